Context: an optimization exercise on an open-source flow, tuned for small area, a short achievable clock period and few clock cycles. The choices shown serve that exercise and are no tape-out recipe. Where RTL was checked, it was by simulation tests only, not by an equivalence proof against the original. Order is by start time. A run may have started before the one above it ended, and the first run may already hold edits. The series may have gaps, and a smaller design here may also do less where the tests do not look. Function not checked in runs 3, 4, 6 to 8 and 11: the RTL went through the layout flow alone.

<file path="flow/design.v">
module PSE ( clk,reset,Xin,Yin,point_num,valid,Xout,Yout);
input clk;
input reset;
input [9:0] Xin;
input [9:0] Yin;
input [2:0] point_num;
output reg valid;
output reg [9:0] Xout;
output reg [9:0] Yout;
reg [1:0] cstate;  
reg [10:0] input_x [0:5];
reg [10:0] input_y [0:5];
reg [10:0] temp_inputx;  
reg [10:0] temp_inputy;
integer input_counter; 
integer output_counter;
reg [2:0] cal_counter;
reg [10:0] A_x;
reg [10:0] A_y;
reg [10:0] B_x;
reg [10:0] B_y;
integer i ;
reg  [21:0] temp1;  
reg  [21:0] temp2;
reg  [22:0] temp3;
parameter  s_read = 2'd0 , s_calculate = 2'd1 ,  s_done = 2'd2;
always@(posedge clk) begin
	if(reset) begin
		valid = 1'd0;
		Xout = 10'd0;
		Yout = 10'd0;
		temp_inputx = 11'd0;
		temp_inputy = 11'd0;
		temp1 = 22'd0;
		temp2 = 22'd0;
		temp3 = 23'd0;
		cstate = s_read;
		input_counter = 0;
		output_counter = 0;
		cal_counter = 3'd0;
		A_x = 11'd0;
		A_y = 11'd0;
		B_x = 11'd0;
		B_y = 11'd0;
		for(i=0;i<=5;i=i+1)begin
			input_x[i] = 11'd0;
			input_y[i] = 11'd0;
		end
	end		
	else begin
		case(cstate)	
			s_read:begin
				valid = 1'd0;
				Xout = 10'd0;
				Yout = 10'd0;
				cal_counter = point_num-3'd1;
				output_counter = 0;
				temp_inputx = 11'd0;
				temp_inputy = 11'd0;
				temp1 = 22'd0;
				temp2 = 22'd0;
				temp3 = 23'd0;
				A_x = 11'd0;
				A_y = 11'd0;
				B_x = 11'd0;
				B_y = 11'd0;
				input_x[input_counter] = {1'b0,Xin};
				input_y[input_counter] = {1'b0,Yin};
				if(input_counter < (point_num-1))begin
					input_counter = input_counter + 1;
					cstate = s_read;
				end
				else begin
					input_counter = 0;
					cstate = s_calculate;
				end
			end
			s_calculate:begin
				valid = 1'd0;
				Xout = 10'd0;
				Yout = 10'd0;
				output_counter = 0;
				if(cal_counter>=3'd2) begin
					for(i=1;i<=4;i=i+1) begin
						if(i<cal_counter) begin
							A_x = input_x[i] - input_x[0];
							A_y = input_y[i] - input_y[0];
							B_x = input_x[i+1] - input_x[0];
							B_y = input_y[i+1] - input_y[0];
							temp1 = {{11{A_x[10]}},A_x}*{{11{B_y[10]}},B_y};
							temp2 = {{11{A_y[10]}},A_y}*{{11{B_x[10]}},B_x};
							temp3 = {temp1[21],temp1} - {temp2[21],temp2};
							if(temp3[22] == 0)begin  
								temp_inputx = input_x[i];
								input_x[i] = input_x[i+1];
								input_x[i+1] = temp_inputx;
								temp_inputy = input_y[i];
								input_y[i] = input_y[i+1];
								input_y[i+1] = temp_inputy;
							end
						end
					end
					cal_counter = cal_counter-3'd1;
					cstate = s_calculate;
				end
				else begin
					cal_counter = point_num-3'd1;
					cstate = s_done;
				end
			end
			s_done:begin
				temp_inputx = 11'd0;
				temp_inputy = 11'd0;
				temp1 = 22'd0;
				temp2 = 22'd0;
				temp3 = 23'd0;
				cstate = s_read;
				input_counter = 0;
				cal_counter = 3'd0;
				A_x = 11'd0;
				A_y = 11'd0;
				B_x = 11'd0;
				B_y = 11'd0;
				Xout = input_x[output_counter][9:0];
				Yout = input_y[output_counter][9:0];
				if(output_counter==point_num)begin
					valid = 1'd0;
					output_counter = 0;
					cstate = s_read;
				end
				else begin
					valid = 1'd1;
					output_counter = output_counter + 1;
					cstate = s_done;
				end
			end
		endcase
	end
end
endmodule
</file>
<file path="flow/run.sh">
#!/bin/bash
# synth_recipe.tcl (not shown) runs the flow's synth.tcl, then flattens the netlist and writes it again
# the make line also repeats each setting of config.mk as NAME=value (left out here)
make -C /OpenROAD-flow-scripts/flow DESIGN_CONFIG=/design/flow/config.mk WORK_HOME=/design/flow/orfs CLKGATE_MAP_FILE= SYNTH_SCRIPT=/design/flow/synth_recipe.tcl finish
</file>
<file path="flow/config.mk">
export PLATFORM = sky130hd
export DESIGN_NAME = PSE
export DESIGN_NICKNAME = PSE
export VERILOG_FILES = /design/flow/design.v
export SDC_FILE = /design/flow/constraint.sdc
export NUM_CORES = 4
export LEC_CHECK = 0
export CAP_MARGIN = 20
export CORE_MARGIN = 2
export CORE_UTILIZATION = 40
export SLEW_MARGIN = 20
</file>
<file path="flow/constraint.sdc">
create_clock -name core_clock -period 35.0 [get_ports {clk}]
set_input_delay 7.0000 -clock core_clock [delete_from_list [all_inputs] [get_ports {clk}]]
set_output_delay 7.0000 -clock core_clock [all_outputs]
set_load 0.01 [all_outputs]
</file>
==> results of run 1 <==
final timing paths:
path | start | cells after the start | endpoint
worst max-delay path | input_y[0][0] | 139 | input_x[4][7]
worst min-delay path | valid | 2 | valid
worst max register to register | input_y[0][0] | 139 | input_x[4][7]
worst min register to register | valid | 2 | valid
tightest hold or removal path: cells and delay by family, from the launching register on:
kind | cells | cell delay (ns)
AOI/OAI and AO/OA | 1 | 0.06
DFF | 1 | 0.31
buffers and inverters | 1 | 0.05
flip-flops by register name, indices dropped and copies added, names as in the netlist:
register        flops
input_y            65
valid               1
input_counter      32
cstate              2
cal_counter         3
Yout               10
input_x            65
Xout               10
output_counter     32
stage by stage:
step                area, um2  setup slack, ns
finish                  62500             1.06
global route            62500           -0.109
CTS                     61400           0.0210
detailed placement      60300            -1.63
global placement        60300            -1.12
floorplan               56700            0.996
synthesized netlist by cell type (all sizes together), types with 41 or more instances:
cell type | n | share of area, %
inv | 1334 | 8.8
a21boi | 45 | 0.62
o21ai | 176 | 1.6
mux2i | 41 | 0.92
a21oi | 243 | 2.2
nand2b | 94 | 1.0
clkbuf | 212 | 1.4
a22oi | 48 | 0.64
or3 | 45 | 0.50
a31oi | 65 | 0.74
nor3 | 78 | 0.69
ha | 520 | 11
and3 | 48 | 0.53
fa | 1116 | 39
or2 | 61 | 0.67
dfxtp | 220 | 7.8
and2 | 73 | 0.81
nand2 | 524 | 3.5
xor2 | 64 | 1.0
nor2 | 714 | 4.7
a21o | 101 | 1.3
nand3 | 74 | 0.65
xnor2 | 169 | 2.6
a211oi | 53 | 0.71
nor2b | 69 | 0.76
metal layers:
layer | global-route usage, % | vias up | part of all wire [%]
li1 | - | 20626 | -
met1 | 34.5 | 23111 | 42
met2 | 40.8 | 1869 | 46
met3 | 3.62 | 428 | 7.9
met4 | 10.3 | 4 | 4.9
met5 | 0 | - | 0.013
area by class of cell:
class / instances / area share [%]
antenna: 1 / 0.00400
clock buffer: 37 / 1.22
clock inverter: 9 / 0.252
inverter: 1337 / 8.03
multi-input combinational: 4734 / 75.5
sequential: 220 / 7.05
tap: 1890 / 3.78
timing repair buffer: 314 / 4.14
repair_timing:
action                                  4_1_cts  5_1_grt
buffers inserted                              1       45
resized for setup                            40      179
endpoints found under the setup margin       44       44
pin swaps                                     2       53
hold endpoints to repair                      0        0
gates cloned                                  0        5
cells in the final DEF (no fill, tap or decap), drive strengths merged, types with 65 or more instances in the layout:
master  instances
nor3           78
nand2         524
fa           1116
nor2b          69
xnor2         170
nor2          714
buf           267
a21o          101
inv          1335
o21ai         176
nand3          74
nand2b         94
a31oi          65
dfxtp         220
ha            520
a21oi         243
and2           73
kinds of logic after synthesis:
group / Yosys count
flip-flops: 220
multiplexers: 55
XOR/XNOR: 236
AO/OA/AOI/OAI: 903
buffers and inverters: 1572
adder cells (fa/ha/maj): 1636
AND/OR/NAND/NOR: 1902
==> run summary, run 1 <==
The global routing usage summed across all routing layers came out at between 20 and 30%. The die is between 300 and 400 um wide. The final sum of negative setup slack came out at 0 ns. The complex-gate fraction of the synthesized area came out at 10.4%.

The count of flip-flops with a built-in enable after synthesis came out at 0. The clock latency on the worst-skew pair is between 0.5 and 0.6 ns. The weighted congestion at the end of routability-driven global placement is 1.07. The most numerous cell type found on the critical path is sky130_fd_sc_hd__fa_1.

The detailed-route wire length is 184 mm. The number of warnings printed during yosys synthesis is 3. The count of endpoints failing setup in the final report came out at 0. The total die area is 0.145 mm2. The maximum single-stage delay on the critical path is 0.67 ns. The worst clock skew is 0.0408 ns. The number of global-route vias before repair came out at 48125. The synthesized netlist occupies a cell area of 0.0567 mm2. The length of the first detailed-routing pass in iterations came out at 7. The aggregate global routing overflow came out at 0. The worst pin sits at a relative slew slack of 14.1%. The post-layout minimum cycle time came out at around 34 ns. The placement row count came out at 138. TritonCTS built the clock tree. The final hold violation count was 0.

The vertical die dimension came out at ~380 um. Once detail routing completed, the nets flagged for antenna violations numbered 0. The path class of the tightest hold or removal check is register to register. The clock drives 220 sinks.

The max capacitance violation total came out at 0. The required time of the critical path came out at 35.42 ns. The simple logic cell fraction of the synthesized area came out at 15.4%.

When the netlist entered floorplanning its net count stood at 8185. The post-layout utilization of the core is 44.3%. In this run the mean area of a mapped cell was 8.69 um2. The number of levels the H-tree was split into came out at 1. The setup check on the worst reg-to-reg path leaves a slack of 1.06 ns.

The data arrival time of the worst path is about 34 ns. Clock tree synthesis selected as its root buffer the cell sky130_fd_sc_hd__clkbuf_16. The maximum clock frequency came out at 0.0295 GHz. The number of cells produced by synthesis is 6524. The floorplan core area came out at 0.141 mm2. The number of buffers inserted by port buffering came out at 45. The clock-pin slew on the worst setup and hold paths is roughly 0.060 ns. The count of routing violations after the opening detailed-route iteration came out at 3875. The number of distinct library cell variants in the gate-level netlist after synthesis is 88.

The clock passes through at most 3 buffers. The ratio of cells with drive above 1 in the final layout is 8.40%. Summing the areas of all fa, ha and maj instances in the mapped netlist gives 50.9% of the synthesized area. In the final layout, flip-flops and latches occupy 0.00441 mm2.

The count of filler cells inserted in the layout is between 10000 and 15000. The effective utilization at floorplan is approximately 40%. The multiplexer fraction of the synthesized cell area came out at around 1.2%. The final route contains 46038 vias. The pin count of the biggest net entering global routing came out at 89. The final HPWL from detailed placement is 152 mm. The cell with the biggest individual delay on the critical path is sky130_fd_sc_hd__fa_2. The first global-routing pass estimated 286 mm of wire.

Synthesis inferred 220 register bits. Dividing the detail-routed wire length by the instance count gives 21.5 um. For the pin with the worst max-slew slack, the measured transition is 1.28 ns.

The top-level port count is 46. The combinational family with the most area after synthesis is adder cells. Together, buffers and inverters on the worst path number 31. The post-synthesis to final-layout area growth came out at 10.2%.

The kind of end point of the critical path is a register. The cell count after placement came out at 8444. The initial antenna violation count came out at 6. The area used by multi-input combinational logic came out at 0.0472 mm2. The area share of xor/xnor cells in the synthesized design came out at 3.75%. The max-slew violation total from the final report is 0. The number of vias per cell after detailed routing is 5.39. The post-detailed-route DRC marker count is 0. The final worst-path cycle share is between 90% and 100%. The tightest hold margin came out at 0.470 ns. The share of the Yosys chip area taken by registers is 7.77%.

The cell family contributing the most delay on the critical path is adder cells. The number of standard cells in the final layout excluding fillers came out at 8542. The post-synthesis async set-or-reset flop share is 0%. The worst setup path is launched from a register. The most used flip-flop cell after synthesis is sky130_fd_sc_hd__dfxtp_1. The largest driver fanout on the critical path came out at 10. The final net count came out at 8294. The run finished with no timing, DRC or antenna violations. The critical path is of the register to register type. The number of CTS-inserted buffers is 26. The post-cts hold buffer count is 0.
Testbench counts, summed over its fixed seeds: cycles 43,057.
Power of run 1 is left out: the tool's default activity adds up to more than one toggle a clock period on the data nets, which glitch-free logic cannot reach.
==> run 2: changes to the inputs <==
==> flow/design.v (replaced) <==
module PSE (clk, reset, Xin, Yin, point_num, valid, Xout, Yout);
input clk;
input reset;
input [9:0] Xin;
input [9:0] Yin;
input [2:0] point_num;
output reg valid;
output reg [9:0] Xout;
output reg [9:0] Yout;
localparam ST_IN = 2'd0, ST_PROC = 2'd1, ST_GAP = 2'd2;
reg [1:0] st;
reg [2:0] nreg;      
reg [2:0] cnt;       
reg [2:0] len;       
reg [2:0] pos;       
reg [2:0] ocnt;      
reg [2:0] L0, L1, L2, L3, L4;
reg [5:1] bsel;      
reg [5:2] asel;      
reg [19:0] S0;
reg [21:0] S1, S2, S3, S4, S5;    
wire [2:0] ins = len + 3'd1;               
wire last_ins = (len == nreg - 3'd2);      
wire outph = (st == ST_PROC) && (ocnt != 3'd0);
wire merging = last_ins && outph;
wire active = last_ins ? merging : (ins < cnt);
wire [21:0] A = ({22{asel[2]}} & S2) | ({22{asel[3]}} & S3) |
                ({22{asel[4]}} & S4) | ({22{asel[5]}} & S5);
wire [21:0] B = ({22{bsel[1]}} & S1) | ({22{bsel[2]}} & S2) | ({22{bsel[3]}} & S3) |
                ({22{bsel[4]}} & S4) | ({22{bsel[5]}} & S5);
wire bef;    
pse_cmp cmp (.ax(A[21:11]), .ay(A[10:0]), .bx(B[21:11]), .by(B[10:0]), .bef(bef));
wire [10:0] dxin = {1'b0, Xin} - {1'b0, S0[19:10]};
wire [10:0] dyin = {1'b0, Yin} - {1'b0, S0[9:0]};
wire [19:0] araw = {A[20:11] + S0[19:10], A[9:0] + S0[9:0]};
wire [19:0] braw = {B[20:11] + S0[19:10], B[9:0] + S0[9:0]};
wire at_end = (pos == len - 3'd1);
wire done_now = active && (bef || at_end);
wire [2:0] q = bef ? pos : pos + 3'd1;     
wire [2:0] len_n = len + {2'd0, done_now};
wire p0_wait = (st == ST_PROC) && (ocnt == 3'd0);
wire emit_p0 = p0_wait && ((len == nreg - 3'd2) || ((len == nreg - 3'd3) && done_now));
wire emit = emit_p0 || outph;
wire out_last = (ocnt == nreg - 3'd1);
wire sel_p0 = (ocnt == 3'd0);
wire sel_a = !sel_p0 && merging && bef;
wire sel_b = !sel_p0 && !(merging && bef);
reg [2:0] Ln0, Ln1, Ln2, Ln3, Ln4, pos_n, lp_n;
always @(*) begin
	Ln0 = L0; Ln1 = L1; Ln2 = L2; Ln3 = L3; Ln4 = L4;
	if (done_now) begin
		if (q == 3'd0) Ln0 = ins;
		if (q == 3'd1) Ln1 = ins; else if (q < 3'd1) Ln1 = L0;
		if (q == 3'd2) Ln2 = ins; else if (q < 3'd2) Ln2 = L1;
		if (q == 3'd3) Ln3 = ins; else if (q < 3'd3) Ln3 = L2;
		if (q == 3'd4) Ln4 = ins; else if (q < 3'd4) Ln4 = L3;
	end
	if (active)
		pos_n = (merging || !done_now) ? pos + 3'd1 : 3'd0;
	else if (outph)
		pos_n = pos + 3'd1;
	else
		pos_n = pos;
	case (pos_n)
		3'd0: lp_n = Ln0;
		3'd1: lp_n = Ln1;
		3'd2: lp_n = Ln2;
		3'd3: lp_n = Ln3;
		default: lp_n = Ln4;
	endcase
end
always @(posedge clk) begin
	if (st == ST_IN) begin
		case (cnt)
			3'd0: S0 <= {Xin, Yin};
			3'd1: S1 <= {dxin, dyin};
			3'd2: S2 <= {dxin, dyin};
			3'd3: S3 <= {dxin, dyin};
			3'd4: S4 <= {dxin, dyin};
			default: S5 <= {dxin, dyin};
		endcase
		if (cnt == 3'd0) nreg <= point_num;
	end
	{Xout, Yout} <= ({20{sel_p0}} & S0) | ({20{sel_a}} & araw) | ({20{sel_b}} & braw);
end
always @(posedge clk) begin
	if (reset || st == ST_GAP) begin
		st <= ST_IN;
		cnt <= 3'd0;
		len <= 3'd1;
		pos <= 3'd0;
		ocnt <= 3'd0;
		L0 <= 3'd1;
		bsel <= 5'b00001;
		asel <= 4'b0001;
		valid <= 1'b0;
	end else begin
		valid <= emit;
		L0 <= Ln0; L1 <= Ln1; L2 <= Ln2; L3 <= Ln3; L4 <= Ln4;
		pos <= pos_n;
		len <= len_n;
		bsel <= {lp_n == 3'd5, lp_n == 3'd4, lp_n == 3'd3, lp_n == 3'd2, lp_n == 3'd1};
		if (done_now) asel <= {asel[4:2], 1'b0};
		if (emit) ocnt <= ocnt + 3'd1;
		if (st == ST_IN) begin
			cnt <= cnt + 3'd1;
			if (cnt != 3'd0 && cnt == nreg - 3'd1) st <= ST_PROC;
		end else if (outph && out_last) begin
			st <= ST_GAP;
		end
	end
end
endmodule
module pse_cmp (ax, ay, bx, by, bef);
input [10:0] ax, ay, bx, by;
output bef;
wire ao1;
wire at2;
wire an3;
wire ap4;
wire ap5;
wire ap6;
wire ap7;
wire ap8;
wire ap9;
wire ap10;
wire ap11;
wire ap12;
wire ap13;
wire ap14;
wire ap15;
wire ao16;
wire at17;
wire an18;
wire ap19;
wire ap20;
wire ap21;
wire ap22;
wire ap23;
wire ap24;
wire ap25;
wire ap26;
wire ap27;
wire ap28;
wire ap29;
wire ap30;
wire ao31;
wire at32;
wire an33;
wire ap34;
wire ap35;
wire ap36;
wire ap37;
wire ap38;
wire ap39;
wire ap40;
wire ap41;
wire ap42;
wire ap43;
wire ap44;
wire ap45;
wire ao46;
wire at47;
wire an48;
wire ap49;
wire ap50;
wire ap51;
wire ap52;
wire ap53;
wire ap54;
wire ap55;
wire ap56;
wire ap57;
wire ap58;
wire ap59;
wire ap60;
wire ao61;
wire at62;
wire an63;
wire ap64;
wire ap65;
wire ap66;
wire ap67;
wire ap68;
wire ap69;
wire ap70;
wire ap71;
wire ap72;
wire ap73;
wire ap74;
wire ap75;
wire ao76;
wire at77;
wire an78;
wire ap79;
wire ap80;
wire ap81;
wire ap82;
wire ap83;
wire ap84;
wire ap85;
wire ap86;
wire ap87;
wire ap88;
wire ap89;
wire ap90;
wire bo91;
wire bt92;
wire bn93;
wire bp94;
wire bp95;
wire bp96;
wire bp97;
wire bp98;
wire bp99;
wire bp100;
wire bp101;
wire bp102;
wire bp103;
wire bp104;
wire bp105;
wire bo106;
wire bt107;
wire bn108;
wire bp109;
wire bp110;
wire bp111;
wire bp112;
wire bp113;
wire bp114;
wire bp115;
wire bp116;
wire bp117;
wire bp118;
wire bp119;
wire bp120;
wire bo121;
wire bt122;
wire bn123;
wire bp124;
wire bp125;
wire bp126;
wire bp127;
wire bp128;
wire bp129;
wire bp130;
wire bp131;
wire bp132;
wire bp133;
wire bp134;
wire bp135;
wire bo136;
wire bt137;
wire bn138;
wire bp139;
wire bp140;
wire bp141;
wire bp142;
wire bp143;
wire bp144;
wire bp145;
wire bp146;
wire bp147;
wire bp148;
wire bp149;
wire bp150;
wire bo151;
wire bt152;
wire bn153;
wire bp154;
wire bp155;
wire bp156;
wire bp157;
wire bp158;
wire bp159;
wire bp160;
wire bp161;
wire bp162;
wire bp163;
wire bp164;
wire bp165;
wire bo166;
wire bt167;
wire bn168;
wire bp169;
wire bp170;
wire bp171;
wire bp172;
wire bp173;
wire bp174;
wire bp175;
wire bp176;
wire bp177;
wire bp178;
wire bp179;
wire bp180;
wire k181;
wire k182;
wire k183;
wire k184;
wire k185;
wire k186;
wire s187;
wire c188;
wire s189;
wire c190;
wire s191;
wire c192;
wire s193;
wire c194;
wire s195;
wire c196;
wire s197;
wire c198;
wire s199;
wire c200;
wire s201;
wire c202;
wire s203;
wire c204;
wire s205;
wire c206;
wire s207;
wire c208;
wire s209;
wire c210;
wire s211;
wire c212;
wire s213;
wire c214;
wire s215;
wire c216;
wire s217;
wire c218;
wire s219;
wire c220;
wire s221;
wire c222;
wire s223;
wire c224;
wire s225;
wire c226;
wire s227;
wire c228;
wire s229;
wire c230;
wire s231;
wire c232;
wire s233;
wire c234;
wire s235;
wire c236;
wire s237;
wire c238;
wire s239;
wire c240;
wire s241;
wire c242;
wire s243;
wire c244;
wire s245;
wire c246;
wire s247;
wire c248;
wire s249;
wire c250;
wire s251;
wire c252;
wire s253;
wire c254;
wire s255;
wire c256;
wire s257;
wire c258;
wire s259;
wire c260;
wire s261;
wire c262;
wire s263;
wire c264;
wire s265;
wire c266;
wire s267;
wire c268;
wire s269;
wire c270;
wire s271;
wire c272;
wire s273;
wire c274;
wire s275;
wire c276;
wire s277;
wire c278;
wire s279;
wire c280;
wire s281;
wire c282;
wire s283;
wire c284;
wire s285;
wire c286;
wire s287;
wire c288;
wire s289;
wire c290;
wire s291;
wire c292;
wire s293;
wire c294;
wire s295;
wire c296;
wire s297;
wire c298;
wire s299;
wire c300;
wire s301;
wire c302;
wire s303;
wire c304;
wire s305;
wire c306;
wire s307;
wire c308;
wire s309;
wire c310;
wire s311;
wire c312;
wire s313;
wire c314;
wire s315;
wire c316;
wire s317;
wire c318;
wire s319;
wire c320;
wire s321;
wire c322;
wire s323;
wire c324;
wire s325;
wire c326;
wire s327;
wire c328;
wire s329;
wire c330;
wire s331;
wire c332;
wire s333;
wire c334;
wire s335;
wire c336;
wire s337;
wire c338;
wire s339;
wire c340;
wire s341;
wire c342;
wire s343;
wire c344;
wire s345;
wire c346;
wire s347;
wire c348;
wire s349;
wire c350;
wire s351;
wire c352;
wire s353;
wire c354;
wire s355;
wire c356;
wire s357;
wire c358;
wire s359;
wire c360;
wire s361;
wire c362;
wire s363;
wire c364;
wire s365;
wire c366;
wire s367;
wire c368;
wire s369;
wire c370;
wire s371;
wire c372;
wire s373;
wire c374;
wire s375;
wire c376;
wire s377;
wire c378;
wire s379;
wire c380;
wire s381;
wire c382;
wire s383;
wire c384;
wire s385;
wire c386;
wire s387;
wire c388;
wire s389;
wire c390;
wire s391;
wire c392;
wire s393;
wire c394;
wire s395;
wire c396;
wire s397;
wire c398;
wire s399;
wire c400;
wire s401;
wire c402;
wire s403;
wire c404;
wire s405;
wire c406;
wire s407;
wire c408;
wire s409;
wire c410;
wire s411;
wire c412;
wire s413;
wire c414;
wire s415;
wire c416;
wire s417;
wire c418;
wire s419;
wire c420;
wire s421;
wire c422;
wire s423;
wire c424;
wire s425;
wire c426;
wire s427;
wire c428;
wire s429;
wire c430;
wire s431;
wire c432;
wire s433;
wire c434;
wire s435;
wire c436;
wire s437;
wire c438;
wire s439;
wire c440;
wire s441;
wire c442;
wire s443;
wire c444;
wire s445;
wire c446;
wire s447;
wire c448;
wire s449;
wire c450;
wire s451;
wire c452;
wire s453;
wire c454;
wire s455;
wire c456;
wire s457;
wire c458;
wire s459;
wire c460;
assign ao1 = ax[0] ^ 1'b0;
assign at2 = (ax[1] & ~ax[0] & ~1'b0) | (~ax[1] & ax[0] & 1'b0);
assign an3 = ax[1];
assign ap4 = ((ao1 & by[0]) | (at2 & 1'b0)) ^ an3;
assign ap5 = ((ao1 & by[1]) | (at2 & by[0])) ^ an3;
assign ap6 = ((ao1 & by[2]) | (at2 & by[1])) ^ an3;
assign ap7 = ((ao1 & by[3]) | (at2 & by[2])) ^ an3;
assign ap8 = ((ao1 & by[4]) | (at2 & by[3])) ^ an3;
assign ap9 = ((ao1 & by[5]) | (at2 & by[4])) ^ an3;
assign ap10 = ((ao1 & by[6]) | (at2 & by[5])) ^ an3;
assign ap11 = ((ao1 & by[7]) | (at2 & by[6])) ^ an3;
assign ap12 = ((ao1 & by[8]) | (at2 & by[7])) ^ an3;
assign ap13 = ((ao1 & by[9]) | (at2 & by[8])) ^ an3;
assign ap14 = ((ao1 & by[10]) | (at2 & by[9])) ^ an3;
assign ap15 = ~(((ao1 & by[10]) | (at2 & by[10])) ^ an3);
assign ao16 = ax[2] ^ ax[1];
assign at17 = (ax[3] & ~ax[2] & ~ax[1]) | (~ax[3] & ax[2] & ax[1]);
assign an18 = ax[3];
assign ap19 = ((ao16 & by[0]) | (at17 & 1'b0)) ^ an18;
assign ap20 = ((ao16 & by[1]) | (at17 & by[0])) ^ an18;
assign ap21 = ((ao16 & by[2]) | (at17 & by[1])) ^ an18;
assign ap22 = ((ao16 & by[3]) | (at17 & by[2])) ^ an18;
assign ap23 = ((ao16 & by[4]) | (at17 & by[3])) ^ an18;
assign ap24 = ((ao16 & by[5]) | (at17 & by[4])) ^ an18;
assign ap25 = ((ao16 & by[6]) | (at17 & by[5])) ^ an18;
assign ap26 = ((ao16 & by[7]) | (at17 & by[6])) ^ an18;
assign ap27 = ((ao16 & by[8]) | (at17 & by[7])) ^ an18;
assign ap28 = ((ao16 & by[9]) | (at17 & by[8])) ^ an18;
assign ap29 = ((ao16 & by[10]) | (at17 & by[9])) ^ an18;
assign ap30 = ~(((ao16 & by[10]) | (at17 & by[10])) ^ an18);
assign ao31 = ax[4] ^ ax[3];
assign at32 = (ax[5] & ~ax[4] & ~ax[3]) | (~ax[5] & ax[4] & ax[3]);
assign an33 = ax[5];
assign ap34 = ((ao31 & by[0]) | (at32 & 1'b0)) ^ an33;
assign ap35 = ((ao31 & by[1]) | (at32 & by[0])) ^ an33;
assign ap36 = ((ao31 & by[2]) | (at32 & by[1])) ^ an33;
assign ap37 = ((ao31 & by[3]) | (at32 & by[2])) ^ an33;
assign ap38 = ((ao31 & by[4]) | (at32 & by[3])) ^ an33;
assign ap39 = ((ao31 & by[5]) | (at32 & by[4])) ^ an33;
assign ap40 = ((ao31 & by[6]) | (at32 & by[5])) ^ an33;
assign ap41 = ((ao31 & by[7]) | (at32 & by[6])) ^ an33;
assign ap42 = ((ao31 & by[8]) | (at32 & by[7])) ^ an33;
assign ap43 = ((ao31 & by[9]) | (at32 & by[8])) ^ an33;
assign ap44 = ((ao31 & by[10]) | (at32 & by[9])) ^ an33;
assign ap45 = ~(((ao31 & by[10]) | (at32 & by[10])) ^ an33);
assign ao46 = ax[6] ^ ax[5];
assign at47 = (ax[7] & ~ax[6] & ~ax[5]) | (~ax[7] & ax[6] & ax[5]);
assign an48 = ax[7];
assign ap49 = ((ao46 & by[0]) | (at47 & 1'b0)) ^ an48;
assign ap50 = ((ao46 & by[1]) | (at47 & by[0])) ^ an48;
assign ap51 = ((ao46 & by[2]) | (at47 & by[1])) ^ an48;
assign ap52 = ((ao46 & by[3]) | (at47 & by[2])) ^ an48;
assign ap53 = ((ao46 & by[4]) | (at47 & by[3])) ^ an48;
assign ap54 = ((ao46 & by[5]) | (at47 & by[4])) ^ an48;
assign ap55 = ((ao46 & by[6]) | (at47 & by[5])) ^ an48;
assign ap56 = ((ao46 & by[7]) | (at47 & by[6])) ^ an48;
assign ap57 = ((ao46 & by[8]) | (at47 & by[7])) ^ an48;
assign ap58 = ((ao46 & by[9]) | (at47 & by[8])) ^ an48;
assign ap59 = ((ao46 & by[10]) | (at47 & by[9])) ^ an48;
assign ap60 = ~(((ao46 & by[10]) | (at47 & by[10])) ^ an48);
assign ao61 = ax[8] ^ ax[7];
assign at62 = (ax[9] & ~ax[8] & ~ax[7]) | (~ax[9] & ax[8] & ax[7]);
assign an63 = ax[9];
assign ap64 = ((ao61 & by[0]) | (at62 & 1'b0)) ^ an63;
assign ap65 = ((ao61 & by[1]) | (at62 & by[0])) ^ an63;
assign ap66 = ((ao61 & by[2]) | (at62 & by[1])) ^ an63;
assign ap67 = ((ao61 & by[3]) | (at62 & by[2])) ^ an63;
assign ap68 = ((ao61 & by[4]) | (at62 & by[3])) ^ an63;
assign ap69 = ((ao61 & by[5]) | (at62 & by[4])) ^ an63;
assign ap70 = ((ao61 & by[6]) | (at62 & by[5])) ^ an63;
assign ap71 = ((ao61 & by[7]) | (at62 & by[6])) ^ an63;
assign ap72 = ((ao61 & by[8]) | (at62 & by[7])) ^ an63;
assign ap73 = ((ao61 & by[9]) | (at62 & by[8])) ^ an63;
assign ap74 = ((ao61 & by[10]) | (at62 & by[9])) ^ an63;
assign ap75 = ~(((ao61 & by[10]) | (at62 & by[10])) ^ an63);
assign ao76 = ax[10] ^ ax[9];
assign at77 = (ax[10] & ~ax[10] & ~ax[9]) | (~ax[10] & ax[10] & ax[9]);
assign an78 = ax[10];
assign ap79 = ((ao76 & by[0]) | (at77 & 1'b0)) ^ an78;
assign ap80 = ((ao76 & by[1]) | (at77 & by[0])) ^ an78;
assign ap81 = ((ao76 & by[2]) | (at77 & by[1])) ^ an78;
assign ap82 = ((ao76 & by[3]) | (at77 & by[2])) ^ an78;
assign ap83 = ((ao76 & by[4]) | (at77 & by[3])) ^ an78;
assign ap84 = ((ao76 & by[5]) | (at77 & by[4])) ^ an78;
assign ap85 = ((ao76 & by[6]) | (at77 & by[5])) ^ an78;
assign ap86 = ((ao76 & by[7]) | (at77 & by[6])) ^ an78;
assign ap87 = ((ao76 & by[8]) | (at77 & by[7])) ^ an78;
assign ap88 = ((ao76 & by[9]) | (at77 & by[8])) ^ an78;
assign ap89 = ((ao76 & by[10]) | (at77 & by[9])) ^ an78;
assign ap90 = ~(((ao76 & by[10]) | (at77 & by[10])) ^ an78);
assign bo91 = ay[0] ^ 1'b0;
assign bt92 = (ay[1] & ~ay[0] & ~1'b0) | (~ay[1] & ay[0] & 1'b0);
assign bn93 = ~ay[1];
assign bp94 = ((bo91 & bx[0]) | (bt92 & 1'b0)) ^ bn93;
assign bp95 = ((bo91 & bx[1]) | (bt92 & bx[0])) ^ bn93;
assign bp96 = ((bo91 & bx[2]) | (bt92 & bx[1])) ^ bn93;
assign bp97 = ((bo91 & bx[3]) | (bt92 & bx[2])) ^ bn93;
assign bp98 = ((bo91 & bx[4]) | (bt92 & bx[3])) ^ bn93;
assign bp99 = ((bo91 & bx[5]) | (bt92 & bx[4])) ^ bn93;
assign bp100 = ((bo91 & bx[6]) | (bt92 & bx[5])) ^ bn93;
assign bp101 = ((bo91 & bx[7]) | (bt92 & bx[6])) ^ bn93;
assign bp102 = ((bo91 & bx[8]) | (bt92 & bx[7])) ^ bn93;
assign bp103 = ((bo91 & bx[9]) | (bt92 & bx[8])) ^ bn93;
assign bp104 = ((bo91 & bx[10]) | (bt92 & bx[9])) ^ bn93;
assign bp105 = ~(((bo91 & bx[10]) | (bt92 & bx[10])) ^ bn93);
assign bo106 = ay[2] ^ ay[1];
assign bt107 = (ay[3] & ~ay[2] & ~ay[1]) | (~ay[3] & ay[2] & ay[1]);
assign bn108 = ~ay[3];
assign bp109 = ((bo106 & bx[0]) | (bt107 & 1'b0)) ^ bn108;
assign bp110 = ((bo106 & bx[1]) | (bt107 & bx[0])) ^ bn108;
assign bp111 = ((bo106 & bx[2]) | (bt107 & bx[1])) ^ bn108;
assign bp112 = ((bo106 & bx[3]) | (bt107 & bx[2])) ^ bn108;
assign bp113 = ((bo106 & bx[4]) | (bt107 & bx[3])) ^ bn108;
assign bp114 = ((bo106 & bx[5]) | (bt107 & bx[4])) ^ bn108;
assign bp115 = ((bo106 & bx[6]) | (bt107 & bx[5])) ^ bn108;
assign bp116 = ((bo106 & bx[7]) | (bt107 & bx[6])) ^ bn108;
assign bp117 = ((bo106 & bx[8]) | (bt107 & bx[7])) ^ bn108;
assign bp118 = ((bo106 & bx[9]) | (bt107 & bx[8])) ^ bn108;
assign bp119 = ((bo106 & bx[10]) | (bt107 & bx[9])) ^ bn108;
assign bp120 = ~(((bo106 & bx[10]) | (bt107 & bx[10])) ^ bn108);
assign bo121 = ay[4] ^ ay[3];
assign bt122 = (ay[5] & ~ay[4] & ~ay[3]) | (~ay[5] & ay[4] & ay[3]);
assign bn123 = ~ay[5];
assign bp124 = ((bo121 & bx[0]) | (bt122 & 1'b0)) ^ bn123;
assign bp125 = ((bo121 & bx[1]) | (bt122 & bx[0])) ^ bn123;
assign bp126 = ((bo121 & bx[2]) | (bt122 & bx[1])) ^ bn123;
assign bp127 = ((bo121 & bx[3]) | (bt122 & bx[2])) ^ bn123;
assign bp128 = ((bo121 & bx[4]) | (bt122 & bx[3])) ^ bn123;
assign bp129 = ((bo121 & bx[5]) | (bt122 & bx[4])) ^ bn123;
assign bp130 = ((bo121 & bx[6]) | (bt122 & bx[5])) ^ bn123;
assign bp131 = ((bo121 & bx[7]) | (bt122 & bx[6])) ^ bn123;
assign bp132 = ((bo121 & bx[8]) | (bt122 & bx[7])) ^ bn123;
assign bp133 = ((bo121 & bx[9]) | (bt122 & bx[8])) ^ bn123;
assign bp134 = ((bo121 & bx[10]) | (bt122 & bx[9])) ^ bn123;
assign bp135 = ~(((bo121 & bx[10]) | (bt122 & bx[10])) ^ bn123);
assign bo136 = ay[6] ^ ay[5];
assign bt137 = (ay[7] & ~ay[6] & ~ay[5]) | (~ay[7] & ay[6] & ay[5]);
assign bn138 = ~ay[7];
assign bp139 = ((bo136 & bx[0]) | (bt137 & 1'b0)) ^ bn138;
assign bp140 = ((bo136 & bx[1]) | (bt137 & bx[0])) ^ bn138;
assign bp141 = ((bo136 & bx[2]) | (bt137 & bx[1])) ^ bn138;
assign bp142 = ((bo136 & bx[3]) | (bt137 & bx[2])) ^ bn138;
assign bp143 = ((bo136 & bx[4]) | (bt137 & bx[3])) ^ bn138;
assign bp144 = ((bo136 & bx[5]) | (bt137 & bx[4])) ^ bn138;
assign bp145 = ((bo136 & bx[6]) | (bt137 & bx[5])) ^ bn138;
assign bp146 = ((bo136 & bx[7]) | (bt137 & bx[6])) ^ bn138;
assign bp147 = ((bo136 & bx[8]) | (bt137 & bx[7])) ^ bn138;
assign bp148 = ((bo136 & bx[9]) | (bt137 & bx[8])) ^ bn138;
assign bp149 = ((bo136 & bx[10]) | (bt137 & bx[9])) ^ bn138;
assign bp150 = ~(((bo136 & bx[10]) | (bt137 & bx[10])) ^ bn138);
assign bo151 = ay[8] ^ ay[7];
assign bt152 = (ay[9] & ~ay[8] & ~ay[7]) | (~ay[9] & ay[8] & ay[7]);
assign bn153 = ~ay[9];
assign bp154 = ((bo151 & bx[0]) | (bt152 & 1'b0)) ^ bn153;
assign bp155 = ((bo151 & bx[1]) | (bt152 & bx[0])) ^ bn153;
assign bp156 = ((bo151 & bx[2]) | (bt152 & bx[1])) ^ bn153;
assign bp157 = ((bo151 & bx[3]) | (bt152 & bx[2])) ^ bn153;
assign bp158 = ((bo151 & bx[4]) | (bt152 & bx[3])) ^ bn153;
assign bp159 = ((bo151 & bx[5]) | (bt152 & bx[4])) ^ bn153;
assign bp160 = ((bo151 & bx[6]) | (bt152 & bx[5])) ^ bn153;
assign bp161 = ((bo151 & bx[7]) | (bt152 & bx[6])) ^ bn153;
assign bp162 = ((bo151 & bx[8]) | (bt152 & bx[7])) ^ bn153;
assign bp163 = ((bo151 & bx[9]) | (bt152 & bx[8])) ^ bn153;
assign bp164 = ((bo151 & bx[10]) | (bt152 & bx[9])) ^ bn153;
assign bp165 = ~(((bo151 & bx[10]) | (bt152 & bx[10])) ^ bn153);
assign bo166 = ay[10] ^ ay[9];
assign bt167 = (ay[10] & ~ay[10] & ~ay[9]) | (~ay[10] & ay[10] & ay[9]);
assign bn168 = ~ay[10];
assign bp169 = ((bo166 & bx[0]) | (bt167 & 1'b0)) ^ bn168;
assign bp170 = ((bo166 & bx[1]) | (bt167 & bx[0])) ^ bn168;
assign bp171 = ((bo166 & bx[2]) | (bt167 & bx[1])) ^ bn168;
assign bp172 = ((bo166 & bx[3]) | (bt167 & bx[2])) ^ bn168;
assign bp173 = ((bo166 & bx[4]) | (bt167 & bx[3])) ^ bn168;
assign bp174 = ((bo166 & bx[5]) | (bt167 & bx[4])) ^ bn168;
assign bp175 = ((bo166 & bx[6]) | (bt167 & bx[5])) ^ bn168;
assign bp176 = ((bo166 & bx[7]) | (bt167 & bx[6])) ^ bn168;
assign bp177 = ((bo166 & bx[8]) | (bt167 & bx[7])) ^ bn168;
assign bp178 = ((bo166 & bx[9]) | (bt167 & bx[8])) ^ bn168;
assign bp179 = ((bo166 & bx[10]) | (bt167 & bx[9])) ^ bn168;
assign bp180 = ~(((bo166 & bx[10]) | (bt167 & bx[10])) ^ bn168);
assign k181 = ~bp171;
assign k182 = ~bp171;
assign k183 = ~bp174;
assign k184 = ~bp176;
assign k185 = ~bp178;
assign k186 = ~bp180;
assign s187 = ap14 ^ ap27;
assign c188 = ap14 & ap27;
assign s189 = ap10 ^ ap23;
assign c190 = ap10 & ap23;
assign s191 = ap12 ^ ap25 ^ ap38;
assign c192 = (ap12 & ap25) | (ap12 & ap38) | (ap25 & ap38);
assign s193 = ap51 ^ ap64;
assign c194 = ap51 & ap64;
assign s195 = ap13 ^ ap26 ^ ap39;
assign c196 = (ap13 & ap26) | (ap13 & ap39) | (ap26 & ap39);
assign s197 = ap52 ^ ap65;
assign c198 = ap52 & ap65;
assign s199 = s187 ^ ap40 ^ ap53;
assign c200 = (s187 & ap40) | (s187 & ap53) | (ap40 & ap53);
assign s201 = ap66 ^ ap79 ^ an78;
assign c202 = (ap66 & ap79) | (ap66 & an78) | (ap79 & an78);
assign s203 = bp104 ^ bp117 ^ bp130;
assign c204 = (bp104 & bp117) | (bp104 & bp130) | (bp117 & bp130);
assign s205 = c188 ^ ap15 ^ ap28;
assign c206 = (c188 & ap15) | (c188 & ap28) | (ap15 & ap28);
assign s207 = ap41 ^ ap54 ^ ap67;
assign c208 = (ap41 & ap54) | (ap41 & ap67) | (ap54 & ap67);
assign s209 = ap80 ^ bp105 ^ bp118;
assign c210 = (ap80 & bp105) | (ap80 & bp118) | (bp105 & bp118);
assign s211 = bp131 ^ bp144;
assign c212 = bp131 & bp144;
assign s213 = ap29 ^ ap42 ^ ap55;
assign c214 = (ap29 & ap42) | (ap29 & ap55) | (ap42 & ap55);
assign s215 = ap68 ^ ap81 ^ bp119;
assign c216 = (ap68 & ap81) | (ap68 & bp119) | (ap81 & bp119);
assign s217 = bp132 ^ bp145;
assign c218 = bp132 & bp145;
assign s219 = ap30 ^ ap43 ^ ap56;
assign c220 = (ap30 & ap43) | (ap30 & ap56) | (ap43 & ap56);
assign s221 = ap69 ^ ap82 ^ bp120;
assign c222 = (ap69 & ap82) | (ap69 & bp120) | (ap82 & bp120);
assign s223 = bp133 ^ bp146;
assign c224 = bp133 & bp146;
assign s225 = ap44 ^ ap57 ^ ap70;
assign c226 = (ap44 & ap57) | (ap44 & ap70) | (ap57 & ap70);
assign s227 = ap83 ^ bp134;
assign c228 = ap83 & bp134;
assign s229 = ap45 ^ ap58;
assign c230 = ap45 & ap58;
assign s231 = ap8 ^ ap21 ^ ap34;
assign c232 = (ap8 & ap21) | (ap8 & ap34) | (ap21 & ap34);
assign s233 = ap9 ^ ap22;
assign c234 = ap9 & ap22;
assign s235 = s189 ^ ap36 ^ ap49;
assign c236 = (s189 & ap36) | (s189 & ap49) | (ap36 & ap49);
assign s237 = an48 ^ bp100 ^ bp113;
assign c238 = (an48 & bp100) | (an48 & bp113) | (bp100 & bp113);
assign s239 = c190 ^ ap11 ^ ap24;
assign c240 = (c190 & ap11) | (c190 & ap24) | (ap11 & ap24);
assign s241 = ap37 ^ ap50 ^ bp101;
assign c242 = (ap37 & ap50) | (ap37 & bp101) | (ap50 & bp101);
assign s243 = bp114 ^ bp127;
assign c244 = bp114 & bp127;
assign s245 = s191 ^ s193 ^ an63;
assign c246 = (s191 & s193) | (s191 & an63) | (s193 & an63);
assign s247 = bp102 ^ bp115 ^ bp128;
assign c248 = (bp102 & bp115) | (bp102 & bp128) | (bp115 & bp128);
assign s249 = bp141 ^ bp154 ^ bn153;
assign c250 = (bp141 & bp154) | (bp141 & bn153) | (bp154 & bn153);
assign s251 = c192 ^ c194 ^ s195;
assign c252 = (c192 & c194) | (c192 & s195) | (c194 & s195);
assign s253 = s197 ^ bp103 ^ bp116;
assign c254 = (s197 & bp103) | (s197 & bp116) | (bp103 & bp116);
assign s255 = bp129 ^ bp142 ^ bp155;
assign c256 = (bp129 & bp142) | (bp129 & bp155) | (bp142 & bp155);
assign s257 = c196 ^ c198 ^ s199;
assign c258 = (c196 & c198) | (c196 & s199) | (c198 & s199);
assign s259 = s201 ^ s203 ^ bp143;
assign c260 = (s201 & s203) | (s201 & bp143) | (s203 & bp143);
assign s261 = bp156 ^ bp169 ^ bn168;
assign c262 = (bp156 & bp169) | (bp156 & bn168) | (bp169 & bn168);
assign s263 = c200 ^ c202 ^ c204;
assign c264 = (c200 & c202) | (c200 & c204) | (c202 & c204);
assign s265 = s205 ^ s207 ^ s209;
assign c266 = (s205 & s207) | (s205 & s209) | (s207 & s209);
assign s267 = s211 ^ bp157 ^ bp170;
assign c268 = (s211 & bp157) | (s211 & bp170) | (bp157 & bp170);
assign s269 = c206 ^ c208 ^ c210;
assign c270 = (c206 & c208) | (c206 & c210) | (c208 & c210);
assign s271 = c212 ^ s213 ^ s215;
assign c272 = (c212 & s213) | (c212 & s215) | (s213 & s215);
assign s273 = s217 ^ bp158 ^ k181;
assign c274 = (s217 & bp158) | (s217 & k181) | (bp158 & k181);
assign s275 = c214 ^ c216 ^ c218;
assign c276 = (c214 & c216) | (c214 & c218) | (c216 & c218);
assign s277 = s219 ^ s221 ^ s223;
assign c278 = (s219 & s221) | (s219 & s223) | (s221 & s223);
assign s279 = bp159 ^ bp172 ^ k182;
assign c280 = (bp159 & bp172) | (bp159 & k182) | (bp172 & k182);
assign s281 = c220 ^ c222 ^ c224;
assign c282 = (c220 & c222) | (c220 & c224) | (c222 & c224);
assign s283 = s225 ^ s227 ^ bp147;
assign c284 = (s225 & s227) | (s225 & bp147) | (s227 & bp147);
assign s285 = bp160 ^ bp173 ^ bp171;
assign c286 = (bp160 & bp173) | (bp160 & bp171) | (bp173 & bp171);
assign s287 = c226 ^ c228 ^ s229;
assign c288 = (c226 & c228) | (c226 & s229) | (c228 & s229);
assign s289 = ap71 ^ ap84 ^ bp135;
assign c290 = (ap71 & ap84) | (ap71 & bp135) | (ap84 & bp135);
assign s291 = bp148 ^ bp161 ^ k183;
assign c292 = (bp148 & bp161) | (bp148 & k183) | (bp161 & k183);
assign s293 = c230 ^ ap59 ^ ap72;
assign c294 = (c230 & ap59) | (c230 & ap72) | (ap59 & ap72);
assign s295 = ap85 ^ bp149 ^ bp162;
assign c296 = (ap85 & bp149) | (ap85 & bp162) | (bp149 & bp162);
assign s297 = bp175 ^ bp174;
assign c298 = bp175 & bp174;
assign s299 = ap60 ^ ap73 ^ ap86;
assign c300 = (ap60 & ap73) | (ap60 & ap86) | (ap73 & ap86);
assign s301 = bp150 ^ bp163;
assign c302 = bp150 & bp163;
assign s303 = ap74 ^ ap87;
assign c304 = ap74 & ap87;
assign s305 = ap6 ^ ap19 ^ an18;
assign c306 = (ap6 & ap19) | (ap6 & an18) | (ap19 & an18);
assign s307 = ap7 ^ ap20;
assign c308 = ap7 & ap20;
assign s309 = s231 ^ an33 ^ bp98;
assign c310 = (s231 & an33) | (s231 & bp98) | (an33 & bp98);
assign s311 = bp111 ^ bp124;
assign c312 = bp111 & bp124;
assign s313 = c232 ^ s233 ^ ap35;
assign c314 = (c232 & s233) | (c232 & ap35) | (s233 & ap35);
assign s315 = bp99 ^ bp112 ^ bp125;
assign c316 = (bp99 & bp112) | (bp99 & bp125) | (bp112 & bp125);
assign s317 = c234 ^ s235 ^ s237;
assign c318 = (c234 & s235) | (c234 & s237) | (s235 & s237);
assign s319 = bp126 ^ bp139 ^ bn138;
assign c320 = (bp126 & bp139) | (bp126 & bn138) | (bp139 & bn138);
assign s321 = c236 ^ c238 ^ s239;
assign c322 = (c236 & c238) | (c236 & s239) | (c238 & s239);
assign s323 = s241 ^ s243 ^ bp140;
assign c324 = (s241 & s243) | (s241 & bp140) | (s243 & bp140);
assign s325 = c240 ^ c242 ^ c244;
assign c326 = (c240 & c242) | (c240 & c244) | (c242 & c244);
assign s327 = s245 ^ s247 ^ s249;
assign c328 = (s245 & s247) | (s245 & s249) | (s247 & s249);
assign s329 = c246 ^ c248 ^ c250;
assign c330 = (c246 & c248) | (c246 & c250) | (c248 & c250);
assign s331 = s251 ^ s253 ^ s255;
assign c332 = (s251 & s253) | (s251 & s255) | (s253 & s255);
assign s333 = c252 ^ c254 ^ c256;
assign c334 = (c252 & c254) | (c252 & c256) | (c254 & c256);
assign s335 = s257 ^ s259 ^ s261;
assign c336 = (s257 & s259) | (s257 & s261) | (s259 & s261);
assign s337 = c258 ^ c260 ^ c262;
assign c338 = (c258 & c260) | (c258 & c262) | (c260 & c262);
assign s339 = s263 ^ s265 ^ s267;
assign c340 = (s263 & s265) | (s263 & s267) | (s265 & s267);
assign s341 = c264 ^ c266 ^ c268;
assign c342 = (c264 & c266) | (c264 & c268) | (c266 & c268);
assign s343 = s269 ^ s271 ^ s273;
assign c344 = (s269 & s271) | (s269 & s273) | (s271 & s273);
assign s345 = c270 ^ c272 ^ c274;
assign c346 = (c270 & c272) | (c270 & c274) | (c272 & c274);
assign s347 = s275 ^ s277 ^ s279;
assign c348 = (s275 & s277) | (s275 & s279) | (s277 & s279);
assign s349 = c276 ^ c278 ^ c280;
assign c350 = (c276 & c278) | (c276 & c280) | (c278 & c280);
assign s351 = s281 ^ s283 ^ s285;
assign c352 = (s281 & s283) | (s281 & s285) | (s283 & s285);
assign s353 = c282 ^ c284 ^ c286;
assign c354 = (c282 & c284) | (c282 & c286) | (c284 & c286);
assign s355 = s287 ^ s289 ^ s291;
assign c356 = (s287 & s289) | (s287 & s291) | (s289 & s291);
assign s357 = c288 ^ c290 ^ c292;
assign c358 = (c288 & c290) | (c288 & c292) | (c290 & c292);
assign s359 = s293 ^ s295 ^ s297;
assign c360 = (s293 & s295) | (s293 & s297) | (s295 & s297);
assign s361 = c294 ^ c296 ^ c298;
assign c362 = (c294 & c296) | (c294 & c298) | (c296 & c298);
assign s363 = s299 ^ s301 ^ k184;
assign c364 = (s299 & s301) | (s299 & k184) | (s301 & k184);
assign s365 = c300 ^ c302 ^ s303;
assign c366 = (c300 & c302) | (c300 & s303) | (c302 & s303);
assign s367 = bp164 ^ bp177 ^ bp176;
assign c368 = (bp164 & bp177) | (bp164 & bp176) | (bp177 & bp176);
assign s369 = c304 ^ ap75 ^ ap88;
assign c370 = (c304 & ap75) | (c304 & ap88) | (ap75 & ap88);
assign s371 = bp165 ^ k185;
assign c372 = bp165 & k185;
assign s373 = ap89 ^ bp179;
assign c374 = ap89 & bp179;
assign s375 = ap4 ^ an3;
assign c376 = ap4 & an3;
assign s377 = s305 ^ bp96;
assign c378 = s305 & bp96;
assign s379 = c306 ^ s307 ^ bp97;
assign c380 = (c306 & s307) | (c306 & bp97) | (s307 & bp97);
assign s381 = c308 ^ s309 ^ s311;
assign c382 = (c308 & s309) | (c308 & s311) | (s309 & s311);
assign s383 = c310 ^ c312 ^ s313;
assign c384 = (c310 & c312) | (c310 & s313) | (c312 & s313);
assign s385 = c314 ^ c316 ^ s317;
assign c386 = (c314 & c316) | (c314 & s317) | (c316 & s317);
assign s387 = c318 ^ c320 ^ s321;
assign c388 = (c318 & c320) | (c318 & s321) | (c320 & s321);
assign s389 = c322 ^ c324 ^ s325;
assign c390 = (c322 & c324) | (c322 & s325) | (c324 & s325);
assign s391 = c326 ^ c328 ^ s329;
assign c392 = (c326 & c328) | (c326 & s329) | (c328 & s329);
assign s393 = c330 ^ c332 ^ s333;
assign c394 = (c330 & c332) | (c330 & s333) | (c332 & s333);
assign s395 = c334 ^ c336 ^ s337;
assign c396 = (c334 & c336) | (c334 & s337) | (c336 & s337);
assign s397 = c338 ^ c340 ^ s341;
assign c398 = (c338 & c340) | (c338 & s341) | (c340 & s341);
assign s399 = c342 ^ c344 ^ s345;
assign c400 = (c342 & c344) | (c342 & s345) | (c344 & s345);
assign s401 = c346 ^ c348 ^ s349;
assign c402 = (c346 & c348) | (c346 & s349) | (c348 & s349);
assign s403 = c350 ^ c352 ^ s353;
assign c404 = (c350 & c352) | (c350 & s353) | (c352 & s353);
assign s405 = c354 ^ c356 ^ s357;
assign c406 = (c354 & c356) | (c354 & s357) | (c356 & s357);
assign s407 = c358 ^ c360 ^ s361;
assign c408 = (c358 & c360) | (c358 & s361) | (c360 & s361);
assign s409 = c362 ^ c364 ^ s365;
assign c410 = (c362 & c364) | (c362 & s365) | (c364 & s365);
assign s411 = c366 ^ c368 ^ s369;
assign c412 = (c366 & c368) | (c366 & s369) | (c368 & s369);
assign s413 = c370 ^ c372 ^ s373;
assign c414 = (c370 & c372) | (c370 & s373) | (c372 & s373);
assign s415 = c374 ^ ap90;
assign c416 = c374 & ap90;
assign s417 = s375 ^ bp94;
assign c418 = s375 & bp94;
assign s419 = c376 ^ ap5 ^ bp95;
assign c420 = (c376 & ap5) | (c376 & bp95) | (ap5 & bp95);
assign s421 = s377 ^ bp109 ^ bn108;
assign c422 = (s377 & bp109) | (s377 & bn108) | (bp109 & bn108);
assign s423 = c378 ^ s379 ^ bp110;
assign c424 = (c378 & s379) | (c378 & bp110) | (s379 & bp110);
assign s425 = c380 ^ s381 ^ bn123;
assign c426 = (c380 & s381) | (c380 & bn123) | (s381 & bn123);
assign s427 = c382 ^ s383 ^ s315;
assign c428 = (c382 & s383) | (c382 & s315) | (s383 & s315);
assign s429 = c384 ^ s385 ^ s319;
assign c430 = (c384 & s385) | (c384 & s319) | (s385 & s319);
assign s431 = c386 ^ s387 ^ s323;
assign c432 = (c386 & s387) | (c386 & s323) | (s387 & s323);
assign s433 = c388 ^ s389 ^ s327;
assign c434 = (c388 & s389) | (c388 & s327) | (s389 & s327);
assign s435 = c390 ^ s391 ^ s331;
assign c436 = (c390 & s391) | (c390 & s331) | (s391 & s331);
assign s437 = c392 ^ s393 ^ s335;
assign c438 = (c392 & s393) | (c392 & s335) | (s393 & s335);
assign s439 = c394 ^ s395 ^ s339;
assign c440 = (c394 & s395) | (c394 & s339) | (s395 & s339);
assign s441 = c396 ^ s397 ^ s343;
assign c442 = (c396 & s397) | (c396 & s343) | (s397 & s343);
assign s443 = c398 ^ s399 ^ s347;
assign c444 = (c398 & s399) | (c398 & s347) | (s399 & s347);
assign s445 = c400 ^ s401 ^ s351;
assign c446 = (c400 & s401) | (c400 & s351) | (s401 & s351);
assign s447 = c402 ^ s403 ^ s355;
assign c448 = (c402 & s403) | (c402 & s355) | (s403 & s355);
assign s449 = c404 ^ s405 ^ s359;
assign c450 = (c404 & s405) | (c404 & s359) | (s405 & s359);
assign s451 = c406 ^ s407 ^ s363;
assign c452 = (c406 & s407) | (c406 & s363) | (s407 & s363);
assign s453 = c408 ^ s409 ^ s367;
assign c454 = (c408 & s409) | (c408 & s367) | (s409 & s367);
assign s455 = c410 ^ s411 ^ s371;
assign c456 = (c410 & s411) | (c410 & s371) | (s411 & s371);
assign s457 = c412 ^ s413 ^ bp178;
assign c458 = (c412 & s413) | (c412 & bp178) | (s413 & bp178);
assign s459 = c414 ^ s415 ^ k186;
assign c460 = (c414 & s415) | (c414 & k186) | (s415 & k186);
wire [21:0] r1 = {c458, c456, c454, c452, c450, c448, c446, c444, c442, c440, c438, c436, c434, c432, c430, c428, c426, c424, c422, c420, c418, s417};
wire [21:0] r2 = {s459, s457, s455, s453, s451, s449, s447, s445, s443, s441, s439, s437, s435, s433, s431, s429, s427, s425, s423, s421, s419, bn93};
wire [21:0] sum = r1 + r2;
assign bef = sum[21];
endmodule
==> run summary, run 2 <==
The floorplan core area came out at 0.0441 mm2 (was 0.141 mm2). The capturing point of the worst reg2reg path is bsel[5] (was input_x[4][7]). The number of levels the H-tree was split into came to 4 (was 1). The origin of the worst min-delay path is L0[2] (was valid). The number of standard cells in the final layout excluding fillers came out at 2559 (was 8542). The critical path class was register to register (unchanged). The most common cell in the synthesized netlist was sky130_fd_sc_hd__a21oi_1 (was sky130_fd_sc_hd__inv_1). The ratio of cells with drive above 1 in the final layout came out at 4.78% (was 8.40%). The depth of the worst register-to-register path is 26 (was 139). The maximum clock frequency came out at 0.102 GHz (was 0.0295 GHz).

The number of cells traversed by the worst hold path is 2 (unchanged). The transition at the pin with the smallest max-transition slack is 1.06 ns (was 1.28 ns). The post-synthesis average cell area is 8.92 um2 (was 8.69 um2). The number of vias per cell after detailed routing came to 6.19 (was 5.39).

The placement row count is 77 (was 138). The total number of vias came to 15831 (was 46038). The antenna cell count came out at 0 (was 1). The chip width is 215 um (was 380 um). The sequential element share of the synthesized area came out at 29.6% (was 7.77%). The cell with the biggest individual delay on the critical path is sky130_fd_sc_hd__clkinv_1 (was sky130_fd_sc_hd__fa_2). The synthesis-stage register bit count is 192 (was 220).

The post-synthesis to final-layout area growth came out at 8.34% (was 10.2%). The tightest slew margin relative to the limit was 29.4% (was 14.1%). The number of CTS-inserted buffers was 17 (was 26). The maximum single-stage delay on the critical path is 0.95 ns (was 0.67 ns). The count of buffer and inverter cells on the critical path came to 4 (was 31). The worst clock skew is 0.0136 ns (was 0.0408 ns). The remaining antenna violation count came out at 0 (unchanged). The total die area came out at 0.0464 mm2 (was 0.145 mm2). The initial antenna violation count is 0 (was 6). The final worst-path cycle share is 28.0% (was 97.0%).

The combined area of all synthesized cells is 0.0179 mm2 (was 0.0567 mm2). The cell count after placement is 2527 (was 8444). Run status: timing/DRC/antenna clean (unchanged). The kind of end point of the critical path is a register (unchanged). The max capacitance violation total was 0 (unchanged).

The root buffer cell was sky130_fd_sc_hd__clkbuf_16 (unchanged). The synthesized netlist net count came out at 2256 (was 8185). The clock sink count came out at 192 (was 220).

The worst-case hold path end point is L0[2] (was valid). The number of warnings printed during yosys synthesis was 1 (was 3). The final sum of negative setup slack is 0 ns (unchanged). The maximum root-to-sink buffer count is 2 (was 3). The first-pass GRT wire length came out at 92.3 mm (was 286 mm). The clock latency on the worst-skew pair is 0.45 ns (was 0.57 ns).

Commonest non-fill, non-tap cells in the layout: 204 x sky130_fd_sc_hd__a21oi_1, 200 x sky130_fd_sc_hd__inv_1, 171 x sky130_fd_sc_hd__nand2_1, 145 x sky130_fd_sc_hd__edfxtp_1, 125 x sky130_fd_sc_hd__o21ai_0 (was 1316 x sky130_fd_sc_hd__inv_1, 1100 x sky130_fd_sc_hd__fa_1, 701 x sky130_fd_sc_hd__nor2_1, 520 x sky130_fd_sc_hd__nand2_1, 511 x sky130_fd_sc_hd__ha_1). The startpoint of the lowest-slack register-to-register path was asel[2] (was input_y[0][0]). The required time of the critical path came out at 35.35 ns (was 35.42 ns). The top-area cell type share of the netlist area is 24.3% (was 39.4%). The final hold violation count came to 0 (unchanged). The aggregate global routing overflow is 0 (unchanged). The effective utilization at floorplan came out at 40.5% (was 40.2%).

The post-detailed-route DRC marker count came out at 0 (unchanged). The TritonCTS clock tree is built (unchanged). The count of routing violations after the opening detailed-route iteration came out at 1747 (was 3875).

The slack of the worst reg-to-reg path is 25.20 ns (was 1.06 ns). The number of distinct library cell variants in the gate-level netlist after synthesis is 74 (was 88). Leading post-synthesis cells by instance count: 204 x sky130_fd_sc_hd__a21oi_1, 200 x sky130_fd_sc_hd__inv_1, 171 x sky130_fd_sc_hd__nand2_1 (was 1325 x sky130_fd_sc_hd__inv_1, 1116 x sky130_fd_sc_hd__fa_1, 713 x sky130_fd_sc_hd__nor2_1). The number of resized instances in the post-cts repair step came out at 0 (was 40). The vertical die dimension is 215 um (was 380 um). The length of the first detailed-routing pass in iterations came out at 6 (was 7). Setup repair after global routing left no endpoint under its margin.

The number of buffers inserted by port buffering was 45 (unchanged). The max-slew violation total from the final report came out at 0 (unchanged). The total setup buffers inserted after CTS is 0 (was 1).

The top-level port count was 46 (unchanged). The data arrival time of the worst path is 10.15 ns (was 34.36 ns). The most repeated library cell on the critical path was sky130_fd_sc_hd__fa_1 (unchanged). The leading cell type in the layout, fill and taps excluded is sky130_fd_sc_hd__a21oi_1 (was sky130_fd_sc_hd__inv_1). The global routing usage summed across all routing layers is 25.9% (was 25.4%). The cell type with the highest aggregate area in the netlist is sky130_fd_sc_hd__edfxtp_1 (was sky130_fd_sc_hd__fa_1). The clock-pin slew on the worst setup and hold paths came out at 0.08 ns (was 0.06 ns). The post-cts hold buffer count is 0 (unchanged).

The post-layout utilization of the core was 43.9% (was 44.3%). The post-layout minimum cycle time is 9.80 ns (was 33.94 ns). The number of global-route vias before repair came to 15288 (was 48125). The final HPWL from detailed placement came out at 44.6 mm (was 152 mm). The count of flip-flops with a built-in enable after synthesis came out at 145 (was 0).

The type of origin of the critical path was a register (unchanged). The post-synthesis async set-or-reset flop share came to 0% (unchanged). The pin count of the biggest net entering global routing is 41 (was 89). Cells taking the most area after synthesis: sky130_fd_sc_hd__edfxtp_1 24%, sky130_fd_sc_hd__fa_1 13%, sky130_fd_sc_hd__ha_1 7.9%, sky130_fd_sc_hd__a21oi_1 5.7%, sky130_fd_sc_hd__dfxtp_1 5.3% (was sky130_fd_sc_hd__fa_1 39%, sky130_fd_sc_hd__ha_1 11%, sky130_fd_sc_hd__inv_1 8.8%, sky130_fd_sc_hd__dfxtp_1 7.8%, sky130_fd_sc_hd__nor2_1 4.7%). The count of endpoints failing setup in the final report came to 0 (unchanged). The detailed-route wire length is 60.1 mm (was 184 mm). The most used flip-flop cell after synthesis was sky130_fd_sc_hd__edfxtp_1 (was sky130_fd_sc_hd__dfxtp_1). The detail-routed net length per standard cell was 23.5 um (was 21.5 um). The cell class contributing the biggest share of worst-path delay is adder cells (unchanged).

The type of the tightest min-delay check is register to register (unchanged). The final net count came out at 2206 (was 8294). The number of cells produced by synthesis is 2004 (was 6524). The weighted congestion at the end of routability-driven global placement was 0.971 (was 1.07). The largest driver fanout on the critical path came out at 27 (was 10).
## run 2: cell count changes after synthesis, moves of 63 or more
cell                       before  now
sky130_fd_sc_hd__a21o_1       101   25
sky130_fd_sc_hd__clkbuf_1     212  118
sky130_fd_sc_hd__dfxtp_1      220   47
sky130_fd_sc_hd__edfxtp_1       0  145
sky130_fd_sc_hd__fa_1        1116  114
sky130_fd_sc_hd__ha_1         520  113
sky130_fd_sc_hd__inv_1       1325  200
sky130_fd_sc_hd__nand2_1      524  171
sky130_fd_sc_hd__nand2b_1      94   18
sky130_fd_sc_hd__nor2_1       713   94
sky130_fd_sc_hd__nor2b_1       69    6
sky130_fd_sc_hd__xnor2_1      168   55
## run 2: worst min-delay path, cell delays in order (launching register included)
cell and delay [ns]:
sky130_fd_sc_hd__dfxtp_1 0.33, sky130_fd_sc_hd__nor2_1 0.10, sky130_fd_sc_hd__a211oi_1 0.05
## run 2: logic make-up after synthesis
family | Yosys count | share of synthesized area (%)
AND/OR/NAND/NOR | 426 | 11.3
XOR/XNOR | 91 | 4.50
multiplexers | 17 | 1.05
buffers and inverters | 359 | 7.58
AO/OA/AOI/OAI | 691 | 25.3
adder cells (fa/ha/maj) | 228 | 20.7
flip-flops | 192 | 29.6
## run 2: worst max-delay path by stage
stage | startpoint | to | slack (ns) | depth (start not counted)
floorplan | Yin[1] | S1[9] | 25.98 | 12
global placement | Yin[1] | S2[9] | 25.24 | 13
detailed placement | Yin[1] | S2[9] | 25.24 | 13
CTS | asel[2] | bsel[5] | 25.34 | 26
global route | asel[2] | bsel[3] | 24.67 | 26
finish | asel[2] | bsel[5] | 25.20 | 26
## run 2: area by class of cell
cell class | instances | area (um2)
Inverter | 213 | 800
Clock inverter | 15 | 189
Sequential cell | 192 | 5300
Clock buffer | 17 | 425
Timing Repair Buffer | 77 | 691
Multi-Input combinational cell | 1453 | 11200
Tap cell | 592 | 741
Fill cell | 4401 | 24800
## run 2: metrics by stage
stage	setup WS (ns)	instance area (um2)	hold WS [ns]
finish	25.20	19400	0.519
CTS	25.34	19400	0.518
floorplan	25.98	17900	0.466
detailed placement	25.24	18800	0.511
global placement	25.24	18800	0.510
global route	24.67	19400	0.576
## run 2: routing by layer
| metal | up-vias | share of wire, % | track usage [%] |
|---|---|---|---|
| met3 | 94 | 7.7 | 3.37 |
| li1 | 7158 | - | - |
| met4 | 0 | 2.7 | 8.09 |
| met5 | - | 0 | 0 |
| met2 | 829 | 45 | 41.4 |
| met1 | 7750 | 44 | 36.6 |
Testbench counts for the RTL of run 2, summed over its fixed seeds: cycles 32,736.
Power of run 2 is left out for the same reason.
==> run 3: changes to the inputs <==
--- a/flow/design.v
+++ b/flow/design.v
@@ -9,3 +9,3 @@
 output reg [9:0] Yout;
-localparam ST_IN = 2'd0, ST_PROC = 2'd1, ST_GAP = 2'd2;
+localparam ST_IN = 2'd0, ST_PAIR = 2'd1, ST_OUT = 2'd2, ST_GAP = 2'd3;
 reg [1:0] st;
@@ -13,58 +13,44 @@
 reg [2:0] cnt;       
-reg [2:0] len;       
-reg [2:0] pos;       
-reg [2:0] ocnt;      
-reg [2:0] L0, L1, L2, L3, L4;
-reg [5:1] bsel;      
-reg [5:2] asel;      
+reg [1:0] len;       
+reg [1:0] pos;       
+reg [1:0] pc;        
+reg [2:0] L0, L1, L2;
+reg [5:1] asel;      
+reg [4:1] bsel;      
 reg [19:0] S0;
-reg [21:0] S1, S2, S3, S4, S5;    
-wire [2:0] ins = len + 3'd1;               
-wire last_ins = (len == nreg - 3'd2);      
-wire outph = (st == ST_PROC) && (ocnt != 3'd0);
-wire merging = last_ins && outph;
-wire active = last_ins ? merging : (ins < cnt);
-wire [21:0] A = ({22{asel[2]}} & S2) | ({22{asel[3]}} & S3) |
-                ({22{asel[4]}} & S4) | ({22{asel[5]}} & S5);
-wire [21:0] B = ({22{bsel[1]}} & S1) | ({22{bsel[2]}} & S2) | ({22{bsel[3]}} & S3) |
-                ({22{bsel[4]}} & S4) | ({22{bsel[5]}} & S5);
+reg [19:0] S1, S2, S3, S4, S5;
+wire [19:0] A = ({20{asel[1]}} & S1) | ({20{asel[2]}} & S2) | ({20{asel[3]}} & S3) |
+                ({20{asel[4]}} & S4) | ({20{asel[5]}} & S5);
+wire [19:0] B = ({20{bsel[1]}} & S1) | ({20{bsel[2]}} & S2) | ({20{bsel[3]}} & S3) |
+                ({20{bsel[4]}} & S4);
 wire bef;    
-pse_cmp cmp (.ax(A[21:11]), .ay(A[10:0]), .bx(B[21:11]), .by(B[10:0]), .bef(bef));
-wire [10:0] dxin = {1'b0, Xin} - {1'b0, S0[19:10]};
-wire [10:0] dyin = {1'b0, Yin} - {1'b0, S0[9:0]};
-wire [19:0] araw = {A[20:11] + S0[19:10], A[9:0] + S0[9:0]};
-wire [19:0] braw = {B[20:11] + S0[19:10], B[9:0] + S0[9:0]};
-wire at_end = (pos == len - 3'd1);
-wire done_now = active && (bef || at_end);
-wire [2:0] q = bef ? pos : pos + 3'd1;     
-wire [2:0] len_n = len + {2'd0, done_now};
-wire p0_wait = (st == ST_PROC) && (ocnt == 3'd0);
-wire emit_p0 = p0_wait && ((len == nreg - 3'd2) || ((len == nreg - 3'd3) && done_now));
-wire emit = emit_p0 || outph;
-wire out_last = (ocnt == nreg - 3'd1);
-wire sel_p0 = (ocnt == 3'd0);
-wire sel_a = !sel_p0 && merging && bef;
-wire sel_b = !sel_p0 && !(merging && bef);
-reg [2:0] Ln0, Ln1, Ln2, Ln3, Ln4, pos_n, lp_n;
+wire [10:0] ax = {1'b0, A[19:10]} - {1'b0, S0[19:10]};
+wire [10:0] ay = {1'b0, A[9:0]} - {1'b0, S0[9:0]};
+wire [10:0] bx = {1'b0, B[19:10]} - {1'b0, S0[19:10]};
+wire [10:0] by = {1'b0, B[9:0]} - {1'b0, S0[9:0]};
+pse_cmp cmp (.ax(ax), .ay(ay), .bx(bx), .by(by), .bef(bef));
+wire [5:1] hi_oh = {nreg == 3'd6, nreg == 3'd5, nreg == 3'd4, nreg == 3'd3, 1'b0};
+wire [5:1] lo_oh = {1'b0, nreg == 3'd6, nreg == 3'd5, nreg == 3'd4, nreg == 3'd3};
+wire [2:0] ins = {1'b0, len} + 3'd1;
+wire ins_act = (st == ST_IN) && (ins + 3'd3 <= nreg) && (ins < cnt) && (cnt != 3'd0);
+wire at_end = (pos == len - 2'd1);
+wire ins_done = ins_act && (bef || at_end);
+wire [1:0] q = bef ? pos : pos + 2'd1;     
+wire lrem = (pos != len);
+wire prem = (pc != 2'd2);
+wire sel_a = prem && (!lrem || bef);
+wire last_out = (pos + pc + 3'd2 == {1'b0, len} + 3'd3) ;    
+reg [2:0] Ln0, Ln1, Ln2, lp;
 always @(*) begin
-	Ln0 = L0; Ln1 = L1; Ln2 = L2; Ln3 = L3; Ln4 = L4;
-	if (done_now) begin
-		if (q == 3'd0) Ln0 = ins;
-		if (q == 3'd1) Ln1 = ins; else if (q < 3'd1) Ln1 = L0;
-		if (q == 3'd2) Ln2 = ins; else if (q < 3'd2) Ln2 = L1;
-		if (q == 3'd3) Ln3 = ins; else if (q < 3'd3) Ln3 = L2;
-		if (q == 3'd4) Ln4 = ins; else if (q < 3'd4) Ln4 = L3;
+	Ln0 = L0; Ln1 = L1; Ln2 = L2;
+	if (ins_done) begin
+		if (q == 2'd0) Ln0 = ins;
+		if (q == 2'd1) Ln1 = ins; else if (q < 2'd1) Ln1 = L0;
+		if (q == 2'd2) Ln2 = ins; else if (q < 2'd2) Ln2 = L1;
 	end
-	if (active)
-		pos_n = (merging || !done_now) ? pos + 3'd1 : 3'd0;
-	else if (outph)
-		pos_n = pos + 3'd1;
-	else
-		pos_n = pos;
-	case (pos_n)
-		3'd0: lp_n = Ln0;
-		3'd1: lp_n = Ln1;
-		3'd2: lp_n = Ln2;
-		3'd3: lp_n = Ln3;
-		default: lp_n = Ln4;
+end
+always @(*) begin
+	case (pos)
+		2'd0: lp = L1;
+		default: lp = L2;
 	endcase
@@ -75,7 +61,7 @@
 			3'd0: S0 <= {Xin, Yin};
-			3'd1: S1 <= {dxin, dyin};
-			3'd2: S2 <= {dxin, dyin};
-			3'd3: S3 <= {dxin, dyin};
-			3'd4: S4 <= {dxin, dyin};
-			default: S5 <= {dxin, dyin};
+			3'd1: S1 <= {Xin, Yin};
+			3'd2: S2 <= {Xin, Yin};
+			3'd3: S3 <= {Xin, Yin};
+			3'd4: S4 <= {Xin, Yin};
+			default: S5 <= {Xin, Yin};
 		endcase
@@ -83,3 +69,6 @@
 	end
-	{Xout, Yout} <= ({20{sel_p0}} & S0) | ({20{sel_a}} & araw) | ({20{sel_b}} & braw);
+	if (st == ST_PAIR)
+		{Xout, Yout} <= S0;
+	else
+		{Xout, Yout} <= ({20{sel_a}} & A) | ({20{!sel_a}} & B);
 end
@@ -89,23 +78,49 @@
 		cnt <= 3'd0;
-		len <= 3'd1;
-		pos <= 3'd0;
-		ocnt <= 3'd0;
+		pos <= 2'd0;
+		pc <= 2'd0;
 		L0 <= 3'd1;
-		bsel <= 5'b00001;
-		asel <= 4'b0001;
+		asel <= 5'b00010;
+		bsel <= 4'b0001;
 		valid <= 1'b0;
 	end else begin
-		valid <= emit;
-		L0 <= Ln0; L1 <= Ln1; L2 <= Ln2; L3 <= Ln3; L4 <= Ln4;
-		pos <= pos_n;
-		len <= len_n;
-		bsel <= {lp_n == 3'd5, lp_n == 3'd4, lp_n == 3'd3, lp_n == 3'd2, lp_n == 3'd1};
-		if (done_now) asel <= {asel[4:2], 1'b0};
-		if (emit) ocnt <= ocnt + 3'd1;
-		if (st == ST_IN) begin
-			cnt <= cnt + 3'd1;
-			if (cnt != 3'd0 && cnt == nreg - 3'd1) st <= ST_PROC;
-		end else if (outph && out_last) begin
-			st <= ST_GAP;
-		end
+		L0 <= Ln0; L1 <= Ln1; L2 <= Ln2;
+		case (st)
+			ST_IN: begin
+				valid <= 1'b0;
+				cnt <= cnt + 3'd1;
+				if (cnt == 3'd0) len <= (point_num == 3'd3) ? 2'd0 : 2'd1;
+				if (ins_done) begin
+					len <= len + 2'd1;
+					pos <= 2'd0;
+					asel <= {asel[4:1], 1'b0};
+					bsel <= (q == 2'd0) ? asel[4:1] : (1'b1 << (L0 - 3'd1));
+				end else if (ins_act) begin
+					pos <= pos + 2'd1;
+					bsel <= 1'b1 << (lp - 3'd1);
+				end
+				if (cnt != 3'd0 && cnt == nreg - 3'd1) begin
+					st <= ST_PAIR;
+					asel <= hi_oh;
+					bsel <= lo_oh[4:1];
+				end
+			end
+			ST_PAIR: begin
+				valid <= 1'b1;
+				st <= ST_OUT;
+				pos <= 2'd0;
+				asel <= bef ? hi_oh : lo_oh;
+				bsel <= 1'b1 << (L0 - 3'd1);
+			end
+			default: begin
+				valid <= 1'b1;
+				if (sel_a) begin
+					pc <= pc + 2'd1;
+					asel <= (hi_oh | lo_oh) & ~asel;
+				end else begin
+					pos <= pos + 2'd1;
+					bsel <= 1'b1 << (lp - 3'd1);
+				end
+				if (last_out) st <= ST_GAP;
+			end
+		endcase
 	end
--- a/flow/config.mk
+++ b/flow/config.mk
@@ -7,5 +7,6 @@
 export LEC_CHECK = 0
+export ABC_AREA = 1
 export CAP_MARGIN = 20
 export CORE_MARGIN = 2
-export CORE_UTILIZATION = 40
-export SLEW_MARGIN = 20
+export CORE_UTILIZATION = 60
+export SLEW_MARGIN = 60
==> run summary, run 3 <==
The weighted congestion at the end of routability-driven global placement came out at 0.981 (was 0.971). The placement row count is 59 (was 77). The tightest slew margin relative to the limit is 59.5% (was 29.4%). Setup repair after global routing missed its margin: no (unchanged).

The total number of vias came out at 12746 (was 15831). The most repeated library cell on the critical path was sky130_fd_sc_hd__inv_1 (was sky130_fd_sc_hd__fa_1). The total die area came out at 0.0274 mm2 (was 0.0464 mm2). The post-detailed-route DRC marker count is 0 (unchanged). The sequential element share of the synthesized area came to 30.5% (was 29.6%). The number of resized instances in the post-cts repair step was 0 (unchanged). The number of buffers inserted by port buffering came out at 45 (unchanged). The detail-routed net length per standard cell came to 19.5 um (was 23.5 um). The global routing usage summed across all routing layers came out at 31.9% (was 25.9%). The maximum single-stage delay on the critical path came out at 0.55 ns (was 0.95 ns). The number of warnings printed during yosys synthesis was 1 (unchanged). The length of the first detailed-routing pass in iterations came out at 6 (unchanged).

The aggregate global routing overflow came out at 0 (unchanged). Leading post-synthesis cells by instance count: 329 x sky130_fd_sc_hd__inv_1, 272 x sky130_fd_sc_hd__nand2_1, 131 x sky130_fd_sc_hd__edfxtp_1 (was 204 x sky130_fd_sc_hd__a21oi_1, 200 x sky130_fd_sc_hd__inv_1, 171 x sky130_fd_sc_hd__nand2_1). The count of flip-flops with a built-in enable after synthesis came out at 131 (was 145). The total setup buffers inserted after CTS is 0 (unchanged). The critical path class is register to register (unchanged). The worst clock skew came out at 0.00985 ns (was 0.0136 ns). The remaining antenna violation count came out at 0 (unchanged).

The most common cell in the synthesized netlist is sky130_fd_sc_hd__inv_1 (was sky130_fd_sc_hd__a21oi_1). The top-area cell type share of the netlist area is 25.1% (was 24.3%). The synthesis-stage register bit count is 173 (was 192). The combined area of all synthesized cells came out at 0.0156 mm2 (was 0.0179 mm2). Commonest non-fill, non-tap cells in the layout: 325 x sky130_fd_sc_hd__inv_1, 270 x sky130_fd_sc_hd__nand2_1, 131 x sky130_fd_sc_hd__edfxtp_1, 116 x sky130_fd_sc_hd__xor2_1, 111 x sky130_fd_sc_hd__o21ai_0 (was 204 x sky130_fd_sc_hd__a21oi_1, 200 x sky130_fd_sc_hd__inv_1, 171 x sky130_fd_sc_hd__nand2_1, 145 x sky130_fd_sc_hd__edfxtp_1, 125 x sky130_fd_sc_hd__o21ai_0). The antenna cell count came out at 0 (unchanged).

The most used flip-flop cell after synthesis is sky130_fd_sc_hd__edfxtp_1 (unchanged). The maximum clock frequency is 0.108 GHz (was 0.102 GHz). The count of buffer and inverter cells on the critical path came out at 8 (was 4).

The number of CTS-inserted buffers is 17 (unchanged). The max capacitance violation total came out at 0 (unchanged). The number of global-route vias before repair came to 12359 (was 15288). The number of distinct library cell variants in the gate-level netlist after synthesis is 52 (was 74).

The effective utilization at floorplan was 60.5% (was 40.5%). The final worst-path cycle share came out at 26.5% (was 28.0%). The floorplan core area is 0.0258 mm2 (was 0.0441 mm2).

The cell class contributing the biggest share of worst-path delay is adder cells (unchanged). The post-cts hold buffer count was 0 (unchanged). The largest driver fanout on the critical path came out at 21 (was 27).

The chip width is 165 um (was 215 um). Run status: timing/DRC/antenna clean (unchanged). The final HPWL from detailed placement came out at 33.3 mm (was 44.6 mm). The count of endpoints failing setup in the final report came out at 0 (unchanged). The number of levels the H-tree was split into is 4 (unchanged). The type of the tightest min-delay check is register to register (unchanged). The transition at the pin with the smallest max-transition slack came to 0.607 ns (was 1.06 ns). The type of origin of the critical path is a register (unchanged). The final hold violation count is 0 (unchanged). The first-pass GRT wire length came out at 66.5 mm (was 92.3 mm). The clock latency on the worst-skew pair came out at 0.44 ns (was 0.45 ns). The kind of end point of the critical path is a register (unchanged).

The count of filler cells inserted in the layout came out at 2194 (was 4401). The maximum root-to-sink buffer count is 2 (unchanged). The leading cell type in the layout, fill and taps excluded is sky130_fd_sc_hd__inv_1 (was sky130_fd_sc_hd__a21oi_1).

The detailed-route wire length is 42.5 mm (was 60.1 mm). The pin count of the biggest net entering global routing came to 41 (unchanged). The top-level port count is 46 (unchanged).

The post-synthesis async set-or-reset flop share came out at 0% (unchanged). The data arrival time of the worst path is 9.38 ns (was 10.15 ns). Cells taking the most area after synthesis: sky130_fd_sc_hd__edfxtp_1 25%, sky130_fd_sc_hd__fa_1 14%, sky130_fd_sc_hd__ha_1 8.2%, sky130_fd_sc_hd__inv_1 7.9%, sky130_fd_sc_hd__xor2_1 6.6% (was sky130_fd_sc_hd__edfxtp_1 24%, sky130_fd_sc_hd__fa_1 13%, sky130_fd_sc_hd__ha_1 7.9%, sky130_fd_sc_hd__a21oi_1 5.7%, sky130_fd_sc_hd__dfxtp_1 5.3%). The post-synthesis to final-layout area growth came to 9.20% (was 8.34%). The number of vias per cell after detailed routing came out at 5.84 (was 6.19). The synthesized netlist net count is 2060 (was 2256).

The clock sink count is 173 (was 192). The vertical die dimension is 165 um (was 215 um). The TritonCTS clock tree is built (unchanged). The clock-pin slew on the worst setup and hold paths came to 0.07 ns (was 0.08 ns). The post-layout minimum cycle time came out at 9.27 ns (was 9.80 ns). The post-synthesis average cell area is 8.59 um2 (was 8.92 um2).

The ratio of cells with drive above 1 in the final layout came out at 6.87% (was 4.78%). The required time of the critical path came to 35.11 ns (was 35.35 ns). The final net count is 2074 (was 2206). The cell type with the highest aggregate area in the netlist is sky130_fd_sc_hd__edfxtp_1 (unchanged). The initial antenna violation count came out at 0 (unchanged). The max-slew violation total from the final report is 0 (unchanged). The count of routing violations after the opening detailed-route iteration came out at 1272 (was 1747). The cell with the biggest individual delay on the critical path is sky130_fd_sc_hd__fa_1 (was sky130_fd_sc_hd__clkinv_1). The number of cells produced by synthesis came out at 1822 (was 2004). The root buffer cell was sky130_fd_sc_hd__clkbuf_16 (unchanged). The final sum of negative setup slack is 0 ns (unchanged).
run 3: cell count changes in the layout (fill, tap and decap cells not counted), moves of 27 or more:
cell                       change
sky130_fd_sc_hd__a21oi_1     -107
sky130_fd_sc_hd__a22oi_1      -87
sky130_fd_sc_hd__inv_1       +125
sky130_fd_sc_hd__nand2_1      +99
sky130_fd_sc_hd__nand3_1      +27
sky130_fd_sc_hd__nor3_1       -32
sky130_fd_sc_hd__o221ai_1     -48
sky130_fd_sc_hd__o22ai_1      +45
sky130_fd_sc_hd__xnor2_1      -37
sky130_fd_sc_hd__xor2_1       +81
run 3: final timing paths:
| path | from | endpoint | slack [ns] | depth (start not counted) |
|---|---|---|---|---|
| max | asel[2] | L2[1] | 25.73 | 36 |
| min | pos[1] | pos[1] | 0.50 | 2 |
| max reg2reg | asel[2] | L2[1] | 25.73 | 36 |
| min reg2reg | pos[1] | pos[1] | 0.50 | 2 |
run 3: layout make-up:
type                       count  area (um2)  share of cell area (%)
multi-input combinational   1232        9390                    54.9
sequential                   173        4780                    28.0
inverter                     349        1310                    7.68
timing repair buffer          63         586                    3.43
clock buffer                  17         425                    2.49
tap                          335         419                    2.45
clock inverter                15         179                    1.05
run 3: routing by layer:
metal	vias to the layer above	routed length, um	track usage [%]
met5	-	0	0
met4	0	1710	14.8
met3	119	2820	4.60
met2	560	19900	52.0
met1	5984	18000	42.4
li1	6083	-	-
run 3: cells by family (layout without fill, tap and decap cells):
family,after synthesis,in the layout,share of synthesized area [%]
simple gates,453,453,12.4
xor+xnor,140,140,8.05
buf+inv,417,444,10.2
fa+ha+maj,213,213,22.4
flops,173,173,30.5
compound gates,426,426,16.5
run 3: worst min-delay path: cells and delay by family (launching register included):
| kind | cells | cell delay [ns] |
|---|---|---|
| flip-flops | 1 | 0.34 |
| AO/OA/AOI/OAI | 1 | 0.06 |
| AND/OR/NAND/NOR | 1 | 0.07 |
run 3: metrics by stage:
stage	hold WS [ns]	worst slack, ns	utilization [%]	area [um2]	cells
after global routing	0.527	25.13	66.1	17100	2184
final	0.505	25.73	66.1	17100	2184
after CTS	0.507	25.73	66.0	17000	2184
after detailed placement	0.495	25.74	63.6	16400	2152
after global placement	0.490	25.37	63.5	16400	2152
after floorplan	0.451	26.90	-	15600	1822
Power of run 3 is left out for the same reason.
==> run 4: changes to the inputs <==
--- a/flow/config.mk
+++ b/flow/config.mk
@@ -8,5 +8,5 @@
 export ABC_AREA = 1
-export CAP_MARGIN = 20
+export CAP_MARGIN = 50
 export CORE_MARGIN = 2
 export CORE_UTILIZATION = 60
-export SLEW_MARGIN = 60
+export SLEW_MARGIN = 85
==> run summary, run 4 <==
Run status: timing/DRC/antenna clean (unchanged). The number of warnings printed during yosys synthesis is 1 (unchanged). The placement row count came out at 59 (unchanged). The final hold violation count is 0 (unchanged). The post-layout utilization of the core came to 76.9% (was 66.1%). The aggregate global routing overflow is 0 (unchanged). The number of vias per cell after detailed routing came out at 5.92 (was 5.84).

Leading post-synthesis cells by instance count: 329 x sky130_fd_sc_hd__inv_1, 272 x sky130_fd_sc_hd__nand2_1, 131 x sky130_fd_sc_hd__edfxtp_1 (unchanged). The initial antenna violation count is 1 (was 0). The number of levels the H-tree was split into came out at 4 (unchanged). The max capacitance violation total came to 0 (unchanged). The cell class contributing the biggest share of worst-path delay was buffers and inverters (was adder cells). The count of buffer and inverter cells on the critical path was 7 (was 8). The total number of vias is 13461 (was 12746). The maximum single-stage delay on the critical path is 0.53 ns (was 0.55 ns). The type of origin of the critical path was an input port (was register). The most used flip-flop cell after synthesis is sky130_fd_sc_hd__edfxtp_1 (unchanged). The detailed-route wire length came out at 45.9 mm (was 42.5 mm).

The post-cts hold buffer count is 0 (unchanged). The number of resized instances in the post-cts repair step is 0 (unchanged). The length of the first detailed-routing pass in iterations came out at 6 (unchanged).

The count of flip-flops with a built-in enable after synthesis was 131 (unchanged). The number of CTS-inserted buffers came to 17 (unchanged). The count of routing violations after the opening detailed-route iteration is 1044 (was 1272). The effective utilization at floorplan is 60.5% (unchanged). The pin count of the biggest net entering global routing came to 28 (was 41). The remaining antenna violation count came to 0 (unchanged). The combined area of all synthesized cells came out at 0.0156 mm2 (unchanged). Cells taking the most area after synthesis: sky130_fd_sc_hd__edfxtp_1 25%, sky130_fd_sc_hd__fa_1 14%, sky130_fd_sc_hd__ha_1 8.2%, sky130_fd_sc_hd__inv_1 7.9%, sky130_fd_sc_hd__xor2_1 6.6% (unchanged). The weighted congestion at the end of routability-driven global placement is 0.981 (unchanged). The most repeated library cell on the critical path is sky130_fd_sc_hd__clkdlybuf4s50_1 (was sky130_fd_sc_hd__inv_1). The area used by multi-input combinational logic was 0.0114 mm2 (was 0.00939 mm2). The worst clock skew is 0.00899 ns (was 0.00985 ns). The post-synthesis to final-layout area growth is 27.0% (was 9.20%).

The clock-pin slew on the worst setup and hold paths came to 0.07 ns (about the same). The max-slew violation total from the final report is 0 (unchanged). The top-area cell type share of the netlist area is 25.1% (unchanged). The clock sink count came out at 173 (unchanged). The most common cell in the synthesized netlist is sky130_fd_sc_hd__inv_1 (unchanged). The total setup buffers inserted after CTS came out at 0 (unchanged). Setup repair after global routing missed its margin: no (unchanged). The data arrival time of the worst path is 10.32 ns (was 9.38 ns).

The count of endpoints failing setup in the final report is 0 (unchanged). The ratio of cells with drive above 1 in the final layout is 26.4% (was 6.87%). The cell type with the highest aggregate area in the netlist was sky130_fd_sc_hd__edfxtp_1 (unchanged).

The sequential element share of the synthesized area is 30.5% (unchanged). The post-layout minimum cycle time came out at 9.95 ns (was 9.27 ns). The top-level port count is 46 (unchanged).

The post-synthesis async set-or-reset flop share was 0% (unchanged). Commonest non-fill, non-tap cells in the layout: 310 x sky130_fd_sc_hd__inv_1, 246 x sky130_fd_sc_hd__nand2_1, 131 x sky130_fd_sc_hd__edfxtp_1, 107 x sky130_fd_sc_hd__fa_1, 83 x sky130_fd_sc_hd__ha_1 (was 325 x sky130_fd_sc_hd__inv_1, 270 x sky130_fd_sc_hd__nand2_1, 131 x sky130_fd_sc_hd__edfxtp_1, 116 x sky130_fd_sc_hd__xor2_1, 111 x sky130_fd_sc_hd__o21ai_0). The transition at the pin with the smallest max-transition slack is 0.272 ns (was 0.607 ns). The leading cell type in the layout, fill and taps excluded is sky130_fd_sc_hd__inv_1 (unchanged). The maximum root-to-sink buffer count is 2 (unchanged). The post-synthesis average cell area came out at 8.59 um2 (unchanged). The antenna cell count came out at 0 (unchanged).

The number of cells produced by synthesis came out at 1822 (unchanged). The floorplan core area is 0.0258 mm2 (unchanged). The total die area was 0.0274 mm2 (unchanged). The sequential cell area came out at 0.00480 mm2 (was 0.00478 mm2).

The critical path class is input port to register (was register to register). The number of buffers inserted by port buffering is 45 (unchanged). The TritonCTS clock tree is built (unchanged).

The type of the tightest min-delay check is register to register (unchanged). The synthesized netlist net count is 2060 (unchanged). The root buffer cell is sky130_fd_sc_hd__clkbuf_16 (unchanged). The final non-filler cell area came to 0.0199 mm2 (was 0.0171 mm2). The tightest hold margin is 0.514 ns (was 0.505 ns). The number of distinct library cell variants in the gate-level netlist after synthesis came to 52 (unchanged). The synthesis-stage register bit count is 173 (unchanged).

The chip width came out at 165 um (unchanged). The count of filler cells inserted in the layout came out at 1832 (was 2194). The required time of the critical path is 35.37 ns (was 35.11 ns). The final worst-path cycle share came out at 28.4% (was 26.5%). The post-detailed-route DRC marker count came to 0 (unchanged). The first-pass GRT wire length came out at 70.4 mm (was 66.5 mm). The final net count is 2163 (was 2074). The number of global-route vias before repair came out at 13330 (was 12359).

The kind of end point of the critical path was a register (unchanged). The vertical die dimension is 165 um (unchanged). The signal on the critical path passes through buf_2 -> a2111oi_4 -> clkdlybuf4s50_1 -> clkdlybuf4s50_1 -> clkdlybuf4s50_1 -> clkdlybuf4s50_1 -> clkdlybuf4s50_1 -> clkdlybuf4s50_1. The global routing usage summed across all routing layers came out at 33.8% (was 31.9%). The cell area after placement came out at 0.0185 mm2 (was 0.0164 mm2).

The maximum clock frequency came out at 0.100 GHz (was 0.108 GHz). The cell with the biggest individual delay on the critical path is sky130_fd_sc_hd__clkdlybuf4s50_1 (was sky130_fd_sc_hd__fa_1). The final sum of negative setup slack is 0 ns (unchanged). The detail-routed net length per standard cell came out at 20.2 um (was 19.5 um). The final HPWL from detailed placement is 35.6 mm (was 33.3 mm). The tightest slew margin relative to the limit is 81.8% (was 59.5%). The clock latency on the worst-skew pair came out at 0.44 ns (about the same).

The largest driver fanout on the critical path is 3 (was 21).
## run 4: path summary, 6_finish.rpt
path / to / startpoint / slack (ns) / cells past startpoint
setup / recovery: st[0] / reset / 25.05 / 8
hold / removal: bsel[3] / bsel[3] / 0.51 / 2
setup reg to reg: bsel[3] / asel[2] / 25.26 / 48
hold reg to reg: bsel[3] / bsel[3] / 0.51 / 2
## run 4: layer usage
layer	track usage, %	vias to the layer above	share of wire, %
met5	0	-	0
met4	17.2	0	4.9
met3	5.54	173	7.0
met2	56.6	615	48
met1	42.2	6443	40
li1	-	6230	-
## run 4: through the flow
stage	instances	setup WS [ns]
6_report	2273	25.05
4_1_cts	2252	25.41
5_1_grt	2273	24.68
3_3_place_gp	2152	25.37
2_1_floorplan	1822	26.90
3_5_place_dp	2220	25.42
## run 4: cells by family after synthesis
family / after synthesis / share of synthesized area, %
AND/OR/NAND/NOR: 453 / 12.4
buffers and inverters: 417 / 10.2
XOR/XNOR: 140 / 8.05
AO/OA/AOI/OAI: 426 / 16.5
adder cells (fa/ha/maj): 213 / 22.4
flip-flops: 173 / 30.5
## run 4: final cells by class
type,instances,share of cell area [%]
inverters,349,7.07
well taps,335,2.11
flip-flops and latches,173,24.2
clock inverters,15,0.913
clock buffers,17,2.14
repair buffers,152,6.33
multi-input cells,1232,57.3
## run 4: worst min-delay path, cell delays in order, from the launching register on
cell,delay [ns]
sky130_fd_sc_hd__dfxtp_4,0.35
sky130_fd_sc_hd__nand2_1,0.06
sky130_fd_sc_hd__a21oi_1,0.06
Power of run 4 is left out for the same reason.
==> run 5: changes to the inputs <==
--- a/flow/design.v
+++ b/flow/design.v
@@ -19,4 +19,3 @@
 reg [4:1] bsel;      
-reg [19:0] S0;
-reg [19:0] S1, S2, S3, S4, S5;
+reg [19:0] S0, S1, S2, S3, S4, S5;
 wire [19:0] A = ({20{asel[1]}} & S1) | ({20{asel[2]}} & S2) | ({20{asel[3]}} & S3) |
@@ -25,3 +24,2 @@
                 ({20{bsel[4]}} & S4);
-wire bef;    
 wire [10:0] ax = {1'b0, A[19:10]} - {1'b0, S0[19:10]};
@@ -30,2 +28,3 @@
 wire [10:0] by = {1'b0, B[9:0]} - {1'b0, S0[9:0]};
+wire bef;    
 pse_cmp cmp (.ax(ax), .ay(ay), .bx(bx), .by(by), .bef(bef));
@@ -34,25 +33,77 @@
 wire [2:0] ins = {1'b0, len} + 3'd1;
-wire ins_act = (st == ST_IN) && (ins + 3'd3 <= nreg) && (ins < cnt) && (cnt != 3'd0);
+wire ins_act = (st == ST_IN) && (ins + 3'd3 <= nreg) && (ins < cnt);
 wire at_end = (pos == len - 2'd1);
-wire ins_done = ins_act && (bef || at_end);
-wire [1:0] q = bef ? pos : pos + 2'd1;     
+wire take_last = (st == ST_IN) && (cnt != 3'd0) && (cnt == nreg - 3'd1);
 wire lrem = (pos != len);
 wire prem = (pc != 2'd2);
-wire sel_a = prem && (!lrem || bef);
-wire last_out = (pos + pc + 3'd2 == {1'b0, len} + 3'd3) ;    
-reg [2:0] Ln0, Ln1, Ln2, lp;
-always @(*) begin
-	Ln0 = L0; Ln1 = L1; Ln2 = L2;
-	if (ins_done) begin
-		if (q == 2'd0) Ln0 = ins;
-		if (q == 2'd1) Ln1 = ins; else if (q < 2'd1) Ln1 = L0;
-		if (q == 2'd2) Ln2 = ins; else if (q < 2'd2) Ln2 = L1;
+wire last_out = ({1'b0, pos} + {1'b0, pc} == {1'b0, len} + 3'd1);   
+wire [2:0] lp = (pos == 2'd0) ? L1 : L2;
+wire [4:1] lp_oh = {1'b0, lp == 3'd3, lp == 3'd2, lp == 3'd1};
+wire [4:1] l0_oh = {1'b0, L0 == 3'd3, L0 == 3'd2, L0 == 3'd1};
+localparam NW = 9 + 2 + 2 + 2 + 5 + 4 + 2 + 1 + 1;
+function [NW-1:0] nxt;
+	input b;
+	reg [2:0] n0, n1, n2;
+	reg [1:0] nlen, npos, npc, nst;
+	reg [5:1] nasel;
+	reg [4:1] nbsel;
+	reg nvalid, sela;
+	reg [1:0] q;
+	begin
+		n0 = L0; n1 = L1; n2 = L2;
+		nlen = len; npos = pos; npc = pc; nst = st;
+		nasel = asel; nbsel = bsel; nvalid = 1'b0; sela = 1'b0;
+		case (st)
+			ST_IN: begin
+				if (ins_act) begin
+					if (b || at_end) begin
+						q = b ? pos : pos + 2'd1;    
+						if (q == 2'd0) n0 = ins;
+						if (q == 2'd1) n1 = ins; else if (q < 2'd1) n1 = L0;
+						if (q == 2'd2) n2 = ins; else if (q < 2'd2) n2 = L1;
+						nlen = len + 2'd1;
+						npos = 2'd0;
+						nasel = {asel[4:1], 1'b0};
+						nbsel = (q == 2'd0) ? asel[4:1] : l0_oh;
+					end else begin
+						npos = pos + 2'd1;
+						nbsel = lp_oh;
+					end
+				end
+				if (take_last) begin
+					nst = ST_PAIR;
+					nasel = hi_oh;
+					nbsel = lo_oh[4:1];
+				end
+			end
+			ST_PAIR: begin
+				nvalid = 1'b1;
+				nst = ST_OUT;
+				npos = 2'd0;
+				nasel = b ? hi_oh : lo_oh;
+				nbsel = l0_oh;
+			end
+			ST_OUT: begin
+				nvalid = 1'b1;
+				sela = prem && (!lrem || b);
+				if (sela) begin
+					npc = pc + 2'd1;
+					nasel = (hi_oh | lo_oh) & ~asel;
+				end else begin
+					npos = pos + 2'd1;
+					nbsel = lp_oh;
+				end
+				if (last_out) nst = ST_GAP;
+			end
+			default: begin
+				nst = ST_IN;
+			end
+		endcase
+		nxt = {n0, n1, n2, nlen, npos, npc, nasel, nbsel, nst, nvalid, sela};
 	end
-end
-always @(*) begin
-	case (pos)
-		2'd0: lp = L1;
-		default: lp = L2;
-	endcase
-end
+endfunction
+wire [NW-1:0] nx0 = nxt(1'b0);
+wire [NW-1:0] nx1 = nxt(1'b1);
+wire [NW-1:0] nx = bef ? nx1 : nx0;
+wire sel_a = nx[0];
 always @(posedge clk) begin
@@ -67,3 +118,2 @@
 		endcase
-		if (cnt == 3'd0) nreg <= point_num;
 	end
@@ -73,7 +123,5 @@
 		{Xout, Yout} <= ({20{sel_a}} & A) | ({20{!sel_a}} & B);
-end
-always @(posedge clk) begin
-	if (reset || st == ST_GAP) begin
-		st <= ST_IN;
-		cnt <= 3'd0;
+	if (st == ST_IN && cnt == 3'd0) begin
+		nreg <= point_num;
+		len <= (point_num == 3'd3) ? 2'd0 : 2'd1;
 		pos <= 2'd0;
@@ -83,44 +131,16 @@
 		bsel <= 4'b0001;
+	end else begin
+		{L0, L1, L2, len, pos, pc, asel, bsel} <= nx[NW-1:4];
+	end
+end
+always @(posedge clk) begin
+	if (reset) begin
+		st <= ST_IN;
+		cnt <= 3'd0;
 		valid <= 1'b0;
 	end else begin
-		L0 <= Ln0; L1 <= Ln1; L2 <= Ln2;
-		case (st)
-			ST_IN: begin
-				valid <= 1'b0;
-				cnt <= cnt + 3'd1;
-				if (cnt == 3'd0) len <= (point_num == 3'd3) ? 2'd0 : 2'd1;
-				if (ins_done) begin
-					len <= len + 2'd1;
-					pos <= 2'd0;
-					asel <= {asel[4:1], 1'b0};
-					bsel <= (q == 2'd0) ? asel[4:1] : (1'b1 << (L0 - 3'd1));
-				end else if (ins_act) begin
-					pos <= pos + 2'd1;
-					bsel <= 1'b1 << (lp - 3'd1);
-				end
-				if (cnt != 3'd0 && cnt == nreg - 3'd1) begin
-					st <= ST_PAIR;
-					asel <= hi_oh;
-					bsel <= lo_oh[4:1];
-				end
-			end
-			ST_PAIR: begin
-				valid <= 1'b1;
-				st <= ST_OUT;
-				pos <= 2'd0;
-				asel <= bef ? hi_oh : lo_oh;
-				bsel <= 1'b1 << (L0 - 3'd1);
-			end
-			default: begin
-				valid <= 1'b1;
-				if (sel_a) begin
-					pc <= pc + 2'd1;
-					asel <= (hi_oh | lo_oh) & ~asel;
-				end else begin
-					pos <= pos + 2'd1;
-					bsel <= 1'b1 << (lp - 3'd1);
-				end
-				if (last_out) st <= ST_GAP;
-			end
-		endcase
+		st <= nx[3:2];
+		valid <= nx[1];
+		if (st == ST_IN) cnt <= cnt + 3'd1;
+		else if (st == ST_GAP) cnt <= 3'd0;
 	end
--- a/flow/config.mk
+++ b/flow/config.mk
@@ -8,5 +8,5 @@
 export ABC_AREA = 1
-export CAP_MARGIN = 50
+export CAP_MARGIN = 20
 export CORE_MARGIN = 2
 export CORE_UTILIZATION = 60
-export SLEW_MARGIN = 85
+export SLEW_MARGIN = 40
==> run summary, run 5 <==
Run status: timing/DRC/antenna clean (unchanged). The total number of vias came out at 13848 (was 13461). The weighted congestion at the end of routability-driven global placement is 1.00 (was 0.981). The worst clock skew came to 0.0158 ns (was 0.00899 ns). The global routing usage summed across all routing layers was 32.4% (was 33.8%). Leading post-synthesis cells by instance count: 400 x sky130_fd_sc_hd__nand2_1, 347 x sky130_fd_sc_hd__inv_1, 131 x sky130_fd_sc_hd__edfxtp_1 (was 329 x sky130_fd_sc_hd__inv_1, 272 x sky130_fd_sc_hd__nand2_1, 131 x sky130_fd_sc_hd__edfxtp_1). The number of levels the H-tree was split into is 4 (unchanged).

The final HPWL from detailed placement is 35.8 mm (was 35.6 mm). The top-level port count came out at 46 (unchanged). The cell count after placement came out at 2355 (was 2220). The pin count of the biggest net entering global routing is 39 (was 28). The combined area of all synthesized cells came out at 0.0165 mm2 (was 0.0156 mm2). The floorplan core area came to 0.0270 mm2 (was 0.0258 mm2).

The post-cts hold buffer count came to 0 (unchanged). The cell area after placement came out at 0.0172 mm2 (was 0.0185 mm2). The most repeated library cell on the critical path was sky130_fd_sc_hd__inv_1 (was sky130_fd_sc_hd__clkdlybuf4s50_1). The kind of end point of the critical path is a register (unchanged). The most common cell in the synthesized netlist was sky130_fd_sc_hd__nand2_1 (was sky130_fd_sc_hd__inv_1). The remaining antenna violation count is 0 (unchanged). The post-layout minimum cycle time came out at 9.50 ns (was 9.95 ns). The max-slew violation total from the final report came out at 0 (unchanged).

The clock sink count is 173 (unchanged). The number of standard cells in the final layout excluding fillers came out at 2387 (was 2273). The post-synthesis async set-or-reset flop share came out at 0% (unchanged). The transition at the pin with the smallest max-transition slack is 0.811 ns (was 0.272 ns). The count of buffer and inverter cells on the critical path came out at 7 (unchanged). The tightest slew margin relative to the limit is 45.8% (was 81.8%).

The count of routing violations after the opening detailed-route iteration came out at 1102 (was 1044). The ratio of cells with drive above 1 in the final layout came to 6.01% (was 26.4%). The placement row count was 60 (was 59). The required time of the critical path is 35.31 ns (was 35.37 ns). The cell with the biggest individual delay on the critical path is sky130_fd_sc_hd__inv_1 (was sky130_fd_sc_hd__clkdlybuf4s50_1).

The root buffer cell was sky130_fd_sc_hd__clkbuf_16 (unchanged). The final worst-path cycle share was 27.1% (was 28.4%). The max capacitance violation total is 0 (unchanged). The post-detailed-route DRC marker count was 0 (unchanged). The TritonCTS clock tree is built (unchanged).

The number of CTS-inserted buffers came out at 17 (unchanged). The sequential element share of the synthesized area is 29.0% (was 30.5%). The clock latency on the worst-skew pair came out at 0.43 ns (was 0.44 ns). The post-synthesis to final-layout area growth is 8.29% (was 27.0%). The synthesized netlist net count is 2266 (was 2060). The number of vias per cell after detailed routing came out at 5.80 (was 5.92).

The aggregate global routing overflow came out at 0 (unchanged). The total setup buffers inserted after CTS was 0 (unchanged). Cells taking the most area after synthesis: sky130_fd_sc_hd__edfxtp_1 24%, sky130_fd_sc_hd__fa_1 14%, sky130_fd_sc_hd__nand2_1 9.1%, sky130_fd_sc_hd__ha_1 8.2%, sky130_fd_sc_hd__inv_1 7.9% (was sky130_fd_sc_hd__edfxtp_1 25%, sky130_fd_sc_hd__fa_1 14%, sky130_fd_sc_hd__ha_1 8.2%, sky130_fd_sc_hd__inv_1 7.9%, sky130_fd_sc_hd__xor2_1 6.6%). The number of resized instances in the post-cts repair step came out at 0 (unchanged). The data arrival time of the worst path is 9.81 ns (was 10.32 ns). The chip width was 170 um (was 165 um). The synthesis-stage register bit count is 173 (unchanged). The largest driver fanout on the critical path is 24 (was 3).

The count of flip-flops with a built-in enable after synthesis came out at 131 (unchanged). The first-pass GRT wire length came out at 71.5 mm (was 70.4 mm). The maximum root-to-sink buffer count came out at 2 (unchanged). The length of the first detailed-routing pass in iterations is 7 (was 6). The final hold violation count is 0 (unchanged). The number of cells produced by synthesis is 2021 (was 1822).

The maximum clock frequency is 0.105 GHz (was 0.100 GHz). The post-synthesis average cell area is 8.15 um2 (was 8.59 um2). The maximum single-stage delay on the critical path came to 0.61 ns (was 0.53 ns). The initial antenna violation count is 0 (was 1). The number of distinct library cell variants in the gate-level netlist after synthesis is 57 (was 52). The critical path class is register to register (was input port to register). The leading cell type in the layout, fill and taps excluded was sky130_fd_sc_hd__nand2_1 (was sky130_fd_sc_hd__inv_1). The count of endpoints failing setup in the final report is 0 (unchanged).

The type of the tightest min-delay check is register to register (unchanged). The number of buffers inserted by port buffering came to 45 (unchanged). The final sum of negative setup slack came to 0 ns (unchanged). The number of global-route vias before repair is 13199 (was 13330). The clock-pin slew on the worst setup and hold paths is 0.08 ns (was 0.07 ns).

The number of warnings printed during yosys synthesis is 1 (unchanged). The detail-routed net length per standard cell came to 19.5 um (was 20.2 um). Setup repair after global routing missed its margin: no (unchanged).

The most used flip-flop cell after synthesis is sky130_fd_sc_hd__edfxtp_1 (unchanged). The total die area is 0.0288 mm2 (was 0.0274 mm2). The post-layout utilization of the core is 66.2% (was 76.9%).

The effective utilization at floorplan came out at 61.1% (was 60.5%). Commonest non-fill, non-tap cells in the layout: 400 x sky130_fd_sc_hd__nand2_1, 346 x sky130_fd_sc_hd__inv_1, 131 x sky130_fd_sc_hd__edfxtp_1, 114 x sky130_fd_sc_hd__xor2_1, 112 x sky130_fd_sc_hd__fa_1 (was 310 x sky130_fd_sc_hd__inv_1, 246 x sky130_fd_sc_hd__nand2_1, 131 x sky130_fd_sc_hd__edfxtp_1, 107 x sky130_fd_sc_hd__fa_1, 83 x sky130_fd_sc_hd__ha_1). The detailed-route wire length is 46.5 mm (was 45.9 mm). The top-area cell type share of the netlist area came out at 23.9% (was 25.1%). The final net count is 2278 (was 2163). The type of origin of the critical path is a register (was input port). The antenna cell count is 0 (unchanged). The cell type with the highest aggregate area in the netlist was sky130_fd_sc_hd__edfxtp_1 (unchanged).

The cell class contributing the biggest share of worst-path delay is simple AND/OR/NAND/NOR gates (was buffers and inverters). The final non-filler cell area is 0.0178 mm2 (was 0.0199 mm2). The vertical die dimension came out at 170 um (was 165 um).
-- run 5: routing by layer --
metal | part of all wire, % | track usage, % | routed length, um | vias up
met5 | 0 | 0 | 0 | -
met4 | 4.2 | 14.3 | 1970 | 0
met3 | 7.3 | 3.73 | 3380 | 118
met2 | 48 | 55.0 | 22100 | 624
met1 | 41 | 42.1 | 19000 | 6456
li1 | - | - | - | 6650
-- run 5: area by class of cell --
| class | instances | area [um2] |
|---|---|---|
| fill | 2343 | 9110 |
| multi-input combinational | 1411 | 10000 |
| inverter | 368 | 1380 |
| clock inverter | 15 | 213 |
| timing repair buffer | 62 | 578 |
| tap | 341 | 427 |
| sequential | 173 | 4770 |
| clock buffer | 17 | 425 |
-- run 5: kinds of logic after synthesis --
logic type,Yosys count,synth area share [%]
adders and majority gates,220,21.8
DFF,173,29.0
muxes,1,0.0608
AOI/OAI and AO/OA,402,14.5
buffers and inverters,437,10.4
xor gates and xnor gates,134,7.17
and+or+nand+nor,654,17.1
-- run 5: worst reg2reg max path, delay by kind of cell (launching register included) --
kind                       cells  cell delay [ns]
xor gates and xnor gates       1             0.17
buffers and inverters          7             1.50
and+or+nand+nor               17             3.29
adders and majority gates      7             3.14
DFF                            1             0.36
AOI/OAI and AO/OA              7             0.94
-- run 5: metrics by stage --
stage	hold slack (ns)	setup WS, ns
floorplan	0.447	27.46
global placement	0.465	25.72
detailed placement	0.471	25.66
CTS	0.491	25.64
global route	0.522	24.89
finish	0.492	25.50
-- run 5: worst paths after layout --
path,startpoint,end,depth (start not counted),slack (ns)
hold / removal,pc[0],pc[0],1,0.49
hold reg to reg,pc[0],pc[0],1,0.49
setup / recovery,asel[2],Xout[3],39,25.50
setup reg to reg,asel[2],Xout[3],39,25.50
Testbench counts for the RTL of run 5, summed over its fixed seeds: cycles 31,902.
Power of run 5 is left out for the same reason.
==> run 6: changes to the inputs <==
--- a/flow/design.v
+++ b/flow/design.v
@@ -331,4 +331,4 @@
 wire bp180;
-wire k181;
-wire k182;
+wire s181;
+wire c182;
 wire k183;
@@ -337,4 +337,4 @@
 wire k186;
-wire s187;
-wire c188;
+wire k187;
+wire k188;
 wire s189;
@@ -791,10 +791,10 @@
 assign bp180 = ~(((bo166 & bx[10]) | (bt167 & bx[10])) ^ bn168);
-assign k181 = ~bp171;
-assign k182 = ~bp171;
-assign k183 = ~bp174;
-assign k184 = ~bp176;
-assign k185 = ~bp178;
-assign k186 = ~bp180;
-assign s187 = ap14 ^ ap27;
-assign c188 = ap14 & ap27;
+assign s181 = an78 ^ bn168;
+assign c182 = an78 & bn168;
+assign k183 = ~bp171;
+assign k184 = ~bp171;
+assign k185 = ~bp174;
+assign k186 = ~bp176;
+assign k187 = ~bp178;
+assign k188 = ~bp180;
 assign s189 = ap10 ^ ap23;
@@ -809,16 +809,16 @@
 assign c198 = ap52 & ap65;
-assign s199 = s187 ^ ap40 ^ ap53;
-assign c200 = (s187 & ap40) | (s187 & ap53) | (ap40 & ap53);
-assign s201 = ap66 ^ ap79 ^ an78;
-assign c202 = (ap66 & ap79) | (ap66 & an78) | (ap79 & an78);
+assign s199 = ap14 ^ ap27 ^ ap40;
+assign c200 = (ap14 & ap27) | (ap14 & ap40) | (ap27 & ap40);
+assign s201 = ap53 ^ ap66 ^ ap79;
+assign c202 = (ap53 & ap66) | (ap53 & ap79) | (ap66 & ap79);
 assign s203 = bp104 ^ bp117 ^ bp130;
 assign c204 = (bp104 & bp117) | (bp104 & bp130) | (bp117 & bp130);
-assign s205 = c188 ^ ap15 ^ ap28;
-assign c206 = (c188 & ap15) | (c188 & ap28) | (ap15 & ap28);
-assign s207 = ap41 ^ ap54 ^ ap67;
-assign c208 = (ap41 & ap54) | (ap41 & ap67) | (ap54 & ap67);
-assign s209 = ap80 ^ bp105 ^ bp118;
-assign c210 = (ap80 & bp105) | (ap80 & bp118) | (bp105 & bp118);
-assign s211 = bp131 ^ bp144;
-assign c212 = bp131 & bp144;
+assign s205 = ap15 ^ ap28 ^ ap41;
+assign c206 = (ap15 & ap28) | (ap15 & ap41) | (ap28 & ap41);
+assign s207 = ap54 ^ ap67 ^ ap80;
+assign c208 = (ap54 & ap67) | (ap54 & ap80) | (ap67 & ap80);
+assign s209 = bp105 ^ bp118 ^ bp131;
+assign c210 = (bp105 & bp118) | (bp105 & bp131) | (bp118 & bp131);
+assign s211 = bp144 ^ bp157;
+assign c212 = bp144 & bp157;
 assign s213 = ap29 ^ ap42 ^ ap55;
@@ -871,4 +871,4 @@
 assign c260 = (s201 & s203) | (s201 & bp143) | (s203 & bp143);
-assign s261 = bp156 ^ bp169 ^ bn168;
-assign c262 = (bp156 & bp169) | (bp156 & bn168) | (bp169 & bn168);
+assign s261 = bp156 ^ bp169 ^ s181;
+assign c262 = (bp156 & bp169) | (bp156 & s181) | (bp169 & s181);
 assign s263 = c200 ^ c202 ^ c204;
@@ -877,4 +877,4 @@
 assign c266 = (s205 & s207) | (s205 & s209) | (s207 & s209);
-assign s267 = s211 ^ bp157 ^ bp170;
-assign c268 = (s211 & bp157) | (s211 & bp170) | (bp157 & bp170);
+assign s267 = s211 ^ bp170 ^ c182;
+assign c268 = (s211 & bp170) | (s211 & c182) | (bp170 & c182);
 assign s269 = c206 ^ c208 ^ c210;
@@ -883,4 +883,4 @@
 assign c272 = (c212 & s213) | (c212 & s215) | (s213 & s215);
-assign s273 = s217 ^ bp158 ^ k181;
-assign c274 = (s217 & bp158) | (s217 & k181) | (bp158 & k181);
+assign s273 = s217 ^ bp158 ^ k183;
+assign c274 = (s217 & bp158) | (s217 & k183) | (bp158 & k183);
 assign s275 = c214 ^ c216 ^ c218;
@@ -889,4 +889,4 @@
 assign c278 = (s219 & s221) | (s219 & s223) | (s221 & s223);
-assign s279 = bp159 ^ bp172 ^ k182;
-assign c280 = (bp159 & bp172) | (bp159 & k182) | (bp172 & k182);
+assign s279 = bp159 ^ bp172 ^ k184;
+assign c280 = (bp159 & bp172) | (bp159 & k184) | (bp172 & k184);
 assign s281 = c220 ^ c222 ^ c224;
@@ -901,4 +901,4 @@
 assign c290 = (ap71 & ap84) | (ap71 & bp135) | (ap84 & bp135);
-assign s291 = bp148 ^ bp161 ^ k183;
-assign c292 = (bp148 & bp161) | (bp148 & k183) | (bp161 & k183);
+assign s291 = bp148 ^ bp161 ^ k185;
+assign c292 = (bp148 & bp161) | (bp148 & k185) | (bp161 & k185);
 assign s293 = c230 ^ ap59 ^ ap72;
@@ -973,4 +973,4 @@
 assign c362 = (c294 & c296) | (c294 & c298) | (c296 & c298);
-assign s363 = s299 ^ s301 ^ k184;
-assign c364 = (s299 & s301) | (s299 & k184) | (s301 & k184);
+assign s363 = s299 ^ s301 ^ k186;
+assign c364 = (s299 & s301) | (s299 & k186) | (s301 & k186);
 assign s365 = c300 ^ c302 ^ s303;
@@ -981,4 +981,4 @@
 assign c370 = (c304 & ap75) | (c304 & ap88) | (ap75 & ap88);
-assign s371 = bp165 ^ k185;
-assign c372 = bp165 & k185;
+assign s371 = bp165 ^ k187;
+assign c372 = bp165 & k187;
 assign s373 = ap89 ^ bp179;
@@ -1069,4 +1069,4 @@
 assign c458 = (c412 & s413) | (c412 & bp178) | (s413 & bp178);
-assign s459 = c414 ^ s415 ^ k186;
-assign c460 = (c414 & s415) | (c414 & k186) | (s415 & k186);
+assign s459 = c414 ^ s415 ^ k188;
+assign c460 = (c414 & s415) | (c414 & k188) | (s415 & k188);
 wire [21:0] r1 = {c458, c456, c454, c452, c450, c448, c446, c444, c442, c440, c438, c436, c434, c432, c430, c428, c426, c424, c422, c420, c418, s417};
--- a/flow/config.mk
+++ b/flow/config.mk
@@ -8,5 +8,5 @@
 export ABC_AREA = 1
-export CAP_MARGIN = 20
+export CAP_MARGIN = 60
 export CORE_MARGIN = 2
 export CORE_UTILIZATION = 60
-export SLEW_MARGIN = 40
+export SLEW_MARGIN = 60
==> run summary, run 6 <==
The initial antenna violation count came to 0 (unchanged). The total number of vias is 14454 (was 13848). The leading cell type in the layout, fill and taps excluded is sky130_fd_sc_hd__nand2_1 (unchanged). The number of gates on the worst path with buffers counted is 42 (was 39). The post-placement worst setup slack came out at 25.95 ns (was 25.66 ns). The sequential cell area is 0.00478 mm2 (was 0.00477 mm2). The top-level port count is 46 (unchanged). The clock sink count is 173 (unchanged). The final worst-path cycle share was 26.5% (was 27.1%). The area share of xor/xnor cells in the synthesized design is 6.49% (was 7.17%). The number of vias per cell after detailed routing is 5.75 (was 5.80).

The total setup buffers inserted after CTS is 0 (unchanged). The combinational family with the most area after synthesis was adder cells (unchanged). The data arrival time of the worst path was 9.58 ns (was 9.81 ns).

The effective utilization at floorplan was 60.7% (was 61.1%). The kind of end point of the critical path is a register (unchanged). The number of cells traversed by the worst hold path is 2 (was 1). The clock-pin slew on the worst setup and hold paths was 0.07 ns (was 0.08 ns). The cell type with the highest aggregate area in the netlist is sky130_fd_sc_hd__edfxtp_1 (unchanged).

The post-cts hold buffer count came out at 0 (unchanged). Run status: timing/DRC/antenna clean (unchanged). The detailed-route wire length came to 47.7 mm (was 46.5 mm). The area used by multi-input combinational logic is 0.0103 mm2 (was 0.0100 mm2). The count of routing violations after the opening detailed-route iteration is 1330 (was 1102). The final hold violation count is 0 (unchanged). The worst setup margin came out at 25.74 ns (was 25.50 ns). The post-synthesis async set-or-reset flop share came out at 0% (unchanged). The tightest slew margin relative to the limit came out at 55.9% (was 45.8%). The cell with the biggest individual delay on the critical path is sky130_fd_sc_hd__fa_1 (was sky130_fd_sc_hd__inv_1). The most used flip-flop cell after synthesis is sky130_fd_sc_hd__edfxtp_1 (unchanged). The post-synthesis to final-layout area growth came out at 8.22% (was 8.29%). The sequential element share of the synthesized area came out at 28.5% (was 29.0%).

The remaining antenna violation count is 0 (unchanged). The number of standard cells in the final layout excluding fillers is 2514 (was 2387). The antenna cell count is 0 (unchanged).

The length of the first detailed-routing pass in iterations is 6 (was 7). The final HPWL from detailed placement came out at 36.8 mm (was 35.8 mm). The weighted congestion at the end of routability-driven global placement is 0.976 (was 1.00).

The detail-routed net length per standard cell is 19.0 um (was 19.5 um). The final sum of negative setup slack is 0 ns (unchanged). The root buffer cell is sky130_fd_sc_hd__clkbuf_16 (unchanged). The type of origin of the critical path is a register (unchanged). The chip width is 171 um (was 170 um). The synthesized netlist net count is 2365 (was 2266). The pin count of the biggest net entering global routing came out at 30 (was 39). The maximum root-to-sink buffer count was 2 (unchanged). The count of flip-flops with a built-in enable after synthesis came out at 131 (unchanged). The number of CTS-inserted buffers is 17 (unchanged).

The total die area is 0.0293 mm2 (was 0.0288 mm2). The floorplan core area came to 0.0276 mm2 (was 0.0270 mm2). The number of warnings printed during yosys synthesis is 1 (unchanged). The largest driver fanout on the critical path came out at 27 (was 24).

The aggregate global routing overflow came out at 0 (unchanged). The multiplexer fraction of the synthesized cell area was 0.0597% (was 0.0608%). The maximum single-stage delay on the critical path is 0.55 ns (was 0.61 ns).

Leading post-synthesis cells by instance count: 511 x sky130_fd_sc_hd__nand2_1, 358 x sky130_fd_sc_hd__inv_1, 131 x sky130_fd_sc_hd__edfxtp_1 (was 400 x sky130_fd_sc_hd__nand2_1, 347 x sky130_fd_sc_hd__inv_1, 131 x sky130_fd_sc_hd__edfxtp_1). The required time of the critical path came out at 35.32 ns (was 35.31 ns). The first-pass GRT wire length is 75.0 mm (was 71.5 mm). The count of buffer and inverter cells on the critical path is 8 (was 7). The number of global-route vias before repair is 14085 (was 13199).

The max capacitance violation total is 0 (unchanged). The global routing usage summed across all routing layers came out at 33.4% (was 32.4%). The number of resized instances in the post-cts repair step is 0 (unchanged).

The type of the tightest min-delay check is register to register (unchanged). Cells taking the most area after synthesis: sky130_fd_sc_hd__edfxtp_1 23%, sky130_fd_sc_hd__fa_1 14%, sky130_fd_sc_hd__nand2_1 11%, sky130_fd_sc_hd__ha_1 8.1%, sky130_fd_sc_hd__inv_1 8.0% (was sky130_fd_sc_hd__edfxtp_1 24%, sky130_fd_sc_hd__fa_1 14%, sky130_fd_sc_hd__nand2_1 9.1%, sky130_fd_sc_hd__ha_1 8.2%, sky130_fd_sc_hd__inv_1 7.9%). The count of endpoints failing setup in the final report is 0 (unchanged). The simple logic cell fraction of the synthesized area is 20.0% (was 17.1%). The number of distinct library cell variants in the gate-level netlist after synthesis is 57 (unchanged). The ratio of cells with drive above 1 in the final layout is 5.95% (was 6.01%). The vertical die dimension was 171 um (was 170 um). The most repeated library cell on the critical path is sky130_fd_sc_hd__nand2_1 (was sky130_fd_sc_hd__inv_1). The cell class contributing the biggest share of worst-path delay was simple AND/OR/NAND/NOR gates (unchanged). The placement row count came out at 61 (was 60). The critical path class was register to register (unchanged). The top-area cell type share of the netlist area came out at 23.5% (was 23.9%). The final net count came out at 2371 (was 2278).

The combined area of all synthesized cells is 0.0168 mm2 (was 0.0165 mm2). The area share of fa/ha/maj cells after synthesis is 21.7% (was 21.8%). Commonest non-fill, non-tap cells in the layout: 508 x sky130_fd_sc_hd__nand2_1, 353 x sky130_fd_sc_hd__inv_1, 131 x sky130_fd_sc_hd__edfxtp_1, 122 x sky130_fd_sc_hd__nand3_1, 113 x sky130_fd_sc_hd__fa_1 (was 400 x sky130_fd_sc_hd__nand2_1, 346 x sky130_fd_sc_hd__inv_1, 131 x sky130_fd_sc_hd__edfxtp_1, 114 x sky130_fd_sc_hd__xor2_1, 112 x sky130_fd_sc_hd__fa_1).

The post-layout minimum cycle time came out at 9.26 ns (was 9.50 ns). The depth of the worst register-to-register path came to 42 (was 39). The clock latency on the worst-skew pair is 0.43 ns (about the same). The TritonCTS clock tree is built (unchanged). The complex-gate fraction of the synthesized area is 12.8% (was 14.5%).

The number of cells produced by synthesis is 2118 (was 2021). The max-slew violation total from the final report is 0 (unchanged). The transition at the pin with the smallest max-transition slack was 0.654 ns (was 0.811 ns). The worst clock skew is 0.0152 ns (was 0.0158 ns). The post-detailed-route DRC marker count was 0 (unchanged). Setup repair after global routing missed its margin: no (unchanged). The number of levels the H-tree was split into is 4 (unchanged). The count of filler cells inserted in the layout is 2428 (was 2343). The maximum clock frequency came out at 0.108 GHz (was 0.105 GHz). The post-synthesis average cell area was 7.92 um2 (was 8.15 um2). The cell count after placement came to 2481 (was 2355). The most common cell in the synthesized netlist is sky130_fd_sc_hd__nand2_1 (unchanged). The number of buffers inserted by port buffering is 45 (unchanged). The synthesis-stage register bit count came to 173 (unchanged).
==> run 6: changes by cell type in the layout (fill, tap and decap cells not counted), sizes merged, moves of 5 or more <==
cell,change
nand3,+43
o21ai,-42
xor2,-14
inv,+8
a21oi,-6
nand2,+111
nand4,-5
==> run 6: cell type report <==
type | instances | share of cell area [%]
Multi-Input combinational cell | 1495 | 56.9
Sequential cell | 173 | 26.4
Inverter | 374 | 7.75
Timing Repair Buffer | 63 | 3.21
Tap cell | 378 | 2.61
Clock buffer | 17 | 2.34
Clock inverter | 14 | 0.820
==> run 6: worst paths after layout <==
kind              slack, ns    start       to
hold reg to reg        0.48   S0[19]  Xout[9]
setup / recovery      25.74  asel[1]  Xout[1]
hold / removal         0.48   S0[19]  Xout[9]
setup reg to reg      25.74  asel[1]  Xout[1]
==> run 6: cells by family after synthesis <==
family | after synthesis
AOI/OAI and AO/OA | 359
xor gates and xnor gates | 117
adders and majority gates | 222
buffers and inverters | 450
DFF | 173
muxes | 1
and+or+nand+nor | 796
==> run 6: routing by layer <==
layer	vias up	routed length, um	GRT usage [%]	share of wire (%)
met2	707	22500	55.7	47
met5	-	0	0	0
met3	153	3520	4.19	7.4
met4	0	2390	16.9	5.0
met1	6703	19300	43.1	40
li1	6891	-	-	-
==> run 6: tightest hold or removal path: cells and delay by family (launching register included) <==
family	cells	cell delay, ns
flip-flops	1	0.35
AND/OR/NAND/NOR	2	0.10
==> run 6: through the flow <==
step / hold slack, ns / utilization, % / instance area, um2
2_1_floorplan: 0.442 / - / 16800
4_1_cts: 0.481 / 65.6 / 18100
3_3_place_gp: 0.456 / 63.2 / 17500
6_report: 0.480 / 65.7 / 18200
3_5_place_dp: 0.465 / 63.5 / 17500
5_1_grt: 0.503 / 65.7 / 18200
Power of run 6 is left out for the same reason.
==> run 7: changes to the inputs <==
--- a/flow/design.v
+++ b/flow/design.v
@@ -799,274 +799,138 @@
 assign k188 = ~bp180;
-assign s189 = ap10 ^ ap23;
-assign c190 = ap10 & ap23;
-assign s191 = ap12 ^ ap25 ^ ap38;
-assign c192 = (ap12 & ap25) | (ap12 & ap38) | (ap25 & ap38);
-assign s193 = ap51 ^ ap64;
-assign c194 = ap51 & ap64;
-assign s195 = ap13 ^ ap26 ^ ap39;
-assign c196 = (ap13 & ap26) | (ap13 & ap39) | (ap26 & ap39);
-assign s197 = ap52 ^ ap65;
-assign c198 = ap52 & ap65;
-assign s199 = ap14 ^ ap27 ^ ap40;
-assign c200 = (ap14 & ap27) | (ap14 & ap40) | (ap27 & ap40);
-assign s201 = ap53 ^ ap66 ^ ap79;
-assign c202 = (ap53 & ap66) | (ap53 & ap79) | (ap66 & ap79);
-assign s203 = bp104 ^ bp117 ^ bp130;
-assign c204 = (bp104 & bp117) | (bp104 & bp130) | (bp117 & bp130);
-assign s205 = ap15 ^ ap28 ^ ap41;
-assign c206 = (ap15 & ap28) | (ap15 & ap41) | (ap28 & ap41);
-assign s207 = ap54 ^ ap67 ^ ap80;
-assign c208 = (ap54 & ap67) | (ap54 & ap80) | (ap67 & ap80);
-assign s209 = bp105 ^ bp118 ^ bp131;
-assign c210 = (bp105 & bp118) | (bp105 & bp131) | (bp118 & bp131);
-assign s211 = bp144 ^ bp157;
-assign c212 = bp144 & bp157;
-assign s213 = ap29 ^ ap42 ^ ap55;
-assign c214 = (ap29 & ap42) | (ap29 & ap55) | (ap42 & ap55);
-assign s215 = ap68 ^ ap81 ^ bp119;
-assign c216 = (ap68 & ap81) | (ap68 & bp119) | (ap81 & bp119);
-assign s217 = bp132 ^ bp145;
-assign c218 = bp132 & bp145;
-assign s219 = ap30 ^ ap43 ^ ap56;
-assign c220 = (ap30 & ap43) | (ap30 & ap56) | (ap43 & ap56);
-assign s221 = ap69 ^ ap82 ^ bp120;
-assign c222 = (ap69 & ap82) | (ap69 & bp120) | (ap82 & bp120);
-assign s223 = bp133 ^ bp146;
-assign c224 = bp133 & bp146;
-assign s225 = ap44 ^ ap57 ^ ap70;
-assign c226 = (ap44 & ap57) | (ap44 & ap70) | (ap57 & ap70);
-assign s227 = ap83 ^ bp134;
-assign c228 = ap83 & bp134;
-assign s229 = ap45 ^ ap58;
-assign c230 = ap45 & ap58;
-assign s231 = ap8 ^ ap21 ^ ap34;
-assign c232 = (ap8 & ap21) | (ap8 & ap34) | (ap21 & ap34);
-assign s233 = ap9 ^ ap22;
-assign c234 = ap9 & ap22;
-assign s235 = s189 ^ ap36 ^ ap49;
-assign c236 = (s189 & ap36) | (s189 & ap49) | (ap36 & ap49);
-assign s237 = an48 ^ bp100 ^ bp113;
-assign c238 = (an48 & bp100) | (an48 & bp113) | (bp100 & bp113);
-assign s239 = c190 ^ ap11 ^ ap24;
-assign c240 = (c190 & ap11) | (c190 & ap24) | (ap11 & ap24);
-assign s241 = ap37 ^ ap50 ^ bp101;
-assign c242 = (ap37 & ap50) | (ap37 & bp101) | (ap50 & bp101);
-assign s243 = bp114 ^ bp127;
-assign c244 = bp114 & bp127;
-assign s245 = s191 ^ s193 ^ an63;
-assign c246 = (s191 & s193) | (s191 & an63) | (s193 & an63);
-assign s247 = bp102 ^ bp115 ^ bp128;
-assign c248 = (bp102 & bp115) | (bp102 & bp128) | (bp115 & bp128);
-assign s249 = bp141 ^ bp154 ^ bn153;
-assign c250 = (bp141 & bp154) | (bp141 & bn153) | (bp154 & bn153);
-assign s251 = c192 ^ c194 ^ s195;
-assign c252 = (c192 & c194) | (c192 & s195) | (c194 & s195);
-assign s253 = s197 ^ bp103 ^ bp116;
-assign c254 = (s197 & bp103) | (s197 & bp116) | (bp103 & bp116);
-assign s255 = bp129 ^ bp142 ^ bp155;
-assign c256 = (bp129 & bp142) | (bp129 & bp155) | (bp142 & bp155);
-assign s257 = c196 ^ c198 ^ s199;
-assign c258 = (c196 & c198) | (c196 & s199) | (c198 & s199);
-assign s259 = s201 ^ s203 ^ bp143;
-assign c260 = (s201 & s203) | (s201 & bp143) | (s203 & bp143);
-assign s261 = bp156 ^ bp169 ^ s181;
-assign c262 = (bp156 & bp169) | (bp156 & s181) | (bp169 & s181);
-assign s263 = c200 ^ c202 ^ c204;
-assign c264 = (c200 & c202) | (c200 & c204) | (c202 & c204);
-assign s265 = s205 ^ s207 ^ s209;
-assign c266 = (s205 & s207) | (s205 & s209) | (s207 & s209);
-assign s267 = s211 ^ bp170 ^ c182;
-assign c268 = (s211 & bp170) | (s211 & c182) | (bp170 & c182);
-assign s269 = c206 ^ c208 ^ c210;
-assign c270 = (c206 & c208) | (c206 & c210) | (c208 & c210);
-assign s271 = c212 ^ s213 ^ s215;
-assign c272 = (c212 & s213) | (c212 & s215) | (s213 & s215);
-assign s273 = s217 ^ bp158 ^ k183;
-assign c274 = (s217 & bp158) | (s217 & k183) | (bp158 & k183);
-assign s275 = c214 ^ c216 ^ c218;
-assign c276 = (c214 & c216) | (c214 & c218) | (c216 & c218);
-assign s277 = s219 ^ s221 ^ s223;
-assign c278 = (s219 & s221) | (s219 & s223) | (s221 & s223);
-assign s279 = bp159 ^ bp172 ^ k184;
-assign c280 = (bp159 & bp172) | (bp159 & k184) | (bp172 & k184);
-assign s281 = c220 ^ c222 ^ c224;
-assign c282 = (c220 & c222) | (c220 & c224) | (c222 & c224);
-assign s283 = s225 ^ s227 ^ bp147;
-assign c284 = (s225 & s227) | (s225 & bp147) | (s227 & bp147);
-assign s285 = bp160 ^ bp173 ^ bp171;
-assign c286 = (bp160 & bp173) | (bp160 & bp171) | (bp173 & bp171);
-assign s287 = c226 ^ c228 ^ s229;
-assign c288 = (c226 & c228) | (c226 & s229) | (c228 & s229);
-assign s289 = ap71 ^ ap84 ^ bp135;
-assign c290 = (ap71 & ap84) | (ap71 & bp135) | (ap84 & bp135);
-assign s291 = bp148 ^ bp161 ^ k185;
-assign c292 = (bp148 & bp161) | (bp148 & k185) | (bp161 & k185);
-assign s293 = c230 ^ ap59 ^ ap72;
-assign c294 = (c230 & ap59) | (c230 & ap72) | (ap59 & ap72);
-assign s295 = ap85 ^ bp149 ^ bp162;
-assign c296 = (ap85 & bp149) | (ap85 & bp162) | (bp149 & bp162);
-assign s297 = bp175 ^ bp174;
-assign c298 = bp175 & bp174;
-assign s299 = ap60 ^ ap73 ^ ap86;
-assign c300 = (ap60 & ap73) | (ap60 & ap86) | (ap73 & ap86);
-assign s301 = bp150 ^ bp163;
-assign c302 = bp150 & bp163;
-assign s303 = ap74 ^ ap87;
-assign c304 = ap74 & ap87;
-assign s305 = ap6 ^ ap19 ^ an18;
-assign c306 = (ap6 & ap19) | (ap6 & an18) | (ap19 & an18);
-assign s307 = ap7 ^ ap20;
-assign c308 = ap7 & ap20;
-assign s309 = s231 ^ an33 ^ bp98;
-assign c310 = (s231 & an33) | (s231 & bp98) | (an33 & bp98);
-assign s311 = bp111 ^ bp124;
-assign c312 = bp111 & bp124;
-assign s313 = c232 ^ s233 ^ ap35;
-assign c314 = (c232 & s233) | (c232 & ap35) | (s233 & ap35);
-assign s315 = bp99 ^ bp112 ^ bp125;
-assign c316 = (bp99 & bp112) | (bp99 & bp125) | (bp112 & bp125);
-assign s317 = c234 ^ s235 ^ s237;
-assign c318 = (c234 & s235) | (c234 & s237) | (s235 & s237);
-assign s319 = bp126 ^ bp139 ^ bn138;
-assign c320 = (bp126 & bp139) | (bp126 & bn138) | (bp139 & bn138);
-assign s321 = c236 ^ c238 ^ s239;
-assign c322 = (c236 & c238) | (c236 & s239) | (c238 & s239);
-assign s323 = s241 ^ s243 ^ bp140;
-assign c324 = (s241 & s243) | (s241 & bp140) | (s243 & bp140);
-assign s325 = c240 ^ c242 ^ c244;
-assign c326 = (c240 & c242) | (c240 & c244) | (c242 & c244);
-assign s327 = s245 ^ s247 ^ s249;
-assign c328 = (s245 & s247) | (s245 & s249) | (s247 & s249);
-assign s329 = c246 ^ c248 ^ c250;
-assign c330 = (c246 & c248) | (c246 & c250) | (c248 & c250);
-assign s331 = s251 ^ s253 ^ s255;
-assign c332 = (s251 & s253) | (s251 & s255) | (s253 & s255);
-assign s333 = c252 ^ c254 ^ c256;
-assign c334 = (c252 & c254) | (c252 & c256) | (c254 & c256);
-assign s335 = s257 ^ s259 ^ s261;
-assign c336 = (s257 & s259) | (s257 & s261) | (s259 & s261);
-assign s337 = c258 ^ c260 ^ c262;
-assign c338 = (c258 & c260) | (c258 & c262) | (c260 & c262);
-assign s339 = s263 ^ s265 ^ s267;
-assign c340 = (s263 & s265) | (s263 & s267) | (s265 & s267);
-assign s341 = c264 ^ c266 ^ c268;
-assign c342 = (c264 & c266) | (c264 & c268) | (c266 & c268);
-assign s343 = s269 ^ s271 ^ s273;
-assign c344 = (s269 & s271) | (s269 & s273) | (s271 & s273);
-assign s345 = c270 ^ c272 ^ c274;
-assign c346 = (c270 & c272) | (c270 & c274) | (c272 & c274);
-assign s347 = s275 ^ s277 ^ s279;
-assign c348 = (s275 & s277) | (s275 & s279) | (s277 & s279);
-assign s349 = c276 ^ c278 ^ c280;
-assign c350 = (c276 & c278) | (c276 & c280) | (c278 & c280);
-assign s351 = s281 ^ s283 ^ s285;
-assign c352 = (s281 & s283) | (s281 & s285) | (s283 & s285);
-assign s353 = c282 ^ c284 ^ c286;
-assign c354 = (c282 & c284) | (c282 & c286) | (c284 & c286);
-assign s355 = s287 ^ s289 ^ s291;
-assign c356 = (s287 & s289) | (s287 & s291) | (s289 & s291);
-assign s357 = c288 ^ c290 ^ c292;
-assign c358 = (c288 & c290) | (c288 & c292) | (c290 & c292);
-assign s359 = s293 ^ s295 ^ s297;
-assign c360 = (s293 & s295) | (s293 & s297) | (s295 & s297);
-assign s361 = c294 ^ c296 ^ c298;
-assign c362 = (c294 & c296) | (c294 & c298) | (c296 & c298);
-assign s363 = s299 ^ s301 ^ k186;
-assign c364 = (s299 & s301) | (s299 & k186) | (s301 & k186);
-assign s365 = c300 ^ c302 ^ s303;
-assign c366 = (c300 & c302) | (c300 & s303) | (c302 & s303);
-assign s367 = bp164 ^ bp177 ^ bp176;
-assign c368 = (bp164 & bp177) | (bp164 & bp176) | (bp177 & bp176);
-assign s369 = c304 ^ ap75 ^ ap88;
-assign c370 = (c304 & ap75) | (c304 & ap88) | (ap75 & ap88);
-assign s371 = bp165 ^ k187;
-assign c372 = bp165 & k187;
-assign s373 = ap89 ^ bp179;
-assign c374 = ap89 & bp179;
-assign s375 = ap4 ^ an3;
-assign c376 = ap4 & an3;
-assign s377 = s305 ^ bp96;
-assign c378 = s305 & bp96;
-assign s379 = c306 ^ s307 ^ bp97;
-assign c380 = (c306 & s307) | (c306 & bp97) | (s307 & bp97);
-assign s381 = c308 ^ s309 ^ s311;
-assign c382 = (c308 & s309) | (c308 & s311) | (s309 & s311);
-assign s383 = c310 ^ c312 ^ s313;
-assign c384 = (c310 & c312) | (c310 & s313) | (c312 & s313);
-assign s385 = c314 ^ c316 ^ s317;
-assign c386 = (c314 & c316) | (c314 & s317) | (c316 & s317);
-assign s387 = c318 ^ c320 ^ s321;
-assign c388 = (c318 & c320) | (c318 & s321) | (c320 & s321);
-assign s389 = c322 ^ c324 ^ s325;
-assign c390 = (c322 & c324) | (c322 & s325) | (c324 & s325);
-assign s391 = c326 ^ c328 ^ s329;
-assign c392 = (c326 & c328) | (c326 & s329) | (c328 & s329);
-assign s393 = c330 ^ c332 ^ s333;
-assign c394 = (c330 & c332) | (c330 & s333) | (c332 & s333);
-assign s395 = c334 ^ c336 ^ s337;
-assign c396 = (c334 & c336) | (c334 & s337) | (c336 & s337);
-assign s397 = c338 ^ c340 ^ s341;
-assign c398 = (c338 & c340) | (c338 & s341) | (c340 & s341);
-assign s399 = c342 ^ c344 ^ s345;
-assign c400 = (c342 & c344) | (c342 & s345) | (c344 & s345);
-assign s401 = c346 ^ c348 ^ s349;
-assign c402 = (c346 & c348) | (c346 & s349) | (c348 & s349);
-assign s403 = c350 ^ c352 ^ s353;
-assign c404 = (c350 & c352) | (c350 & s353) | (c352 & s353);
-assign s405 = c354 ^ c356 ^ s357;
-assign c406 = (c354 & c356) | (c354 & s357) | (c356 & s357);
-assign s407 = c358 ^ c360 ^ s361;
-assign c408 = (c358 & c360) | (c358 & s361) | (c360 & s361);
-assign s409 = c362 ^ c364 ^ s365;
-assign c410 = (c362 & c364) | (c362 & s365) | (c364 & s365);
-assign s411 = c366 ^ c368 ^ s369;
-assign c412 = (c366 & c368) | (c366 & s369) | (c368 & s369);
-assign s413 = c370 ^ c372 ^ s373;
-assign c414 = (c370 & c372) | (c370 & s373) | (c372 & s373);
-assign s415 = c374 ^ ap90;
-assign c416 = c374 & ap90;
-assign s417 = s375 ^ bp94;
-assign c418 = s375 & bp94;
-assign s419 = c376 ^ ap5 ^ bp95;
-assign c420 = (c376 & ap5) | (c376 & bp95) | (ap5 & bp95);
-assign s421 = s377 ^ bp109 ^ bn108;
-assign c422 = (s377 & bp109) | (s377 & bn108) | (bp109 & bn108);
-assign s423 = c378 ^ s379 ^ bp110;
-assign c424 = (c378 & s379) | (c378 & bp110) | (s379 & bp110);
-assign s425 = c380 ^ s381 ^ bn123;
-assign c426 = (c380 & s381) | (c380 & bn123) | (s381 & bn123);
-assign s427 = c382 ^ s383 ^ s315;
-assign c428 = (c382 & s383) | (c382 & s315) | (s383 & s315);
-assign s429 = c384 ^ s385 ^ s319;
-assign c430 = (c384 & s385) | (c384 & s319) | (s385 & s319);
-assign s431 = c386 ^ s387 ^ s323;
-assign c432 = (c386 & s387) | (c386 & s323) | (s387 & s323);
-assign s433 = c388 ^ s389 ^ s327;
-assign c434 = (c388 & s389) | (c388 & s327) | (s389 & s327);
-assign s435 = c390 ^ s391 ^ s331;
-assign c436 = (c390 & s391) | (c390 & s331) | (s391 & s331);
-assign s437 = c392 ^ s393 ^ s335;
-assign c438 = (c392 & s393) | (c392 & s335) | (s393 & s335);
-assign s439 = c394 ^ s395 ^ s339;
-assign c440 = (c394 & s395) | (c394 & s339) | (s395 & s339);
-assign s441 = c396 ^ s397 ^ s343;
-assign c442 = (c396 & s397) | (c396 & s343) | (s397 & s343);
-assign s443 = c398 ^ s399 ^ s347;
-assign c444 = (c398 & s399) | (c398 & s347) | (s399 & s347);
-assign s445 = c400 ^ s401 ^ s351;
-assign c446 = (c400 & s401) | (c400 & s351) | (s401 & s351);
-assign s447 = c402 ^ s403 ^ s355;
-assign c448 = (c402 & s403) | (c402 & s355) | (s403 & s355);
-assign s449 = c404 ^ s405 ^ s359;
-assign c450 = (c404 & s405) | (c404 & s359) | (s405 & s359);
-assign s451 = c406 ^ s407 ^ s363;
-assign c452 = (c406 & s407) | (c406 & s363) | (s407 & s363);
-assign s453 = c408 ^ s409 ^ s367;
-assign c454 = (c408 & s409) | (c408 & s367) | (s409 & s367);
-assign s455 = c410 ^ s411 ^ s371;
-assign c456 = (c410 & s411) | (c410 & s371) | (s411 & s371);
-assign s457 = c412 ^ s413 ^ bp178;
-assign c458 = (c412 & s413) | (c412 & bp178) | (s413 & bp178);
-assign s459 = c414 ^ s415 ^ k188;
-assign c460 = (c414 & s415) | (c414 & k188) | (s415 & k188);
+pse_ha us189 (.a(ap10), .b(ap23), .s(s189), .co(c190));
+pse_fa us191 (.a(ap12), .b(ap25), .c(ap38), .s(s191), .co(c192));
+pse_ha us193 (.a(ap51), .b(ap64), .s(s193), .co(c194));
+pse_fa us195 (.a(ap13), .b(ap26), .c(ap39), .s(s195), .co(c196));
+pse_ha us197 (.a(ap52), .b(ap65), .s(s197), .co(c198));
+pse_fa us199 (.a(ap14), .b(ap27), .c(ap40), .s(s199), .co(c200));
+pse_fa us201 (.a(ap53), .b(ap66), .c(ap79), .s(s201), .co(c202));
+pse_fa us203 (.a(bp104), .b(bp117), .c(bp130), .s(s203), .co(c204));
+pse_fa us205 (.a(ap15), .b(ap28), .c(ap41), .s(s205), .co(c206));
+pse_fa us207 (.a(ap54), .b(ap67), .c(ap80), .s(s207), .co(c208));
+pse_fa us209 (.a(bp105), .b(bp118), .c(bp131), .s(s209), .co(c210));
+pse_ha us211 (.a(bp144), .b(bp157), .s(s211), .co(c212));
+pse_fa us213 (.a(ap29), .b(ap42), .c(ap55), .s(s213), .co(c214));
+pse_fa us215 (.a(ap68), .b(ap81), .c(bp119), .s(s215), .co(c216));
+pse_ha us217 (.a(bp132), .b(bp145), .s(s217), .co(c218));
+pse_fa us219 (.a(ap30), .b(ap43), .c(ap56), .s(s219), .co(c220));
+pse_fa us221 (.a(ap69), .b(ap82), .c(bp120), .s(s221), .co(c222));
+pse_ha us223 (.a(bp133), .b(bp146), .s(s223), .co(c224));
+pse_fa us225 (.a(ap44), .b(ap57), .c(ap70), .s(s225), .co(c226));
+pse_ha us227 (.a(ap83), .b(bp134), .s(s227), .co(c228));
+pse_ha us229 (.a(ap45), .b(ap58), .s(s229), .co(c230));
+pse_fa us231 (.a(ap8), .b(ap21), .c(ap34), .s(s231), .co(c232));
+pse_ha us233 (.a(ap9), .b(ap22), .s(s233), .co(c234));
+pse_fa us235 (.a(s189), .b(ap36), .c(ap49), .s(s235), .co(c236));
+pse_fa us237 (.a(an48), .b(bp100), .c(bp113), .s(s237), .co(c238));
+pse_fa us239 (.a(c190), .b(ap11), .c(ap24), .s(s239), .co(c240));
+pse_fa us241 (.a(ap37), .b(ap50), .c(bp101), .s(s241), .co(c242));
+pse_ha us243 (.a(bp114), .b(bp127), .s(s243), .co(c244));
+pse_fa us245 (.a(s191), .b(s193), .c(an63), .s(s245), .co(c246));
+pse_fa us247 (.a(bp102), .b(bp115), .c(bp128), .s(s247), .co(c248));
+pse_fa us249 (.a(bp141), .b(bp154), .c(bn153), .s(s249), .co(c250));
+pse_fa us251 (.a(c192), .b(c194), .c(s195), .s(s251), .co(c252));
+pse_fa us253 (.a(s197), .b(bp103), .c(bp116), .s(s253), .co(c254));
+pse_fa us255 (.a(bp129), .b(bp142), .c(bp155), .s(s255), .co(c256));
+pse_fa us257 (.a(c196), .b(c198), .c(s199), .s(s257), .co(c258));
+pse_fa us259 (.a(s201), .b(s203), .c(bp143), .s(s259), .co(c260));
+pse_fa us261 (.a(bp156), .b(bp169), .c(s181), .s(s261), .co(c262));
+pse_fa us263 (.a(c200), .b(c202), .c(c204), .s(s263), .co(c264));
+pse_fa us265 (.a(s205), .b(s207), .c(s209), .s(s265), .co(c266));
+pse_fa us267 (.a(s211), .b(bp170), .c(c182), .s(s267), .co(c268));
+pse_fa us269 (.a(c206), .b(c208), .c(c210), .s(s269), .co(c270));
+pse_fa us271 (.a(c212), .b(s213), .c(s215), .s(s271), .co(c272));
+pse_fa us273 (.a(s217), .b(bp158), .c(k183), .s(s273), .co(c274));
+pse_fa us275 (.a(c214), .b(c216), .c(c218), .s(s275), .co(c276));
+pse_fa us277 (.a(s219), .b(s221), .c(s223), .s(s277), .co(c278));
+pse_fa us279 (.a(bp159), .b(bp172), .c(k184), .s(s279), .co(c280));
+pse_fa us281 (.a(c220), .b(c222), .c(c224), .s(s281), .co(c282));
+pse_fa us283 (.a(s225), .b(s227), .c(bp147), .s(s283), .co(c284));
+pse_fa us285 (.a(bp160), .b(bp173), .c(bp171), .s(s285), .co(c286));
+pse_fa us287 (.a(c226), .b(c228), .c(s229), .s(s287), .co(c288));
+pse_fa us289 (.a(ap71), .b(ap84), .c(bp135), .s(s289), .co(c290));
+pse_fa us291 (.a(bp148), .b(bp161), .c(k185), .s(s291), .co(c292));
+pse_fa us293 (.a(c230), .b(ap59), .c(ap72), .s(s293), .co(c294));
+pse_fa us295 (.a(ap85), .b(bp149), .c(bp162), .s(s295), .co(c296));
+pse_ha us297 (.a(bp175), .b(bp174), .s(s297), .co(c298));
+pse_fa us299 (.a(ap60), .b(ap73), .c(ap86), .s(s299), .co(c300));
+pse_ha us301 (.a(bp150), .b(bp163), .s(s301), .co(c302));
+pse_ha us303 (.a(ap74), .b(ap87), .s(s303), .co(c304));
+pse_fa us305 (.a(ap6), .b(ap19), .c(an18), .s(s305), .co(c306));
+pse_ha us307 (.a(ap7), .b(ap20), .s(s307), .co(c308));
+pse_fa us309 (.a(s231), .b(an33), .c(bp98), .s(s309), .co(c310));
+pse_ha us311 (.a(bp111), .b(bp124), .s(s311), .co(c312));
+pse_fa us313 (.a(c232), .b(s233), .c(ap35), .s(s313), .co(c314));
+pse_fa us315 (.a(bp99), .b(bp112), .c(bp125), .s(s315), .co(c316));
+pse_fa us317 (.a(c234), .b(s235), .c(s237), .s(s317), .co(c318));
+pse_fa us319 (.a(bp126), .b(bp139), .c(bn138), .s(s319), .co(c320));
+pse_fa us321 (.a(c236), .b(c238), .c(s239), .s(s321), .co(c322));
+pse_fa us323 (.a(s241), .b(s243), .c(bp140), .s(s323), .co(c324));
+pse_fa us325 (.a(c240), .b(c242), .c(c244), .s(s325), .co(c326));
+pse_fa us327 (.a(s245), .b(s247), .c(s249), .s(s327), .co(c328));
+pse_fa us329 (.a(c246), .b(c248), .c(c250), .s(s329), .co(c330));
+pse_fa us331 (.a(s251), .b(s253), .c(s255), .s(s331), .co(c332));
+pse_fa us333 (.a(c252), .b(c254), .c(c256), .s(s333), .co(c334));
+pse_fa us335 (.a(s257), .b(s259), .c(s261), .s(s335), .co(c336));
+pse_fa us337 (.a(c258), .b(c260), .c(c262), .s(s337), .co(c338));
+pse_fa us339 (.a(s263), .b(s265), .c(s267), .s(s339), .co(c340));
+pse_fa us341 (.a(c264), .b(c266), .c(c268), .s(s341), .co(c342));
+pse_fa us343 (.a(s269), .b(s271), .c(s273), .s(s343), .co(c344));
+pse_fa us345 (.a(c270), .b(c272), .c(c274), .s(s345), .co(c346));
+pse_fa us347 (.a(s275), .b(s277), .c(s279), .s(s347), .co(c348));
+pse_fa us349 (.a(c276), .b(c278), .c(c280), .s(s349), .co(c350));
+pse_fa us351 (.a(s281), .b(s283), .c(s285), .s(s351), .co(c352));
+pse_fa us353 (.a(c282), .b(c284), .c(c286), .s(s353), .co(c354));
+pse_fa us355 (.a(s287), .b(s289), .c(s291), .s(s355), .co(c356));
+pse_fa us357 (.a(c288), .b(c290), .c(c292), .s(s357), .co(c358));
+pse_fa us359 (.a(s293), .b(s295), .c(s297), .s(s359), .co(c360));
+pse_fa us361 (.a(c294), .b(c296), .c(c298), .s(s361), .co(c362));
+pse_fa us363 (.a(s299), .b(s301), .c(k186), .s(s363), .co(c364));
+pse_fa us365 (.a(c300), .b(c302), .c(s303), .s(s365), .co(c366));
+pse_fa us367 (.a(bp164), .b(bp177), .c(bp176), .s(s367), .co(c368));
+pse_fa us369 (.a(c304), .b(ap75), .c(ap88), .s(s369), .co(c370));
+pse_ha us371 (.a(bp165), .b(k187), .s(s371), .co(c372));
+pse_ha us373 (.a(ap89), .b(bp179), .s(s373), .co(c374));
+pse_ha us375 (.a(ap4), .b(an3), .s(s375), .co(c376));
+pse_ha us377 (.a(s305), .b(bp96), .s(s377), .co(c378));
+pse_fa us379 (.a(c306), .b(s307), .c(bp97), .s(s379), .co(c380));
+pse_fa us381 (.a(c308), .b(s309), .c(s311), .s(s381), .co(c382));
+pse_fa us383 (.a(c310), .b(c312), .c(s313), .s(s383), .co(c384));
+pse_fa us385 (.a(c314), .b(c316), .c(s317), .s(s385), .co(c386));
+pse_fa us387 (.a(c318), .b(c320), .c(s321), .s(s387), .co(c388));
+pse_fa us389 (.a(c322), .b(c324), .c(s325), .s(s389), .co(c390));
+pse_fa us391 (.a(c326), .b(c328), .c(s329), .s(s391), .co(c392));
+pse_fa us393 (.a(c330), .b(c332), .c(s333), .s(s393), .co(c394));
+pse_fa us395 (.a(c334), .b(c336), .c(s337), .s(s395), .co(c396));
+pse_fa us397 (.a(c338), .b(c340), .c(s341), .s(s397), .co(c398));
+pse_fa us399 (.a(c342), .b(c344), .c(s345), .s(s399), .co(c400));
+pse_fa us401 (.a(c346), .b(c348), .c(s349), .s(s401), .co(c402));
+pse_fa us403 (.a(c350), .b(c352), .c(s353), .s(s403), .co(c404));
+pse_fa us405 (.a(c354), .b(c356), .c(s357), .s(s405), .co(c406));
+pse_fa us407 (.a(c358), .b(c360), .c(s361), .s(s407), .co(c408));
+pse_fa us409 (.a(c362), .b(c364), .c(s365), .s(s409), .co(c410));
+pse_fa us411 (.a(c366), .b(c368), .c(s369), .s(s411), .co(c412));
+pse_fa us413 (.a(c370), .b(c372), .c(s373), .s(s413), .co(c414));
+pse_ha us415 (.a(c374), .b(ap90), .s(s415), .co(c416));
+pse_ha us417 (.a(s375), .b(bp94), .s(s417), .co(c418));
+pse_fa us419 (.a(c376), .b(ap5), .c(bp95), .s(s419), .co(c420));
+pse_fa us421 (.a(s377), .b(bp109), .c(bn108), .s(s421), .co(c422));
+pse_fa us423 (.a(c378), .b(s379), .c(bp110), .s(s423), .co(c424));
+pse_fa us425 (.a(c380), .b(s381), .c(bn123), .s(s425), .co(c426));
+pse_fa us427 (.a(c382), .b(s383), .c(s315), .s(s427), .co(c428));
+pse_fa us429 (.a(c384), .b(s385), .c(s319), .s(s429), .co(c430));
+pse_fa us431 (.a(c386), .b(s387), .c(s323), .s(s431), .co(c432));
+pse_fa us433 (.a(c388), .b(s389), .c(s327), .s(s433), .co(c434));
+pse_fa us435 (.a(c390), .b(s391), .c(s331), .s(s435), .co(c436));
+pse_fa us437 (.a(c392), .b(s393), .c(s335), .s(s437), .co(c438));
+pse_fa us439 (.a(c394), .b(s395), .c(s339), .s(s439), .co(c440));
+pse_fa us441 (.a(c396), .b(s397), .c(s343), .s(s441), .co(c442));
+pse_fa us443 (.a(c398), .b(s399), .c(s347), .s(s443), .co(c444));
+pse_fa us445 (.a(c400), .b(s401), .c(s351), .s(s445), .co(c446));
+pse_fa us447 (.a(c402), .b(s403), .c(s355), .s(s447), .co(c448));
+pse_fa us449 (.a(c404), .b(s405), .c(s359), .s(s449), .co(c450));
+pse_fa us451 (.a(c406), .b(s407), .c(s363), .s(s451), .co(c452));
+pse_fa us453 (.a(c408), .b(s409), .c(s367), .s(s453), .co(c454));
+pse_fa us455 (.a(c410), .b(s411), .c(s371), .s(s455), .co(c456));
+pse_fa us457 (.a(c412), .b(s413), .c(bp178), .s(s457), .co(c458));
+pse_fa us459 (.a(c414), .b(s415), .c(k188), .s(s459), .co(c460));
 wire [21:0] r1 = {c458, c456, c454, c452, c450, c448, c446, c444, c442, c440, c438, c436, c434, c432, c430, c428, c426, c424, c422, c420, c418, s417};
@@ -1076 +940,13 @@
 endmodule
+module pse_fa (a, b, c, s, co);
+input a, b, c;
+output s, co;
+assign s = a ^ b ^ c;
+assign co = (a & b) | (a & c) | (b & c);
+endmodule
+module pse_ha (a, b, s, co);
+input a, b;
+output s, co;
+assign s = a ^ b;
+assign co = a & b;
+endmodule
--- a/flow/config.mk
+++ b/flow/config.mk
@@ -8,3 +8,3 @@
 export ABC_AREA = 1
-export CAP_MARGIN = 60
+export CAP_MARGIN = 20
 export CORE_MARGIN = 2
@@ -12 +12,3 @@
 export SLEW_MARGIN = 60
+export SYNTH_HIERARCHICAL = 1
+export SYNTH_MINIMUM_KEEP_SIZE = 0
==> run summary, run 7 <==
The number of warnings printed during yosys synthesis is 7 (was 1). The antenna cell count was 0 (unchanged). The number of resized instances in the post-cts repair step came out at 0 (unchanged).

The post-synthesis to final-layout area growth is 9.07% (was 8.22%). The origin of the worst min-delay path was S0[10] (was S0[19]). The number of global-route vias before repair came to 12671 (was 14085). The maximum root-to-sink buffer count came out at 2 (unchanged). The top-area cell type share of the netlist area is 24.8% (was 23.5%). The required time of the critical path came out at 35.31 ns (was 35.32 ns). Leading post-synthesis cells by instance count: 359 x sky130_fd_sc_hd__nand2_1, 208 x sky130_fd_sc_hd__inv_1, 134 x sky130_fd_sc_hd__xor2_1 (was 511 x sky130_fd_sc_hd__nand2_1, 358 x sky130_fd_sc_hd__inv_1, 131 x sky130_fd_sc_hd__edfxtp_1). The final hold violation count is 0 (unchanged). The critical path class is register to register (unchanged). The post-synthesis async set-or-reset flop share came to 0% (unchanged).

The cell count after placement is 2152 (was 2481). The remaining antenna violation count is 0 (unchanged). The combined area of all synthesized cells is 0.0159 mm2 (was 0.0168 mm2). The final HPWL from detailed placement came out at 33.9 mm (was 36.8 mm). The tightest slew margin relative to the limit is 59.3% (was 55.9%). Setup repair after global routing missed its margin: no (unchanged). The synthesized netlist net count came to 2071 (was 2365). The count of endpoints failing setup in the final report is 0 (unchanged). The post-cts hold buffer count was 0 (unchanged). The clock latency on the worst-skew pair came to 0.44 ns (was 0.43 ns). The sequential element share of the synthesized area is 30.1% (was 28.5%). The chip width is 167 um (was 171 um).

The vertical die dimension came out at 167 um (was 171 um). The aggregate global routing overflow is 0 (unchanged). The final sum of negative setup slack is 0 ns (unchanged). The startpoint of the lowest-slack register-to-register path is asel[2] (was asel[1]).

The initial antenna violation count is 0 (unchanged). The slack of the worst reg-to-reg path came to 25.71 ns (was 25.74 ns). The number of cells produced by synthesis is 1818 (was 2118).

The top-level port count came out at 46 (unchanged). The worst-case hold path end point is Xout[0] (was Xout[9]). The most common cell in the synthesized netlist is sky130_fd_sc_hd__nand2_1 (unchanged).

The effective utilization at floorplan came out at 61.1% (was 60.7%). The first-pass GRT wire length is 69.0 mm (was 75.0 mm). The worst clock skew came out at 0.0137 ns (was 0.0152 ns). The count of routing violations after the opening detailed-route iteration came out at 1214 (was 1330).

The count of flip-flops with a built-in enable after synthesis came out at 131 (unchanged). The TritonCTS clock tree is built (unchanged). The clock-pin slew on the worst setup and hold paths came out at 0.08 ns (was 0.07 ns).

The pin count of the biggest net entering global routing is 32 (was 30). Commonest non-fill, non-tap cells in the layout: 358 x sky130_fd_sc_hd__nand2_1, 205 x sky130_fd_sc_hd__inv_1, 131 x sky130_fd_sc_hd__edfxtp_1, 128 x sky130_fd_sc_hd__xor2_1, 120 x sky130_fd_sc_hd__fa_1 (was 508 x sky130_fd_sc_hd__nand2_1, 353 x sky130_fd_sc_hd__inv_1, 131 x sky130_fd_sc_hd__edfxtp_1, 122 x sky130_fd_sc_hd__nand3_1, 113 x sky130_fd_sc_hd__fa_1). The most used flip-flop cell after synthesis was sky130_fd_sc_hd__edfxtp_1 (unchanged). The data arrival time of the worst path came out at 9.60 ns (was 9.58 ns).

The total die area came out at 0.0278 mm2 (was 0.0293 mm2). The synthesis-stage register bit count came out at 173 (unchanged). The capturing point of the worst reg2reg path is Xout[1] (unchanged). The kind of end point of the critical path was a register (unchanged). The count of buffer and inverter cells on the critical path is 4 (was 8). The maximum clock frequency is 0.108 GHz (about the same).

The post-detailed-route DRC marker count came out at 0 (unchanged). The cell type with the highest aggregate area in the netlist is sky130_fd_sc_hd__edfxtp_1 (unchanged). The root buffer cell is sky130_fd_sc_hd__clkbuf_16 (unchanged). The depth of the worst register-to-register path was 36 (was 42). The post-layout minimum cycle time came out at 9.29 ns (was 9.26 ns). The type of the tightest min-delay check is register to register (unchanged). The type of origin of the critical path is a register (unchanged). The total number of vias came out at 12905 (was 14454). The weighted congestion at the end of routability-driven global placement is 0.984 (was 0.976). The transition at the pin with the smallest max-transition slack came out at 0.608 ns (was 0.654 ns).

The total setup buffers inserted after CTS is 0 (unchanged). The largest driver fanout on the critical path is 29 (was 27). The number of standard cells in the final layout excluding fillers was 2185 (was 2514). The number of distinct library cell variants in the gate-level netlist after synthesis came to 49 (was 57). The number of CTS-inserted buffers came to 17 (unchanged). The max capacitance violation total was 0 (unchanged).

Run status: timing/DRC/antenna clean (unchanged). The floorplan core area is 0.0260 mm2 (was 0.0276 mm2). The length of the first detailed-routing pass in iterations is 6 (unchanged). The max-slew violation total from the final report came out at 0 (unchanged). The number of buffers inserted by port buffering is 45 (unchanged). The global routing usage summed across all routing layers is 31.7% (was 33.4%). The leading cell type in the layout, fill and taps excluded is sky130_fd_sc_hd__nand2_1 (unchanged). The number of vias per cell after detailed routing is 5.91 (was 5.75).

The number of levels the H-tree was split into is 4 (unchanged). Cells taking the most area after synthesis: sky130_fd_sc_hd__edfxtp_1 25%, sky130_fd_sc_hd__fa_1 15%, sky130_fd_sc_hd__ha_1 8.5%, sky130_fd_sc_hd__nand2_1 8.5%, sky130_fd_sc_hd__xor2_1 7.4% (was sky130_fd_sc_hd__edfxtp_1 23%, sky130_fd_sc_hd__fa_1 14%, sky130_fd_sc_hd__nand2_1 11%, sky130_fd_sc_hd__ha_1 8.1%, sky130_fd_sc_hd__inv_1 8.0%). The final net count came out at 2090 (was 2371). The maximum single-stage delay on the critical path is 0.51 ns (was 0.55 ns). The post-synthesis average cell area is 8.73 um2 (was 7.92 um2).

The detailed-route wire length came out at 43.3 mm (was 47.7 mm). The number of cells traversed by the worst hold path is 2 (unchanged). The clock sink count came to 173 (unchanged). The cell class contributing the biggest share of worst-path delay is adder cells (was simple AND/OR/NAND/NOR gates). The final worst-path cycle share was 26.5% (about the same).

The placement row count is 59 (was 61). The cell with the biggest individual delay on the critical path is sky130_fd_sc_hd__fa_1 (unchanged). The detail-routed net length per standard cell came out at 19.8 um (was 19.0 um). The ratio of cells with drive above 1 in the final layout is 6.76% (was 5.95%).
## run 7: cell count changes after synthesis, sizes merged, moves of 32 or more
cell	delta
inv	-148
nand3	-70
xor2	+33
clkbuf	-32
nand2	-156
## run 7: kinds of logic after synthesis
family / count (synthesis) / share of synthesized area [%]
AOI/OAI and AO/OA: 399 / 15.4
xor gates and xnor gates: 147 / 8.11
adders and majority gates: 228 / 23.7
buffers and inverters: 312 / 8.17
DFF: 173 / 30.1
and+or+nand+nor: 559 / 14.6
## run 7: final cells by class
type,count,area (um2)
Sequential cell,173,4780
Clock inverter,15,193
Timing Repair Buffer,65,613
Inverter,247,937
Clock buffer,17,425
Tap cell,335,419
Multi-Input combinational cell,1333,9940
Fill cell,2252,8680
## run 7: worst max-delay path by stage
stage / start / endpoint / slack (ns) / cells past startpoint
2_1_floorplan: asel[2] / L2[0] / 27.43 / 37
3_3_place_gp: asel[2] / Xout[1] / 25.00 / 36
3_5_place_dp: asel[1] / Xout[1] / 25.81 / 36
4_1_cts: asel[1] / Xout[1] / 25.78 / 36
5_1_grt: asel[1] / Xout[1] / 25.09 / 36
6_report: asel[2] / Xout[1] / 25.71 / 36
## run 7: modules after synthesis, one instance, submodules excluded
module   cell area, um2  times used  flops+latches  cells inside
pse_cmp            3050           1              0           509
pse_ha             12.5          21              0             1
PSE               10300           1            173          1173
pse_fa             20.0         115              0             1
## run 7: metrics by stage
stage	hold WS (ns)	worst slack [ns]	area (um2)	utilization (%)
floorplan	0.469	27.43	15900	-
global placement	0.515	25.00	16600	63.7
detailed placement	0.521	25.81	16700	64.2
CTS	0.535	25.78	17300	66.6
global route	0.582	25.09	17300	66.6
finish	0.543	25.71	17300	66.6
## run 7: worst min-delay path, cell delays in order (launching register included)
cell and delay (ns):
sky130_fd_sc_hd__edfxtp_1 0.38, sky130_fd_sc_hd__nand2_1 0.08, sky130_fd_sc_hd__nand2_1 0.06
## run 7: routing by layer
layer | vias to the layer above | track usage, % | share of wire [%]
met4 | 0 | 9.41 | 2.3
met5 | - | 0 | 0
met1 | 6192 | 43.6 | 43
met3 | 62 | 3.16 | 5.9
li1 | 6152 | - | -
met2 | 499 | 53.5 | 49
Power of run 7 is left out for the same reason.
==> run 8: changes to the inputs <==
==> flow/flow/run.sh (new file) <==
#!/bin/bash
# Layout flow: the standard flow (standard.sh), with two changes in how
# the layout is made:
#  * the port buffers are sky130_fd_sc_hd__buf_2 cells (buffer_ports picks a
#    slow delay cell by default);
#  * after global placement and repair_design, size.tcl upsizes gates on the
#    worst paths (drive strengths only; the netlist's function, the registers
#    and the constraints stay the same), before detailed placement.
# Each step's full output goes to a log file of its own in this folder.
set -euo pipefail
export BUFFER_PORTS_ARGS="-buffer_cell sky130_fd_sc_hd__buf_2"
RES=$PWD/orfs/results/$FLOW_PLATFORM/PSE/base
bash standard.sh $RES/3_4_place_resized.odb > flow_1_to_resize.log 2>&1
cp $RES/3_4_place_resized.odb $RES/3_4_place_resized_unsized.odb
SIZE_IN=$RES/3_4_place_resized_unsized.odb SIZE_OUT=$RES/3_4_place_resized.odb \
  LIB=$FLOW_HOME/platforms/$FLOW_PLATFORM/lib/sky130_fd_sc_hd__tt_025C_1v80.lib \
  SDC=$FLOW_SDC SIZE_ITERS=400 SIZE_WINDOW=0.3 \
  openroad -exit -no_init flow/size.tcl > flow_2_size.log 2>&1
bash standard.sh > flow_3_to_finish.log 2>&1
==> flow/flow/size.tcl (new file) <==
# Gate sizing on the worst paths.  For the worst endpoint, try a one-step
# upsize of each cell that drives a stage of its worst path and keep the one
# that helps that endpoint most without hurting the design's worst slack;
# repeat.  Constraints are not changed: this only picks drive strengths.
read_db $::env(SIZE_IN)
read_liberty $::env(LIB)
read_sdc $::env(SDC)
source $::env(FLOW_HOME)/platforms/sky130hd/setRC.tcl
estimate_parasitics -placement

proc wns {} { return [expr {[sta::worst_slack_cmd max] * 1e9}] }
proc ep_slack {pin} {
  set pe [lindex [find_timing_paths -path_delay max -to $pin -group_path_count 1] 0]
  return [expr {[$pe slack] * 1e9}]
}
proc bigger {master} {
  if {![regexp {^(.*)_([0-9]+)$} $master -> base sz]} { return "" }
  foreach s {1 2 4 6 8 12 16} {
    if {$s <= $sz} continue
    if {[llength [get_lib_cells -quiet */${base}_$s]] > 0} { return "${base}_$s" }
  }
  return ""
}
set dont {__fa_ __ha_ __clkbuf_ __clkinv dlygate clkdlybuf __tap __fill __decap __conb}

set start [wns]
puts "start wns [format %.3f $start]"
set stuck [dict create]
set n 0
for {set it 0} {$it < $::env(SIZE_ITERS)} {incr it} {
  set ws [wns]
  # worst endpoint that is not stuck
  set pe ""
  foreach p [find_timing_paths -path_delay max -group_path_count 200 -endpoint_path_count 1 -sort_by_slack] {
    set ep [get_full_name [$p pin]]
    if {![dict exists $stuck $ep]} { set pe $p; break }
  }
  if {$pe eq ""} break
  set endpin [$pe pin]
  set epname [get_full_name $endpin]
  if {[expr {[$pe slack] * 1e9}] > $ws + $::env(SIZE_WINDOW)} break
  set es [expr {[$pe slack] * 1e9}]
  set cands {}
  foreach pin [[$pe path] pins] {
    if {![$pin is_driver]} continue
    set inst [$pin instance]
    if {$inst eq "NULL" || $inst eq ""} continue
    set iname [get_full_name $inst]
    set m [get_property $inst ref_name]
    set skip 0
    foreach d $dont { if {[string first $d $m] >= 0} { set skip 1 } }
    if {$skip} continue
    set b [bigger $m]
    if {$b ne ""} { lappend cands [list $iname $m $b] }
  }
  set best ""; set bestes [expr {$es + 0.002}]
  foreach c $cands {
    lassign $c iname m b
    replace_cell $iname [get_lib_cells */$b]
    estimate_parasitics -placement
    set e [ep_slack $endpin]
    set w [wns]
    replace_cell $iname [get_lib_cells */$m]
    estimate_parasitics -placement
    if {$e > $bestes && $w >= $ws - 0.0005} { set bestes $e; set best $c }
  }
  if {$best eq ""} { dict set stuck $epname 1; continue }
  lassign $best iname m b
  replace_cell $iname [get_lib_cells */$b]
  estimate_parasitics -placement
  incr n
  puts "it $it $epname: $iname $m -> $b endpoint [format %.3f $es] -> [format %.3f $bestes] wns [format %.3f [wns]]"
}
puts "end wns [format %.3f [wns]] (start [format %.3f $start]), $n cells upsized"
write_db $::env(SIZE_OUT)
==> flow/standard.sh (new file) <==
#!/bin/bash
# synth_recipe.tcl (not shown) runs the flow's synth.tcl, then flattens the netlist and writes it again
# the make line also repeats each setting of config.mk as NAME=value (left out here)
make -C /OpenROAD-flow-scripts/flow DESIGN_CONFIG=/design/flow/config.mk WORK_HOME=/design/flow/orfs CLKGATE_MAP_FILE= SYNTH_SCRIPT=/design/flow/synth_recipe.tcl "${@:-finish}"
removed: flow/run.sh
==> run summary, run 8 <==
Run status: timing/DRC/antenna clean (unchanged). The transition at the pin with the smallest max-transition slack came to 0.609 ns (was 0.608 ns). The cell area after placement is 0.0166 mm2 (was 0.0167 mm2). The timing endpoint of the critical path is Xout[3] (was Xout[1]).

The number of standard cells in the final layout excluding fillers came to 2183 (was 2185). The cell with the biggest individual delay on the critical path is sky130_fd_sc_hd__fa_1 (unchanged). The post-cts hold buffer count is 0 (unchanged).

The type of origin of the critical path is a register (unchanged). The number of warnings printed during yosys synthesis is 7 (unchanged). The clock sink count came out at 173 (unchanged). The count of flip-flops with a built-in enable after synthesis was 131 (unchanged). The global routing usage summed across all routing layers came out at 32.1% (was 31.7%). The most used flip-flop cell after synthesis is sky130_fd_sc_hd__edfxtp_1 (unchanged). The final hold violation count was 0 (unchanged).

The post-synthesis average cell area is 8.73 um2 (unchanged). The floorplan core area came to 0.0260 mm2 (unchanged). The aggregate global routing overflow came to 0 (unchanged). The combined area of all synthesized cells is 0.0159 mm2 (unchanged). The first-pass GRT wire length is 69.8 mm (was 69.0 mm). The pin count of the biggest net entering global routing came out at 32 (unchanged). The number of global-route vias before repair is 12917 (was 12671).

Counting stages on the worst path, the most repeated cell is sky130_fd_sc_hd__fa_1. The number of cells produced by synthesis is 1818 (unchanged). The worst clock skew is 0.0168 ns (was 0.0137 ns). The max capacitance violation total came out at 0 (unchanged).

The leading cell type in the layout, fill and taps excluded is sky130_fd_sc_hd__nand2_1 (unchanged). The max-slew violation total from the final report is 0 (unchanged). The largest driver fanout on the critical path came out at 29 (unchanged).

The top-area cell type share of the netlist area is 24.8% (unchanged). The count of endpoints failing setup in the final report is 0 (unchanged). The TritonCTS clock tree was built (unchanged). The number of cells traversed by the worst hold path is 2 (unchanged). The maximum single-stage delay on the critical path came to 0.61 ns (was 0.51 ns).

The number of resized instances in the post-cts repair step came out at 0 (unchanged). The chip width was 167 um (unchanged). The number of distinct library cell variants in the gate-level netlist after synthesis came out at 49 (unchanged).

The slack of the worst reg-to-reg path is 26.35 ns (was 25.71 ns). The number of levels the H-tree was split into came out at 4 (unchanged). The detailed-route wire length came out at 44.1 mm (was 43.3 mm). The startpoint of the lowest-slack register-to-register path is asel[2] (unchanged).

The capturing point of the worst reg2reg path is Xout[3] (was Xout[1]). The final sum of negative setup slack came out at 0 ns (unchanged). The number of buffers inserted by port buffering is 45 (unchanged). The placement row count came out at 59 (unchanged). The initial antenna violation count is 0 (unchanged).

The clock latency on the worst-skew pair is 0.44 ns (about the same). The synthesis-stage register bit count came out at 173 (unchanged). The maximum clock frequency came to 0.116 GHz (was 0.108 GHz).

The number of vias per cell after detailed routing came to 5.93 (was 5.91). The vertical die dimension came out at 167 um (unchanged). The sequential element share of the synthesized area was 30.1% (unchanged). The post-detailed-route DRC marker count came out at 0 (unchanged). Cells taking the most area after synthesis: sky130_fd_sc_hd__edfxtp_1 25%, sky130_fd_sc_hd__fa_1 15%, sky130_fd_sc_hd__ha_1 8.5%, sky130_fd_sc_hd__nand2_1 8.5%, sky130_fd_sc_hd__xor2_1 7.4% (unchanged). Leading post-synthesis cells by instance count: 359 x sky130_fd_sc_hd__nand2_1, 208 x sky130_fd_sc_hd__inv_1, 134 x sky130_fd_sc_hd__xor2_1 (unchanged).

The final net count came out at 2088 (was 2090). The type of the tightest min-delay check was register to register (unchanged). The tightest slew margin relative to the limit came out at 59.2% (was 59.3%).

The detail-routed net length per standard cell is 20.2 um (was 19.8 um). The final non-filler cell area is 0.0173 mm2 (about the same). The launch point of the critical path is asel[2] (unchanged). The depth of the worst register-to-register path was 33 (was 36). The number of CTS-inserted buffers came out at 17 (unchanged). The total setup buffers inserted after CTS came to 0 (unchanged). Setup repair after global routing missed its margin: no (unchanged).

The post-synthesis to final-layout area growth came out at 8.74% (was 9.07%). The weighted congestion at the end of routability-driven global placement is 0.942 (was 0.984). The final worst-path cycle share is 24.7% (was 26.5%). The synthesized netlist net count came out at 2071 (unchanged). The critical path class was register to register (unchanged). The top-level port count is 46 (unchanged). The final HPWL from detailed placement was 34.5 mm (was 33.9 mm). The ratio of cells with drive above 1 in the final layout came to 10.8% (was 6.76%). The required time of the critical path came out at 35.30 ns (was 35.31 ns). The total number of vias is 12948 (was 12905). The root buffer cell is sky130_fd_sc_hd__clkbuf_16 (unchanged).

The most common cell in the synthesized netlist is sky130_fd_sc_hd__nand2_1 (unchanged). The maximum root-to-sink buffer count is 2 (unchanged). The kind of end point of the critical path was a register (unchanged).

The post-synthesis async set-or-reset flop share came out at 0% (unchanged). The length of the first detailed-routing pass in iterations was 5 (was 6). The post-layout minimum cycle time is 8.65 ns (was 9.29 ns).

The antenna cell count is 0 (unchanged). The count of routing violations after the opening detailed-route iteration is 1083 (was 1214). The remaining antenna violation count came out at 0 (unchanged). Commonest non-fill, non-tap cells in the layout: 348 x sky130_fd_sc_hd__nand2_1, 203 x sky130_fd_sc_hd__inv_1, 131 x sky130_fd_sc_hd__edfxtp_1, 129 x sky130_fd_sc_hd__xor2_1, 120 x sky130_fd_sc_hd__fa_1 (was 358 x sky130_fd_sc_hd__nand2_1, 205 x sky130_fd_sc_hd__inv_1, 131 x sky130_fd_sc_hd__edfxtp_1, 128 x sky130_fd_sc_hd__xor2_1, 120 x sky130_fd_sc_hd__fa_1). The total die area came out at 0.0278 mm2 (unchanged).

The cell type with the highest aggregate area in the netlist is sky130_fd_sc_hd__edfxtp_1 (unchanged). The cell count after placement is 2151 (was 2152). The effective utilization at floorplan is 61.1% (unchanged). The clock-pin slew on the worst setup and hold paths came to 0.08 ns (about the same). The data arrival time of the worst path is 8.95 ns (was 9.60 ns).
## run 8: final cells by class
class / instances / area, um2
multi-input cells: 1333 / 10100
flip-flops and latches: 173 / 4780
clock buffers: 17 / 425
clock inverters: 15 / 216
repair buffers: 63 / 360
inverters: 247 / 961
fillers: 2177 / 8730
well taps: 335 / 419
## run 8: how the worst min path moves through the flow
| stage | startpoint | endpoint |
|---|---|---|
| 6_report | S0[10] | Xout[0] |
| 3_3_place_gp | S0[10] | Xout[0] |
| 2_1_floorplan | pc[0] | pc[0] |
| 3_5_place_dp | S0[10] | Xout[0] |
| 5_1_grt | S0[16] | Xout[6] |
| 4_1_cts | S0[10] | Xout[0] |
## run 8: Yosys stat by module, one instance, submodules excluded
| module | cells inside | flops+latches |
|---|---|---|
| PSE | 1173 | 173 |
| pse_cmp | 509 | 0 |
| pse_fa | 1 | 0 |
| pse_ha | 1 | 0 |
## run 8: worst max-delay path: cells and delay by family (launching register included)
family,cells,cell delay [ns]
XOR/XNOR,2,0.36
flip-flops,1,0.40
AND/OR/NAND/NOR,10,2.20
AO/OA/AOI/OAI,10,1.60
buffers and inverters,4,0.78
adder cells (fa/ha/maj),7,3.13
## run 8: logic make-up (layout without fill, tap and decap cells)
family / after synthesis / in the layout / share of synthesized area [%]
simple gates: 559 / 559 / 14.6
compound gates: 399 / 399 / 15.4
buf+inv: 312 / 342 / 8.17
fa+ha+maj: 228 / 228 / 23.7
flops: 173 / 173 / 30.1
xor+xnor: 147 / 147 / 8.11
## run 8: through the flow
step           worst slack (ns)  util (%)  hold WS, ns
2_1_floorplan             27.43         -        0.469
3_3_place_gp              24.94      62.8        0.503
3_5_place_dp              26.44      63.8        0.515
4_1_cts                   26.40      66.3        0.534
5_1_grt                   25.76      66.4        0.577
6_report                  26.35      66.4        0.526
## run 8: routing by layer
layer / track usage, % / vias to the layer above / wire length, um
met1: 43.2 / 6199 / 18700
met3: 3.78 / 78 / 2810
li1: - / 6149 / -
met5: 0 / - / 0
met4: 11.2 / 0 / 1370
met2: 54.2 / 522 / 21200
Power of run 8 is left out for the same reason.
==> run 9: changes to the inputs <==
==> flow/design.v: back to that of run 5 <==
==> flow/run.sh (new file) <==
#!/bin/bash
# synth_recipe.tcl (not shown) runs the flow's synth.tcl, then flattens the netlist and writes it again
# the make line also repeats each setting of config.mk as NAME=value (left out here)
make -C /OpenROAD-flow-scripts/flow DESIGN_CONFIG=/design/flow/config.mk WORK_HOME=/design/flow/orfs CLKGATE_MAP_FILE= SYNTH_SCRIPT=/design/flow/synth_recipe.tcl finish
--- a/flow/config.mk
+++ b/flow/config.mk
@@ -12,3 +12 @@
 export SLEW_MARGIN = 60
-export SYNTH_HIERARCHICAL = 1
-export SYNTH_MINIMUM_KEEP_SIZE = 0
removed: flow/flow/run.sh
removed: flow/flow/size.tcl
removed: flow/standard.sh
==> run summary, run 9 <==
The clock latency on the worst-skew pair came out at 0.44 ns (about the same). The number of vias per cell after detailed routing is 5.84 (was 5.93). The area share of xor/xnor cells in the synthesized design is 7.17% (was 8.11%). The combined area of all synthesized cells came out at 0.0165 mm2 (was 0.0159 mm2).

The simple logic cell fraction of the synthesized area is 17.1% (was 14.6%). The depth of the worst register-to-register path came out at 34 (was 33). Cells taking the most area after synthesis: sky130_fd_sc_hd__edfxtp_1 24%, sky130_fd_sc_hd__fa_1 14%, sky130_fd_sc_hd__nand2_1 9.1%, sky130_fd_sc_hd__ha_1 8.2%, sky130_fd_sc_hd__inv_1 7.9% (was sky130_fd_sc_hd__edfxtp_1 25%, sky130_fd_sc_hd__fa_1 15%, sky130_fd_sc_hd__ha_1 8.5%, sky130_fd_sc_hd__nand2_1 8.5%, sky130_fd_sc_hd__xor2_1 7.4%). The complex-gate fraction of the synthesized area came out at 14.5% (was 15.4%). The worst clock skew is 0.0169 ns (was 0.0168 ns). The number of warnings printed during yosys synthesis came to 1 (was 7). The final worst-path cycle share came out at 25.3% (was 24.7%). The length of the first detailed-routing pass in iterations is 6 (was 5). The effective utilization at floorplan came to 61.1% (about the same). The final net count came to 2282 (was 2088). The post-synthesis async set-or-reset flop share is 0% (unchanged). The maximum root-to-sink buffer count came out at 2 (unchanged). The post-synthesis average cell area is 8.15 um2 (was 8.73 um2). Commonest non-fill, non-tap cells in the layout: 396 x sky130_fd_sc_hd__nand2_1, 343 x sky130_fd_sc_hd__inv_1, 131 x sky130_fd_sc_hd__edfxtp_1, 114 x sky130_fd_sc_hd__xor2_1, 111 x sky130_fd_sc_hd__fa_1 (was 348 x sky130_fd_sc_hd__nand2_1, 203 x sky130_fd_sc_hd__inv_1, 131 x sky130_fd_sc_hd__edfxtp_1, 129 x sky130_fd_sc_hd__xor2_1, 120 x sky130_fd_sc_hd__fa_1). The final hold violation count came out at 0 (unchanged). The initial antenna violation count is 0 (unchanged).

The number of gates on the worst path with buffers counted came out at 34 (was 33). The number of resized instances in the post-cts repair step is 0 (unchanged). The post-layout minimum cycle time came out at 8.85 ns (was 8.65 ns). The total setup buffers inserted after CTS was 0 (unchanged). The slack of the worst reg-to-reg path is 26.15 ns (was 26.35 ns). The clock-pin slew on the worst setup and hold paths came out at 0.08 ns (about the same).

The required time of the critical path is 35.14 ns (was 35.30 ns). The synthesis-stage register bit count is 173 (unchanged). Run status: timing/DRC/antenna clean (unchanged). The cell class contributing the biggest share of worst-path delay is adder cells (unchanged). The kind of end point of the critical path is a register (unchanged). The count of flip-flops with a built-in enable after synthesis was 131 (unchanged). The weighted congestion at the end of routability-driven global placement is 1.00 (was 0.942). The post-placement worst setup slack is 26.20 ns (was 26.44 ns). The timing endpoint of the critical path is L2[2] (was Xout[3]). The type of origin of the critical path was a register (unchanged). The number of global-route vias before repair came out at 13201 (was 12917). The post-detailed-route DRC marker count was 0 (unchanged). The multiplexer fraction of the synthesized cell area came out at 0.0608% (was 0%). The tightest slew margin relative to the limit came out at 58.4% (was 59.2%). The antenna cell count is 0 (unchanged).

The TritonCTS clock tree is built (unchanged). The cell type with the highest aggregate area in the netlist is sky130_fd_sc_hd__edfxtp_1 (unchanged). Setup repair after global routing missed its margin: no (unchanged).

The most used flip-flop cell after synthesis was sky130_fd_sc_hd__edfxtp_1 (unchanged). The sequential element share of the synthesized area came out at 29.0% (was 30.1%). The count of endpoints failing setup in the final report was 0 (unchanged).

The worst setup margin came out at 26.15 ns (was 26.35 ns). The post-layout utilization of the core came to 66.5% (was 66.4%). The leading cell type in the layout, fill and taps excluded is sky130_fd_sc_hd__nand2_1 (unchanged). The number of cells produced by synthesis was 2021 (was 1818).

The maximum clock frequency came out at 0.113 GHz (was 0.116 GHz). The capturing point of the worst reg2reg path is L2[2] (was Xout[3]). The vertical die dimension is 170 um (was 167 um). The aggregate global routing overflow came out at 0 (unchanged). The number of buffers inserted by port buffering came out at 45 (unchanged). The critical path class is register to register (unchanged). The ratio of cells with drive above 1 in the final layout came to 6.73% (was 10.8%).

The final sum of negative setup slack is 0 ns (unchanged). Leading post-synthesis cells by instance count: 400 x sky130_fd_sc_hd__nand2_1, 347 x sky130_fd_sc_hd__inv_1, 131 x sky130_fd_sc_hd__edfxtp_1 (was 359 x sky130_fd_sc_hd__nand2_1, 208 x sky130_fd_sc_hd__inv_1, 134 x sky130_fd_sc_hd__xor2_1). The detailed-route wire length is 46.7 mm (was 44.1 mm). The maximum single-stage delay on the critical path came out at 0.76 ns (was 0.61 ns). The chip width is 170 um (was 167 um).

The cell with the biggest individual delay on the critical path is sky130_fd_sc_hd__fa_1 (unchanged). The placement row count is 60 (was 59). The tightest hold margin was 0.487 ns (was 0.526 ns). The final HPWL from detailed placement is 35.8 mm (was 34.5 mm).

The number of levels the H-tree was split into is 4 (unchanged). The number of CTS-inserted buffers was 17 (unchanged). The clock sink count is 173 (unchanged). The detail-routed net length per standard cell is 19.5 um (was 20.2 um). The startpoint of the lowest-slack register-to-register path is asel[4] (was asel[2]). The data arrival time of the worst path is 9.00 ns (was 8.95 ns).

The type of the tightest min-delay check was register to register (unchanged). The max capacitance violation total is 0 (unchanged). The post-synthesis to final-layout area growth is 8.82% (was 8.74%). The first-pass GRT wire length came to 71.9 mm (was 69.8 mm). The top-level port count is 46 (unchanged). The floorplan core area is 0.0270 mm2 (was 0.0260 mm2). The root buffer cell is sky130_fd_sc_hd__clkbuf_16 (unchanged). The total die area came out at 0.0288 mm2 (was 0.0278 mm2).

The number of distinct library cell variants in the gate-level netlist after synthesis came out at 57 (was 49). The combinational family with the most area after synthesis is adder cells (unchanged). The global routing usage summed across all routing layers was 32.7% (was 32.1%). The top-area cell type share of the netlist area was 23.9% (was 24.8%). The max-slew violation total from the final report was 0 (unchanged). The remaining antenna violation count is 0 (unchanged).

The most common cell in the synthesized netlist is sky130_fd_sc_hd__nand2_1 (unchanged). The count of routing violations after the opening detailed-route iteration is 1339 (was 1083). The area share of fa/ha/maj cells after synthesis was 21.8% (was 23.7%). The launch point of the critical path is asel[4] (was asel[2]).

The pin count of the biggest net entering global routing was 39 (was 32). The count of buffer and inverter cells on the critical path came to 9 (was 4). The post-cts hold buffer count is 0 (unchanged).

The total number of vias is 13971 (was 12948). The transition at the pin with the smallest max-transition slack came out at 0.617 ns (was 0.609 ns). The synthesized netlist net count is 2266 (was 2071). The largest driver fanout on the critical path came out at 24 (was 29).
[run 9: cells by family (layout without fill, tap and decap cells)]
| family | Yosys count | after routing |
|---|---|---|
| AND/OR/NAND/NOR | 654 | 654 |
| XOR/XNOR | 134 | 134 |
| multiplexers | 1 | 1 |
| buffers and inverters | 437 | 466 |
| adder cells (fa/ha/maj) | 220 | 220 |
| AO/OA/AOI/OAI | 402 | 402 |
| flip-flops | 173 | 173 |
[run 9: final cells by class]
| type | instances | area [um2] |
|---|---|---|
| tap | 341 | 427 |
| sequential | 173 | 4770 |
| multi-input combinational | 1411 | 10100 |
| clock buffer | 17 | 425 |
| timing repair buffer | 66 | 613 |
| fill | 2362 | 9020 |
| clock inverter | 15 | 210 |
| inverter | 368 | 1380 |
[run 9: worst min path at each step]
stage | from | endpoint | slack, ns | cells after the start
CTS | pc[0] | pc[0] | 0.49 | 1
finish | pc[0] | pc[0] | 0.49 | 1
global placement | pc[0] | pc[0] | 0.47 | 1
global route | pc[0] | pc[0] | 0.52 | 1
detailed placement | pc[0] | pc[0] | 0.47 | 1
floorplan | pc[0] | pc[0] | 0.45 | 1
[run 9: per-stage QoR]
step | std cells | area, um2
4_1_cts | 2388 | 17900
5_1_grt | 2391 | 17900
6_report | 2391 | 17900
2_1_floorplan | 2021 | 16500
3_5_place_dp | 2356 | 17300
3_3_place_gp | 2355 | 17200
[run 9: per-layer routing]
metal,GRT usage (%),vias up,part of all wire [%]
met5,0,-,0
met4,14.7,0,4.3
met3,4.90,133,7.0
met2,54.7,609,47
met1,42.3,6567,41
li1,-,6662,-
[run 9: worst reg2reg max path: cells and delay by family, from the launching register on]
kind / cells / cell delay, ns
flip-flops: 1 / 0.31
XOR/XNOR: 1 / 0.45
AO/OA/AOI/OAI: 2 / 0.44
AND/OR/NAND/NOR: 14 / 2.47
buffers and inverters: 9 / 1.11
adder cells (fa/ha/maj): 8 / 3.79
Testbench counts for the RTL of run 9, summed over its fixed seeds: cycles 31,902.
Power of run 9 is left out for the same reason.
==> run 10: changes to the inputs <==
--- a/flow/design.v
+++ b/flow/design.v
@@ -107,3 +107,9 @@
 wire [NW-1:0] nx = bef ? nx1 : nx0;
-wire sel_a = nx[0];
+wire pair = (st == ST_PAIR);
+wire sa1 = !pair && prem;
+wire sa0 = !pair && prem && !lrem;
+wire sb1 = !pair && !prem;
+wire sb0 = !pair && !(prem && !lrem);
+wire [19:0] xo1 = ({20{pair}} & S0) | ({20{sa1}} & A) | ({20{sb1}} & B);
+wire [19:0] xo0 = ({20{pair}} & S0) | ({20{sa0}} & A) | ({20{sb0}} & B);
 always @(posedge clk) begin
@@ -119,6 +125,3 @@
 	end
-	if (st == ST_PAIR)
-		{Xout, Yout} <= S0;
-	else
-		{Xout, Yout} <= ({20{sel_a}} & A) | ({20{!sel_a}} & B);
+	{Xout, Yout} <= ({20{bef}} & xo1) | ({20{!bef}} & xo0);
 	if (st == ST_IN && cnt == 3'd0) begin
@@ -331,4 +334,4 @@
 wire bp180;
-wire k181;
-wire k182;
+wire s181;
+wire c182;
 wire k183;
@@ -337,4 +340,4 @@
 wire k186;
-wire s187;
-wire c188;
+wire k187;
+wire k188;
 wire s189;
@@ -791,282 +794,146 @@
 assign bp180 = ~(((bo166 & bx[10]) | (bt167 & bx[10])) ^ bn168);
-assign k181 = ~bp171;
-assign k182 = ~bp171;
-assign k183 = ~bp174;
-assign k184 = ~bp176;
-assign k185 = ~bp178;
-assign k186 = ~bp180;
-assign s187 = ap14 ^ ap27;
-assign c188 = ap14 & ap27;
-assign s189 = ap10 ^ ap23;
-assign c190 = ap10 & ap23;
-assign s191 = ap12 ^ ap25 ^ ap38;
-assign c192 = (ap12 & ap25) | (ap12 & ap38) | (ap25 & ap38);
-assign s193 = ap51 ^ ap64;
-assign c194 = ap51 & ap64;
-assign s195 = ap13 ^ ap26 ^ ap39;
-assign c196 = (ap13 & ap26) | (ap13 & ap39) | (ap26 & ap39);
-assign s197 = ap52 ^ ap65;
-assign c198 = ap52 & ap65;
-assign s199 = s187 ^ ap40 ^ ap53;
-assign c200 = (s187 & ap40) | (s187 & ap53) | (ap40 & ap53);
-assign s201 = ap66 ^ ap79 ^ an78;
-assign c202 = (ap66 & ap79) | (ap66 & an78) | (ap79 & an78);
-assign s203 = bp104 ^ bp117 ^ bp130;
-assign c204 = (bp104 & bp117) | (bp104 & bp130) | (bp117 & bp130);
-assign s205 = c188 ^ ap15 ^ ap28;
-assign c206 = (c188 & ap15) | (c188 & ap28) | (ap15 & ap28);
-assign s207 = ap41 ^ ap54 ^ ap67;
-assign c208 = (ap41 & ap54) | (ap41 & ap67) | (ap54 & ap67);
-assign s209 = ap80 ^ bp105 ^ bp118;
-assign c210 = (ap80 & bp105) | (ap80 & bp118) | (bp105 & bp118);
-assign s211 = bp131 ^ bp144;
-assign c212 = bp131 & bp144;
-assign s213 = ap29 ^ ap42 ^ ap55;
-assign c214 = (ap29 & ap42) | (ap29 & ap55) | (ap42 & ap55);
-assign s215 = ap68 ^ ap81 ^ bp119;
-assign c216 = (ap68 & ap81) | (ap68 & bp119) | (ap81 & bp119);
-assign s217 = bp132 ^ bp145;
-assign c218 = bp132 & bp145;
-assign s219 = ap30 ^ ap43 ^ ap56;
-assign c220 = (ap30 & ap43) | (ap30 & ap56) | (ap43 & ap56);
-assign s221 = ap69 ^ ap82 ^ bp120;
-assign c222 = (ap69 & ap82) | (ap69 & bp120) | (ap82 & bp120);
-assign s223 = bp133 ^ bp146;
-assign c224 = bp133 & bp146;
-assign s225 = ap44 ^ ap57 ^ ap70;
-assign c226 = (ap44 & ap57) | (ap44 & ap70) | (ap57 & ap70);
-assign s227 = ap83 ^ bp134;
-assign c228 = ap83 & bp134;
-assign s229 = ap45 ^ ap58;
-assign c230 = ap45 & ap58;
-assign s231 = ap8 ^ ap21 ^ ap34;
-assign c232 = (ap8 & ap21) | (ap8 & ap34) | (ap21 & ap34);
-assign s233 = ap9 ^ ap22;
-assign c234 = ap9 & ap22;
-assign s235 = s189 ^ ap36 ^ ap49;
-assign c236 = (s189 & ap36) | (s189 & ap49) | (ap36 & ap49);
-assign s237 = an48 ^ bp100 ^ bp113;
-assign c238 = (an48 & bp100) | (an48 & bp113) | (bp100 & bp113);
-assign s239 = c190 ^ ap11 ^ ap24;
-assign c240 = (c190 & ap11) | (c190 & ap24) | (ap11 & ap24);
-assign s241 = ap37 ^ ap50 ^ bp101;
-assign c242 = (ap37 & ap50) | (ap37 & bp101) | (ap50 & bp101);
-assign s243 = bp114 ^ bp127;
-assign c244 = bp114 & bp127;
-assign s245 = s191 ^ s193 ^ an63;
-assign c246 = (s191 & s193) | (s191 & an63) | (s193 & an63);
-assign s247 = bp102 ^ bp115 ^ bp128;
-assign c248 = (bp102 & bp115) | (bp102 & bp128) | (bp115 & bp128);
-assign s249 = bp141 ^ bp154 ^ bn153;
-assign c250 = (bp141 & bp154) | (bp141 & bn153) | (bp154 & bn153);
-assign s251 = c192 ^ c194 ^ s195;
-assign c252 = (c192 & c194) | (c192 & s195) | (c194 & s195);
-assign s253 = s197 ^ bp103 ^ bp116;
-assign c254 = (s197 & bp103) | (s197 & bp116) | (bp103 & bp116);
-assign s255 = bp129 ^ bp142 ^ bp155;
-assign c256 = (bp129 & bp142) | (bp129 & bp155) | (bp142 & bp155);
-assign s257 = c196 ^ c198 ^ s199;
-assign c258 = (c196 & c198) | (c196 & s199) | (c198 & s199);
-assign s259 = s201 ^ s203 ^ bp143;
-assign c260 = (s201 & s203) | (s201 & bp143) | (s203 & bp143);
-assign s261 = bp156 ^ bp169 ^ bn168;
-assign c262 = (bp156 & bp169) | (bp156 & bn168) | (bp169 & bn168);
-assign s263 = c200 ^ c202 ^ c204;
-assign c264 = (c200 & c202) | (c200 & c204) | (c202 & c204);
-assign s265 = s205 ^ s207 ^ s209;
-assign c266 = (s205 & s207) | (s205 & s209) | (s207 & s209);
-assign s267 = s211 ^ bp157 ^ bp170;
-assign c268 = (s211 & bp157) | (s211 & bp170) | (bp157 & bp170);
-assign s269 = c206 ^ c208 ^ c210;
-assign c270 = (c206 & c208) | (c206 & c210) | (c208 & c210);
-assign s271 = c212 ^ s213 ^ s215;
-assign c272 = (c212 & s213) | (c212 & s215) | (s213 & s215);
-assign s273 = s217 ^ bp158 ^ k181;
-assign c274 = (s217 & bp158) | (s217 & k181) | (bp158 & k181);
-assign s275 = c214 ^ c216 ^ c218;
-assign c276 = (c214 & c216) | (c214 & c218) | (c216 & c218);
-assign s277 = s219 ^ s221 ^ s223;
-assign c278 = (s219 & s221) | (s219 & s223) | (s221 & s223);
-assign s279 = bp159 ^ bp172 ^ k182;
-assign c280 = (bp159 & bp172) | (bp159 & k182) | (bp172 & k182);
-assign s281 = c220 ^ c222 ^ c224;
-assign c282 = (c220 & c222) | (c220 & c224) | (c222 & c224);
-assign s283 = s225 ^ s227 ^ bp147;
-assign c284 = (s225 & s227) | (s225 & bp147) | (s227 & bp147);
-assign s285 = bp160 ^ bp173 ^ bp171;
-assign c286 = (bp160 & bp173) | (bp160 & bp171) | (bp173 & bp171);
-assign s287 = c226 ^ c228 ^ s229;
-assign c288 = (c226 & c228) | (c226 & s229) | (c228 & s229);
-assign s289 = ap71 ^ ap84 ^ bp135;
-assign c290 = (ap71 & ap84) | (ap71 & bp135) | (ap84 & bp135);
-assign s291 = bp148 ^ bp161 ^ k183;
-assign c292 = (bp148 & bp161) | (bp148 & k183) | (bp161 & k183);
-assign s293 = c230 ^ ap59 ^ ap72;
-assign c294 = (c230 & ap59) | (c230 & ap72) | (ap59 & ap72);
-assign s295 = ap85 ^ bp149 ^ bp162;
-assign c296 = (ap85 & bp149) | (ap85 & bp162) | (bp149 & bp162);
-assign s297 = bp175 ^ bp174;
-assign c298 = bp175 & bp174;
-assign s299 = ap60 ^ ap73 ^ ap86;
-assign c300 = (ap60 & ap73) | (ap60 & ap86) | (ap73 & ap86);
-assign s301 = bp150 ^ bp163;
-assign c302 = bp150 & bp163;
-assign s303 = ap74 ^ ap87;
-assign c304 = ap74 & ap87;
-assign s305 = ap6 ^ ap19 ^ an18;
-assign c306 = (ap6 & ap19) | (ap6 & an18) | (ap19 & an18);
-assign s307 = ap7 ^ ap20;
-assign c308 = ap7 & ap20;
-assign s309 = s231 ^ an33 ^ bp98;
-assign c310 = (s231 & an33) | (s231 & bp98) | (an33 & bp98);
-assign s311 = bp111 ^ bp124;
-assign c312 = bp111 & bp124;
-assign s313 = c232 ^ s233 ^ ap35;
-assign c314 = (c232 & s233) | (c232 & ap35) | (s233 & ap35);
-assign s315 = bp99 ^ bp112 ^ bp125;
-assign c316 = (bp99 & bp112) | (bp99 & bp125) | (bp112 & bp125);
-assign s317 = c234 ^ s235 ^ s237;
-assign c318 = (c234 & s235) | (c234 & s237) | (s235 & s237);
-assign s319 = bp126 ^ bp139 ^ bn138;
-assign c320 = (bp126 & bp139) | (bp126 & bn138) | (bp139 & bn138);
-assign s321 = c236 ^ c238 ^ s239;
-assign c322 = (c236 & c238) | (c236 & s239) | (c238 & s239);
-assign s323 = s241 ^ s243 ^ bp140;
-assign c324 = (s241 & s243) | (s241 & bp140) | (s243 & bp140);
-assign s325 = c240 ^ c242 ^ c244;
-assign c326 = (c240 & c242) | (c240 & c244) | (c242 & c244);
-assign s327 = s245 ^ s247 ^ s249;
-assign c328 = (s245 & s247) | (s245 & s249) | (s247 & s249);
-assign s329 = c246 ^ c248 ^ c250;
-assign c330 = (c246 & c248) | (c246 & c250) | (c248 & c250);
-assign s331 = s251 ^ s253 ^ s255;
-assign c332 = (s251 & s253) | (s251 & s255) | (s253 & s255);
-assign s333 = c252 ^ c254 ^ c256;
-assign c334 = (c252 & c254) | (c252 & c256) | (c254 & c256);
-assign s335 = s257 ^ s259 ^ s261;
-assign c336 = (s257 & s259) | (s257 & s261) | (s259 & s261);
-assign s337 = c258 ^ c260 ^ c262;
-assign c338 = (c258 & c260) | (c258 & c262) | (c260 & c262);
-assign s339 = s263 ^ s265 ^ s267;
-assign c340 = (s263 & s265) | (s263 & s267) | (s265 & s267);
-assign s341 = c264 ^ c266 ^ c268;
-assign c342 = (c264 & c266) | (c264 & c268) | (c266 & c268);
-assign s343 = s269 ^ s271 ^ s273;
-assign c344 = (s269 & s271) | (s269 & s273) | (s271 & s273);
-assign s345 = c270 ^ c272 ^ c274;
-assign c346 = (c270 & c272) | (c270 & c274) | (c272 & c274);
-assign s347 = s275 ^ s277 ^ s279;
-assign c348 = (s275 & s277) | (s275 & s279) | (s277 & s279);
-assign s349 = c276 ^ c278 ^ c280;
-assign c350 = (c276 & c278) | (c276 & c280) | (c278 & c280);
-assign s351 = s281 ^ s283 ^ s285;
-assign c352 = (s281 & s283) | (s281 & s285) | (s283 & s285);
-assign s353 = c282 ^ c284 ^ c286;
-assign c354 = (c282 & c284) | (c282 & c286) | (c284 & c286);
-assign s355 = s287 ^ s289 ^ s291;
-assign c356 = (s287 & s289) | (s287 & s291) | (s289 & s291);
-assign s357 = c288 ^ c290 ^ c292;
-assign c358 = (c288 & c290) | (c288 & c292) | (c290 & c292);
-assign s359 = s293 ^ s295 ^ s297;
-assign c360 = (s293 & s295) | (s293 & s297) | (s295 & s297);
-assign s361 = c294 ^ c296 ^ c298;
-assign c362 = (c294 & c296) | (c294 & c298) | (c296 & c298);
-assign s363 = s299 ^ s301 ^ k184;
-assign c364 = (s299 & s301) | (s299 & k184) | (s301 & k184);
-assign s365 = c300 ^ c302 ^ s303;
-assign c366 = (c300 & c302) | (c300 & s303) | (c302 & s303);
-assign s367 = bp164 ^ bp177 ^ bp176;
-assign c368 = (bp164 & bp177) | (bp164 & bp176) | (bp177 & bp176);
-assign s369 = c304 ^ ap75 ^ ap88;
-assign c370 = (c304 & ap75) | (c304 & ap88) | (ap75 & ap88);
-assign s371 = bp165 ^ k185;
-assign c372 = bp165 & k185;
-assign s373 = ap89 ^ bp179;
-assign c374 = ap89 & bp179;
-assign s375 = ap4 ^ an3;
-assign c376 = ap4 & an3;
-assign s377 = s305 ^ bp96;
-assign c378 = s305 & bp96;
-assign s379 = c306 ^ s307 ^ bp97;
-assign c380 = (c306 & s307) | (c306 & bp97) | (s307 & bp97);
-assign s381 = c308 ^ s309 ^ s311;
-assign c382 = (c308 & s309) | (c308 & s311) | (s309 & s311);
-assign s383 = c310 ^ c312 ^ s313;
-assign c384 = (c310 & c312) | (c310 & s313) | (c312 & s313);
-assign s385 = c314 ^ c316 ^ s317;
-assign c386 = (c314 & c316) | (c314 & s317) | (c316 & s317);
-assign s387 = c318 ^ c320 ^ s321;
-assign c388 = (c318 & c320) | (c318 & s321) | (c320 & s321);
-assign s389 = c322 ^ c324 ^ s325;
-assign c390 = (c322 & c324) | (c322 & s325) | (c324 & s325);
-assign s391 = c326 ^ c328 ^ s329;
-assign c392 = (c326 & c328) | (c326 & s329) | (c328 & s329);
-assign s393 = c330 ^ c332 ^ s333;
-assign c394 = (c330 & c332) | (c330 & s333) | (c332 & s333);
-assign s395 = c334 ^ c336 ^ s337;
-assign c396 = (c334 & c336) | (c334 & s337) | (c336 & s337);
-assign s397 = c338 ^ c340 ^ s341;
-assign c398 = (c338 & c340) | (c338 & s341) | (c340 & s341);
-assign s399 = c342 ^ c344 ^ s345;
-assign c400 = (c342 & c344) | (c342 & s345) | (c344 & s345);
-assign s401 = c346 ^ c348 ^ s349;
-assign c402 = (c346 & c348) | (c346 & s349) | (c348 & s349);
-assign s403 = c350 ^ c352 ^ s353;
-assign c404 = (c350 & c352) | (c350 & s353) | (c352 & s353);
-assign s405 = c354 ^ c356 ^ s357;
-assign c406 = (c354 & c356) | (c354 & s357) | (c356 & s357);
-assign s407 = c358 ^ c360 ^ s361;
-assign c408 = (c358 & c360) | (c358 & s361) | (c360 & s361);
-assign s409 = c362 ^ c364 ^ s365;
-assign c410 = (c362 & c364) | (c362 & s365) | (c364 & s365);
-assign s411 = c366 ^ c368 ^ s369;
-assign c412 = (c366 & c368) | (c366 & s369) | (c368 & s369);
-assign s413 = c370 ^ c372 ^ s373;
-assign c414 = (c370 & c372) | (c370 & s373) | (c372 & s373);
-assign s415 = c374 ^ ap90;
-assign c416 = c374 & ap90;
-assign s417 = s375 ^ bp94;
-assign c418 = s375 & bp94;
-assign s419 = c376 ^ ap5 ^ bp95;
-assign c420 = (c376 & ap5) | (c376 & bp95) | (ap5 & bp95);
-assign s421 = s377 ^ bp109 ^ bn108;
-assign c422 = (s377 & bp109) | (s377 & bn108) | (bp109 & bn108);
-assign s423 = c378 ^ s379 ^ bp110;
-assign c424 = (c378 & s379) | (c378 & bp110) | (s379 & bp110);
-assign s425 = c380 ^ s381 ^ bn123;
-assign c426 = (c380 & s381) | (c380 & bn123) | (s381 & bn123);
-assign s427 = c382 ^ s383 ^ s315;
-assign c428 = (c382 & s383) | (c382 & s315) | (s383 & s315);
-assign s429 = c384 ^ s385 ^ s319;
-assign c430 = (c384 & s385) | (c384 & s319) | (s385 & s319);
-assign s431 = c386 ^ s387 ^ s323;
-assign c432 = (c386 & s387) | (c386 & s323) | (s387 & s323);
-assign s433 = c388 ^ s389 ^ s327;
-assign c434 = (c388 & s389) | (c388 & s327) | (s389 & s327);
-assign s435 = c390 ^ s391 ^ s331;
-assign c436 = (c390 & s391) | (c390 & s331) | (s391 & s331);
-assign s437 = c392 ^ s393 ^ s335;
-assign c438 = (c392 & s393) | (c392 & s335) | (s393 & s335);
-assign s439 = c394 ^ s395 ^ s339;
-assign c440 = (c394 & s395) | (c394 & s339) | (s395 & s339);
-assign s441 = c396 ^ s397 ^ s343;
-assign c442 = (c396 & s397) | (c396 & s343) | (s397 & s343);
-assign s443 = c398 ^ s399 ^ s347;
-assign c444 = (c398 & s399) | (c398 & s347) | (s399 & s347);
-assign s445 = c400 ^ s401 ^ s351;
-assign c446 = (c400 & s401) | (c400 & s351) | (s401 & s351);
-assign s447 = c402 ^ s403 ^ s355;
-assign c448 = (c402 & s403) | (c402 & s355) | (s403 & s355);
-assign s449 = c404 ^ s405 ^ s359;
-assign c450 = (c404 & s405) | (c404 & s359) | (s405 & s359);
-assign s451 = c406 ^ s407 ^ s363;
-assign c452 = (c406 & s407) | (c406 & s363) | (s407 & s363);
-assign s453 = c408 ^ s409 ^ s367;
-assign c454 = (c408 & s409) | (c408 & s367) | (s409 & s367);
-assign s455 = c410 ^ s411 ^ s371;
-assign c456 = (c410 & s411) | (c410 & s371) | (s411 & s371);
-assign s457 = c412 ^ s413 ^ bp178;
-assign c458 = (c412 & s413) | (c412 & bp178) | (s413 & bp178);
-assign s459 = c414 ^ s415 ^ k186;
-assign c460 = (c414 & s415) | (c414 & k186) | (s415 & k186);
+assign s181 = an78 ^ bn168;
+assign c182 = an78 & bn168;
+assign k183 = ~bp171;
+assign k184 = ~bp171;
+assign k185 = ~bp174;
+assign k186 = ~bp176;
+assign k187 = ~bp178;
+assign k188 = ~bp180;
+pse_ha us189 (.a(ap10), .b(ap23), .s(s189), .co(c190));
+pse_fa us191 (.a(ap12), .b(ap25), .c(ap38), .s(s191), .co(c192));
+pse_ha us193 (.a(ap51), .b(ap64), .s(s193), .co(c194));
+pse_fa us195 (.a(ap13), .b(ap26), .c(ap39), .s(s195), .co(c196));
+pse_ha us197 (.a(ap52), .b(ap65), .s(s197), .co(c198));
+pse_fa us199 (.a(ap14), .b(ap27), .c(ap40), .s(s199), .co(c200));
+pse_fa us201 (.a(ap53), .b(ap66), .c(ap79), .s(s201), .co(c202));
+pse_fa us203 (.a(bp104), .b(bp117), .c(bp130), .s(s203), .co(c204));
+pse_fa us205 (.a(ap15), .b(ap28), .c(ap41), .s(s205), .co(c206));
+pse_fa us207 (.a(ap54), .b(ap67), .c(ap80), .s(s207), .co(c208));
+pse_fa us209 (.a(bp105), .b(bp118), .c(bp131), .s(s209), .co(c210));
+pse_ha us211 (.a(bp144), .b(bp157), .s(s211), .co(c212));
+pse_fa us213 (.a(ap29), .b(ap42), .c(ap55), .s(s213), .co(c214));
+pse_fa us215 (.a(ap68), .b(ap81), .c(bp119), .s(s215), .co(c216));
+pse_ha us217 (.a(bp132), .b(bp145), .s(s217), .co(c218));
+pse_fa us219 (.a(ap30), .b(ap43), .c(ap56), .s(s219), .co(c220));
+pse_fa us221 (.a(ap69), .b(ap82), .c(bp120), .s(s221), .co(c222));
+pse_ha us223 (.a(bp133), .b(bp146), .s(s223), .co(c224));
+pse_fa us225 (.a(ap44), .b(ap57), .c(ap70), .s(s225), .co(c226));
+pse_ha us227 (.a(ap83), .b(bp134), .s(s227), .co(c228));
+pse_ha us229 (.a(ap45), .b(ap58), .s(s229), .co(c230));
+pse_fa us231 (.a(ap8), .b(ap21), .c(ap34), .s(s231), .co(c232));
+pse_ha us233 (.a(ap9), .b(ap22), .s(s233), .co(c234));
+pse_fa us235 (.a(s189), .b(ap36), .c(ap49), .s(s235), .co(c236));
+pse_fa us237 (.a(an48), .b(bp100), .c(bp113), .s(s237), .co(c238));
+pse_fa us239 (.a(c190), .b(ap11), .c(ap24), .s(s239), .co(c240));
+pse_fa us241 (.a(ap37), .b(ap50), .c(bp101), .s(s241), .co(c242));
+pse_ha us243 (.a(bp114), .b(bp127), .s(s243), .co(c244));
+pse_fa us245 (.a(s191), .b(s193), .c(an63), .s(s245), .co(c246));
+pse_fa us247 (.a(bp102), .b(bp115), .c(bp128), .s(s247), .co(c248));
+pse_fa us249 (.a(bp141), .b(bp154), .c(bn153), .s(s249), .co(c250));
+pse_fa us251 (.a(c192), .b(c194), .c(s195), .s(s251), .co(c252));
+pse_fa us253 (.a(s197), .b(bp103), .c(bp116), .s(s253), .co(c254));
+pse_fa us255 (.a(bp129), .b(bp142), .c(bp155), .s(s255), .co(c256));
+pse_fa us257 (.a(c196), .b(c198), .c(s199), .s(s257), .co(c258));
+pse_fa us259 (.a(s201), .b(s203), .c(bp143), .s(s259), .co(c260));
+pse_fa us261 (.a(bp156), .b(bp169), .c(s181), .s(s261), .co(c262));
+pse_fa us263 (.a(c200), .b(c202), .c(c204), .s(s263), .co(c264));
+pse_fa us265 (.a(s205), .b(s207), .c(s209), .s(s265), .co(c266));
+pse_fa us267 (.a(s211), .b(bp170), .c(c182), .s(s267), .co(c268));
+pse_fa us269 (.a(c206), .b(c208), .c(c210), .s(s269), .co(c270));
+pse_fa us271 (.a(c212), .b(s213), .c(s215), .s(s271), .co(c272));
+pse_fa us273 (.a(s217), .b(bp158), .c(k183), .s(s273), .co(c274));
+pse_fa us275 (.a(c214), .b(c216), .c(c218), .s(s275), .co(c276));
+pse_fa us277 (.a(s219), .b(s221), .c(s223), .s(s277), .co(c278));
+pse_fa us279 (.a(bp159), .b(bp172), .c(k184), .s(s279), .co(c280));
+pse_fa us281 (.a(c220), .b(c222), .c(c224), .s(s281), .co(c282));
+pse_fa us283 (.a(s225), .b(s227), .c(bp147), .s(s283), .co(c284));
+pse_fa us285 (.a(bp160), .b(bp173), .c(bp171), .s(s285), .co(c286));
+pse_fa us287 (.a(c226), .b(c228), .c(s229), .s(s287), .co(c288));
+pse_fa us289 (.a(ap71), .b(ap84), .c(bp135), .s(s289), .co(c290));
+pse_fa us291 (.a(bp148), .b(bp161), .c(k185), .s(s291), .co(c292));
+pse_fa us293 (.a(c230), .b(ap59), .c(ap72), .s(s293), .co(c294));
+pse_fa us295 (.a(ap85), .b(bp149), .c(bp162), .s(s295), .co(c296));
+pse_ha us297 (.a(bp175), .b(bp174), .s(s297), .co(c298));
+pse_fa us299 (.a(ap60), .b(ap73), .c(ap86), .s(s299), .co(c300));
+pse_ha us301 (.a(bp150), .b(bp163), .s(s301), .co(c302));
+pse_ha us303 (.a(ap74), .b(ap87), .s(s303), .co(c304));
+pse_fa us305 (.a(ap6), .b(ap19), .c(an18), .s(s305), .co(c306));
+pse_ha us307 (.a(ap7), .b(ap20), .s(s307), .co(c308));
+pse_fa us309 (.a(s231), .b(an33), .c(bp98), .s(s309), .co(c310));
+pse_ha us311 (.a(bp111), .b(bp124), .s(s311), .co(c312));
+pse_fa us313 (.a(c232), .b(s233), .c(ap35), .s(s313), .co(c314));
+pse_fa us315 (.a(bp99), .b(bp112), .c(bp125), .s(s315), .co(c316));
+pse_fa us317 (.a(c234), .b(s235), .c(s237), .s(s317), .co(c318));
+pse_fa us319 (.a(bp126), .b(bp139), .c(bn138), .s(s319), .co(c320));
+pse_fa us321 (.a(c236), .b(c238), .c(s239), .s(s321), .co(c322));
+pse_fa us323 (.a(s241), .b(s243), .c(bp140), .s(s323), .co(c324));
+pse_fa us325 (.a(c240), .b(c242), .c(c244), .s(s325), .co(c326));
+pse_fa us327 (.a(s245), .b(s247), .c(s249), .s(s327), .co(c328));
+pse_fa us329 (.a(c246), .b(c248), .c(c250), .s(s329), .co(c330));
+pse_fa us331 (.a(s251), .b(s253), .c(s255), .s(s331), .co(c332));
+pse_fa us333 (.a(c252), .b(c254), .c(c256), .s(s333), .co(c334));
+pse_fa us335 (.a(s257), .b(s259), .c(s261), .s(s335), .co(c336));
+pse_fa us337 (.a(c258), .b(c260), .c(c262), .s(s337), .co(c338));
+pse_fa us339 (.a(s263), .b(s265), .c(s267), .s(s339), .co(c340));
+pse_fa us341 (.a(c264), .b(c266), .c(c268), .s(s341), .co(c342));
+pse_fa us343 (.a(s269), .b(s271), .c(s273), .s(s343), .co(c344));
+pse_fa us345 (.a(c270), .b(c272), .c(c274), .s(s345), .co(c346));
+pse_fa us347 (.a(s275), .b(s277), .c(s279), .s(s347), .co(c348));
+pse_fa us349 (.a(c276), .b(c278), .c(c280), .s(s349), .co(c350));
+pse_fa us351 (.a(s281), .b(s283), .c(s285), .s(s351), .co(c352));
+pse_fa us353 (.a(c282), .b(c284), .c(c286), .s(s353), .co(c354));
+pse_fa us355 (.a(s287), .b(s289), .c(s291), .s(s355), .co(c356));
+pse_fa us357 (.a(c288), .b(c290), .c(c292), .s(s357), .co(c358));
+pse_fa us359 (.a(s293), .b(s295), .c(s297), .s(s359), .co(c360));
+pse_fa us361 (.a(c294), .b(c296), .c(c298), .s(s361), .co(c362));
+pse_fa us363 (.a(s299), .b(s301), .c(k186), .s(s363), .co(c364));
+pse_fa us365 (.a(c300), .b(c302), .c(s303), .s(s365), .co(c366));
+pse_fa us367 (.a(bp164), .b(bp177), .c(bp176), .s(s367), .co(c368));
+pse_fa us369 (.a(c304), .b(ap75), .c(ap88), .s(s369), .co(c370));
+pse_ha us371 (.a(bp165), .b(k187), .s(s371), .co(c372));
+pse_ha us373 (.a(ap89), .b(bp179), .s(s373), .co(c374));
+pse_ha us375 (.a(ap4), .b(an3), .s(s375), .co(c376));
+pse_ha us377 (.a(s305), .b(bp96), .s(s377), .co(c378));
+pse_fa us379 (.a(c306), .b(s307), .c(bp97), .s(s379), .co(c380));
+pse_fa us381 (.a(c308), .b(s309), .c(s311), .s(s381), .co(c382));
+pse_fa us383 (.a(c310), .b(c312), .c(s313), .s(s383), .co(c384));
+pse_fa us385 (.a(c314), .b(c316), .c(s317), .s(s385), .co(c386));
+pse_fa us387 (.a(c318), .b(c320), .c(s321), .s(s387), .co(c388));
+pse_fa us389 (.a(c322), .b(c324), .c(s325), .s(s389), .co(c390));
+pse_fa us391 (.a(c326), .b(c328), .c(s329), .s(s391), .co(c392));
+pse_fa us393 (.a(c330), .b(c332), .c(s333), .s(s393), .co(c394));
+pse_fa us395 (.a(c334), .b(c336), .c(s337), .s(s395), .co(c396));
+pse_fa us397 (.a(c338), .b(c340), .c(s341), .s(s397), .co(c398));
+pse_fa us399 (.a(c342), .b(c344), .c(s345), .s(s399), .co(c400));
+pse_fa us401 (.a(c346), .b(c348), .c(s349), .s(s401), .co(c402));
+pse_fa us403 (.a(c350), .b(c352), .c(s353), .s(s403), .co(c404));
+pse_fa us405 (.a(c354), .b(c356), .c(s357), .s(s405), .co(c406));
+pse_fa us407 (.a(c358), .b(c360), .c(s361), .s(s407), .co(c408));
+pse_fa us409 (.a(c362), .b(c364), .c(s365), .s(s409), .co(c410));
+pse_fa us411 (.a(c366), .b(c368), .c(s369), .s(s411), .co(c412));
+pse_fa us413 (.a(c370), .b(c372), .c(s373), .s(s413), .co(c414));
+pse_ha us415 (.a(c374), .b(ap90), .s(s415), .co(c416));
+pse_ha us417 (.a(s375), .b(bp94), .s(s417), .co(c418));
+pse_fa us419 (.a(c376), .b(ap5), .c(bp95), .s(s419), .co(c420));
+pse_fa us421 (.a(s377), .b(bp109), .c(bn108), .s(s421), .co(c422));
+pse_fa us423 (.a(c378), .b(s379), .c(bp110), .s(s423), .co(c424));
+pse_fa us425 (.a(c380), .b(s381), .c(bn123), .s(s425), .co(c426));
+pse_fa us427 (.a(c382), .b(s383), .c(s315), .s(s427), .co(c428));
+pse_fa us429 (.a(c384), .b(s385), .c(s319), .s(s429), .co(c430));
+pse_fa us431 (.a(c386), .b(s387), .c(s323), .s(s431), .co(c432));
+pse_fa us433 (.a(c388), .b(s389), .c(s327), .s(s433), .co(c434));
+pse_fa us435 (.a(c390), .b(s391), .c(s331), .s(s435), .co(c436));
+pse_fa us437 (.a(c392), .b(s393), .c(s335), .s(s437), .co(c438));
+pse_fa us439 (.a(c394), .b(s395), .c(s339), .s(s439), .co(c440));
+pse_fa us441 (.a(c396), .b(s397), .c(s343), .s(s441), .co(c442));
+pse_fa us443 (.a(c398), .b(s399), .c(s347), .s(s443), .co(c444));
+pse_fa us445 (.a(c400), .b(s401), .c(s351), .s(s445), .co(c446));
+pse_fa us447 (.a(c402), .b(s403), .c(s355), .s(s447), .co(c448));
+pse_fa us449 (.a(c404), .b(s405), .c(s359), .s(s449), .co(c450));
+pse_fa us451 (.a(c406), .b(s407), .c(s363), .s(s451), .co(c452));
+pse_fa us453 (.a(c408), .b(s409), .c(s367), .s(s453), .co(c454));
+pse_fa us455 (.a(c410), .b(s411), .c(s371), .s(s455), .co(c456));
+pse_fa us457 (.a(c412), .b(s413), .c(bp178), .s(s457), .co(c458));
+pse_fa us459 (.a(c414), .b(s415), .c(k188), .s(s459), .co(c460));
 wire [21:0] r1 = {c458, c456, c454, c452, c450, c448, c446, c444, c442, c440, c438, c436, c434, c432, c430, c428, c426, c424, c422, c420, c418, s417};
@@ -1076 +943,13 @@
 endmodule
+module pse_fa (a, b, c, s, co);
+input a, b, c;
+output s, co;
+assign s = a ^ b ^ c;
+assign co = (a & b) | (a & c) | (b & c);
+endmodule
+module pse_ha (a, b, s, co);
+input a, b;
+output s, co;
+assign s = a ^ b;
+assign co = a & b;
+endmodule
==> flow/flow/run.sh (new file) <==
#!/bin/bash
# Layout flow: the standard flow (standard.sh), with two changes in how
# the layout is made:
#  * the port buffers are sky130_fd_sc_hd__buf_2 cells (buffer_ports picks a
#    slow delay cell by default);
#  * after global placement and repair_design, size.tcl upsizes gates on the
#    worst paths (drive strengths only; the netlist's function, the registers
#    and the constraints stay the same), before detailed placement.
# Each step's full output goes to a log file of its own in this folder.
set -euo pipefail
export BUFFER_PORTS_ARGS="-buffer_cell sky130_fd_sc_hd__buf_2"
RES=$PWD/orfs/results/$FLOW_PLATFORM/PSE/base
bash standard.sh $RES/3_4_place_resized.odb > flow_1_to_resize.log 2>&1
cp $RES/3_4_place_resized.odb $RES/3_4_place_resized_unsized.odb
SIZE_IN=$RES/3_4_place_resized_unsized.odb SIZE_OUT=$RES/3_4_place_resized.odb \
  LIB=$FLOW_HOME/platforms/$FLOW_PLATFORM/lib/sky130_fd_sc_hd__tt_025C_1v80.lib \
  SDC=$FLOW_SDC SIZE_ITERS=400 SIZE_WINDOW=0.3 \
  openroad -exit -no_init flow/size.tcl > flow_2_size.log 2>&1
bash standard.sh > flow_3_to_finish.log 2>&1
==> flow/flow/size.tcl (new file) <==
# Gate sizing on the worst paths.  For the worst endpoint, try a one-step
# upsize of each cell that drives a stage of its worst path and keep the one
# that helps that endpoint most without hurting the design's worst slack;
# repeat.  Constraints are not changed: this only picks drive strengths.
read_db $::env(SIZE_IN)
read_liberty $::env(LIB)
read_sdc $::env(SDC)
source $::env(FLOW_HOME)/platforms/sky130hd/setRC.tcl
estimate_parasitics -placement

proc wns {} { return [expr {[sta::worst_slack_cmd max] * 1e9}] }
proc ep_slack {pin} {
  set pe [lindex [find_timing_paths -path_delay max -to $pin -group_path_count 1] 0]
  return [expr {[$pe slack] * 1e9}]
}
proc bigger {master} {
  if {![regexp {^(.*)_([0-9]+)$} $master -> base sz]} { return "" }
  foreach s {1 2 4 6 8 12 16} {
    if {$s <= $sz} continue
    if {[llength [get_lib_cells -quiet */${base}_$s]] > 0} { return "${base}_$s" }
  }
  return ""
}
set dont {__fa_ __ha_ __clkbuf_ __clkinv dlygate clkdlybuf __tap __fill __decap __conb}

set start [wns]
puts "start wns [format %.3f $start]"
set stuck [dict create]
set n 0
for {set it 0} {$it < $::env(SIZE_ITERS)} {incr it} {
  set ws [wns]
  # worst endpoint that is not stuck
  set pe ""
  # the worst endpoint sets the period: stop once it cannot be helped
  set p [lindex [find_timing_paths -path_delay max -group_path_count 1 -sort_by_slack] 0]
  if {[dict exists $stuck [get_full_name [$p pin]]]} break
  set pe $p
  set endpin [$pe pin]
  set epname [get_full_name $endpin]
  if {[expr {[$pe slack] * 1e9}] > $ws + $::env(SIZE_WINDOW)} break
  set es [expr {[$pe slack] * 1e9}]
  set cands {}
  foreach pin [[$pe path] pins] {
    if {![$pin is_driver]} continue
    set inst [$pin instance]
    if {$inst eq "NULL" || $inst eq ""} continue
    set iname [get_full_name $inst]
    set m [get_property $inst ref_name]
    set skip 0
    foreach d $dont { if {[string first $d $m] >= 0} { set skip 1 } }
    if {$skip} continue
    set b [bigger $m]
    if {$b ne ""} { lappend cands [list $iname $m $b] }
  }
  set best ""; set bestes [expr {$es + 0.002}]
  foreach c $cands {
    lassign $c iname m b
    replace_cell $iname [get_lib_cells */$b]
    estimate_parasitics -placement
    set e [ep_slack $endpin]
    set w [wns]
    replace_cell $iname [get_lib_cells */$m]
    estimate_parasitics -placement
    if {$e > $bestes && $w >= $ws - 0.0005} { set bestes $e; set best $c }
  }
  if {$best eq ""} { dict set stuck $epname 1; continue }
  lassign $best iname m b
  replace_cell $iname [get_lib_cells */$b]
  estimate_parasitics -placement
  incr n
  puts "it $it $epname: $iname $m -> $b endpoint [format %.3f $es] -> [format %.3f $bestes] wns [format %.3f [wns]]"
}
puts "end wns [format %.3f [wns]] (start [format %.3f $start]), $n cells upsized"
write_db $::env(SIZE_OUT)
==> flow/standard.sh (new file) <==
#!/bin/bash
# synth_recipe.tcl (not shown) runs the flow's synth.tcl, then flattens the netlist and writes it again
# the make line also repeats each setting of config.mk as NAME=value (left out here)
make -C /OpenROAD-flow-scripts/flow DESIGN_CONFIG=/design/flow/config.mk WORK_HOME=/design/flow/orfs CLKGATE_MAP_FILE= SYNTH_SCRIPT=/design/flow/synth_recipe.tcl "${@:-finish}"
--- a/flow/config.mk
+++ b/flow/config.mk
@@ -12 +12,3 @@
 export SLEW_MARGIN = 60
+export SYNTH_HIERARCHICAL = 1
+export SYNTH_MINIMUM_KEEP_SIZE = 0
removed: flow/run.sh
==> run summary, run 10 <==
Run status: timing/DRC/antenna clean (unchanged). The weighted congestion at the end of routability-driven global placement is 0.970 (was 1.00). The top-area cell type share of the netlist area came to 24.3% (was 23.9%).

The most common cell in the synthesized netlist is sky130_fd_sc_hd__nand2_1 (unchanged). The largest driver fanout on the critical path is 23 (was 24). The clock-pin slew on the worst setup and hold paths came out at 0.08 ns (about the same). The maximum single-stage delay on the critical path was 0.65 ns (was 0.76 ns). The worst-case hold path end point is Xout[4] (was pc[0]). The clock latency on the worst-skew pair is 0.45 ns (was 0.44 ns). The length of the first detailed-routing pass in iterations is 6 (unchanged).

The leading cell type in the layout, fill and taps excluded is sky130_fd_sc_hd__nand2_1 (unchanged). The max capacitance violation total is 0 (unchanged). The number of warnings printed during yosys synthesis is 7 (was 1). The startpoint of the lowest-slack register-to-register path is asel[3] (was asel[4]). The initial antenna violation count is 0 (unchanged). The number of distinct library cell variants in the gate-level netlist after synthesis is 52 (was 57). The combined area of all synthesized cells is 0.0162 mm2 (was 0.0165 mm2). The number of levels the H-tree was split into came out at 4 (unchanged). The number of vias per cell after detailed routing was 5.99 (was 5.84).

The number of resized instances in the post-cts repair step is 0 (unchanged). The maximum clock frequency came to 0.120 GHz (was 0.113 GHz). The complex-gate fraction of the synthesized area is 14.8% (was 14.5%).

The total setup buffers inserted after CTS is 0 (unchanged). The clock sink count came out at 173 (unchanged). The floorplan core area was 0.0267 mm2 (was 0.0270 mm2).

The count of flip-flops with a built-in enable after synthesis was 131 (unchanged). The synthesis-stage register bit count came to 173 (unchanged). The cell type with the highest aggregate area in the netlist is sky130_fd_sc_hd__edfxtp_1 (unchanged). The ratio of cells with drive above 1 in the final layout came out at 9.93% (was 6.73%).

The area share of xor/xnor cells in the synthesized design was 7.90% (was 7.17%). The final hold violation count came out at 0 (unchanged). The post-synthesis average cell area is 8.47 um2 (was 8.15 um2).

The final worst-path cycle share came out at 23.7% (was 25.3%). The first-pass GRT wire length came out at 74.3 mm (was 71.9 mm). The chip width was 168 um (was 170 um). The synthesized netlist net count is 2165 (was 2266). The count of routing violations after the opening detailed-route iteration came out at 1597 (was 1339). The post-synthesis to final-layout area growth is 8.44% (was 8.82%).

The aggregate global routing overflow came out at 0 (unchanged). The final sum of negative setup slack is 0 ns (unchanged). The post-synthesis async set-or-reset flop share came to 0% (unchanged). The vertical die dimension came to 168 um (was 170 um). The top-level port count came out at 46 (unchanged). The post-layout utilization of the core was 65.7% (was 66.5%). The number of global-route vias before repair is 13233 (was 13201). The final net count is 2173 (was 2282). The worst clock skew is 0.0122 ns (was 0.0169 ns). The detailed-route wire length came out at 47.4 mm (was 46.7 mm). The simple logic cell fraction of the synthesized area is 17.6% (was 17.1%). Cells taking the most area after synthesis: sky130_fd_sc_hd__edfxtp_1 24%, sky130_fd_sc_hd__fa_1 15%, sky130_fd_sc_hd__nand2_1 11%, sky130_fd_sc_hd__ha_1 8.3%, sky130_fd_sc_hd__xor2_1 7.0% (was sky130_fd_sc_hd__edfxtp_1 24%, sky130_fd_sc_hd__fa_1 14%, sky130_fd_sc_hd__nand2_1 9.1%, sky130_fd_sc_hd__ha_1 8.2%, sky130_fd_sc_hd__inv_1 7.9%). The max-slew violation total from the final report is 0 (unchanged). The tightest slew margin relative to the limit came out at 63.6% (was 58.4%). The post-cts hold buffer count is 0 (unchanged).

The maximum root-to-sink buffer count came out at 2 (unchanged). The detail-routed net length per standard cell is 20.9 um (was 19.5 um). The most used flip-flop cell after synthesis was sky130_fd_sc_hd__edfxtp_1 (unchanged). The number of cells traversed by the worst hold path was 2 (was 1).

The kind of end point of the critical path is a register (unchanged). The effective utilization at floorplan came out at 60.6% (was 61.1%). The combinational family with the most area after synthesis is adder cells (unchanged). The pin count of the biggest net entering global routing was 56 (was 39).

The number of cells produced by synthesis is 1912 (was 2021). The remaining antenna violation count came to 0 (unchanged). The cell with the biggest individual delay on the critical path is sky130_fd_sc_hd__dfxtp_2 (was sky130_fd_sc_hd__fa_1). The count of endpoints failing setup in the final report is 0 (unchanged). Among the stages of the critical path, the cell type that occurs most often is sky130_fd_sc_hd__nand2_1. The total die area came out at 0.0283 mm2 (was 0.0288 mm2). Setup repair after global routing missed its margin: no (unchanged). The critical path class is register to register (unchanged). The post-detailed-route DRC marker count is 0 (unchanged). The number of CTS-inserted buffers is 17 (unchanged). Leading post-synthesis cells by instance count: 483 x sky130_fd_sc_hd__nand2_1, 158 x sky130_fd_sc_hd__inv_1, 148 x sky130_fd_sc_hd__a21oi_1 (was 400 x sky130_fd_sc_hd__nand2_1, 347 x sky130_fd_sc_hd__inv_1, 131 x sky130_fd_sc_hd__edfxtp_1). Commonest non-fill, non-tap cells in the layout: 479 x sky130_fd_sc_hd__nand2_1, 154 x sky130_fd_sc_hd__inv_1, 148 x sky130_fd_sc_hd__a21oi_1, 131 x sky130_fd_sc_hd__edfxtp_1 (was 396 x sky130_fd_sc_hd__nand2_1, 343 x sky130_fd_sc_hd__inv_1, 131 x sky130_fd_sc_hd__edfxtp_1, 114 x sky130_fd_sc_hd__xor2_1, 111 x sky130_fd_sc_hd__fa_1).

The origin of the worst min-delay path is S0[14] (was pc[0]). The placement row count is 60 (unchanged). The root buffer cell is sky130_fd_sc_hd__clkbuf_16 (unchanged). The total number of vias came out at 13621 (was 13971).

The count of filler cells inserted in the layout came out at 2260 (was 2362). The TritonCTS clock tree is built (unchanged). The slack of the worst reg-to-reg path is 26.70 ns (was 26.15 ns). The antenna cell count is 0 (unchanged). The depth of the worst register-to-register path is 36 (was 34).

The transition at the pin with the smallest max-transition slack is 0.543 ns (was 0.617 ns). The sequential element share of the synthesized area came to 29.5% (was 29.0%). The number of buffers inserted by port buffering is 45 (unchanged). The multiplexer fraction of the synthesized cell area was 0% (was 0.0608%). The post-layout minimum cycle time came out at 8.30 ns (was 8.85 ns). The global routing usage summed across all routing layers came out at 34.1% (was 32.7%).

The capturing point of the worst reg2reg path was bsel[2] (was L2[2]). The type of the tightest min-delay check was register to register (unchanged). The type of origin of the critical path is a register (unchanged). The final HPWL from detailed placement came out at 37.5 mm (was 35.8 mm). The data arrival time of the worst path came out at 8.67 ns (was 9.00 ns). The area share of fa/ha/maj cells after synthesis is 23.2% (was 21.8%).

The required time of the critical path is 35.37 ns (was 35.14 ns).
## run 10: cell count changes after synthesis, moves of 16 or more
cell | previous run | this run
sky130_fd_sc_hd__clkbuf_1 | 42 | 26
sky130_fd_sc_hd__inv_1 | 347 | 158
sky130_fd_sc_hd__and3_1 | 20 | 0
sky130_fd_sc_hd__nand2_1 | 400 | 483
sky130_fd_sc_hd__clkinv_1 | 8 | 25
sky130_fd_sc_hd__buf_2 | 15 | 33
sky130_fd_sc_hd__a21oi_1 | 97 | 148
sky130_fd_sc_hd__nand3_1 | 79 | 51
sky130_fd_sc_hd__o21ai_0 | 103 | 82
## run 10: kinds of logic after synthesis
logic type               count (synthesis)
flip-flops                             173
XOR/XNOR                               146
AND/OR/NAND/NOR                        682
AO/OA/AOI/OAI                          414
adder cells (fa/ha/maj)                228
buffers and inverters                  269
## run 10: how the worst max path moves through the flow
stage / from / to / slack, ns / cells after the start
floorplan: point_num[1] / len[0] / 27.52 / 3
global placement: asel[2] / L2[0] / 25.35 / 29
detailed placement: asel[3] / L2[1] / 26.82 / 33
CTS: asel[3] / L2[0] / 26.82 / 33
global route: asel[1] / asel[4] / 26.18 / 38
finish: asel[3] / bsel[2] / 26.70 / 36
## run 10: Yosys stat by module, one instance, submodules excluded
module	area [um2]	times used	cells	flops+latches
PSE	10600	1	1267	173
pse_cmp	3050	1	509	0
pse_fa	20.0	115	1	0
pse_ha	12.5	21	1	0
## run 10: final cells by class
cell class                      instances  area, um2  share of cell area [%]
Tap cell                              341        427                    2.43
Timing Repair Buffer                   61        375                    2.14
Sequential cell                       173       4780                    27.2
Inverter                              197        763                    4.35
Clock inverter                         15        223                    1.27
Clock buffer                           17        425                    2.42
Multi-Input combinational cell       1470      10600                    60.1
## run 10: worst max-delay path: cells and delay by family (launching register included)
kind | cells | cell delay, ns
AND/OR/NAND/NOR | 18 | 2.23
XOR/XNOR | 2 | 0.34
buffers and inverters | 1 | 0.25
adder cells (fa/ha/maj) | 7 | 3.06
AO/OA/AOI/OAI | 8 | 1.61
flip-flops | 1 | 0.65
## run 10: per-layer routing
layer / vias to the layer above / track usage, % / share of wire, %
met2: 643 / 57.0 / 48
met3: 110 / 3.90 / 7.0
met5: - / 0 / 0
li1: 6437 / - / -
met4: 0 / 16.9 / 5.4
met1: 6431 / 44.3 / 40
## run 10: per-stage QoR
stage / std cells / hold slack [ns] / area, um2 / setup WS [ns]
finish: 2274 / 0.504 / 17600 / 26.70
global route: 2274 / 0.510 / 17600 / 26.18
CTS: 2274 / 0.499 / 17500 / 26.82
detailed placement: 2242 / 0.482 / 16900 / 26.82
global placement: 2237 / 0.477 / 16600 / 25.35
floorplan: 1912 / 0.446 / 16200 / 27.52
Testbench counts for the RTL of run 10, summed over its fixed seeds: cycles 31,902.
Power of run 10 is left out for the same reason.
==> run 11: changes to the inputs <==
--- a/flow/design.v
+++ b/flow/design.v
@@ -107,9 +107,3 @@
 wire [NW-1:0] nx = bef ? nx1 : nx0;
-wire pair = (st == ST_PAIR);
-wire sa1 = !pair && prem;
-wire sa0 = !pair && prem && !lrem;
-wire sb1 = !pair && !prem;
-wire sb0 = !pair && !(prem && !lrem);
-wire [19:0] xo1 = ({20{pair}} & S0) | ({20{sa1}} & A) | ({20{sb1}} & B);
-wire [19:0] xo0 = ({20{pair}} & S0) | ({20{sa0}} & A) | ({20{sb0}} & B);
+wire sel_a = nx[0];
 always @(posedge clk) begin
@@ -125,3 +119,6 @@
 	end
-	{Xout, Yout} <= ({20{bef}} & xo1) | ({20{!bef}} & xo0);
+	if (st == ST_PAIR)
+		{Xout, Yout} <= S0;
+	else
+		{Xout, Yout} <= ({20{sel_a}} & A) | ({20{!sel_a}} & B);
 	if (st == ST_IN && cnt == 3'd0) begin
--- a/flow/config.mk
+++ b/flow/config.mk
@@ -10,3 +10,4 @@
 export CORE_MARGIN = 2
-export CORE_UTILIZATION = 60
+export CORE_UTILIZATION = 70
+export PLACE_DENSITY = 0.75
 export SLEW_MARGIN = 60
==> run summary, run 11 <==
The transition at the pin with the smallest max-transition slack was 0.553 ns (was 0.543 ns). The most repeated library cell on the critical path is sky130_fd_sc_hd__nand2_1 (unchanged). The origin of the worst min-delay path is S0[16] (was S0[14]). The TritonCTS clock tree was built (unchanged). The effective utilization at floorplan came to 70.7% (was 60.6%). The aggregate global routing overflow is 0 (unchanged). The max capacitance violation total is 0 (unchanged). The worst clock skew came out at 0.0158 ns (was 0.0122 ns). The clock sink count is 173 (unchanged).

Leading post-synthesis cells by instance count: 359 x sky130_fd_sc_hd__nand2_1, 208 x sky130_fd_sc_hd__inv_1, 134 x sky130_fd_sc_hd__xor2_1 (was 483 x sky130_fd_sc_hd__nand2_1, 158 x sky130_fd_sc_hd__inv_1, 148 x sky130_fd_sc_hd__a21oi_1). Commonest non-fill, non-tap cells in the layout: 354 x sky130_fd_sc_hd__nand2_1, 205 x sky130_fd_sc_hd__inv_1, 131 x sky130_fd_sc_hd__edfxtp_1, 127 x sky130_fd_sc_hd__xor2_1, 120 x sky130_fd_sc_hd__fa_1 (was 479 x sky130_fd_sc_hd__nand2_1, 154 x sky130_fd_sc_hd__inv_1, 148 x sky130_fd_sc_hd__a21oi_1, 131 x sky130_fd_sc_hd__edfxtp_1). The total setup buffers inserted after CTS is 0 (unchanged). The count of filler cells inserted in the layout is 1658 (was 2260).

The number of warnings printed during yosys synthesis came out at 7 (unchanged). The post-synthesis async set-or-reset flop share is 0% (unchanged). The sequential element share of the synthesized area is 30.1% (was 29.5%). The number of resized instances in the post-cts repair step came out at 0 (unchanged). The final net count came to 2089 (was 2173).

The final non-filler cell area is 0.0171 mm2 (was 0.0176 mm2). The data arrival time of the worst path came out at 8.94 ns (was 8.67 ns). The number of levels the H-tree was split into came out at 4 (unchanged). The post-synthesis to final-layout area growth came out at 7.79% (was 8.44%).

The ratio of cells with drive above 1 in the final layout is 9.63% (was 9.93%). The leading cell type in the layout, fill and taps excluded is sky130_fd_sc_hd__nand2_1 (unchanged). The max-slew violation total from the final report is 0 (unchanged).

The cell type with the highest aggregate area in the netlist was sky130_fd_sc_hd__edfxtp_1 (unchanged). The maximum clock frequency came out at 0.116 GHz (was 0.120 GHz). The type of the tightest min-delay check is register to register (unchanged). The top-level port count came out at 46 (unchanged).

The pin count of the biggest net entering global routing came to 32 (was 56). The detail-routed net length per standard cell is 20.1 um (was 20.9 um). The number of global-route vias before repair was 13318 (was 13233). The largest driver fanout on the critical path is 29 (was 23). The final sum of negative setup slack was 0 ns (unchanged).

The count of endpoints failing setup in the final report came out at 0 (unchanged). The cell with the biggest individual delay on the critical path is sky130_fd_sc_hd__fa_1 (was sky130_fd_sc_hd__dfxtp_2). The number of CTS-inserted buffers is 17 (unchanged). The chip width is 155 um (was 168 um). The number of distinct library cell variants in the gate-level netlist after synthesis came out at 49 (was 52). The count of routing violations after the opening detailed-route iteration is 1402 (was 1597).

The vertical die dimension came out at 155 um (was 168 um). The total die area came out at 0.0239 mm2 (was 0.0283 mm2). Setup repair after global routing missed its margin: no (unchanged). The startpoint of the lowest-slack register-to-register path is bsel[2] (was asel[3]).

The number of buffers inserted by port buffering is 45 (unchanged). The antenna cell count came out at 0 (unchanged). The total number of vias is 13199 (was 13621). The clock-pin slew on the worst setup and hold paths came out at 0.08 ns (about the same). The final HPWL from detailed placement came out at 32.9 mm (was 37.5 mm). The post-synthesis average cell area is 8.73 um2 (was 8.47 um2). The detailed-route wire length came out at 42.9 mm (was 47.4 mm).

The area share of xor/xnor cells in the synthesized design came out at 8.11% (was 7.90%). The tightest slew margin relative to the limit is 63.0% (was 63.6%). The most used flip-flop cell after synthesis was sky130_fd_sc_hd__edfxtp_1 (unchanged). The clock latency on the worst-skew pair is 0.44 ns (was 0.45 ns). The simple logic cell fraction of the synthesized area is 14.6% (was 17.6%). The combined area of all synthesized cells came out at 0.0159 mm2 (was 0.0162 mm2).

The critical path class was register to register (unchanged). The initial antenna violation count came out at 0 (unchanged). The top-area cell type share of the netlist area came out at 24.8% (was 24.3%). The final hold violation count is 0 (unchanged). The placement row count is 55 (was 60). The number of vias per cell after detailed routing came to 6.19 (was 5.99).

The cell area after placement was 0.0165 mm2 (was 0.0169 mm2). The launch point of the critical path is bsel[2] (was asel[3]). The synthesis-stage register bit count is 173 (unchanged).

The required time of the critical path is 35.31 ns (was 35.37 ns). The multiplexer fraction of the synthesized cell area is 0% (unchanged). The maximum root-to-sink buffer count is 2 (unchanged). The number of cells produced by synthesis is 1818 (was 1912). The floorplan core area is 0.0224 mm2 (was 0.0267 mm2).

The first-pass GRT wire length is 69.1 mm (was 74.3 mm). The combinational family with the most area after synthesis is adder cells (unchanged). The global routing usage summed across all routing layers came out at 36.9% (was 34.1%). The remaining antenna violation count is 0 (unchanged).

The complex-gate fraction of the synthesized area is 15.4% (was 14.8%). The post-layout minimum cycle time is 8.64 ns (was 8.30 ns). The weighted congestion at the end of routability-driven global placement came to 0.965 (was 0.970).

The post-cts hold buffer count came out at 0 (unchanged). The length of the first detailed-routing pass in iterations is 6 (unchanged). The kind of end point of the critical path is a register (unchanged). The area share of fa/ha/maj cells after synthesis is 23.7% (was 23.2%).

Cells taking the most area after synthesis: sky130_fd_sc_hd__edfxtp_1 25%, sky130_fd_sc_hd__fa_1 15%, sky130_fd_sc_hd__ha_1 8.5%, sky130_fd_sc_hd__nand2_1 8.5%, sky130_fd_sc_hd__xor2_1 7.4% (was sky130_fd_sc_hd__edfxtp_1 24%, sky130_fd_sc_hd__fa_1 15%, sky130_fd_sc_hd__nand2_1 11%, sky130_fd_sc_hd__ha_1 8.3%, sky130_fd_sc_hd__xor2_1 7.0%). The type of origin of the critical path is a register (unchanged). The final worst-path cycle share is 24.7% (was 23.7%). The synthesized netlist net count came out at 2071 (was 2165). The maximum single-stage delay on the critical path came to 0.58 ns (was 0.65 ns). The root buffer cell is sky130_fd_sc_hd__clkbuf_16 (unchanged). The most common cell in the synthesized netlist is sky130_fd_sc_hd__nand2_1 (unchanged).

The count of flip-flops with a built-in enable after synthesis is 131 (unchanged). Run status: timing/DRC/antenna clean (unchanged). The post-detailed-route DRC marker count was 0 (unchanged).
==> run 11: changes by cell type after synthesis, moves of 7 or more <==
| cell | previous run | this run |
|---|---|---|
| sky130_fd_sc_hd__a21oi_1 | 148 | 94 |
| sky130_fd_sc_hd__a22o_1 | 4 | 22 |
| sky130_fd_sc_hd__inv_1 | 158 | 208 |
| sky130_fd_sc_hd__nand2_1 | 483 | 359 |
| sky130_fd_sc_hd__o21ai_2 | 1 | 8 |
| sky130_fd_sc_hd__o22ai_1 | 99 | 111 |
==> run 11: worst max-delay path, delay by kind of cell, from the launching register on <==
family / cells / cell delay, ns
XOR/XNOR: 2 / 0.57
flip-flops: 1 / 0.38
AO/OA/AOI/OAI: 8 / 1.46
adder cells (fa/ha/maj): 7 / 3.11
buffers and inverters: 5 / 1.05
AND/OR/NAND/NOR: 14 / 1.86
==> run 11: kinds of logic (layout without fill, tap and decap cells) <==
logic type / count (synthesis) / count (layout)
adders and majority gates: 228 / 228
AOI/OAI and AO/OA: 399 / 399
and+or+nand+nor: 559 / 559
buffers and inverters: 312 / 343
xor gates and xnor gates: 147 / 147
DFF: 173 / 173
==> run 11: cell type report <==
class,instances,area [um2],share of cell area (%)
Sequential cell,173,4780,27.9
Inverter,247,967,5.65
Clock inverter,15,208,1.21
Multi-Input combinational cell,1333,10000,58.5
Timing Repair Buffer,64,372,2.17
Tap cell,285,357,2.08
Clock buffer,17,425,2.49
==> run 11: metrics by stage <==
step / instances / hold slack, ns / util [%] / worst slack [ns]
final: 2134 / 0.527 / 76.3 / 26.36
after global routing: 2134 / 0.558 / 76.3 / 25.82
after CTS: 2134 / 0.526 / 76.2 / 26.46
after detailed placement: 2102 / 0.506 / 73.4 / 26.56
after global placement: 2100 / 0.508 / 72.5 / 25.03
after floorplan: 1818 / 0.469 / - / 27.43
==> run 11: worst paths after layout <==
kind	end	slack (ns)	cells past startpoint
hold reg to reg	Xout[6]	0.53	2
setup / recovery	Xout[3]	26.36	36
hold / removal	Xout[6]	0.53	2
setup reg to reg	Xout[3]	26.36	36
==> run 11: modules after synthesis, one instance, submodules excluded <==
module   copies in the design  flops+latches  cells
pse_fa                    115              0      1
pse_cmp                     1              0    509
PSE                         1            173   1173
pse_ha                     21              0      1
==> run 11: layer usage <==
| metal | track usage (%) | part of all wire [%] | wire length, um | vias to the layer above |
|---|---|---|---|---|
| li1 | - | - | - | 6140 |
| met2 | 62.6 | 48 | 20800 | 663 |
| met3 | 4.34 | 7.7 | 3280 | 139 |
| met1 | 48.7 | 40 | 17100 | 6257 |
| met4 | 15.2 | 4.0 | 1700 | 0 |
| met5 | 0 | 0 | 0 | - |
Power of run 11 is left out for the same reason.
==> run 12: changes to the inputs <==
--- a/flow/design.v
+++ b/flow/design.v
@@ -107,3 +107,9 @@
 wire [NW-1:0] nx = bef ? nx1 : nx0;
-wire sel_a = nx[0];
+wire pair = (st == ST_PAIR);
+wire sa1 = !pair && prem;
+wire sa0 = !pair && prem && !lrem;
+wire sb1 = !pair && !prem;
+wire sb0 = !pair && !(prem && !lrem);
+wire [19:0] xo1 = ({20{pair}} & S0) | ({20{sa1}} & A) | ({20{sb1}} & B);
+wire [19:0] xo0 = ({20{pair}} & S0) | ({20{sa0}} & A) | ({20{sb0}} & B);
 always @(posedge clk) begin
@@ -119,6 +125,3 @@
 	end
-	if (st == ST_PAIR)
-		{Xout, Yout} <= S0;
-	else
-		{Xout, Yout} <= ({20{sel_a}} & A) | ({20{!sel_a}} & B);
+	{Xout, Yout} <= ({20{bef}} & xo1) | ({20{!bef}} & xo0);
 	if (st == ST_IN && cnt == 3'd0) begin
--- a/flow/flow/size.tcl
+++ b/flow/flow/size.tcl
@@ -23,3 +23,3 @@
 }
-set dont {__fa_ __ha_ __clkbuf_ __clkinv dlygate clkdlybuf __tap __fill __decap __conb}
+set dont {__clkbuf_ __clkinv dlygate clkdlybuf __tap __fill __decap __conb}
 
--- a/flow/config.mk
+++ b/flow/config.mk
@@ -10,4 +10,3 @@
 export CORE_MARGIN = 2
-export CORE_UTILIZATION = 70
-export PLACE_DENSITY = 0.75
+export CORE_UTILIZATION = 60
 export SLEW_MARGIN = 60
==> run summary, run 12 <==
The final net count is 2173 (was 2089). The number of cells traversed by the worst hold path is 2 (unchanged). The ratio of cells with drive above 1 in the final layout is 9.93% (was 9.63%). The met1 routing resource usage after global routing came to 43.8% (was 48.7%). The final worst-path cycle share came out at 23.8% (was 24.7%). The length of the first detailed-routing pass in iterations came out at 6 (unchanged). The capturing point of the worst reg2reg path is bsel[2] (was Xout[3]). The cell with the biggest individual delay on the critical path is sky130_fd_sc_hd__fa_1 (unchanged). Setup repair after global routing missed its margin: no (unchanged). The top-area cell type share of the netlist area is 24.3% (was 24.8%). The transition at the pin with the smallest max-transition slack is 0.589 ns (was 0.553 ns). The detailed-route wire length came out at 47.6 mm (was 42.9 mm). The number of vias per cell after detailed routing was 6.00 (was 6.19). The number of cells produced by synthesis came out at 1912 (was 1818). The total number of vias is 13647 (was 13199). Leading post-synthesis cells by instance count: 483 x sky130_fd_sc_hd__nand2_1, 158 x sky130_fd_sc_hd__inv_1, 148 x sky130_fd_sc_hd__a21oi_1 (was 359 x sky130_fd_sc_hd__nand2_1, 208 x sky130_fd_sc_hd__inv_1, 134 x sky130_fd_sc_hd__xor2_1). The number of distinct library cell variants in the gate-level netlist after synthesis came out at 52 (was 49). The type of origin of the critical path is a register (unchanged). The sequential cell area came to 0.00479 mm2 (was 0.00478 mm2). The post-layout minimum cycle time is 8.32 ns (was 8.64 ns). The effective utilization at floorplan is 60.6% (was 70.7%). Run status: timing/DRC/antenna clean (unchanged). The maximum clock frequency came out at 0.120 GHz (was 0.116 GHz).

The type of the tightest min-delay check is register to register (unchanged). The number of warnings printed during yosys synthesis came out at 7 (unchanged). The kind of end point of the critical path was a register (unchanged). The floorplan core area is 0.0267 mm2 (was 0.0224 mm2). The post-synthesis average cell area is 8.47 um2 (was 8.73 um2). The depth of the worst register-to-register path is 35 (was 36). The max capacitance violation total is 0 (unchanged). The critical path class is register to register (unchanged). The met2 usage is 57.6% (was 62.6%). The count of filler cells inserted in the layout came out at 2243 (was 1658). The top-level port count came out at 46 (unchanged). The final non-filler cell area came out at 0.0176 mm2 (was 0.0171 mm2). The antenna cell count is 0 (unchanged). The startpoint of the lowest-slack register-to-register path is asel[1] (was bsel[2]). The count of routing violations after the opening detailed-route iteration is 1640 (was 1402).

The number of levels the H-tree was split into was 4 (unchanged). The max-slew violation total from the final report is 0 (unchanged). The met3 layer usage reported by global route is 3.93% (was 4.34%). The cell class contributing the biggest share of worst-path delay is adder cells (unchanged).

The initial antenna violation count was 0 (unchanged). The most common cell in the synthesized netlist was sky130_fd_sc_hd__nand2_1 (unchanged). The maximum single-stage delay on the critical path was 0.54 ns (was 0.58 ns). The required time of the critical path came to 35.37 ns (was 35.31 ns).

The detail-routed net length per standard cell is 20.9 um (was 20.1 um). The count of endpoints failing setup in the final report came to 0 (unchanged). The cell area after placement is 0.0169 mm2 (was 0.0165 mm2). The vertical die dimension is 168 um (was 155 um). The weighted congestion at the end of routability-driven global placement came out at 0.970 (was 0.965).

The global routing usage summed across all routing layers is 34.1% (was 36.9%). Cells taking the most area after synthesis: sky130_fd_sc_hd__edfxtp_1 24%, sky130_fd_sc_hd__fa_1 15%, sky130_fd_sc_hd__nand2_1 11%, sky130_fd_sc_hd__ha_1 8.3%, sky130_fd_sc_hd__xor2_1 7.0% (was sky130_fd_sc_hd__edfxtp_1 25%, sky130_fd_sc_hd__fa_1 15%, sky130_fd_sc_hd__ha_1 8.5%, sky130_fd_sc_hd__nand2_1 8.5%, sky130_fd_sc_hd__xor2_1 7.4%). The clock sink count came out at 173 (unchanged). The most repeated library cell on the critical path is sky130_fd_sc_hd__nand2_1 (unchanged). The post-synthesis to final-layout area growth is 8.41% (was 7.79%). The synthesized netlist net count came to 2165 (was 2071). The root buffer cell is sky130_fd_sc_hd__clkbuf_16 (unchanged). The cell type with the highest aggregate area in the netlist is sky130_fd_sc_hd__edfxtp_1 (unchanged). The post-detailed-route DRC marker count is 0 (unchanged). The chip width is 168 um (was 155 um).

The origin of the worst min-delay path is S0[14] (was S0[16]). The pin count of the biggest net entering global routing is 56 (was 32). The final HPWL from detailed placement came to 37.4 mm (was 32.9 mm).

The worst clock skew came out at 0.0116 ns (was 0.0158 ns). The remaining antenna violation count is 0 (unchanged). The worst-case hold path end point is Xout[4] (was Xout[6]). The number of resized instances in the post-cts repair step came to 0 (unchanged). The clock latency on the worst-skew pair came out at 0.45 ns (was 0.44 ns). The tightest slew margin relative to the limit came out at 60.6% (was 63.0%). The post-synthesis async set-or-reset flop share was 0% (unchanged).

Commonest non-fill, non-tap cells in the layout: 479 x sky130_fd_sc_hd__nand2_1, 154 x sky130_fd_sc_hd__inv_1, 148 x sky130_fd_sc_hd__a21oi_1, 131 x sky130_fd_sc_hd__edfxtp_1, 121 x sky130_fd_sc_hd__xor2_1 (was 354 x sky130_fd_sc_hd__nand2_1, 205 x sky130_fd_sc_hd__inv_1, 131 x sky130_fd_sc_hd__edfxtp_1, 127 x sky130_fd_sc_hd__xor2_1, 120 x sky130_fd_sc_hd__fa_1). The clock-pin slew on the worst setup and hold paths came out at 0.08 ns (about the same). The first-pass GRT wire length is 74.2 mm (was 69.1 mm). The final hold violation count is 0 (unchanged). The busiest layer in global routing is met2 (unchanged). The slack of the worst reg-to-reg path is 26.68 ns (was 26.36 ns).

The total setup buffers inserted after CTS was 0 (unchanged). The number of CTS-inserted buffers is 17 (unchanged). The leading cell type in the layout, fill and taps excluded is sky130_fd_sc_hd__nand2_1 (unchanged). The total die area came out at 0.0283 mm2 (was 0.0239 mm2). The combined area of all synthesized cells came to 0.0162 mm2 (was 0.0159 mm2). The largest driver fanout on the critical path came out at 22 (was 29). The number of buffers inserted by port buffering is 45 (unchanged).

The count of buffer and inverter cells on the critical path is 2 (was 5). The most used flip-flop cell after synthesis is sky130_fd_sc_hd__edfxtp_1 (unchanged). The post-cts hold buffer count came out at 0 (unchanged).

The count of flip-flops with a built-in enable after synthesis came out at 131 (unchanged). The TritonCTS clock tree is built (unchanged). The sequential element share of the synthesized area is 29.5% (was 30.1%).

The placement row count is 60 (was 55). The data arrival time of the worst path is 8.69 ns (was 8.94 ns). The aggregate global routing overflow came to 0 (unchanged). The number of global-route vias before repair came out at 13356 (was 13318). The synthesis-stage register bit count came out at 173 (unchanged). The maximum root-to-sink buffer count is 2 (unchanged).

The final sum of negative setup slack came out at 0 ns (unchanged). The area used by multi-input combinational logic came out at 0.0106 mm2 (was 0.0100 mm2).
run 12: worst max path at each step:
stage / to / depth (start not counted) / startpoint
after CTS: L2[1] / 30 / asel[1]
after global routing: bsel[2] / 36 / asel[3]
after detailed placement: L2[0] / 30 / asel[3]
after global placement: L2[0] / 29 / asel[2]
final: bsel[2] / 35 / asel[1]
after floorplan: len[0] / 3 / point_num[1]
run 12: tightest hold or removal path: cells and delay by family (launching register included):
kind / cells / cell delay [ns]
DFF: 1 / 0.37
AOI/OAI and AO/OA: 1 / 0.07
and+or+nand+nor: 1 / 0.05
run 12: through the flow:
stage          utilization [%]  hold WS [ns]  setup slack (ns)  instances
4_1_cts                   65.6         0.499             26.83       2274
3_3_place_gp              62.1         0.477             25.35       2237
2_1_floorplan                -         0.446             27.52       1912
5_1_grt                   65.7         0.511             26.16       2274
6_report                  65.7         0.508             26.68       2274
3_5_place_dp              63.2         0.481             26.83       2242
run 12: metal layers:
| layer | wire (um) | vias up |
|---|---|---|
| met5 | 0 | - |
| met3 | 2910 | 111 |
| li1 | - | 6432 |
| met4 | 2380 | 0 |
| met1 | 19300 | 6484 |
| met2 | 23100 | 620 |
run 12: kinds of logic after synthesis:
logic type               synth area share, %
AO/OA/AOI/OAI                           14.8
XOR/XNOR                                7.90
adder cells (fa/ha/maj)                 23.2
buffers and inverters                   6.97
flip-flops                              29.5
AND/OR/NAND/NOR                         17.6
run 12: layout make-up:
| type | instances | share of cell area, % |
|---|---|---|
| clock buffers | 17 | 2.42 |
| multi-input cells | 1470 | 60.1 |
| flip-flops and latches | 173 | 27.3 |
| clock inverters | 15 | 1.27 |
| repair buffers | 61 | 2.14 |
| well taps | 341 | 2.43 |
| inverters | 197 | 4.35 |
run 12: per-module statistics from Yosys, one instance, submodules excluded:
| module | flip-flops and latches | cells inside |
|---|---|---|
| PSE | 173 | 1267 |
| pse_cmp | 0 | 509 |
| pse_fa | 0 | 1 |
| pse_ha | 0 | 1 |
Testbench counts for the RTL of run 12, summed over its fixed seeds: cycles 31,902.
Power of run 12 is left out for the same reason.
==> run 13: changes to the inputs <==
--- a/flow/config.mk
+++ b/flow/config.mk
@@ -11,3 +11,3 @@
 export CORE_UTILIZATION = 60
-export SLEW_MARGIN = 60
+export SLEW_MARGIN = 20
 export SYNTH_HIERARCHICAL = 1
==> run summary, run 13 <==
The maximum clock frequency came to 0.116 GHz (was 0.120 GHz). The type of the tightest min-delay check is register to register (unchanged). The most common cell in the synthesized netlist is sky130_fd_sc_hd__nand2_1 (unchanged). The count of endpoints failing setup in the final report is 0 (unchanged). The final worst-path cycle share is 24.7% (was 23.8%).

The clock-pin slew on the worst setup and hold paths is 0.08 ns (about the same). The max-slew violation total from the final report came out at 0 (unchanged). The weighted congestion at the end of routability-driven global placement is 0.970 (unchanged).

The chip width came out at 168 um (unchanged). The worst clock skew was 0.0134 ns (was 0.0116 ns). The slack of the worst reg-to-reg path came out at 26.37 ns (was 26.68 ns).

The type of origin of the critical path is a register (unchanged). The global routing usage summed across all routing layers was 33.8% (was 34.1%). The number of resized instances in the post-cts repair step is 0 (unchanged). The count of filler cells inserted in the layout was 2284 (was 2243). The maximum single-stage delay on the critical path is 0.93 ns (was 0.54 ns).

The length of the first detailed-routing pass in iterations came out at 5 (was 6). The final net count came out at 2169 (was 2173). The most used flip-flop cell after synthesis is sky130_fd_sc_hd__edfxtp_1 (unchanged). The transition at the pin with the smallest max-transition slack came to 1.09 ns (was 0.589 ns). The number of warnings printed during yosys synthesis came out at 7 (unchanged).

The root buffer cell was sky130_fd_sc_hd__clkbuf_16 (unchanged). The floorplan core area came out at 0.0267 mm2 (unchanged). The kind of end point of the critical path is a register (unchanged). The number of distinct library cell variants in the gate-level netlist after synthesis is 52 (unchanged). The final sum of negative setup slack is 0 ns (unchanged). The synthesized netlist net count came out at 2165 (unchanged). The number of levels the H-tree was split into came out at 4 (unchanged). The startpoint of the lowest-slack register-to-register path is asel[3] (was asel[1]). The max capacitance violation total came out at 0 (unchanged).

Setup repair after global routing missed its margin: no (unchanged). The clock latency on the worst-skew pair came to 0.44 ns (was 0.45 ns). The post-layout minimum cycle time came to 8.63 ns (was 8.32 ns). Leading post-synthesis cells by instance count: 483 x sky130_fd_sc_hd__nand2_1, 158 x sky130_fd_sc_hd__inv_1, 148 x sky130_fd_sc_hd__a21oi_1 (unchanged).

The tightest slew margin relative to the limit was 27.3% (was 60.6%). The synthesis-stage register bit count was 173 (unchanged). The antenna cell count came out at 0 (unchanged).

The total setup buffers inserted after CTS is 0 (unchanged). Commonest non-fill, non-tap cells in the layout: 481 x sky130_fd_sc_hd__nand2_1, 156 x sky130_fd_sc_hd__inv_1, 147 x sky130_fd_sc_hd__a21oi_1, 131 x sky130_fd_sc_hd__edfxtp_1, 126 x sky130_fd_sc_hd__xor2_1 (was 479 x sky130_fd_sc_hd__nand2_1, 154 x sky130_fd_sc_hd__inv_1, 148 x sky130_fd_sc_hd__a21oi_1, 131 x sky130_fd_sc_hd__edfxtp_1, 121 x sky130_fd_sc_hd__xor2_1). The aggregate global routing overflow is 0 (unchanged). The detailed-route wire length was 47.3 mm (was 47.6 mm). The most repeated library cell on the critical path is sky130_fd_sc_hd__nand2_1 (unchanged). The total die area came out at 0.0283 mm2 (unchanged). The clock sink count came out at 173 (unchanged). Cells taking the most area after synthesis: sky130_fd_sc_hd__edfxtp_1 24%, sky130_fd_sc_hd__fa_1 15%, sky130_fd_sc_hd__nand2_1 11%, sky130_fd_sc_hd__ha_1 8.3%, sky130_fd_sc_hd__xor2_1 7.0% (unchanged). The first-pass GRT wire length is 73.5 mm (was 74.2 mm). The placement row count came out at 60 (unchanged). The data arrival time of the worst path came out at 8.78 ns (was 8.69 ns). The origin of the worst min-delay path was S0[14] (unchanged). The cell type with the highest aggregate area in the netlist is sky130_fd_sc_hd__edfxtp_1 (unchanged). The number of global-route vias before repair is 13163 (was 13356). The post-synthesis average cell area is 8.47 um2 (unchanged). The count of flip-flops with a built-in enable after synthesis is 131 (unchanged). The number of cells produced by synthesis is 1912 (unchanged). The post-synthesis to final-layout area growth came out at 7.42% (was 8.41%).

The number of buffers inserted by port buffering came out at 45 (unchanged). The ratio of cells with drive above 1 in the final layout is 8.55% (was 9.93%). The top-level port count came out at 46 (unchanged).

The cell with the biggest individual delay on the critical path was sky130_fd_sc_hd__dfxtp_1 (was sky130_fd_sc_hd__fa_1). The maximum root-to-sink buffer count came out at 2 (unchanged). The vertical die dimension came to 168 um (unchanged). The sequential element share of the synthesized area came out at 29.5% (unchanged). The critical path class is register to register (unchanged).

The final hold violation count is 0 (unchanged). The largest driver fanout on the critical path is 55 (was 22). The post-cts hold buffer count came to 0 (unchanged).

The top-area cell type share of the netlist area came out at 24.3% (unchanged). The detail-routed net length per standard cell came to 20.8 um (was 20.9 um). The required time of the critical path is 35.15 ns (was 35.37 ns). The count of routing violations after the opening detailed-route iteration came out at 1353 (was 1640). The pin count of the biggest net entering global routing was 56 (unchanged). The leading cell type in the layout, fill and taps excluded is sky130_fd_sc_hd__nand2_1 (unchanged). The final HPWL from detailed placement came out at 37.1 mm (was 37.4 mm). Run status: timing/DRC/antenna clean (unchanged). The TritonCTS clock tree is built (unchanged). The combined area of all synthesized cells came out at 0.0162 mm2 (unchanged). The number of CTS-inserted buffers came out at 17 (unchanged).

The launch point of the critical path is asel[3] (was asel[1]). The post-detailed-route DRC marker count came out at 0 (unchanged). The remaining antenna violation count is 0 (unchanged). The total number of vias came out at 13620 (was 13647). The initial antenna violation count is 0 (unchanged). The effective utilization at floorplan was 60.6% (unchanged). The number of vias per cell after detailed routing was 6.00 (about the same).

The post-synthesis async set-or-reset flop share came out at 0% (unchanged).
-- run 13: cell counts after synthesis --
Identical to the previous run, type by type.
-- run 13: logic make-up after synthesis --
family / Yosys count / synth area share (%)
AO/OA/AOI/OAI: 414 / 14.8
XOR/XNOR: 146 / 7.90
adder cells (fa/ha/maj): 228 / 23.2
buffers and inverters: 269 / 6.97
flip-flops: 173 / 29.5
AND/OR/NAND/NOR: 682 / 17.6
-- run 13: per-module statistics from Yosys, one instance, submodules excluded --
| module | cells | area [um2] | copies in the design | flops+latches |
|---|---|---|---|---|
| pse_cmp | 509 | 3050 | 1 | 0 |
| pse_fa | 1 | 20.0 | 115 | 0 |
| pse_ha | 1 | 12.5 | 21 | 0 |
| PSE | 1267 | 10600 | 1 | 173 |
-- run 13: final timing paths --
path	depth (start not counted)	to
hold reg to reg	2	Xout[4]
setup reg to reg	30	L1[2]
setup / recovery	30	L1[2]
hold / removal	2	Xout[4]
-- run 13: per-stage QoR --
step | area (um2) | cells | worst slack (ns) | hold WS (ns) | util, %
2_1_floorplan | 16200 | 1912 | 27.52 | 0.446 | -
3_3_place_gp | 16600 | 2237 | 25.35 | 0.477 | 62.1
3_5_place_dp | 16700 | 2238 | 26.48 | 0.469 | 62.6
4_1_cts | 17400 | 2270 | 26.44 | 0.487 | 65.1
5_1_grt | 17400 | 2270 | 25.84 | 0.500 | 65.1
6_report | 17400 | 2270 | 26.37 | 0.493 | 65.1
-- run 13: metal layers --
| layer | vias to the layer above | track usage [%] | routed length (um) |
|---|---|---|---|
| met4 | 0 | 17.0 | 2510 |
| li1 | 6428 | - | - |
| met5 | - | 0 | 0 |
| met3 | 116 | 3.97 | 3160 |
| met2 | 646 | 56.7 | 22600 |
| met1 | 6430 | 43.7 | 19100 |
-- run 13: final cells by class --
class	count	area (um2)	share of cell area, %
inverter	197	759	4.37
multi-input combinational	1470	10500	60.1
tap	341	427	2.45
sequential	173	4780	27.5
clock inverter	15	228	1.31
timing repair buffer	57	323	1.86
clock buffer	17	425	2.45
-- run 13: critical path: cells and delay by family, from the launching register on --
family                   cells  cell delay, ns
adder cells (fa/ha/maj)      7            3.05
AO/OA/AOI/OAI                9            1.69
AND/OR/NAND/NOR             10            1.65
flip-flops                   1            0.93
XOR/XNOR                     2            0.78
buffers and inverters        2            0.18
Power of run 13 is left out for the same reason.
==> run 14: changes to the inputs <==
--- a/flow/config.mk
+++ b/flow/config.mk
@@ -11,3 +11,3 @@
 export CORE_UTILIZATION = 60
-export SLEW_MARGIN = 20
+export SLEW_MARGIN = 40
 export SYNTH_HIERARCHICAL = 1
==> run summary, run 14 <==
Run status: timing/DRC/antenna clean (unchanged). The final HPWL from detailed placement came out at 37.0 mm (was 37.1 mm). The global routing usage summed across all routing layers is 34.0% (was 33.8%). The transition at the pin with the smallest max-transition slack came out at 0.917 ns (was 1.09 ns).

The post-synthesis async set-or-reset flop share is 0% (unchanged). The max-slew violation total from the final report is 0 (unchanged). The initial antenna violation count came to 0 (unchanged). The simple logic cell fraction of the synthesized area is 17.6% (unchanged). The type of origin of the critical path was a register (unchanged). The count of buffer and inverter cells on the critical path is 1 (was 2).

The chip width came out at 168 um (unchanged). The final worst-path cycle share is 24.5% (was 24.7%). The detailed-route wire length came out at 47.3 mm (about the same). The ratio of cells with drive above 1 in the final layout is 8.82% (was 8.55%). The depth of the worst register-to-register path was 33 (was 30).

The weighted congestion at the end of routability-driven global placement is 0.970 (unchanged). The top-level port count came out at 46 (unchanged). The root buffer cell was sky130_fd_sc_hd__clkbuf_16 (unchanged). The clock latency on the worst-skew pair came out at 0.44 ns (about the same).

The total setup buffers inserted after CTS was 0 (unchanged). The area share of fa/ha/maj cells after synthesis is 23.2% (unchanged). The length of the first detailed-routing pass in iterations came out at 6 (was 5).

The worst clock skew is 0.0139 ns (was 0.0134 ns). The sequential element share of the synthesized area is 29.5% (unchanged). The type of the tightest min-delay check was register to register (unchanged). Cells taking the most area after synthesis: sky130_fd_sc_hd__edfxtp_1 24%, sky130_fd_sc_hd__fa_1 15%, sky130_fd_sc_hd__nand2_1 11%, sky130_fd_sc_hd__ha_1 8.3%, sky130_fd_sc_hd__xor2_1 7.0% (unchanged). The antenna cell count came out at 0 (unchanged). The combined area of all synthesized cells came out at 0.0162 mm2 (unchanged).

The final hold violation count came out at 0 (unchanged). The clock sink count is 173 (unchanged). The most common cell in the synthesized netlist was sky130_fd_sc_hd__nand2_1 (unchanged). The vertical die dimension is 168 um (unchanged). The count of endpoints failing setup in the final report came out at 0 (unchanged). The total die area came to 0.0283 mm2 (unchanged). The combinational family with the most area after synthesis was adder cells (unchanged).

The complex-gate fraction of the synthesized area came out at 14.8% (unchanged). The number of distinct library cell variants in the gate-level netlist after synthesis is 52 (unchanged). The cell with the biggest individual delay on the critical path is sky130_fd_sc_hd__dfxtp_1 (unchanged). The detail-routed net length per standard cell came out at 20.8 um (about the same). The cell class contributing the biggest share of worst-path delay is adder cells (unchanged). The area share of xor/xnor cells in the synthesized design came out at 7.90% (unchanged). The final net count came out at 2168 (was 2169). The critical path class is register to register (unchanged).

The number of CTS-inserted buffers came out at 17 (unchanged). Leading post-synthesis cells by instance count: 483 x sky130_fd_sc_hd__nand2_1, 158 x sky130_fd_sc_hd__inv_1, 148 x sky130_fd_sc_hd__a21oi_1 (unchanged). The pin count of the biggest net entering global routing came out at 56 (unchanged). The largest driver fanout on the critical path is 22 (was 55). The floorplan core area was 0.0267 mm2 (unchanged).

The startpoint of the lowest-slack register-to-register path is bsel[2] (was asel[3]). The slack of the worst reg-to-reg path is 26.43 ns (was 26.37 ns). The synthesis-stage register bit count came out at 173 (unchanged). The post-detailed-route DRC marker count was 0 (unchanged). The number of warnings printed during yosys synthesis came out at 7 (unchanged). Commonest non-fill, non-tap cells in the layout: 482 x sky130_fd_sc_hd__nand2_1, 155 x sky130_fd_sc_hd__inv_1, 147 x sky130_fd_sc_hd__a21oi_1, 131 x sky130_fd_sc_hd__edfxtp_1, 126 x sky130_fd_sc_hd__xor2_1 (was 481 x sky130_fd_sc_hd__nand2_1, 156 x sky130_fd_sc_hd__inv_1, 147 x sky130_fd_sc_hd__a21oi_1, 131 x sky130_fd_sc_hd__edfxtp_1, 126 x sky130_fd_sc_hd__xor2_1). The number of vias per cell after detailed routing came to 5.98 (was 6.00). The kind of end point of the critical path was a register (unchanged). The synthesized netlist net count is 2165 (unchanged). The number of global-route vias before repair came out at 13226 (was 13163).

The post-cts hold buffer count came out at 0 (unchanged). The count of flip-flops with a built-in enable after synthesis is 131 (unchanged). The total number of vias is 13559 (was 13620).

The most repeated library cell on the critical path was sky130_fd_sc_hd__nand2_1 (unchanged). The post-layout minimum cycle time came out at 8.57 ns (was 8.63 ns). The final sum of negative setup slack came out at 0 ns (unchanged).

The effective utilization at floorplan came out at 60.6% (unchanged). The TritonCTS clock tree is built (unchanged). The most used flip-flop cell after synthesis is sky130_fd_sc_hd__edfxtp_1 (unchanged). The capturing point of the worst reg2reg path is bsel[2] (was L1[2]).

The leading cell type in the layout, fill and taps excluded is sky130_fd_sc_hd__nand2_1 (unchanged). The worst-case hold path end point is Xout[4] (unchanged). The post-synthesis to final-layout area growth is 7.42% (unchanged). The maximum root-to-sink buffer count is 2 (unchanged). Setup repair after global routing missed its margin: no (unchanged).

The first-pass GRT wire length is 73.9 mm (was 73.5 mm). The number of resized instances in the post-cts repair step came out at 0 (unchanged). The cell type with the highest aggregate area in the netlist is sky130_fd_sc_hd__edfxtp_1 (unchanged). The maximum single-stage delay on the critical path is 0.89 ns (was 0.93 ns).

The data arrival time of the worst path is 8.94 ns (was 8.78 ns). The multiplexer fraction of the synthesized cell area is 0% (unchanged). The number of cells traversed by the worst hold path is 2 (unchanged). The clock-pin slew on the worst setup and hold paths came out at 0.08 ns (about the same). The aggregate global routing overflow was 0 (unchanged). The top-area cell type share of the netlist area came out at 24.3% (unchanged). The origin of the worst min-delay path is S0[14] (unchanged). The number of cells produced by synthesis is 1912 (unchanged). The tightest slew margin relative to the limit is 38.8% (was 27.3%). The max capacitance violation total is 0 (unchanged). The maximum clock frequency came out at 0.117 GHz (was 0.116 GHz).

The required time of the critical path came out at 35.37 ns (was 35.15 ns). The remaining antenna violation count came out at 0 (unchanged). The number of levels the H-tree was split into is 4 (unchanged). The number of buffers inserted by port buffering came out at 45 (unchanged). The count of routing violations after the opening detailed-route iteration came out at 1422 (was 1353). The post-synthesis average cell area came out at 8.47 um2 (unchanged).

The placement row count came out at 60 (unchanged).
## run 14: changes by cell type in the layout (fill, tap and decap cells not counted), sizes merged
| cell | before | now |
|---|---|---|
| clkinv | 30 | 27 |
| buf | 57 | 56 |
| inv | 182 | 185 |
## run 14: worst min-delay path, cell delays in order (launching register included)
cell and delay, ns:
sky130_fd_sc_hd__edfxtp_1 0.35, sky130_fd_sc_hd__a21oi_1 0.07, sky130_fd_sc_hd__nand2_1 0.05
## run 14: kinds of logic (layout without fill, tap and decap cells)
family,after synthesis,count (layout)
AND/OR/NAND/NOR,682,682
flip-flops,173,173
XOR/XNOR,146,146
AO/OA/AOI/OAI,414,414
adder cells (fa/ha/maj),228,228
buffers and inverters,269,285
## run 14: area by class of cell
type                       count  area, um2
multi-input combinational   1470      10500
fill                        2295       9330
sequential                   173       4780
inverter                     197        759
tap                          341        427
clock buffer                  17        425
timing repair buffer          56        308
clock inverter                15        223
## run 14: metal layers
layer	up-vias	track usage [%]	part of all wire, %
met1	6394	43.7	40
met2	627	56.8	48
met5	-	0	0
met3	113	4.61	6.6
li1	6425	-	-
met4	0	16.9	5.3
## run 14: how the worst max path moves through the flow
stage                             from      end  cells past startpoint
after floorplan           point_num[1]   len[0]                      3
after detailed placement       asel[3]    L2[1]                     30
after CTS                      asel[3]    L2[0]                     30
final                          bsel[2]  bsel[2]                     33
after global routing           bsel[2]  bsel[2]                     33
after global placement         asel[2]    L2[0]                     29
## run 14: modules after synthesis, one instance, submodules excluded
module / copies in the design / cell area [um2]
pse_cmp: 1 / 3050
pse_ha: 21 / 12.5
pse_fa: 115 / 20.0
PSE: 1 / 10600
## run 14: per-stage QoR
step	worst slack (ns)	hold slack, ns	utilization (%)	cell area [um2]	cells
after floorplan	27.52	0.446	-	16200	1912
after global routing	25.98	0.485	65.1	17400	2269
after detailed placement	26.48	0.467	62.6	16700	2237
final	26.43	0.490	65.1	17400	2269
after global placement	25.35	0.477	62.1	16600	2237
after CTS	26.47	0.483	65.1	17400	2269
Power of run 14 is left out for the same reason.
==> run 15: changes to the inputs <==
--- a/flow/flow/run.sh
+++ b/flow/flow/run.sh
@@ -16,3 +16,3 @@
   LIB=$FLOW_HOME/platforms/$FLOW_PLATFORM/lib/sky130_fd_sc_hd__tt_025C_1v80.lib \
-  SDC=$FLOW_SDC SIZE_ITERS=400 SIZE_WINDOW=0.3 \
+  SDC=$FLOW_SDC SIZE_ITERS=80 SIZE_WINDOW=0.3 \
   openroad -exit -no_init flow/size.tcl > flow_2_size.log 2>&1
--- a/flow/flow/size.tcl
+++ b/flow/flow/size.tcl
@@ -33,6 +33,9 @@
   set pe ""
-  # the worst endpoint sets the period: stop once it cannot be helped
-  set p [lindex [find_timing_paths -path_delay max -group_path_count 1 -sort_by_slack] 0]
-  if {[dict exists $stuck [get_full_name [$p pin]]]} break
-  set pe $p
+  # the worst endpoint that can still be helped, among those within
+  # SIZE_WINDOW of the worst slack (after routing, any of them may be worst)
+  set pe ""
+  foreach p [find_timing_paths -path_delay max -group_path_count 300 -endpoint_path_count 1 -sort_by_slack] {
+    if {![dict exists $stuck [get_full_name [$p pin]]]} { set pe $p; break }
+  }
+  if {$pe eq ""} break
   set endpin [$pe pin]
--- a/flow/config.mk
+++ b/flow/config.mk
@@ -11,3 +11,3 @@
 export CORE_UTILIZATION = 60
-export SLEW_MARGIN = 40
+export SLEW_MARGIN = 60
 export SYNTH_HIERARCHICAL = 1
==> run summary, run 15 <==
Run status: timing/DRC/antenna clean (unchanged). The number of cells traversed by the worst hold path was 2 (unchanged). The total setup buffers inserted after CTS is 0 (unchanged). The placement row count was 60 (unchanged). The post-detailed-route DRC marker count came to 0 (unchanged). The count of buffer and inverter cells on the critical path came out at 2 (was 1). The cell class contributing the biggest share of worst-path delay was adder cells (unchanged). The worst clock skew came out at 0.0132 ns (was 0.0139 ns). The cell with the biggest individual delay on the critical path is sky130_fd_sc_hd__dfxtp_2 (was sky130_fd_sc_hd__dfxtp_1). Commonest non-fill, non-tap cells in the layout: 468 x sky130_fd_sc_hd__nand2_1, 153 x sky130_fd_sc_hd__inv_1, 144 x sky130_fd_sc_hd__a21oi_1, 131 x sky130_fd_sc_hd__edfxtp_1, 121 x sky130_fd_sc_hd__xor2_1 (was 482 x sky130_fd_sc_hd__nand2_1, 155 x sky130_fd_sc_hd__inv_1, 147 x sky130_fd_sc_hd__a21oi_1, 131 x sky130_fd_sc_hd__edfxtp_1, 126 x sky130_fd_sc_hd__xor2_1).

The transition at the pin with the smallest max-transition slack is 0.563 ns (was 0.917 ns). The top-area cell type share of the netlist area came out at 24.3% (unchanged). The simple logic cell fraction of the synthesized area was 17.6% (unchanged). The most common cell in the synthesized netlist is sky130_fd_sc_hd__nand2_1 (unchanged). The remaining antenna violation count is 0 (unchanged).

The type of the tightest min-delay check is register to register (unchanged). The maximum single-stage delay on the critical path came out at 0.66 ns (was 0.89 ns). Leading post-synthesis cells by instance count: 483 x sky130_fd_sc_hd__nand2_1, 158 x sky130_fd_sc_hd__inv_1, 148 x sky130_fd_sc_hd__a21oi_1 (unchanged).

The chip width is 168 um (unchanged). The root buffer cell is sky130_fd_sc_hd__clkbuf_16 (unchanged). The detail-routed net length per standard cell is 20.9 um (was 20.8 um).

The largest driver fanout on the critical path came to 23 (was 22). The maximum root-to-sink buffer count is 2 (unchanged). The final net count came out at 2173 (was 2168). The number of vias per cell after detailed routing came out at 5.99 (was 5.98). The synthesis-stage register bit count is 173 (unchanged). The combined area of all synthesized cells came out at 0.0162 mm2 (unchanged). The detailed-route wire length came out at 47.5 mm (was 47.3 mm). The max-slew violation total from the final report is 0 (unchanged). The area share of xor/xnor cells in the synthesized design came out at 7.90% (unchanged).

The data arrival time of the worst path is 8.60 ns (was 8.94 ns). The length of the first detailed-routing pass in iterations was 6 (unchanged). The post-cts hold buffer count was 0 (unchanged).

The max capacitance violation total is 0 (unchanged). The clock sink count was 173 (unchanged). The floorplan core area came to 0.0267 mm2 (unchanged). The ratio of cells with drive above 1 in the final layout is 11.3% (was 8.82%). The total number of vias came out at 13629 (was 13559). The number of warnings printed during yosys synthesis is 7 (unchanged). The final non-filler cell area is 0.0177 mm2 (was 0.0174 mm2). The post-synthesis to final-layout area growth was 9.06% (was 7.42%).

The number of buffers inserted by port buffering is 45 (unchanged). The final worst-path cycle share is 23.5% (was 24.5%). The number of cells produced by synthesis came out at 1912 (unchanged). The antenna cell count is 0 (unchanged).

The pin count of the biggest net entering global routing is 56 (unchanged). The final HPWL from detailed placement was 37.5 mm (was 37.0 mm). The count of flip-flops with a built-in enable after synthesis came to 131 (unchanged). The cell area after placement is 0.0170 mm2 (was 0.0167 mm2). Setup repair after global routing missed its margin: no (unchanged). The global routing usage summed across all routing layers is 34.0% (about the same). The initial antenna violation count is 0 (unchanged). The maximum clock frequency is 0.121 GHz (was 0.117 GHz). The aggregate global routing overflow is 0 (unchanged). The weighted congestion at the end of routability-driven global placement is 0.970 (unchanged). The combinational family with the most area after synthesis is adder cells (unchanged).

The number of distinct library cell variants in the gate-level netlist after synthesis came out at 52 (unchanged). The synthesized netlist net count is 2165 (unchanged). The effective utilization at floorplan came out at 60.6% (unchanged). The multiplexer fraction of the synthesized cell area is 0% (unchanged). The depth of the worst register-to-register path is 37 (was 33). The type of origin of the critical path was a register (unchanged). The vertical die dimension is 168 um (unchanged).

The required time of the critical path is 35.36 ns (was 35.37 ns). The clock-pin slew on the worst setup and hold paths is 0.08 ns (about the same). The final sum of negative setup slack is 0 ns (unchanged). The sequential element share of the synthesized area came to 29.5% (unchanged). The complex-gate fraction of the synthesized area came out at 14.8% (unchanged).

The number of gates on the worst path with buffers counted is 37 (was 33). The number of CTS-inserted buffers came out at 17 (unchanged). The number of global-route vias before repair is 13189 (was 13226). The area share of fa/ha/maj cells after synthesis came to 23.2% (unchanged). Cells taking the most area after synthesis: sky130_fd_sc_hd__edfxtp_1 24%, sky130_fd_sc_hd__fa_1 15%, sky130_fd_sc_hd__nand2_1 11%, sky130_fd_sc_hd__ha_1 8.3%, sky130_fd_sc_hd__xor2_1 7.0% (unchanged). The number of levels the H-tree was split into is 4 (unchanged). The post-synthesis average cell area is 8.47 um2 (unchanged). The count of routing violations after the opening detailed-route iteration was 1521 (was 1422). The post-layout minimum cycle time is 8.24 ns (was 8.57 ns). The top-level port count was 46 (unchanged).

The leading cell type in the layout, fill and taps excluded is sky130_fd_sc_hd__nand2_1 (unchanged). The total die area is 0.0283 mm2 (unchanged). The final hold violation count came out at 0 (unchanged). The number of resized instances in the post-cts repair step was 0 (unchanged). The most used flip-flop cell after synthesis is sky130_fd_sc_hd__edfxtp_1 (unchanged). The clock latency on the worst-skew pair was 0.44 ns (about the same).

The TritonCTS clock tree is built (unchanged). The count of endpoints failing setup in the final report is 0 (unchanged). The cell type with the highest aggregate area in the netlist is sky130_fd_sc_hd__edfxtp_1 (unchanged). The critical path class is register to register (unchanged). The tightest slew margin relative to the limit is 62.3% (was 38.8%). The kind of end point of the critical path is a register (unchanged). The post-synthesis async set-or-reset flop share came out at 0% (unchanged).

The most repeated library cell on the critical path is sky130_fd_sc_hd__nand2_1 (unchanged). The first-pass GRT wire length was 73.9 mm (unchanged).
-- run 15: cell types whose count changed in the layout (fill, tap and decap cells not counted), sizes merged --
cell / previous run / this run
inv: 185 / 183
buf: 56 / 61
clkinv: 27 / 29
-- run 15: path summary, 6_finish.rpt --
kind                start  endpoint  slack [ns]
setup / recovery  asel[3]   bsel[3]       26.76
hold / removal     S0[14]   Xout[4]        0.50
setup reg to reg  asel[3]   bsel[3]       26.76
hold reg to reg    S0[14]   Xout[4]        0.50
-- run 15: cell type report --
class / instances / area (um2)
Multi-Input combinational cell: 1470 / 10600
Timing Repair Buffer: 61 / 375
Tap cell: 341 / 427
Inverter: 197 / 774
Fill cell: 2292 / 9070
Sequential cell: 173 / 4790
Clock buffer: 17 / 425
Clock inverter: 15 / 223
-- run 15: Yosys stat by module (local to each module, per instance) --
module | times used | area [um2]
pse_fa | 115 | 20.0
pse_cmp | 1 | 3050
PSE | 1 | 10600
pse_ha | 21 | 12.5
-- run 15: cell families after synthesis --
group           Yosys count
fa+ha+maj               228
compound gates          414
simple gates            682
buf+inv                 269
xor+xnor                146
flops                   173
-- run 15: through the flow --
stage               util (%)  setup slack [ns]  hold WS, ns  std cells
global route            66.1             26.28        0.498       2274
detailed placement      63.6             26.89        0.473       2242
floorplan                  -             27.52        0.446       1912
CTS                     66.0             26.87        0.492       2274
finish                  66.1             26.76        0.499       2274
global placement        62.1             25.35        0.477       2237
-- run 15: tightest hold or removal path: stages, from the launching register on --
cell	delay [ns]
sky130_fd_sc_hd__edfxtp_1	0.35
sky130_fd_sc_hd__a21oi_1	0.07
sky130_fd_sc_hd__nand2_1	0.05
-- run 15: per-layer routing --
| layer | global-route usage [%] | up-vias | wire length, um |
|---|---|---|---|
| met5 | 0 | - | 0 |
| met4 | 15.2 | 0 | 2420 |
| met3 | 3.46 | 122 | 2870 |
| met2 | 57.7 | 601 | 23000 |
| met1 | 44.3 | 6464 | 19300 |
| li1 | - | 6442 | - |
Power of run 15 is left out for the same reason.
==> run 16: changes to the inputs <==
--- a/flow/config.mk
+++ b/flow/config.mk
@@ -10,3 +10,4 @@
 export CORE_MARGIN = 2
-export CORE_UTILIZATION = 60
+export CORE_UTILIZATION = 70
+export PLACE_DENSITY = 0.7
 export SLEW_MARGIN = 60
==> run summary, run 16 <==
The largest driver fanout on the critical path is 22 (was 23). The pin count of the biggest net entering global routing was 56 (unchanged). The maximum clock frequency is 0.122 GHz (was 0.121 GHz). The number of CTS-inserted buffers came out at 17 (unchanged).

The kind of end point of the critical path is a register (unchanged). The max capacitance violation total came out at 0 (unchanged). The final HPWL from detailed placement was 36.5 mm (was 37.5 mm). The final sum of negative setup slack came out at 0 ns (unchanged). The post-synthesis to final-layout area growth was 8.94% (was 9.06%). Commonest non-fill, non-tap cells in the layout: 470 x sky130_fd_sc_hd__nand2_1, 152 x sky130_fd_sc_hd__inv_1, 143 x sky130_fd_sc_hd__a21oi_1, 131 x sky130_fd_sc_hd__edfxtp_1, 122 x sky130_fd_sc_hd__xor2_1 (was 468 x sky130_fd_sc_hd__nand2_1, 153 x sky130_fd_sc_hd__inv_1, 144 x sky130_fd_sc_hd__a21oi_1, 131 x sky130_fd_sc_hd__edfxtp_1, 121 x sky130_fd_sc_hd__xor2_1). The synthesis-stage register bit count came out at 173 (unchanged).

Setup repair after global routing missed its margin: no (unchanged). The number of cells traversed by the worst hold path was 2 (unchanged). The total number of vias is 14294 (was 13629). The top-level port count is 46 (unchanged). The count of flip-flops with a built-in enable after synthesis is 131 (unchanged). The number of levels the H-tree was split into is 4 (unchanged). The synthesized netlist net count is 2165 (unchanged). The chip width came to 156 um (was 168 um). The initial antenna violation count is 0 (unchanged). The post-cts hold buffer count came out at 0 (unchanged).

The post-detailed-route DRC marker count is 0 (unchanged). The number of vias per cell after detailed routing is 6.44 (was 5.99). The vertical die dimension is 156 um (was 168 um).

The cell area after placement is 0.0170 mm2 (about the same). The cell class contributing the biggest share of worst-path delay is adder cells (unchanged). The weighted congestion at the end of routability-driven global placement is 1.01 (was 0.970). The TritonCTS clock tree was built (unchanged). The number of global-route vias before repair was 13901 (was 13189). The detailed-route wire length came to 48.5 mm (was 47.5 mm). The clock latency on the worst-skew pair came out at 0.44 ns (about the same). The maximum root-to-sink buffer count came out at 2 (unchanged). The number of buffers inserted by port buffering came out at 45 (unchanged). Leading post-synthesis cells by instance count: 483 x sky130_fd_sc_hd__nand2_1, 158 x sky130_fd_sc_hd__inv_1, 148 x sky130_fd_sc_hd__a21oi_1 (unchanged). The depth of the worst register-to-register path was 33 (was 37). The detail-routed net length per standard cell came out at 21.9 um (was 20.9 um). The count of buffer and inverter cells on the critical path came out at 3 (was 2). The number of cells produced by synthesis is 1912 (unchanged).

The number of distinct library cell variants in the gate-level netlist after synthesis came out at 52 (unchanged). The root buffer cell is sky130_fd_sc_hd__clkbuf_16 (unchanged). The cell type with the highest aggregate area in the netlist was sky130_fd_sc_hd__edfxtp_1 (unchanged). The final worst-path cycle share is 23.4% (was 23.5%). The launch point of the critical path was bsel[1] (was asel[3]).

The most common cell in the synthesized netlist is sky130_fd_sc_hd__nand2_1 (unchanged). The total setup buffers inserted after CTS came out at 0 (unchanged). The floorplan core area came to 0.0226 mm2 (was 0.0267 mm2).

Run status: timing/DRC/antenna clean (unchanged). The ratio of cells with drive above 1 in the final layout is 11.4% (was 11.3%). The final non-filler cell area was 0.0176 mm2 (was 0.0177 mm2). The number of warnings printed during yosys synthesis is 7 (unchanged). The length of the first detailed-routing pass in iterations came out at 6 (unchanged). The first-pass GRT wire length is 75.4 mm (was 73.9 mm). The critical path class was register to register (unchanged). The placement row count came to 55 (was 60). The effective utilization at floorplan is 71.5% (was 60.6%). The transition at the pin with the smallest max-transition slack is 0.584 ns (was 0.563 ns). The top-area cell type share of the netlist area is 24.3% (unchanged). The final hold violation count came out at 0 (unchanged). The final net count came out at 2175 (was 2173). The startpoint of the lowest-slack register-to-register path is bsel[1] (was asel[3]). The most used flip-flop cell after synthesis is sky130_fd_sc_hd__edfxtp_1 (unchanged). The cell with the biggest individual delay on the critical path was sky130_fd_sc_hd__fa_1 (was sky130_fd_sc_hd__dfxtp_2). The data arrival time of the worst path was 8.55 ns (was 8.60 ns).

The tightest slew margin relative to the limit came out at 61.0% (was 62.3%). The clock-pin slew on the worst setup and hold paths was 0.08 ns (about the same). The post-layout utilization of the core is 77.9% (was 66.1%). The remaining antenna violation count is 0 (unchanged). The post-synthesis average cell area is 8.47 um2 (unchanged). Cells taking the most area after synthesis: sky130_fd_sc_hd__edfxtp_1 24%, sky130_fd_sc_hd__fa_1 15%, sky130_fd_sc_hd__nand2_1 11%, sky130_fd_sc_hd__ha_1 8.3%, sky130_fd_sc_hd__xor2_1 7.0% (unchanged). The max-slew violation total from the final report is 0 (unchanged). The combined area of all synthesized cells is 0.0162 mm2 (unchanged). The total die area came out at 0.0244 mm2 (was 0.0283 mm2). The type of origin of the critical path is a register (unchanged). The aggregate global routing overflow was 0 (unchanged). The maximum single-stage delay on the critical path is 0.54 ns (was 0.66 ns). The type of the tightest min-delay check is register to register (unchanged). The count of filler cells inserted in the layout is 1585 (was 2292). The antenna cell count is 0 (unchanged). The tightest hold margin is 0.506 ns (was 0.499 ns).

The worst clock skew is 0.0103 ns (was 0.0132 ns). The number of gates on the worst path with buffers counted is 33 (was 37). The global routing usage summed across all routing layers is 40.7% (was 34.0%). The count of endpoints failing setup in the final report was 0 (unchanged).

The leading cell type in the layout, fill and taps excluded is sky130_fd_sc_hd__nand2_1 (unchanged). The count of routing violations after the opening detailed-route iteration came to 1766 (was 1521). The post-layout minimum cycle time is 8.18 ns (was 8.24 ns). The post-synthesis async set-or-reset flop share came to 0% (unchanged).

The number of resized instances in the post-cts repair step came out at 0 (unchanged). The required time of the critical path came out at 35.37 ns (was 35.36 ns). The sequential element share of the synthesized area came out at 29.5% (unchanged). The origin of the worst min-delay path is pc[0] (was S0[14]). The clock sink count is 173 (unchanged).
==> run 16: cell counts after synthesis <==
No cell type changed its count.
==> run 16: per-module statistics from Yosys (local to each module, per instance) <==
module	cell area [um2]	copies in the design
PSE	10600	1
pse_cmp	3050	1
pse_fa	20.0	115
pse_ha	12.5	21
==> run 16: per-stage QoR <==
step	cells	worst slack (ns)
after detailed placement	2188	27.08
after global placement	2179	25.42
after global routing	2220	26.33
after floorplan	1912	27.52
after CTS	2220	26.99
final	2220	26.82
==> run 16: area by class of cell <==
cell class	count	area, um2	area share [%]
multi-input combinational	1470	10700	60.5
clock inverter	15	226	1.28
clock buffer	17	425	2.41
inverter	197	774	4.39
timing repair buffer	63	389	2.21
tap	285	357	2.02
sequential	173	4790	27.2
==> run 16: cells by family after synthesis <==
group                    after synthesis  share of synthesized area [%]
buffers and inverters                269                           6.97
flip-flops                           173                           29.5
adder cells (fa/ha/maj)              228                           23.2
AO/OA/AOI/OAI                        414                           14.8
XOR/XNOR                             146                           7.90
AND/OR/NAND/NOR                      682                           17.6
==> run 16: worst min-delay path, delay by kind of cell (launching register included) <==
kind / cells / cell delay [ns]
AOI/OAI and AO/OA: 1 / 0.06
DFF: 1 / 0.32
buffers and inverters: 1 / 0.08
==> run 16: path summary, 6_finish.rpt <==
kind                                 to  slack (ns)
worst max-delay path            bsel[2]       26.82
worst min register to register    pc[0]        0.51
worst max register to register  bsel[2]       26.82
worst min-delay path              pc[0]        0.51
==> run 16: per-layer routing <==
metal	share of wire [%]	vias to the layer above	GRT usage, %
li1	-	6430	-
met1	37	6701	51.2
met2	47	968	66.4
met3	9.6	195	7.69
met4	6.2	0	23.1
met5	0	-	0
Power of run 16 is left out for the same reason.
==> run 17: changes to the inputs <==
--- a/flow/design.v
+++ b/flow/design.v
@@ -24,6 +24,7 @@
                 ({20{bsel[4]}} & S4);
-wire [10:0] ax = {1'b0, A[19:10]} - {1'b0, S0[19:10]};
-wire [10:0] ay = {1'b0, A[9:0]} - {1'b0, S0[9:0]};
-wire [10:0] bx = {1'b0, B[19:10]} - {1'b0, S0[19:10]};
-wire [10:0] by = {1'b0, B[9:0]} - {1'b0, S0[9:0]};
+wire [10:0] ax, ay, bx, by;      
+pse_sub sax (.a(A[19:10]), .b(S0[19:10]), .d(ax));
+pse_sub say (.a(A[9:0]), .b(S0[9:0]), .d(ay));
+pse_sub sbx (.a(B[19:10]), .b(S0[19:10]), .d(bx));
+pse_sub sby (.a(B[9:0]), .b(S0[9:0]), .d(by));
 wire bef;    
@@ -151,2 +152,7 @@
 endmodule
+module pse_sub (a, b, d);
+input [9:0] a, b;
+output [10:0] d;
+assign d = {1'b0, a} - {1'b0, b};
+endmodule
 module pse_cmp (ax, ay, bx, by, bef);
==> run summary, run 17 <==
Commonest non-fill, non-tap cells in the layout: 555 x sky130_fd_sc_hd__nand2_1, 195 x sky130_fd_sc_hd__inv_1, 155 x sky130_fd_sc_hd__a21oi_1, 131 x sky130_fd_sc_hd__edfxtp_1, 114 x sky130_fd_sc_hd__xor2_1 (was 470 x sky130_fd_sc_hd__nand2_1, 152 x sky130_fd_sc_hd__inv_1, 143 x sky130_fd_sc_hd__a21oi_1, 131 x sky130_fd_sc_hd__edfxtp_1, 122 x sky130_fd_sc_hd__xor2_1). The post-cts hold buffer count came to 0 (unchanged). The clock latency on the worst-skew pair came out at 0.45 ns (was 0.44 ns). The total number of vias is 15075 (was 14294).

The most repeated library cell on the critical path is sky130_fd_sc_hd__nand2_1. The final sum of negative setup slack is 0 ns (unchanged). The kind of end point of the critical path is a register (unchanged).

The number of vias per cell after detailed routing came out at 6.31 (was 6.44). The startpoint of the lowest-slack register-to-register path was bsel[1] (unchanged). The first-pass GRT wire length is 79.1 mm (was 75.4 mm). The post-synthesis async set-or-reset flop share is 0% (unchanged). The vertical die dimension came out at 157 um (was 156 um). Cells taking the most area after synthesis: sky130_fd_sc_hd__edfxtp_1 24%, sky130_fd_sc_hd__fa_1 15%, sky130_fd_sc_hd__nand2_1 13%, sky130_fd_sc_hd__ha_1 8.1%, sky130_fd_sc_hd__xor2_1 6.3% (was sky130_fd_sc_hd__edfxtp_1 24%, sky130_fd_sc_hd__fa_1 15%, sky130_fd_sc_hd__nand2_1 11%, sky130_fd_sc_hd__ha_1 8.3%, sky130_fd_sc_hd__xor2_1 7.0%). The transition at the pin with the smallest max-transition slack is 0.594 ns (was 0.584 ns).

The number of cells produced by synthesis came out at 2046 (was 1912). The effective utilization at floorplan came to 70.9% (was 71.5%). The number of warnings printed during yosys synthesis is 7 (unchanged).

The highest signal layer in the routed design is met4 (unchanged). The pin count of the biggest net entering global routing came out at 53 (was 56). The number of global-route vias before repair came out at 14620 (was 13901). The wire length on met3 is 6.00 mm (was 4.67 mm).

The slack of the worst reg-to-reg path came out at 26.78 ns (was 26.82 ns). The clock-pin slew on the worst setup and hold paths came to 0.09 ns (was 0.08 ns). The data arrival time of the worst path is 8.35 ns (was 8.55 ns). The top-area cell type share of the netlist area came out at 23.9% (was 24.3%). The largest driver fanout on the critical path is 52 (was 22). The root buffer cell is sky130_fd_sc_hd__clkbuf_16 (unchanged). The combined area of all synthesized cells came out at 0.0165 mm2 (was 0.0162 mm2).

The sequential element share of the synthesized area came out at 29.0% (was 29.5%). The origin of the worst min-delay path is pc[0] (unchanged). The count of filler cells inserted in the layout is 1673 (was 1585).

The wire length on met2 was 23.2 mm (was 22.7 mm). The worst clock skew came to 0.0184 ns (was 0.0103 ns). The floorplan core area is 0.0233 mm2 (was 0.0226 mm2). The TritonCTS clock tree is built (unchanged). The initial antenna violation count is 0 (unchanged). The cell with the biggest individual delay on the critical path is sky130_fd_sc_hd__fa_1 (unchanged). The number of distinct library cell variants in the gate-level netlist after synthesis came out at 50 (was 52).

The detail-routed net length per standard cell came to 21.7 um (was 21.9 um). The number of cells traversed by the worst hold path is 2 (unchanged). The most common cell in the synthesized netlist is sky130_fd_sc_hd__nand2_1 (unchanged). The most used flip-flop cell after synthesis is sky130_fd_sc_hd__edfxtp_1 (unchanged).

The placement row count is 56 (was 55). The maximum root-to-sink buffer count came out at 2 (unchanged). The number of gates on the worst path with buffers counted came out at 31 (was 33).

The aggregate global routing overflow is 0 (unchanged). The ratio of cells with drive above 1 in the final layout came out at 10.2% (was 11.4%). The max-slew violation total from the final report came out at 0 (unchanged).

Run status: timing/DRC/antenna clean (unchanged). The count of flip-flops with a built-in enable after synthesis is 131 (unchanged). The final worst-path cycle share came out at 23.5% (was 23.4%). The synthesized netlist net count is 2298 (was 2165).

The global routing usage summed across all routing layers came to 42.4% (was 40.7%). The count of buffer and inverter cells on the critical path came out at 3 (unchanged). The tightest slew margin relative to the limit is 60.4% (was 61.0%).

The length of the first detailed-routing pass in iterations is 7 (was 6). The post-layout minimum cycle time is 8.22 ns (was 8.18 ns). The number of buffers inserted by port buffering was 45 (unchanged).

The type of the tightest min-delay check is register to register (unchanged). The total die area is 0.0248 mm2 (was 0.0244 mm2). The worst-case hold path end point was pc[0] (unchanged).

The post-detailed-route DRC marker count came out at 0 (unchanged). Leading post-synthesis cells by instance count: 574 x sky130_fd_sc_hd__nand2_1, 200 x sky130_fd_sc_hd__inv_1, 156 x sky130_fd_sc_hd__a21oi_1 (was 483 x sky130_fd_sc_hd__nand2_1, 158 x sky130_fd_sc_hd__inv_1, 148 x sky130_fd_sc_hd__a21oi_1). The synthesis-stage register bit count came to 173 (unchanged).

The detailed-route wire length was 51.9 mm (was 48.5 mm). The maximum single-stage delay on the critical path is 0.57 ns (was 0.54 ns). The clock sink count came out at 173 (unchanged). The leading cell type in the layout, fill and taps excluded is sky130_fd_sc_hd__nand2_1 (unchanged). The number of CTS-inserted buffers came out at 17 (unchanged). The remaining antenna violation count is 0 (unchanged).

The top-level port count is 46 (unchanged). The final HPWL from detailed placement came out at 38.0 mm (was 36.5 mm). The number of levels the H-tree was split into came out at 4 (unchanged). The cell class contributing the biggest share of worst-path delay was adder cells (unchanged). The launch point of the critical path is bsel[1] (unchanged). The required time of the critical path came out at 35.13 ns (was 35.37 ns). The capturing point of the worst reg2reg path was L2[2] (was bsel[2]).

The post-synthesis to final-layout area growth came to 8.01% (was 8.94%). The met1 wire length was 18.8 mm (was 18.1 mm). The type of origin of the critical path was a register (unchanged).

The count of endpoints failing setup in the final report is 0 (unchanged). The critical path class is register to register (unchanged). The weighted congestion at the end of routability-driven global placement is 1.00 (was 1.01). The chip width is 157 um (was 156 um). The post-synthesis average cell area came out at 8.06 um2 (was 8.47 um2). The count of routing violations after the opening detailed-route iteration is 2120 (was 1766). The final hold violation count is 0 (unchanged). The cell type with the highest aggregate area in the netlist is sky130_fd_sc_hd__edfxtp_1 (unchanged).

The depth of the worst register-to-register path is 31 (was 33). The number of resized instances in the post-cts repair step is 0 (unchanged). The max capacitance violation total was 0 (unchanged). Setup repair after global routing missed its margin: no (unchanged).

The final net count is 2308 (was 2175). The maximum clock frequency came out at 0.122 GHz (about the same). The total setup buffers inserted after CTS came out at 0 (unchanged).
[run 17: worst max path at each step]
| stage | to | slack (ns) |
|---|---|---|
| floorplan | len[0] | 27.49 |
| global placement | L2[0] | 25.85 |
| detailed placement | L2[1] | 27.09 |
| CTS | L2[2] | 26.98 |
| global route | L2[0] | 26.53 |
| finish | L2[2] | 26.78 |
[run 17: metrics by stage]
stage                     instance area, um2  instances  setup slack [ns]  hold WS, ns  util, %
after floorplan                        16500       2046             27.49        0.458        -
after global routing                   17800       2388             26.53        0.561     76.5
final                                  17800       2389             26.78        0.528     76.6
after global placement                 16800       2349             25.85        0.477     72.4
after detailed placement               17100       2355             27.09        0.509     73.7
after CTS                              17800       2387             26.98        0.524     76.4
[run 17: area by class of cell]
cell class / instances / area (um2) / share of cell area [%]
Clock inverter: 15 / 215 / 1.21
Sequential cell: 173 / 4790 / 26.9
Antenna cell: 1 / 2.50 / 0.0141
Inverter: 234 / 891 / 5.00
Multi-Input combinational cell: 1566 / 10700 / 60.1
Timing Repair Buffer: 64 / 385 / 2.16
Clock buffer: 17 / 425 / 2.39
Tap cell: 319 / 399 / 2.24
[run 17: worst min-delay path: stages, from the launching register on]
cell                      delay (ns)
sky130_fd_sc_hd__dfxtp_1        0.33
sky130_fd_sc_hd__inv_1          0.09
sky130_fd_sc_hd__a21oi_1        0.07
[run 17: per-layer routing]
layer | global-route usage [%] | up-vias
met5 | 0 | -
met4 | 27.9 | 0
met3 | 11.1 | 271
met2 | 66.0 | 1114
met1 | 52.1 | 6924
li1 | - | 6766
[run 17: modules after synthesis (local to each module, per instance)]
| module | cells | times used | flip-flops and latches |
|---|---|---|---|
| PSE | 973 | 1 | 173 |
| pse_cmp | 509 | 1 | 0 |
| pse_sub | 107 | 4 | 0 |
| pse_fa | 1 | 115 | 0 |
| pse_ha | 1 | 21 | 0 |
[run 17: cells by family (layout without fill, tap and decap cells)]
logic type / count (synthesis) / count (layout) / synth area share (%)
simple gates: 801 / 801 / 19.5
compound gates: 411 / 411 / 14.3
buf+inv: 307 / 330 / 7.73
fa+ha+maj: 227 / 227 / 22.7
flops: 173 / 173 / 29.0
xor+xnor: 127 / 127 / 6.75
other cells: 0 / 1 / 0
Testbench counts for the RTL of run 17, summed over its fixed seeds: cycles 31,902.
Power of run 17 is left out for the same reason.
==> run 18: changes to the inputs <==
--- a/flow/design.v
+++ b/flow/design.v
@@ -24,7 +24,6 @@
                 ({20{bsel[4]}} & S4);
-wire [10:0] ax, ay, bx, by;      
-pse_sub sax (.a(A[19:10]), .b(S0[19:10]), .d(ax));
-pse_sub say (.a(A[9:0]), .b(S0[9:0]), .d(ay));
-pse_sub sbx (.a(B[19:10]), .b(S0[19:10]), .d(bx));
-pse_sub sby (.a(B[9:0]), .b(S0[9:0]), .d(by));
+wire [10:0] ax = {1'b0, A[19:10]} - {1'b0, S0[19:10]};
+wire [10:0] ay = {1'b0, A[9:0]} - {1'b0, S0[9:0]};
+wire [10:0] bx = {1'b0, B[19:10]} - {1'b0, S0[19:10]};
+wire [10:0] by = {1'b0, B[9:0]} - {1'b0, S0[9:0]};
 wire bef;    
@@ -152,7 +151,2 @@
 endmodule
-module pse_sub (a, b, d);
-input [9:0] a, b;
-output [10:0] d;
-assign d = {1'b0, a} - {1'b0, b};
-endmodule
 module pse_cmp (ax, ay, bx, by, bef);
--- a/flow/config.mk
+++ b/flow/config.mk
@@ -11,2 +11,4 @@
 export CORE_UTILIZATION = 70
+export CTS_BUF_LIST = sky130_fd_sc_hd__clkbuf_8
+export CTS_CLUSTER_SIZE = 40
 export PLACE_DENSITY = 0.7
==> run summary, run 18 <==
The final sum of negative setup slack came out at 0 ns (unchanged). The floorplan core area is 0.0226 mm2 (was 0.0233 mm2). The aggregate global routing overflow is 0 (unchanged). The effective utilization at floorplan is 71.5% (was 70.9%).

The first-pass GRT wire length came out at 74.1 mm (was 79.1 mm). The combined area of all synthesized cells came out at 0.0162 mm2 (was 0.0165 mm2). The number of buffers inserted by port buffering came out at 45 (unchanged). The count of routing violations after the opening detailed-route iteration came out at 1745 (was 2120).

The most used flip-flop cell after synthesis was sky130_fd_sc_hd__edfxtp_1 (unchanged). The number of levels the H-tree was split into came to 4 (unchanged). The number of distinct library cell variants in the gate-level netlist after synthesis is 52 (was 50). The chip width came to 156 um (was 157 um). The transition at the pin with the smallest max-transition slack came out at 0.587 ns (was 0.594 ns).

The antenna cell count is 0 (was 1). The cell area after placement came out at 0.0170 mm2 (was 0.0171 mm2). The synthesized netlist net count came to 2165 (was 2298).

The post-cts hold buffer count is 0 (unchanged). The synthesis-stage register bit count came to 173 (unchanged). The placement row count is 55 (was 56).

The clock-pin slew on the worst setup and hold paths came out at 0.12 ns (was 0.09 ns). The maximum clock frequency is 0.122 GHz (about the same). The total setup buffers inserted after CTS is 0 (unchanged). The number of vias per cell after detailed routing is 6.43 (was 6.31). The total number of vias is 14281 (was 15075).

Setup repair after global routing missed its margin: no (unchanged). The root buffer cell is sky130_fd_sc_hd__clkbuf_8 (was sky130_fd_sc_hd__clkbuf_16). The post-detailed-route DRC marker count came out at 0 (unchanged). The most common cell in the synthesized netlist is sky130_fd_sc_hd__nand2_1 (unchanged).

The top-area cell type share of the netlist area is 24.3% (was 23.9%). The weighted congestion at the end of routability-driven global placement came out at 1.01 (was 1.00). The final net count is 2175 (was 2308).

The sequential element share of the synthesized area came to 29.5% (was 29.0%). The remaining antenna violation count came out at 0 (unchanged). The maximum single-stage delay on the critical path is 0.58 ns (was 0.57 ns). The type of origin of the critical path is a register (unchanged).

The cell with the biggest individual delay on the critical path is sky130_fd_sc_hd__fa_1 (unchanged). The required time of the critical path came out at 35.41 ns (was 35.13 ns). The most repeated library cell on the critical path is sky130_fd_sc_hd__nand2_1 (unchanged). The number of global-route vias before repair is 13684 (was 14620). The largest driver fanout on the critical path was 22 (was 52). Cells taking the most area after synthesis: sky130_fd_sc_hd__edfxtp_1 24%, sky130_fd_sc_hd__fa_1 15%, sky130_fd_sc_hd__nand2_1 11%, sky130_fd_sc_hd__ha_1 8.3%, sky130_fd_sc_hd__xor2_1 7.0% (was sky130_fd_sc_hd__edfxtp_1 24%, sky130_fd_sc_hd__fa_1 15%, sky130_fd_sc_hd__nand2_1 13%, sky130_fd_sc_hd__ha_1 8.1%, sky130_fd_sc_hd__xor2_1 6.3%). The initial antenna violation count is 0 (unchanged). The final non-filler cell area is 0.0174 mm2 (was 0.0178 mm2). The max-slew violation total from the final report was 0 (unchanged). The post-layout minimum cycle time came out at 8.19 ns (was 8.22 ns). The top-level port count is 46 (unchanged). The global routing usage summed across all routing layers is 40.0% (was 42.4%).

The clock latency on the worst-skew pair is 0.49 ns (was 0.45 ns). The post-synthesis average cell area came out at 8.47 um2 (was 8.06 um2). The kind of end point of the critical path is a register (unchanged). The critical path class is register to register (unchanged).

The final HPWL from detailed placement is 36.5 mm (was 38.0 mm). Commonest non-fill, non-tap cells in the layout: 470 x sky130_fd_sc_hd__nand2_1, 152 x sky130_fd_sc_hd__inv_1, 143 x sky130_fd_sc_hd__a21oi_1, 131 x sky130_fd_sc_hd__edfxtp_1, 122 x sky130_fd_sc_hd__xor2_1 (was 555 x sky130_fd_sc_hd__nand2_1, 195 x sky130_fd_sc_hd__inv_1, 155 x sky130_fd_sc_hd__a21oi_1, 131 x sky130_fd_sc_hd__edfxtp_1, 114 x sky130_fd_sc_hd__xor2_1). Run status: timing/DRC/antenna clean (unchanged). The count of flip-flops with a built-in enable after synthesis is 131 (unchanged).

The worst clock skew is 0.0132 ns (was 0.0184 ns). The maximum root-to-sink buffer count is 2 (unchanged). The post-synthesis to final-layout area growth is 7.76% (was 8.01%). The detailed-route wire length came out at 48.2 mm (was 51.9 mm).

The type of the tightest min-delay check was register to register (unchanged). The final hold violation count is 0 (unchanged). The cell type with the highest aggregate area in the netlist is sky130_fd_sc_hd__edfxtp_1 (unchanged). The final worst-path cycle share is 23.4% (was 23.5%).

The vertical die dimension is 156 um (was 157 um). The worst setup margin is 26.81 ns (was 26.78 ns). The number of warnings printed during yosys synthesis came out at 7 (unchanged). The count of buffer and inverter cells on the critical path came out at 2 (was 3).

The TritonCTS clock tree is built (unchanged). The ratio of cells with drive above 1 in the final layout is 11.5% (was 10.2%). The post-placement worst setup slack was 27.08 ns (was 27.09 ns). The number of CTS-inserted buffers is 17 (unchanged). The cell class contributing the biggest share of worst-path delay is adder cells (unchanged). The count of endpoints failing setup in the final report came out at 0 (unchanged). The tightest slew margin relative to the limit came out at 60.7% (was 60.4%). The number of resized instances in the post-cts repair step is 0 (unchanged).

The data arrival time of the worst path came out at 8.61 ns (was 8.35 ns). The leading cell type in the layout, fill and taps excluded is sky130_fd_sc_hd__nand2_1 (unchanged). The number of cells produced by synthesis was 1912 (was 2046). The total die area came to 0.0244 mm2 (was 0.0248 mm2). The max capacitance violation total is 0 (unchanged). Leading post-synthesis cells by instance count: 483 x sky130_fd_sc_hd__nand2_1, 158 x sky130_fd_sc_hd__inv_1, 148 x sky130_fd_sc_hd__a21oi_1 (was 574 x sky130_fd_sc_hd__nand2_1, 200 x sky130_fd_sc_hd__inv_1, 156 x sky130_fd_sc_hd__a21oi_1). The detail-routed net length per standard cell is 21.7 um (about the same). The length of the first detailed-routing pass in iterations is 6 (was 7).

The clock sink count came out at 173 (unchanged). The post-synthesis async set-or-reset flop share came out at 0% (unchanged). The pin count of the biggest net entering global routing came out at 56 (was 53).
==> run 18: changes by cell type after synthesis, sizes merged, moves of 6 or more <==
cell	delta
a21oi	-7
o21ai	-14
nand2	-91
clkbuf	-7
o22ai	+9
xor2	+10
buf	+6
nor2	-25
inv	-36
xnor2	+9
==> run 18: cells by family (layout without fill, tap and decap cells) <==
logic type | after synthesis | in the layout | share of synthesized area, %
AND/OR/NAND/NOR | 682 | 682 | 17.6
buffers and inverters | 269 | 292 | 6.97
AO/OA/AOI/OAI | 414 | 414 | 14.8
adder cells (fa/ha/maj) | 228 | 228 | 23.2
flip-flops | 173 | 173 | 29.5
XOR/XNOR | 146 | 146 | 7.90
==> run 18: worst min-delay path: cells and delay by family, from the launching register on <==
family / cells / cell delay (ns)
AOI/OAI and AO/OA: 1 / 0.06
buffers and inverters: 1 / 0.08
DFF: 1 / 0.33
==> run 18: worst paths after layout <==
| kind | to | slack [ns] | startpoint | cells after the start |
|---|---|---|---|---|
| worst max-delay path | bsel[2] | 26.81 | bsel[1] | 32 |
| worst min-delay path | pc[0] | 0.51 | pc[0] | 2 |
| worst max register to register | bsel[2] | 26.81 | bsel[1] | 32 |
| worst min register to register | pc[0] | 0.51 | pc[0] | 2 |
==> run 18: Yosys stat by module, one instance, submodules excluded <==
| module | cells inside | area, um2 |
|---|---|---|
| pse_cmp | 509 | 3050 |
| pse_fa | 1 | 20.0 |
| pse_ha | 1 | 12.5 |
| PSE | 1267 | 10600 |
==> run 18: layout make-up <==
cell class                 instances  area [um2]
inverter                         197         774
tap                              285         357
sequential                       173        4790
multi-input combinational       1470       10700
clock buffer                      17         234
fill                            1621        5190
timing repair buffer              63         389
clock inverter                    15         226
==> run 18: metal layers <==
metal,track usage [%],wire (um)
met1,50.3,17800
met3,8.11,4770
met5,0,0
met2,65.3,22400
met4,21.8,3220
==> run 18: metrics by stage <==
| stage | hold slack [ns] | utilization (%) | instances |
|---|---|---|---|
| after floorplan | 0.446 | - | 1912 |
| after global placement | 0.484 | 73.0 | 2179 |
| after detailed placement | 0.488 | 74.9 | 2188 |
| after CTS | 0.507 | 76.9 | 2220 |
| after global routing | 0.540 | 77.1 | 2220 |
| final | 0.512 | 77.1 | 2220 |
Testbench counts for the RTL of run 18, summed over its fixed seeds: cycles 31,902.
Power of run 18 is left out for the same reason.
==> run 19: changes to the inputs <==
--- a/flow/config.mk
+++ b/flow/config.mk
@@ -11,4 +11,3 @@
 export CORE_UTILIZATION = 70
-export CTS_BUF_LIST = sky130_fd_sc_hd__clkbuf_8
-export CTS_CLUSTER_SIZE = 40
+export CTS_BUF_LIST = sky130_fd_sc_hd__clkbuf_8 sky130_fd_sc_hd__clkbuf_16
 export PLACE_DENSITY = 0.7
==> run summary, run 19 <==
The clock latency on the worst-skew pair came out at 0.44 ns (was 0.49 ns). The remaining antenna violation count came out at 0 (unchanged). The data arrival time of the worst path is 8.55 ns (was 8.61 ns). The synthesized netlist net count came to 2165 (unchanged).

The final worst-path cycle share came out at 23.4% (about the same). The most common cell in the synthesized netlist is sky130_fd_sc_hd__nand2_1 (unchanged). The number of warnings printed during yosys synthesis came to 7 (unchanged). The placement row count was 55 (unchanged).

The worst clock skew is 0.0103 ns (was 0.0132 ns). The weighted congestion at the end of routability-driven global placement is 1.01 (unchanged). The post-synthesis average cell area is 8.47 um2 (unchanged). The top-area cell type share of the netlist area is 24.3% (unchanged). The ratio of cells with drive above 1 in the final layout was 11.4% (was 11.5%). The top-level port count was 46 (unchanged). The effective utilization at floorplan is 71.5% (unchanged).

The first-pass GRT wire length is 75.4 mm (was 74.1 mm). The number of global-route vias before repair is 13901 (was 13684). The count of flip-flops with a built-in enable after synthesis came to 131 (unchanged). The number of distinct library cell variants in the gate-level netlist after synthesis came out at 52 (unchanged). The tightest slew margin relative to the limit is 61.0% (was 60.7%). The chip width was 156 um (unchanged). The maximum single-stage delay on the critical path came out at 0.54 ns (was 0.58 ns). The final net count was 2175 (unchanged). The largest driver fanout on the critical path is 22 (unchanged). The maximum clock frequency came out at 0.122 GHz (about the same). The global routing usage summed across all routing layers came out at 40.7% (was 40.0%). The count of routing violations after the opening detailed-route iteration is 1766 (was 1745). The number of resized instances in the post-cts repair step is 0 (unchanged). Setup repair after global routing missed its margin: no (unchanged). The count of filler cells inserted in the layout is 1585 (was 1621). The post-layout minimum cycle time came out at 8.18 ns (was 8.19 ns). The initial antenna violation count was 0 (unchanged). The clock sink count is 173 (unchanged). The number of vias per cell after detailed routing came to 6.44 (was 6.43). The max-slew violation total from the final report was 0 (unchanged).

The post-detailed-route DRC marker count came to 0 (unchanged). The maximum root-to-sink buffer count came out at 2 (unchanged). The detailed-route wire length came out at 48.5 mm (was 48.2 mm).

The final HPWL from detailed placement came out at 36.5 mm (unchanged). The number of cells produced by synthesis is 1912 (unchanged). The total number of vias came out at 14294 (was 14281).

The sequential element share of the synthesized area was 29.5% (unchanged). The final sum of negative setup slack came out at 0 ns (unchanged). The synthesis-stage register bit count is 173 (unchanged). The required time of the critical path came to 35.37 ns (was 35.41 ns).

Run status: timing/DRC/antenna clean (unchanged). The max capacitance violation total came out at 0 (unchanged). The number of levels the H-tree was split into came out at 4 (unchanged). The number of buffers inserted by port buffering is 45 (unchanged).

The wire length on met3 came out at 4.67 mm (was 4.77 mm). The post-cts hold buffer count is 0 (unchanged). Leading post-synthesis cells by instance count: 483 x sky130_fd_sc_hd__nand2_1, 158 x sky130_fd_sc_hd__inv_1, 148 x sky130_fd_sc_hd__a21oi_1 (unchanged).

The pin count of the biggest net entering global routing came out at 56 (unchanged). The total die area is 0.0244 mm2 (unchanged). The clock-pin slew on the worst setup and hold paths came out at 0.08 ns (was 0.12 ns).

The count of endpoints failing setup in the final report came out at 0 (unchanged). The detail-routed net length per standard cell came out at 21.9 um (was 21.7 um). The root buffer cell is sky130_fd_sc_hd__clkbuf_16 (was sky130_fd_sc_hd__clkbuf_8).

The vertical die dimension is 156 um (unchanged). The total setup buffers inserted after CTS was 0 (unchanged). Commonest non-fill, non-tap cells in the layout: 470 x sky130_fd_sc_hd__nand2_1, 152 x sky130_fd_sc_hd__inv_1, 143 x sky130_fd_sc_hd__a21oi_1, 131 x sky130_fd_sc_hd__edfxtp_1, 122 x sky130_fd_sc_hd__xor2_1 (unchanged).

The type of origin of the critical path is a register (unchanged). The wire length on met2 is 22.7 mm (was 22.4 mm). The critical path class is register to register (unchanged). The length of the first detailed-routing pass in iterations is 6 (unchanged). The number of CTS-inserted buffers came out at 17 (unchanged).

The cell with the biggest individual delay on the critical path is sky130_fd_sc_hd__fa_1 (unchanged). The combined area of all synthesized cells came to 0.0162 mm2 (unchanged). The TritonCTS clock tree is built (unchanged).

The leading cell type in the layout, fill and taps excluded is sky130_fd_sc_hd__nand2_1 (unchanged). The final hold violation count is 0 (unchanged). The type of the tightest min-delay check was register to register (unchanged).

The transition at the pin with the smallest max-transition slack came out at 0.584 ns (was 0.587 ns). Cells taking the most area after synthesis: sky130_fd_sc_hd__edfxtp_1 24%, sky130_fd_sc_hd__fa_1 15%, sky130_fd_sc_hd__nand2_1 11%, sky130_fd_sc_hd__ha_1 8.3%, sky130_fd_sc_hd__xor2_1 7.0% (unchanged). The highest signal layer in the routed design was met4 (unchanged).

The aggregate global routing overflow was 0 (unchanged). The antenna cell count came out at 0 (unchanged). The floorplan core area came to 0.0226 mm2 (unchanged).

The met1 wire length is 18.1 mm (was 17.8 mm). The kind of end point of the critical path is a register (unchanged). The post-synthesis async set-or-reset flop share came to 0% (unchanged). The post-synthesis to final-layout area growth is 8.94% (was 7.76%). The most used flip-flop cell after synthesis is sky130_fd_sc_hd__edfxtp_1 (unchanged).

The cell type with the highest aggregate area in the netlist was sky130_fd_sc_hd__edfxtp_1 (unchanged).
==> run 19: cell counts after synthesis <==
No cell type changed its count.
==> run 19: kinds of logic (layout without fill, tap and decap cells) <==
| family | after synthesis | after routing | synth area share [%] |
|---|---|---|---|
| flops | 173 | 173 | 29.5 |
| buf+inv | 269 | 292 | 6.97 |
| compound gates | 414 | 414 | 14.8 |
| xor+xnor | 146 | 146 | 7.90 |
| fa+ha+maj | 228 | 228 | 23.2 |
| simple gates | 682 | 682 | 17.6 |
==> run 19: Yosys stat by module, one instance, submodules excluded <==
module   flip-flops and latches  cells
pse_ha                        0      1
pse_cmp                       0    509
pse_fa                        0      1
PSE                         173   1267
==> run 19: metal layers <==
layer	track usage, %	vias up
met4	23.1	0
met1	51.2	6701
met2	66.4	968
met3	7.69	195
li1	-	6430
met5	0	-
==> run 19: layout make-up <==
type | instances | area, um2 | share of cell area (%)
inverter | 197 | 774 | 4.39
clock buffer | 17 | 425 | 2.41
tap | 285 | 357 | 2.02
clock inverter | 15 | 226 | 1.28
multi-input combinational | 1470 | 10700 | 60.5
timing repair buffer | 63 | 389 | 2.21
sequential | 173 | 4790 | 27.2
==> run 19: metrics by stage <==
| step | instances | hold WS (ns) | area, um2 | worst slack, ns | util, % |
|---|---|---|---|---|---|
| 2_1_floorplan | 1912 | 0.446 | 16200 | 27.52 | - |
| 3_3_place_gp | 2179 | 0.484 | 16500 | 25.42 | 73.0 |
| 3_5_place_dp | 2188 | 0.488 | 17000 | 27.08 | 74.9 |
| 4_1_cts | 2220 | 0.503 | 17600 | 26.99 | 77.8 |
| 5_1_grt | 2220 | 0.534 | 17600 | 26.33 | 77.9 |
| 6_report | 2220 | 0.506 | 17600 | 26.82 | 77.9 |
==> run 19: worst paths after layout <==
| kind | cells past startpoint | from | slack (ns) | endpoint |
|---|---|---|---|---|
| setup / recovery | 33 | bsel[1] | 26.82 | bsel[2] |
| hold / removal | 2 | pc[0] | 0.51 | pc[0] |
| hold reg to reg | 2 | pc[0] | 0.51 | pc[0] |
| setup reg to reg | 33 | bsel[1] | 26.82 | bsel[2] |
==> run 19: worst max-delay path, delay by kind of cell (launching register included) <==
| kind | cells | cell delay (ns) |
|---|---|---|
| and+or+nand+nor | 16 | 2.07 |
| xor gates and xnor gates | 2 | 0.68 |
| adders and majority gates | 7 | 3.11 |
| AOI/OAI and AO/OA | 5 | 1.00 |
| DFF | 1 | 0.37 |
| buffers and inverters | 3 | 0.83 |
Power of run 19 is left out for the same reason.

## port drivers added, routing unchanged
The flow's constraints put no driver on any port. The routed layouts listed below were extracted and timed again, unchanged, in two steps.
Step 1 sets driving cells, clkbuf_16 on the clock port and buf_2 on the other inputs (assumed; they add their load-dependent delay and slew).
Step 2 times the ports against the registers' clock, not the clock port: input delays grow and output delays shrink by t, the midpoint of the rising clock arrivals with the driver on.
a / b / c = no drivers / after step 1 / after step 2; a / b = the first two.
run	t (ns)	setup WS [ns]	hold slack, ns	clock arrival spread, ns	worst data-port slew with drivers (ns)
run 1	0.605	1.060 / 1.060 / 1.060	0.470 / 0.470 / 0.470	0.041 / 0.041	0.12
run 2	0.493	25.198 / 25.198 / 25.175	0.519 / 0.519 / 0.519	0.014 / 0.014	0.05
run 3	0.476	25.730 / 25.730 / 25.730	0.505 / 0.505 / 0.505	0.011 / 0.011	0.03
run 4	0.479	25.048 / 25.070 / 24.591	0.514 / 0.514 / 0.514	0.009 / 0.009	0.03
run 5	0.467	25.499 / 25.499 / 25.499	0.492 / 0.492 / 0.492	0.016 / 0.016	0.04
run 6	0.470	25.742 / 25.742 / 25.742	0.480 / 0.480 / 0.480	0.016 / 0.015	0.04
run 7	0.473	25.711 / 25.711 / 25.711	0.543 / 0.543 / 0.543	0.014 / 0.014	0.03
run 8	0.477	26.348 / 26.348 / 26.348	0.526 / 0.526 / 0.526	0.016 / 0.017	0.05
run 9	0.473	26.148 / 26.148 / 26.148	0.487 / 0.487 / 0.487	0.017 / 0.017	0.04
run 10	0.486	26.700 / 26.700 / 26.700	0.504 / 0.504 / 0.504	0.013 / 0.012	0.03
run 11	0.476	26.362 / 26.362 / 26.362	0.527 / 0.527 / 0.527	0.016 / 0.016	0.03
run 12	0.491	26.681 / 26.681 / 26.681	0.508 / 0.508 / 0.508	0.012 / 0.012	0.03
run 13	0.484	26.366 / 26.366 / 26.366	0.493 / 0.493 / 0.493	0.014 / 0.014	0.03
run 14	0.485	26.433 / 26.433 / 26.433	0.490 / 0.490 / 0.490	0.014 / 0.014	0.03
run 15	0.485	26.761 / 26.761 / 26.761	0.499 / 0.499 / 0.499	0.014 / 0.013	0.03
run 16	0.485	26.817 / 26.817 / 26.817	0.506 / 0.506 / 0.506	0.010 / 0.010	0.03
run 17	0.487	26.784 / 26.784 / 26.784	0.528 / 0.528 / 0.528	0.019 / 0.019	0.04
run 18	0.516	26.805 / 26.805 / 26.805	0.512 / 0.512 / 0.512	0.015 / 0.014	0.03
run 19	0.485	26.817 / 26.817 / 26.817	0.506 / 0.506 / 0.506	0.010 / 0.010	0.03
After both steps every run listed still meets setup and hold. The setup slack of run 4, which loses most, moves by +0.022 ns with the drivers and by -0.457 ns with both steps.
